What follows belongs to an exercise in optimizing a design on an open flow for small area, a short achievable clock period and few clock cycles per item; a production flow would make more cautious choices.
Where RTL was checked, it was by simulation tests only, not by an equivalence proof against the original.
The runs stand in the order in which they began. Some may have run side by side, so a run need not build on the results above it, and the first need not be the original design.
Some runs may be left out. An edit can pass the tests and still lose a function that they never use.
For runs 2 to 13, 16, 17, 26 to 29, 35 and 37 to 42, only the layout was checked, not whether the RTL still works.

<file path="flow/config.mk">
export PLATFORM = sky130hd
export DESIGN_NAME = cordic_vec_top
export DESIGN_NICKNAME = cordic_vec_top
export VERILOG_FILES = /design/flow/design.v
export SDC_FILE = /design/flow/constraint.sdc
export NUM_CORES = 4
export LEC_CHECK = 0
export CAP_MARGIN = 20
export CORE_MARGIN = 2
export CORE_UTILIZATION = 40
export SLEW_MARGIN = 20
</file>
<file path="flow/constraint.sdc">
create_clock -name core_clock -period 9.0 [get_ports {clk}]
set_input_delay 1.8000 -clock core_clock [delete_from_list [all_inputs] [get_ports {clk}]]
set_output_delay 1.8000 -clock core_clock [all_outputs]
set_load 0.01 [all_outputs]
</file>
<file path="flow/design.v">
package cordic_pkg;
    localparam int XY_W = 16;
    localparam int ANGLE_W = 32;
    localparam int MAX_ITER = 32;  
    localparam logic signed [31:0] ANG_PI = 32'sh8000_0000;
    localparam logic signed [31:0] ANG_PI_2 = 32'sh4000_0000;
    localparam logic signed [15:0] KINV_Q15 = 16'sd19898;  
    localparam int KINV_SHIFT = 15;
    localparam real PI = 3.14159265358979323846;
    function automatic logic signed [MAX_ITER-1:0] atan_lut(input int unsigned idx);
        case (idx)
          0: atan_lut = 32'sh2000_0000;
          1: atan_lut = 32'sh12E4_051D;
          2: atan_lut = 32'sh09FB_385B;
          3: atan_lut = 32'sh0511_11D4;
          4: atan_lut = 32'sh028B_0D43;
          5: atan_lut = 32'sh0145_77E1;
          6: atan_lut = 32'sh00A2_EC1E;
          7: atan_lut = 32'sh0051_F155;
          8: atan_lut = 32'sh0028_F953;
          9: atan_lut = 32'sh0014_7E6E;
          10: atan_lut = 32'sh000A_7CC8;
          11: atan_lut = 32'sh0005_3E64;
          12: atan_lut = 32'sh0002_9F32;
          13: atan_lut = 32'sh0001_4F99;
          14: atan_lut = 32'sh0000_A7CC;
          15: atan_lut = 32'sh0000_53E6;
          default: atan_lut = 32'sd0;
        endcase
    endfunction
endpackage
module cordic_stage #(
    parameter int XYI = 19,
    parameter int ANGLE_W = 32,
    parameter int I = 0,
    parameter logic MODE = 1'b0  
)(
    input logic clk,
    input logic rst_n,
    input logic ce,
    input logic signed [XYI:0] x_in,
    input logic signed [XYI:0] y_in,
    input logic signed [ANGLE_W-1:0] z_in,
    output logic signed [XYI:0] x_out,
    output logic signed [XYI:0] y_out,
    output logic signed [ANGLE_W-1:0] z_out
);
    typedef enum logic {MODE_ROT = 1'b0, MODE_VEC = 1'b1} cordic_mode_e;
    logic signed [XYI:0] x_shr;
    logic signed [XYI:0] y_shr;
    logic signed [ANGLE_W-1:0] atan_i;
    logic dir;
    always_comb begin
        x_shr = x_in >>> I;
        y_shr = y_in >>> I;
        atan_i = $signed(cordic_pkg::atan_lut(I));
        dir = (MODE == MODE_ROT) ? z_in[ANGLE_W-1] : y_in[XYI];
    end
    always_ff @(posedge clk or negedge rst_n) begin
        if (!rst_n) begin
            x_out <= '0;
            y_out <= '0;
            z_out <= '0;
        end else if (ce) begin
            if (MODE == MODE_ROT) begin
                x_out <= dir ? (x_in + y_shr) : (x_in - y_shr);
                y_out <= dir ? (y_in - x_shr) : (y_in + x_shr);
                z_out <= dir ? (z_in + atan_i) : (z_in - atan_i);
            end else begin
                x_out <= dir ? (x_in - y_shr) : (x_in + y_shr);
                y_out <= dir ? (y_in + x_shr) : (y_in - x_shr);
                z_out <= dir ? (z_in - atan_i) : (z_in + atan_i);
            end
        end
      end
endmodule
module cordic_preproc_vec #(
  parameter int XY_W = 16,
  parameter int XYI = 19,
  parameter int ANGLE_W = 32
)(
  input logic clk, 
  input logic rst_n,
  input logic ce,
  input logic load,
  input logic signed [XY_W-1:0] x_in,
  input logic signed [XY_W-1:0] y_in,
  output logic signed [XYI:0] x0,
  output logic signed [XYI:0] y0,
  output logic signed [ANGLE_W-1:0] z0
);
  logic signed [XYI:0] x_ext, y_ext;
  always_comb begin
    x_ext = {{(XYI-XY_W+1){x_in[XY_W-1]}}, x_in};
    y_ext = {{(XYI-XY_W+1){y_in[XY_W-1]}}, y_in};
  end
  always_ff @(posedge clk or negedge rst_n) begin
    if (!rst_n) begin
      x0 <= '0;
      y0 <= '0;
      z0 <= '0;
    end else if (ce) begin
      if (load) begin
        if (x_ext == 0) begin
          x0 <= (y_ext < 0) ? -y_ext : y_ext;
          y0 <= '0;
          z0 <= (y_ext < 0) ? -$signed(cordic_pkg::ANG_PI_2) : $signed(cordic_pkg::ANG_PI_2);
        end else if (x_ext < 0) begin
          x0 <= -x_ext;
          y0 <= -y_ext;
          z0 <= (y_ext < 0) ? -$signed(cordic_pkg::ANG_PI) : $signed(cordic_pkg::ANG_PI);
        end else begin
          x0 <= x_ext;
          y0 <= y_ext;
          z0 <= '0;
        end
      end
    end
  end
endmodule
module cordic_vectoring #(
    parameter int XY_W = 16,
    parameter int ANGLE_W = 32,
    parameter int ITER = 16,
    parameter int GUARD = 3,
    parameter int GAIN_COMP = 0
)(
    input logic clk,
    input logic rst_n,
    input logic in_valid,
    output logic in_ready,
    input logic signed [XY_W-1:0] x_start,
    input logic signed [XY_W-1:0] y_start,
    output logic out_valid,
    input logic out_ready,
    output logic signed [XY_W-1:0] mag,
    output logic signed [ANGLE_W-1:0] theta
);
    logic stall;
    logic accept;
    assign stall = out_valid && !out_ready;
    assign in_ready = !stall;
    assign accept = in_valid && in_ready;
    logic [ITER:0] vld;
    always_ff @(posedge clk or negedge rst_n) begin
        if (!rst_n) begin
            vld <= '0;
        end else if (!stall) begin
            vld <= {vld[ITER-1:0], accept};
        end
    end
    assign out_valid = vld[ITER];
    localparam int XYI = XY_W + GUARD;
    logic signed [XYI:0] x0, y0;
    logic signed [ANGLE_W-1:0] z0;
    cordic_preproc_vec #(
        .XY_W(XY_W),
        .XYI(XYI),
        .ANGLE_W(ANGLE_W)
    ) u_preproc_vec (
        .clk(clk),
        .rst_n(rst_n),
        .ce(!stall),
        .load(accept),
        .x_in(x_start),
        .y_in(y_start),
        .x0(x0),
        .y0(y0),
        .z0(z0)
    );
    logic signed [XYI:0] x_pipe [0:ITER];
    logic signed [XYI:0] y_pipe [0:ITER];
    logic signed [ANGLE_W-1:0] z_pipe [0:ITER];
    assign x_pipe[0] = x0;
    assign y_pipe[0] = y0;
    assign z_pipe[0] = z0;
    genvar i;
    generate
        for (i = 0; i < ITER; i++) begin : STG
            cordic_stage #(
                .XYI(XYI),
                .ANGLE_W(ANGLE_W),
                .I(i),
                .MODE(1'b1)
            ) u_stage (
                .clk(clk),
                .rst_n(rst_n),
                .ce(!stall),
                .x_in(x_pipe[i]),
                .y_in(y_pipe[i]),
                .z_in(z_pipe[i]),
                .x_out(x_pipe[i+1]),
                .y_out(y_pipe[i+1]),
                .z_out(z_pipe[i+1])
            );
        end
    endgenerate
    logic signed [XYI:0] mag_raw;
    assign mag_raw = x_pipe[ITER];
    localparam int MULT_W = (XYI+1) + 16;
    logic signed [MULT_W-1:0] mag_prod;
    logic signed [XYI:0] mag_sc;
    logic signed [XYI:0] mag_sel;
    always_comb begin
        mag_prod = $signed(mag_raw) * $signed(cordic_pkg::KINV_Q15);
        mag_sc = $signed(mag_prod >>> cordic_pkg::KINV_SHIFT);
        mag_sel = (GAIN_COMP != 0) ? mag_sc : mag_raw;
    end
    assign mag = mag_sel[XY_W-1:0];
    assign theta = z_pipe[ITER];
endmodule
module cordic_vec_top (
    input logic clk,
    input logic rst_n,
    input logic in_valid,
    output logic in_ready,
    input logic signed [15:0] x_start,
    input logic signed [15:0] y_start,
    output logic out_valid,
    input logic out_ready,
    output logic signed [15:0] mag,
    output logic signed [31:0] theta
);
    cordic_vectoring #(
        .XY_W(16),
        .ANGLE_W(32),
        .ITER(16),
        .GUARD(3),
        .GAIN_COMP(1)
    ) u_vec (
        .clk(clk),
        .rst_n(rst_n),
        .in_valid(in_valid),
        .in_ready(in_ready),
        .x_start(x_start),
        .y_start(y_start),
        .out_valid(out_valid),
        .out_ready(out_ready),
        .mag(mag),
        .theta(theta)
    );
endmodule
</file>
<file path="flow/run.sh">
#!/bin/bash
# synth_recipe.tcl (not shown) runs the flow's synth.tcl, then flattens the netlist and writes it again
# the make line also repeats each setting of config.mk as NAME=value (left out here)
make -C /OpenROAD-flow-scripts/flow DESIGN_CONFIG=/design/flow/config.mk WORK_HOME=/design/flow/orfs CLKGATE_MAP_FILE= SYNTH_SCRIPT=/design/flow/synth_recipe.tcl finish
</file>
==> results of run 1 <==
==> worst paths after layout <==
check / from / end / slack, ns / depth (start not counted)
setup / recovery: u_vec.STG[15].u_stage.x_out[7] / mag[8] / 0.40 / 23
hold / removal: u_vec.vld[15] / u_vec.vld[15] / 0.46 / 2
setup reg to reg: u_vec.STG[11].u_stage.x_out[14] / u_vec.STG[12].u_stage.y_out[19] / 3.85 / 14
hold reg to reg: u_vec.vld[15] / u_vec.vld[15] / 0.46 / 2
max in group asynchronous: rst_n / u_vec.u_preproc_vec.x0[13] / 5.94 / 3
min in group asynchronous: rst_n / u_vec.STG[7].u_stage.y_out[1] / 1.00 / 1
==> routing by layer <==
metal / vias to the layer above / track usage / wire (um)
met2: 1360 / 0.358 / 127000
met4: 0 / 0.0517 / 5700
met3: 361 / 0.0204 / 8170
met1: 40900 / 0.271 / 121000
li1: 42400 / - / -
met5: - / 0 / 0
==> cells by family after synthesis <==
logic type | Yosys count
compound gates | 3545
xor+xnor | 1105
fa+ha+maj | 1325
buf+inv | 1042
flops | 1119
mux | 78
simple gates | 3739
==> critical path: stages, from the launching register on <==
cell,delay (ns)
dfrtp_2,0.46
ha_1,0.32
xor2_1,0.17
ha_1,0.29
inv_1,0.08
fa_1,0.45
fa_1,0.55
inv_1,0.05
fa_1,0.49
inv_1,0.05
fa_1,0.47
inv_1,0.04
ha_1,0.29
a21o_1,0.17
a21oi_1,0.19
o21ai_2,0.11
a2111oi_2,0.22
buf_4,0.18
o31ai_4,0.10
and2_1,0.21
o21a_1,0.21
o21a_1,0.20
nor2_1,0.12
clkdlybuf4s50_1,0.54
==> stage by stage <==
stage	cell area (um^2)	instances
after CTS	108000	15200
after floorplan	99000	12000
after detailed placement	103000	15000
final	108000	15200
after global placement	103000	15000
after global routing	108000	15200
==> cell type report <==
class / instances / area, um^2
sequential: 1119 / 28000
antenna: 1 / 2.50
fill: 24200 / 137000
clock inverter: 54 / 920
timing repair buffer: 180 / 1740
clock buffer: 206 / 4150
multi-input combinational: 9792 / 67100
tap: 3220 / 4030
inverter: 656 / 2470
==> flip-flops by register name (all words and copies together) (netlist names) <==
signal and flops:
u_vec.u_preproc_vec.x0 20, u_vec.STG.u_stage.z_out 456, u_vec.vld 17, u_vec.STG.u_stage.y_out 285, u_vec.u_preproc_vec.y0 20, u_vec.STG.u_stage.x_out 319
u_vec.u_preproc_vec.z0 2
==> cell usage in the layout (no fill, tap or decap), drive strengths merged, types with 135 or more instances in the layout <==
cell,instances
nor3,308
o21ai,806
nand3,180
xnor2,581
dfrtp,1119
xor2,524
a211oi,135
inv,659
o31ai,144
nor2b,135
a21oi,1306
nor2,1231
fa,151
a21o,302
nand2,1179
ha,1174
clkbuf,206
==> timing repair <==
| action | 4_1_cts | 5_1_grt |
|---|---|---|
| buffers inserted | 10 | 1 |
| resized for setup | 16 | 6 |
| endpoints found under the setup margin | 13 | 4 |
| hold buffers | 0 | 0 |
| pin swaps | 4 | 4 |
==> results.toml, run 1 <==
[clock_network]
numCtsBuffers = 143
path_clk_slew_ns = 0.06
htree_levels = 4
cts.sinks = 1119
clock_latency_ns = 0.82
cts_root_buffer = "clkbuf_16"
ctsLongestPathBuffers = 3
cts_tree = "built"

[global_route]
grt_max_degree = 204
grt_overflow_total = 0
grt_pass1_vias = 83800
track_usage = 0.205
grt_pass1_wl_um = 433000
antenna_found_initial = 1

[logic_synthesis]
synth.area.top_cells = "dfrtp_1, ha_1, a21oi_1, xnor2_1, nor2_1"
synth.ff_latch_count = 1119
synth_top_cell_by_area = "dfrtp_1"
synth_top_family_by_area = "compound AO/OA/AOI/OAI gates"
syn-num-nets = 13300
ys_seq_area_frac = 0.283
synthMostInstantiatedCell = "a21oi_1"
synth-edff-count = 0
synth_compound_area_frac = 0.220
synth_adder_area_share = 0.179
syn_inst = 12000
synth_area_per_cell_um2 = 8.28
netlist_area_mm2 = 0.0990
yosys_warnings = 24
synth_cell_types = 80
muxShareOfSynthArea = 0.00833
yosys.area.top_type_share = 0.283
synthXorXnorAreaFrac = 0.0978
synth_common_cells = "a21oi_1, nor2_1, nand2_1"
postSynth.asyncResetShare = 1.00
synth_flop_cell = "dfrtp_1"
synthSimpleGateAreaFrac = 0.173

[timing]
min_period_over_period = 0.956
layout_setup_ws_ns = 0.399
slew_headroom = 0.199
tightest_slew_ns = 1.19
maxSlewViolCount = 0
rsz0062_at_grt = "false"
clock_skew_ns = 0.0408
max_freq_mhz = 116
finalSetupViolCount = 0
min_period_ns = 8.60
hold_viol_final = 0
whs_ns = 0.461
timing.setup.tns_ns = 0

[run_status]
outcome = "finished clean"

[place]
place_ws_ns = 0.0262
dp_hpwl_um = 199000
gp_congestion = 0.887
io_buffer_count = 85

[die]
initial_core_util = 0.402
rows = 182
fp.dieW_um = 501
ios = 86
die_area_mm2 = 0.251
die_h_um = 501
fp.coreArea_mm2 = 0.246

[setup_path]
end_kind = "output port"
arrival_ns = 6.80
crit_type = "flip-flop to output port"
cp-start-kind = "flip-flop"
critical_path.max_fanout = 5
critical_path_required_ns = 7.20

[route]
vias = 85000
vias_per_cell = 5.58
wl_per_cell_um = 17.2
drc = 0
wl_um = 262000
drt_iter0_drc = 5162
drt_pre_antenna_iters = 6
ant_nets = 0

[layout]
nets = 13300
final_core_util = 0.441
syn2layout_area_growth_pct = 9.58
drive_above_1_share = 0.0392

[job]
drv_cap = 0

[min_path]
holdCritPathClass = "flip-flop to flip-flop"
Testbench counts, summed over its fixed seeds: cycles 16,136, items 16,000.
Power of run 1 is left out: the tool's default activity adds up to more than one toggle a clock period on the data nets, which glitch-free logic cannot reach.
--- run 2: outline of the changes from run 1 ---
flow/design.v: 242 -> 1123 lines; modules unchanged: 0
  cordic_vec_top: edited, 31 -> 1123 lines, shown in part
  removed: cordic_stage, cordic_preproc_vec, cordic_vectoring
  code outside the modules changed too, not shown
==> module cordic_vec_top, changes in run 2, first 41 of 1148 lines <==
@@ -1,31 +1,1123 @@
 module cordic_vec_top (
-    input logic clk,
-    input logic rst_n,
-    input logic in_valid,
+    input  logic clk,
+    input  logic rst_n,
+    input  logic in_valid,
     output logic in_ready,
-    input logic signed [15:0] x_start,
-    input logic signed [15:0] y_start,
+    input  logic signed [15:0] x_start,
+    input  logic signed [15:0] y_start,
     output logic out_valid,
-    input logic out_ready,
+    input  logic out_ready,
     output logic signed [15:0] mag,
     output logic signed [31:0] theta
 );
-    cordic_vectoring #(
-        .XY_W(16),
-        .ANGLE_W(32),
-        .ITER(16),
-        .GUARD(3),
-        .GAIN_COMP(1)
-    ) u_vec (
-        .clk(clk),
-        .rst_n(rst_n),
-        .in_valid(in_valid),
-        .in_ready(in_ready),
-        .x_start(x_start),
-        .y_start(y_start),
-        .out_valid(out_valid),
-        .out_ready(out_ready),
-        .mag(mag),
-        .theta(theta)
-    );
+    logic k_v, o_v, adv;
+    assign adv = ~k_v;
+    assign in_ready = adv;
+    logic o_en;
==> run 2 against run 1 <==
  * Design area shrank 63%
  * Register-to-register slack lost 2.6 ns
  * Sequential cell count shrank 653
  * Non-clock buffer count shrank 74
  * First-iteration DRC count shrank 76%
  * Sequential share of layout area grew 7.5 points
  * Global-route usage shrank 4.7 points
  * Routed wire length shrank 72%
  * Clock-buffer cell count shrank 142
  * Largest cell class unchanged
  * Fmax grew 11%
  * Via count shrank 72%
  * Worst hold slack lost 0.048 ns
==> results.toml, run 2 <==
[run_status]
outcome = "finished clean"

[setup_path]
slowest_stage = "nor4_1"
cp-start-kind = "flip-flop"
end_kind = "flip-flop"
r2r_start = "s6_y[6]"
arrival_ns = 8.14
critical_path.max_fanout = 8
cp_slowest_stage_delay_ns = 0.72
rrSetupSlack_ns = 1.25
r2r-end = "s7_x[16]"
crit_type = "flip-flop to flip-flop"
critical_path_required_ns = 9.39
r2r_cells = 28

[route]
ant_nets = 0
vias_per_cell = 5.01
vias = 23600
wl_um = 72800
drc = 0
drt_iter0_drc = 1250
drt_pre_antenna_iters = 5
wl_per_cell_um = 15.4

[layout]
drive_above_1_share = 0.0505
reg_top3 = "k_theta: 32 flops, o_theta: 32 flops, s8_zu: 31 flops"
finalInstanceArea_mm2 = 0.0403
n_fill_cell = 8439
syn2layout_area_growth_pct = 11.3
final_cells = 4722
nets = 4029
diodes = 0
layout_common_cells = "edfxtp_1, xnor2_1, inv_1"
final_common_cell = "edfxtp_1"

[logic_synthesis]
synthMostInstantiatedCell = "edfxtp_1"
synth_top_family_by_area = "adder cells"
syn-num-nets = 3931
synthXorXnorAreaFrac = 0.140
synth_common_cells = "edfxtp_1, xnor2_1, inv_1"
synth-edff-count = 407
synth_cell_types = 87
ys_seq_area_frac = 0.371
netlist_area_mm2 = 0.0362
synth_area_per_cell_um2 = 10.6
yosys.area.top_type_share = 0.337
synth_compound_area_frac = 0.112
synth.ff_latch_count = 466
syn_inst = 3403
synth.area.top_cells = "edfxtp_1, fa_1, ha_1, xnor2_1, xor2_1"
synth_adder_area_share = 0.213
synth_flop_cell = "edfxtp_1"
muxShareOfSynthArea = 0.0111
yosys_warnings = 1
synth_top_cell_by_area = "edfxtp_1"
synthSimpleGateAreaFrac = 0.111
postSynth.asyncResetShare = 0.0236

[min_path]
holdCritPathClass = "flip-flop to flip-flop"
worstHoldEndpoint = "s4_d[4]"
holdCritStartpoint = "s3_d[4]"
hold_depth = 0

[place]
io_buffer_count = 85
gp_congestion = 0.840
dp_hpwl_um = 57300
dpl-instance-area_mm2 = 0.0385
dp_cells = 4621

[clock_network]
cts.sinks = 466
htree_levels = 2
ctsLongestPathBuffers = 3
post_cts_buffers = 0
path_clk_slew_ns = 0.06
cts_tree = "built"
hold_buffers = 0
cts-resized-gates = 0
cts_root_buffer = "clkbuf_16"
numCtsBuffers = 54
clock_latency_ns = 0.65

[die]
die_area_mm2 = 0.0930
fp.coreArea_mm2 = 0.0899
ios = 86
initial_core_util = 0.403
rows = 110
die_h_um = 305
fp.dieW_um = 305

[timing]
min_period_over_period = 0.861
finalSetupViolCount = 0
timing.setup.tns_ns = 0
clock_skew_ns = 0.0734
min_period_ns = 7.75
tightest_slew_ns = 1.01
hold_viol_final = 0
slew_headroom = 0.317
rsz0062_at_grt = "false"
max_freq_mhz = 129
maxSlewViolCount = 0

[global_route]
grt_overflow_total = 0
grt_max_degree = 160
grt_pass1_vias = 23900
grt_pass1_wl_um = 122000
antenna_found_initial = 0
track_usage = 0.158

[job]
drv_cap = 0
run 2: cell count changes in the layout (fill, tap and decap cells not counted), moves of 200 or more:
cell      before  now
o21ai_0      804  144
a21oi_1     1304  157
xor2_1       524  193
dfrtp_1     1106   10
ha_1        1174  290
edfxtp_1       0  407
a21o_1       302   49
nand2_1     1177  196
xnor2_1      581  381
nor2_1      1231  189
nor3_1       307   72
inv_1        650  336
run 2: area by class of cell:
type | instances | area, um^2 | share of cell area
clock buffers | 64 | 1420 | 0.0352
clock inverters | 37 | 395 | 0.00981
inverters | 339 | 1280 | 0.0317
multi-input cells | 2534 | 21300 | 0.527
flip-flops and latches | 466 | 13500 | 0.334
well taps | 1176 | 1470 | 0.0365
repair buffers | 106 | 1030 | 0.0256
run 2: worst max path at each step:
stage | endpoint | startpoint | cells after the start | slack [ns]
global placement | s7_x[16] | s6_y[6] | 28 | 1.39
detailed placement | s7_x[16] | s6_y[6] | 28 | 1.21
CTS | s7_x[16] | s6_y[6] | 28 | 1.19
floorplan | s7_x[16] | s6_y[6] | 28 | 2.36
global route | s7_x[16] | s6_y[6] | 28 | 0.35
finish | s7_x[16] | s6_y[6] | 28 | 1.25
run 2: cell families after synthesis:
family,after synthesis
buf+inv,403
compound gates,620
flops,466
mux,38
simple gates,803
fa+ha+maj,496
xor+xnor,577
run 2: metal layers:
| metal | vias up | part of all wire | GRT usage |
|---|---|---|---|
| met3 | 102 | 0.028 | 0.0186 |
| li1 | 12100 | - | - |
| met5 | - | 0 | 0 |
| met1 | 11200 | 0.47 | 0.210 |
| met2 | 271 | 0.48 | 0.273 |
| met4 | 0 | 0.023 | 0.0424 |
run 2: stage by stage:
stage | worst slack (ns) | util | hold slack (ns)
2_1_floorplan | 2.36 | - | 0.400
3_5_place_dp | 1.21 | 0.428 | 0.405
4_1_cts | 1.19 | 0.449 | 0.402
3_3_place_gp | 1.39 | 0.428 | 0.401
6_report | 1.25 | 0.449 | 0.413
5_1_grt | 0.348 | 0.449 | 0.405
run 2: critical path, delay by kind of cell, from the launching register on:
family,cells,cell delay [ns]
xor gates and xnor gates,6,1.57
DFF,1,0.56
and+or+nand+nor,12,2.96
adders and majority gates,5,1.60
buffers and inverters,1,0.07
AOI/OAI and AO/OA,4,0.73
Power of run 2 is left out for the same reason.
--- run 3: outline of the changes from run 2 ---
flow/design.v: 1123 -> 863 lines; modules unchanged: 0
  cordic_vec_top: edited, 1123 -> 863 lines, not shown
--- a/flow/config.mk
+++ b/flow/config.mk
@@ -5,7 +5,9 @@
 export SDC_FILE = /design/flow/constraint.sdc
 export NUM_CORES = 4
 export LEC_CHECK = 0
+export ABC_CLOCK_PERIOD_IN_PS = 2500
 export CAP_MARGIN = 20
 export CORE_MARGIN = 2
 export CORE_UTILIZATION = 40
+export SETUP_SLACK_MARGIN = 5
 export SLEW_MARGIN = 20
==> run 3 against run 2 <==
  * Routed wire length grew 13%
  * Worst hold slack lost 0.0020 ns
  * Still clean
  * Non-clock buffer count grew 268
  * Critical endpoint is now s11_mu[13]
  * Synthesized area grew 5.9%
  * Clock skew shrank 0.040 ns
  * Largest cell class unchanged
==> results.toml, run 3 <==
[logic_synthesis]
synth_cell_types = 86
synth.ff_latch_count = 565
synth-edff-count = 503
netlist_area_mm2 = 0.0384
yosys.area.top_type_share = 0.394
synthMostInstantiatedCell = "edfxtp_1"
syn-num-nets = 3961
yosys_warnings = 1
ys_seq_area_frac = 0.428
synth_flop_cell = "edfxtp_1"
syn_inst = 3484
synth_common_cells = "edfxtp_1, xnor2_1, inv_1"
synth_top_cell_by_area = "edfxtp_1"
postSynth.asyncResetShare = 0.0248
synth.area.top_cells = "edfxtp_1, ha_1, xnor2_1, fa_1, xor2_1"
synth_area_per_cell_um2 = 11.0

[timing]
min_period_ns = 6.03
timing.setup.tns_ns = 0
layout_setup_ws_ns = 2.97
hold_viol_final = 0
max_freq_mhz = 166
finalSetupViolCount = 0
rsz0062_at_grt = "true"
min_period_over_period = 0.670
tightest_slew_ns = 1.18
clock_skew_ns = 0.0331
maxSlewViolCount = 0
slew_headroom = 0.210

[setup_path]
critical_path.max_fanout = 2
crit_type = "flip-flop to flip-flop"
cp_slowest_stage_delay_ns = 0.49
crit_family = "adder cells"
arrival_ns = 6.39
cpMostUsedCell = "fa_2"
end_kind = "flip-flop"
crit_chain = "inv_4 -> fa_1 -> inv_1 -> fa_1 -> inv_1 -> fa_1 -> inv_2 -> fa_2 -> inv_2 -> fa_2 -> fa_2 -> fa_2 -> fa_2 -> fa_2 -> fa_2 -> fa_2 -> fa_2 -> fa_2 -> fa_2"
worstSetupStartpoint = "s10_x[12]"
slowest_stage = "fa_1"
critical_path_required_ns = 9.36
critPathBufInv = 5
r2r_start = "s10_x[12]"
cp-start-kind = "flip-flop"

[route]
wl_met1_um = 35700
ant_nets = 0
wl_um = 82200
drt_iter0_drc = 1388
vias = 25800
drt_pre_antenna_iters = 5
wl_per_cell_um = 15.9
top_layer = "met4"
wl_met2_um = 41100
drc = 0
vias_per_cell = 5.01
route.met3.wl_um = 2780

[clock_network]
path_clk_slew_ns = 0.06
cts_root_buffer = "clkbuf_16"
htree_levels = 3
cts.sinks = 565
ctsLongestPathBuffers = 3
cts_tree = "built"
hold_buffers = 0
numCtsBuffers = 69
clock_latency_ns = 0.62

[layout]
layout_common_cells = "edfxtp_1, xnor2_1, inv_1"
diodes = 0
finalInstanceArea_mm2 = 0.0475
reg_top3 = "k_theta: 32 flops, o_theta: 32 flops, s11_z: 31 flops"
drive_above_1_share = 0.212
nets = 4313
final_common_cell = "edfxtp_1"
syn2layout_area_growth_pct = 23.8

[global_route]
grt_max_degree = 175
grt_pass1_wl_um = 132000
track_usage = 0.164
antenna_found_initial = 1
grt_overflow_total = 0
grt_pass1_vias = 25900

[place]
io_buffer_count = 85
dp_hpwl_um = 57600
place_ws_ns = 2.75
gp_congestion = 0.863
dpl-instance-area_mm2 = 0.0413

[job]
drv_cap = 0

[die]
ios = 86
fp.coreArea_mm2 = 0.0950
die_h_um = 314
die_area_mm2 = 0.0984
fp.dieW_um = 314
rows = 113
initial_core_util = 0.404

[min_path]
holdCritStartpoint = "s9_d[2]"
holdCritPathClass = "flip-flop to flip-flop"

[run_status]
outcome = "finished clean"
run 3: cell count changes in the layout (fill, tap and decap cells not counted), sizes merged, moves of 20 or more:
cell,change
mux2,+42
nor3,-20
a21oi,+21
edfxtp,+96
clkbuf,+22
buf,+268
fa,-69
inv,-27
run 3: cell families (layout without fill, tap and decap cells):
logic type	after synthesis	after routing	share of synthesized area
compound gates	636	636	0.105
xor+xnor	590	590	0.135
fa+ha+maj	450	450	0.172
buf+inv	408	815	0.0404
flops	565	565	0.428
mux	77	77	0.0220
simple gates	758	758	0.0973
run 3: final timing paths:
| path | to | slack [ns] | cells past startpoint |
|---|---|---|---|
| setup / recovery | s11_mu[13] | 2.97 | 19 |
| setup reg to reg | s11_mu[13] | 2.97 | 19 |
| hold / removal | s10_d[2] | 0.41 | 0 |
| hold reg to reg | s10_d[2] | 0.41 | 0 |
| min in group asynchronous | s0_v | 1.56 | 1 |
| max in group asynchronous | k_v | 7.01 | 1 |
run 3: repair_timing:
action / in CTS / in global routing
pin swaps: 131 / 123
endpoints found under the setup margin: 134 / 129
resized for setup: 206 / 189
gates cloned: 0 / 0
buffers inserted: 190 / 85
run 3: routing by layer:
metal | GRT usage | up-vias
met2 | 0.289 | 383
met1 | 0.206 | 12400
met4 | 0.0527 | 0
met3 | 0.0260 | 164
met5 | 0 | -
li1 | - | 12900
run 3: cell type report:
class / instances / area, um^2
clock buffers: 86 / 1880
fillers: 8372 / 47500
clock inverters: 40 / 357
well taps: 1265 / 1580
repair buffers: 374 / 3360
inverters: 315 / 1210
flip-flops and latches: 565 / 16400
multi-input cells: 2511 / 22700
run 3: per-stage QoR:
stage / hold WS [ns] / util / instances
floorplan: 0.400 / - / 3484
global placement: 0.401 / 0.434 / 4755
detailed placement: 0.405 / 0.434 / 4755
CTS: 0.411 / 0.483 / 5071
global route: 0.421 / 0.500 / 5156
finish: 0.411 / 0.500 / 5156
Power of run 3 is left out for the same reason.
==> inputs of run 4 (changes only) <==
--- a/flow/config.mk
+++ b/flow/config.mk
@@ -5,9 +5,7 @@
 export SDC_FILE = /design/flow/constraint.sdc
 export NUM_CORES = 4
 export LEC_CHECK = 0
-export ABC_CLOCK_PERIOD_IN_PS = 2500
 export CAP_MARGIN = 20
 export CORE_MARGIN = 2
 export CORE_UTILIZATION = 40
-export SETUP_SLACK_MARGIN = 5
 export SLEW_MARGIN = 20
==> run 4 against run 3 <==
  * Design area down 9.7%
  * Via count shrank 6.2%
  * Worst hold slack lost 0.0025 ns
  * Register-to-register slack worse by 0.58 ns
  * Clock-buffer cell count shrank 7
  * Fmax down 8.8%
  * First-iteration DRC count grew 0.36%
  * Synthesized area is the same
  * Routed wire length is 8.7% lower
  * Clock skew is 0.0050 ns lower
==> results.toml, run 4 <==
[min_path]
holdCritStartpoint = "s9_d[8]"
holdCritPathClass = "flip-flop to flip-flop"

[clock_network]
htree_levels = 3
path_clk_slew_ns = 0.06
cts-resized-gates = 0
cts_root_buffer = "clkbuf_16"
cts.sinks = 565
ctsLongestPathBuffers = 3
numCtsBuffers = 69
hold_buffers = 0
post_cts_buffers = 0
cts_tree = "built"
clock_latency_ns = 0.62

[layout]
reg_top3 = "k_theta: 32 flops, o_theta: 32 flops, s11_z: 31 flops"
layout_common_cells = "edfxtp_1, xnor2_1, inv_1"
syn2layout_area_growth_pct = 11.8
finalInstanceArea_mm2 = 0.0429
n_fill_cell = 8867
diodes = 0
final_core_util = 0.451
nets = 4039
final_cells = 4881
drive_above_1_share = 0.0628
final_common_cell = "edfxtp_1"

[setup_path]
slowest_stage = "fa_1"
cpMostUsedCell = "fa_1"
critPathBufInv = 5
cp-start-kind = "flip-flop"
critical_path.max_fanout = 4
cp_slowest_stage_delay_ns = 0.56
crit_family = "adder cells"
crit_type = "flip-flop to flip-flop"
r2r_start = "s10_x[9]"
end_kind = "flip-flop"
worstSetupStartpoint = "s10_x[9]"
critical_path_required_ns = 9.36
rrSetupSlack_ns = 2.39
arrival_ns = 6.97
crit_chain = "inv_1 -> fa_1 -> inv_1 -> fa_1 -> inv_1 -> fa_1 -> inv_1 -> fa_1 -> inv_1 -> fa_1 -> fa_1 -> fa_1 -> fa_1 -> fa_1 -> fa_1 -> fa_1 -> fa_1 -> fa_1 -> fa_1"

[global_route]
grt_pass1_wl_um = 125000
grt_max_degree = 155
track_usage = 0.155
use_met2 = 0.271
antenna_found_initial = 1
grt.busiest_layer = "met2"
grt_pass1_vias = 24200
grt_overflow_total = 0
use_met3 = 0.0199
grt_util_met1 = 0.200

[timing]
maxSlewViolCount = 0
slew_headroom = 0.336
min_period_over_period = 0.735
timing.setup.tns_ns = 0
min_period_ns = 6.61
finalSetupViolCount = 0
hold_viol_final = 0
rsz0062_at_grt = "false"
tightest_slew_ns = 0.989
max_freq_mhz = 151
clock_skew_ns = 0.0281

[logic_synthesis]
synth_flop_cell = "edfxtp_1"
synth.area.top_cells = "edfxtp_1, ha_1, xnor2_1, fa_1, xor2_1"
synth_common_cells = "edfxtp_1, xnor2_1, inv_1"
synth_area_per_cell_um2 = 11.0
synthMostInstantiatedCell = "edfxtp_1"
synth_top_cell_by_area = "edfxtp_1"
synth.ff_latch_count = 565
synth-edff-count = 503
yosys.area.top_type_share = 0.394
postSynth.asyncResetShare = 0.0248
yosys_warnings = 1
syn_inst = 3484
netlist_area_mm2 = 0.0384
syn-num-nets = 3961
synth_cell_types = 86
ys_seq_area_frac = 0.428

[route]
wl_per_cell_um = 15.4
vias = 24200
wl_um = 75100
drt_iter0_drc = 1393
drc = 0
ant_nets = 0
vias_per_cell = 4.96
drt_pre_antenna_iters = 5

[place]
gp_congestion = 0.854
dpl-instance-area_mm2 = 0.0406
io_buffer_count = 85
dp_hpwl_um = 57300
dp_cells = 4756

[die]
ios = 86
fp.coreArea_mm2 = 0.0950
initial_core_util = 0.404
rows = 113
die_area_mm2 = 0.0984
die_h_um = 314
fp.dieW_um = 314

[run_status]
outcome = "finished clean"

[job]
drv_cap = 0
run 4: area by class of cell:
class | count | area (um^2) | area share
Clock buffer | 79 | 1790 | 0.0418
Inverter | 315 | 1190 | 0.0277
Sequential cell | 565 | 16400 | 0.383
Timing Repair Buffer | 100 | 988 | 0.0230
Tap cell | 1265 | 1580 | 0.0369
Multi-Input combinational cell | 2511 | 20400 | 0.476
Clock inverter | 46 | 526 | 0.0123
run 4: path summary, 6_finish.rpt:
| check | depth (start not counted) | end |
|---|---|---|
| max in group asynchronous | 1 | k_v |
| min | 0 | s10_d[8] |
| max | 19 | s11_mu[13] |
| min in group asynchronous | 1 | o_v |
| min reg2reg | 0 | s10_d[8] |
| max reg2reg | 19 | s11_mu[13] |
run 4: per-stage QoR:
step	worst slack (ns)	hold WS [ns]
floorplan	0.499	0.400
finish	2.39	0.409
global placement	2.39	0.401
global route	2.07	0.411
detailed placement	2.33	0.405
CTS	2.35	0.407
run 4: kinds of logic (layout without fill, tap and decap cells):
| group | Yosys count | count (layout) | synth area share |
|---|---|---|---|
| AOI/OAI and AO/OA | 636 | 636 | 0.105 |
| DFF | 565 | 565 | 0.428 |
| buffers and inverters | 408 | 540 | 0.0404 |
| and+or+nand+nor | 758 | 758 | 0.0973 |
| adders and majority gates | 450 | 450 | 0.172 |
| xor gates and xnor gates | 590 | 590 | 0.135 |
| muxes | 77 | 77 | 0.0220 |
run 4: layer usage:
layer	share of wire	up-vias
met3	0.028	103
met1	0.46	11500
met2	0.49	297
met5	0	-
li1	-	12300
met4	0.024	0
Power of run 4 is left out for the same reason.
==> run 5: too many edits to list; what changed since run 4 <==
flow/design.v: 863 -> 867 lines; modules unchanged: 0
  cordic_vec_top: edited, 863 -> 867 lines, not shown
==> run 5 against run 4 <==
  * Via count grew 4.7%
  * Synthesized area grew 3.7%
  * Critical endpoint is now s9_x[11]
  * Fmax grew 7.6%
  * Sequential share of layout area shrank 0.33 points
  * Core utilization shrank 0.21 points
  * Largest cell class unchanged
  * Cell count grew 3.1%
==> results.toml, run 5 <==
[run_status]
outcome = "finished clean"

[global_route]
grt_overflow_total = 0
grt_pass1_vias = 24900
grt_max_degree = 86
track_usage = 0.152
grt_pass1_wl_um = 128000
antenna_found_initial = 1

[setup_path]
critical_path_required_ns = 9.32
critical_path.max_fanout = 10
arrival_ns = 6.46
slowest_stage = "edfxtp_1"
cp-start-kind = "flip-flop"
crit_chain = "ha_1 -> ha_1 -> nand4_1 -> nor4_1 -> xnor2_1 -> xnor2_1 -> inv_1 -> fa_1 -> nor2b_1 -> nor3_1 -> o21bai_1 -> a21oi_1 -> xnor3_1 -> xor2_1 -> inv_1 -> ha_1 -> and3_1 -> nand2_1 -> or4_1 -> or2_1 -> o32ai_1 -> xnor2_1"
rrSetupSlack_ns = 2.85
end_kind = "flip-flop"
crit_type = "flip-flop to flip-flop"
cp_slowest_stage_delay_ns = 0.64

[layout]
layout_common_cells = "edfxtp_1, xnor2_1, ha_1"
drive_above_1_share = 0.0619
nets = 4209
finalInstanceArea_mm2 = 0.0442
final_core_util = 0.449
diodes = 0
final_common_cell = "edfxtp_1"
syn2layout_area_growth_pct = 11.1
reg_top3 = "k_theta: 32 flops, o_theta: 32 flops, s11_z: 31 flops"

[die]
fp.coreArea_mm2 = 0.0984
fp.dieW_um = 319
rows = 115
initial_core_util = 0.404
ios = 86
die_area_mm2 = 0.102
die_h_um = 319

[logic_synthesis]
syn-num-nets = 4124
yosys_warnings = 1
synth_flop_cell = "edfxtp_1"
synth_cell_types = 107
synthMostInstantiatedCell = "edfxtp_1"
ys_seq_area_frac = 0.422
syn_inst = 3617
yosys.area.top_type_share = 0.389
synth_common_cells = "edfxtp_1, xnor2_1, ha_1"
postSynth.asyncResetShare = 0.0243
synth_top_cell_by_area = "edfxtp_1"
synth_area_per_cell_um2 = 11.0
synth.area.top_cells = "edfxtp_1, ha_1, xnor2_1, fa_1, xor2_1"
synth-edff-count = 515
netlist_area_mm2 = 0.0398
synth.ff_latch_count = 577

[route]
drt_pre_antenna_iters = 5
ant_nets = 0
wl_um = 76800
drt_iter0_drc = 1407
drc = 0
wl_per_cell_um = 15.3
vias = 25300
vias_per_cell = 5.03

[clock_network]
cts_root_buffer = "clkbuf_16"
path_clk_slew_ns = 0.06
cts_tree = "built"
cts-resized-gates = 0
clock_latency_ns = 0.61
htree_levels = 3
post_cts_buffers = 0
numCtsBuffers = 66
ctsLongestPathBuffers = 3
hold_buffers = 0
cts.sinks = 577

[timing]
timing.setup.tns_ns = 0
min_period_ns = 6.15
hold_viol_final = 0
min_period_over_period = 0.683
slew_headroom = 0.291
max_freq_mhz = 163
clock_skew_ns = 0.0208
rsz0062_at_grt = "false"
tightest_slew_ns = 1.04
maxSlewViolCount = 0
finalSetupViolCount = 0

[place]
dpl-instance-area_mm2 = 0.0420
dp_hpwl_um = 59100
io_buffer_count = 85
gp_congestion = 0.866

[job]
drv_cap = 0

[min_path]
holdCritPathClass = "flip-flop to flip-flop"
[run 5: cell count changes after synthesis, sizes merged, moves of 14 or more]
cell / previous run / this run
a21oi: 180 / 218
clkbuf: 68 / 53
fa: 133 / 117
ha: 308 / 354
inv: 312 / 351
nand2b: 58 / 44
nor2: 200 / 183
o211ai: 8 / 23
o21bai: 48 / 65
xnor2: 394 / 377
[run 5: cell families after synthesis]
| family | Yosys count | share of synthesized area |
|---|---|---|
| AOI/OAI and AO/OA | 721 | 0.119 |
| muxes | 79 | 0.0219 |
| DFF | 577 | 0.422 |
| and+or+nand+nor | 745 | 0.0944 |
| adders and majority gates | 472 | 0.170 |
| xor gates and xnor gates | 585 | 0.130 |
| buffers and inverters | 438 | 0.0426 |
[run 5: path summary, 6_finish.rpt]
kind,to,start,cells past startpoint
max in group asynchronous,k_v,rst_n,1
min reg2reg,s5_d[0],s4_d[0],0
max,s9_x[11],s8_y[8],22
max reg2reg,s9_x[11],s8_y[8],22
min,s5_d[0],s4_d[0],0
min in group asynchronous,k_v,rst_n,1
[run 5: layout make-up]
cell class              count  area (um^2)
clock buffers              85         1830
clock inverters            28          349
fillers                  9168        54200
inverters                 351         1320
multi-input cells        2602        21300
flip-flops and latches    577        16800
well taps                1287         1610
repair buffers            104         1010
[run 5: worst max-delay path: cells and delay by family (launching register included)]
kind                     cells  cell delay, ns
flip-flops                   1            0.64
buffers and inverters        2            0.32
AND/OR/NAND/NOR              8            1.76
AO/OA/AOI/OAI                3            0.54
adder cells (fa/ha/maj)      4            1.36
XOR/XNOR                     5            1.26
[run 5: layer usage]
metal  global-route usage  routed length (um)  vias to the layer above
met4               0.0422                1660                        0
li1                     -                   -                    12900
met3               0.0215                2070                      111
met1                0.203               36400                    12000
met5                    0                   0                        -
met2                0.259               36700                      279
[run 5: through the flow]
step	hold slack (ns)	worst slack, ns	std cells
after detailed placement	0.405	2.83	4920
after global routing	0.426	2.31	5034
final	0.410	2.85	5034
after floorplan	0.400	0.556	3617
after global placement	0.401	2.91	4920
after CTS	0.411	2.81	5033
Power of run 5 is left out for the same reason.
--- run 6: outline of the changes from run 5 ---
flow/design.v: 867 -> 3528 lines; modules unchanged: 0
  cordic_vec_top: edited, 867 -> 3528 lines, shown in part
==> module cordic_vec_top, changes in run 6, first 29 of 2951 lines <==
@@ -10,14 +10,14 @@
     output logic signed [15:0] mag,
     output logic signed [31:0] theta
 );
-    logic k_v, o_v, adv;
-    assign adv = ~k_v;
-    assign in_ready = adv;
-    logic o_en;
-    assign o_en = ~o_v | out_ready;
+    logic i_v, o_v, adv;
+    assign adv = ~o_v | out_ready;
+    assign in_ready = ~i_v;
+    logic [15:0] i_x, i_y;
+    always_ff @(posedge clk) if (~i_v) begin i_x <= x_start; i_y <= y_start; end
     logic [15:0] s0_x, s0_y;
     logic s0_v;
-    always_ff @(posedge clk) if (adv) begin s0_x <= x_start; s0_y <= y_start; end
+    always_ff @(posedge clk) if (adv) begin s0_x <= i_v ? i_x : x_start; s0_y <= i_v ? i_y : y_start; end
     logic xneg, yneg, xz, yz, sflip;
     logic [16:0] pa, pb;
     assign xneg = s0_x[15]; assign yneg = s0_y[15];
@@ -42,12 +42,297 @@
     logic d_1;
     assign d_1 = s1_y[15];
     logic [16:0] x_2;
-    logic signed [16:0] ysh_1;
-    assign ysh_1 = $signed({{1{s1_y[15]}}, s1_y}) >>> 1;
-    assign x_2 = s1_x + (ysh_1 ^ {17{d_1}}) + {16'd0, d_1};
-    logic [15:0] xsh_1, y_2;
==> run 6 against run 5 <==
  * Critical endpoint is now s9_y[4]
  * Global-route usage is 0.55 points higher
  * Fmax is 2.2% higher
  * Sequential share of layout area fell by 1.8 points
  * Register-to-register slack better by 0.13 ns
  * Die area is 2.7% higher
  * First-iteration DRC count is 2.9% lower
  * Synthesized area increased by 2.7%
  * Non-clock buffer count shrank 3
  * Critical path type unchanged
  * Still clean
  * Clock-buffer cell count is 7 higher
  * Critical path depth decreased by 1
  * Design area rose by 2.7%
==> results.toml, run 6 <==
[job]
drv_cap = 0

[setup_path]
worst-path-stages = 21
critical_path.max_fanout = 20
arrival_ns = 6.40
crit_family = "compound AO/OA/AOI/OAI gates"
cp-start-kind = "flip-flop"
r2r_cells = 21
end_kind = "flip-flop"
cpMostUsedCell = "a21o_1"
cp_slowest_stage_delay_ns = 0.84
crit_chain = "xnor2_1 -> ha_1 -> nand3_1 -> or3_1 -> a211o_1 -> o211a_2 -> xor2_1 -> ha_1 -> a21o_1 -> a21o_1 -> a211oi_1 -> nand4_1 -> mux2_4 -> nand2_2 -> xnor2_1 -> ha_1 -> a31o_2 -> a21o_1 -> a21o_1 -> a21oi_1 -> xnor2_1"
critPathBufInv = 0
critical_path_required_ns = 9.38
slowest_stage = "edfxtp_1"
crit_type = "flip-flop to flip-flop"

[die]
initial_core_util = 0.402
fp.dieW_um = 324
fp.coreArea_mm2 = 0.102
die_area_mm2 = 0.105
ios = 86
rows = 117
die_h_um = 324

[logic_synthesis]
ys_seq_area_frac = 0.402
syn-num-nets = 4392
synth_cell_types = 106
synth-edff-count = 514
synthMostInstantiatedCell = "edfxtp_1"
synth_flop_cell = "edfxtp_1"
netlist_area_mm2 = 0.0409
yosys.area.top_type_share = 0.378
synth_area_per_cell_um2 = 10.5
postSynth.asyncResetShare = 0.0250
synth.area.top_cells = "edfxtp_1, ha_1, xnor2_1, fa_1, xor2_1"
synth_top_cell_by_area = "edfxtp_1"
synth.ff_latch_count = 560
syn_inst = 3888
synth_common_cells = "edfxtp_1, xnor2_1, ha_1"
yosys_warnings = 1

[timing]
rsz0062_at_grt = "false"
max_freq_mhz = 166
timing.setup.tns_ns = 0
tightest_slew_ns = 1.03
layout_setup_ws_ns = 2.99
finalSetupViolCount = 0
min_period_over_period = 0.668
min_period_ns = 6.01
clock_skew_ns = 0.0375
maxSlewViolCount = 0
slew_headroom = 0.316
hold_viol_final = 0

[clock_network]
cts_root_buffer = "clkbuf_16"
cts-resized-gates = 0
cts.sinks = 560
numCtsBuffers = 68
htree_levels = 3
ctsLongestPathBuffers = 3
path_clk_slew_ns = 0.07
clock_latency_ns = 0.66
hold_buffers = 0
cts_tree = "built"
post_cts_buffers = 0

[route]
wl_per_cell_um = 15.2
vias_per_cell = 5.11
drt_pre_antenna_iters = 5
drc = 0
ant_nets = 0
wl_um = 81700
drt_iter0_drc = 1366
vias = 27500

[layout]
final_common_cell = "edfxtp_1"
n_fill_cell = 9679
syn2layout_area_growth_pct = 11.2
diodes = 0
final_core_util = 0.447
layout_common_cells = "edfxtp_1, xnor2_1, ha_1"
reg_top3 = "o_theta: 31 flops, s11_z: 31 flops"
drive_above_1_share = 0.0571
nets = 4460

[min_path]
hold_depth = 0
holdCritPathClass = "flip-flop to flip-flop"

[global_route]
track_usage = 0.158
grt_pass1_vias = 27100
grt_pass1_wl_um = 136000
grt_overflow_total = 0
grt_max_degree = 149
antenna_found_initial = 0

[place]
dp_hpwl_um = 62300
gp_congestion = 0.899
io_buffer_count = 84
place_ws_ns = 2.96

[run_status]
outcome = "finished clean"
[run 6: area by class of cell]
cell class | instances | area, um^2 | share of cell area
Multi-Input combinational cell | 2897 | 22800 | 0.502
Tap cell | 1368 | 1710 | 0.0377
Inverter | 328 | 1230 | 0.0271
Clock inverter | 29 | 354 | 0.00780
Sequential cell | 560 | 16400 | 0.362
Timing Repair Buffer | 101 | 1010 | 0.0222
Clock buffer | 92 | 1890 | 0.0417
[run 6: routing by layer]
metal | up-vias | track usage | share of wire
li1 | 13900 | - | -
met3 | 130 | 0.0239 | 0.034
met2 | 422 | 0.274 | 0.48
met5 | - | 0 | 0
met1 | 13000 | 0.201 | 0.46
met4 | 0 | 0.0513 | 0.029
[run 6: cells by family (layout without fill, tap and decap cells)]
group                    count (synthesis)  in the layout  synth area share
AND/OR/NAND/NOR                        974            974             0.121
AO/OA/AOI/OAI                          738            738             0.118
XOR/XNOR                               631            631             0.135
flip-flops                             560            560             0.402
adder cells (fa/ha/maj)                468            468             0.161
buffers and inverters                  431            550            0.0403
multiplexers                            85             85            0.0225
other                                    1              1         0.0000918
[run 6: path summary, 6_finish.rpt]
check	start	end	slack (ns)
max	s8_y[8]	s9_y[4]	2.99
min	s1_q[1]	s2_q[1]	0.39
max reg2reg	s8_y[8]	s9_y[4]	2.99
min reg2reg	s1_q[1]	s2_q[1]	0.39
max in group asynchronous	rst_n	s6_v	7.06
min in group asynchronous	rst_n	i_v	1.54
[run 6: metrics by stage]
stage / instance area, um^2 / cells / hold WS, ns
floorplan: 40900 / 3888 / 0.400
finish: 45400 / 5375 / 0.393
global route: 45400 / 5375 / 0.419
detailed placement: 43200 / 5254 / 0.405
global placement: 43200 / 5254 / 0.400
CTS: 45400 / 5375 / 0.403
Power of run 6 is left out for the same reason.
--- run 7: outline of the changes from run 6 ---
flow/design.v: 3528 -> 2514 lines; modules unchanged: 0
  cordic_vec_top: edited, 3528 -> 2514 lines, shown in part
==> module cordic_vec_top as of run 7, first 28 of 2514 lines <==
module cordic_vec_top (
    input  logic clk,
    input  logic rst_n,
    input  logic in_valid,
    output logic in_ready,
    input  logic signed [15:0] x_start,
    input  logic signed [15:0] y_start,
    output logic out_valid,
    input  logic out_ready,
    output logic signed [15:0] mag,
    output logic signed [31:0] theta
);
    logic i_v, o_v, adv;
    assign adv = ~o_v | out_ready;
    assign in_ready = ~i_v;
    logic [15:0] i_x, i_y;
    always_ff @(posedge clk) if (~i_v) begin i_x <= x_start; i_y <= y_start; end
    logic [15:0] s0_x, s0_y;
    logic s0_v;
    always_ff @(posedge clk) if (adv) begin s0_x <= i_v ? i_x : x_start; s0_y <= i_v ? i_y : y_start; end
    logic xneg, yneg, xz, yz, sflip;
    logic [16:0] pa, pb;
    assign xneg = s0_x[15]; assign yneg = s0_y[15];
    assign xz = (s0_x == 16'd0); assign yz = (s0_y == 16'd0);
    assign pa = xneg ? (17'd0 - {1'b1, s0_x}) : {1'b0, s0_x};
    assign pb = yneg ? (17'd0 - {1'b1, s0_y}) : {1'b0, s0_y};
    assign sflip = (~xneg & ~xz & ~yneg) | (xneg & (yneg | yz));
    logic [16:0] x_1;
==> run 7 against run 6 <==
  * Worst setup slack lost 1.3 ns
  * Worst hold slack gained 0.0076 ns
  * Design area fell by 4.5%
  * Sequential cell count is the same
  * Largest cell class unchanged
  * Register-to-register slack got worse by 1.3 ns
  * Synthesized area down 4.9%
  * Non-clock buffer count decreased by 2
  * Still clean on timing, DRC and antenna
  * Critical endpoint is now s9_x[16]
  * Synthesized cell count down 15%
  * Clock-buffer cell count down 14
  * Cell count decreased by 12%
  * Routed wire length fell by 12%
==> results.toml, run 7 <==
[logic_synthesis]
synth_flop_cell = "edfxtp_1"
synth_area_per_cell_um2 = 11.8
synth_top_cell_by_area = "edfxtp_1"
synth-edff-count = 514
synthMostInstantiatedCell = "edfxtp_1"
synth.ff_latch_count = 560
ys_seq_area_frac = 0.423
yosys_warnings = 1
synth.area.top_cells = "edfxtp_1, ha_1, fa_1, xnor2_1, xor2_1"
netlist_area_mm2 = 0.0388
synth_common_cells = "edfxtp_1, ha_1, inv_1"
syn_inst = 3292
yosys.area.top_type_share = 0.397
synth_cell_types = 94
syn-num-nets = 3947
postSynth.asyncResetShare = 0.0250

[clock_network]
ctsLongestPathBuffers = 3
htree_levels = 3
path_clk_slew_ns = 0.06
cts.sinks = 560
post_cts_buffers = 0
hold_buffers = 0
cts_root_buffer = "clkbuf_16"
cts-resized-gates = 0
clock_latency_ns = 0.64
cts_tree = "built"
numCtsBuffers = 66

[route]
wl_met2_um = 34500
drt_pre_antenna_iters = 5
drc = 0
top_layer = "met4"
drt_iter0_drc = 1266
route.met3.wl_um = 2440
wl_per_cell_um = 15.2
wl_met1_um = 32700
vias_per_cell = 4.95
wl_um = 71500
vias = 23300
ant_nets = 0

[min_path]
holdCritStartpoint = "s5_q[0]"
holdCritPathClass = "flip-flop to flip-flop"
hold_depth = 0

[timing]
timing.setup.tns_ns = 0
min_period_over_period = 0.818
hold_viol_final = 0
maxSlewViolCount = 0
finalSetupViolCount = 0
clock_skew_ns = 0.0342
max_freq_mhz = 136
slew_headroom = 0.258
min_period_ns = 7.36
tightest_slew_ns = 1.11
rsz0062_at_grt = "false"

[global_route]
track_usage = 0.148
grt_overflow_total = 0
grt_pass1_wl_um = 120000
antenna_found_initial = 1
grt_max_degree = 154
grt_pass1_vias = 23500

[die]
fp.dieW_um = 316
initial_core_util = 0.403
die_area_mm2 = 0.0996
rows = 114
fp.coreArea_mm2 = 0.0964
die_h_um = 316
ios = 86

[setup_path]
slowest_stage = "xor2_1"
worstSetupStartpoint = "s8_y[8]"
cp_slowest_stage_delay_ns = 0.68
arrival_ns = 7.75
cpMostUsedCell = "and3_1"
worst-path-stages = 27
critical_path_required_ns = 9.39
cp-start-kind = "flip-flop"
r2r_cells = 27
end_kind = "flip-flop"
crit_family = "XOR/XNOR gates"
r2r_start = "s8_y[8]"
critPathBufInv = 1
critical_path.max_fanout = 11
crit_type = "flip-flop to flip-flop"

[layout]
diodes = 0
layout_common_cells = "edfxtp_1, ha_1, inv_1"
nets = 4043
n_fill_cell = 8987
reg_top3 = "o_theta: 31 flops, s11_z: 31 flops"
final_core_util = 0.450
drive_above_1_share = 0.0645
final_common_cell = "edfxtp_1"
syn2layout_area_growth_pct = 11.7

[place]
dp_hpwl_um = 55500
gp_congestion = 0.854
io_buffer_count = 84

[job]
drv_cap = 0

[run_status]
outcome = "finished clean"
run 7: changes by cell type after synthesis, sizes merged, moves of 26 or more:
cell,change
xnor2,-173
nor2,-140
fa,+92
nand2,-82
a21oi,-77
nand3,-68
inv,+67
ha,+59
o21ai,-43
and3,+33
o21bai,-26
run 7: path summary, 6_finish.rpt:
check	end	slack, ns
max	s9_x[16]	1.64
min	s6_q[0]	0.40
max reg2reg	s9_x[16]	1.64
min reg2reg	s6_q[0]	0.40
max in group asynchronous	s7_v	7.04
min in group asynchronous	s1_v	1.55
run 7: logic make-up after synthesis:
family | Yosys count | synth area share
adder cells (fa/ha/maj) | 619 | 0.236
AND/OR/NAND/NOR | 577 | 0.0767
flip-flops | 560 | 0.423
AO/OA/AOI/OAI | 513 | 0.0879
XOR/XNOR | 485 | 0.111
buffers and inverters | 466 | 0.0453
multiplexers | 71 | 0.0206
other | 1 | 0.0000966
run 7: per-stage QoR:
stage	instances	hold slack [ns]	worst slack [ns]	instance area, um^2
2_1_floorplan	3292	0.400	2.39	38800
3_5_place_dp	4596	0.405	1.54	41200
5_1_grt	4717	0.407	1.07	43400
6_report	4717	0.401	1.64	43400
3_3_place_gp	4595	0.402	1.64	41100
4_1_cts	4717	0.395	1.56	43400
run 7: area by class of cell:
cell class                      count  area [um^2]  area share
Multi-Input combinational cell   2266        20700       0.477
Sequential cell                   560        16400       0.379
Clock buffer                       78         1780      0.0411
Tap cell                         1276         1600      0.0368
Inverter                          395         1480      0.0342
Timing Repair Buffer               99          982      0.0226
Clock inverter                     43          434      0.0100
run 7: routing by layer:
layer | vias up | track usage
met3 | 101 | 0.0228
li1 | 11700 | -
met4 | 0 | 0.0474
met1 | 11200 | 0.192
met2 | 356 | 0.253
met5 | - | 0
run 7: worst reg2reg max path: stages, from the launching register on:
cell	delay, ns
edfxtp_1	0.66
xor2_1	0.29
inv_1	0.07
ha_1	0.20
a21o_1	0.19
a21oi_1	0.21
nand3_1	0.21
a31oi_1	0.25
xor2_1	0.68
xnor2_1	0.24
ha_1	0.24
a21o_1	0.17
a31o_2	0.23
a31o_2	0.26
fa_1	0.38
xnor2_1	0.15
xnor2_1	0.68
xnor2_1	0.18
ha_1	0.27
and3_1	0.18
and3_1	0.18
and3_1	0.18
and3_1	0.18
and3_1	0.18
and3_1	0.18
and3_1	0.17
ha_1	0.18
xnor2_1	0.12
Power of run 7 is left out for the same reason.
==> run 8: too many edits to list; what changed since run 7 <==
flow/design.v: 2514 -> 4122 lines; modules unchanged: 0
  cordic_vec_top: edited, 2514 -> 4122 lines, shown in part
==> module cordic_vec_top as of run 8, first 23 of 4122 lines <==
module cordic_vec_top (
    input  logic clk,
    input  logic rst_n,
    input  logic in_valid,
    output logic in_ready,
    input  logic signed [15:0] x_start,
    input  logic signed [15:0] y_start,
    output logic out_valid,
    input  logic out_ready,
    output logic signed [15:0] mag,
    output logic signed [31:0] theta
);
    logic i_v, o_v, adv;
    assign adv = ~o_v | out_ready;
    assign in_ready = ~i_v;
    logic [15:0] i_x, i_y;
    always_ff @(posedge clk) if (~i_v) begin i_x <= x_start; i_y <= y_start; end
    logic [15:0] s0_x, s0_y;
    logic s0_v;
    always_ff @(posedge clk) if (adv) begin s0_x <= i_v ? i_x : x_start; s0_y <= i_v ? i_y : y_start; end
    logic xneg, yneg, xz, yz, sflip;
    logic [16:0] pa, pb;
    assign xneg = s0_x[15]; assign yneg = s0_y[15];
--- a/flow/config.mk
+++ b/flow/config.mk
@@ -5,6 +5,7 @@
 export SDC_FILE = /design/flow/constraint.sdc
 export NUM_CORES = 4
 export LEC_CHECK = 0
+export ABC_CLOCK_PERIOD_IN_PS = 2000
 export CAP_MARGIN = 20
 export CORE_MARGIN = 2
 export CORE_UTILIZATION = 40
==> run 8 against run 7 <==
  * First-iteration DRC count rose by 13%
  * Global-route usage is 0.84 points higher
  * Clock skew rose by 0.0087 ns
  * Fmax grew 19%
  * Core utilization is 0.058 points higher
  * Worst setup slack improved by 1.2 ns
  * Cell count up 12%
  * Synthesized cell count grew 15%
  * Sequential share of layout area decreased by 1.5 points
  * Non-clock buffer count grew 3
  * Clock-buffer cell count up 5
  * Critical endpoint is now s9_x[13]
  * Highest routed layer unchanged
==> results.toml, run 8 <==
[setup_path]
rrSetupSlack_ns = 2.84
slowest_stage = "edfxtp_1"
crit_family = "compound AO/OA/AOI/OAI gates"
end_kind = "flip-flop"
r2r_start = "s8_y[8]"
crit_type = "flip-flop to flip-flop"
cp_slowest_stage_delay_ns = 0.86
worst-path-stages = 21
r2r-end = "s9_x[13]"
cpMostUsedCell = "a21o_1"
critical_path_required_ns = 9.38
worstSetupStartpoint = "s8_y[8]"
r2r_cells = 21
critPathBufInv = 1
cp-start-kind = "flip-flop"
critical_path.max_fanout = 21
critPathCapture = "s9_x[13]"
arrival_ns = 6.55
crit_chain = "xnor2_1 -> ha_1 -> a21o_1 -> a21o_1 -> o21a_1 -> o211ai_2 -> xnor2_1 -> ha_1 -> a21o_1 -> a21o_1 -> a221o_1 -> a31oi_1 -> mux2i_1 -> xor2_1 -> buf_4 -> ha_1 -> nand2_1 -> nor3b_1 -> nand4_1 -> nand2b_1 -> xnor2_1"

[place]
place_ws_ns = 2.77
gp_congestion = 0.832
dpl-instance-area_mm2 = 0.0428
dp_hpwl_um = 60900
dp_cells = 5161
io_buffer_count = 84

[layout]
reg_top3 = "o_theta: 31 flops, s11_z: 31 flops"
n_fill_cell = 9419
register_area_mm2 = 0.0164
multi_input_area_mm2 = 0.0225
layout_common_cells = "edfxtp_1, xnor2_1, ha_1"
nets = 4380
drive_above_1_share = 0.0610
final_common_cell = "edfxtp_1"
finalInstanceArea_mm2 = 0.0452
diodes = 0
syn2layout_area_growth_pct = 11.5
final_cells = 5290

[global_route]
grt_max_degree = 168
grt_pass1_wl_um = 134000
antenna_found_initial = 0
grt_overflow_total = 0
track_usage = 0.157
grt_pass1_vias = 26700

[logic_synthesis]
synth-edff-count = 514
synth_top_cell_by_area = "edfxtp_1"
synth_area_per_cell_um2 = 10.7
synth_flop_cell = "edfxtp_1"
synthMostInstantiatedCell = "edfxtp_1"
netlist_area_mm2 = 0.0405
synth_common_cells = "edfxtp_1, xnor2_1, ha_1"
synth.ff_latch_count = 560
postSynth.asyncResetShare = 0.0250
synth_cell_types = 99
yosys.area.top_type_share = 0.381
synth.area.top_cells = "edfxtp_1, ha_1, xnor2_1, fa_1, xor2_1"
yosys_warnings = 1
syn-num-nets = 4304
syn_inst = 3800
ys_seq_area_frac = 0.405

[timing]
hold_viol_final = 0
max_freq_mhz = 162
maxSlewViolCount = 0
finalSetupViolCount = 0
slew_headroom = 0.370
clock_skew_ns = 0.0428
min_period_ns = 6.16
timing.setup.tns_ns = 0
tightest_slew_ns = 0.945
rsz0062_at_grt = "false"
min_period_over_period = 0.685
layout_setup_ws_ns = 2.84

[route]
drt_pre_antenna_iters = 5
wl_um = 79900
vias_per_cell = 5.07
vias = 26800
ant_nets = 0
wl_per_cell_um = 15.1
drc = 0
drt_iter0_drc = 1427

[clock_network]
cts.sinks = 560
ctsLongestPathBuffers = 3
clock_latency_ns = 0.65
numCtsBuffers = 70
hold_buffers = 0
cts-resized-gates = 0
path_clk_slew_ns = 0.06
post_cts_buffers = 0
cts_tree = "built"
htree_levels = 3
cts_root_buffer = "clkbuf_16"

[die]
initial_core_util = 0.404
die_area_mm2 = 0.104
fp.coreArea_mm2 = 0.100
fp.dieW_um = 322
rows = 116
ios = 86
die_h_um = 322

[run_status]
outcome = "finished clean"

[min_path]
holdCritPathClass = "flip-flop to flip-flop"

[job]
drv_cap = 0
-- run 8: changes by cell type after synthesis, moves of 45 or more --
| cell | previous run | this run |
|---|---|---|
| ha_1 | 432 | 374 |
| nand2_1 | 127 | 181 |
| a21oi_1 | 136 | 221 |
| nor2_1 | 121 | 213 |
| xnor2_1 | 271 | 427 |
| nand3_1 | 34 | 79 |
| inv_1 | 393 | 322 |
| fa_1 | 187 | 94 |
-- run 8: worst min path at each step --
| stage | start | end | slack, ns | cells after the start |
|---|---|---|---|---|
| floorplan | s11_z[10] | o_theta[10] | 0.40 | 0 |
| global placement | s11_z[26] | o_theta[26] | 0.40 | 0 |
| detailed placement | s9_d[6] | s10_d[6] | 0.40 | 0 |
| CTS | s11_z[2] | o_theta[2] | 0.41 | 0 |
| global route | s6_d[1] | s7_d[1] | 0.41 | 0 |
| finish | s11_z[24] | o_theta[24] | 0.41 | 0 |
-- run 8: cell type report --
class / instances / share of cell area
Clock buffer: 83 / 0.0403
Clock inverter: 46 / 0.0114
Inverter: 327 / 0.0272
Multi-Input combinational cell: 2815 / 0.498
Sequential cell: 560 / 0.364
Tap cell: 1357 / 0.0376
Timing Repair Buffer: 102 / 0.0222
-- run 8: kinds of logic (layout without fill, tap and decap cells) --
family,count (synthesis),count (layout),synth area share
buffers and inverters,425,558,0.0399
AO/OA/AOI/OAI,756,756,0.122
adder cells (fa/ha/maj),468,468,0.162
multiplexers,80,80,0.0215
XOR/XNOR,640,640,0.139
flip-flops,560,560,0.405
AND/OR/NAND/NOR,870,870,0.111
other,1,1,0.0000926
-- run 8: routing by layer --
metal	share of wire	up-vias	global-route usage
met2	0.48	380	0.271
met3	0.035	148	0.0261
met1	0.45	12600	0.197
met5	0	-	0
li1	-	13700	-
met4	0.033	0	0.0541
-- run 8: metrics by stage --
stage | utilization | hold WS [ns]
2_1_floorplan | - | 0.400
3_3_place_gp | 0.427 | 0.401
3_5_place_dp | 0.427 | 0.405
4_1_cts | 0.450 | 0.407
5_1_grt | 0.450 | 0.415
6_report | 0.450 | 0.412
Power of run 8 is left out for the same reason.
==> inputs of run 9 (changes only) <==
--- a/flow/config.mk
+++ b/flow/config.mk
@@ -9,4 +9,5 @@
 export CAP_MARGIN = 20
 export CORE_MARGIN = 2
 export CORE_UTILIZATION = 40
+export SETUP_SLACK_MARGIN = 5
 export SLEW_MARGIN = 20
==> run 9 against run 8 <==
  * Still clean on timing, DRC and antenna
  * Critical path depth rose by 1
  * Clock skew fell by 0.0037 ns
  * Clock-buffer cell count rose by 5
  * Synthesized cell count did not move
==> results.toml, run 9 <==
[logic_synthesis]
synthXorXnorAreaFrac = 0.139
syn-num-nets = 4304
muxShareOfSynthArea = 0.0215
postSynth.asyncResetShare = 0.0250
synth_top_cell_by_area = "edfxtp_1"
netlist_area_mm2 = 0.0405
synthMostInstantiatedCell = "edfxtp_1"
synthSimpleGateAreaFrac = 0.111
synth_adder_area_share = 0.162
synth_flop_cell = "edfxtp_1"
yosys.area.top_type_share = 0.381
synth_cell_types = 99
synth_compound_area_frac = 0.122
yosys_warnings = 1
synth.ff_latch_count = 560
synth_common_cells = "edfxtp_1, xnor2_1, ha_1"
synth_top_family_by_area = "adder cells"
syn_inst = 3800
synth-edff-count = 514
synth_area_per_cell_um2 = 10.7
ys_seq_area_frac = 0.405
synth.area.top_cells = "edfxtp_1, ha_1, xnor2_1, fa_1, xor2_1"

[route]
vias = 28300
drc = 0
wl_per_cell_um = 15.7
wl_um = 86300
ant_nets = 0
drt_pre_antenna_iters = 8
vias_per_cell = 5.13
drt_iter0_drc = 1399

[setup_path]
rrSetupSlack_ns = 4.04
cpMostUsedCell = "a21o_1"
cp-start-kind = "flip-flop"
r2r_start = "s8_y[8]"
arrival_ns = 5.34
critical_path.max_fanout = 6
cp_slowest_stage_delay_ns = 0.49
critical_path_required_ns = 9.37
r2r-end = "s9_y[5]"
r2r_cells = 22
end_kind = "flip-flop"
slowest_stage = "edfxtp_1"
crit_type = "flip-flop to flip-flop"
crit_chain = "xnor2_1 -> ha_1 -> a21o_1 -> a21o_1 -> o21a_1 -> o211ai_4 -> buf_12 -> xnor2_4 -> ha_4 -> a21o_1 -> a21o_1 -> a221o_1 -> a31oi_1 -> mux2i_2 -> xor2_4 -> buf_12 -> xnor2_2 -> ha_1 -> or2_2 -> a21oi_2 -> a31oi_2 -> xnor2_1"

[die]
initial_core_util = 0.404
die_h_um = 322
fp.dieW_um = 322
fp.coreArea_mm2 = 0.100
ios = 86
rows = 116
die_area_mm2 = 0.104

[global_route]
grt_max_degree = 132
grt_overflow_total = 0
track_usage = 0.164
antenna_found_initial = 0
grt_pass1_wl_um = 140000
grt_pass1_vias = 27700

[timing]
tightest_slew_ns = 0.898
finalSetupViolCount = 0
clock_skew_ns = 0.0392
max_freq_mhz = 202
min_period_ns = 4.96
hold_viol_final = 0
slew_headroom = 0.396
maxSlewViolCount = 0
min_period_over_period = 0.551
rsz0062_at_grt = "true"
timing.setup.tns_ns = 0

[clock_network]
htree_levels = 3
ctsLongestPathBuffers = 3
cts.sinks = 560
path_clk_slew_ns = 0.06
clock_latency_ns = 0.65
cts_root_buffer = "clkbuf_16"
cts_tree = "built"
numCtsBuffers = 68
hold_buffers = 0

[run_status]
outcome = "finished clean"

[min_path]
holdCritPathClass = "flip-flop to flip-flop"
hold_depth = 0
holdCritStartpoint = "s5_d[2]"
worstHoldEndpoint = "s6_d[2]"

[layout]
final_core_util = 0.492
reg_top3 = "o_theta: 31 flops, s11_z: 31 flops"
syn2layout_area_growth_pct = 21.8
layout_common_cells = "edfxtp_1, xnor2_1, ha_1"
drive_above_1_share = 0.184
diodes = 0
final_common_cell = "edfxtp_1"
nets = 4606

[place]
gp_congestion = 0.852
dp_hpwl_um = 61500
io_buffer_count = 84

[job]
drv_cap = 0
[run 9: cells by family after synthesis]
family | after synthesis
flip-flops | 560
AO/OA/AOI/OAI | 756
buffers and inverters | 425
multiplexers | 80
adder cells (fa/ha/maj) | 468
AND/OR/NAND/NOR | 870
other | 1
XOR/XNOR | 640
[run 9: layer usage]
layer / up-vias / wire, um / global-route usage
li1: 14100 / - / -
met1: 13600 / 38200 / 0.204
met2: 422 / 43000 / 0.291
met3: 132 / 2870 / 0.0251
met4: 0 / 2270 / 0.0483
met5: - / 0 / 0
[run 9: final cells by class]
type                            count  area [um^2]
Timing Repair Buffer              329         3020
Clock buffer                       88         1810
Sequential cell                   560        16400
Clock inverter                     37          443
Multi-Input combinational cell   2816        24700
Fill cell                        8986        50900
Tap cell                         1357         1700
Inverter                          327         1240
[run 9: per-stage QoR]
stage	hold WS, ns	setup WS [ns]	instance area (um^2)	instances
after floorplan	0.400	3.86	41100	3800
after global placement	0.401	2.66	43300	5162
after detailed placement	0.405	2.70	43300	5163
after CTS	0.398	4.06	47800	5440
after global routing	0.416	3.84	49300	5514
final	0.407	4.04	49300	5514
[run 9: critical path: cells and delay by family, from the launching register on]
| kind | cells | cell delay [ns] |
|---|---|---|
| simple gates | 1 | 0.33 |
| flops | 1 | 0.49 |
| fa+ha+maj | 3 | 0.86 |
| xor+xnor | 5 | 0.72 |
| buf+inv | 2 | 0.33 |
| mux | 1 | 0.13 |
| compound gates | 10 | 1.83 |
[run 9: what timing repair did]
action,4_1_cts,5_1_grt
gates cloned,3,1
endpoints found under the setup margin,112,255
buffers inserted,149,73
gates resized for setup,199,183
pin swaps,121,115
[run 9: worst max-delay path by stage]
| stage | startpoint | to | slack, ns | depth (start not counted) |
|---|---|---|---|---|
| floorplan | s8_y[8] | s9_y[5] | 3.86 | 24 |
| global placement | s8_y[8] | s9_y[5] | 2.66 | 20 |
| detailed placement | s8_y[8] | s9_y[5] | 2.70 | 20 |
| CTS | s8_y[8] | s9_y[5] | 4.06 | 22 |
| global route | s8_y[8] | s9_y[5] | 3.84 | 22 |
| finish | s8_y[8] | s9_y[5] | 4.04 | 22 |
Power of run 9 is left out for the same reason.
--- run 10: outline of the changes from run 9 ---
flow/design.v: 4122 -> 4515 lines; modules unchanged: 0
  cordic_vec_top: edited, 4122 -> 4515 lines, not shown
==> run 10 against run 9 <==
  * Design area increased by 1.0%
  * Global-route usage decreased by 0.99 points
  * Cell count fell by 1.5%
  * Routed wire length shrank 3.2%
  * First-iteration DRC count up 3.6%
  * Non-clock buffer count down 83
  * Synthesized cell count decreased by 1.3%
  * Die area rose by 4.9%
  * Worst hold slack better by 0.0037 ns
  * Highest routed layer unchanged
  * Sequential share of layout area is 5.4 points higher
  * Critical path type unchanged
  * Largest cell class unchanged
  * Sequential cell count is 95 higher
  * Clock-buffer cell count increased by 8
==> results.toml, run 10 <==
[layout]
layout_common_cells = "edfxtp_1, xnor2_1, ha_1"
diodes = 0
drive_above_1_share = 0.131
final_cells = 5433
syn2layout_area_growth_pct = 17.3
top_register = "o_theta"
nets = 4495
final_common_cell = "edfxtp_1"
largest_reg_flops = 31

[global_route]
track_usage = 0.154
grt_pass1_vias = 27100
grt_pass1_wl_um = 137000
grt_overflow_total = 0
antenna_found_initial = 0
grt_max_degree = 141

[die]
initial_core_util = 0.403
rows = 119
die_area_mm2 = 0.109
fp.coreArea_mm2 = 0.105
die_h_um = 330
ios = 86
fp.dieW_um = 330

[min_path]
holdCritStartpoint = "s11_d[11]"
holdCritPathClass = "flip-flop to flip-flop"
worstHoldEndpoint = "s12_d[11]"
hold_depth = 0

[setup_path]
slowest_stage = "fa_1"
cp-start-kind = "flip-flop"
critPathBufInv = 2
critical_path.max_fanout = 3
end_kind = "flip-flop"
rrSetupSlack_ns = 4.60
r2r_start = "s12_d[5]"
arrival_ns = 4.79
critical_path_required_ns = 9.39
cp_slowest_stage_delay_ns = 0.55
r2r-end = "s13_zl[14]"
crit_chain = "buf_6 -> ha_4 -> nand2_4 -> o211ai_1 -> o21ai_1 -> fa_1 -> fa_1 -> inv_2 -> ha_4 -> fa_2 -> a21o_1 -> a21oi_2 -> o21bai_1 -> a21oi_2 -> o21bai_1 -> a21oi_2 -> o211ai_1 -> a21o_1 -> a21oi_2 -> xnor2_1"
crit_type = "flip-flop to flip-flop"
crit_family = "adder cells"
cpMostUsedCell = "a21oi_2"
r2r_cells = 20

[clock_network]
hold_buffers = 0
path_clk_slew_ns = 0.06
numCtsBuffers = 78
ctsLongestPathBuffers = 3
clock_latency_ns = 0.65
cts_root_buffer = "clkbuf_16"
htree_levels = 3
cts_tree = "built"
cts.sinks = 655

[logic_synthesis]
synthSimpleGateAreaFrac = 0.0983
ys_seq_area_frac = 0.453
synth.ff_latch_count = 655
yosys_warnings = 1
syn-num-nets = 4267
synth_common_cells = "edfxtp_1, xnor2_1, ha_1"
postSynth.asyncResetShare = 0.0244
synth_top_cell_by_area = "edfxtp_1"
muxShareOfSynthArea = 0.0179
synth_top_family_by_area = "adder cells"
yosys.area.top_type_share = 0.429
synth.area.top_cells = "edfxtp_1, ha_1, xnor2_1, fa_1, xor2_1"
netlist_area_mm2 = 0.0425
synth_cell_types = 98
synth_area_per_cell_um2 = 11.3
synth_compound_area_frac = 0.0988
synth-edff-count = 607
syn_inst = 3751
synth_flop_cell = "edfxtp_1"
synthXorXnorAreaFrac = 0.139
synthMostInstantiatedCell = "edfxtp_1"
synth_adder_area_share = 0.158

[route]
ant_nets = 0
vias = 27300
wl_per_cell_um = 15.4
wl_um = 83600
drt_iter0_drc = 1450
vias_per_cell = 5.02
drc = 0
drt_pre_antenna_iters = 16

[timing]
finalSetupViolCount = 0
rsz0062_at_grt = "true"
slew_headroom = 0.336
min_period_ns = 4.40
whs_ns = 0.411
max_freq_mhz = 227
maxSlewViolCount = 0
min_period_over_period = 0.489
tightest_slew_ns = 0.996
timing.setup.tns_ns = 0
hold_viol_final = 0
clock_skew_ns = 0.0170

[place]
io_buffer_count = 84
gp_congestion = 0.852
dp_cells = 5149
dp_hpwl_um = 60300

[run_status]
outcome = "finished clean"

[job]
drv_cap = 0
-- run 10: cell types whose count changed after synthesis, moves of 13 or more --
cell / change
nand4_1: +17
o21bai_1: -14
and3_1: -17
nor2_1: +26
edfxtp_1: +93
ha_1: +13
inv_1: -39
o31ai_1: -13
a21boi_0: +13
a21o_1: -38
a21oi_1: -35
xnor2_1: +41
-- run 10: area by class of cell --
cell class	count	area [um^2]
clock buffer	96	2060
clock inverter	47	598
fill	9600	55600
inverter	284	1090
multi-input combinational	2714	22900
sequential	655	19300
tap	1391	1740
timing repair buffer	246	2250
-- run 10: through the flow --
| step | area, um^2 | util | setup WS, ns |
|---|---|---|---|
| floorplan | 42900 | - | 4.68 |
| global placement | 45200 | 0.428 | 3.92 |
| detailed placement | 45200 | 0.428 | 3.88 |
| CTS | 49000 | 0.465 | 4.63 |
| global route | 49900 | 0.473 | 4.43 |
| finish | 49900 | 0.473 | 4.60 |
-- run 10: metal layers --
metal  global-route usage  up-vias  routed length [um]
met3               0.0211      119                2310
met1                0.195    13000               37600
met2                0.274      333               41800
li1                     -    13800                   -
met5                    0        -                   0
met4               0.0423        0                1820
-- run 10: timing repair --
item                       4_1_cts  5_1_grt
setup buffers                  100       40
setup endpoints to repair       63       40
gates resized for setup         81       95
gates cloned                     1        0
pin swaps                       47       68
-- run 10: cells by family after synthesis --
kind of cell             count (synthesis)
multiplexers                            70
flip-flops                             655
AND/OR/NAND/NOR                        846
AO/OA/AOI/OAI                          644
buffers and inverters                  382
XOR/XNOR                               673
adder cells (fa/ha/maj)                480
other                                    1
-- run 10: how the worst max path moves through the flow --
stage	slack (ns)	start	endpoint	cells past startpoint
2_1_floorplan	4.68	s0_x[15]	s1_y[15]	21
3_3_place_gp	3.92	s0_y[15]	s1_y[15]	20
3_5_place_dp	3.88	s0_x[15]	s1_y[15]	20
4_1_cts	4.63	s11_y[5]	s12_x[15]	20
5_1_grt	4.43	s12_d[5]	s13_zc	20
6_report	4.60	s12_d[5]	s13_zl[14]	20
Power of run 10 is left out for the same reason.
--- run 11: outline of the changes from run 10 ---
flow/design.v: 4515 -> 3455 lines; modules unchanged: 0
  cordic_vec_top: edited, 4515 -> 3455 lines, shown in part
==> module cordic_vec_top as of run 11, first 29 of 3455 lines <==
module cordic_vec_top (
    input  logic clk,
    input  logic rst_n,
    input  logic in_valid,
    output logic in_ready,
    input  logic signed [15:0] x_start,
    input  logic signed [15:0] y_start,
    output logic out_valid,
    input  logic out_ready,
    output logic signed [15:0] mag,
    output logic signed [31:0] theta
);
    logic i_v, o_v, adv;
    assign adv = ~o_v | out_ready;
    assign in_ready = ~i_v;
    logic [15:0] i_x, i_y;
    always_ff @(posedge clk) if (~i_v) begin i_x <= x_start; i_y <= y_start; end
    logic [15:0] s0_x, s0_y;
    logic s0_v;
    always_ff @(posedge clk) if (adv) begin s0_x <= i_v ? i_x : x_start; s0_y <= i_v ? i_y : y_start; end
    logic xneg, yneg, xz, yz, sflip, cyn, cxn;
    assign xneg = s0_x[15]; assign yneg = s0_y[15];
    assign xz = (s0_x == 16'd0); assign yz = (s0_y == 16'd0);
    assign sflip = (~xneg & ~xz & ~yneg) | (xneg & (yneg | yz));
    assign cyn = ~sflip ^ yneg;
    assign cxn = sflip ^ xneg;
    wire pxc_1;
    wire pxc_2;
    assign pxc_1 = (s0_x[0] ^ xneg) ^ (s0_y[0] ^ yneg);
==> run 11 against run 10 <==
  * Core utilization increased by 0.35 points
  * Worst hold slack got worse by 0.018 ns
  * Clock skew increased by 0.0091 ns
  * Sequential share of layout area up 2.4 points
  * Sequential cell count is the same
  * Via count is 16% lower
  * Register-to-register slack got worse by 0.34 ns
  * Die area is 6.5% lower
  * Global-route usage shrank 0.86 points
  * Critical endpoint is now s12_x[16]
  * Fmax fell by 7.2%
==> results.toml, run 11 <==
[run_status]
outcome = "finished clean"

[route]
wl_um = 73100
vias_per_cell = 4.81
ant_nets = 0
drt_iter0_drc = 1196
drt_pre_antenna_iters = 5
wl_per_cell_um = 15.4
drc = 0
vias = 22900

[clock_network]
cts_tree = "built"
htree_levels = 3
clock_latency_ns = 0.64
cts.sinks = 655
ctsLongestPathBuffers = 3
cts_root_buffer = "clkbuf_16"
path_clk_slew_ns = 0.06
numCtsBuffers = 78

[layout]
largest_reg_flops = 31
top_register = "o_theta"
drive_above_1_share = 0.151
final_common_cell = "edfxtp_1"
nets = 3999
n_fill_cell = 8857
layout_common_cells = "edfxtp_1, ha_1, inv_1"
finalInstanceArea_mm2 = 0.0469
syn2layout_area_growth_pct = 18.0
final_core_util = 0.476

[logic_synthesis]
synth.ff_latch_count = 655
ys_seq_area_frac = 0.485
yosys_warnings = 1
yosys.area.top_type_share = 0.459
syn-num-nets = 3730
synth.area.top_cells = "edfxtp_1, ha_1, fa_1, xnor2_1, xor2_1"
postSynth.asyncResetShare = 0.0244
synth_cell_types = 73
syn_inst = 3135
synth-edff-count = 607
synthMostInstantiatedCell = "edfxtp_1"
synth_area_per_cell_um2 = 12.7
synth_top_cell_by_area = "edfxtp_1"
synth_flop_cell = "edfxtp_1"
netlist_area_mm2 = 0.0397
synth_common_cells = "edfxtp_1, ha_1, inv_1"

[timing]
min_period_ns = 4.74
finalSetupViolCount = 0
rsz0062_at_grt = "true"
min_period_over_period = 0.527
clock_skew_ns = 0.0260
slew_headroom = 0.269
timing.setup.tns_ns = 0
tightest_slew_ns = 1.10
maxSlewViolCount = 0
max_freq_mhz = 211
hold_viol_final = 0

[setup_path]
cp_slowest_stage_delay_ns = 0.43
critical_path.max_fanout = 3
end_kind = "flip-flop"
crit_family = "adder cells"
critical_path_required_ns = 9.37
cp-start-kind = "flip-flop"
arrival_ns = 5.11
cpMostUsedCell = "xor2_2"
critPathBufInv = 3
slowest_stage = "edfxtp_1"
crit_type = "flip-flop to flip-flop"

[place]
gp_congestion = 0.863
io_buffer_count = 84
dpl-instance-area_mm2 = 0.0425
dp_hpwl_um = 52500

[global_route]
grt_overflow_total = 0
grt_max_degree = 184
track_usage = 0.145
grt_pass1_vias = 23400
antenna_found_initial = 1
grt_pass1_wl_um = 120000

[die]
rows = 115
initial_core_util = 0.404
fp.coreArea_mm2 = 0.0984
ios = 86
die_area_mm2 = 0.102
fp.dieW_um = 319
die_h_um = 319

[min_path]
holdCritPathClass = "flip-flop to flip-flop"

[job]
drv_cap = 0
run 11: cell count changes after synthesis, moves of 69 or more:
cell and delta:
nor2_1 -97, nand2_1 -79, o21ai_0 -79, xnor2_1 -173, fa_1 +69, a21oi_1 -83
run 11: worst register-to-register path: stages (launching register included):
cell and delay, ns:
edfxtp_1 0.43, xor2_2 0.21, inv_1 0.06, ha_1 0.28
inv_1 0.04, o21bai_1 0.17, a21oi_2 0.08, fa_2 0.36
xnor2_2 0.20, xor2_2 0.23, inv_2 0.09, xnor2_2 0.13
ha_1 0.28, a21oi_2 0.13, o21a_1 0.14, ha_2 0.18
and3_4 0.20, nand3_4 0.07, a21oi_4 0.12, and3_4 0.19
and2_4 0.14, nand4_1 0.11, nor3b_2 0.21, ha_2 0.21
xor2_2 0.14, xnor2_1 0.07
run 11: cell families after synthesis:
family,count (synthesis),share of synthesized area
mux,69,0.0195
fa+ha+maj,563,0.208
compound gates,374,0.0615
xor+xnor,554,0.122
flops,655,0.485
simple gates,535,0.0675
buf+inv,384,0.0368
other cells,1,0.0000944
run 11: final timing paths:
path,from,end,slack (ns),cells past startpoint
max,s11_x[14],s12_x[16],4.26,25
min,s7_d[6],s8_d[6],0.39,0
max reg2reg,s11_x[14],s12_x[16],4.26,25
min reg2reg,s7_d[6],s8_d[6],0.39,0
max in group asynchronous,rst_n,s8_v,6.94,1
min in group asynchronous,rst_n,i_v,1.60,1
run 11: layout make-up:
class | count | area, um^2 | share of cell area
multi-input cells | 2096 | 20000 | 0.426
repair buffers | 254 | 2350 | 0.0501
clock buffers | 97 | 2080 | 0.0443
inverters | 319 | 1210 | 0.0258
diodes | 1 | 2.50 | 0.0000534
clock inverters | 47 | 392 | 0.00835
flip-flops and latches | 655 | 19300 | 0.411
well taps | 1287 | 1610 | 0.0343
run 11: per-layer routing:
layer,vias to the layer above,part of all wire,GRT usage
met1,10900,0.43,0.178
met3,118,0.037,0.0236
met2,333,0.50,0.256
met4,0,0.033,0.0539
met5,-,0,0
li1,11500,-,-
run 11: repair_timing:
item,in CTS,in global routing
gates resized for setup,82,82
gates cloned,2,0
hold buffers,0,0
pin swaps,80,74
setup endpoints to repair,74,68
setup buffers,103,47
run 11: through the flow:
| stage | setup slack (ns) | hold slack, ns | std cells |
|---|---|---|---|
| 2_1_floorplan | 4.30 | 0.400 | 3135 |
| 3_3_place_gp | 3.94 | 0.400 | 4459 |
| 3_5_place_dp | 3.89 | 0.405 | 4459 |
| 4_1_cts | 4.24 | 0.386 | 4708 |
| 5_1_grt | 3.97 | 0.406 | 4755 |
| 6_report | 4.26 | 0.393 | 4756 |
Power of run 11 is left out for the same reason.
==> run 12: too many edits to list; what changed since run 11 <==
flow/design.v: 3455 -> 3491 lines; modules unchanged: 0
  cordic_vec_top: edited, 3455 -> 3491 lines, not shown
==> run 12 against run 11 <==
  * Register-to-register slack better by 0.37 ns
  * Via count barely moved
  * Clock skew up 0.0082 ns
  * Critical path depth shrank 8
  * Worst hold slack improved by 0.0059 ns
  * Clock-buffer cell count is 6 higher
  * Design area grew 2.0%
  * Non-clock buffer count down 60
  * Largest cell class is now sequential cells
  * Highest routed layer unchanged
==> results.toml, run 12 <==
[run_status]
outcome = "finished clean"

[setup_path]
slowest_stage = "fa_1"
cp-start-kind = "flip-flop"
critical_path_required_ns = 9.36
crit_chain = "ha_2 -> and3_4 -> and3_4 -> and3_4 -> and3_4 -> nand4_1 -> buf_4 -> xnor2_4 -> inv_2 -> fa_1 -> inv_1 -> fa_1 -> fa_1 -> ha_1 -> or3_1 -> o21ai_1 -> a21oi_1"
r2r_cells = 17
worstSetupStartpoint = "s13_y[4]"
crit_type = "flip-flop to flip-flop"
r2r_start = "s13_y[4]"
arrival_ns = 4.73
rrSetupSlack_ns = 4.63
end_kind = "flip-flop"
critical_path.max_fanout = 4
cp_slowest_stage_delay_ns = 0.50
critPathCapture = "s14_mc"
cpMostUsedCell = "and3_4"
r2r-end = "s14_mc"

[place]
io_buffer_count = 84
gp_congestion = 0.823
dp_hpwl_um = 52200

[die]
fp.coreArea_mm2 = 0.102
die_h_um = 326
ios = 86
fp.dieW_um = 326
rows = 117
die_area_mm2 = 0.106
initial_core_util = 0.405

[logic_synthesis]
postSynth.asyncResetShare = 0.0240
synthMostInstantiatedCell = "edfxtp_1"
synth_cell_types = 76
synth-edff-count = 658
syn_inst = 3172
syn-num-nets = 3776
synth_top_cell_by_area = "edfxtp_1"
synth_common_cells = "edfxtp_1, ha_1, xnor2_1"
synth.ff_latch_count = 707
ys_seq_area_frac = 0.504
synth_area_per_cell_um2 = 13.0
synth_flop_cell = "edfxtp_1"
synth.area.top_cells = "edfxtp_1, ha_1, fa_1, xnor2_1, xor2_1"
yosys_warnings = 1
netlist_area_mm2 = 0.0414
yosys.area.top_type_share = 0.478

[route]
vias_per_cell = 4.76
vias = 22900
wl_um = 72300
wl_per_cell_um = 15.0
drc = 0
drt_pre_antenna_iters = 5
ant_nets = 0
drt_iter0_drc = 1180

[clock_network]
clock_latency_ns = 0.64
path_clk_slew_ns = 0.06
htree_levels = 3
ctsLongestPathBuffers = 3
cts_root_buffer = "clkbuf_16"
numCtsBuffers = 79
cts_tree = "built"
cts.sinks = 707

[timing]
clock_skew_ns = 0.0342
rsz0062_at_grt = "true"
maxSlewViolCount = 0
min_period_over_period = 0.485
tightest_slew_ns = 1.25
finalSetupViolCount = 0
timing.setup.tns_ns = 0
slew_headroom = 0.159
max_freq_mhz = 229
min_period_ns = 4.37
hold_viol_final = 0

[min_path]
holdCritPathClass = "flip-flop to flip-flop"

[layout]
reg_top3 = "o_theta: 31 flops, s14_zu: 31 flops, s14_zv: 29 flops"
layout_common_cells = "edfxtp_1, ha_1, xnor2_1"
syn2layout_area_growth_pct = 15.6
nets = 3988
n_fill_cell = 9161
diodes = 0
drive_above_1_share = 0.124
final_common_cell = "edfxtp_1"

[global_route]
grt_pass1_wl_um = 120000
grt_overflow_total = 0
antenna_found_initial = 0
grt_pass1_vias = 23500
track_usage = 0.139
grt_max_degree = 169

[job]
drv_cap = 0
## run 12: logic make-up (layout without fill, tap and decap cells)
| kind of cell | count (synthesis) | count (layout) | share of synthesized area |
|---|---|---|---|
| multiplexers | 70 | 70 | 0.0193 |
| other | 1 | 1 | 0.0000907 |
| buffers and inverters | 344 | 612 | 0.0318 |
| AO/OA/AOI/OAI | 378 | 378 | 0.0599 |
| AND/OR/NAND/NOR | 533 | 533 | 0.0636 |
| XOR/XNOR | 569 | 569 | 0.121 |
| adder cells (fa/ha/maj) | 570 | 570 | 0.201 |
| flip-flops | 707 | 707 | 0.504 |
## run 12: worst max-delay path: cells and delay by family, from the launching register on
kind,cells,cell delay (ns)
buffers and inverters,3,0.31
DFF,1,0.37
AOI/OAI and AO/OA,2,0.13
xor gates and xnor gates,1,0.17
and+or+nand+nor,6,1.22
adders and majority gates,5,1.91
## run 12: routing by layer
layer | part of all wire | vias up | GRT usage
li1 | - | 11500 | -
met1 | 0.44 | 11000 | 0.172
met2 | 0.50 | 268 | 0.243
met3 | 0.034 | 117 | 0.0250
met4 | 0.030 | 0 | 0.0492
met5 | 0 | - | 0
## run 12: layout make-up
type                    instances  area [um^2]  area share
flip-flops and latches        707        20800       0.436
multi-input cells            2121        20000       0.418
clock buffers                 103         2110      0.0441
repair buffers                194         1820      0.0380
well taps                    1368         1710      0.0358
inverters                     281         1080      0.0226
clock inverters                34          305     0.00638
## run 12: worst min-delay path by stage
stage | startpoint | to | slack, ns | cells after the start
CTS | s11_q[1] | s12_q[1] | 0.38 | 0
global route | s11_q[1] | s12_q[1] | 0.39 | 0
floorplan | s14_zu[1] | o_theta[1] | 0.40 | 0
global placement | s9_d[2] | s10_d[2] | 0.40 | 0
detailed placement | s9_d[1] | s10_d[1] | 0.40 | 0
finish | s8_d[4] | s9_d[4] | 0.40 | 0
## run 12: metrics by stage
step	setup slack [ns]	cells	util	hold WS, ns	cell area [um^2]
global placement	3.71	4578	0.430	0.401	43900
detailed placement	3.68	4578	0.430	0.405	43900
floorplan	4.66	3172	-	0.400	41500
CTS	4.67	4770	0.461	0.385	47100
finish	4.63	4808	0.468	0.399	47800
global route	4.46	4808	0.468	0.393	47800
## run 12: repair_timing
item | CTS | global route
endpoints found under the hold margin | 0 | 0
gates cloned | 1 | 0
buffers inserted | 54 | 38
resized for setup | 58 | 93
hold buffers | 0 | 0
endpoints found under the setup margin | 60 | 53
pin swaps | 32 | 61
Power of run 12 is left out for the same reason.
==> run 13: too many edits to list; what changed since run 12 <==
flow/design.v: 3491 -> 4574 lines; modules unchanged: 0
  cordic_vec_top: edited, 3491 -> 4574 lines, shown in part
==> module cordic_vec_top as of run 13, first 29 of 4574 lines <==
module cordic_vec_top (
    input  logic clk,
    input  logic rst_n,
    input  logic in_valid,
    output logic in_ready,
    input  logic signed [15:0] x_start,
    input  logic signed [15:0] y_start,
    output logic out_valid,
    input  logic out_ready,
    output logic signed [15:0] mag,
    output logic signed [31:0] theta
);
    logic i_v, o_v, adv;
    assign adv = ~o_v | out_ready;
    assign in_ready = ~i_v;
    logic [15:0] i_x, i_y;
    always_ff @(posedge clk) if (~i_v) begin i_x <= x_start; i_y <= y_start; end
    logic [15:0] s0_x, s0_y;
    logic s0_v;
    always_ff @(posedge clk) if (adv) begin s0_x <= i_v ? i_x : x_start; s0_y <= i_v ? i_y : y_start; end
    logic xneg, yneg, xz, yz, sflip, cyn, cxn;
    assign xneg = s0_x[15]; assign yneg = s0_y[15];
    assign xz = (s0_x == 16'd0); assign yz = (s0_y == 16'd0);
    assign sflip = (~xneg & ~xz & ~yneg) | (xneg & (yneg | yz));
    assign cyn = ~sflip ^ yneg;
    assign cxn = sflip ^ xneg;
    wire pxc_1;
    wire pxc_2;
    assign pxc_1 = (s0_x[0] ^ xneg) ^ (s0_y[0] ^ yneg);
==> run 13 against run 12 <==
  * Clock-buffer cell count decreased by 2
  * Sequential cell count unchanged
  * Worst hold slack improved by 0.013 ns
  * Core utilization decreased by 0.73 points
  * Cell count increased by 11%
  * Critical endpoint is now s1_y[15]
==> results.toml, run 13 <==
[layout]
final_core_util = 0.461
layout_common_cells = "edfxtp_1, xnor2_1, ha_1"
final_common_cell = "edfxtp_1"
finalInstanceArea_mm2 = 0.0495
diodes = 0
syn2layout_area_growth_pct = 14.0
drive_above_1_share = 0.0888
reg_top3 = "o_theta: 31 flops, s14_zu: 31 flops, s14_zv: 29 flops"
nets = 4376
n_fill_cell = 9684

[die]
die_h_um = 333
initial_core_util = 0.404
die_area_mm2 = 0.111
fp.dieW_um = 333
fp.coreArea_mm2 = 0.107
ios = 86
rows = 120

[logic_synthesis]
synth_flop_cell = "edfxtp_1"
postSynth.asyncResetShare = 0.0240
synth_cell_types = 82
syn_inst = 3683
netlist_area_mm2 = 0.0434
synth.area.top_cells = "edfxtp_1, ha_1, xnor2_1, xor2_1, fa_1"
ys_seq_area_frac = 0.480
yosys.area.top_type_share = 0.455
synthMostInstantiatedCell = "edfxtp_1"
yosys_warnings = 1
synth_area_per_cell_um2 = 11.8
synth.ff_latch_count = 707
syn-num-nets = 4206
synth_common_cells = "edfxtp_1, xnor2_1, ha_1"
synth_top_cell_by_area = "edfxtp_1"
synth-edff-count = 658

[clock_network]
cts.sinks = 707
cts_tree = "built"
ctsLongestPathBuffers = 3
cts_root_buffer = "clkbuf_16"
htree_levels = 3
numCtsBuffers = 84
clock_latency_ns = 0.64
path_clk_slew_ns = 0.06
hold_buffers = 0

[route]
drt_iter0_drc = 1410
wl_um = 81500
drc = 0
vias = 26400
drt_pre_antenna_iters = 5
vias_per_cell = 4.97
wl_per_cell_um = 15.3
ant_nets = 0

[timing]
tightest_slew_ns = 1.07
max_freq_mhz = 242
hold_viol_final = 0
maxSlewViolCount = 0
finalSetupViolCount = 0
min_period_ns = 4.12
clock_skew_ns = 0.0196
min_period_over_period = 0.458
timing.setup.tns_ns = 0
rsz0062_at_grt = "true"
slew_headroom = 0.289
layout_setup_ws_ns = 4.88

[place]
dp_hpwl_um = 59800
gp_congestion = 0.837
io_buffer_count = 84
place_ws_ns = 3.99
dpl-instance-area_mm2 = 0.0460

[global_route]
grt_max_degree = 172
grt_overflow_total = 0
grt_pass1_wl_um = 134000
grt_pass1_vias = 26600
antenna_found_initial = 1
track_usage = 0.148

[job]
drv_cap = 0

[setup_path]
critical_path_required_ns = 9.40
critPathCapture = "s1_y[15]"
r2r_start = "s0_y[15]"
arrival_ns = 4.52
r2r_cells = 19
critical_path.max_fanout = 4
rrSetupSlack_ns = 4.88
r2r-end = "s1_y[15]"
worstSetupStartpoint = "s0_y[15]"
crit_type = "flip-flop to flip-flop"
cp-start-kind = "flip-flop"
end_kind = "flip-flop"

[min_path]
holdCritPathClass = "flip-flop to flip-flop"

[run_status]
outcome = "finished clean"
==> run 13: cell count changes after synthesis, sizes merged, moves of 17 or more <==
| cell | previous run | this run |
|---|---|---|
| xnor2 | 301 | 450 |
| or3 | 7 | 24 |
| nor2b | 25 | 45 |
| a21boi | 5 | 27 |
| o21ai | 81 | 136 |
| nand4 | 7 | 32 |
| a21oi | 106 | 177 |
| nor2 | 146 | 217 |
| nand2 | 107 | 181 |
| nand3 | 41 | 82 |
| xor2 | 268 | 240 |
| fa | 158 | 92 |
| o21bai | 20 | 39 |
==> run 13: worst min-delay path by stage <==
stage,start,end,cells past startpoint
CTS,s12_q[0],s13_q[0],0
detailed placement,s9_d[6],s10_d[6],0
global route,s10_d[9],s11_d[9],0
global placement,s13_q[1],s14_zv[31],0
floorplan,s14_zu[1],o_theta[1],0
finish,s12_q[0],s13_q[0],0
==> run 13: layer usage <==
layer	up-vias	share of wire	global-route usage
li1	13400	-	-
met1	12500	0.44	0.182
met2	364	0.49	0.261
met3	137	0.036	0.0255
met4	0	0.028	0.0509
met5	-	0	0
==> run 13: final cells by class <==
cell class,count,area (um^2),share of cell area
inverters,266,1010,0.0204
multi-input cells,2633,21600,0.437
repair buffers,161,1540,0.0312
clock buffers,101,2210,0.0446
flip-flops and latches,707,20800,0.421
well taps,1403,1760,0.0355
clock inverters,51,478,0.00967
==> run 13: cells by family (layout without fill, tap and decap cells) <==
family	Yosys count	in the layout	synth area share
AND/OR/NAND/NOR	789	789	0.0889
flip-flops	707	707	0.480
XOR/XNOR	690	690	0.139
AO/OA/AOI/OAI	596	596	0.0877
adder cells (fa/ha/maj)	487	487	0.156
buffers and inverters	343	579	0.0301
multiplexers	70	70	0.0175
other	1	1	0.0000864
==> run 13: worst max-delay path: stages, from the launching register on <==
cell       delay, ns
edfxtp_1        0.42
buf_12          0.16
clkinv_8        0.04
ha_4            0.10
nor4b_4         0.16
nand4b_1        0.27
o21ai_2         0.26
o31ai_4         0.10
buf_6           0.14
xor2_2          0.14
ha_1            0.30
ha_2            0.19
or4_4           0.54
nor3_4          0.18
o31ai_4         0.11
o22ai_2         0.15
o2111ai_2       0.16
a21o_1          0.23
a21oi_2         0.15
xor2_1          0.07
==> run 13: per-stage QoR <==
| stage | cells | hold slack, ns |
|---|---|---|
| 2_1_floorplan | 3683 | 0.400 |
| 3_3_place_gp | 5113 | 0.400 |
| 3_5_place_dp | 5113 | 0.405 |
| 4_1_cts | 5303 | 0.411 |
| 5_1_grt | 5322 | 0.420 |
| 6_report | 5322 | 0.412 |
==> run 13: what timing repair did <==
action,CTS,global route
gates cloned,2,0
buffers inserted,36,19
resized for setup,44,28
pin swaps,22,25
setup endpoints to repair,58,21
Power of run 13 is left out for the same reason.
==> inputs of run 14 (changes only) <==
--- a/flow/design.v
+++ b/flow/design.v
@@ -17,13 +17,25 @@
     always_ff @(posedge clk) if (~i_v) begin i_x <= x_start; i_y <= y_start; end
     logic [15:0] s0_x, s0_y;
     logic s0_v;
-    always_ff @(posedge clk) if (adv) begin s0_x <= i_v ? i_x : x_start; s0_y <= i_v ? i_y : y_start; end
+    logic [15:0] e_x, e_y;
+    assign e_x = i_v ? i_x : x_start;
+    assign e_y = i_v ? i_y : y_start;
+    logic e_xn, e_yn, e_xz, e_yz, e_sf;
+    assign e_xn = e_x[15]; assign e_yn = e_y[15];
+    assign e_xz = (e_x == 16'd0); assign e_yz = (e_y == 16'd0);
+    assign e_sf = (~e_xn & ~e_xz & ~e_yn) | (e_xn & (e_yn | e_yz));
+    logic s0_cyn, s0_cxn, s0_d0;
+    logic [1:0] s0_q;
+    always_ff @(posedge clk) if (adv) begin
+        s0_x <= e_x; s0_y <= e_y;
+        s0_cyn <= ~e_sf ^ e_yn; s0_cxn <= e_sf ^ e_xn;
+        s0_d0 <= (~e_xn & ~e_xz & e_yn) | (e_xn & ~e_yn & ~e_yz);
+        s0_q <= e_xz ? {e_yn, 1'b1} : (e_xn ? 2'b10 : 2'b00);
+    end
     logic xneg, yneg, xz, yz, sflip, cyn, cxn;
     assign xneg = s0_x[15]; assign yneg = s0_y[15];
-    assign xz = (s0_x == 16'd0); assign yz = (s0_y == 16'd0);
-    assign sflip = (~xneg & ~xz & ~yneg) | (xneg & (yneg | yz));
-    assign cyn = ~sflip ^ yneg;
-    assign cxn = sflip ^ xneg;
+    assign cyn = s0_cyn;
+    assign cxn = s0_cxn;
     wire pxc_1;
     wire pxc_2;
     assign pxc_1 = (s0_x[0] ^ xneg) ^ (s0_y[0] ^ yneg);
@@ -458,8 +470,8 @@
     logic [1:0] q0;
     assign x_1 = pxs;
     assign y_1 = pys;
-    assign d_0 = (~xneg & ~xz & yneg) | (xneg & ~yneg & ~yz);
-    assign q0 = xz ? {yneg, 1'b1} : (xneg ? 2'b10 : 2'b00);
+    assign d_0 = s0_d0;
+    assign q0 = s0_q;
     logic s1_v;
     logic [16:0] s1_x;
     logic [0:0] s1_d;
@@ -3239,392 +3251,342 @@
     logic [1:0] s13_q;
     logic [4:0] s13_y;
     always_ff @(posedge clk) if (adv) begin s13_x <= x_15; s13_d <= {d_14, s12_d[13], s12_d[12], s12_d[11], s12_d[10], s12_d[9], s12_d[8], s12_d[7], s12_d[6], s12_d[5], s12_d[4], s12_d[3], s12_d[2], s12_d[1], s12_d[0]}; s13_q <= s12_q; s13_y <= y_15; end
-    wire x16aw_1 = s13_x[0] & s13_y[4];
-    wire x16aw_2 = s13_x[1] & s13_x[0];
-    wire x16aw_3 = s13_x[2] & s13_x[1];
-    wire x16aw_4 = s13_x[3] & s13_x[2];
-    wire x16aw_5 = s13_x[4] & s13_x[3];
-    wire x16aw_6 = s13_x[5] & s13_x[4];
-    wire x16aw_7 = s13_x[6] & s13_x[5];
-    wire x16aw_8 = s13_x[7] & s13_x[6];
-    wire x16aw_9 = s13_x[8] & s13_x[7];
-    wire x16aw_10 = s13_x[9] & s13_x[8];
-    wire x16aw_11 = s13_x[10] & s13_x[9];
-    wire x16aw_12 = s13_x[11] & s13_x[10];
-    wire x16aw_13 = s13_x[12] & s13_x[11];
-    wire x16aw_14 = s13_x[13] & s13_x[12];
-    wire x16aw_15 = s13_x[14] & s13_x[13];
-    wire x16aw_16 = s13_x[15] & s13_x[14];
-    wire x16aw_17 = s13_x[16] & s13_x[15];
-    wire x16aw_18 = x16aw_2 & s13_y[4];
-    wire x16aw_19 = x16aw_3 & x16aw_1;
-    wire x16aw_20 = x16aw_4 & x16aw_2;
-    wire x16aw_21 = x16aw_5 & x16aw_3;
-    wire x16aw_22 = x16aw_6 & x16aw_4;
-    wire x16aw_23 = x16aw_7 & x16aw_5;
-    wire x16aw_24 = x16aw_8 & x16aw_6;
-    wire x16aw_25 = x16aw_9 & x16aw_7;
-    wire x16aw_26 = x16aw_10 & x16aw_8;
-    wire x16aw_27 = x16aw_11 & x16aw_9;
-    wire x16aw_28 = x16aw_12 & x16aw_10;
-    wire x16aw_29 = x16aw_13 & x16aw_11;
-    wire x16aw_30 = x16aw_14 & x16aw_12;
-    wire x16aw_31 = x16aw_15 & x16aw_13;
-    wire x16aw_32 = x16aw_16 & x16aw_14;
-    wire x16aw_33 = x16aw_17 & x16aw_15;
-    wire x16aw_34 = x16aw_20 & s13_y[4];
-    wire x16aw_35 = x16aw_21 & x16aw_1;
-    wire x16aw_36 = x16aw_22 & x16aw_18;
-    wire x16aw_37 = x16aw_23 & x16aw_19;
-    wire x16aw_38 = x16aw_24 & x16aw_20;
-    wire x16aw_39 = x16aw_25 & x16aw_21;
-    wire x16aw_40 = x16aw_26 & x16aw_22;
-    wire x16aw_41 = x16aw_27 & x16aw_23;
-    wire x16aw_42 = x16aw_28 & x16aw_24;
-    wire x16aw_43 = x16aw_29 & x16aw_25;
-    wire x16aw_44 = x16aw_30 & x16aw_26;
-    wire x16aw_45 = x16aw_31 & x16aw_27;
-    wire x16aw_46 = x16aw_32 & x16aw_28;
-    wire x16aw_47 = x16aw_33 & x16aw_29;
-    wire x16aw_48 = x16aw_38 & s13_y[4];
-    wire x16aw_49 = x16aw_39 & x16aw_1;
-    wire x16aw_50 = x16aw_40 & x16aw_18;
-    wire x16aw_51 = x16aw_41 & x16aw_19;
-    wire x16aw_52 = x16aw_42 & x16aw_34;
-    wire x16aw_53 = x16aw_43 & x16aw_35;
-    wire x16aw_54 = x16aw_44 & x16aw_36;
-    wire x16aw_55 = x16aw_45 & x16aw_37;
-    wire x16aw_56 = x16aw_46 & x16aw_38;
-    wire x16aw_57 = x16aw_47 & x16aw_39;
-    wire x16aw_58 = x16aw_56 & s13_y[4];
-    wire x16aw_59 = x16aw_57 & x16aw_1;
-    wire x16aw_60 = s13_x[0] ^ s13_y[4];
-    wire x16aw_61 = s13_x[1] ^ x16aw_1;
-    wire x16aw_62 = s13_x[2] ^ x16aw_18;
-    wire x16aw_63 = s13_x[3] ^ x16aw_19;
-    wire x16aw_64 = s13_x[4] ^ x16aw_34;
-    wire x16aw_65 = s13_x[5] ^ x16aw_35;
-    wire x16aw_66 = s13_x[6] ^ x16aw_36;
-    wire x16aw_67 = s13_x[7] ^ x16aw_37;
-    wire x16aw_68 = s13_x[8] ^ x16aw_48;
-    wire x16aw_69 = s13_x[9] ^ x16aw_49;
-    wire x16aw_70 = s13_x[10] ^ x16aw_50;
-    wire x16aw_71 = s13_x[11] ^ x16aw_51;
-    wire x16aw_72 = s13_x[12] ^ x16aw_52;
-    wire x16aw_73 = s13_x[13] ^ x16aw_53;
-    wire x16aw_74 = s13_x[14] ^ x16aw_54;
-    wire x16aw_75 = s13_x[15] ^ x16aw_55;
-    wire x16aw_76 = s13_x[16] ^ x16aw_58;
-    logic [16:0] x16a;
-    assign x16a = {x16aw_76, x16aw_75, x16aw_74, x16aw_73, x16aw_72, x16aw_71, x16aw_70, x16aw_69, x16aw_68, x16aw_67, x16aw_66, x16aw_65, x16aw_64, x16aw_63, x16aw_62, x16aw_61, x16aw_60};
     wire mc_1;
     wire mc_2;
-    assign mc_1 = x16a[8] ^ ~x16a[0];
-    assign mc_2 = x16a[8] & ~x16a[0];
+    assign mc_1 = s13_x[0] ^ s13_x[2];
+    assign mc_2 = s13_x[0] & s13_x[2];
     wire mc_3;
     wire mc_4;
-    assign mc_3 = x16a[9] ^ ~x16a[1];
-    assign mc_4 = x16a[9] & ~x16a[1];
+    assign mc_3 = s13_x[1] ^ s13_x[3];
+    assign mc_4 = s13_x[1] & s13_x[3];
     wire mc_5;
     wire mc_6;
-    assign mc_5 = x16a[10] ^ ~x16a[2];
-    assign mc_6 = x16a[10] & ~x16a[2];
+    assign mc_5 = s13_x[2] ^ s13_x[4];
+    assign mc_6 = s13_x[2] & s13_x[4];
     wire mc_7;
     wire mc_8;
-    assign mc_7 = x16a[0] ^ x16a[11] ^ ~x16a[3];
-    assign mc_8 = (x16a[0] & x16a[11]) | (x16a[0] & ~x16a[3]) | (x16a[11] & ~x16a[3]);
+    assign mc_7 = s13_x[3] ^ s13_x[5];
+    assign mc_8 = s13_x[3] & s13_x[5];
     wire mc_9;
     wire mc_10;
-    assign mc_9 = x16a[1] ^ x16a[12] ^ ~x16a[4];
-    assign mc_10 = (x16a[1] & x16a[12]) | (x16a[1] & ~x16a[4]) | (x16a[12] & ~x16a[4]);
+    assign mc_9 = s13_x[8] ^ ~s13_x[0];
+    assign mc_10 = s13_x[8] & ~s13_x[0];
     wire mc_11;
     wire mc_12;
-    assign mc_11 = x16a[0] ^ x16a[2] ^ x16a[13];
-    assign mc_12 = (x16a[0] & x16a[2]) | (x16a[0] & x16a[13]) | (x16a[2] & x16a[13]);
+    assign mc_11 = s13_x[9] ^ ~s13_x[1] ^ ~s13_x[4];
+    assign mc_12 = (s13_x[9] & ~s13_x[1]) | (s13_x[9] & ~s13_x[4]) | (~s13_x[1] & ~s13_x[4]);
     wire mc_13;
     wire mc_14;
-    assign mc_13 = ~x16a[5] ^ ~x16a[8];
-    assign mc_14 = ~x16a[5] & ~x16a[8];
+    assign mc_13 = s13_x[10] ^ ~s13_x[2] ^ ~s13_x[5];
+    assign mc_14 = (s13_x[10] & ~s13_x[2]) | (s13_x[10] & ~s13_x[5]) | (~s13_x[2] & ~s13_x[5]);
     wire mc_15;
     wire mc_16;
-    assign mc_15 = x16a[1] ^ x16a[3] ^ x16a[14];
-    assign mc_16 = (x16a[1] & x16a[3]) | (x16a[1] & x16a[14]) | (x16a[3] & x16a[14]);
+    assign mc_15 = s13_x[0] ^ s13_x[11] ^ ~s13_x[3];
+    assign mc_16 = (s13_x[0] & s13_x[11]) | (s13_x[0] & ~s13_x[3]) | (s13_x[11] & ~s13_x[3]);
     wire mc_17;
     wire mc_18;
-    assign mc_17 = ~x16a[6] ^ ~x16a[9] ^ ~x16a[12];
-    assign mc_18 = (~x16a[6] & ~x16a[9]) | (~x16a[6] & ~x16a[12]) | (~x16a[9] & ~x16a[12]);
+    assign mc_17 = s13_x[1] ^ s13_x[12] ^ ~s13_x[4];
+    assign mc_18 = (s13_x[1] & s13_x[12]) | (s13_x[1] & ~s13_x[4]) | (s13_x[12] & ~s13_x[4]);
     wire mc_19;
     wire mc_20;
-    assign mc_19 = x16a[2] ^ x16a[4] ^ x16a[15];
-    assign mc_20 = (x16a[2] & x16a[4]) | (x16a[2] & x16a[15]) | (x16a[4] & x16a[15]);
+    assign mc_19 = s13_x[13] ^ ~s13_x[5] ^ ~s13_x[8];
+    assign mc_20 = (s13_x[13] & ~s13_x[5]) | (s13_x[13] & ~s13_x[8]) | (~s13_x[5] & ~s13_x[8]);
     wire mc_21;
     wire mc_22;
-    assign mc_21 = ~x16a[7] ^ ~x16a[10] ^ ~x16a[13];
-    assign mc_22 = (~x16a[7] & ~x16a[10]) | (~x16a[7] & ~x16a[13]) | (~x16a[10] & ~x16a[13]);
+    assign mc_21 = ~s13_x[11] ^ s13_y[4];
+    assign mc_22 = ~s13_x[11] & s13_y[4];
     wire mc_23;
     wire mc_24;
-    assign mc_23 = x16a[3] ^ x16a[5] ^ x16a[16];
-    assign mc_24 = (x16a[3] & x16a[5]) | (x16a[3] & x16a[16]) | (x16a[5] & x16a[16]);
+    assign mc_23 = s13_x[14] ^ ~s13_x[6] ^ ~s13_x[9];
+    assign mc_24 = (s13_x[14] & ~s13_x[6]) | (s13_x[14] & ~s13_x[9]) | (~s13_x[6] & ~s13_x[9]);
     wire mc_25;
     wire mc_26;
-    assign mc_25 = ~x16a[8] ^ ~x16a[11] ^ ~x16a[14];
-    assign mc_26 = (~x16a[8] & ~x16a[11]) | (~x16a[8] & ~x16a[14]) | (~x16a[11] & ~x16a[14]);
+    assign mc_25 = ~s13_x[12] ^ mc_3 ^ mc_2;
+    assign mc_26 = (~s13_x[12] & mc_3) | (~s13_x[12] & mc_2) | (mc_3 & mc_2);
     wire mc_27;
     wire mc_28;
-    assign mc_27 = x16a[4] ^ x16a[6] ^ ~x16a[9];
-    assign mc_28 = (x16a[4] & x16a[6]) | (x16a[4] & ~x16a[9]) | (x16a[6] & ~x16a[9]);
+    assign mc_27 = s13_x[15] ^ ~s13_x[7] ^ ~s13_x[10];
+    assign mc_28 = (s13_x[15] & ~s13_x[7]) | (s13_x[15] & ~s13_x[10]) | (~s13_x[7] & ~s13_x[10]);
     wire mc_29;
     wire mc_30;
-    assign mc_29 = ~x16a[12] ^ ~x16a[15];
-    assign mc_30 = ~x16a[12] & ~x16a[15];
+    assign mc_29 = ~s13_x[13] ^ mc_5 ^ mc_4;
+    assign mc_30 = (~s13_x[13] & mc_5) | (~s13_x[13] & mc_4) | (mc_5 & mc_4);
     wire mc_31;
     wire mc_32;
-    assign mc_31 = x16a[5] ^ x16a[7] ^ ~x16a[10];
-    assign mc_32 = (x16a[5] & x16a[7]) | (x16a[5] & ~x16a[10]) | (x16a[7] & ~x16a[10]);
+    assign mc_31 = s13_x[16] ^ ~s13_x[8] ^ ~s13_x[11];
+    assign mc_32 = (s13_x[16] & ~s13_x[8]) | (s13_x[16] & ~s13_x[11]) | (~s13_x[8] & ~s13_x[11]);
     wire mc_33;
     wire mc_34;
-    assign mc_33 = ~x16a[13] ^ ~x16a[16];
-    assign mc_34 = ~x16a[13] & ~x16a[16];
+    assign mc_33 = ~s13_x[14] ^ mc_7 ^ mc_6;
+    assign mc_34 = (~s13_x[14] & mc_7) | (~s13_x[14] & mc_6) | (mc_7 & mc_6);
     wire mc_35;
     wire mc_36;
-    assign mc_35 = x16a[6] ^ x16a[8] ^ ~x16a[11];
-    assign mc_36 = (x16a[6] & x16a[8]) | (x16a[6] & ~x16a[11]) | (x16a[8] & ~x16a[11]);
+    assign mc_35 = s13_x[4] ^ s13_x[6] ^ ~s13_x[9];
+    assign mc_36 = (s13_x[4] & s13_x[6]) | (s13_x[4] & ~s13_x[9]) | (s13_x[6] & ~s13_x[9]);
     wire mc_37;
     wire mc_38;
-    assign mc_37 = ~x16a[14] ^ 1'b1;
-    assign mc_38 = ~x16a[14] & 1'b1;
+    assign mc_37 = ~s13_x[12] ^ ~s13_x[15] ^ mc_8;
+    assign mc_38 = (~s13_x[12] & ~s13_x[15]) | (~s13_x[12] & mc_8) | (~s13_x[15] & mc_8);
     wire mc_39;
     wire mc_40;
-    assign mc_39 = x16a[7] ^ x16a[9] ^ ~x16a[12];
-    assign mc_40 = (x16a[7] & x16a[9]) | (x16a[7] & ~x16a[12]) | (x16a[9] & ~x16a[12]);
+    assign mc_39 = s13_x[5] ^ s13_x[7] ^ ~s13_x[10];
+    assign mc_40 = (s13_x[5] & s13_x[7]) | (s13_x[5] & ~s13_x[10]) | (s13_x[7] & ~s13_x[10]);
     wire mc_41;
     wire mc_42;
-    assign mc_41 = ~x16a[15] ^ 1'b1;
-    assign mc_42 = ~x16a[15] & 1'b1;
+    assign mc_41 = ~s13_x[13] ^ ~s13_x[16];
+    assign mc_42 = ~s13_x[13] & ~s13_x[16];
     wire mc_43;
     wire mc_44;
-    assign mc_43 = x16a[8] ^ x16a[10] ^ ~x16a[13];
-    assign mc_44 = (x16a[8] & x16a[10]) | (x16a[8] & ~x16a[13]) | (x16a[10] & ~x16a[13]);
+    assign mc_43 = s13_x[6] ^ s13_x[8] ^ ~s13_x[11];
+    assign mc_44 = (s13_x[6] & s13_x[8]) | (s13_x[6] & ~s13_x[11]) | (s13_x[8] & ~s13_x[11]);
     wire mc_45;
     wire mc_46;
-    assign mc_45 = ~x16a[16] ^ 1'b1;
-    assign mc_46 = ~x16a[16] & 1'b1;
+    assign mc_45 = ~s13_x[14] ^ 1'b1;
+    assign mc_46 = ~s13_x[14] & 1'b1;
     wire mc_47;
     wire mc_48;
-    assign mc_47 = x16a[9] ^ x16a[11];
-    assign mc_48 = x16a[9] & x16a[11];
+    assign mc_47 = s13_x[7] ^ s13_x[9] ^ ~s13_x[12];
+    assign mc_48 = (s13_x[7] & s13_x[9]) | (s13_x[7] & ~s13_x[12]) | (s13_x[9] & ~s13_x[12]);
     wire mc_49;
     wire mc_50;
-    assign mc_49 = x16a[10] ^ x16a[12];
-    assign mc_50 = x16a[10] & x16a[12];
+    assign mc_49 = ~s13_x[15] ^ 1'b1;
+    assign mc_50 = ~s13_x[15] & 1'b1;
     wire mc_51;
     wire mc_52;
-    assign mc_51 = x16a[11] ^ x16a[13];
-    assign mc_52 = x16a[11] & x16a[13];
+    assign mc_51 = s13_x[8] ^ s13_x[10] ^ ~s13_x[13];
+    assign mc_52 = (s13_x[8] & s13_x[10]) | (s13_x[8] & ~s13_x[13]) | (s13_x[10] & ~s13_x[13]);
     wire mc_53;
     wire mc_54;
-    assign mc_53 = x16a[5] ^ ~x16a[0];
-    assign mc_54 = x16a[5] & ~x16a[0];
+    assign mc_53 = ~s13_x[16] ^ 1'b1;
+    assign mc_54 = ~s13_x[16] & 1'b1;
     wire mc_55;
     wire mc_56;
-    assign mc_55 = x16a[6] ^ ~x16a[1];
-    assign mc_56 = x16a[6] & ~x16a[1];
+    assign mc_55 = s13_x[9] ^ s13_x[11];
+    assign mc_56 = s13_x[9] & s13_x[11];
     wire mc_57;
     wire mc_58;
-    assign mc_57 = x16a[7] ^ ~x16a[2];
-    assign mc_58 = x16a[7] & ~x16a[2];
+    assign mc_57 = s13_x[10] ^ s13_x[12];
+    assign mc_58 = s13_x[10] & s13_x[12];
     wire mc_59;
     wire mc_60;
-    assign mc_59 = ~x16a[3] ^ ~x16a[6] ^ 1'b1;
-    assign mc_60 = (~x16a[3] & ~x16a[6]) | (~x16a[3] & 1'b1) | (~x16a[6] & 1'b1);
+    assign mc_59 = s13_x[11] ^ s13_x[13];
+    assign mc_60 = s13_x[11] & s13_x[13];
     wire mc_61;
     wire mc_62;
-    assign mc_61 = ~x16a[4] ^ ~x16a[7] ^ mc_3;
-    assign mc_62 = (~x16a[4] & ~x16a[7]) | (~x16a[4] & mc_3) | (~x16a[7] & mc_3);
+    assign mc_61 = s13_x[2] ^ ~s13_x[0];
+    assign mc_62 = s13_x[2] & ~s13_x[0];
     wire mc_63;
     wire mc_64;
-    assign mc_63 = ~x16a[5] ^ ~x16a[8] ^ mc_5;
-    assign mc_64 = (~x16a[5] & ~x16a[8]) | (~x16a[5] & mc_5) | (~x16a[8] & mc_5);
+    assign mc_63 = s13_x[3] ^ ~s13_x[1];
+    assign mc_64 = s13_x[3] & ~s13_x[1];
     wire mc_65;
     wire mc_66;
-    assign mc_65 = ~x16a[6] ^ ~x16a[9] ^ mc_7;
-    assign mc_66 = (~x16a[6] & ~x16a[9]) | (~x16a[6] & mc_7) | (~x16a[9] & mc_7);
+    assign mc_65 = s13_x[4] ^ ~s13_x[2];
+    assign mc_66 = s13_x[4] & ~s13_x[2];
     wire mc_67;
     wire mc_68;
-    assign mc_67 = ~x16a[7] ^ ~x16a[10] ^ mc_9;
-    assign mc_68 = (~x16a[7] & ~x16a[10]) | (~x16a[7] & mc_9) | (~x16a[10] & mc_9);
+    assign mc_67 = s13_x[5] ^ ~s13_x[0] ^ ~s13_x[3];
+    assign mc_68 = (s13_x[5] & ~s13_x[0]) | (s13_x[5] & ~s13_x[3]) | (~s13_x[0] & ~s13_x[3]);
     wire mc_69;
     wire mc_70;
-    assign mc_69 = ~x16a[11] ^ mc_11 ^ mc_13;
-    assign mc_70 = (~x16a[11] & mc_11) | (~x16a[11] & mc_13) | (mc_11 & mc_13);
+    assign mc_69 = s13_x[6] ^ ~s13_x[1] ^ ~s13_x[4];
+    assign mc_70 = (s13_x[6] & ~s13_x[1]) | (s13_x[6] & ~s13_x[4]) | (~s13_x[1] & ~s13_x[4]);
     wire mc_71;
     wire mc_72;
-    assign mc_71 = mc_15 ^ mc_17 ^ mc_12;
-    assign mc_72 = (mc_15 & mc_17) | (mc_15 & mc_12) | (mc_17 & mc_12);
+    assign mc_71 = s13_x[7] ^ ~s13_x[2] ^ ~s13_x[5];
+    assign mc_72 = (s13_x[7] & ~s13_x[2]) | (s13_x[7] & ~s13_x[5]) | (~s13_x[2] & ~s13_x[5]);
     wire mc_73;
     wire mc_74;
-    assign mc_73 = mc_19 ^ mc_21 ^ mc_16;
-    assign mc_74 = (mc_19 & mc_21) | (mc_19 & mc_16) | (mc_21 & mc_16);
+    assign mc_73 = ~s13_x[3] ^ ~s13_x[6] ^ 1'b1;
+    assign mc_74 = (~s13_x[3] & ~s13_x[6]) | (~s13_x[3] & 1'b1) | (~s13_x[6] & 1'b1);
     wire mc_75;
     wire mc_76;
-    assign mc_75 = mc_23 ^ mc_25 ^ mc_20;
-    assign mc_76 = (mc_23 & mc_25) | (mc_23 & mc_20) | (mc_25 & mc_20);
+    assign mc_75 = ~s13_x[7] ^ s13_y[4] ^ mc_11;
+    assign mc_76 = (~s13_x[7] & s13_y[4]) | (~s13_x[7] & mc_11) | (s13_y[4] & mc_11);
     wire mc_77;
     wire mc_78;
-    assign mc_77 = mc_27 ^ mc_29 ^ mc_24;
-    assign mc_78 = (mc_27 & mc_29) | (mc_27 & mc_24) | (mc_29 & mc_24);
+    assign mc_77 = ~s13_x[8] ^ s13_y[4] ^ mc_13;
+    assign mc_78 = (~s13_x[8] & s13_y[4]) | (~s13_x[8] & mc_13) | (s13_y[4] & mc_13);
     wire mc_79;
     wire mc_80;
-    assign mc_79 = mc_31 ^ mc_33 ^ mc_28;
-    assign mc_80 = (mc_31 & mc_33) | (mc_31 & mc_28) | (mc_33 & mc_28);
+    assign mc_79 = ~s13_x[6] ^ ~s13_x[9] ^ mc_15;
+    assign mc_80 = (~s13_x[6] & ~s13_x[9]) | (~s13_x[6] & mc_15) | (~s13_x[9] & mc_15);
     wire mc_81;
     wire mc_82;
-    assign mc_81 = mc_35 ^ mc_37 ^ mc_32;
-    assign mc_82 = (mc_35 & mc_37) | (mc_35 & mc_32) | (mc_37 & mc_32);
+    assign mc_81 = ~s13_x[7] ^ ~s13_x[10] ^ mc_17;
+    assign mc_82 = (~s13_x[7] & ~s13_x[10]) | (~s13_x[7] & mc_17) | (~s13_x[10] & mc_17);
     wire mc_83;
     wire mc_84;
-    assign mc_83 = mc_39 ^ mc_41 ^ mc_36;
-    assign mc_84 = (mc_39 & mc_41) | (mc_39 & mc_36) | (mc_41 & mc_36);
+    assign mc_83 = mc_1 ^ mc_19 ^ mc_21;
+    assign mc_84 = (mc_1 & mc_19) | (mc_1 & mc_21) | (mc_19 & mc_21);
     wire mc_85;
     wire mc_86;
-    assign mc_85 = mc_43 ^ mc_45 ^ mc_40;
-    assign mc_86 = (mc_43 & mc_45) | (mc_43 & mc_40) | (mc_45 & mc_40);
+    assign mc_85 = mc_23 ^ mc_25 ^ mc_20;
+    assign mc_86 = (mc_23 & mc_25) | (mc_23 & mc_20) | (mc_25 & mc_20);
     wire mc_87;
     wire mc_88;
-    assign mc_87 = ~x16a[14] ^ mc_47 ^ mc_44;
-    assign mc_88 = (~x16a[14] & mc_47) | (~x16a[14] & mc_44) | (mc_47 & mc_44);
+    assign mc_87 = mc_27 ^ mc_29 ^ mc_24;
+    assign mc_88 = (mc_27 & mc_29) | (mc_27 & mc_24) | (mc_29 & mc_24);
     wire mc_89;
     wire mc_90;
-    assign mc_89 = ~x16a[15] ^ 1'b1 ^ mc_49;
-    assign mc_90 = (~x16a[15] & 1'b1) | (~x16a[15] & mc_49) | (1'b1 & mc_49);
+    assign mc_89 = mc_31 ^ mc_33 ^ mc_28;
+    assign mc_90 = (mc_31 & mc_33) | (mc_31 & mc_28) | (mc_33 & mc_28);
     wire mc_91;
     wire mc_92;
-    assign mc_91 = ~x16a[16] ^ 1'b1 ^ mc_51;
-    assign mc_92 = (~x16a[16] & 1'b1) | (~x16a[16] & mc_51) | (1'b1 & mc_51);
+    assign mc_91 = mc_35 ^ mc_37 ^ mc_32;
+    assign mc_92 = (mc_35 & mc_37) | (mc_35 & mc_32) | (mc_37 & mc_32);
     wire mc_93;
     wire mc_94;
-    assign mc_93 = x16a[12] ^ x16a[14];
-    assign mc_94 = x16a[12] & x16a[14];
+    assign mc_93 = mc_39 ^ mc_41 ^ mc_36;
+    assign mc_94 = (mc_39 & mc_41) | (mc_39 & mc_36) | (mc_41 & mc_36);
     wire mc_95;
     wire mc_96;
-    assign mc_95 = x16a[13] ^ x16a[15];
-    assign mc_96 = x16a[13] & x16a[15];
+    assign mc_95 = mc_43 ^ mc_45 ^ mc_40;
+    assign mc_96 = (mc_43 & mc_45) | (mc_43 & mc_40) | (mc_45 & mc_40);
     wire mc_97;
     wire mc_98;
-    assign mc_97 = x16a[14] ^ x16a[16];
-    assign mc_98 = x16a[14] & x16a[16];
+    assign mc_97 = mc_47 ^ mc_49 ^ mc_44;
+    assign mc_98 = (mc_47 & mc_49) | (mc_47 & mc_44) | (mc_49 & mc_44);
     wire mc_99;
     wire mc_100;
-    assign mc_99 = x16a[2] ^ ~x16a[0];
-    assign mc_100 = x16a[2] & ~x16a[0];
+    assign mc_99 = mc_51 ^ mc_53 ^ mc_48;
+    assign mc_100 = (mc_51 & mc_53) | (mc_51 & mc_48) | (mc_53 & mc_48);
     wire mc_101;
     wire mc_102;
-    assign mc_101 = x16a[3] ^ ~x16a[1];
-    assign mc_102 = x16a[3] & ~x16a[1];
+    assign mc_101 = ~s13_x[14] ^ mc_55 ^ mc_52;
+    assign mc_102 = (~s13_x[14] & mc_55) | (~s13_x[14] & mc_52) | (mc_55 & mc_52);
     wire mc_103;
     wire mc_104;
-    assign mc_103 = x16a[4] ^ ~x16a[2];
-    assign mc_104 = x16a[4] & ~x16a[2];
+    assign mc_103 = ~s13_x[15] ^ 1'b1 ^ mc_57;
+    assign mc_104 = (~s13_x[15] & 1'b1) | (~s13_x[15] & mc_57) | (1'b1 & mc_57);
     wire mc_105;
     wire mc_106;
-    assign mc_105 = ~x16a[3] ^ 1'b1 ^ mc_53;
-    assign mc_106 = (~x16a[3] & 1'b1) | (~x16a[3] & mc_53) | (1'b1 & mc_53);
+    assign mc_105 = ~s13_x[16] ^ 1'b1 ^ mc_59;
+    assign mc_106 = (~s13_x[16] & 1'b1) | (~s13_x[16] & mc_59) | (1'b1 & mc_59);
     wire mc_107;
     wire mc_108;
-    assign mc_107 = ~x16a[4] ^ mc_55 ^ mc_54;
-    assign mc_108 = (~x16a[4] & mc_55) | (~x16a[4] & mc_54) | (mc_55 & mc_54);
+    assign mc_107 = s13_x[12] ^ s13_x[14];
+    assign mc_108 = s13_x[12] & s13_x[14];
     wire mc_109;
     wire mc_110;
-    assign mc_109 = ~x16a[5] ^ mc_57 ^ mc_56;
-    assign mc_110 = (~x16a[5] & mc_57) | (~x16a[5] & mc_56) | (mc_57 & mc_56);
+    assign mc_109 = s13_x[13] ^ s13_x[15];
+    assign mc_110 = s13_x[13] & s13_x[15];
     wire mc_111;
     wire mc_112;
-    assign mc_111 = mc_1 ^ mc_59 ^ mc_58;
-    assign mc_112 = (mc_1 & mc_59) | (mc_1 & mc_58) | (mc_59 & mc_58);
+    assign mc_111 = s13_x[14] ^ s13_x[16];
+    assign mc_112 = s13_x[14] & s13_x[16];
     wire mc_113;
     wire mc_114;
-    assign mc_113 = mc_2 ^ mc_61 ^ mc_60;
-    assign mc_114 = (mc_2 & mc_61) | (mc_2 & mc_60) | (mc_61 & mc_60);
+    assign mc_113 = s13_y[4] ^ 1'b1;
+    assign mc_114 = s13_y[4] & 1'b1;
     wire mc_115;
     wire mc_116;
-    assign mc_115 = mc_4 ^ mc_63 ^ mc_62;
-    assign mc_116 = (mc_4 & mc_63) | (mc_4 & mc_62) | (mc_63 & mc_62);
+    assign mc_115 = s13_y[4] ^ mc_63 ^ mc_62;
+    assign mc_116 = (s13_y[4] & mc_63) | (s13_y[4] & mc_62) | (mc_63 & mc_62);
     wire mc_117;
     wire mc_118;
-    assign mc_117 = mc_6 ^ mc_65 ^ mc_64;
-    assign mc_118 = (mc_6 & mc_65) | (mc_6 & mc_64) | (mc_65 & mc_64);
+    assign mc_117 = s13_y[4] ^ mc_65 ^ mc_64;
+    assign mc_118 = (s13_y[4] & mc_65) | (s13_y[4] & mc_64) | (mc_65 & mc_64);
     wire mc_119;
     wire mc_120;
-    assign mc_119 = mc_8 ^ mc_67 ^ mc_66;
-    assign mc_120 = (mc_8 & mc_67) | (mc_8 & mc_66) | (mc_67 & mc_66);
+    assign mc_119 = 1'b1 ^ mc_67 ^ mc_66;
+    assign mc_120 = (1'b1 & mc_67) | (1'b1 & mc_66) | (mc_67 & mc_66);
     wire mc_121;
     wire mc_122;
-    assign mc_121 = mc_10 ^ mc_69 ^ mc_68;
-    assign mc_122 = (mc_10 & mc_69) | (mc_10 & mc_68) | (mc_69 & mc_68);
+    assign mc_121 = s13_y[4] ^ mc_69 ^ mc_68;
+    assign mc_122 = (s13_y[4] & mc_69) | (s13_y[4] & mc_68) | (mc_69 & mc_68);
     wire mc_123;
     wire mc_124;
-    assign mc_123 = mc_14 ^ mc_71 ^ mc_70;
-    assign mc_124 = (mc_14 & mc_71) | (mc_14 & mc_70) | (mc_71 & mc_70);
+    assign mc_123 = s13_y[4] ^ mc_71 ^ mc_70;
+    assign mc_124 = (s13_y[4] & mc_71) | (s13_y[4] & mc_70) | (mc_71 & mc_70);
     wire mc_125;
     wire mc_126;
-    assign mc_125 = mc_18 ^ mc_73 ^ mc_72;
-    assign mc_126 = (mc_18 & mc_73) | (mc_18 & mc_72) | (mc_73 & mc_72);
+    assign mc_125 = mc_9 ^ mc_73 ^ mc_72;
+    assign mc_126 = (mc_9 & mc_73) | (mc_9 & mc_72) | (mc_73 & mc_72);
     wire mc_127;
     wire mc_128;
-    assign mc_127 = mc_22 ^ mc_75 ^ mc_74;
-    assign mc_128 = (mc_22 & mc_75) | (mc_22 & mc_74) | (mc_75 & mc_74);
+    assign mc_127 = mc_10 ^ mc_75 ^ mc_74;
+    assign mc_128 = (mc_10 & mc_75) | (mc_10 & mc_74) | (mc_75 & mc_74);
     wire mc_129;
     wire mc_130;
-    assign mc_129 = mc_26 ^ mc_77 ^ mc_76;
-    assign mc_130 = (mc_26 & mc_77) | (mc_26 & mc_76) | (mc_77 & mc_76);
+    assign mc_129 = mc_12 ^ mc_77 ^ mc_76;
+    assign mc_130 = (mc_12 & mc_77) | (mc_12 & mc_76) | (mc_77 & mc_76);
     wire mc_131;
     wire mc_132;
-    assign mc_131 = mc_30 ^ mc_79 ^ mc_78;
-    assign mc_132 = (mc_30 & mc_79) | (mc_30 & mc_78) | (mc_79 & mc_78);
+    assign mc_131 = mc_14 ^ mc_79 ^ mc_78;
+    assign mc_132 = (mc_14 & mc_79) | (mc_14 & mc_78) | (mc_79 & mc_78);
     wire mc_133;
     wire mc_134;
-    assign mc_133 = mc_34 ^ mc_81 ^ mc_80;
-    assign mc_134 = (mc_34 & mc_81) | (mc_34 & mc_80) | (mc_81 & mc_80);
+    assign mc_133 = mc_16 ^ mc_81 ^ mc_80;
+    assign mc_134 = (mc_16 & mc_81) | (mc_16 & mc_80) | (mc_81 & mc_80);
     wire mc_135;
     wire mc_136;
-    assign mc_135 = mc_38 ^ mc_83 ^ mc_82;
-    assign mc_136 = (mc_38 & mc_83) | (mc_38 & mc_82) | (mc_83 & mc_82);
+    assign mc_135 = mc_18 ^ mc_83 ^ mc_82;
+    assign mc_136 = (mc_18 & mc_83) | (mc_18 & mc_82) | (mc_83 & mc_82);
     wire mc_137;
     wire mc_138;
-    assign mc_137 = mc_42 ^ mc_85 ^ mc_84;
-    assign mc_138 = (mc_42 & mc_85) | (mc_42 & mc_84) | (mc_85 & mc_84);
+    assign mc_137 = mc_22 ^ mc_85 ^ mc_84;
+    assign mc_138 = (mc_22 & mc_85) | (mc_22 & mc_84) | (mc_85 & mc_84);
     wire mc_139;
     wire mc_140;
-    assign mc_139 = mc_46 ^ mc_87 ^ mc_86;
-    assign mc_140 = (mc_46 & mc_87) | (mc_46 & mc_86) | (mc_87 & mc_86);
+    assign mc_139 = mc_26 ^ mc_87 ^ mc_86;
+    assign mc_140 = (mc_26 & mc_87) | (mc_26 & mc_86) | (mc_87 & mc_86);
     wire mc_141;
     wire mc_142;
-    assign mc_141 = mc_48 ^ mc_89 ^ mc_88;
-    assign mc_142 = (mc_48 & mc_89) | (mc_48 & mc_88) | (mc_89 & mc_88);
+    assign mc_141 = mc_30 ^ mc_89 ^ mc_88;
+    assign mc_142 = (mc_30 & mc_89) | (mc_30 & mc_88) | (mc_89 & mc_88);
     wire mc_143;
     wire mc_144;
-    assign mc_143 = mc_50 ^ mc_91 ^ mc_90;
-    assign mc_144 = (mc_50 & mc_91) | (mc_50 & mc_90) | (mc_91 & mc_90);
+    assign mc_143 = mc_34 ^ mc_91 ^ mc_90;
+    assign mc_144 = (mc_34 & mc_91) | (mc_34 & mc_90) | (mc_91 & mc_90);
     wire mc_145;
     wire mc_146;
-    assign mc_145 = mc_52 ^ mc_93 ^ mc_92;
-    assign mc_146 = (mc_52 & mc_93) | (mc_52 & mc_92) | (mc_93 & mc_92);
+    assign mc_145 = mc_38 ^ mc_93 ^ mc_92;
+    assign mc_146 = (mc_38 & mc_93) | (mc_38 & mc_92) | (mc_93 & mc_92);
     wire mc_147;
     wire mc_148;
-    assign mc_147 = 1'b1 ^ mc_95 ^ mc_94;
-    assign mc_148 = (1'b1 & mc_95) | (1'b1 & mc_94) | (mc_95 & mc_94);
+    assign mc_147 = mc_42 ^ mc_95 ^ mc_94;
+    assign mc_148 = (mc_42 & mc_95) | (mc_42 & mc_94) | (mc_95 & mc_94);
     wire mc_149;
     wire mc_150;
-    assign mc_149 = 1'b1 ^ mc_97 ^ mc_96;
-    assign mc_150 = (1'b1 & mc_97) | (1'b1 & mc_96) | (mc_97 & mc_96);
+    assign mc_149 = mc_46 ^ mc_97 ^ mc_96;
+    assign mc_150 = (mc_46 & mc_97) | (mc_46 & mc_96) | (mc_97 & mc_96);
     wire mc_151;
     wire mc_152;
-    assign mc_151 = x16a[15] ^ 1'b1 ^ mc_98;
-    assign mc_152 = (x16a[15] & 1'b1) | (x16a[15] & mc_98) | (1'b1 & mc_98);
+    assign mc_151 = mc_50 ^ mc_99 ^ mc_98;
+    assign mc_152 = (mc_50 & mc_99) | (mc_50 & mc_98) | (mc_99 & mc_98);
     wire mc_153;
     wire mc_154;
-    assign mc_153 = x16a[16] ^ 1'b1;
-    assign mc_154 = x16a[16] & 1'b1;
+    assign mc_153 = mc_54 ^ mc_101 ^ mc_100;
+    assign mc_154 = (mc_54 & mc_101) | (mc_54 & mc_100) | (mc_101 & mc_100);
+    wire mc_155;
+    wire mc_156;
+    assign mc_155 = mc_56 ^ mc_103 ^ mc_102;
+    assign mc_156 = (mc_56 & mc_103) | (mc_56 & mc_102) | (mc_103 & mc_102);
+    wire mc_157;
+    wire mc_158;
+    assign mc_157 = mc_58 ^ mc_105 ^ mc_104;
+    assign mc_158 = (mc_58 & mc_105) | (mc_58 & mc_104) | (mc_105 & mc_104);
+    wire mc_159;
+    wire mc_160;
+    assign mc_159 = mc_60 ^ mc_107 ^ mc_106;
+    assign mc_160 = (mc_60 & mc_107) | (mc_60 & mc_106) | (mc_107 & mc_106);
+    wire mc_161;
+    wire mc_162;
+    assign mc_161 = 1'b1 ^ mc_109 ^ mc_108;
+    assign mc_162 = (1'b1 & mc_109) | (1'b1 & mc_108) | (mc_109 & mc_108);
+    wire mc_163;
+    wire mc_164;
+    assign mc_163 = 1'b1 ^ mc_111 ^ mc_110;
+    assign mc_164 = (1'b1 & mc_111) | (1'b1 & mc_110) | (mc_111 & mc_110);
+    wire mc_165;
+    wire mc_166;
+    assign mc_165 = s13_x[15] ^ 1'b1 ^ mc_112;
+    assign mc_166 = (s13_x[15] & 1'b1) | (s13_x[15] & mc_112) | (1'b1 & mc_112);
+    wire mc_167;
+    wire mc_168;
+    assign mc_167 = s13_x[16] ^ 1'b1;
+    assign mc_168 = s13_x[16] & 1'b1;
     logic [31:0] zt0;
     wire [3:0] zi0 = {~s13_d[3], ~s13_d[2], ~s13_d[1], ~s13_d[0]};
     always_comb case (zi0)
@@ -3915,8 +3877,8 @@
     assign zc_104 = zt0[27] & zt1[27];
     logic [30:0] mu, mv;
     logic [31:0] zu, zv;
-    assign mu = {mc_153, mc_151, mc_149, mc_147, mc_145, mc_143, mc_141, mc_139, mc_137, mc_135, mc_133, mc_131, mc_129, mc_127, mc_125, mc_123, mc_121, mc_119, mc_117, mc_115, mc_113, mc_111, mc_109, mc_107, mc_105, mc_103, mc_101, 1'b1, x16a[1], x16a[0], 1'b0};
-    assign mv = {mc_152, mc_150, mc_148, mc_146, mc_144, mc_142, mc_140, mc_138, mc_136, mc_134, mc_132, mc_130, mc_128, mc_126, mc_124, mc_122, mc_120, mc_118, mc_116, mc_114, mc_112, mc_110, mc_108, mc_106, mc_104, mc_102, mc_100, mc_99, 1'b0, 1'b0, 1'b0};
+    assign mu = {mc_167, mc_165, mc_163, mc_161, mc_159, mc_157, mc_155, mc_153, mc_151, mc_149, mc_147, mc_145, mc_143, mc_141, mc_139, mc_137, mc_135, mc_133, mc_131, mc_129, mc_127, mc_125, mc_123, mc_121, mc_119, mc_117, mc_115, mc_61, s13_x[1], s13_x[0], 1'b0};
+    assign mv = {mc_166, mc_164, mc_162, mc_160, mc_158, mc_156, mc_154, mc_152, mc_150, mc_148, mc_146, mc_144, mc_142, mc_140, mc_138, mc_136, mc_134, mc_132, mc_130, mc_128, mc_126, mc_124, mc_122, mc_120, mc_118, mc_116, mc_114, mc_113, 1'b0, s13_y[4], 1'b0};
     assign zu = {zt0[31], zt0[30], zt0[29], zt0[28], zc_103, zc_101, zc_99, zc_97, zc_95, zc_93, zc_91, zc_89, zc_87, zc_85, zc_83, zc_81, zc_79, zc_77, zc_75, zc_73, zc_71, zc_69, zc_67, zc_65, zc_63, zc_61, zc_59, zc_57, zc_55, zc_53, zc_51, zc_1};
     assign zv = {s13_q[1], s13_q[0], 1'b0, zc_104, zc_102, zc_100, zc_98, zc_96, zc_94, zc_92, zc_90, zc_88, zc_86, zc_84, zc_82, zc_80, zc_78, zc_76, zc_74, zc_72, zc_70, zc_68, zc_66, zc_64, zc_62, zc_60, zc_58, zc_56, zc_54, zc_52, zc_50, zc_49};
     logic s14_v;
==> flow/flow/run.sh (new file) <==
#!/bin/bash
# Own flow: the standard synthesis and layout (standard.sh), but with the
# post-synthesis / post-CTS / post-route repair_timing aiming at a larger
# setup margin (the clock period and all constraints stay the design's).
set -euo pipefail
MARGIN=$(cat flow/margin.txt)
bash standard.sh synth > synth.log 2>&1
# same make command as standard.sh, with SETUP_SLACK_MARGIN raised
CMD=$(grep '^make ' standard.sh | sed -e 's/"\${@:-finish}"//' -e "s/SETUP_SLACK_MARGIN=[^ ]*//")
eval "$CMD SETUP_SLACK_MARGIN=$MARGIN finish" > layout.log 2>&1
RES=$(ls -d orfs/results/*/cordic_vec_top/base)
: # left out here: write the final layout as DEF
==> flow/flow/margin.txt (new file) <==
6
==> flow/standard.sh (new file) <==
#!/bin/bash
# synth_recipe.tcl (not shown) runs the flow's synth.tcl, then flattens the netlist and writes it again
# the make line also repeats each setting of config.mk as NAME=value (left out here)
make -C /OpenROAD-flow-scripts/flow DESIGN_CONFIG=/design/flow/config.mk WORK_HOME=/design/flow/orfs CLKGATE_MAP_FILE= SYNTH_SCRIPT=/design/flow/synth_recipe.tcl "${@:-finish}"
removed: flow/run.sh
==> run 14 against run 13 <==
  * Die area rose by 2.0%
  * Sequential share of layout area fell by 2.3 points
  * Core utilization rose by 1.8 points
  * Critical path depth rose by 2
  * Via count rose by 7.1%
  * Sequential cell count rose by 5
  * Worst hold slack improved by 0.0053 ns
  * Register-to-register slack improved by 0.52 ns
  * First-iteration DRC count rose by 4.1%
  * Synthesized area rose by 2.0%
  * Critical endpoint is now s11_y[6]
==> results.toml, run 14 <==
[run_status]
outcome = "finished clean"

[logic_synthesis]
synth_common_cells = "edfxtp_1, xnor2_1, ha_1"
syn_inst = 3814
yosys.area.top_type_share = 0.450
synth.area.top_cells = "edfxtp_1, ha_1, xnor2_1, xor2_1, fa_1"
synthMostInstantiatedCell = "edfxtp_1"
synth.ff_latch_count = 712
postSynth.asyncResetShare = 0.0239
synth_area_per_cell_um2 = 11.6
syn-num-nets = 4340
synth_top_cell_by_area = "edfxtp_1"
ys_seq_area_frac = 0.474
synth_flop_cell = "edfxtp_1"
synth_cell_types = 82
synth-edff-count = 663
netlist_area_mm2 = 0.0443
yosys_warnings = 1

[die]
fp.coreArea_mm2 = 0.110
die_h_um = 337
initial_core_util = 0.402
ios = 86
die_area_mm2 = 0.113
rows = 122
fp.dieW_um = 337

[timing]
rsz0062_at_grt = "true"
tightest_slew_ns = 0.913
clock_skew_ns = 0.0313
hold_viol_final = 0
max_freq_mhz = 277
min_period_ns = 3.61
timing.setup.tns_ns = 0
min_period_over_period = 0.401
finalSetupViolCount = 0
layout_setup_ws_ns = 5.39
slew_headroom = 0.391
maxSlewViolCount = 0
whs_ns = 0.417

[setup_path]
critical_path_required_ns = 9.38
end_kind = "flip-flop"
rrSetupSlack_ns = 5.39
cp_slowest_stage_delay_ns = 0.38
cpMostUsedCell = "o21a_1"
cp-start-kind = "flip-flop"
r2r_cells = 21
crit_family = "compound AO/OA/AOI/OAI gates"
slowest_stage = "edfxtp_1"
crit_chain = "buf_6 -> xnor2_4 -> ha_4 -> and3_4 -> a21oi_4 -> a31oi_2 -> o21a_1 -> nor2_2 -> xnor2_2 -> buf_6 -> xnor2_4 -> ha_4 -> a21oi_2 -> nor2b_1 -> o21a_1 -> o21a_1 -> o21ai_1 -> nand2b_1 -> nor2_1 -> mux2i_1 -> xnor2_1"
critPathBufInv = 2
arrival_ns = 3.99
r2r_start = "s10_y[8]"
r2r-end = "s11_y[6]"
critical_path.max_fanout = 7
crit_type = "flip-flop to flip-flop"

[layout]
nets = 4627
diodes = 0
final_common_cell = "edfxtp_1"
syn2layout_area_growth_pct = 19.1
drive_above_1_share = 0.164
reg_top3 = "o_theta: 31 flops, s14_zu: 31 flops, s14_zv: 29 flops"
final_core_util = 0.478
layout_common_cells = "edfxtp_1, xnor2_1, ha_1"
n_fill_cell = 9948

[min_path]
hold_depth = 0
holdCritPathClass = "flip-flop to flip-flop"
worstHoldEndpoint = "s11_d[4]"
holdCritStartpoint = "s10_d[4]"

[route]
vias_per_cell = 5.00
wl_um = 91000
wl_per_cell_um = 16.1
ant_nets = 0
top_layer = "met4"
wl_met1_um = 42000
drc = 0
route.met3.wl_um = 3630
vias = 28300
drt_pre_antenna_iters = 5
drt_iter0_drc = 1468
wl_met2_um = 43100

[clock_network]
clock_latency_ns = 0.65
htree_levels = 3
ctsLongestPathBuffers = 3
cts_tree = "built"
path_clk_slew_ns = 0.06
cts.sinks = 712
numCtsBuffers = 83
hold_buffers = 0
cts_root_buffer = "clkbuf_16"

[global_route]
grt_pass1_wl_um = 144000
grt_pass1_vias = 27500
antenna_found_initial = 2
track_usage = 0.157
grt_max_degree = 162
grt_overflow_total = 0

[place]
io_buffer_count = 84
dp_hpwl_um = 62700
place_ws_ns = 4.59
gp_congestion = 0.833

[job]
drv_cap = 0
-- run 14: cell types whose count changed in the layout (fill, tap and decap cells not counted), sizes merged, moves of 9 or more --
cell	change
fa	+9
o21a	-15
a21oi	+33
a21o	+24
nand4	+12
xnor2	-18
a2111oi	+10
clkdlybuf4s50	-54
or3	-15
inv	+15
buf	+174
o21ai	+25
o21bai	-11
a31oi	+10
-- run 14: through the flow --
| stage | instances | instance area (um^2) |
|---|---|---|
| after detailed placement | 5313 | 47000 |
| final | 5659 | 52700 |
| after floorplan | 3814 | 44600 |
| after global routing | 5659 | 52700 |
| after CTS | 5587 | 51300 |
| after global placement | 5313 | 47000 |
-- run 14: worst max path at each step --
stage                     startpoint        to  slack [ns]  depth (start not counted)
after floorplan            out_ready     s11_v        4.69                          4
after global placement      s10_y[8]  s11_y[6]        4.49                         20
after detailed placement    s10_y[8]  s11_y[6]        4.59                         20
after CTS                   s10_y[8]  s11_y[6]        5.34                         21
after global routing        s10_y[8]  s11_y[6]        5.16                         22
final                       s10_y[8]  s11_y[6]        5.39                         21
-- run 14: final cells by class --
type | count | area [um^2] | share of cell area
multi-input cells | 2728 | 23300 | 0.442
flip-flops and latches | 712 | 21000 | 0.398
repair buffers | 293 | 2690 | 0.0510
clock buffers | 100 | 2170 | 0.0412
well taps | 1488 | 1860 | 0.0353
inverters | 283 | 1080 | 0.0205
clock inverters | 55 | 638 | 0.0121
-- run 14: worst register-to-register path, stage by stage, from the launching register on --
cell	delay (ns)
edfxtp_1	0.38
buf_6	0.17
xnor2_4	0.14
ha_4	0.25
and3_4	0.18
a21oi_4	0.12
a31oi_2	0.11
o21a_1	0.20
nor2_2	0.12
xnor2_2	0.12
buf_6	0.16
xnor2_4	0.13
ha_4	0.24
a21oi_2	0.13
nor2b_1	0.06
o21a_1	0.16
o21a_1	0.16
o21ai_1	0.12
nand2b_1	0.08
nor2_1	0.09
mux2i_1	0.09
xnor2_1	0.13
-- run 14: routing by layer --
layer | vias up | GRT usage
met1 | 13500 | 0.211
li1 | 14200 | -
met5 | - | 0
met2 | 494 | 0.265
met4 | 0 | 0.0455
met3 | 142 | 0.0217
-- run 14: cells by family after synthesis --
group	Yosys count	share of synthesized area
muxes	75	0.0189
adders and majority gates	490	0.156
other	1	0.0000847
AOI/OAI and AO/OA	680	0.0965
DFF	712	0.474
xor gates and xnor gates	675	0.134
buffers and inverters	376	0.0323
and+or+nand+nor	805	0.0893
-- run 14: timing repair --
action,CTS,global route
buffers inserted,111,69
pin swaps,73,92
setup endpoints to repair,818,305
cloned,8,3
endpoints found under the hold margin,0,0
resized for setup,358,185
Testbench counts for the RTL of run 14, summed over its fixed seeds: cycles 16,128, items 16,000.
Power of run 14 is left out for the same reason.
==> inputs of run 15 (changes only) <==
==> flow/run.sh (new file) <==
#!/bin/bash
# synth_recipe.tcl (not shown) runs the flow's synth.tcl, then flattens the netlist and writes it again
# the make line also repeats each setting of config.mk as NAME=value (left out here)
make -C /OpenROAD-flow-scripts/flow DESIGN_CONFIG=/design/flow/config.mk WORK_HOME=/design/flow/orfs CLKGATE_MAP_FILE= SYNTH_SCRIPT=/design/flow/synth_recipe.tcl finish
removed: flow/flow/run.sh
removed: flow/flow/margin.txt
removed: flow/standard.sh
==> run 15 against run 14 <==
  * Largest cell class unchanged
  * Die area did not move
  * Clock skew rose by 0.013 ns
  * Routed wire length down 7.6%
  * Register-to-register slack worse by 0.27 ns
  * Sequential share of layout area up 2.2 points
  * Fmax down 6.8%
  * Worst hold slack worse by 0.021 ns
  * Synthesized cell count stayed put
  * Core utilization is 2.5 points lower
  * Still clean
  * Clock-buffer cell count down 1
==> results.toml, run 15 <==
[timing]
min_period_over_period = 0.430
whs_ns = 0.397
max_freq_mhz = 258
tightest_slew_ns = 1.01
rsz0062_at_grt = "true"
hold_viol_final = 0
slew_headroom = 0.325
clock_skew_ns = 0.0440
layout_setup_ws_ns = 5.13
finalSetupViolCount = 0
min_period_ns = 3.87
timing.setup.tns_ns = 0
maxSlewViolCount = 0

[logic_synthesis]
postSynth.asyncResetShare = 0.0239
synth_common_cells = "edfxtp_1, xnor2_1, ha_1"
yosys_warnings = 1
netlist_area_mm2 = 0.0443
synth_cell_types = 82
synthMostInstantiatedCell = "edfxtp_1"
synth.area.top_cells = "edfxtp_1, ha_1, xnor2_1, xor2_1, fa_1"
yosys.area.top_type_share = 0.450
syn-num-nets = 4340
synth.ff_latch_count = 712
ys_seq_area_frac = 0.474
synth_flop_cell = "edfxtp_1"
synth_area_per_cell_um2 = 11.6
syn_inst = 3814
synth_top_cell_by_area = "edfxtp_1"
synth-edff-count = 663

[layout]
multi_input_area_mm2 = 0.0219
syn2layout_area_growth_pct = 12.9
final_core_util = 0.453
register_area_mm2 = 0.0210
n_fill_cell = 10100
layout_common_cells = "edfxtp_1, xnor2_1, ha_1"
drive_above_1_share = 0.0704
nets = 4463
reg_top3 = "o_theta: 31 flops, s14_zu: 31 flops, s14_zv: 29 flops"
final_common_cell = "edfxtp_1"
diodes = 0

[place]
gp_congestion = 0.836
dp_hpwl_um = 62000
io_buffer_count = 84
place_ws_ns = 4.36

[global_route]
antenna_found_initial = 0
track_usage = 0.148
grt_overflow_total = 0
grt_pass1_vias = 26100
grt_pass1_wl_um = 136000
grt_max_degree = 169

[setup_path]
cp-start-kind = "flip-flop"
end_kind = "flip-flop"
slowest_stage = "edfxtp_1"
crit_chain = "xnor2_1 -> ha_1 -> and3_1 -> a21oi_2 -> a31oi_1 -> o21a_1 -> nor2_2 -> xnor2_2 -> buf_6 -> xnor2_1 -> ha_1 -> nor2b_1 -> o21a_1 -> o21a_1 -> o21ai_0 -> nand2b_1 -> nor2_1 -> mux2i_1 -> xnor2_1"
crit_type = "flip-flop to flip-flop"
critical_path.max_fanout = 6
r2r-end = "s11_y[6]"
r2r_start = "s10_y[8]"
r2r_cells = 19
arrival_ns = 4.25
cp_slowest_stage_delay_ns = 0.50
rrSetupSlack_ns = 5.13
critical_path_required_ns = 9.38

[clock_network]
cts_tree = "built"
path_clk_slew_ns = 0.06
clock_latency_ns = 0.64
htree_levels = 3
ctsLongestPathBuffers = 3
cts_root_buffer = "clkbuf_16"
cts.sinks = 712
numCtsBuffers = 81

[die]
rows = 122
ios = 86
fp.dieW_um = 337
die_h_um = 337
initial_core_util = 0.402
fp.coreArea_mm2 = 0.110
die_area_mm2 = 0.113

[min_path]
holdCritStartpoint = "s10_q[1]"
worstHoldEndpoint = "s11_q[1]"
holdCritPathClass = "flip-flop to flip-flop"
hold_depth = 0

[route]
ant_nets = 0
vias_per_cell = 4.93
drt_iter0_drc = 1432
wl_per_cell_um = 15.3
drc = 0
vias = 27100
wl_um = 84100
drt_pre_antenna_iters = 5

[run_status]
outcome = "finished clean"

[job]
drv_cap = 0
[run 15: cell types whose count changed in the layout (fill, tap and decap cells not counted), sizes merged]
| cell | before | now |
|---|---|---|
| buf | 249 | 47 |
| clkdlybuf4s50 | 30 | 84 |
| clkinv | 36 | 29 |
| bufbuf | 6 | 0 |
| dlymetal6s2s | 4 | 0 |
| clkbuf | 103 | 100 |
| clkinvlp | 6 | 8 |
| bufinv | 10 | 11 |
| dlygate4sd2 | 1 | 0 |
| inv | 286 | 287 |
| nand2b | 42 | 41 |
[run 15: what timing repair did]
item,4_1_cts,5_1_grt
cloned,0,2
buffers inserted,3,26
hold buffers,0,0
pin swaps,0,3
resized for setup,2,9
setup endpoints to repair,4,86
[run 15: per-stage QoR]
| stage | instances | cell area, um^2 |
|---|---|---|
| global placement | 5311 | 46800 |
| finish | 5493 | 50000 |
| global route | 5493 | 50000 |
| floorplan | 3814 | 44300 |
| detailed placement | 5311 | 46800 |
| CTS | 5465 | 49700 |
[run 15: worst max path at each step]
stage	startpoint	endpoint	cells past startpoint	slack, ns
6_report	s10_y[8]	s11_y[6]	19	5.13
5_1_grt	s10_y[8]	s11_y[6]	19	4.82
4_1_cts	s10_y[8]	s11_y[6]	20	4.99
3_5_place_dp	out_ready	s14_mv[7]	4	4.36
3_3_place_gp	out_ready	o_mag[12]	4	4.37
2_1_floorplan	out_ready	s11_v	4	4.69
[run 15: logic make-up after synthesis]
group / Yosys count / share of synthesized area
compound gates: 680 / 0.0965
xor+xnor: 675 / 0.134
fa+ha+maj: 490 / 0.156
buf+inv: 376 / 0.0323
flops: 712 / 0.474
mux: 75 / 0.0189
other cells: 1 / 0.0000847
simple gates: 805 / 0.0893
[run 15: cell type report]
cell class,instances,area share
Multi-Input combinational cell,2727,0.439
Inverter,283,0.0213
Clock inverter,52,0.0118
Tap cell,1488,0.0373
Sequential cell,712,0.420
Timing Repair Buffer,132,0.0249
Clock buffer,99,0.0459
[run 15: worst max-delay path, delay by kind of cell (launching register included)]
family | cells | cell delay (ns)
compound gates | 6 | 0.92
xor+xnor | 4 | 0.55
fa+ha+maj | 2 | 0.72
buf+inv | 1 | 0.18
flops | 1 | 0.50
mux | 1 | 0.09
simple gates | 5 | 0.67
[run 15: layer usage]
layer / track usage / share of wire
met2: 0.238 / 0.45
met4: 0.0414 / 0.022
met5: 0 / 0
met1: 0.205 / 0.48
met3: 0.0246 / 0.039
Power of run 15 is left out for the same reason.
--- run 16: outline of the changes from run 15 ---
flow/design.v: 4536 -> 4617 lines; modules unchanged: 0
  cordic_vec_top: edited, 4536 -> 4617 lines, not shown
removed: flow/run.sh
==> flow/flow/run.sh (new file) <==
#!/bin/bash
# Own flow: the standard synthesis and layout (standard.sh), but with the
# post-synthesis / post-CTS / post-route repair_timing aiming at a larger
# setup margin (the clock period and all constraints stay the design's).
set -euo pipefail
MARGIN=$(cat flow/margin.txt)
bash standard.sh synth > synth.log 2>&1
# same make command as standard.sh, with SETUP_SLACK_MARGIN raised
CMD=$(grep '^make ' standard.sh | sed -e 's/"\${@:-finish}"//' -e "s/SETUP_SLACK_MARGIN=[^ ]*//")
eval "$CMD SETUP_SLACK_MARGIN=$MARGIN finish" > layout.log 2>&1
RES=$(ls -d orfs/results/*/cordic_vec_top/base)
: # left out here: write the final layout as DEF
==> flow/flow/margin.txt (new file) <==
6
==> flow/standard.sh (new file) <==
#!/bin/bash
# synth_recipe.tcl (not shown) runs the flow's synth.tcl, then flattens the netlist and writes it again
# the make line also repeats each setting of config.mk as NAME=value (left out here)
make -C /OpenROAD-flow-scripts/flow DESIGN_CONFIG=/design/flow/config.mk WORK_HOME=/design/flow/orfs CLKGATE_MAP_FILE= SYNTH_SCRIPT=/design/flow/synth_recipe.tcl "${@:-finish}"
==> run 16 against run 15 <==
  * Via count is 5.5% higher
  * Cell count increased by 3.4%
  * Critical path depth fell by 7
  * Clock skew fell by 0.015 ns
  * First-iteration DRC count grew 10%
  * Largest cell class unchanged
  * Non-clock buffer count up 94
==> results.toml, run 16 <==
[die]
fp.coreArea_mm2 = 0.113
die_h_um = 342
rows = 123
ios = 86
die_area_mm2 = 0.117
initial_core_util = 0.405
fp.dieW_um = 342

[clock_network]
cts_root_buffer = "clkbuf_16"
cts_tree = "built"
cts.sinks = 735
htree_levels = 3
clock_latency_ns = 0.66
path_clk_slew_ns = 0.06
numCtsBuffers = 85
ctsLongestPathBuffers = 3

[logic_synthesis]
synth.ff_latch_count = 735
yosys.area.top_type_share = 0.451
synth.area.top_cells = "edfxtp_1, ha_1, xnor2_1, fa_1, xor2_1"
synth_cell_types = 86
ys_seq_area_frac = 0.475
postSynth.asyncResetShare = 0.0245
syn-num-nets = 4417
synth_area_per_cell_um2 = 11.8
synth_top_cell_by_area = "edfxtp_1"
yosys_warnings = 1
synth-edff-count = 685
synth_flop_cell = "edfxtp_1"
netlist_area_mm2 = 0.0456
synth_common_cells = "edfxtp_1, xnor2_1, ha_1"
synthMostInstantiatedCell = "edfxtp_1"
syn_inst = 3876

[timing]
finalSetupViolCount = 0
tightest_slew_ns = 0.802
min_period_ns = 3.16
rsz0062_at_grt = "true"
maxSlewViolCount = 0
clock_skew_ns = 0.0292
layout_setup_ws_ns = 5.84
hold_viol_final = 0
max_freq_mhz = 317
slew_headroom = 0.464
min_period_over_period = 0.351
timing.setup.tns_ns = 0

[setup_path]
crit_family = "compound AO/OA/AOI/OAI gates"
slowest_stage = "or4_4"
cp_slowest_stage_delay_ns = 0.43
critical_path_required_ns = 9.40
crit_type = "flip-flop to flip-flop"
r2r_start = "s0_cxn"
r2r_cells = 12
rrSetupSlack_ns = 5.84
crit_chain = "buf_6 -> xor2_1 -> ha_1 -> inv_2 -> fa_2 -> nor2b_4 -> o31a_1 -> or4_4 -> a32o_2 -> a311oi_2 -> o21ai_1 -> xnor2_1"
end_kind = "flip-flop"
cp-start-kind = "flip-flop"
critical_path.max_fanout = 5
critPathBufInv = 2
r2r-end = "s1_y[15]"
arrival_ns = 3.56

[layout]
reg_top3 = "o_theta: 31 flops, s15_zu: 30 flops, s15_zv: 28 flops"
final_common_cell = "edfxtp_1"
top_register = "o_theta"
layout_common_cells = "edfxtp_1, xnor2_1, ha_1"
drive_above_1_share = 0.130
finalInstanceArea_mm2 = 0.0531
n_fill_cell = 10100
syn2layout_area_growth_pct = 16.4
nets = 4648
largest_reg_flops = 31

[global_route]
antenna_found_initial = 2
grt_util_met1 = 0.209
grt_overflow_total = 0
use_met2 = 0.258
use_met3 = 0.0226
grt_pass1_vias = 28400
grt.busiest_layer = "met2"
track_usage = 0.156
grt_pass1_wl_um = 147000
grt_max_degree = 93

[place]
place_ws_ns = 4.42
gp_congestion = 0.845
dp_hpwl_um = 63900
io_buffer_count = 84
dpl-instance-area_mm2 = 0.0483

[route]
vias_per_cell = 5.03
drc = 0
drt_iter0_drc = 1579
ant_nets = 0
drt_pre_antenna_iters = 5
wl_um = 91800
wl_per_cell_um = 16.2
vias = 28600

[min_path]
holdCritPathClass = "flip-flop to flip-flop"
worstHoldEndpoint = "s9_d[4]"
holdCritStartpoint = "s8_d[4]"
hold_depth = 0

[run_status]
outcome = "finished clean"

[job]
drv_cap = 0
## run 16: cell type report
class                   instances  area (um^2)  share of cell area
clock inverters                55          539              0.0101
clock buffers                 102         2310              0.0434
inverters                     275         1040              0.0197
multi-input cells            2784        23400               0.441
diodes                          1         2.50           0.0000471
flip-flops and latches        735        21700               0.408
well taps                    1500         1880              0.0353
repair buffers                226         2270              0.0426
## run 16: per-stage QoR
step | util | hold slack [ns] | std cells
floorplan | - | 0.400 | 3876
global placement | 0.428 | 0.401 | 5392
CTS | 0.463 | 0.392 | 5648
finish | 0.471 | 0.403 | 5678
global route | 0.471 | 0.416 | 5677
detailed placement | 0.428 | 0.405 | 5392
## run 16: worst max path at each step
stage | depth (start not counted) | end | slack [ns] | start
after CTS | 3 | in_ready | 5.75 | i_v
after floorplan | 3 | s13_v | 4.79 | out_ready
final | 12 | s1_y[15] | 5.84 | s0_cxn
after global routing | 12 | s1_y[15] | 5.75 | s0_cxn
after detailed placement | 4 | o_mag[15] | 4.42 | out_ready
after global placement | 4 | o_mag[15] | 4.48 | out_ready
## run 16: routing by layer
layer	up-vias	share of wire
met3	157	0.038
met1	13500	0.47
met4	0	0.028
met2	467	0.46
li1	14400	-
met5	-	0
## run 16: cells by family after synthesis
family,Yosys count,share of synthesized area
AND/OR/NAND/NOR,859,0.0963
flip-flops,735,0.475
AO/OA/AOI/OAI,693,0.0982
XOR/XNOR,654,0.125
adder cells (fa/ha/maj),505,0.158
buffers and inverters,359,0.0301
multiplexers,70,0.0167
other,1,0.0000821
## run 16: what timing repair did
| item | 4_1_cts | 5_1_grt |
|---|---|---|
| gates cloned | 12 | 6 |
| buffers inserted | 87 | 23 |
| resized for setup | 299 | 125 |
| setup endpoints to repair | 807 | 623 |
| pin swaps | 27 | 50 |
| hold buffers | 0 | 0 |
Power of run 16 is left out for the same reason.
## Run 17: large edit since run 16, in outline
flow/design.v: 4617 -> 3558 lines; modules unchanged: 0
  cordic_vec_top: edited, 4617 -> 3558 lines, shown in part
==> module cordic_vec_top as of run 17, first 30 of 3558 lines <==
module cordic_vec_top (
    input  logic clk,
    input  logic rst_n,
    input  logic in_valid,
    output logic in_ready,
    input  logic signed [15:0] x_start,
    input  logic signed [15:0] y_start,
    output logic out_valid,
    input  logic out_ready,
    output logic signed [15:0] mag,
    output logic signed [31:0] theta
);
    logic i_v, o_v, adv;
    assign adv = ~o_v | out_ready;
    assign in_ready = ~i_v;
    logic [15:0] i_x, i_y;
    always_ff @(posedge clk) if (~i_v) begin i_x <= x_start; i_y <= y_start; end
    logic [15:0] s0_x, s0_y;
    logic s0_v;
    logic [15:0] e_x, e_y;
    assign e_x = i_v ? i_x : x_start;
    assign e_y = i_v ? i_y : y_start;
    logic e_xn, e_yn, e_xz, e_yz, e_sf;
    assign e_xn = e_x[15]; assign e_yn = e_y[15];
    assign e_xz = (e_x == 16'd0); assign e_yz = (e_y == 16'd0);
    assign e_sf = (~e_xn & ~e_xz & ~e_yn) | (e_xn & (e_yn | e_yz));
    logic s0_cyn, s0_cxn, s0_d0;
    logic [1:0] s0_q;
    always_ff @(posedge clk) if (adv) begin
        s0_x <= e_x; s0_y <= e_y;
==> run 17 against run 16 <==
  * Routed wire length is 15% lower
  * Highest routed layer unchanged
  * Register-to-register slack worse by 0.24 ns
  * Die area is 7.6% lower
  * Still clean
  * Global-route usage is 1.0 points lower
  * Core utilization is 0.97 points higher
  * Cell count is 14% lower
  * Largest cell class is now sequential cells
==> results.toml, run 17 <==
[run_status]
outcome = "finished clean"

[timing]
slew_headroom = 0.470
min_period_over_period = 0.378
timing.setup.tns_ns = 0
hold_viol_final = 0
maxSlewViolCount = 0
tightest_slew_ns = 0.793
min_period_ns = 3.40
finalSetupViolCount = 0
layout_setup_ws_ns = 5.60
max_freq_mhz = 294
clock_skew_ns = 0.0321
rsz0062_at_grt = "true"

[clock_network]
path_clk_slew_ns = 0.07
clock_latency_ns = 0.65
htree_levels = 3
cts.sinks = 735
hold_buffers = 0
cts_root_buffer = "clkbuf_16"
ctsLongestPathBuffers = 3
numCtsBuffers = 86
cts_tree = "built"

[global_route]
grt_pass1_wl_um = 125000
track_usage = 0.146
grt_pass1_vias = 24000
grt_overflow_total = 0
grt_max_degree = 124
antenna_found_initial = 2

[logic_synthesis]
synth.ff_latch_count = 735
synthMostInstantiatedCell = "edfxtp_1"
yosys.area.top_type_share = 0.488
synth-edff-count = 685
synth_common_cells = "edfxtp_1, ha_1, inv_1"
synth_flop_cell = "edfxtp_1"
yosys_warnings = 1
netlist_area_mm2 = 0.0421
synth_top_cell_by_area = "edfxtp_1"
syn_inst = 3122
synth_area_per_cell_um2 = 13.5
synth_cell_types = 72
ys_seq_area_frac = 0.514
synth.area.top_cells = "edfxtp_1, ha_1, fa_1, xor2_1, xnor2_1"
syn-num-nets = 3739
postSynth.asyncResetShare = 0.0245

[layout]
layout_common_cells = "edfxtp_1, ha_1, inv_1"
syn2layout_area_growth_pct = 19.8
reg_top3 = "o_theta: 31 flops, s15_zu: 30 flops, s15_zv: 28 flops"
top_register = "o_theta"
largest_reg_flops = 31
n_fill_cell = 9239
drive_above_1_share = 0.180
final_common_cell = "edfxtp_1"
nets = 4054
finalInstanceArea_mm2 = 0.0505

[setup_path]
end_kind = "flip-flop"
critPathBufInv = 3
crit_chain = "xor2_2 -> inv_1 -> ha_1 -> inv_1 -> o21bai_1 -> a21oi_1 -> fa_2 -> xnor2_4 -> inv_2 -> ha_4 -> and3_4 -> nand3_4 -> nor3b_4 -> and3_4 -> and4b_1 -> ha_4 -> xnor2_1"
crit_type = "flip-flop to flip-flop"
critical_path.max_fanout = 3
slowest_stage = "edfxtp_1"
cp_slowest_stage_delay_ns = 0.45
critical_path_required_ns = 9.38
cp-start-kind = "flip-flop"
crit_family = "adder cells"
arrival_ns = 3.77

[place]
place_ws_ns = 4.42
io_buffer_count = 84
dpl-instance-area_mm2 = 0.0449
gp_congestion = 0.801
dp_hpwl_um = 51800

[die]
die_area_mm2 = 0.108
ios = 86
fp.dieW_um = 329
die_h_um = 329
rows = 119
fp.coreArea_mm2 = 0.105
initial_core_util = 0.402

[job]
drv_cap = 0

[route]
vias_per_cell = 4.72
wl_per_cell_um = 15.9
drt_pre_antenna_iters = 5
drc = 0
drt_iter0_drc = 892
ant_nets = 0
wl_um = 77900
vias = 23100

[min_path]
holdCritPathClass = "flip-flop to flip-flop"
## run 17: repair_timing
item,CTS,global route
buffers inserted,98,64
pin swaps,50,96
setup endpoints to repair,841,487
cloned,13,3
gates resized for setup,308,166
## run 17: final timing paths
check | endpoint | from | cells after the start | slack (ns)
worst max-delay path | s14_x[16] | s13_y[5] | 17 | 5.60
worst min-delay path | s14_d[2] | s13_d[2] | 0 | 0.40
worst max register to register | s14_x[16] | s13_y[5] | 17 | 5.60
worst min register to register | s14_d[2] | s13_d[2] | 0 | 0.40
max in group asynchronous | i_v | rst_n | 1 | 6.82
min in group asynchronous | s14_v | rst_n | 1 | 1.64
## run 17: layer usage
metal | wire [um] | share of wire | vias to the layer above | track usage
met1 | 32000 | 0.41 | 11200 | 0.168
li1 | - | - | 11500 | -
met2 | 40600 | 0.52 | 291 | 0.268
met5 | 0 | 0 | - | 0
met4 | 2680 | 0.034 | 0 | 0.0572
met3 | 2500 | 0.032 | 137 | 0.0236
## run 17: cells by family after synthesis
group	after synthesis	share of synthesized area
flops	735	0.514
fa+ha+maj	583	0.207
xor+xnor	574	0.119
simple gates	450	0.0556
buf+inv	380	0.0341
compound gates	330	0.0523
mux	69	0.0181
other cells	1	0.0000890
## run 17: cell type report
class | instances | area, um^2 | area share
Sequential cell | 735 | 21700 | 0.429
Tap cell | 1391 | 1740 | 0.0345
Inverter | 327 | 1240 | 0.0247
Clock buffer | 104 | 2290 | 0.0454
Antenna cell | 1 | 2.50 | 0.0000496
Multi-Input combinational cell | 2009 | 20300 | 0.403
Clock inverter | 54 | 472 | 0.00935
Timing Repair Buffer | 278 | 2730 | 0.0542
## run 17: metrics by stage
| step | cells | util | hold slack [ns] |
|---|---|---|---|
| 2_1_floorplan | 3122 | - | 0.400 |
| 3_3_place_gp | 4562 | 0.428 | 0.401 |
| 3_5_place_dp | 4562 | 0.428 | 0.405 |
| 4_1_cts | 4831 | 0.467 | 0.394 |
| 5_1_grt | 4898 | 0.481 | 0.421 |
| 6_report | 4899 | 0.481 | 0.400 |
Power of run 17 is left out for the same reason.
## Run 18: large edit since run 17, in outline
flow/design.v: 3558 -> 3888 lines; modules unchanged: 0
  cordic_vec_top: edited, 3558 -> 3888 lines, not shown
==> run 18 against run 17 <==
  * Global-route usage up 0.89 points
  * Register-to-register slack improved by 0.20 ns
  * Synthesized cell count is 8.5% higher
  * Core utilization is 0.34 points lower
  * Worst setup slack gained 0.20 ns
  * Routed wire length grew 12%
==> results.toml, run 18 <==
[global_route]
antenna_found_initial = 1
grt_max_degree = 135
grt_overflow_total = 0
grt_pass1_wl_um = 138000
grt_pass1_vias = 26000
track_usage = 0.155

[logic_synthesis]
synth.area.top_cells = "edfxtp_1, ha_1, fa_1, xor2_1, xnor2_1"
syn-num-nets = 3989
postSynth.asyncResetShare = 0.0245
netlist_area_mm2 = 0.0436
yosys_warnings = 1
synth_area_per_cell_um2 = 12.9
ys_seq_area_frac = 0.497
synth_top_cell_by_area = "edfxtp_1"
yosys.area.top_type_share = 0.472
synth_flop_cell = "edfxtp_1"
synth_common_cells = "edfxtp_1, ha_1, inv_1"
synth_cell_types = 94
synth-edff-count = 685
synthMostInstantiatedCell = "edfxtp_1"
syn_inst = 3388
synth.ff_latch_count = 735

[die]
rows = 121
die_h_um = 334
fp.coreArea_mm2 = 0.109
initial_core_util = 0.402
ios = 86
fp.dieW_um = 334
die_area_mm2 = 0.112

[setup_path]
crit_type = "flip-flop to flip-flop"
end_kind = "flip-flop"
cp_slowest_stage_delay_ns = 0.48
cpMostUsedCell = "and2_4"
crit_chain = "buf_6 -> xnor2_2 -> ha_1 -> o21ai_2 -> a21oi_2 -> or4b_4 -> and2_4 -> inv_4 -> ha_4 -> o21ai_4 -> a21oi_4 -> buf_4 -> and2_4 -> nand4_1 -> xor2_1"
cp-start-kind = "flip-flop"
arrival_ns = 3.59
critical_path.max_fanout = 4
r2r_start = "s13_y[5]"
critical_path_required_ns = 9.39
slowest_stage = "or4b_4"
worstSetupStartpoint = "s13_y[5]"

[clock_network]
clock_latency_ns = 0.67
htree_levels = 3
ctsLongestPathBuffers = 3
cts_tree = "built"
numCtsBuffers = 85
cts_root_buffer = "clkbuf_16"
cts.sinks = 735
path_clk_slew_ns = 0.06
hold_buffers = 0

[timing]
timing.setup.tns_ns = 0
tightest_slew_ns = 0.790
min_period_ns = 3.19
clock_skew_ns = 0.0501
max_freq_mhz = 313
hold_viol_final = 0
layout_setup_ws_ns = 5.81
finalSetupViolCount = 0
slew_headroom = 0.473
min_period_over_period = 0.355
maxSlewViolCount = 0
rsz0062_at_grt = "true"

[route]
vias = 25400
drt_pre_antenna_iters = 4
drc = 0
wl_um = 87300
wl_met2_um = 45300
ant_nets = 0
route.met3.wl_um = 2670
wl_per_cell_um = 16.9
top_layer = "met4"
wl_met1_um = 36900
drt_iter0_drc = 1200
vias_per_cell = 4.92

[layout]
final_cells = 5168
syn2layout_area_growth_pct = 18.8
largest_reg_flops = 31
nets = 4288
diodes = 0
drive_above_1_share = 0.169
final_common_cell = "edfxtp_1"
top_register = "o_theta"
layout_common_cells = "edfxtp_1, ha_1, inv_1"
final_core_util = 0.477
reg_top3 = "o_theta: 31 flops, s15_zu: 30 flops, s15_zv: 28 flops"

[min_path]
holdCritStartpoint = "s11_q[0]"
holdCritPathClass = "flip-flop to flip-flop"

[place]
io_buffer_count = 84
place_ws_ns = 4.69
dp_hpwl_um = 60500
dp_cells = 4833
gp_congestion = 0.846

[run_status]
outcome = "finished clean"

[job]
drv_cap = 0
==> run 18: area by class of cell <==
cell class              instances  area, um^2
well taps                    1414        1770
clock buffers                 106        2280
clock inverters                48         502
multi-input cells            2283       21900
inverters                     305        1170
repair buffers                277        2590
fillers                      9468       56700
flip-flops and latches        735       21700
==> run 18: cells by family after synthesis <==
group,after synthesis,synth area share
AO/OA/AOI/OAI,502,0.0765
XOR/XNOR,580,0.116
adder cells (fa/ha/maj),566,0.192
buffers and inverters,372,0.0327
flip-flops,735,0.497
multiplexers,71,0.0180
other,1,0.0000860
AND/OR/NAND/NOR,561,0.0672
==> run 18: what timing repair did <==
action / CTS / global route
gates resized for setup: 313 / 173
setup endpoints to repair: 813 / 308
hold endpoints to repair: 0 / 0
buffers inserted: 110 / 58
pin swaps: 46 / 97
cloned: 8 / 5
==> run 18: worst paths after layout <==
path,to,slack [ns],cells past startpoint
max in group asynchronous,o_v,6.87,1
min in group asynchronous,s14_v,1.59,1
worst min register to register,s12_q[0],0.38,0
worst max register to register,s14_x[15],5.81,15
worst min-delay path,s12_q[0],0.38,0
worst max-delay path,s14_x[15],5.81,15
==> run 18: worst max-delay path, delay by kind of cell (launching register included) <==
family | cells | cell delay (ns)
xor+xnor | 2 | 0.28
fa+ha+maj | 2 | 0.46
compound gates | 4 | 0.47
buf+inv | 3 | 0.37
flops | 1 | 0.47
simple gates | 4 | 0.87
==> run 18: metal layers <==
metal	up-vias	GRT usage
li1	12700	-
met1	12300	0.187
met2	322	0.280
met3	142	0.0244
met4	0	0.0488
met5	-	0
==> run 18: stage by stage <==
stage | hold WS, ns | area (um^2)
after global placement | 0.400 | 46200
after floorplan | 0.400 | 43900
after global routing | 0.375 | 51800
after CTS | 0.360 | 50400
after detailed placement | 0.405 | 46200
final | 0.378 | 51800
Testbench counts for the RTL of run 18, summed over its fixed seeds: cycles 16,136, items 16,000.
Power of run 18 is left out for the same reason.
==> run 19: too many edits to list; what changed since run 18 <==
flow/design.v: 3888 -> 4529 lines; modules unchanged: 0
  cordic_vec_top: edited, 3888 -> 4529 lines, shown in part
==> module cordic_vec_top as of run 19, first 30 of 4529 lines <==
module cordic_vec_top (
    input  logic clk,
    input  logic rst_n,
    input  logic in_valid,
    output logic in_ready,
    input  logic signed [15:0] x_start,
    input  logic signed [15:0] y_start,
    output logic out_valid,
    input  logic out_ready,
    output logic signed [15:0] mag,
    output logic signed [31:0] theta
);
    logic i_v, o_v, adv;
    assign adv = ~o_v | out_ready;
    assign in_ready = ~i_v;
    logic [15:0] i_x, i_y;
    always_ff @(posedge clk) if (~i_v) begin i_x <= x_start; i_y <= y_start; end
    logic [15:0] s0_x, s0_y;
    logic s0_v;
    logic [15:0] e_x, e_y;
    assign e_x = i_v ? i_x : x_start;
    assign e_y = i_v ? i_y : y_start;
    logic e_xn, e_yn, e_xz, e_yz, e_sf;
    assign e_xn = e_x[15]; assign e_yn = e_y[15];
    assign e_xz = (e_x == 16'd0); assign e_yz = (e_y == 16'd0);
    assign e_sf = (~e_xn & ~e_xz & ~e_yn) | (e_xn & (e_yn | e_yz));
    logic s0_cyn, s0_cxn, s0_d0;
    logic [1:0] s0_q;
    always_ff @(posedge clk) if (adv) begin
        s0_x <= e_x; s0_y <= e_y;
==> run 19 against run 18 <==
  * Still clean on timing, DRC and antenna
  * Synthesized area increased by 4.8%
  * Worst hold slack improved by 0.024 ns
  * Core utilization decreased by 1.2 points
  * Via count increased by 14%
  * Clock-buffer cell count decreased by 4
  * Design area increased by 1.4%
  * Critical endpoint is now s15_mc
==> results.toml, run 19 <==
[run_status]
outcome = "finished clean"

[place]
gp_congestion = 0.850
dp_hpwl_um = 65400
place_ws_ns = 4.32
io_buffer_count = 84

[global_route]
antenna_found_initial = 1
grt.busiest_layer = "met2"
track_usage = 0.156
grt_overflow_total = 0
grt_pass1_vias = 28400
use_met2 = 0.269
grt_pass1_wl_um = 147000
grt_util_met1 = 0.202
use_met3 = 0.0218
grt_max_degree = 82

[logic_synthesis]
synth_top_cell_by_area = "edfxtp_1"
postSynth.asyncResetShare = 0.0245
yosys_warnings = 1
synth_flop_cell = "edfxtp_1"
ys_seq_area_frac = 0.475
synth.area.top_cells = "edfxtp_1, ha_1, xnor2_1, xor2_1, fa_1"
synth_area_per_cell_um2 = 11.6
synth_cell_types = 92
syn_inst = 3952
yosys.area.top_type_share = 0.451
synth_common_cells = "edfxtp_1, xnor2_1, ha_1"
synth-edff-count = 686
netlist_area_mm2 = 0.0457
syn-num-nets = 4466
synth.ff_latch_count = 736
synthMostInstantiatedCell = "edfxtp_1"

[setup_path]
r2r_start = "s14_x[4]"
rrSetupSlack_ns = 5.82
cp-start-kind = "flip-flop"
arrival_ns = 3.59
critical_path.max_fanout = 3
r2r-end = "s15_mc"
end_kind = "flip-flop"
critical_path_required_ns = 9.41
r2r_cells = 9
crit_type = "flip-flop to flip-flop"

[layout]
layout_common_cells = "edfxtp_1, xnor2_1, ha_1"
n_fill_cell = 10300
final_core_util = 0.465
register_area_mm2 = 0.0217
nets = 4653
multi_input_area_mm2 = 0.0233
reg_top3 = "o_theta: 31 flops, s15_zu: 31 flops, s15_zv: 28 flops"
syn2layout_area_growth_pct = 15.0
diodes = 0
drive_above_1_share = 0.116
final_common_cell = "edfxtp_1"

[timing]
maxSlewViolCount = 0
min_period_ns = 3.18
finalSetupViolCount = 0
min_period_over_period = 0.353
max_freq_mhz = 314
slew_headroom = 0.357
timing.setup.tns_ns = 0
hold_viol_final = 0
tightest_slew_ns = 0.962
rsz0062_at_grt = "true"
clock_skew_ns = 0.0382
layout_setup_ws_ns = 5.82

[die]
ios = 86
die_area_mm2 = 0.117
fp.coreArea_mm2 = 0.113
die_h_um = 342
rows = 123
initial_core_util = 0.405
fp.dieW_um = 342

[clock_network]
cts_root_buffer = "clkbuf_16"
cts.sinks = 736
clock_latency_ns = 0.68
cts_tree = "built"
htree_levels = 3
ctsLongestPathBuffers = 3
numCtsBuffers = 84
path_clk_slew_ns = 0.06

[min_path]
worstHoldEndpoint = "s9_q[1]"
holdCritPathClass = "flip-flop to flip-flop"
hold_depth = 0
holdCritStartpoint = "s8_q[1]"

[route]
drt_pre_antenna_iters = 5
drc = 0
vias_per_cell = 5.09
ant_nets = 0
wl_um = 92300
vias = 29100
wl_per_cell_um = 16.2
drt_iter0_drc = 1499

[job]
drv_cap = 0
-- run 19: worst max-delay path by stage --
stage,from,to,slack (ns),depth (start not counted)
after floorplan,out_ready,s13_v,4.79,3
after global placement,out_ready,s14_d[0],4.35,4
after detailed placement,out_ready,s14_d[0],4.32,4
after CTS,o_theta[1],theta[1],5.83,1
after global routing,s14_x[4],s15_mc,5.64,10
final,s14_x[4],s15_mc,5.82,9
-- run 19: cell families after synthesis --
logic type,Yosys count,synth area share
buf+inv,344,0.0292
fa+ha+maj,478,0.147
mux,76,0.0186
xor+xnor,668,0.128
simple gates,879,0.0942
flops,736,0.475
compound gates,770,0.108
other cells,1,0.0000821
-- run 19: metal layers --
metal | vias to the layer above | part of all wire
met4 | 0 | 0.028
li1 | 14600 | -
met3 | 152 | 0.034
met1 | 13800 | 0.45
met2 | 453 | 0.49
met5 | - | 0
-- run 19: stage by stage --
step,hold slack (ns),std cells,instance area (um^2)
after floorplan,0.400,3952,45800
after global placement,0.401,5456,48200
after detailed placement,0.405,5456,48200
after CTS,0.409,5670,51800
after global routing,0.410,5708,52500
final,0.402,5708,52500
-- run 19: final cells by class --
cell class | count | area share
clock inverter | 53 | 0.0117
multi-input combinational | 2874 | 0.443
clock buffer | 102 | 0.0421
timing repair buffer | 198 | 0.0370
sequential | 736 | 0.413
tap | 1500 | 0.0357
inverter | 245 | 0.0177
-- run 19: worst max-delay path, cell delays in order, from the launching register on --
cell       delay, ns
edfxtp_1        0.43
fa_1            0.59
fa_1            0.43
fa_1            0.49
inv_1           0.04
ha_2            0.21
a2111oi_4       0.35
a21oi_2         0.11
a2111oi_2       0.21
nor2_1          0.06
-- run 19: timing repair --
action / CTS / global route
cloned: 9 / 2
buffers inserted: 50 / 36
setup endpoints to repair: 765 / 446
gates resized for setup: 279 / 94
hold buffers: 0 / 0
pin swaps: 19 / 22
Testbench counts for the RTL of run 19, summed over its fixed seeds: cycles 16,136, items 16,000.
Power of run 19 is left out for the same reason.
==> inputs of run 20 (changes only) <==
==> flow/design.v: back to that of run 18 <==
--- a/flow/config.mk
+++ b/flow/config.mk
@@ -9,5 +9,7 @@
 export CAP_MARGIN = 20
 export CORE_MARGIN = 2
 export CORE_UTILIZATION = 40
+export CTS_CLUSTER_DIAMETER = 100
+export CTS_CLUSTER_SIZE = 30
 export SETUP_SLACK_MARGIN = 5
 export SLEW_MARGIN = 20
==> run 20 against run 19 <==
  * Synthesized area is 4.6% lower
  * Via count shrank 14%
  * Cell count is 11% lower
  * Design area decreased by 4.0%
  * Synthesized cell count is 14% lower
  * Non-clock buffer count grew 104
==> results.toml, run 20 <==
[setup_path]
crit_type = "flip-flop to flip-flop"
rrSetupSlack_ns = 5.85
critical_path_required_ns = 9.36
cp-start-kind = "flip-flop"
critical_path.max_fanout = 6
end_kind = "flip-flop"
arrival_ns = 3.52

[global_route]
grt_overflow_total = 0
grt_pass1_wl_um = 134000
track_usage = 0.150
antenna_found_initial = 1
grt_max_degree = 130
grt_pass1_vias = 25400

[timing]
slew_headroom = 0.478
hold_viol_final = 0
timing.setup.tns_ns = 0
maxSlewViolCount = 0
min_period_ns = 3.15
tightest_slew_ns = 0.781
rsz0062_at_grt = "true"
finalSetupViolCount = 0
max_freq_mhz = 317
min_period_over_period = 0.351
clock_skew_ns = 0.0466

[place]
gp_congestion = 0.846
dp_hpwl_um = 60500
io_buffer_count = 84
dpl-instance-area_mm2 = 0.0462

[layout]
finalInstanceArea_mm2 = 0.0504
largest_reg_flops = 31
nets = 4265
top_register = "o_theta"
layout_common_cells = "edfxtp_1, ha_1, xor2_1"
diodes = 0
drive_above_1_share = 0.160
n_fill_cell = 9609
syn2layout_area_growth_pct = 15.6
final_core_util = 0.464
reg_top3 = "o_theta: 31 flops, s15_zu: 30 flops, s15_zv: 28 flops"
final_common_cell = "edfxtp_1"

[route]
wl_per_cell_um = 16.9
ant_nets = 0
drt_iter0_drc = 1097
drc = 0
drt_pre_antenna_iters = 5
vias_per_cell = 4.93
vias = 25100
wl_um = 86300

[logic_synthesis]
synth.ff_latch_count = 735
synth_area_per_cell_um2 = 12.9
syn-num-nets = 3989
synthMostInstantiatedCell = "edfxtp_1"
synth_common_cells = "edfxtp_1, ha_1, inv_1"
synth.area.top_cells = "edfxtp_1, ha_1, fa_1, xor2_1, xnor2_1"
synth-edff-count = 685
postSynth.asyncResetShare = 0.0245
yosys.area.top_type_share = 0.472
synth_top_cell_by_area = "edfxtp_1"
yosys_warnings = 1
synth_flop_cell = "edfxtp_1"
ys_seq_area_frac = 0.497
syn_inst = 3388
netlist_area_mm2 = 0.0436
synth_cell_types = 94

[clock_network]
cts_tree = "built"
numCtsBuffers = 37
ctsLongestPathBuffers = 3
cts_root_buffer = "clkbuf_16"
htree_levels = 2
path_clk_slew_ns = 0.11
clock_latency_ns = 0.63
hold_buffers = 0
cts.sinks = 735

[die]
rows = 121
die_h_um = 334
die_area_mm2 = 0.112
ios = 86
fp.dieW_um = 334
fp.coreArea_mm2 = 0.109
initial_core_util = 0.402

[job]
drv_cap = 0

[min_path]
holdCritPathClass = "flip-flop to flip-flop"

[run_status]
outcome = "finished clean"
-- run 20: stage by stage --
stage                     std cells  setup slack, ns  hold WS (ns)
after floorplan                3388             4.79         0.400
after global placement         4833             4.71         0.400
after detailed placement       4833             4.69         0.405
after CTS                      5006             5.71         0.429
after global routing           5101             5.70         0.433
final                          5101             5.85         0.428
-- run 20: path summary, 6_finish.rpt --
path                       startpoint       end  depth (start not counted)
setup / recovery             s0_y[15]  s1_x[13]                         14
hold / removal                s7_d[3]   s8_d[3]                          0
setup reg to reg             s0_y[15]  s1_x[13]                         14
hold reg to reg               s7_d[3]   s8_d[3]                          0
max in group asynchronous       rst_n       o_v                          1
min in group asynchronous       rst_n       o_v                          1
-- run 20: logic make-up after synthesis --
| kind of cell | synth area share |
|---|---|
| multiplexers | 0.0180 |
| flip-flops | 0.497 |
| other | 0.0000860 |
| XOR/XNOR | 0.116 |
| AO/OA/AOI/OAI | 0.0765 |
| adder cells (fa/ha/maj) | 0.192 |
| AND/OR/NAND/NOR | 0.0672 |
| buffers and inverters | 0.0327 |
-- run 20: area by class of cell --
cell class	instances	area [um^2]	area share
multi-input cells	2283	21700	0.431
clock buffers	41	941	0.0187
flip-flops and latches	735	21700	0.430
inverters	305	1170	0.0233
well taps	1414	1770	0.0351
clock inverters	21	323	0.00640
repair buffers	302	2830	0.0562
-- run 20: critical path: stages (launching register included) --
cell and delay (ns):
edfxtp_1 0.47, buf_12 0.18, xor2_1 0.16, ha_1 0.34
ha_4 0.23, nor2b_4 0.12, o31a_1 0.30, o21ai_2 0.17
a21oi_2 0.08, buf_6 0.13, o41ai_4 0.20, buf_4 0.19
buf_4 0.11, o21ai_2 0.05, xor2_1 0.15
-- run 20: layer usage --
layer / vias to the layer above / track usage / part of all wire
met5: - / 0 / 0
met1: 12200 / 0.185 / 0.43
li1: 12500 / - / -
met3: 114 / 0.0173 / 0.027
met2: 284 / 0.277 / 0.52
met4: 0 / 0.0422 / 0.028
-- run 20: what timing repair did --
action,CTS,global route
setup endpoints to repair,812,229
resized for setup,307,182
pin swaps,40,106
cloned,8,7
buffers inserted,103,88
Testbench counts for the RTL of run 20, summed over its fixed seeds: cycles 16,136, items 16,000.
Power of run 20 is left out for the same reason.
==> inputs of run 21 (changes only) <==
--- a/flow/config.mk
+++ b/flow/config.mk
@@ -8,8 +8,7 @@
 export ABC_CLOCK_PERIOD_IN_PS = 2000
 export CAP_MARGIN = 20
 export CORE_MARGIN = 2
-export CORE_UTILIZATION = 40
-export CTS_CLUSTER_DIAMETER = 100
-export CTS_CLUSTER_SIZE = 30
+export CORE_UTILIZATION = 60
+export PLACE_DENSITY = 0.75
 export SETUP_SLACK_MARGIN = 5
 export SLEW_MARGIN = 20
==> run 21 against run 20 <==
  * Fmax down 0.15%
  * Sequential share of layout area down 0.75 points
  * Still clean
  * Synthesized area unchanged
  * Core utilization up 25 points
  * Sequential cell count unchanged
  * Synthesized cell count unchanged
  * Non-clock buffer count down 4
  * Design area up 1.8%
  * Worst hold slack worse by 0.017 ns
==> results.toml, run 21 <==
[run_status]
outcome = "finished clean"

[layout]
largest_reg_flops = 31
layout_common_cells = "edfxtp_1, ha_1, inv_1"
finalInstanceArea_mm2 = 0.0513
reg_top3 = "o_theta: 31 flops, s15_zu: 30 flops, s15_zv: 28 flops"
diodes = 0
n_fill_cell = 4707
final_core_util = 0.715
drive_above_1_share = 0.177
syn2layout_area_growth_pct = 17.6
nets = 4302
top_register = "o_theta"
final_common_cell = "edfxtp_1"

[timing]
clock_skew_ns = 0.0200
min_period_over_period = 0.351
finalSetupViolCount = 0
tightest_slew_ns = 0.783
slew_headroom = 0.477
hold_viol_final = 0
maxSlewViolCount = 0
max_freq_mhz = 317
timing.setup.tns_ns = 0
rsz0062_at_grt = "true"
min_period_ns = 3.16

[global_route]
use_met2 = 0.436
track_usage = 0.234
use_met3 = 0.0275
grt_util_met1 = 0.280
grt.busiest_layer = "met2"
grt_pass1_wl_um = 140000
grt_max_degree = 98
grt_overflow_total = 0
grt_pass1_vias = 27600
antenna_found_initial = 0

[min_path]
holdCritStartpoint = "s6_d[3]"
worstHoldEndpoint = "s7_d[3]"
holdCritPathClass = "flip-flop to flip-flop"
hold_depth = 0

[logic_synthesis]
synth.ff_latch_count = 735
ys_seq_area_frac = 0.497
postSynth.asyncResetShare = 0.0245
synth_top_cell_by_area = "edfxtp_1"
synth.area.top_cells = "edfxtp_1, ha_1, fa_1, xor2_1, xnor2_1"
synth_common_cells = "edfxtp_1, ha_1, inv_1"
synth_cell_types = 94
yosys.area.top_type_share = 0.472
synthMostInstantiatedCell = "edfxtp_1"
yosys_warnings = 1
synth_flop_cell = "edfxtp_1"
syn_inst = 3388
synth_area_per_cell_um2 = 12.9
synth-edff-count = 685
syn-num-nets = 3989
netlist_area_mm2 = 0.0436

[route]
wl_um = 88900
vias = 26400
drt_pre_antenna_iters = 6
drc = 0
wl_per_cell_um = 18.9
vias_per_cell = 5.59
ant_nets = 0
drt_iter0_drc = 1437

[setup_path]
cpMostUsedCell = "a21o_1"
end_kind = "flip-flop"
arrival_ns = 3.51
critical_path.max_fanout = 5
cp-start-kind = "flip-flop"
cp_slowest_stage_delay_ns = 0.45
crit_chain = "buf_12 -> buf_6 -> xor2_2 -> ha_1 -> a21o_1 -> a21o_1 -> a21o_1 -> a41o_1 -> o311a_1 -> o21ai_2 -> nor2_2 -> ha_4 -> xor2_1"
crit_family = "compound AO/OA/AOI/OAI gates"
r2r_cells = 13
crit_type = "flip-flop to flip-flop"
rrSetupSlack_ns = 5.84
r2r_start = "s2_y[15]"
slowest_stage = "edfxtp_1"
critical_path_required_ns = 9.35
r2r-end = "s3_x[16]"
critPathBufInv = 2

[die]
ios = 86
fp.coreArea_mm2 = 0.0717
fp.dieW_um = 274
rows = 98
die_h_um = 274
initial_core_util = 0.608
die_area_mm2 = 0.0749

[clock_network]
htree_levels = 3
clock_latency_ns = 0.62
hold_buffers = 0
cts_root_buffer = "clkbuf_16"
cts_tree = "built"
ctsLongestPathBuffers = 3
numCtsBuffers = 78
path_clk_slew_ns = 0.06
cts.sinks = 735

[place]
dp_hpwl_um = 60900
dpl-instance-area_mm2 = 0.0456
io_buffer_count = 84
gp_congestion = 0.881

[job]
drv_cap = 0
[run 21: cell families (layout without fill, tap and decap cells)]
kind of cell,Yosys count,count (layout),share of synthesized area
buf+inv,372,746,0.0327
mux,71,71,0.0180
xor+xnor,580,580,0.116
simple gates,561,563,0.0672
fa+ha+maj,566,566,0.192
other cells,1,1,0.0000860
flops,735,735,0.497
compound gates,502,502,0.0765
[run 21: layout make-up]
cell class | instances | area, um^2 | share of cell area
timing repair buffer | 298 | 2710 | 0.0528
tap | 950 | 1190 | 0.0232
clock buffer | 107 | 2260 | 0.0440
sequential | 735 | 21700 | 0.422
multi-input combinational | 2283 | 22000 | 0.428
clock inverter | 36 | 357 | 0.00695
inverter | 305 | 1160 | 0.0227
[run 21: what timing repair did]
| action | CTS | global route |
|---|---|---|
| setup endpoints to repair | 835 | 328 |
| pin swaps | 58 | 108 |
| gates cloned | 11 | 2 |
| resized for setup | 312 | 206 |
| buffers inserted | 116 | 74 |
[run 21: worst max-delay path by stage]
| stage | end | cells past startpoint | slack, ns | startpoint |
|---|---|---|---|---|
| 2_1_floorplan | s13_v | 3 | 4.79 | out_ready |
| 3_3_place_gp | s5_y[13] | 4 | 4.45 | out_ready |
| 3_5_place_dp | s5_y[10] | 4 | 4.41 | out_ready |
| 4_1_cts | in_ready | 3 | 5.85 | i_v |
| 5_1_grt | s14_x[13] | 15 | 5.73 | s13_y[5] |
| 6_report | s3_x[16] | 13 | 5.84 | s2_y[15] |
[run 21: metal layers]
layer	wire length (um)	up-vias
li1	-	12600
met1	35700	13100
met2	47600	483
met3	2680	176
met4	2860	0
met5	0	-
[run 21: stage by stage]
step	hold WS [ns]	setup slack [ns]	instances
after floorplan	0.400	4.79	3388
after CTS	0.410	5.85	4638
after global routing	0.424	5.73	4714
after global placement	0.401	4.45	4368
final	0.412	5.84	4714
after detailed placement	0.405	4.41	4368
Power of run 21 is left out for the same reason.
==> inputs of run 22 (changes only) <==
--- a/flow/config.mk
+++ b/flow/config.mk
@@ -8,7 +8,8 @@
 export ABC_CLOCK_PERIOD_IN_PS = 2000
 export CAP_MARGIN = 20
 export CORE_MARGIN = 2
-export CORE_UTILIZATION = 60
-export PLACE_DENSITY = 0.75
+export CORE_UTILIZATION = 40
+export CTS_CLUSTER_DIAMETER = 80
+export CTS_CLUSTER_SIZE = 20
 export SETUP_SLACK_MARGIN = 5
 export SLEW_MARGIN = 20
==> run 22 against run 21 <==
  * Critical path depth increased by 1
  * Clock-buffer cell count decreased by 48
  * Die area increased by 49%
  * Non-clock buffer count decreased by 10
  * Worst hold slack got worse by 0.0021 ns
  * Routed wire length decreased by 1.9%
  * Via count decreased by 4.3%
  * Synthesized area unchanged
  * Sequential cell count unchanged
  * Global-route usage decreased by 8.2 points
  * Sequential share of layout area increased by 0.37 points
==> results.toml, run 22 <==
[clock_network]
hold_buffers = 0
numCtsBuffers = 51
path_clk_slew_ns = 0.09
htree_levels = 2
ctsLongestPathBuffers = 3
cts.sinks = 735
cts_root_buffer = "clkbuf_16"
clock_latency_ns = 0.63
cts_tree = "built"

[route]
drt_pre_antenna_iters = 6
drt_iter0_drc = 1160
wl_per_cell_um = 17.1
vias_per_cell = 4.94
vias = 25200
ant_nets = 0
drc = 0
wl_um = 87200

[setup_path]
cp_slowest_stage_delay_ns = 0.48
crit_chain = "buf_6 -> xnor2_2 -> ha_1 -> o21ai_2 -> a21oi_2 -> or4b_4 -> and2_4 -> inv_4 -> ha_4 -> o21ai_4 -> a21oi_4 -> o211ai_1 -> or2_1 -> xnor2_1"
critical_path_required_ns = 9.38
end_kind = "flip-flop"
critPathBufInv = 2
crit_family = "simple AND/OR/NAND/NOR gates"
cp-start-kind = "flip-flop"
crit_type = "flip-flop to flip-flop"
critical_path.max_fanout = 4
arrival_ns = 3.51
slowest_stage = "or4b_4"

[layout]
drive_above_1_share = 0.160
layout_common_cells = "edfxtp_1, ha_1, inv_1"
largest_reg_flops = 31
reg_top3 = "o_theta: 31 flops, s15_zu: 30 flops, s15_zv: 28 flops"
final_common_cell = "edfxtp_1"
n_fill_cell = 9556
syn2layout_area_growth_pct = 16.6
nets = 4265
top_register = "o_theta"
finalInstanceArea_mm2 = 0.0509
diodes = 0

[logic_synthesis]
synth_flop_cell = "edfxtp_1"
synth.area.top_cells = "edfxtp_1, ha_1, fa_1, xor2_1, xnor2_1"
synthMostInstantiatedCell = "edfxtp_1"
yosys_warnings = 1
synth-edff-count = 685
synth.ff_latch_count = 735
postSynth.asyncResetShare = 0.0245
synth_top_cell_by_area = "edfxtp_1"
netlist_area_mm2 = 0.0436
synth_area_per_cell_um2 = 12.9
syn-num-nets = 3989
synth_common_cells = "edfxtp_1, ha_1, inv_1"
syn_inst = 3388
ys_seq_area_frac = 0.497
synth_cell_types = 94
yosys.area.top_type_share = 0.472

[min_path]
holdCritPathClass = "flip-flop to flip-flop"

[timing]
rsz0062_at_grt = "true"
hold_viol_final = 0
timing.setup.tns_ns = 0
finalSetupViolCount = 0
maxSlewViolCount = 0
max_freq_mhz = 319
min_period_ns = 3.13
min_period_over_period = 0.348
tightest_slew_ns = 0.773
slew_headroom = 0.483
clock_skew_ns = 0.0176

[global_route]
track_usage = 0.152
grt_pass1_wl_um = 136000
antenna_found_initial = 1
grt_overflow_total = 0
grt_max_degree = 106
grt_pass1_vias = 25500

[die]
fp.coreArea_mm2 = 0.109
initial_core_util = 0.402
ios = 86
rows = 121
fp.dieW_um = 334
die_area_mm2 = 0.112
die_h_um = 334

[place]
dp_hpwl_um = 60500
gp_congestion = 0.846
dpl-instance-area_mm2 = 0.0462
io_buffer_count = 84

[job]
drv_cap = 0

[run_status]
outcome = "finished clean"
## run 22: cell counts after synthesis
No cell type changed its count.
## run 22: through the flow
stage	hold slack [ns]	std cells	setup WS (ns)	utilization
CTS	0.414	5030	5.78	0.454
floorplan	0.400	3388	4.79	-
finish	0.410	5109	5.87	0.468
global placement	0.400	4833	4.71	0.426
global route	0.418	5109	5.72	0.468
detailed placement	0.405	4833	4.69	0.426
## run 22: final timing paths
path | startpoint | end | slack [ns] | depth (start not counted)
max in group asynchronous | rst_n | s13_v | 6.88 | 1
min in group asynchronous | rst_n | o_v | 1.62 | 1
max reg2reg | s13_y[5] | s14_x[9] | 5.87 | 14
max | s13_y[5] | s14_x[9] | 5.87 | 14
min reg2reg | s4_d[1] | s5_d[1] | 0.41 | 0
min | s4_d[1] | s5_d[1] | 0.41 | 0
## run 22: cells by family after synthesis
group                      after synthesis  synth area share
DFF                                    735             0.497
xor gates and xnor gates               580             0.116
adders and majority gates              566             0.192
and+or+nand+nor                        561            0.0672
AOI/OAI and AO/OA                      502            0.0765
buffers and inverters                  372            0.0327
muxes                                   71            0.0180
other                                    1         0.0000860
## run 22: worst register-to-register path: cells and delay by family, from the launching register on
kind | cells | cell delay (ns)
flip-flops | 1 | 0.47
AO/OA/AOI/OAI | 5 | 0.58
AND/OR/NAND/NOR | 3 | 0.89
adder cells (fa/ha/maj) | 2 | 0.47
XOR/XNOR | 2 | 0.24
buffers and inverters | 2 | 0.23
## run 22: cell type report
cell class / count / area [um^2] / share of cell area
timing repair buffer: 288 / 2760 / 0.0543
sequential: 735 / 21700 / 0.426
clock inverter: 25 / 317 / 0.00622
multi-input combinational: 2283 / 21800 / 0.429
clock buffer: 59 / 1350 / 0.0265
tap: 1414 / 1770 / 0.0348
inverter: 305 / 1170 / 0.0230
## run 22: layer usage
| metal | global-route usage | routed length, um | part of all wire | up-vias |
|---|---|---|---|---|
| met5 | 0 | 0 | 0 | - |
| met3 | 0.0191 | 2400 | 0.028 | 108 |
| met4 | 0.0419 | 2370 | 0.027 | 0 |
| met1 | 0.186 | 37000 | 0.42 | 12200 |
| li1 | - | - | - | 12600 |
| met2 | 0.280 | 45400 | 0.52 | 302 |
## run 22: repair_timing
| action | 4_1_cts | 5_1_grt |
|---|---|---|
| gates cloned | 9 | 9 |
| pin swaps | 44 | 89 |
| setup buffers | 104 | 70 |
| setup endpoints to repair | 814 | 268 |
| resized for setup | 310 | 173 |
Power of run 22 is left out for the same reason.
==> inputs of run 23 (changes only) <==
==> flow/flow/margin.txt (replaced) <==
6.4
==> run 23 against run 22 <==
  * Still clean on timing, DRC and antenna
  * Core utilization increased by 3.9 points
  * Cell count increased by 3.5%
  * Via count increased by 4.6%
  * Fmax decreased by 0.36%
  * Die area unchanged
  * Sequential share of layout area decreased by 3.3 points
  * Worst hold slack improved by 0.0034 ns
==> results.toml, run 23 <==
[run_status]
outcome = "finished clean"

[clock_network]
numCtsBuffers = 48
cts_root_buffer = "clkbuf_16"
path_clk_slew_ns = 0.08
hold_buffers = 0
ctsLongestPathBuffers = 3
cts_tree = "built"
clock_latency_ns = 0.66
htree_levels = 2
cts.sinks = 735

[logic_synthesis]
synth_cell_types = 94
synth.area.top_cells = "edfxtp_1, ha_1, fa_1, xor2_1, xnor2_1"
ys_seq_area_frac = 0.497
synth_top_cell_by_area = "edfxtp_1"
syn_inst = 3388
netlist_area_mm2 = 0.0436
yosys_warnings = 1
postSynth.asyncResetShare = 0.0245
syn-num-nets = 3989
synth_common_cells = "edfxtp_1, ha_1, inv_1"
yosys.area.top_type_share = 0.472
synth_flop_cell = "edfxtp_1"
synthMostInstantiatedCell = "edfxtp_1"
synth.ff_latch_count = 735
synth-edff-count = 685
synth_area_per_cell_um2 = 12.9

[setup_path]
cp-start-kind = "flip-flop"
critical_path_required_ns = 9.38
r2r-end = "s2_x[16]"
r2r_cells = 12
critical_path.max_fanout = 6
arrival_ns = 3.53
crit_type = "flip-flop to flip-flop"
end_kind = "flip-flop"
r2r_start = "s1_y[15]"
rrSetupSlack_ns = 5.86

[route]
vias_per_cell = 4.99
wl_per_cell_um = 17.5
drc = 0
ant_nets = 0
drt_pre_antenna_iters = 5
drt_iter0_drc = 1168
vias = 26400
wl_um = 92700

[place]
dpl-instance-area_mm2 = 0.0466
gp_congestion = 0.843
io_buffer_count = 84
place_ws_ns = 4.46
dp_hpwl_um = 60200

[die]
initial_core_util = 0.402
rows = 121
ios = 86
fp.dieW_um = 334
die_area_mm2 = 0.112
fp.coreArea_mm2 = 0.109
die_h_um = 334

[min_path]
holdCritStartpoint = "s3_q[1]"
holdCritPathClass = "flip-flop to flip-flop"
hold_depth = 0
worstHoldEndpoint = "s4_q[1]"

[layout]
syn2layout_area_growth_pct = 26.3
finalInstanceArea_mm2 = 0.0551
reg_top3 = "o_theta: 31 flops, s15_zu: 30 flops, s15_zv: 28 flops"
layout_common_cells = "edfxtp_1, ha_1, xor2_1"
top_register = "o_theta"
final_common_cell = "edfxtp_1"
drive_above_1_share = 0.289
largest_reg_flops = 31
nets = 4450

[timing]
max_freq_mhz = 318
rsz0062_at_grt = "true"
min_period_ns = 3.14
whs_ns = 0.413
maxSlewViolCount = 0
timing.setup.tns_ns = 0
layout_setup_ws_ns = 5.86
hold_viol_final = 0
min_period_over_period = 0.349
slew_headroom = 0.447
finalSetupViolCount = 0
tightest_slew_ns = 0.826
clock_skew_ns = 0.0321

[global_route]
grt_overflow_total = 0
antenna_found_initial = 1
grt_pass1_vias = 26700
grt_max_degree = 93
grt_pass1_wl_um = 143000
track_usage = 0.160

[job]
drv_cap = 0
[run 23: layout make-up]
type / instances / area, um^2
fill: 9200 / 53500
multi-input combinational: 2283 / 24200
sequential: 735 / 21700
timing repair buffer: 476 / 4700
tap: 1414 / 1770
clock buffer: 56 / 1270
inverter: 305 / 1190
clock inverter: 19 / 230
antenna: 1 / 2.50
[run 23: worst max path at each step]
stage                          from        to  cells past startpoint
after floorplan           out_ready     s13_v                      3
after global placement    out_ready   s7_d[3]                      4
after detailed placement  out_ready   s6_d[3]                      4
after CTS                       i_v  in_ready                      3
after global routing       s13_y[5]  s14_x[9]                     13
final                      s1_y[15]  s2_x[16]                     12
[run 23: per-stage QoR]
step | utilization | cells
global route | 0.507 | 5289
floorplan | - | 3388
CTS | 0.483 | 5163
detailed placement | 0.430 | 4832
finish | 0.507 | 5289
global placement | 0.430 | 4832
[run 23: worst max-delay path, cell delays in order, from the launching register on]
cell and delay [ns]:
edfxtp_1 0.47, buf_12 0.19, xor2_1 0.21, ha_1 0.30, a21o_1 0.17, a21o_1 0.18
a21oi_2 0.17, o31ai_4 0.10, o31a_1 0.28, a311o_1 0.36, and2_4 0.16, ha_4 0.14
xor2_1 0.13
[run 23: what timing repair did]
item,4_1_cts,5_1_grt
cloned,20,5
buffers inserted,236,120
endpoints found under the setup margin,976,669
pin swaps,210,180
gates resized for setup,674,335
[run 23: layer usage]
metal	global-route usage	vias to the layer above	share of wire
li1	-	12900	-
met4	0.0492	0	0.030
met2	0.288	321	0.52
met1	0.200	13000	0.42
met3	0.0206	147	0.025
met5	0	-	0
[run 23: cells by family after synthesis]
family	Yosys count	share of synthesized area
DFF	735	0.497
xor gates and xnor gates	580	0.116
adders and majority gates	566	0.192
and+or+nand+nor	561	0.0672
AOI/OAI and AO/OA	502	0.0765
buffers and inverters	372	0.0327
muxes	71	0.0180
other	1	0.0000860
Power of run 23 is left out for the same reason.
==> inputs of run 24 (changes only) <==
==> flow/flow/margin.txt (replaced) <==
5.7
==> run 24 against run 23 <==
  * Still clean on timing, DRC and antenna
  * Global-route usage fell by 1.4 points
  * Non-clock buffer count fell by 276
  * Sequential cell count did not move
  * Synthesized area did not move
  * Clock skew barely moved
  * Fmax fell by 3.4%
  * Largest cell class is now sequential cells
==> results.toml, run 24 <==
[run_status]
outcome = "finished clean"

[clock_network]
cts_tree = "built"
clock_latency_ns = 0.63
path_clk_slew_ns = 0.08
cts_root_buffer = "clkbuf_16"
ctsLongestPathBuffers = 3
htree_levels = 2
hold_buffers = 0
cts.sinks = 735
numCtsBuffers = 46

[setup_path]
critPathBufInv = 1
rrSetupSlack_ns = 5.77
crit_family = "simple AND/OR/NAND/NOR gates"
crit_type = "input pin to flip-flop"
slowest_stage = "or4_4"
cp_slowest_stage_delay_ns = 0.56
critical_path.max_fanout = 3
crit_chain = "clkdlybuf4s50_1 -> mux2_1 -> or4_4 -> nor3_4 -> nand2b_4 -> a21oi_1"
critical_path_required_ns = 9.37
end_kind = "flip-flop"
arrival_ns = 3.63
r2r-end = "s3_x[16]"
r2r_cells = 12
r2r_start = "s2_y[15]"
cp-start-kind = "input pin"

[global_route]
grt_max_degree = 95
grt_overflow_total = 0
track_usage = 0.146
antenna_found_initial = 1
grt_pass1_vias = 24600
grt_pass1_wl_um = 130000

[layout]
top_register = "o_theta"
layout_common_cells = "edfxtp_1, ha_1, inv_1"
largest_reg_flops = 31
syn2layout_area_growth_pct = 11.9
reg_top3 = "o_theta: 31 flops, s15_zu: 30 flops, s15_zv: 28 flops"
finalInstanceArea_mm2 = 0.0488
nets = 4172
drive_above_1_share = 0.0864
final_common_cell = "edfxtp_1"

[timing]
min_period_ns = 3.25
tightest_slew_ns = 0.920
maxSlewViolCount = 0
finalSetupViolCount = 0
timing.setup.tns_ns = 0
max_freq_mhz = 307
hold_viol_final = 0
layout_setup_ws_ns = 5.75
whs_ns = 0.419
clock_skew_ns = 0.0324
rsz0062_at_grt = "true"
slew_headroom = 0.387
min_period_over_period = 0.362

[route]
ant_nets = 0
drt_pre_antenna_iters = 7
wl_per_cell_um = 16.4
vias = 24700
drc = 0
wl_um = 82300
vias_per_cell = 4.93
drt_iter0_drc = 1145

[logic_synthesis]
synth.area.top_cells = "edfxtp_1, ha_1, fa_1, xor2_1, xnor2_1"
ys_seq_area_frac = 0.497
postSynth.asyncResetShare = 0.0245
yosys_warnings = 1
synth_cell_types = 94
synth_common_cells = "edfxtp_1, ha_1, inv_1"
synthMostInstantiatedCell = "edfxtp_1"
netlist_area_mm2 = 0.0436
synth_top_cell_by_area = "edfxtp_1"
syn_inst = 3388
synth.ff_latch_count = 735
synth_area_per_cell_um2 = 12.9
synth_flop_cell = "edfxtp_1"
synth-edff-count = 685
yosys.area.top_type_share = 0.472
syn-num-nets = 3989

[place]
dpl-instance-area_mm2 = 0.0461
io_buffer_count = 84
dp_hpwl_um = 59800
place_ws_ns = 4.32
gp_congestion = 0.844

[die]
ios = 86
fp.coreArea_mm2 = 0.109
rows = 121
die_h_um = 334
fp.dieW_um = 334
die_area_mm2 = 0.112
initial_core_util = 0.402

[job]
drv_cap = 0

[min_path]
holdCritStartpoint = "s8_d[4]"
hold_depth = 0
worstHoldEndpoint = "s9_d[4]"
holdCritPathClass = "flip-flop to flip-flop"
## run 24: cells by family after synthesis
logic type	share of synthesized area
and+or+nand+nor	0.0672
muxes	0.0180
AOI/OAI and AO/OA	0.0765
DFF	0.497
xor gates and xnor gates	0.116
buffers and inverters	0.0327
other	0.0000860
adders and majority gates	0.192
## run 24: worst register-to-register path: cells and delay by family (launching register included)
kind | cells | cell delay (ns)
buffers and inverters | 1 | 0.19
and+or+nand+nor | 2 | 0.46
xor gates and xnor gates | 2 | 0.35
AOI/OAI and AO/OA | 5 | 1.15
adders and majority gates | 2 | 0.38
DFF | 1 | 0.47
## run 24: layer usage
| layer | GRT usage | vias up | wire, um |
|---|---|---|---|
| met2 | 0.268 | 283 | 42400 |
| met4 | 0.0401 | 0 | 1990 |
| met5 | 0 | - | 0 |
| met1 | 0.180 | 12000 | 35600 |
| li1 | - | 12300 | - |
| met3 | 0.0174 | 100 | 2350 |
## run 24: repair_timing
action,4_1_cts,5_1_grt
pin swaps,3,30
gates cloned,7,3
endpoints found under the setup margin,701,95
setup buffers,26,66
resized for setup,81,55
## run 24: per-stage QoR
stage               instances   util
floorplan                3388      -
global placement         4835  0.425
detailed placement       4835  0.425
CTS                      4944  0.442
global route             5014  0.450
finish                   5014  0.450
## run 24: worst max-delay path by stage
stage | startpoint | to | depth (start not counted)
floorplan | out_ready | s13_v | 3
CTS | out_ready | s4_x[4] | 4
global placement | out_ready | s4_x[4] | 4
finish | x_start[13] | s0_cxn | 6
detailed placement | out_ready | s4_x[4] | 4
global route | s2_y[15] | s3_x[16] | 12
## run 24: final cells by class
cell class                 instances  area, um^2
antenna                            1        2.50
clock buffer                      60        1220
clock inverter                    16         215
fill                            9840       59700
inverter                         305        1150
multi-input combinational       2283       20800
sequential                       735       21700
tap                             1414        1770
timing repair buffer             200        1960
Power of run 24 is left out for the same reason.
==> inputs of run 25 (changes only) <==
==> flow/flow/margin.txt (replaced) <==
5.8
--- a/flow/config.mk
+++ b/flow/config.mk
@@ -5,7 +5,7 @@
 export SDC_FILE = /design/flow/constraint.sdc
 export NUM_CORES = 4
 export LEC_CHECK = 0
-export ABC_CLOCK_PERIOD_IN_PS = 2000
+export ABC_CLOCK_PERIOD_IN_PS = 3000
 export CAP_MARGIN = 20
 export CORE_MARGIN = 2
 export CORE_UTILIZATION = 40
==> run 25 against run 24 <==
  * Still clean on timing, DRC and antenna
  * Register-to-register slack better by 0.08 ns
  * Fmax hardly changed
  * Sequential cell count stayed put
  * Worst hold slack worse by 0.012 ns
  * Worst setup slack worse by 0.0016 ns
  * Routed wire length is 1.7% higher
  * Cell count hardly changed
  * First-iteration DRC count is 9.3% higher
==> results.toml, run 25 <==
[logic_synthesis]
syn_inst = 3388
syn-num-nets = 3989
synth.area.top_cells = "edfxtp_1, ha_1, fa_1, xor2_1, xnor2_1"
synthMostInstantiatedCell = "edfxtp_1"
synth.ff_latch_count = 735
netlist_area_mm2 = 0.0436
synth-edff-count = 685
yosys_warnings = 1
synth_area_per_cell_um2 = 12.9
ys_seq_area_frac = 0.497
synth_top_cell_by_area = "edfxtp_1"
synth_common_cells = "edfxtp_1, ha_1, inv_1"
synth_cell_types = 94
postSynth.asyncResetShare = 0.0245
yosys.area.top_type_share = 0.472
synth_flop_cell = "edfxtp_1"

[setup_path]
critical_path.max_fanout = 121
end_kind = "flip-flop"
arrival_ns = 3.52
slowest_stage = "clkdlybuf4s50_1"
worstSetupStartpoint = "out_ready"
critical_path_required_ns = 9.26
crit_type = "input pin to flip-flop"
r2r-end = "s14_x[9]"
crit_family = "buffers and inverters"
cp-start-kind = "input pin"
cp_slowest_stage_delay_ns = 0.58
crit_chain = "clkdlybuf4s50_1 -> nand2b_4 -> buf_16"
rrSetupSlack_ns = 5.85
r2r_start = "s13_y[5]"
r2r_cells = 13
worst-path-stages = 3
critPathBufInv = 2
critPathCapture = "o_theta[9]"

[timing]
timing.setup.tns_ns = 0
slew_headroom = 0.450
min_period_ns = 3.26
max_freq_mhz = 307
tightest_slew_ns = 0.825
min_period_over_period = 0.362
finalSetupViolCount = 0
rsz0062_at_grt = "true"
hold_viol_final = 0
maxSlewViolCount = 0
clock_skew_ns = 0.0398

[die]
rows = 121
initial_core_util = 0.402
die_h_um = 334
fp.coreArea_mm2 = 0.109
ios = 86
fp.dieW_um = 334
die_area_mm2 = 0.112

[layout]
final_cells = 5013
layout_common_cells = "edfxtp_1, ha_1, inv_1"
n_fill_cell = 9819
largest_reg_flops = 31
nets = 4169
top_register = "o_theta"
final_common_cell = "edfxtp_1"
syn2layout_area_growth_pct = 12.3
reg_top3 = "o_theta: 31 flops, s15_zu: 30 flops, s15_zv: 28 flops"
drive_above_1_share = 0.0928
diodes = 0

[global_route]
grt_pass1_wl_um = 134000
track_usage = 0.149
grt_max_degree = 122
grt_overflow_total = 0
antenna_found_initial = 0
grt_pass1_vias = 25200

[route]
vias = 24800
drt_pre_antenna_iters = 5
wl_um = 83700
drt_iter0_drc = 1252
ant_nets = 0
drc = 0
vias_per_cell = 4.95
wl_per_cell_um = 16.7

[place]
dp_hpwl_um = 60400
dp_cells = 4833
gp_congestion = 0.862
io_buffer_count = 84

[clock_network]
htree_levels = 2
clock_latency_ns = 0.65
path_clk_slew_ns = 0.08
cts_root_buffer = "clkbuf_16"
cts_tree = "built"
ctsLongestPathBuffers = 3
numCtsBuffers = 49
cts.sinks = 735

[job]
drv_cap = 0

[min_path]
hold_depth = 0
holdCritPathClass = "flip-flop to flip-flop"

[run_status]
outcome = "finished clean"
==> run 25: cell type report <==
cell class | count | area, um^2 | area share
clock buffer | 59 | 1330 | 0.0271
tap | 1414 | 1770 | 0.0361
inverter | 305 | 1150 | 0.0235
clock inverter | 23 | 215 | 0.00439
sequential | 735 | 21700 | 0.442
timing repair buffer | 194 | 1920 | 0.0392
multi-input combinational | 2283 | 20900 | 0.428
==> run 25: worst register-to-register path: cells and delay by family (launching register included) <==
| family | cells | cell delay (ns) |
|---|---|---|
| xor+xnor | 2 | 0.31 |
| compound gates | 5 | 0.62 |
| buf+inv | 1 | 0.06 |
| simple gates | 3 | 0.94 |
| flops | 1 | 0.52 |
| fa+ha+maj | 2 | 0.47 |
==> run 25: how the worst min path moves through the flow <==
stage,startpoint,end,slack [ns]
2_1_floorplan,s15_zu[1],o_theta[1],0.40
3_3_place_gp,s13_d[3],s14_d[3],0.40
3_5_place_dp,s10_d[7],s11_d[7],0.40
4_1_cts,s7_d[4],s8_d[4],0.40
5_1_grt,s7_d[4],s8_d[4],0.42
6_report,s7_d[4],s8_d[4],0.41
==> run 25: cells by family (layout without fill, tap and decap cells) <==
group | Yosys count | count (layout) | share of synthesized area
fa+ha+maj | 566 | 566 | 0.192
xor+xnor | 580 | 580 | 0.116
buf+inv | 372 | 581 | 0.0327
mux | 71 | 71 | 0.0180
compound gates | 502 | 502 | 0.0765
other cells | 1 | 1 | 0.0000860
simple gates | 561 | 563 | 0.0672
flops | 735 | 735 | 0.497
==> run 25: what timing repair did <==
action / 4_1_cts / 5_1_grt
hold buffers: 0 / 0
pin swaps: 10 / 35
resized for setup: 91 / 71
endpoints found under the setup margin: 766 / 212
gates cloned: 6 / 2
buffers inserted: 48 / 42
==> run 25: per-layer routing <==
| metal | global-route usage | vias up | wire, um |
|---|---|---|---|
| li1 | - | 12300 | - |
| met1 | 0.189 | 12100 | 37000 |
| met2 | 0.269 | 266 | 42800 |
| met3 | 0.0191 | 98 | 2110 |
| met4 | 0.0355 | 0 | 1700 |
| met5 | 0 | - | 0 |
==> run 25: metrics by stage <==
stage | hold WS (ns) | cell area [um^2] | setup WS, ns | util
after floorplan | 0.400 | 43700 | 4.79 | -
after global placement | 0.401 | 46200 | 4.71 | 0.425
after detailed placement | 0.405 | 46200 | 4.69 | 0.425
after CTS | 0.402 | 48300 | 5.45 | 0.445
after global routing | 0.421 | 49000 | 5.70 | 0.451
final | 0.407 | 49000 | 5.74 | 0.451
Power of run 25 is left out for the same reason.
==> run 26: too many edits to list; what changed since run 25 <==
flow/design.v: 3888 -> 4024 lines; modules unchanged: 0
  cordic_vec_top: edited, 3888 -> 4024 lines, not shown
==> flow/flow/margin.txt (replaced) <==
6
--- a/flow/config.mk
+++ b/flow/config.mk
@@ -5,7 +5,7 @@
 export SDC_FILE = /design/flow/constraint.sdc
 export NUM_CORES = 4
 export LEC_CHECK = 0
-export ABC_CLOCK_PERIOD_IN_PS = 3000
+export ABC_CLOCK_PERIOD_IN_PS = 2000
 export CAP_MARGIN = 20
 export CORE_MARGIN = 2
 export CORE_UTILIZATION = 40
==> run 26 against run 25 <==
  * Still clean on timing, DRC and antenna
  * Sequential share of layout area shrank 5.9 points
  * Sequential cell count down 76
  * First-iteration DRC count decreased by 13%
  * Critical endpoint is now s10_y[7]
  * Largest cell class is now multi-input gates
  * Highest routed layer unchanged
==> results.toml, run 26 <==
[run_status]
outcome = "finished clean"

[clock_network]
numCtsBuffers = 46
ctsLongestPathBuffers = 3
path_clk_slew_ns = 0.09
cts_tree = "built"
cts_root_buffer = "clkbuf_16"
hold_buffers = 0
clock_latency_ns = 0.64
cts.sinks = 659
htree_levels = 2

[global_route]
track_usage = 0.156
antenna_found_initial = 1
grt_pass1_wl_um = 134000
grt_max_degree = 97
grt_pass1_vias = 25500
grt_overflow_total = 0

[layout]
top_register = "o_theta"
final_common_cell = "edfxtp_1"
layout_common_cells = "edfxtp_1, ha_1, inv_1"
final_cells = 5164
nets = 4339
drive_above_1_share = 0.229
syn2layout_area_growth_pct = 22.1
reg_top3 = "o_theta: 31 flops, s13_zu: 30 flops, s13_zv: 28 flops"
diodes = 0
largest_reg_flops = 31
finalInstanceArea_mm2 = 0.0506

[timing]
max_freq_mhz = 277
finalSetupViolCount = 0
timing.setup.tns_ns = 0
tightest_slew_ns = 0.821
min_period_ns = 3.61
maxSlewViolCount = 0
slew_headroom = 0.449
rsz0062_at_grt = "true"
min_period_over_period = 0.401
clock_skew_ns = 0.0398
hold_viol_final = 0
whs_ns = 0.410

[die]
die_area_mm2 = 0.106
ios = 86
die_h_um = 326
fp.coreArea_mm2 = 0.103
rows = 118
fp.dieW_um = 326
initial_core_util = 0.402

[job]
drv_cap = 0

[logic_synthesis]
yosys.area.top_type_share = 0.442
yosys_warnings = 1
synth_common_cells = "edfxtp_1, ha_1, inv_1"
synthMostInstantiatedCell = "edfxtp_1"
syn-num-nets = 3967
synth.area.top_cells = "edfxtp_1, ha_1, fa_1, xnor2_1, xor2_1"
synth_area_per_cell_um2 = 12.3
synth.ff_latch_count = 659
synth_cell_types = 87
postSynth.asyncResetShare = 0.0243
synth_flop_cell = "edfxtp_1"
synth-edff-count = 611
synth_top_cell_by_area = "edfxtp_1"
ys_seq_area_frac = 0.468
netlist_area_mm2 = 0.0415
syn_inst = 3385

[setup_path]
arrival_ns = 4.00
critPathBufInv = 1
critical_path.max_fanout = 6
worst-path-stages = 16
r2r_cells = 16
crit_type = "flip-flop to flip-flop"
cp-start-kind = "flip-flop"
crit_chain = "buf_12 -> xnor2_2 -> ha_1 -> nor2b_1 -> o21a_1 -> o21ai_2 -> a21oi_2 -> mux2i_2 -> and2_4 -> xnor2_2 -> ha_1 -> and2_4 -> a22oi_2 -> a31oi_4 -> a21oi_2 -> o211ai_1"
r2r_start = "s9_y[9]"
cp_slowest_stage_delay_ns = 0.45
slowest_stage = "edfxtp_1"
critical_path_required_ns = 9.39
crit_family = "compound AO/OA/AOI/OAI gates"
end_kind = "flip-flop"
worstSetupStartpoint = "s9_y[9]"

[route]
vias_per_cell = 4.88
ant_nets = 0
vias = 25200
drt_pre_antenna_iters = 5
drt_iter0_drc = 1093
wl_per_cell_um = 16.5
wl_um = 85500
drc = 0

[min_path]
hold_depth = 0
holdCritStartpoint = "s1_q[0]"
holdCritPathClass = "flip-flop to flip-flop"

[place]
io_buffer_count = 84
dp_hpwl_um = 58500
dp_cells = 4795
dpl-instance-area_mm2 = 0.0444
gp_congestion = 0.851
-- run 26: cell count changes in the layout (fill, tap and decap cells not counted), moves of 17 or more --
| cell | previous run | this run |
|---|---|---|
| ha_1 | 383 | 335 |
| nand2_1 | 115 | 132 |
| buf_2 | 0 | 47 |
| buf_4 | 87 | 232 |
| xnor2_2 | 2 | 21 |
| xor2_1 | 288 | 268 |
| and3_1 | 41 | 24 |
| dlygate4sd2_1 | 43 | 0 |
| a21oi_2 | 7 | 35 |
| o21ai_0 | 73 | 53 |
| buf_6 | 7 | 43 |
| a21oi_1 | 136 | 99 |
| ha_4 | 2 | 33 |
| edfxtp_1 | 685 | 611 |
-- run 26: final timing paths --
kind,slack (ns),endpoint
max,5.39,s10_y[7]
min,0.41,s2_q[0]
max reg2reg,5.39,s10_y[7]
min reg2reg,0.41,s2_q[0]
max in group asynchronous,6.93,i_v
min in group asynchronous,1.59,s0_v
-- run 26: final cells by class --
| type | count | area [um^2] |
|---|---|---|
| fill | 9032 | 52600 |
| tap | 1380 | 1730 |
| timing repair buffer | 393 | 3650 |
| sequential | 659 | 19400 |
| inverter | 326 | 1260 |
| multi-input combinational | 2331 | 23100 |
| clock buffer | 54 | 1240 |
| clock inverter | 21 | 229 |
-- run 26: routing by layer --
metal,vias to the layer above,global-route usage,share of wire
met1,12200,0.194,0.42
met4,0,0.0421,0.027
met3,109,0.0223,0.031
li1,12600,-,-
met2,299,0.283,0.52
met5,-,0,0
-- run 26: logic make-up after synthesis --
family	after synthesis	synth area share
AOI/OAI and AO/OA	475	0.0771
xor gates and xnor gates	609	0.129
adders and majority gates	546	0.195
buffers and inverters	398	0.0372
DFF	659	0.468
muxes	66	0.0176
other	1	0.0000904
and+or+nand+nor	631	0.0769
-- run 26: repair_timing --
| item | 4_1_cts | 5_1_grt |
|---|---|---|
| endpoints found under the setup margin | 831 | 663 |
| gates resized for setup | 461 | 208 |
| pin swaps | 138 | 152 |
| setup buffers | 163 | 114 |
| gates cloned | 10 | 7 |
-- run 26: metrics by stage --
step	utilization	worst slack, ns
finish	0.491	5.39
global route	0.491	5.24
CTS	0.470	5.44
detailed placement	0.430	4.33
global placement	0.430	4.37
floorplan	-	4.94
Power of run 26 is left out for the same reason.
==> run 27: too many edits to list; what changed since run 26 <==
flow/design.v: 4024 -> 3892 lines; modules unchanged: 0
  cordic_vec_top: edited, 4024 -> 3892 lines, shown in part
==> module cordic_vec_top, changes in run 27, first 31 of 1774 lines <==
@@ -10,16 +10,16 @@
     output logic signed [15:0] mag,
     output logic signed [31:0] theta
 );
-    logic i_v, o_v, adv;
-    assign adv = ~o_v | out_ready;
-    assign in_ready = ~i_v;
-    logic [15:0] i_x, i_y;
-    always_ff @(posedge clk) if (~i_v) begin i_x <= x_start; i_y <= y_start; end
+    logic k_v, o_v, adv;
+    assign adv = ~k_v;
+    assign in_ready = adv;
+    logic o_en;
+    assign o_en = ~o_v | out_ready;
     logic [15:0] s0_x, s0_y;
     logic s0_v;
     logic [15:0] e_x, e_y;
-    assign e_x = i_v ? i_x : x_start;
-    assign e_y = i_v ? i_y : y_start;
+    assign e_x = x_start;
+    assign e_y = y_start;
     logic e_xn, e_yn, e_xz, e_yz, e_sf;
     assign e_xn = e_x[15]; assign e_yn = e_y[15];
     assign e_xz = (e_x == 16'd0); assign e_yz = (e_y == 16'd0);
@@ -1861,83 +1861,59 @@
     assign d_9 = s9_y[9];
     logic [16:0] x_10;
     wire xa_9w_1 = s9_x[0] & d_9;
-    wire xa_9w_2 = s9_x[1] & s9_x[0];
-    wire xa_9w_3 = s9_x[2] & s9_x[1];
-    wire xa_9w_4 = s9_x[3] & s9_x[2];
==> flow/flow/margin.txt (replaced) <==
5.8
==> run 27 against run 26 <==
  * Global-route usage shrank 0.75 points
  * Routed wire length shrank 1.7%
  * Register-to-register slack gained 0.14 ns
  * Worst setup slack gained 0.14 ns
  * Sequential share of layout area grew 6.0 points
  * Design area shrank 1.8%
  * Core utilization shrank 3.4 points
  * Still clean
  * Largest cell class is now sequential cells
  * Clock-buffer cell count grew 16
  * Clock skew grew 0.0035 ns
  * Non-clock buffer count shrank 174
  * Fmax grew 4.1%
  * Synthesized area grew 6.1%
==> results.toml, run 27 <==
[run_status]
outcome = "finished clean"

[logic_synthesis]
synth_area_per_cell_um2 = 12.8
synth_flop_cell = "edfxtp_1"
netlist_area_mm2 = 0.0440
synth_cell_types = 96
synth_top_cell_by_area = "edfxtp_1"
syn-num-nets = 4051
yosys.area.top_type_share = 0.468
yosys_warnings = 1
syn_inst = 3450
synth_common_cells = "edfxtp_1, ha_1, inv_1"
synth-edff-count = 686
ys_seq_area_frac = 0.500
postSynth.asyncResetShare = 0.0239
synthMostInstantiatedCell = "edfxtp_1"
synth.ff_latch_count = 752
synth.area.top_cells = "edfxtp_1, ha_1, fa_1, xnor2_1, xor2_1"

[timing]
maxSlewViolCount = 0
slew_headroom = 0.364
min_period_over_period = 0.385
min_period_ns = 3.47
hold_viol_final = 0
max_freq_mhz = 288
finalSetupViolCount = 0
clock_skew_ns = 0.0433
timing.setup.tns_ns = 0
rsz0062_at_grt = "true"
tightest_slew_ns = 0.953

[clock_network]
ctsLongestPathBuffers = 3
hold_buffers = 0
cts.sinks = 752
numCtsBuffers = 50
path_clk_slew_ns = 0.09
clock_latency_ns = 0.65
cts_tree = "built"
htree_levels = 2
cts_root_buffer = "clkbuf_16"

[setup_path]
cp-start-kind = "flip-flop"
rrSetupSlack_ns = 5.53
slowest_stage = "edfxtp_1"
r2r_start = "s13_y[5]"
r2r_cells = 17
end_kind = "flip-flop"
critical_path_required_ns = 9.41
arrival_ns = 3.88
cp_slowest_stage_delay_ns = 0.39
r2r-end = "s14_x[13]"
crit_family = "compound AO/OA/AOI/OAI gates"
crit_type = "flip-flop to flip-flop"
critical_path.max_fanout = 5
crit_chain = "buf_6 -> buf_12 -> xnor2_1 -> ha_1 -> o21ai_4 -> a21o_1 -> a211oi_4 -> inv_2 -> ha_4 -> nand3b_1 -> o21ai_2 -> o221ai_2 -> xor2_1 -> nor3_2 -> and4b_1 -> o21ai_2 -> xnor2_1"
critPathBufInv = 3

[layout]
diodes = 0
layout_common_cells = "edfxtp_1, ha_1, inv_1"
syn2layout_area_growth_pct = 13.0
final_common_cell = "edfxtp_1"
nets = 4251
drive_above_1_share = 0.103
n_fill_cell = 9884
reg_top3 = "k_theta: 32 flops, o_theta: 32 flops, s15_zu: 30 flops"

[place]
dp_hpwl_um = 59700
gp_congestion = 0.877
io_buffer_count = 85

[global_route]
grt_overflow_total = 0
grt_max_degree = 97
grt_pass1_wl_um = 134000
track_usage = 0.149
grt_pass1_vias = 25400
antenna_found_initial = 0

[die]
fp.coreArea_mm2 = 0.109
fp.dieW_um = 336
die_area_mm2 = 0.113
initial_core_util = 0.404
ios = 86
rows = 121
die_h_um = 336

[min_path]
holdCritStartpoint = "s6_d[1]"
hold_depth = 0
holdCritPathClass = "flip-flop to flip-flop"
worstHoldEndpoint = "s7_d[1]"

[route]
wl_um = 84000
wl_per_cell_um = 16.5
ant_nets = 0
drc = 0
vias = 25100
drt_iter0_drc = 1367
drt_pre_antenna_iters = 6
vias_per_cell = 4.92

[job]
drv_cap = 0
-- run 27: cell count changes after synthesis, moves of 13 or more --
| cell | delta |
|---|---|
| xnor2_1 | -28 |
| inv_1 | -20 |
| o21ai_0 | +19 |
| and3_1 | +13 |
| nand2_1 | +25 |
| a21oi_1 | -23 |
| mux2_2 | -27 |
| edfxtp_1 | +75 |
| dfxtp_1 | +16 |
-- run 27: per-layer routing --
layer / vias up / track usage / share of wire
met1: 12200 / 0.180 / 0.43
met4: 0 / 0.0394 / 0.024
met5: - / 0 / 0
met3: 100 / 0.0208 / 0.029
li1: 12500 / - / -
met2: 262 / 0.276 / 0.52
-- run 27: repair_timing --
| item | in CTS | in global routing |
|---|---|---|
| setup endpoints to repair | 266 | 123 |
| resized for setup | 91 | 83 |
| pin swaps | 17 | 38 |
| buffers inserted | 50 | 65 |
| hold endpoints to repair | 0 | 0 |
| gates cloned | 5 | 2 |
-- run 27: worst reg2reg max path: cells and delay by family, from the launching register on --
| kind | cells | cell delay, ns |
|---|---|---|
| and+or+nand+nor | 3 | 0.66 |
| xor gates and xnor gates | 3 | 0.35 |
| adders and majority gates | 2 | 0.51 |
| AOI/OAI and AO/OA | 6 | 0.95 |
| buffers and inverters | 3 | 0.36 |
| DFF | 1 | 0.39 |
-- run 27: final cells by class --
class / instances / area [um^2] / share of cell area
sequential: 752 / 22000 / 0.443
multi-input combinational: 2315 / 21000 / 0.422
timing repair buffer: 219 / 2050 / 0.0413
tap: 1414 / 1770 / 0.0356
clock buffer: 70 / 1390 / 0.0280
inverter: 309 / 1190 / 0.0240
clock inverter: 20 / 264 / 0.00531
timing repair inverter: 3 / 48.8 / 0.000981
-- run 27: cell families after synthesis --
family / Yosys count / share of synthesized area
XOR/XNOR: 578 / 0.115
flip-flops: 752 / 0.500
buffers and inverters: 383 / 0.0338
AND/OR/NAND/NOR: 638 / 0.0735
adder cells (fa/ha/maj): 565 / 0.190
AO/OA/AOI/OAI: 489 / 0.0755
multiplexers: 45 / 0.0113
-- run 27: how the worst max path moves through the flow --
stage | startpoint | to | slack, ns | depth (start not counted)
final | s13_y[5] | s14_x[13] | 5.53 | 17
after global routing | s13_y[5] | s14_x[15] | 5.28 | 17
after detailed placement | s13_y[5] | s14_x[15] | 4.77 | 16
after global placement | s13_y[5] | s14_x[13] | 4.86 | 16
after floorplan | k_v | in_ready | 5.03 | 3
after CTS | s13_y[5] | s14_x[15] | 5.58 | 17
-- run 27: metrics by stage --
step,instances,utilization,setup WS (ns),hold WS [ns],instance area [um^2]
4_1_cts,5035,0.448,5.58,0.383,48800
6_report,5102,0.456,5.53,0.382,49700
3_3_place_gp,4890,0.427,4.86,0.400,46500
5_1_grt,5102,0.456,5.28,0.386,49700
2_1_floorplan,3450,-,5.03,0.400,44200
3_5_place_dp,4890,0.427,4.77,0.405,46500
Power of run 27 is left out for the same reason.
--- run 28: outline of the changes from run 27 ---
flow/design.v: 3892 -> 3928 lines; modules unchanged: 0
  cordic_vec_top: edited, 3892 -> 3928 lines, not shown
==> run 28 against run 27 <==
  * Still clean
  * Global-route usage is 0.20 points lower
  * Sequential cell count did not move
  * Register-to-register slack better by 0.35 ns
  * Fmax rose by 7.4%
  * Synthesized cell count fell by 1.8%
  * Critical path type is now flip-flop to output port
  * Largest cell class unchanged
==> results.toml, run 28 <==
[layout]
syn2layout_area_growth_pct = 11.7
diodes = 0
drive_above_1_share = 0.0855
reg_top3 = "k_theta: 32 flops, o_theta: 32 flops, s15_zu: 30 flops"
final_common_cell = "edfxtp_1"
nets = 4156
n_fill_cell = 9907
layout_common_cells = "edfxtp_1, ha_1, xnor2_1"

[logic_synthesis]
synth-edff-count = 686
synth_area_per_cell_um2 = 12.9
synthMostInstantiatedCell = "edfxtp_1"
synth.ff_latch_count = 752
syn_inst = 3389
yosys.area.top_type_share = 0.473
synth_common_cells = "edfxtp_1, ha_1, inv_1"
ys_seq_area_frac = 0.505
syn-num-nets = 3974
synth_top_cell_by_area = "edfxtp_1"
synth_flop_cell = "edfxtp_1"
synth.area.top_cells = "edfxtp_1, ha_1, fa_1, xnor2_1, xor2_1"
postSynth.asyncResetShare = 0.0239
synth_cell_types = 86
yosys_warnings = 1
netlist_area_mm2 = 0.0436

[setup_path]
critical_path_required_ns = 7.20
r2r_start = "s3_y[14]"
r2r-end = "s4_x[16]"
r2r_cells = 12
crit_type = "flip-flop to output port"
critical_path.max_fanout = 8
end_kind = "output port"
cp-start-kind = "flip-flop"
rrSetupSlack_ns = 5.88
arrival_ns = 1.43

[die]
fp.dieW_um = 334
ios = 86
die_h_um = 334
rows = 121
die_area_mm2 = 0.112
fp.coreArea_mm2 = 0.108
initial_core_util = 0.402

[global_route]
grt_max_degree = 80
grt_pass1_vias = 24900
track_usage = 0.147
grt_pass1_wl_um = 132000
grt_overflow_total = 0
antenna_found_initial = 0

[clock_network]
cts.sinks = 752
htree_levels = 2
ctsLongestPathBuffers = 3
path_clk_slew_ns = 0.08
numCtsBuffers = 48
cts_root_buffer = "clkbuf_16"
clock_latency_ns = 0.63
cts_tree = "built"
hold_buffers = 0

[route]
vias = 24700
drc = 0
drt_iter0_drc = 1068
drt_pre_antenna_iters = 7
wl_per_cell_um = 16.4
vias_per_cell = 4.93
wl_um = 82400
ant_nets = 0

[min_path]
holdCritPathClass = "flip-flop to flip-flop"
hold_depth = 0
holdCritStartpoint = "s8_d[2]"
worstHoldEndpoint = "s9_d[2]"

[timing]
min_period_ns = 3.23
hold_viol_final = 0
tightest_slew_ns = 0.985
min_period_over_period = 0.359
rsz0062_at_grt = "true"
timing.setup.tns_ns = 0
slew_headroom = 0.343
finalSetupViolCount = 0
clock_skew_ns = 0.0351
maxSlewViolCount = 0
max_freq_mhz = 310

[place]
gp_congestion = 0.847
io_buffer_count = 85
dp_hpwl_um = 60200

[run_status]
outcome = "finished clean"

[job]
drv_cap = 0
run 28: changes by cell type in the layout (fill, tap and decap cells not counted), moves of 13 or more:
cell      delta
xnor2_1     +14
ha_1        -13
nor3_1      -35
nand2b_1    -15
nor2_1      -26
buf_4       -13
and2_1      -14
a21oi_1     +27
run 28: layout make-up:
type	instances	area, um^2	area share
Sequential cell	752	22000	0.452
Tap cell	1414	1770	0.0364
Timing Repair inverter	3	48.8	0.00100
Multi-Input combinational cell	2263	20400	0.420
Clock inverter	17	188	0.00386
Timing Repair Buffer	195	1730	0.0355
Inverter	308	1190	0.0245
Clock buffer	64	1270	0.0261
run 28: critical path, cell delays in order (launching register included):
cell and delay [ns]:
dfrtp_4 0.55, clkinv_16 0.10, clkbuf_2 0.14
run 28: worst max path at each step:
stage	start	to	cells past startpoint	slack, ns
after floorplan	k_v	in_ready	3	5.04
after global placement	k_v	s0_q[1]	4	5.09
after detailed placement	k_v	s0_cxn	4	5.05
after CTS	k_v	in_ready	2	5.53
after global routing	k_v	in_ready	2	5.70
final	k_v	in_ready	2	5.77
run 28: per-stage QoR:
step	area, um^2	std cells	hold slack, ns	setup WS, ns	util
floorplan	43600	3389	0.400	5.04	-
CTS	48100	4980	0.390	5.53	0.443
finish	48700	5016	0.394	5.77	0.449
global route	48700	5016	0.403	5.70	0.449
global placement	46000	4836	0.401	5.09	0.425
detailed placement	46000	4836	0.405	5.05	0.425
run 28: cell families after synthesis:
kind of cell               after synthesis  synth area share
DFF                                    752             0.505
adders and majority gates              550             0.188
AOI/OAI and AO/OA                      528            0.0801
muxes                                   41            0.0103
and+or+nand+nor                        555            0.0646
buffers and inverters                  374            0.0331
xor gates and xnor gates               589             0.118
run 28: repair_timing:
action / CTS / global route
setup buffers: 60 / 34
pin swaps: 7 / 29
endpoints found under the setup margin: 337 / 38
gates resized for setup: 78 / 58
cloned: 3 / 2
run 28: per-layer routing:
metal | GRT usage | vias to the layer above | part of all wire | wire [um]
met1 | 0.177 | 12000 | 0.43 | 35200
met2 | 0.277 | 262 | 0.53 | 43300
li1 | - | 12400 | - | -
met3 | 0.0161 | 104 | 0.024 | 1940
met4 | 0.0388 | 0 | 0.023 | 1920
met5 | 0 | - | 0 | 0
Power of run 28 is left out for the same reason.
==> inputs of run 29 (changes only) <==
--- a/flow/design.v
+++ b/flow/design.v
@@ -10,16 +10,16 @@
     output logic signed [15:0] mag,
     output logic signed [31:0] theta
 );
-    logic k_v, o_v, adv;
-    assign adv = ~k_v;
-    assign in_ready = adv;
-    logic o_en;
-    assign o_en = ~o_v | out_ready;
+    logic i_v, o_v, adv;
+    assign adv = ~o_v | out_ready;
+    assign in_ready = ~i_v;
+    logic [15:0] i_x, i_y;
+    always_ff @(posedge clk) if (~i_v) begin i_x <= x_start; i_y <= y_start; end
     logic [15:0] s0_x, s0_y;
     logic s0_v;
     logic [15:0] e_x, e_y;
-    assign e_x = x_start;
-    assign e_y = y_start;
+    assign e_x = i_v ? i_x : x_start;
+    assign e_y = i_v ? i_y : y_start;
     logic e_xn, e_yn, e_xz, e_yz, e_sf;
     assign e_xn = e_x[15]; assign e_yn = e_y[15];
     assign e_xz = (e_x == 16'd0); assign e_yz = (e_y == 16'd0);
@@ -3890,11 +3890,11 @@
             s13_v <= 1'b0;
             s14_v <= 1'b0;
             s15_v <= 1'b0;
-            k_v <= 1'b0;
+            i_v <= 1'b0;
             o_v <= 1'b0;
         end else begin
             if (adv) begin
-                s0_v <= in_valid;
+                s0_v <= i_v | in_valid;
                 s1_v <= s0_v;
                 s2_v <= s1_v;
                 s3_v <= s2_v;
@@ -3910,18 +3910,14 @@
                 s13_v <= s12_v;
                 s14_v <= s13_v;
                 s15_v <= s14_v;
+                o_v <= s15_v;
             end
-            k_v <= ~o_en & (k_v | s15_v);
-            if (o_en) o_v <= k_v | s15_v;
+            i_v <= ~adv & (i_v | in_valid);
         end
     end
-    logic [15:0] k_mag, o_mag;
-    logic [31:0] k_theta, o_theta;
-    always_ff @(posedge clk) if (adv) begin k_mag <= f_mag; k_theta <= f_theta; end
-    always_ff @(posedge clk) if (o_en) begin
-        o_mag <= k_v ? k_mag : f_mag;
-        o_theta <= k_v ? k_theta : f_theta;
-    end
+    logic [15:0] o_mag;
+    logic [31:0] o_theta;
+    always_ff @(posedge clk) if (adv) begin o_mag <= f_mag; o_theta <= f_theta; end
     assign out_valid = o_v;
     assign mag = o_mag;
     assign theta = o_theta;
==> run 29 against run 28 <==
  * Still clean on timing, DRC and antenna
  * Non-clock buffer count fell by 19
  * Synthesized cell count shrank 1.4%
  * Sequential share of layout area fell by 0.24 points
  * Cell count down 1.6%
  * Clock skew is 0.0069 ns higher
  * Fmax is 0.14% lower
  * Routed wire length fell by 3.5%
  * First-iteration DRC count decreased by 7.8%
  * Global-route usage fell by 0.35 points
  * Die area is 0.87% lower
  * Design area shrank 1.1%
  * Largest cell class unchanged
==> results.toml, run 29 <==
[run_status]
outcome = "finished clean"

[logic_synthesis]
synth.ff_latch_count = 735
synth-edff-count = 685
yosys_warnings = 1
synth_flop_cell = "edfxtp_1"
synth_cell_types = 91
postSynth.asyncResetShare = 0.0245
muxShareOfSynthArea = 0.0167
netlist_area_mm2 = 0.0432
synth_compound_area_frac = 0.0754
syn-num-nets = 3925
yosys.area.top_type_share = 0.476
syn_inst = 3340
ys_seq_area_frac = 0.502
synth_top_cell_by_area = "edfxtp_1"
synth_common_cells = "edfxtp_1, ha_1, inv_1"
synth_area_per_cell_um2 = 12.9
synth.area.top_cells = "edfxtp_1, ha_1, fa_1, xnor2_1, xor2_1"
synth_top_family_by_area = "adder cells"
synthMostInstantiatedCell = "edfxtp_1"
synthXorXnorAreaFrac = 0.121
synth_adder_area_share = 0.190
synthSimpleGateAreaFrac = 0.0613

[setup_path]
cp-start-kind = "flip-flop"
rrSetupSlack_ns = 5.79
critical_path_required_ns = 7.20
critical_path.max_fanout = 18
r2r_cells = 12
r2r-end = "s1_y[15]"
r2r_start = "s0_cxn"
end_kind = "output port"
crit_type = "flip-flop to output port"
arrival_ns = 1.43

[route]
ant_nets = 0
wl_per_cell_um = 16.1
wl_um = 79500
drt_pre_antenna_iters = 5
drc = 0
drt_iter0_drc = 985
vias = 24000
vias_per_cell = 4.86

[layout]
largest_reg_flops = 31
syn2layout_area_growth_pct = 11.5
layout_common_cells = "edfxtp_1, ha_1, xnor2_1"
diodes = 0
finalInstanceArea_mm2 = 0.0481
nets = 4091
final_common_cell = "edfxtp_1"
multi_input_area_mm2 = 0.0203
top_register = "o_theta"
register_area_mm2 = 0.0217
final_cells = 4938
drive_above_1_share = 0.0812
n_fill_cell = 9651
reg_top3 = "o_theta: 31 flops, s15_zu: 30 flops, s15_zv: 28 flops"

[place]
place_ws_ns = 4.62
dp_hpwl_um = 57700
dpl-instance-area_mm2 = 0.0457
gp_congestion = 0.827
dp_cells = 4779
io_buffer_count = 84

[timing]
rsz0062_at_grt = "true"
tightest_slew_ns = 0.851
slew_headroom = 0.433
min_period_over_period = 0.359
timing.setup.tns_ns = 0
min_period_ns = 3.23
finalSetupViolCount = 0
maxSlewViolCount = 0
max_freq_mhz = 309
clock_skew_ns = 0.0419
hold_viol_final = 0
layout_setup_ws_ns = 5.77

[clock_network]
clock_latency_ns = 0.66
ctsLongestPathBuffers = 3
path_clk_slew_ns = 0.08
cts_root_buffer = "clkbuf_16"
cts_tree = "built"
htree_levels = 2
numCtsBuffers = 48
hold_buffers = 0
cts.sinks = 735

[global_route]
grt_pass1_wl_um = 128000
antenna_found_initial = 0
grt_overflow_total = 0
grt_max_degree = 109
track_usage = 0.143
grt_pass1_vias = 24200

[die]
fp.dieW_um = 333
die_h_um = 333
rows = 120
fp.coreArea_mm2 = 0.107
ios = 86
die_area_mm2 = 0.111
initial_core_util = 0.403

[job]
drv_cap = 0

[min_path]
worstHoldEndpoint = "s7_q[0]"
holdCritStartpoint = "s6_q[0]"
holdCritPathClass = "flip-flop to flip-flop"
hold_depth = 0
run 29: changes by cell type after synthesis, sizes merged, moves of 11 or more:
cell	before	now
dfxtp	48	32
nor3	30	42
and3	43	29
inv	307	318
o21ai	105	86
xnor2	304	315
nand2	153	129
mux2	32	56
run 29: cell type report:
type	instances	area share
sequential	735	0.450
inverter	319	0.0249
multi-input combinational	2226	0.421
timing repair buffer	176	0.0368
tap	1403	0.0365
clock inverter	18	0.00351
clock buffer	61	0.0271
run 29: cells by family (layout without fill, tap and decap cells):
group	after synthesis	in the layout
adders and majority gates	549	549
and+or+nand+nor	522	524
buffers and inverters	381	574
other	1	1
xor gates and xnor gates	597	597
DFF	735	735
muxes	65	65
AOI/OAI and AO/OA	490	490
run 29: metrics by stage:
step	hold WS, ns	util
floorplan	0.400	-
global placement	0.401	0.427
detailed placement	0.405	0.427
CTS	0.413	0.444
global route	0.420	0.450
finish	0.406	0.450
run 29: repair_timing:
item	4_1_cts	5_1_grt
cloned	5	2
setup buffers	33	40
endpoints found under the setup margin	743	49
pin swaps	3	18
resized for setup	69	52
run 29: how the worst max path moves through the flow:
| stage | start | end | slack [ns] | cells past startpoint |
|---|---|---|---|---|
| 2_1_floorplan | out_ready | s13_v | 4.79 | 3 |
| 3_3_place_gp | out_ready | s15_zu[20] | 4.64 | 3 |
| 3_5_place_dp | out_ready | s15_zv[31] | 4.62 | 3 |
| 4_1_cts | i_v | in_ready | 5.53 | 3 |
| 5_1_grt | i_v | in_ready | 5.69 | 3 |
| 6_report | i_v | in_ready | 5.77 | 3 |
run 29: worst max-delay path, stage by stage (launching register included):
cell,delay [ns]
dfrtp_2,0.43
buf_12,0.16
inv_1,0.08
clkbuf_2,0.13
run 29: per-layer routing:
layer,routed length [um],share of wire,global-route usage
met4,2060,0.026,0.0401
met3,2200,0.028,0.0205
met2,39600,0.50,0.254
met5,0,0,0
met1,35600,0.45,0.183
Power of run 29 is left out for the same reason.
==> inputs of run 30 (changes only) <==
--- a/flow/design.v
+++ b/flow/design.v
@@ -10,16 +10,17 @@
     output logic signed [15:0] mag,
     output logic signed [31:0] theta
 );
-    logic i_v, o_v, adv;
-    assign adv = ~o_v | out_ready;
-    assign in_ready = ~i_v;
-    logic [15:0] i_x, i_y;
-    always_ff @(posedge clk) if (~i_v) begin i_x <= x_start; i_y <= y_start; end
+    logic k_v, o_v, adv;
+    assign adv = ~k_v;
+    logic rdy_q;
+    assign in_ready = rdy_q;
+    logic o_en;
+    assign o_en = ~o_v | out_ready;
     logic [15:0] s0_x, s0_y;
     logic s0_v;
     logic [15:0] e_x, e_y;
-    assign e_x = i_v ? i_x : x_start;
-    assign e_y = i_v ? i_y : y_start;
+    assign e_x = x_start;
+    assign e_y = y_start;
     logic e_xn, e_yn, e_xz, e_yz, e_sf;
     assign e_xn = e_x[15]; assign e_yn = e_y[15];
     assign e_xz = (e_x == 16'd0); assign e_yz = (e_y == 16'd0);
@@ -3890,11 +3891,12 @@
             s13_v <= 1'b0;
             s14_v <= 1'b0;
             s15_v <= 1'b0;
-            i_v <= 1'b0;
+            k_v <= 1'b0;
+            rdy_q <= 1'b1;
             o_v <= 1'b0;
         end else begin
             if (adv) begin
-                s0_v <= i_v | in_valid;
+                s0_v <= in_valid;
                 s1_v <= s0_v;
                 s2_v <= s1_v;
                 s3_v <= s2_v;
@@ -3910,14 +3912,19 @@
                 s13_v <= s12_v;
                 s14_v <= s13_v;
                 s15_v <= s14_v;
-                o_v <= s15_v;
             end
-            i_v <= ~adv & (i_v | in_valid);
+            k_v <= ~o_en & (k_v | s15_v);
+            rdy_q <= o_en | ~(k_v | s15_v);
+            if (o_en) o_v <= k_v | s15_v;
         end
     end
-    logic [15:0] o_mag;
-    logic [31:0] o_theta;
-    always_ff @(posedge clk) if (adv) begin o_mag <= f_mag; o_theta <= f_theta; end
+    logic [15:0] k_mag, o_mag;
+    logic [31:0] k_theta, o_theta;
+    always_ff @(posedge clk) if (adv) begin k_mag <= f_mag; k_theta <= f_theta; end
+    always_ff @(posedge clk) if (o_en) begin
+        o_mag <= k_v ? k_mag : f_mag;
+        o_theta <= k_v ? k_theta : f_theta;
+    end
     assign out_valid = o_v;
     assign mag = o_mag;
     assign theta = o_theta;
==> flow/flow/margin.txt (replaced) <==
6.0
==> run 30 against run 29 <==
  * Global-route usage rose by 0.39 points
  * Register-to-register slack improved by 0.09 ns
  * Clock-buffer cell count increased by 6
  * Cell count rose by 3.6%
  * Still clean on timing, DRC and antenna
  * Sequential cell count up 18
  * Via count is 4.2% higher
  * Worst hold slack gained 0.0081 ns
  * Critical path depth is 9 higher
  * Fmax grew 3.6%
  * Non-clock buffer count is 93 higher
  * Design area is 3.5% higher
==> results.toml, run 30 <==
[run_status]
outcome = "finished clean"

[layout]
syn2layout_area_growth_pct = 14.3
final_cells = 5115
final_core_util = 0.459
final_common_cell = "edfxtp_1"
reg_top3 = "k_theta: 32 flops, o_theta: 32 flops, s15_zu: 30 flops"
finalInstanceArea_mm2 = 0.0498
nets = 4254
n_fill_cell = 9744
diodes = 0
layout_common_cells = "edfxtp_1, ha_1, xnor2_1"
drive_above_1_share = 0.139

[logic_synthesis]
synth_top_cell_by_area = "edfxtp_1"
syn-num-nets = 4003
synth.area.top_cells = "edfxtp_1, ha_1, fa_1, xnor2_1, xor2_1"
synth_cell_types = 77
netlist_area_mm2 = 0.0436
ys_seq_area_frac = 0.506
synth_common_cells = "edfxtp_1, ha_1, inv_1"
synth_flop_cell = "edfxtp_1"
syn_inst = 3418
synth.ff_latch_count = 753
synth-edff-count = 686
yosys_warnings = 1
postSynth.asyncResetShare = 0.0252
synthMostInstantiatedCell = "edfxtp_1"
yosys.area.top_type_share = 0.473
synth_area_per_cell_um2 = 12.7

[route]
drt_iter0_drc = 1154
ant_nets = 0
drt_pre_antenna_iters = 5
wl_per_cell_um = 16.4
wl_um = 83900
vias_per_cell = 4.89
vias = 25000
drc = 0

[timing]
clock_skew_ns = 0.0316
min_period_ns = 3.12
finalSetupViolCount = 0
max_freq_mhz = 320
rsz0062_at_grt = "true"
tightest_slew_ns = 1.01
hold_viol_final = 0
maxSlewViolCount = 0
slew_headroom = 0.326
timing.setup.tns_ns = 0
min_period_over_period = 0.347

[clock_network]
clock_latency_ns = 0.64
cts.sinks = 753
cts_root_buffer = "clkbuf_16"
cts_tree = "built"
numCtsBuffers = 47
hold_buffers = 0
path_clk_slew_ns = 0.09
htree_levels = 2
ctsLongestPathBuffers = 3

[place]
gp_congestion = 0.869
dpl-instance-area_mm2 = 0.0461
io_buffer_count = 85
dp_cells = 4868
dp_hpwl_um = 60000

[die]
initial_core_util = 0.402
ios = 86
die_area_mm2 = 0.112
rows = 121
fp.dieW_um = 334
fp.coreArea_mm2 = 0.108
die_h_um = 334

[setup_path]
cp_slowest_stage_delay_ns = 0.51
critical_path_required_ns = 9.36
arrival_ns = 3.49
crit_chain = "xor2_1 -> ha_1 -> inv_2 -> fa_2 -> nor2b_2 -> o31a_1 -> o211ai_1 -> buf_4 -> a211o_1 -> a21oi_2 -> nor4_1 -> a311o_1"
cp-start-kind = "flip-flop"
slowest_stage = "edfxtp_1"
crit_type = "flip-flop to flip-flop"
critical_path.max_fanout = 4
end_kind = "flip-flop"

[global_route]
track_usage = 0.147
grt_pass1_wl_um = 132000
grt_pass1_vias = 25100
antenna_found_initial = 0
grt_max_degree = 115
grt_overflow_total = 0

[min_path]
holdCritPathClass = "flip-flop to flip-flop"

[job]
drv_cap = 0
run 30: cell count changes after synthesis, moves of 14 or more:
cell	delta
nor2_1	+23
o21ai_1	-14
dfxtp_1	+16
nand2_1	+46
o21ai_0	+39
mux2_2	-21
run 30: what timing repair did:
action	CTS	global route
pin swaps	35	82
setup endpoints to repair	351	218
gates cloned	3	4
resized for setup	273	142
setup buffers	73	86
run 30: path summary, 6_finish.rpt:
path / depth (start not counted) / end / slack, ns / from
worst min-delay path: 0 / s14_d[7] / 0.41 / s13_d[7]
max in group asynchronous: 1 / k_v / 6.77 / rst_n
min in group asynchronous: 1 / s15_v / 1.64 / rst_n
worst max register to register: 12 / s1_y[15] / 5.88 / s0_x[0]
worst max-delay path: 12 / s1_y[15] / 5.88 / s0_x[0]
worst min register to register: 0 / s14_d[7] / 0.41 / s13_d[7]
run 30: per-stage QoR:
step           hold WS [ns]  setup slack [ns]
4_1_cts               0.414              5.75
2_1_floorplan         0.400              5.93
6_report              0.414              5.88
3_5_place_dp          0.405              5.34
5_1_grt               0.420              5.78
3_3_place_gp          0.401              5.40
run 30: cell type report:
class                   count  area, um^2  area share
flip-flops and latches    753       22000       0.443
multi-input cells        2286       21100       0.423
repair buffers            269        2260      0.0454
well taps                1414        1770      0.0355
clock buffers              67        1290      0.0260
inverters                 312        1200      0.0241
clock inverters            14         180     0.00362
run 30: metal layers:
metal / global-route usage / routed length, um / up-vias
met5: 0 / 0 / -
li1: - / - / 12500
met4: 0.0429 / 2410 / 0
met1: 0.181 / 36200 / 12000
met2: 0.271 / 43100 / 312
met3: 0.0164 / 2200 / 125
run 30: cells by family after synthesis:
| group | share of synthesized area |
|---|---|
| muxes | 0.0106 |
| buffers and inverters | 0.0331 |
| and+or+nand+nor | 0.0649 |
| xor gates and xnor gates | 0.119 |
| DFF | 0.506 |
| AOI/OAI and AO/OA | 0.0788 |
| adders and majority gates | 0.188 |
run 30: worst max-delay path: cells and delay by family (launching register included):
family / cells / cell delay (ns)
compound gates: 5 / 1.04
fa+ha+maj: 2 / 0.68
flops: 1 / 0.51
simple gates: 2 / 0.22
buf+inv: 2 / 0.21
xor+xnor: 1 / 0.21
Testbench counts for the RTL of run 30, summed over its fixed seeds: cycles 16,136, items 16,000.
Power of run 30 is left out for the same reason.
==> inputs of run 31 (changes only) <==
==> flow/flow/margin.txt (replaced) <==
5.8
==> run 31 against run 30 <==
  * Cell count is 1.6% lower
  * Worst hold slack improved by 0.0011 ns
  * Register-to-register slack barely moved
  * Routed wire length down 4.4%
  * Critical path depth decreased by 11
  * Highest routed layer unchanged
  * Clock-buffer cell count decreased by 1
  * Die area unchanged
  * Sequential share of layout area rose by 1.2 points
  * Design area decreased by 2.6%
  * Clock skew shrank 0.0042 ns
==> results.toml, run 31 <==
[run_status]
outcome = "finished clean"

[setup_path]
arrival_ns = 1.33
slowest_stage = "edfxtp_1"
worst-path-stages = 1
crit_chain = "dlygate4sd2_1"
cp-start-kind = "flip-flop"
end_kind = "output port"
cp_slowest_stage_delay_ns = 0.40
r2r_cells = 11
critical_path_required_ns = 7.20
critical_path.max_fanout = 1
critPathBufInv = 1
crit_family = "flip-flops"
crit_type = "flip-flop to output port"

[timing]
min_period_over_period = 0.347
timing.setup.tns_ns = 0
finalSetupViolCount = 0
maxSlewViolCount = 0
hold_viol_final = 0
slew_headroom = 0.351
max_freq_mhz = 320
clock_skew_ns = 0.0273
rsz0062_at_grt = "true"
tightest_slew_ns = 0.974
min_period_ns = 3.13

[min_path]
hold_depth = 0
holdCritPathClass = "flip-flop to flip-flop"

[die]
ios = 86
die_h_um = 334
fp.dieW_um = 334
die_area_mm2 = 0.112
initial_core_util = 0.402
fp.coreArea_mm2 = 0.108
rows = 121

[place]
dp_cells = 4864
dp_hpwl_um = 59700
gp_congestion = 0.834
io_buffer_count = 85

[logic_synthesis]
synth_flop_cell = "edfxtp_1"
postSynth.asyncResetShare = 0.0252
synth.ff_latch_count = 753
yosys.area.top_type_share = 0.473
syn_inst = 3418
synth_cell_types = 77
synth_area_per_cell_um2 = 12.7
ys_seq_area_frac = 0.506
netlist_area_mm2 = 0.0436
synth-edff-count = 686
synthMostInstantiatedCell = "edfxtp_1"
synth.area.top_cells = "edfxtp_1, ha_1, fa_1, xnor2_1, xor2_1"
syn-num-nets = 4003
yosys_warnings = 1
synth_top_cell_by_area = "edfxtp_1"
synth_common_cells = "edfxtp_1, ha_1, inv_1"

[global_route]
grt_pass1_wl_um = 129000
track_usage = 0.143
grt_max_degree = 182
antenna_found_initial = 0
grt_overflow_total = 0
grt_pass1_vias = 24700

[layout]
diodes = 0
nets = 4169
n_fill_cell = 9947
final_cells = 5032
final_core_util = 0.448
drive_above_1_share = 0.0793
layout_common_cells = "edfxtp_1, ha_1, xnor2_1"
final_common_cell = "edfxtp_1"
syn2layout_area_growth_pct = 11.4
reg_top3 = "k_theta: 32 flops, o_theta: 32 flops, s15_zu: 30 flops"

[clock_network]
numCtsBuffers = 48
hold_buffers = 0
cts_tree = "built"
ctsLongestPathBuffers = 3
path_clk_slew_ns = 0.08
cts_root_buffer = "clkbuf_16"
htree_levels = 2
clock_latency_ns = 0.65
cts.sinks = 753

[route]
drc = 0
wl_um = 80200
drt_iter0_drc = 1209
wl_per_cell_um = 15.9
vias = 24400
vias_per_cell = 4.86
drt_pre_antenna_iters = 4
ant_nets = 0

[job]
drv_cap = 0
==> run 31: cell count changes in the layout (fill, tap and decap cells not counted), moves of 12 or more <==
cell	delta
dlygate4sd2_1	+45
a21oi_2	-14
a21oi_1	+15
o21ai_0	+12
buf_4	-76
buf_2	-46
ha_1	+17
==> run 31: through the flow <==
step,hold WS (ns),instance area [um^2],setup WS [ns]
after floorplan,0.400,43600,5.81
final,0.416,48500,5.87
after global routing,0.424,48500,5.70
after CTS,0.417,47800,5.75
after global placement,0.401,46100,5.38
after detailed placement,0.405,46100,5.36
==> run 31: path summary, 6_finish.rpt <==
| path | slack [ns] | to | start |
|---|---|---|---|
| max in group asynchronous | 6.74 | k_v | rst_n |
| min | 0.42 | s6_q[0] | s5_q[0] |
| min in group asynchronous | 1.65 | s6_v | rst_n |
| max | 5.87 | theta[31] | o_theta[31] |
| max reg2reg | 5.88 | s1_y[15] | s0_x[0] |
| min reg2reg | 0.42 | s6_q[0] | s5_q[0] |
==> run 31: what timing repair did <==
action,4_1_cts,5_1_grt
setup endpoints to repair,113,74
gates cloned,0,2
resized for setup,73,59
pin swaps,5,24
setup buffers,33,49
==> run 31: per-layer routing <==
metal | part of all wire | GRT usage | vias to the layer above
li1 | - | - | 12400
met1 | 0.44 | 0.178 | 11700
met2 | 0.51 | 0.263 | 254
met3 | 0.025 | 0.0178 | 82
met4 | 0.021 | 0.0365 | 0
met5 | 0 | 0 | -
==> run 31: cells by family after synthesis <==
group | count (synthesis) | share of synthesized area
AO/OA/AOI/OAI | 525 | 0.0788
XOR/XNOR | 592 | 0.119
adder cells (fa/ha/maj) | 549 | 0.188
buffers and inverters | 379 | 0.0331
flip-flops | 753 | 0.506
multiplexers | 42 | 0.0106
AND/OR/NAND/NOR | 578 | 0.0649
==> run 31: cell type report <==
class | instances | area, um^2 | area share
inverters | 312 | 1180 | 0.0243
clock inverters | 18 | 195 | 0.00402
well taps | 1414 | 1770 | 0.0365
multi-input cells | 2286 | 20400 | 0.420
repair buffers | 183 | 1630 | 0.0337
flip-flops and latches | 753 | 22000 | 0.454
clock buffers | 66 | 1300 | 0.0269
Power of run 31 is left out for the same reason.
==> inputs of run 32 (changes only) <==
--- a/flow/config.mk
+++ b/flow/config.mk
@@ -9,7 +9,7 @@
 export CAP_MARGIN = 20
 export CORE_MARGIN = 2
 export CORE_UTILIZATION = 40
-export CTS_CLUSTER_DIAMETER = 80
-export CTS_CLUSTER_SIZE = 20
+export CTS_CLUSTER_DIAMETER = 90
+export CTS_CLUSTER_SIZE = 25
 export SETUP_SLACK_MARGIN = 5
 export SLEW_MARGIN = 20
==> run 32 against run 31 <==
  * Still clean on timing, DRC and antenna
  * Clock skew rose by 0.021 ns
  * Fmax is 0.39% higher
  * Global-route usage hardly changed
  * Synthesized cell count unchanged
  * Sequential share of layout area up 0.12 points
  * Via count about the same
  * Routed wire length hardly changed
  * Cell count fell by 0.20%
  * Clock-buffer cell count decreased by 10
  * Sequential cell count unchanged
  * Critical endpoint is now s15_mc
==> results.toml, run 32 <==
[die]
ios = 86
fp.coreArea_mm2 = 0.108
fp.dieW_um = 334
rows = 121
initial_core_util = 0.402
die_h_um = 334
die_area_mm2 = 0.112

[place]
dp_cells = 4864
io_buffer_count = 85
dp_hpwl_um = 59700
gp_congestion = 0.834
place_ws_ns = 5.36

[global_route]
antenna_found_initial = 0
track_usage = 0.143
grt_pass1_wl_um = 129000
grt_overflow_total = 0
grt_max_degree = 182
grt_pass1_vias = 24600

[timing]
maxSlewViolCount = 0
layout_setup_ws_ns = 5.89
rsz0062_at_grt = "true"
min_period_over_period = 0.346
slew_headroom = 0.332
whs_ns = 0.409
max_freq_mhz = 321
finalSetupViolCount = 0
hold_viol_final = 0
timing.setup.tns_ns = 0
min_period_ns = 3.11
tightest_slew_ns = 1.00
clock_skew_ns = 0.0480

[clock_network]
cts_root_buffer = "clkbuf_16"
path_clk_slew_ns = 0.09
htree_levels = 2
cts_tree = "built"
clock_latency_ns = 0.63
numCtsBuffers = 41
ctsLongestPathBuffers = 3
cts.sinks = 753
hold_buffers = 0

[setup_path]
worstSetupStartpoint = "s14_x[10]"
critical_path_required_ns = 9.37
critPathCapture = "s15_mc"
r2r_start = "s14_x[10]"
crit_type = "flip-flop to flip-flop"
end_kind = "flip-flop"
arrival_ns = 3.49
r2r-end = "s15_mc"
cp-start-kind = "flip-flop"
r2r_cells = 9
critical_path.max_fanout = 4
rrSetupSlack_ns = 5.89

[logic_synthesis]
yosys.area.top_type_share = 0.473
synth.ff_latch_count = 753
postSynth.asyncResetShare = 0.0252
synth-edff-count = 686
synth_common_cells = "edfxtp_1, ha_1, inv_1"
syn_inst = 3418
yosys_warnings = 1
synth.area.top_cells = "edfxtp_1, ha_1, fa_1, xnor2_1, xor2_1"
ys_seq_area_frac = 0.506
syn-num-nets = 4003
netlist_area_mm2 = 0.0436
synth_area_per_cell_um2 = 12.7
synthMostInstantiatedCell = "edfxtp_1"
synth_flop_cell = "edfxtp_1"
synth_cell_types = 77
synth_top_cell_by_area = "edfxtp_1"

[route]
drt_pre_antenna_iters = 5
drt_iter0_drc = 1191
ant_nets = 0
wl_per_cell_um = 16.0
vias_per_cell = 4.87
drc = 0
vias = 24400
wl_um = 80200

[layout]
final_common_cell = "edfxtp_1"
diodes = 0
drive_above_1_share = 0.0787
reg_top3 = "k_theta: 32 flops, o_theta: 32 flops, s15_zu: 30 flops"
syn2layout_area_growth_pct = 11.1
final_cells = 5022
layout_common_cells = "edfxtp_1, ha_1, xnor2_1"
nets = 4164

[job]
drv_cap = 0

[min_path]
holdCritPathClass = "flip-flop to flip-flop"

[run_status]
outcome = "finished clean"
-- run 32: area by class of cell --
cell class | count | area [um^2]
timing repair buffer | 185 | 1660
clock buffer | 56 | 1130
tap | 1414 | 1770
inverter | 312 | 1180
sequential | 753 | 22000
fill | 9954 | 60000
clock inverter | 16 | 186
multi-input combinational | 2286 | 20400
-- run 32: metal layers --
metal / global-route usage / vias up / wire [um]
met4: 0.0363 / 0 / 1840
li1: - / 12300 / -
met1: 0.178 / 11700 / 35400
met2: 0.261 / 276 / 40900
met3: 0.0180 / 84 / 2130
met5: 0 / - / 0
-- run 32: timing repair --
action | 4_1_cts | 5_1_grt
endpoints found under the setup margin | 115 | 73
gates resized for setup | 74 | 68
gates cloned | 0 | 2
pin swaps | 5 | 27
setup buffers | 34 | 50
-- run 32: worst min-delay path by stage --
stage | startpoint | end | depth (start not counted) | slack [ns]
detailed placement | s12_d[10] | s13_d[10] | 0 | 0.40
finish | s10_q[1] | s11_q[1] | 0 | 0.41
CTS | s10_q[1] | s11_q[1] | 0 | 0.41
floorplan | s9_d[0] | s10_d[0] | 0 | 0.40
global route | s11_d[4] | s12_d[4] | 0 | 0.43
global placement | s11_q[1] | s12_q[1] | 0 | 0.40
-- run 32: per-stage QoR --
| stage | util | area [um^2] |
|---|---|---|
| after global placement | 0.425 | 46100 |
| final | 0.446 | 48400 |
| after floorplan | - | 43600 |
| after global routing | 0.446 | 48400 |
| after CTS | 0.440 | 47600 |
| after detailed placement | 0.425 | 46100 |
-- run 32: cell families (layout without fill, tap and decap cells) --
kind of cell / count (synthesis) / count (layout) / share of synthesized area
AO/OA/AOI/OAI: 525 / 525 / 0.0788
XOR/XNOR: 592 / 592 / 0.119
adder cells (fa/ha/maj): 549 / 549 / 0.188
buffers and inverters: 379 / 569 / 0.0331
flip-flops: 753 / 753 / 0.506
multiplexers: 42 / 42 / 0.0106
AND/OR/NAND/NOR: 578 / 578 / 0.0649
-- run 32: critical path, cell delays in order (launching register included) --
cell      delay (ns)
edfxtp_1        0.46
inv_4           0.14
fa_1            0.43
fa_1            0.49
inv_1           0.05
fa_1            0.44
ha_4            0.26
a21o_1          0.17
a211o_1         0.28
o22a_1          0.16
Power of run 32 is left out for the same reason.
==> inputs of run 33 (changes only) <==
==> flow/flow/margin.txt (replaced) <==
5.9
==> run 33 against run 32 <==
  * Still clean
  * Worst hold slack lost 0.0066 ns
  * Core utilization grew 0.50 points
  * Design area grew 1.1%
  * Non-clock buffer count grew 26
  * Cell count grew 0.52%
  * Critical path type is now flip-flop to output port
==> results.toml, run 33 <==
[logic_synthesis]
synth.area.top_cells = "edfxtp_1, ha_1, fa_1, xnor2_1, xor2_1"
muxShareOfSynthArea = 0.0106
syn_inst = 3418
yosys.area.top_type_share = 0.473
synth_top_family_by_area = "adder cells"
synth-edff-count = 686
syn-num-nets = 4003
synth_common_cells = "edfxtp_1, ha_1, inv_1"
synth.ff_latch_count = 753
synth_compound_area_frac = 0.0788
synth_adder_area_share = 0.188
netlist_area_mm2 = 0.0436
synthSimpleGateAreaFrac = 0.0649
postSynth.asyncResetShare = 0.0252
synth_area_per_cell_um2 = 12.7
ys_seq_area_frac = 0.506
synth_flop_cell = "edfxtp_1"
synthMostInstantiatedCell = "edfxtp_1"
synthXorXnorAreaFrac = 0.119
synth_cell_types = 77
yosys_warnings = 1
synth_top_cell_by_area = "edfxtp_1"

[die]
initial_core_util = 0.402
fp.dieW_um = 334
die_area_mm2 = 0.112
rows = 121
ios = 86
fp.coreArea_mm2 = 0.108
die_h_um = 334

[route]
vias_per_cell = 4.90
drc = 0
ant_nets = 0
drt_pre_antenna_iters = 5
wl_um = 81500
drt_iter0_drc = 1112
vias = 24700
wl_per_cell_um = 16.2

[timing]
min_period_ns = 3.07
clock_skew_ns = 0.0330
hold_viol_final = 0
slew_headroom = 0.302
min_period_over_period = 0.341
max_freq_mhz = 326
maxSlewViolCount = 0
rsz0062_at_grt = "true"
layout_setup_ws_ns = 5.93
tightest_slew_ns = 1.05
finalSetupViolCount = 0
timing.setup.tns_ns = 0

[global_route]
antenna_found_initial = 0
grt_pass1_vias = 24900
grt_overflow_total = 0
grt_pass1_wl_um = 131000
track_usage = 0.145
grt_max_degree = 169

[setup_path]
critical_path.max_fanout = 1
arrival_ns = 1.27
slowest_stage = "edfxtp_1"
crit_type = "flip-flop to output port"
cp-start-kind = "flip-flop"
critPathBufInv = 1
end_kind = "output port"
worst-path-stages = 1
crit_family = "flip-flops"
crit_chain = "buf_2"
critical_path_required_ns = 7.20
cp_slowest_stage_delay_ns = 0.46
r2r_cells = 9

[min_path]
holdCritPathClass = "flip-flop to flip-flop"
hold_depth = 0

[layout]
final_common_cell = "edfxtp_1"
reg_top3 = "k_theta: 32 flops, o_theta: 32 flops, s15_zu: 30 flops"
diodes = 0
nets = 4189
drive_above_1_share = 0.105
finalInstanceArea_mm2 = 0.0489
n_fill_cell = 9853
layout_common_cells = "edfxtp_1, ha_1, xnor2_1"
syn2layout_area_growth_pct = 12.3

[place]
gp_congestion = 0.868
place_ws_ns = 5.28
dpl-instance-area_mm2 = 0.0461
dp_hpwl_um = 59700
io_buffer_count = 85

[clock_network]
numCtsBuffers = 40
htree_levels = 2
cts_root_buffer = "clkbuf_16"
ctsLongestPathBuffers = 3
cts.sinks = 753
path_clk_slew_ns = 0.10
cts_tree = "built"
clock_latency_ns = 0.65
hold_buffers = 0

[job]
drv_cap = 0

[run_status]
outcome = "finished clean"
## run 33: cell counts after synthesis
No cell type changed its count.
## run 33: per-stage QoR
step           std cells  hold WS, ns   util
5_1_grt             5048        0.411  0.451
3_5_place_dp        4862        0.405  0.425
6_report            5048        0.402  0.451
2_1_floorplan       3418        0.400      -
3_3_place_gp        4862        0.402  0.425
4_1_cts             4998        0.403  0.443
## run 33: cell families (layout without fill, tap and decap cells)
kind of cell	Yosys count	in the layout
flops	753	753
compound gates	525	525
simple gates	578	578
mux	42	42
fa+ha+maj	549	549
buf+inv	379	595
xor+xnor	592	592
## run 33: layout make-up
cell class | count | area (um^2) | area share
clock buffers | 53 | 1060 | 0.0217
flip-flops and latches | 753 | 22000 | 0.450
well taps | 1414 | 1770 | 0.0362
multi-input cells | 2286 | 20800 | 0.425
repair buffers | 211 | 1870 | 0.0383
clock inverters | 19 | 210 | 0.00430
inverters | 312 | 1190 | 0.0243
## run 33: worst paths after layout
kind | start | endpoint | slack, ns
max in group asynchronous | rst_n | k_v | 6.76
hold reg to reg | s2_q[1] | s3_q[1] | 0.40
hold / removal | s2_q[1] | s3_q[1] | 0.40
setup / recovery | o_theta[4] | theta[4] | 5.93
setup reg to reg | s14_x[11] | s15_mc | 5.95
min in group asynchronous | rst_n | s1_v | 1.65
## run 33: layer usage
layer,vias up,global-route usage,share of wire
met5,-,0,0
met4,0,0.0386,0.025
met3,105,0.0155,0.023
met2,285,0.271,0.52
met1,11900,0.177,0.43
li1,12400,-,-
## run 33: timing repair
action / in CTS / in global routing
setup buffers: 63 / 48
pin swaps: 17 / 53
cloned: 1 / 2
gates resized for setup: 192 / 110
endpoints found under the setup margin: 233 / 74
Power of run 33 is left out for the same reason.
==> inputs of run 34 (changes only) <==
--- a/flow/design.v
+++ b/flow/design.v
@@ -2903,64 +2903,76 @@
     assign mc_167 = s14_x[16] ^ 1'b1;
     assign mc_168 = s14_x[16] & 1'b1;
     logic [31:0] zt0;
-    wire [2:0] zi0 = {~s14_d[2], ~s14_d[1], ~s14_d[0]};
+    wire [3:0] zi0 = {~s14_d[3], ~s14_d[2], ~s14_d[1], ~s14_d[0]};
     always_comb case (zi0)
-        3'd0: zt0 = 32'hb8f830b3;
-        3'd1: zt0 = 32'hdec03aed;
-        3'd2: zt0 = 32'hcceea169;
-        3'd3: zt0 = 32'hf2b6aba3;
-        3'd4: zt0 = 32'hc31a545b;
-        3'd5: zt0 = 32'he8e25e95;
-        3'd6: zt0 = 32'hd710c511;
-        3'd7: zt0 = 32'hfcd8cf4b;
+        4'd0: zt0 = 32'hb8f830b3;
+        4'd1: zt0 = 32'hdec03aed;
+        4'd2: zt0 = 32'hcceea169;
+        4'd3: zt0 = 32'hf2b6aba3;
+        4'd4: zt0 = 32'hc31a545b;
+        4'd5: zt0 = 32'he8e25e95;
+        4'd6: zt0 = 32'hd710c511;
+        4'd7: zt0 = 32'hfcd8cf4b;
+        4'd8: zt0 = 32'hbe0e4b39;
+        4'd9: zt0 = 32'he3d65573;
+        4'd10: zt0 = 32'hd204bbef;
+        4'd11: zt0 = 32'hf7ccc629;
+        4'd12: zt0 = 32'hc8306ee1;
+        4'd13: zt0 = 32'hedf8791b;
+        4'd14: zt0 = 32'hdc26df97;
+        4'd15: zt0 = 32'h1eee9d1;
     endcase
-    logic [27:0] zt1;
-    wire [2:0] zi1 = {~s14_d[5], ~s14_d[4], ~s14_d[3]};
+    logic [26:0] zt1;
+    wire [3:0] zi1 = {~s14_d[7], ~s14_d[6], ~s14_d[5], ~s14_d[4]};
     always_comb case (zi1)
-        3'd0: zt1 = 28'h0;
-        3'd1: zt1 = 28'h5161a86;
-        3'd2: zt1 = 28'h28aefc2;
-        3'd3: zt1 = 28'h7a10a48;
-        3'd4: zt1 = 28'h145d83c;
-        3'd5: zt1 = 28'h65bf2c2;
-        3'd6: zt1 = 28'h3d0c7fe;
-        3'd7: zt1 = 28'h8e6e284;
+        4'd0: zt1 = 27'h0;
+        4'd1: zt1 = 27'h28aefc2;
+        4'd2: zt1 = 27'h145d83c;
+        4'd3: zt1 = 27'h3d0c7fe;
+        4'd4: zt1 = 27'ha3e2aa;
+        4'd5: zt1 = 27'h32ed26c;
+        4'd6: zt1 = 27'h1e9bae6;
+        4'd7: zt1 = 27'h474aaa8;
+        4'd8: zt1 = 27'h51f2a6;
+        4'd9: zt1 = 27'h2dce268;
+        4'd10: zt1 = 27'h197cae2;
+        4'd11: zt1 = 27'h422baa4;
+        4'd12: zt1 = 27'hf5d550;
+        4'd13: zt1 = 27'h380c512;
+        4'd14: zt1 = 27'h23bad8c;
+        4'd15: zt1 = 27'h4c69d4e;
     endcase
-    logic [24:0] zt2;
-    wire [2:0] zi2 = {~s14_d[8], ~s14_d[7], ~s14_d[6]};
+    logic [22:0] zt2;
+    wire [3:0] zi2 = {~s14_d[11], ~s14_d[10], ~s14_d[9], ~s14_d[8]};
     always_comb case (zi2)
-        3'd0: zt2 = 25'h0;
-        3'd1: zt2 = 25'ha3e2aa;
-        3'd2: zt2 = 25'h51f2a6;
-        3'd3: zt2 = 25'hf5d550;
-        3'd4: zt2 = 25'h28fcdc;
-        3'd5: zt2 = 25'hccdf86;
-        3'd6: zt2 = 25'h7aef82;
-        3'd7: zt2 = 25'h11ed22c;
+        4'd0: zt2 = 23'h0;
+        4'd1: zt2 = 23'h28fcdc;
+        4'd2: zt2 = 23'h14f990;
+        4'd3: zt2 = 23'h3df66c;
+        4'd4: zt2 = 23'ha7cc8;
+        4'd5: zt2 = 23'h3379a4;
+        4'd6: zt2 = 23'h1f7658;
+        4'd7: zt2 = 23'h487334;
+        4'd8: zt2 = 23'h53e64;
+        4'd9: zt2 = 23'h2e3b40;
+        4'd10: zt2 = 23'h1a37f4;
+        4'd11: zt2 = 23'h4334d0;
+        4'd12: zt2 = 23'hfbb2c;
+        4'd13: zt2 = 23'h38b808;
+        4'd14: zt2 = 23'h24b4bc;
+        4'd15: zt2 = 23'h4db198;
     endcase
-    logic [21:0] zt3;
-    wire [2:0] zi3 = {~s14_d[11], ~s14_d[10], ~s14_d[9]};
+    logic [18:0] zt3;
+    wire [2:0] zi3 = {~s14_y[4], ~s14_d[13], ~s14_d[12]};
     always_comb case (zi3)
-        3'd0: zt3 = 22'h0;
-        3'd1: zt3 = 22'h14f990;
-        3'd2: zt3 = 22'ha7cc8;
-        3'd3: zt3 = 22'h1f7658;
-        3'd4: zt3 = 22'h53e64;
-        3'd5: zt3 = 22'h1a37f4;
-        3'd6: zt3 = 22'hfbb2c;
-        3'd7: zt3 = 22'h24b4bc;
-    endcase
-    logic [18:0] zt4;
-    wire [2:0] zi4 = {~s14_y[4], ~s14_d[13], ~s14_d[12]};
-    always_comb case (zi4)
-        3'd0: zt4 = 19'h0;
-        3'd1: zt4 = 19'h29f32;
-        3'd2: zt4 = 19'h14f98;
-        3'd3: zt4 = 19'h3eeca;
-        3'd4: zt4 = 19'ha7cc;
-        3'd5: zt4 = 19'h346fe;
-        3'd6: zt4 = 19'h1f764;
-        3'd7: zt4 = 19'h49696;
+        3'd0: zt3 = 19'h0;
+        3'd1: zt3 = 19'h29f32;
+        3'd2: zt3 = 19'h14f98;
+        3'd3: zt3 = 19'h3eeca;
+        3'd4: zt3 = 19'ha7cc;
+        3'd5: zt3 = 19'h346fe;
+        3'd6: zt3 = 19'h1f764;
+        3'd7: zt3 = 19'h49696;
     endcase
     wire zc_1;
     wire zc_2;
@@ -3052,222 +3064,122 @@
     assign zc_44 = zt0[21] & zt1[21];
     wire zc_45;
     wire zc_46;
-    assign zc_45 = zt2[0] ^ zt3[0];
-    assign zc_46 = zt2[0] & zt3[0];
+    assign zc_45 = zt0[22] ^ zt1[22];
+    assign zc_46 = zt0[22] & zt1[22];
     wire zc_47;
     wire zc_48;
-    assign zc_47 = zt3[1] ^ zt4[1] ^ zc_3;
-    assign zc_48 = (zt3[1] & zt4[1]) | (zt3[1] & zc_3) | (zt4[1] & zc_3);
+    assign zc_47 = zt2[0] ^ zt3[0];
+    assign zc_48 = zt2[0] & zt3[0];
     wire zc_49;
     wire zc_50;
-    assign zc_49 = zt3[2] ^ zt4[2] ^ zc_5;
-    assign zc_50 = (zt3[2] & zt4[2]) | (zt3[2] & zc_5) | (zt4[2] & zc_5);
+    assign zc_49 = zt3[1] ^ zc_3 ^ zc_2;
+    assign zc_50 = (zt3[1] & zc_3) | (zt3[1] & zc_2) | (zc_3 & zc_2);
     wire zc_51;
     wire zc_52;
-    assign zc_51 = zt3[3] ^ zt4[3] ^ zc_7;
-    assign zc_52 = (zt3[3] & zt4[3]) | (zt3[3] & zc_7) | (zt4[3] & zc_7);
+    assign zc_51 = zt3[2] ^ zc_5 ^ zc_4;
+    assign zc_52 = (zt3[2] & zc_5) | (zt3[2] & zc_4) | (zc_5 & zc_4);
     wire zc_53;
     wire zc_54;
-    assign zc_53 = zt3[4] ^ zt4[4] ^ zc_9;
-    assign zc_54 = (zt3[4] & zt4[4]) | (zt3[4] & zc_9) | (zt4[4] & zc_9);
+    assign zc_53 = zt3[3] ^ zc_7 ^ zc_6;
+    assign zc_54 = (zt3[3] & zc_7) | (zt3[3] & zc_6) | (zc_7 & zc_6);
     wire zc_55;
     wire zc_56;
-    assign zc_55 = zt3[5] ^ zt4[5] ^ zc_11;
-    assign zc_56 = (zt3[5] & zt4[5]) | (zt3[5] & zc_11) | (zt4[5] & zc_11);
+    assign zc_55 = zt3[4] ^ zc_9 ^ zc_8;
+    assign zc_56 = (zt3[4] & zc_9) | (zt3[4] & zc_8) | (zc_9 & zc_8);
     wire zc_57;
     wire zc_58;
-    assign zc_57 = zt3[6] ^ zt4[6] ^ zc_13;
-    assign zc_58 = (zt3[6] & zt4[6]) | (zt3[6] & zc_13) | (zt4[6] & zc_13);
+    assign zc_57 = zt3[5] ^ zc_11 ^ zc_10;
+    assign zc_58 = (zt3[5] & zc_11) | (zt3[5] & zc_10) | (zc_11 & zc_10);
     wire zc_59;
     wire zc_60;
-    assign zc_59 = zt3[7] ^ zt4[7] ^ zc_15;
-    assign zc_60 = (zt3[7] & zt4[7]) | (zt3[7] & zc_15) | (zt4[7] & zc_15);
+    assign zc_59 = zt3[6] ^ zc_13 ^ zc_12;
+    assign zc_60 = (zt3[6] & zc_13) | (zt3[6] & zc_12) | (zc_13 & zc_12);
     wire zc_61;
     wire zc_62;
-    assign zc_61 = zt3[8] ^ zt4[8] ^ zc_17;
-    assign zc_62 = (zt3[8] & zt4[8]) | (zt3[8] & zc_17) | (zt4[8] & zc_17);
+    assign zc_61 = zt3[7] ^ zc_15 ^ zc_14;
+    assign zc_62 = (zt3[7] & zc_15) | (zt3[7] & zc_14) | (zc_15 & zc_14);
     wire zc_63;
     wire zc_64;
-    assign zc_63 = zt3[9] ^ zt4[9] ^ zc_19;
-    assign zc_64 = (zt3[9] & zt4[9]) | (zt3[9] & zc_19) | (zt4[9] & zc_19);
+    assign zc_63 = zt3[8] ^ zc_17 ^ zc_16;
+    assign zc_64 = (zt3[8] & zc_17) | (zt3[8] & zc_16) | (zc_17 & zc_16);
     wire zc_65;
     wire zc_66;
-    assign zc_65 = zt3[10] ^ zt4[10] ^ zc_21;
-    assign zc_66 = (zt3[10] & zt4[10]) | (zt3[10] & zc_21) | (zt4[10] & zc_21);
+    assign zc_65 = zt3[9] ^ zc_19 ^ zc_18;
+    assign zc_66 = (zt3[9] & zc_19) | (zt3[9] & zc_18) | (zc_19 & zc_18);
     wire zc_67;
     wire zc_68;
-    assign zc_67 = zt3[11] ^ zt4[11] ^ zc_23;
-    assign zc_68 = (zt3[11] & zt4[11]) | (zt3[11] & zc_23) | (zt4[11] & zc_23);
+    assign zc_67 = zt3[10] ^ zc_21 ^ zc_20;
+    assign zc_68 = (zt3[10] & zc_21) | (zt3[10] & zc_20) | (zc_21 & zc_20);
     wire zc_69;
     wire zc_70;
-    assign zc_69 = zt3[12] ^ zt4[12] ^ zc_25;
-    assign zc_70 = (zt3[12] & zt4[12]) | (zt3[12] & zc_25) | (zt4[12] & zc_25);
+    assign zc_69 = zt3[11] ^ zc_23 ^ zc_22;
+    assign zc_70 = (zt3[11] & zc_23) | (zt3[11] & zc_22) | (zc_23 & zc_22);
     wire zc_71;
     wire zc_72;
-    assign zc_71 = zt3[13] ^ zt4[13] ^ zc_27;
-    assign zc_72 = (zt3[13] & zt4[13]) | (zt3[13] & zc_27) | (zt4[13] & zc_27);
+    assign zc_71 = zt3[12] ^ zc_25 ^ zc_24;
+    assign zc_72 = (zt3[12] & zc_25) | (zt3[12] & zc_24) | (zc_25 & zc_24);
     wire zc_73;
     wire zc_74;
-    assign zc_73 = zt3[14] ^ zt4[14] ^ zc_29;
-    assign zc_74 = (zt3[14] & zt4[14]) | (zt3[14] & zc_29) | (zt4[14] & zc_29);
+    assign zc_73 = zt3[13] ^ zc_27 ^ zc_26;
+    assign zc_74 = (zt3[13] & zc_27) | (zt3[13] & zc_26) | (zc_27 & zc_26);
     wire zc_75;
     wire zc_76;
-    assign zc_75 = zt3[15] ^ zt4[15] ^ zc_31;
-    assign zc_76 = (zt3[15] & zt4[15]) | (zt3[15] & zc_31) | (zt4[15] & zc_31);
+    assign zc_75 = zt3[14] ^ zc_29 ^ zc_28;
+    assign zc_76 = (zt3[14] & zc_29) | (zt3[14] & zc_28) | (zc_29 & zc_28);
     wire zc_77;
     wire zc_78;
-    assign zc_77 = zt3[16] ^ zt4[16] ^ zc_33;
-    assign zc_78 = (zt3[16] & zt4[16]) | (zt3[16] & zc_33) | (zt4[16] & zc_33);
+    assign zc_77 = zt3[15] ^ zc_31 ^ zc_30;
+    assign zc_78 = (zt3[15] & zc_31) | (zt3[15] & zc_30) | (zc_31 & zc_30);
     wire zc_79;
     wire zc_80;
-    assign zc_79 = zt3[17] ^ zt4[17] ^ zc_35;
-    assign zc_80 = (zt3[17] & zt4[17]) | (zt3[17] & zc_35) | (zt4[17] & zc_35);
+    assign zc_79 = zt3[16] ^ zc_33 ^ zc_32;
+    assign zc_80 = (zt3[16] & zc_33) | (zt3[16] & zc_32) | (zc_33 & zc_32);
     wire zc_81;
     wire zc_82;
-    assign zc_81 = zt3[18] ^ zt4[18] ^ zc_37;
-    assign zc_82 = (zt3[18] & zt4[18]) | (zt3[18] & zc_37) | (zt4[18] & zc_37);
+    assign zc_81 = zt3[17] ^ zc_35 ^ zc_34;
+    assign zc_82 = (zt3[17] & zc_35) | (zt3[17] & zc_34) | (zc_35 & zc_34);
     wire zc_83;
     wire zc_84;
-    assign zc_83 = zt2[19] ^ zt3[19] ^ zc_39;
-    assign zc_84 = (zt2[19] & zt3[19]) | (zt2[19] & zc_39) | (zt3[19] & zc_39);
+    assign zc_83 = zt3[18] ^ zc_37 ^ zc_36;
+    assign zc_84 = (zt3[18] & zc_37) | (zt3[18] & zc_36) | (zc_37 & zc_36);
     wire zc_85;
     wire zc_86;
-    assign zc_85 = zt2[20] ^ zt3[20] ^ zc_41;
-    assign zc_86 = (zt2[20] & zt3[20]) | (zt2[20] & zc_41) | (zt3[20] & zc_41);
+    assign zc_85 = zt2[19] ^ zc_39 ^ zc_38;
+    assign zc_86 = (zt2[19] & zc_39) | (zt2[19] & zc_38) | (zc_39 & zc_38);
     wire zc_87;
     wire zc_88;
-    assign zc_87 = zt2[21] ^ zt3[21] ^ zc_43;
-    assign zc_88 = (zt2[21] & zt3[21]) | (zt2[21] & zc_43) | (zt3[21] & zc_43);
+    assign zc_87 = zt2[20] ^ zc_41 ^ zc_40;
+    assign zc_88 = (zt2[20] & zc_41) | (zt2[20] & zc_40) | (zc_41 & zc_40);
     wire zc_89;
     wire zc_90;
-    assign zc_89 = zt0[22] ^ zt1[22] ^ zt2[22];
-    assign zc_90 = (zt0[22] & zt1[22]) | (zt0[22] & zt2[22]) | (zt1[22] & zt2[22]);
+    assign zc_89 = zt2[21] ^ zc_43 ^ zc_42;
+    assign zc_90 = (zt2[21] & zc_43) | (zt2[21] & zc_42) | (zc_43 & zc_42);
     wire zc_91;
     wire zc_92;
-    assign zc_91 = zt0[23] ^ zt1[23];
-    assign zc_92 = zt0[23] & zt1[23];
+    assign zc_91 = zt2[22] ^ zc_45 ^ zc_44;
+    assign zc_92 = (zt2[22] & zc_45) | (zt2[22] & zc_44) | (zc_45 & zc_44);
     wire zc_93;
     wire zc_94;
-    assign zc_93 = zt0[24] ^ zt1[24];
-    assign zc_94 = zt0[24] & zt1[24];
+    assign zc_93 = zt0[23] ^ zt1[23] ^ zc_46;
+    assign zc_94 = (zt0[23] & zt1[23]) | (zt0[23] & zc_46) | (zt1[23] & zc_46);
     wire zc_95;
     wire zc_96;
-    assign zc_95 = zt4[0] ^ zc_1;
-    assign zc_96 = zt4[0] & zc_1;
+    assign zc_95 = zt0[24] ^ zt1[24];
+    assign zc_96 = zt0[24] & zt1[24];
     wire zc_97;
     wire zc_98;
-    assign zc_97 = zc_2 ^ zc_47 ^ zc_46;
-    assign zc_98 = (zc_2 & zc_47) | (zc_2 & zc_46) | (zc_47 & zc_46);
+    assign zc_97 = zt0[25] ^ zt1[25];
+    assign zc_98 = zt0[25] & zt1[25];
     wire zc_99;
     wire zc_100;
-    assign zc_99 = zc_4 ^ zc_49 ^ zc_48;
-    assign zc_100 = (zc_4 & zc_49) | (zc_4 & zc_48) | (zc_49 & zc_48);
-    wire zc_101;
-    wire zc_102;
-    assign zc_101 = zc_6 ^ zc_51 ^ zc_50;
-    assign zc_102 = (zc_6 & zc_51) | (zc_6 & zc_50) | (zc_51 & zc_50);
-    wire zc_103;
-    wire zc_104;
-    assign zc_103 = zc_8 ^ zc_53 ^ zc_52;
-    assign zc_104 = (zc_8 & zc_53) | (zc_8 & zc_52) | (zc_53 & zc_52);
-    wire zc_105;
-    wire zc_106;
-    assign zc_105 = zc_10 ^ zc_55 ^ zc_54;
-    assign zc_106 = (zc_10 & zc_55) | (zc_10 & zc_54) | (zc_55 & zc_54);
-    wire zc_107;
-    wire zc_108;
-    assign zc_107 = zc_12 ^ zc_57 ^ zc_56;
-    assign zc_108 = (zc_12 & zc_57) | (zc_12 & zc_56) | (zc_57 & zc_56);
-    wire zc_109;
-    wire zc_110;
-    assign zc_109 = zc_14 ^ zc_59 ^ zc_58;
-    assign zc_110 = (zc_14 & zc_59) | (zc_14 & zc_58) | (zc_59 & zc_58);
-    wire zc_111;
-    wire zc_112;
-    assign zc_111 = zc_16 ^ zc_61 ^ zc_60;
-    assign zc_112 = (zc_16 & zc_61) | (zc_16 & zc_60) | (zc_61 & zc_60);
-    wire zc_113;
-    wire zc_114;
-    assign zc_113 = zc_18 ^ zc_63 ^ zc_62;
-    assign zc_114 = (zc_18 & zc_63) | (zc_18 & zc_62) | (zc_63 & zc_62);
-    wire zc_115;
-    wire zc_116;
-    assign zc_115 = zc_20 ^ zc_65 ^ zc_64;
-    assign zc_116 = (zc_20 & zc_65) | (zc_20 & zc_64) | (zc_65 & zc_64);
-    wire zc_117;
-    wire zc_118;
-    assign zc_117 = zc_22 ^ zc_67 ^ zc_66;
-    assign zc_118 = (zc_22 & zc_67) | (zc_22 & zc_66) | (zc_67 & zc_66);
-    wire zc_119;
-    wire zc_120;
-    assign zc_119 = zc_24 ^ zc_69 ^ zc_68;
-    assign zc_120 = (zc_24 & zc_69) | (zc_24 & zc_68) | (zc_69 & zc_68);
-    wire zc_121;
-    wire zc_122;
-    assign zc_121 = zc_26 ^ zc_71 ^ zc_70;
-    assign zc_122 = (zc_26 & zc_71) | (zc_26 & zc_70) | (zc_71 & zc_70);
-    wire zc_123;
-    wire zc_124;
-    assign zc_123 = zc_28 ^ zc_73 ^ zc_72;
-    assign zc_124 = (zc_28 & zc_73) | (zc_28 & zc_72) | (zc_73 & zc_72);
-    wire zc_125;
-    wire zc_126;
-    assign zc_125 = zc_30 ^ zc_75 ^ zc_74;
-    assign zc_126 = (zc_30 & zc_75) | (zc_30 & zc_74) | (zc_75 & zc_74);
-    wire zc_127;
-    wire zc_128;
-    assign zc_127 = zc_32 ^ zc_77 ^ zc_76;
-    assign zc_128 = (zc_32 & zc_77) | (zc_32 & zc_76) | (zc_77 & zc_76);
-    wire zc_129;
-    wire zc_130;
-    assign zc_129 = zc_34 ^ zc_79 ^ zc_78;
-    assign zc_130 = (zc_34 & zc_79) | (zc_34 & zc_78) | (zc_79 & zc_78);
-    wire zc_131;
-    wire zc_132;
-    assign zc_131 = zc_36 ^ zc_81 ^ zc_80;
-    assign zc_132 = (zc_36 & zc_81) | (zc_36 & zc_80) | (zc_81 & zc_80);
-    wire zc_133;
-    wire zc_134;
-    assign zc_133 = zc_38 ^ zc_83 ^ zc_82;
-    assign zc_134 = (zc_38 & zc_83) | (zc_38 & zc_82) | (zc_83 & zc_82);
-    wire zc_135;
-    wire zc_136;
-    assign zc_135 = zc_40 ^ zc_85 ^ zc_84;
-    assign zc_136 = (zc_40 & zc_85) | (zc_40 & zc_84) | (zc_85 & zc_84);
-    wire zc_137;
-    wire zc_138;
-    assign zc_137 = zc_42 ^ zc_87 ^ zc_86;
-    assign zc_138 = (zc_42 & zc_87) | (zc_42 & zc_86) | (zc_87 & zc_86);
-    wire zc_139;
-    wire zc_140;
-    assign zc_139 = zc_44 ^ zc_89 ^ zc_88;
-    assign zc_140 = (zc_44 & zc_89) | (zc_44 & zc_88) | (zc_89 & zc_88);
-    wire zc_141;
-    wire zc_142;
-    assign zc_141 = zt2[23] ^ zc_91 ^ zc_90;
-    assign zc_142 = (zt2[23] & zc_91) | (zt2[23] & zc_90) | (zc_91 & zc_90);
-    wire zc_143;
-    wire zc_144;
-    assign zc_143 = zt2[24] ^ zc_93 ^ zc_92;
-    assign zc_144 = (zt2[24] & zc_93) | (zt2[24] & zc_92) | (zc_93 & zc_92);
-    wire zc_145;
-    wire zc_146;
-    assign zc_145 = zt0[25] ^ zt1[25] ^ zc_94;
-    assign zc_146 = (zt0[25] & zt1[25]) | (zt0[25] & zc_94) | (zt1[25] & zc_94);
-    wire zc_147;
-    wire zc_148;
-    assign zc_147 = zt0[26] ^ zt1[26];
-    assign zc_148 = zt0[26] & zt1[26];
-    wire zc_149;
-    wire zc_150;
-    assign zc_149 = zt0[27] ^ zt1[27];
-    assign zc_150 = zt0[27] & zt1[27];
+    assign zc_99 = zt0[26] ^ zt1[26];
+    assign zc_100 = zt0[26] & zt1[26];
     logic [30:0] mu, mv;
     logic [31:0] zu, zv;
     assign mu = {mc_167, mc_165, mc_163, mc_161, mc_159, mc_157, mc_155, mc_153, mc_151, mc_149, mc_147, mc_145, mc_143, mc_141, mc_139, mc_137, mc_135, mc_133, mc_131, mc_129, mc_127, mc_125, mc_123, mc_121, mc_119, mc_117, mc_115, mc_61, s14_x[1], s14_x[0], 1'b0};
     assign mv = {mc_166, mc_164, mc_162, mc_160, mc_158, mc_156, mc_154, mc_152, mc_150, mc_148, mc_146, mc_144, mc_142, mc_140, mc_138, mc_136, mc_134, mc_132, mc_130, mc_128, mc_126, mc_124, mc_122, mc_120, mc_118, mc_116, mc_114, mc_113, 1'b0, s14_y[4], 1'b0};
-    assign zu = {zt0[31], zt0[30], zt0[29], zt0[28], zc_149, zc_147, zc_145, zc_143, zc_141, zc_139, zc_137, zc_135, zc_133, zc_131, zc_129, zc_127, zc_125, zc_123, zc_121, zc_119, zc_117, zc_115, zc_113, zc_111, zc_109, zc_107, zc_105, zc_103, zc_101, zc_99, zc_97, zc_45};
-    assign zv = {s14_q[1], s14_q[0], 1'b0, zc_150, zc_148, zc_146, zc_144, zc_142, zc_140, zc_138, zc_136, zc_134, zc_132, zc_130, zc_128, zc_126, zc_124, zc_122, zc_120, zc_118, zc_116, zc_114, zc_112, zc_110, zc_108, zc_106, zc_104, zc_102, zc_100, zc_98, zc_96, zc_95};
+    assign zu = {zt0[31], zt0[30], zt0[29], zt0[28], zt0[27], zc_99, zc_97, zc_95, zc_93, zc_91, zc_89, zc_87, zc_85, zc_83, zc_81, zc_79, zc_77, zc_75, zc_73, zc_71, zc_69, zc_67, zc_65, zc_63, zc_61, zc_59, zc_57, zc_55, zc_53, zc_51, zc_49, zc_1};
+    assign zv = {s14_q[1], s14_q[0], 1'b0, 1'b0, zc_100, zc_98, zc_96, zc_94, zc_92, zc_90, zc_88, zc_86, zc_84, zc_82, zc_80, zc_78, zc_76, zc_74, zc_72, zc_70, zc_68, zc_66, zc_64, zc_62, zc_60, zc_58, zc_56, zc_54, zc_52, zc_50, zc_48, zc_47};
     logic s15_v;
     logic [15:0] s15_mu, s15_mv;
     logic s15_mc;
==> flow/flow/margin.txt (replaced) <==
5.8
==> run 34 against run 33 <==
  * Design area is 1.5% lower
  * First-iteration DRC count is 18% higher
  * Sequential cell count is 1 higher
  * Worst setup slack worse by 0.062 ns
  * Worst hold slack better by 0.012 ns
  * Fmax is 2.0% lower
  * Non-clock buffer count is 54 lower
  * Cell count hardly changed
==> results.toml, run 34 <==
[timing]
timing.setup.tns_ns = 0
min_period_over_period = 0.348
rsz0062_at_grt = "true"
finalSetupViolCount = 0
tightest_slew_ns = 1.06
slew_headroom = 0.297
min_period_ns = 3.13
max_freq_mhz = 319
clock_skew_ns = 0.0340
hold_viol_final = 0
maxSlewViolCount = 0

[clock_network]
path_clk_slew_ns = 0.09
cts_root_buffer = "clkbuf_16"
numCtsBuffers = 41
ctsLongestPathBuffers = 3
cts_tree = "built"
hold_buffers = 0
clock_latency_ns = 0.62
cts.sinks = 754
htree_levels = 2

[route]
vias = 25000
wl_per_cell_um = 16.2
ant_nets = 0
drt_pre_antenna_iters = 5
wl_um = 81900
vias_per_cell = 4.95
drc = 0
drt_iter0_drc = 1313

[layout]
n_fill_cell = 9947
reg_top3 = "k_theta: 32 flops, o_theta: 32 flops, s15_zu: 31 flops"
syn2layout_area_growth_pct = 10.1
final_common_cell = "edfxtp_1"
drive_above_1_share = 0.0652
diodes = 0
layout_common_cells = "edfxtp_1, ha_1, xnor2_1"
nets = 4162

[die]
initial_core_util = 0.403
rows = 121
fp.dieW_um = 335
die_area_mm2 = 0.112
ios = 86
die_h_um = 335
fp.coreArea_mm2 = 0.109

[setup_path]
cp-start-kind = "flip-flop"
crit_type = "flip-flop to output port"
r2r-end = "s3_x[16]"
critPathBufInv = 1
r2r_cells = 12
end_kind = "output port"
arrival_ns = 1.33
crit_family = "flip-flops"
cp_slowest_stage_delay_ns = 0.41
rrSetupSlack_ns = 5.91
slowest_stage = "dfrtp_1"
critical_path.max_fanout = 2
crit_chain = "dlygate4sd2_1"
critical_path_required_ns = 7.20
r2r_start = "s2_y[15]"

[global_route]
grt_max_degree = 189
grt_pass1_vias = 24900
grt_overflow_total = 0
track_usage = 0.146
grt_pass1_wl_um = 132000
antenna_found_initial = 0

[place]
gp_congestion = 0.849
io_buffer_count = 85
dp_hpwl_um = 61200

[logic_synthesis]
ys_seq_area_frac = 0.504
synth_flop_cell = "edfxtp_1"
syn_inst = 3486
netlist_area_mm2 = 0.0438
synth_common_cells = "edfxtp_1, ha_1, xnor2_1"
synthMostInstantiatedCell = "edfxtp_1"
synth.area.top_cells = "edfxtp_1, ha_1, fa_1, xnor2_1, xor2_1"
synth_cell_types = 77
synth.ff_latch_count = 754
synth_area_per_cell_um2 = 12.6
yosys_warnings = 1
syn-num-nets = 4044
postSynth.asyncResetShare = 0.0252
yosys.area.top_type_share = 0.471
synth_top_cell_by_area = "edfxtp_1"
synth-edff-count = 687

[min_path]
holdCritStartpoint = "s9_d[1]"
worstHoldEndpoint = "s10_d[1]"
holdCritPathClass = "flip-flop to flip-flop"
hold_depth = 0

[job]
drv_cap = 0

[run_status]
outcome = "finished clean"
run 34: cell count changes in the layout (fill, tap and decap cells not counted), sizes merged, moves of 9 or more:
| cell | change |
|---|---|
| a21o | +18 |
| a31oi | +13 |
| nor3 | +9 |
| dlygate4sd2 | +48 |
| clkdlybuf4s15 | -29 |
| nor2 | +10 |
| buf | -69 |
| o21ai | +35 |
| fa | -24 |
| o211ai | +10 |
| inv | -45 |
run 34: cell families after synthesis:
kind of cell,count (synthesis),share of synthesized area
simple gates,607,0.0687
compound gates,608,0.0892
buf+inv,349,0.0307
fa+ha+maj,522,0.175
mux,49,0.0127
xor+xnor,597,0.119
flops,754,0.504
run 34: cell type report:
class	count	area, um^2	area share
timing repair buffer	157	1430	0.0297
clock buffer	60	1170	0.0243
inverter	267	1030	0.0213
sequential	754	22100	0.458
tap	1414	1770	0.0367
multi-input combinational	2383	20500	0.426
clock inverter	15	200	0.00415
run 34: repair_timing:
action | CTS | global route
gates resized for setup | 63 | 48
buffers inserted | 27 | 28
endpoints found under the setup margin | 303 | 171
gates cloned | 0 | 0
pin swaps | 1 | 9
run 34: worst max-delay path by stage:
stage | start | end | slack (ns) | depth (start not counted)
final | o_v | out_valid | 5.87 | 1
after global routing | s2_y[15] | s3_x[16] | 5.72 | 12
after CTS | rdy_q | in_ready | 5.71 | 1
after detailed placement | y_start[13] | s0_cyn | 5.30 | 6
after global placement | y_start[10] | s0_cyn | 5.21 | 6
after floorplan | s14_y[4] | s15_mc | 5.81 | 11
run 34: per-stage QoR:
stage          instances  worst slack [ns]  instance area [um^2]  utilization  hold slack (ns)
5_1_grt             5050              5.72                 48200        0.443            0.433
2_1_floorplan       3486              5.81                 43800            -            0.400
3_3_place_gp        4920              5.21                 46200        0.425            0.400
3_5_place_dp        4920              5.30                 46200        0.425            0.405
6_report            5050              5.87                 48200        0.443            0.414
4_1_cts             5022              5.71                 47800        0.440            0.422
run 34: routing by layer:
layer  up-vias  wire length [um]  track usage
met5         -                 0            0
li1      12700                 -            -
met2       266             42800        0.269
met3        90              1880       0.0158
met4         0              1730       0.0356
met1     12000             35600        0.181
Testbench counts for the RTL of run 34, summed over its fixed seeds: cycles 16,136, items 16,000.
Power of run 34 is left out for the same reason.
==> inputs of run 35 (changes only) <==
--- a/flow/design.v
+++ b/flow/design.v
@@ -10,17 +10,17 @@
     output logic signed [15:0] mag,
     output logic signed [31:0] theta
 );
-    logic k_v, o_v, adv;
-    assign adv = ~k_v;
+    logic i_v, o_v, adv;
+    assign adv = ~o_v | out_ready;
     logic rdy_q;
     assign in_ready = rdy_q;
-    logic o_en;
-    assign o_en = ~o_v | out_ready;
+    logic [15:0] i_x, i_y;
+    always_ff @(posedge clk) if (~i_v) begin i_x <= x_start; i_y <= y_start; end
     logic [15:0] s0_x, s0_y;
     logic s0_v;
     logic [15:0] e_x, e_y;
-    assign e_x = x_start;
-    assign e_y = y_start;
+    assign e_x = i_v ? i_x : x_start;
+    assign e_y = i_v ? i_y : y_start;
     logic e_xn, e_yn, e_xz, e_yz, e_sf;
     assign e_xn = e_x[15]; assign e_yn = e_y[15];
     assign e_xz = (e_x == 16'd0); assign e_yz = (e_y == 16'd0);
@@ -3803,12 +3803,12 @@
             s13_v <= 1'b0;
             s14_v <= 1'b0;
             s15_v <= 1'b0;
-            k_v <= 1'b0;
+            i_v <= 1'b0;
             rdy_q <= 1'b1;
             o_v <= 1'b0;
         end else begin
             if (adv) begin
-                s0_v <= in_valid;
+                s0_v <= i_v | in_valid;
                 s1_v <= s0_v;
                 s2_v <= s1_v;
                 s3_v <= s2_v;
@@ -3824,19 +3824,15 @@
                 s13_v <= s12_v;
                 s14_v <= s13_v;
                 s15_v <= s14_v;
+                o_v <= s15_v;
             end
-            k_v <= ~o_en & (k_v | s15_v);
-            rdy_q <= o_en | ~(k_v | s15_v);
-            if (o_en) o_v <= k_v | s15_v;
+            i_v <= ~adv & (i_v | in_valid);
+            rdy_q <= adv | ~(i_v | in_valid);
         end
     end
-    logic [15:0] k_mag, o_mag;
-    logic [31:0] k_theta, o_theta;
-    always_ff @(posedge clk) if (adv) begin k_mag <= f_mag; k_theta <= f_theta; end
-    always_ff @(posedge clk) if (o_en) begin
-        o_mag <= k_v ? k_mag : f_mag;
-        o_theta <= k_v ? k_theta : f_theta;
-    end
+    logic [15:0] o_mag;
+    logic [31:0] o_theta;
+    always_ff @(posedge clk) if (adv) begin o_mag <= f_mag; o_theta <= f_theta; end
     assign out_valid = o_v;
     assign mag = o_mag;
     assign theta = o_theta;
==> flow/flow/margin.txt (replaced) <==
5.9
==> run 35 against run 34 <==
  * Global-route usage grew 0.32 points
  * Design area grew 0.67%
  * Core utilization grew 1.1 points
  * Worst setup slack lost 0.049 ns
  * Largest cell class unchanged
==> results.toml, run 35 <==
[run_status]
outcome = "finished clean"

[timing]
finalSetupViolCount = 0
max_freq_mhz = 315
hold_viol_final = 0
tightest_slew_ns = 1.03
rsz0062_at_grt = "true"
slew_headroom = 0.312
timing.setup.tns_ns = 0
maxSlewViolCount = 0
min_period_over_period = 0.353
min_period_ns = 3.18
clock_skew_ns = 0.0273
layout_setup_ws_ns = 5.82

[global_route]
antenna_found_initial = 0
grt_pass1_wl_um = 131000
grt_overflow_total = 0
grt_pass1_vias = 24800
grt_max_degree = 181
track_usage = 0.149

[setup_path]
crit_type = "flip-flop to flip-flop"
cp_slowest_stage_delay_ns = 0.44
critical_path.max_fanout = 10
slowest_stage = "edfxtp_1"
end_kind = "flip-flop"
critical_path_required_ns = 9.39
crit_chain = "buf_12 -> xor2_1 -> ha_1 -> a21o_1 -> a21oi_2 -> a31oi_4 -> o2111ai_4 -> a31oi_4 -> o21a_1 -> o21a_1 -> and2_1 -> ha_2 -> xor2_1"
cp-start-kind = "flip-flop"
arrival_ns = 3.57
crit_family = "compound AO/OA/AOI/OAI gates"
critPathBufInv = 1

[route]
vias_per_cell = 4.96
wl_per_cell_um = 16.7
drt_iter0_drc = 1187
drc = 0
vias = 24500
wl_um = 82600
ant_nets = 0
drt_pre_antenna_iters = 5

[logic_synthesis]
syn-num-nets = 3885
synth.ff_latch_count = 737
syn_inst = 3327
synth_flop_cell = "edfxtp_1"
synth_cell_types = 88
synth.area.top_cells = "edfxtp_1, ha_1, fa_1, xnor2_1, xor2_1"
synth_area_per_cell_um2 = 12.9
synthMostInstantiatedCell = "edfxtp_1"
yosys.area.top_type_share = 0.480
postSynth.asyncResetShare = 0.0258
synth_top_cell_by_area = "edfxtp_1"
ys_seq_area_frac = 0.506
yosys_warnings = 1
synth_common_cells = "edfxtp_1, ha_1, xnor2_1"
netlist_area_mm2 = 0.0429
synth-edff-count = 686

[clock_network]
hold_buffers = 0
cts.sinks = 737
cts_root_buffer = "clkbuf_16"
htree_levels = 2
path_clk_slew_ns = 0.09
numCtsBuffers = 42
clock_latency_ns = 0.64
ctsLongestPathBuffers = 3
cts_tree = "built"

[layout]
syn2layout_area_growth_pct = 13.2
final_core_util = 0.455
layout_common_cells = "edfxtp_1, ha_1, xnor2_1"
final_cells = 4945
reg_top3 = "o_theta: 31 flops, s15_zu: 31 flops, s15_zv: 28 flops"
final_common_cell = "edfxtp_1"
drive_above_1_share = 0.123
diodes = 0
nets = 4077

[place]
place_ws_ns = 4.48
dp_hpwl_um = 59800
io_buffer_count = 84
gp_congestion = 0.845
dp_cells = 4770

[die]
ios = 86
initial_core_util = 0.402
die_area_mm2 = 0.110
fp.coreArea_mm2 = 0.107
fp.dieW_um = 331
die_h_um = 331
rows = 120

[min_path]
holdCritPathClass = "flip-flop to flip-flop"

[job]
drv_cap = 0
==> run 35: cell count changes in the layout (fill, tap and decap cells not counted), moves of 13 or more <==
cell           change
o21a_1            +13
nand2_1           -36
dfxtp_1           -16
buf_2             +30
dlygate4sd2_1     -48
a21oi_1           -26
buf_4             +37
o21ai_0           -58
ha_1              -19
a211oi_1          -16
ha_4              +15
mux2_2            +21
==> run 35: per-stage QoR <==
| step | hold slack [ns] | instance area (um^2) |
|---|---|---|
| after global routing | 0.419 | 48500 |
| after global placement | 0.401 | 45400 |
| after detailed placement | 0.405 | 45400 |
| final | 0.407 | 48500 |
| after floorplan | 0.400 | 43000 |
| after CTS | 0.404 | 47700 |
==> run 35: final cells by class <==
cell class	count	area [um^2]
flip-flops and latches	737	21700
inverters	257	971
fillers	9571	58200
clock buffers	48	1130
well taps	1403	1760
repair buffers	211	1990
multi-input cells	2270	20700
clock inverters	19	289
==> run 35: path summary, 6_finish.rpt <==
kind	from	end	slack, ns	depth (start not counted)
max	s2_y[15]	s3_x[16]	5.82	13
min	s5_q[1]	s6_q[1]	0.41	0
max reg2reg	s2_y[15]	s3_x[16]	5.82	13
min reg2reg	s5_q[1]	s6_q[1]	0.41	0
max in group asynchronous	rst_n	o_v	6.77	1
min in group asynchronous	rst_n	i_v	1.64	1
==> run 35: routing by layer <==
metal / up-vias / share of wire / GRT usage
li1: 12200 / - / -
met1: 11900 / 0.42 / 0.180
met2: 319 / 0.52 / 0.273
met3: 119 / 0.030 / 0.0222
met4: 0 / 0.027 / 0.0428
met5: - / 0 / 0
==> run 35: timing repair <==
item,4_1_cts,5_1_grt
endpoints found under the setup margin,663,356
hold endpoints to repair,0,0
resized for setup,227,126
pin swaps,30,68
setup buffers,58,43
gates cloned,6,1
==> run 35: cells by family (layout without fill, tap and decap cells) <==
family,count (synthesis),count (layout),synth area share
flops,737,737,0.506
xor+xnor,596,596,0.122
simple gates,556,557,0.0635
compound gates,523,523,0.0816
fa+ha+maj,522,522,0.179
buf+inv,321,535,0.0290
mux,71,71,0.0189
other cells,1,1,0.0000875
Power of run 35 is left out for the same reason.
==> inputs of run 36 (changes only) <==
--- a/flow/design.v
+++ b/flow/design.v
@@ -10,17 +10,17 @@
     output logic signed [15:0] mag,
     output logic signed [31:0] theta
 );
-    logic i_v, o_v, adv;
-    assign adv = ~o_v | out_ready;
+    logic k_v, o_v, adv;
+    assign adv = ~k_v;
     logic rdy_q;
     assign in_ready = rdy_q;
-    logic [15:0] i_x, i_y;
-    always_ff @(posedge clk) if (~i_v) begin i_x <= x_start; i_y <= y_start; end
+    logic o_en;
+    assign o_en = ~o_v | out_ready;
     logic [15:0] s0_x, s0_y;
     logic s0_v;
     logic [15:0] e_x, e_y;
-    assign e_x = i_v ? i_x : x_start;
-    assign e_y = i_v ? i_y : y_start;
+    assign e_x = x_start;
+    assign e_y = y_start;
     logic e_xn, e_yn, e_xz, e_yz, e_sf;
     assign e_xn = e_x[15]; assign e_yn = e_y[15];
     assign e_xz = (e_x == 16'd0); assign e_yz = (e_y == 16'd0);
@@ -3803,12 +3803,12 @@
             s13_v <= 1'b0;
             s14_v <= 1'b0;
             s15_v <= 1'b0;
-            i_v <= 1'b0;
+            k_v <= 1'b0;
             rdy_q <= 1'b1;
             o_v <= 1'b0;
         end else begin
             if (adv) begin
-                s0_v <= i_v | in_valid;
+                s0_v <= in_valid;
                 s1_v <= s0_v;
                 s2_v <= s1_v;
                 s3_v <= s2_v;
@@ -3824,15 +3824,19 @@
                 s13_v <= s12_v;
                 s14_v <= s13_v;
                 s15_v <= s14_v;
-                o_v <= s15_v;
             end
-            i_v <= ~adv & (i_v | in_valid);
-            rdy_q <= adv | ~(i_v | in_valid);
+            k_v <= ~o_en & (k_v | s15_v);
+            rdy_q <= o_en | ~(k_v | s15_v);
+            if (o_en) o_v <= k_v | s15_v;
         end
     end
-    logic [15:0] o_mag;
-    logic [31:0] o_theta;
-    always_ff @(posedge clk) if (adv) begin o_mag <= f_mag; o_theta <= f_theta; end
+    logic [15:0] k_mag, o_mag;
+    logic [31:0] k_theta, o_theta;
+    always_ff @(posedge clk) if (adv) begin k_mag <= f_mag; k_theta <= f_theta; end
+    always_ff @(posedge clk) if (o_en) begin
+        o_mag <= k_v ? k_mag : f_mag;
+        o_theta <= k_v ? k_theta : f_theta;
+    end
     assign out_valid = o_v;
     assign mag = o_mag;
     assign theta = o_theta;
==> run 36 against run 35 <==
  * Worst setup slack better by 0.12 ns
  * Critical path depth shrank 12
  * Global-route usage is 0.38 points lower
  * Clock-buffer cell count increased by 7
  * Via count up 3.0%
  * Non-clock buffer count decreased by 21
  * Fmax is 4.1% higher
  * Synthesized area is 2.1% higher
  * Critical path type is now flip-flop to output port
  * Critical endpoint is now in_ready
  * Largest cell class unchanged
==> results.toml, run 36 <==
[setup_path]
crit_family = "flip-flops"
crit_chain = "buf_6"
arrival_ns = 1.26
critical_path_required_ns = 7.20
end_kind = "output port"
critPathBufInv = 1
rrSetupSlack_ns = 6.01
crit_type = "flip-flop to output port"
cp-start-kind = "flip-flop"
r2r_cells = 11
r2r-end = "s15_mc"
slowest_stage = "dfstp_2"
cp_slowest_stage_delay_ns = 0.54
r2r_start = "s14_x[10]"
critical_path.max_fanout = 1

[clock_network]
cts.sinks = 754
cts_root_buffer = "clkbuf_16"
hold_buffers = 0
ctsLongestPathBuffers = 3
cts_tree = "built"
htree_levels = 2
path_clk_slew_ns = 0.09
numCtsBuffers = 41
clock_latency_ns = 0.63

[place]
dp_hpwl_um = 60300
gp_congestion = 0.851
io_buffer_count = 85

[min_path]
holdCritStartpoint = "s6_d[0]"
holdCritPathClass = "flip-flop to flip-flop"
hold_depth = 0
worstHoldEndpoint = "s7_d[0]"

[global_route]
track_usage = 0.145
grt_pass1_vias = 25000
grt_util_met1 = 0.169
grt_overflow_total = 0
antenna_found_initial = 1
grt.busiest_layer = "met2"
grt_max_degree = 183
use_met3 = 0.0190
use_met2 = 0.273
grt_pass1_wl_um = 131000

[route]
vias = 25200
wl_um = 81700
wl_per_cell_um = 16.1
drt_iter0_drc = 1298
drc = 0
vias_per_cell = 4.97
drt_pre_antenna_iters = 5
ant_nets = 0

[logic_synthesis]
synth_area_per_cell_um2 = 12.6
synth-edff-count = 687
synth.area.top_cells = "edfxtp_1, ha_1, fa_1, xnor2_1, xor2_1"
yosys_warnings = 1
synth_common_cells = "edfxtp_1, ha_1, xnor2_1"
synth.ff_latch_count = 754
ys_seq_area_frac = 0.504
synth_top_cell_by_area = "edfxtp_1"
synth_flop_cell = "edfxtp_1"
syn_inst = 3486
synthMostInstantiatedCell = "edfxtp_1"
postSynth.asyncResetShare = 0.0252
yosys.area.top_type_share = 0.471
netlist_area_mm2 = 0.0438
synth_cell_types = 77
syn-num-nets = 4044

[die]
die_h_um = 335
ios = 86
initial_core_util = 0.403
die_area_mm2 = 0.112
fp.coreArea_mm2 = 0.109
fp.dieW_um = 335
rows = 121

[timing]
min_period_ns = 3.06
max_freq_mhz = 327
hold_viol_final = 0
slew_headroom = 0.254
finalSetupViolCount = 0
clock_skew_ns = 0.0359
rsz0062_at_grt = "true"
min_period_over_period = 0.340
whs_ns = 0.409
maxSlewViolCount = 0
tightest_slew_ns = 1.12
timing.setup.tns_ns = 0

[layout]
reg_top3 = "k_theta: 32 flops, o_theta: 32 flops, s15_zu: 31 flops"
final_common_cell = "edfxtp_1"
register_area_mm2 = 0.0221
multi_input_area_mm2 = 0.0207
drive_above_1_share = 0.0887
n_fill_cell = 9896
nets = 4195
layout_common_cells = "edfxtp_1, ha_1, xnor2_1"
syn2layout_area_growth_pct = 10.8

[run_status]
outcome = "finished clean"

[job]
drv_cap = 0
==> run 36: cells by family (layout without fill, tap and decap cells) <==
group / count (synthesis) / count (layout) / synth area share
other: 0 / 1 / 0
buffers and inverters: 349 / 529 / 0.0307
adder cells (fa/ha/maj): 522 / 522 / 0.175
XOR/XNOR: 597 / 597 / 0.119
flip-flops: 754 / 754 / 0.504
AND/OR/NAND/NOR: 607 / 607 / 0.0687
AO/OA/AOI/OAI: 608 / 608 / 0.0892
multiplexers: 49 / 49 / 0.0127
==> run 36: worst max path at each step <==
stage                           start          end  cells past startpoint
after global routing         s2_y[15]     s3_x[16]                     12
final                           rdy_q     in_ready                      1
after CTS                   s15_zu[2]  o_theta[22]                     10
after floorplan              s14_x[3]       s15_mc                     10
after global placement    y_start[10]       s0_cyn                      6
after detailed placement  y_start[10]       s0_cyn                      6
==> run 36: cell type report <==
class                      count  share of cell area
antenna                        1           0.0000516
clock buffer                  55              0.0229
clock inverter                17             0.00431
inverter                     267              0.0211
multi-input combinational   2383               0.426
sequential                   754               0.455
tap                         1414              0.0365
timing repair buffer         190              0.0344
==> run 36: per-layer routing <==
metal | routed length, um | vias up
li1 | - | 12700
met1 | 33600 | 12100
met2 | 43500 | 308
met3 | 2330 | 95
met4 | 2300 | 0
met5 | 0 | -
==> run 36: stage by stage <==
| stage | area, um^2 | setup slack (ns) | util | instances |
|---|---|---|---|---|
| CTS | 48000 | 5.85 | 0.442 | 5038 |
| finish | 48500 | 5.94 | 0.446 | 5081 |
| detailed placement | 46200 | 5.34 | 0.425 | 4920 |
| global placement | 46200 | 5.29 | 0.425 | 4920 |
| global route | 48500 | 5.81 | 0.446 | 5080 |
| floorplan | 43800 | 5.91 | - | 3486 |
==> run 36: repair_timing <==
action / in CTS / in global routing
resized for setup: 181 / 72
cloned: 1 / 1
endpoints found under the setup margin: 337 / 86
pin swaps: 3 / 20
buffers inserted: 45 / 40
Testbench counts for the RTL of run 36, summed over its fixed seeds: cycles 16,136, items 16,000.
Power of run 36 is left out for the same reason.
==> inputs of run 37 (changes only) <==
--- a/flow/design.v
+++ b/flow/design.v
@@ -1988,34 +1988,43 @@
     logic [1:0] s10_q;
     logic [8:0] s10_y;
     always_ff @(posedge clk) if (adv) begin s10_x <= x_10; s10_q <= s9_q; s10_d <= {d_9, s9_d[7], s9_d[6], s9_d[5], s9_d[4], s9_d[3], s9_d[2], s9_d[1], s9_d[0]}; s10_y <= y_10; end
+    logic [16:0] k_x, m_x;
+    assign m_x = k_v ? k_x : s10_x;
+    logic [1:0] k_q, m_q;
+    assign m_q = k_v ? k_q : s10_q;
+    logic [8:0] k_d, m_d;
+    assign m_d = k_v ? k_d : s10_d;
+    logic [8:0] k_y, m_y;
+    assign m_y = k_v ? k_y : s10_y;
+    always_ff @(posedge clk) if (adv) begin k_x <= s10_x; k_q <= s10_q; k_d <= s10_d; k_y <= s10_y; end
     logic d_10;
-    assign d_10 = s10_y[8];
+    assign d_10 = m_y[8];
     logic [16:0] x_11;
-    wire xa_10w_1 = s10_x[1] & s10_x[0];
-    wire xa_10w_2 = s10_x[3] & s10_x[2];
-    wire xa_10w_3 = s10_x[5] & s10_x[4];
-    wire xa_10w_4 = s10_x[7] & s10_x[6];
-    wire xa_10w_5 = s10_x[9] & s10_x[8];
-    wire xa_10w_6 = s10_x[11] & s10_x[10];
-    wire xa_10w_7 = s10_x[13] & s10_x[12];
-    wire xa_10w_8 = s10_x[15] & s10_x[14];
-    wire xa_10w_9 = s10_x[2] & xa_10w_1;
+    wire xa_10w_1 = m_x[1] & m_x[0];
+    wire xa_10w_2 = m_x[3] & m_x[2];
+    wire xa_10w_3 = m_x[5] & m_x[4];
+    wire xa_10w_4 = m_x[7] & m_x[6];
+    wire xa_10w_5 = m_x[9] & m_x[8];
+    wire xa_10w_6 = m_x[11] & m_x[10];
+    wire xa_10w_7 = m_x[13] & m_x[12];
+    wire xa_10w_8 = m_x[15] & m_x[14];
+    wire xa_10w_9 = m_x[2] & xa_10w_1;
     wire xa_10w_10 = xa_10w_2 & xa_10w_1;
-    wire xa_10w_11 = s10_x[6] & xa_10w_3;
+    wire xa_10w_11 = m_x[6] & xa_10w_3;
     wire xa_10w_12 = xa_10w_4 & xa_10w_3;
-    wire xa_10w_13 = s10_x[10] & xa_10w_5;
+    wire xa_10w_13 = m_x[10] & xa_10w_5;
     wire xa_10w_14 = xa_10w_6 & xa_10w_5;
-    wire xa_10w_15 = s10_x[14] & xa_10w_7;
+    wire xa_10w_15 = m_x[14] & xa_10w_7;
     wire xa_10w_16 = xa_10w_8 & xa_10w_7;
-    wire xa_10w_17 = s10_x[4] & xa_10w_10;
+    wire xa_10w_17 = m_x[4] & xa_10w_10;
     wire xa_10w_18 = xa_10w_3 & xa_10w_10;
     wire xa_10w_19 = xa_10w_11 & xa_10w_10;
     wire xa_10w_20 = xa_10w_12 & xa_10w_10;
-    wire xa_10w_21 = s10_x[12] & xa_10w_14;
+    wire xa_10w_21 = m_x[12] & xa_10w_14;
     wire xa_10w_22 = xa_10w_7 & xa_10w_14;
     wire xa_10w_23 = xa_10w_15 & xa_10w_14;
     wire xa_10w_24 = xa_10w_16 & xa_10w_14;
-    wire xa_10w_25 = s10_x[8] & xa_10w_20;
+    wire xa_10w_25 = m_x[8] & xa_10w_20;
     wire xa_10w_26 = xa_10w_5 & xa_10w_20;
     wire xa_10w_27 = xa_10w_13 & xa_10w_20;
     wire xa_10w_28 = xa_10w_14 & xa_10w_20;
@@ -2023,59 +2032,59 @@
     wire xa_10w_30 = xa_10w_22 & xa_10w_20;
     wire xa_10w_31 = xa_10w_23 & xa_10w_20;
     wire xa_10w_32 = xa_10w_24 & xa_10w_20;
-    wire xa_10w_33 = s10_x[16] & xa_10w_32;
-    wire xa_10w_34 = s10_x[0] ^ d_10;
-    wire xa_10w_35 = d_10 & s10_x[0];
-    wire xa_10w_36 = s10_x[1] ^ xa_10w_35;
+    wire xa_10w_33 = m_x[16] & xa_10w_32;
+    wire xa_10w_34 = m_x[0] ^ d_10;
+    wire xa_10w_35 = d_10 & m_x[0];
+    wire xa_10w_36 = m_x[1] ^ xa_10w_35;
     wire xa_10w_37 = d_10 & xa_10w_1;
-    wire xa_10w_38 = s10_x[2] ^ xa_10w_37;
+    wire xa_10w_38 = m_x[2] ^ xa_10w_37;
     wire xa_10w_39 = d_10 & xa_10w_9;
-    wire xa_10w_40 = s10_x[3] ^ xa_10w_39;
+    wire xa_10w_40 = m_x[3] ^ xa_10w_39;
     wire xa_10w_41 = d_10 & xa_10w_10;
-    wire xa_10w_42 = s10_x[4] ^ xa_10w_41;
+    wire xa_10w_42 = m_x[4] ^ xa_10w_41;
     wire xa_10w_43 = d_10 & xa_10w_17;
-    wire xa_10w_44 = s10_x[5] ^ xa_10w_43;
+    wire xa_10w_44 = m_x[5] ^ xa_10w_43;
     wire xa_10w_45 = d_10 & xa_10w_18;
-    wire xa_10w_46 = s10_x[6] ^ xa_10w_45;
+    wire xa_10w_46 = m_x[6] ^ xa_10w_45;
     wire xa_10w_47 = d_10 & xa_10w_19;
-    wire xa_10w_48 = s10_x[7] ^ xa_10w_47;
+    wire xa_10w_48 = m_x[7] ^ xa_10w_47;
     wire xa_10w_49 = d_10 & xa_10w_20;
-    wire xa_10w_50 = s10_x[8] ^ xa_10w_49;
+    wire xa_10w_50 = m_x[8] ^ xa_10w_49;
     wire xa_10w_51 = d_10 & xa_10w_25;
-    wire xa_10w_52 = s10_x[9] ^ xa_10w_51;
+    wire xa_10w_52 = m_x[9] ^ xa_10w_51;
     wire xa_10w_53 = d_10 & xa_10w_26;
-    wire xa_10w_54 = s10_x[10] ^ xa_10w_53;
+    wire xa_10w_54 = m_x[10] ^ xa_10w_53;
     wire xa_10w_55 = d_10 & xa_10w_27;
-    wire xa_10w_56 = s10_x[11] ^ xa_10w_55;
+    wire xa_10w_56 = m_x[11] ^ xa_10w_55;
     wire xa_10w_57 = d_10 & xa_10w_28;
-    wire xa_10w_58 = s10_x[12] ^ xa_10w_57;
+    wire xa_10w_58 = m_x[12] ^ xa_10w_57;
     wire xa_10w_59 = d_10 & xa_10w_29;
-    wire xa_10w_60 = s10_x[13] ^ xa_10w_59;
+    wire xa_10w_60 = m_x[13] ^ xa_10w_59;
     wire xa_10w_61 = d_10 & xa_10w_30;
-    wire xa_10w_62 = s10_x[14] ^ xa_10w_61;
+    wire xa_10w_62 = m_x[14] ^ xa_10w_61;
     wire xa_10w_63 = d_10 & xa_10w_31;
-    wire xa_10w_64 = s10_x[15] ^ xa_10w_63;
+    wire xa_10w_64 = m_x[15] ^ xa_10w_63;
     wire xa_10w_65 = d_10 & xa_10w_32;
-    wire xa_10w_66 = s10_x[16] ^ xa_10w_65;
+    wire xa_10w_66 = m_x[16] ^ xa_10w_65;
     logic [16:0] xa_10;
     assign xa_10 = {xa_10w_66, xa_10w_64, xa_10w_62, xa_10w_60, xa_10w_58, xa_10w_56, xa_10w_54, xa_10w_52, xa_10w_50, xa_10w_48, xa_10w_46, xa_10w_44, xa_10w_42, xa_10w_40, xa_10w_38, xa_10w_36, xa_10w_34};
     assign x_11 = xa_10;
-    wire ya_10w_1 = s10_y[0] ^ ~(s10_x[10] ^ d_10);
-    wire ya_10w_2 = s10_y[0] & ~(s10_x[10] ^ d_10);
-    wire ya_10w_3 = s10_y[1] ^ ~(s10_x[11] ^ d_10);
-    wire ya_10w_4 = s10_y[1] & ~(s10_x[11] ^ d_10);
-    wire ya_10w_5 = s10_y[2] ^ ~(s10_x[12] ^ d_10);
-    wire ya_10w_6 = s10_y[2] & ~(s10_x[12] ^ d_10);
-    wire ya_10w_7 = s10_y[3] ^ ~(s10_x[13] ^ d_10);
-    wire ya_10w_8 = s10_y[3] & ~(s10_x[13] ^ d_10);
-    wire ya_10w_9 = s10_y[4] ^ ~(s10_x[14] ^ d_10);
-    wire ya_10w_10 = s10_y[4] & ~(s10_x[14] ^ d_10);
-    wire ya_10w_11 = s10_y[5] ^ ~(s10_x[15] ^ d_10);
-    wire ya_10w_12 = s10_y[5] & ~(s10_x[15] ^ d_10);
-    wire ya_10w_13 = s10_y[6] ^ ~(s10_x[16] ^ d_10);
-    wire ya_10w_14 = s10_y[6] & ~(s10_x[16] ^ d_10);
-    wire ya_10w_15 = s10_y[7] ^ ~d_10;
-    wire ya_10w_16 = s10_y[7] & ~d_10;
+    wire ya_10w_1 = m_y[0] ^ ~(m_x[10] ^ d_10);
+    wire ya_10w_2 = m_y[0] & ~(m_x[10] ^ d_10);
+    wire ya_10w_3 = m_y[1] ^ ~(m_x[11] ^ d_10);
+    wire ya_10w_4 = m_y[1] & ~(m_x[11] ^ d_10);
+    wire ya_10w_5 = m_y[2] ^ ~(m_x[12] ^ d_10);
+    wire ya_10w_6 = m_y[2] & ~(m_x[12] ^ d_10);
+    wire ya_10w_7 = m_y[3] ^ ~(m_x[13] ^ d_10);
+    wire ya_10w_8 = m_y[3] & ~(m_x[13] ^ d_10);
+    wire ya_10w_9 = m_y[4] ^ ~(m_x[14] ^ d_10);
+    wire ya_10w_10 = m_y[4] & ~(m_x[14] ^ d_10);
+    wire ya_10w_11 = m_y[5] ^ ~(m_x[15] ^ d_10);
+    wire ya_10w_12 = m_y[5] & ~(m_x[15] ^ d_10);
+    wire ya_10w_13 = m_y[6] ^ ~(m_x[16] ^ d_10);
+    wire ya_10w_14 = m_y[6] & ~(m_x[16] ^ d_10);
+    wire ya_10w_15 = m_y[7] ^ ~d_10;
+    wire ya_10w_16 = m_y[7] & ~d_10;
     wire ya_10w_17 = ya_10w_2 | (ya_10w_1 & ~d_10);
     wire ya_10w_18 = ya_10w_6 | (ya_10w_5 & ya_10w_4);
     wire ya_10w_19 = ya_10w_5 & ya_10w_3;
@@ -2111,7 +2120,7 @@
     logic [9:0] s11_d;
     logic [1:0] s11_q;
     logic [7:0] s11_y;
-    always_ff @(posedge clk) if (adv) begin s11_x <= x_11; s11_q <= s10_q; s11_d <= {d_10, s10_d[8], s10_d[7], s10_d[6], s10_d[5], s10_d[4], s10_d[3], s10_d[2], s10_d[1], s10_d[0]}; s11_y <= y_11; end
+    always_ff @(posedge clk) if (o_en) begin s11_x <= x_11; s11_q <= m_q; s11_d <= {d_10, m_d[8], m_d[7], m_d[6], m_d[5], m_d[4], m_d[3], m_d[2], m_d[1], m_d[0]}; s11_y <= y_11; end
     logic d_11;
     assign d_11 = s11_y[7];
     logic [16:0] x_12;
@@ -2231,7 +2240,7 @@
     logic [10:0] s12_d;
     logic [1:0] s12_q;
     logic [6:0] s12_y;
-    always_ff @(posedge clk) if (adv) begin s12_x <= x_12; s12_q <= s11_q; s12_d <= {d_11, s11_d[9], s11_d[8], s11_d[7], s11_d[6], s11_d[5], s11_d[4], s11_d[3], s11_d[2], s11_d[1], s11_d[0]}; s12_y <= y_12; end
+    always_ff @(posedge clk) if (o_en) begin s12_x <= x_12; s12_q <= s11_q; s12_d <= {d_11, s11_d[9], s11_d[8], s11_d[7], s11_d[6], s11_d[5], s11_d[4], s11_d[3], s11_d[2], s11_d[1], s11_d[0]}; s12_y <= y_12; end
     logic d_12;
     assign d_12 = s12_y[6];
     logic [16:0] x_13;
@@ -2343,7 +2352,7 @@
     logic [11:0] s13_d;
     logic [1:0] s13_q;
     logic [5:0] s13_y;
-    always_ff @(posedge clk) if (adv) begin s13_x <= x_13; s13_q <= s12_q; s13_d <= {d_12, s12_d[10], s12_d[9], s12_d[8], s12_d[7], s12_d[6], s12_d[5], s12_d[4], s12_d[3], s12_d[2], s12_d[1], s12_d[0]}; s13_y <= y_13; end
+    always_ff @(posedge clk) if (o_en) begin s13_x <= x_13; s13_q <= s12_q; s13_d <= {d_12, s12_d[10], s12_d[9], s12_d[8], s12_d[7], s12_d[6], s12_d[5], s12_d[4], s12_d[3], s12_d[2], s12_d[1], s12_d[0]}; s13_y <= y_13; end
     logic d_13;
     assign d_13 = s13_y[5];
     logic [16:0] x_14;
@@ -2565,7 +2574,7 @@
     logic [13:0] s14_d;
     logic [1:0] s14_q;
     logic [4:0] s14_y;
-    always_ff @(posedge clk) if (adv) begin s14_x <= x_15; s14_q <= s13_q; s14_d <= {d_14, d_13, s13_d[11], s13_d[10], s13_d[9], s13_d[8], s13_d[7], s13_d[6], s13_d[5], s13_d[4], s13_d[3], s13_d[2], s13_d[1], s13_d[0]}; s14_y <= y_15; end
+    always_ff @(posedge clk) if (o_en) begin s14_x <= x_15; s14_q <= s13_q; s14_d <= {d_14, d_13, s13_d[11], s13_d[10], s13_d[9], s13_d[8], s13_d[7], s13_d[6], s13_d[5], s13_d[4], s13_d[3], s13_d[2], s13_d[1], s13_d[0]}; s14_y <= y_15; end
     wire mc_1;
     wire mc_2;
     assign mc_1 = s14_x[0] ^ s14_x[2];
@@ -3309,7 +3318,7 @@
     wire mlow_123 = mlow_29 ^ mlow_108;
     logic [15:0] mlo;
     assign mlo = {mlow_109, mlow_123, mlow_122, mlow_121, mlow_120, mlow_119, mlow_118, mlow_117, mlow_116, mlow_115, mlow_114, mlow_113, mlow_112, mlow_111, mlow_110, mlow_1};
-    always_ff @(posedge clk) if (adv) begin s15_mu <= mu[30:15]; s15_mv <= mv[30:15]; s15_mc <= mlo[15]; s15_zu <= zu; s15_zv <= zv; end
+    always_ff @(posedge clk) if (o_en) begin s15_mu <= mu[30:15]; s15_mv <= mv[30:15]; s15_mc <= mlo[15]; s15_zu <= zu; s15_zv <= zv; end
     logic [15:0] f_mag;
     logic [31:0] f_theta;
     wire msumw_1 = s15_mu[0] ^ s15_mv[0];
@@ -3819,24 +3828,22 @@
                 s8_v <= s7_v;
                 s9_v <= s8_v;
                 s10_v <= s9_v;
-                s11_v <= s10_v;
+            end
+            k_v <= ~o_en & (k_v | s10_v);
+            rdy_q <= o_en | ~(k_v | s10_v);
+            if (o_en) begin
+                s11_v <= k_v | s10_v;
                 s12_v <= s11_v;
                 s13_v <= s12_v;
                 s14_v <= s13_v;
                 s15_v <= s14_v;
+                o_v <= s15_v;
             end
-            k_v <= ~o_en & (k_v | s15_v);
-            rdy_q <= o_en | ~(k_v | s15_v);
-            if (o_en) o_v <= k_v | s15_v;
         end
     end
-    logic [15:0] k_mag, o_mag;
-    logic [31:0] k_theta, o_theta;
-    always_ff @(posedge clk) if (adv) begin k_mag <= f_mag; k_theta <= f_theta; end
-    always_ff @(posedge clk) if (o_en) begin
-        o_mag <= k_v ? k_mag : f_mag;
-        o_theta <= k_v ? k_theta : f_theta;
-    end
+    logic [15:0] o_mag;
+    logic [31:0] o_theta;
+    always_ff @(posedge clk) if (o_en) begin o_mag <= f_mag; o_theta <= f_theta; end
     assign out_valid = o_v;
     assign mag = o_mag;
     assign theta = o_theta;
==> run 37 against run 36 <==
  * Cell count down 0.75%
  * Core utilization up 0.21 points
  * Critical endpoint is now s1_y[15]
  * Highest routed layer unchanged
  * First-iteration DRC count shrank 1.2%
  * Largest cell class unchanged
==> results.toml, run 37 <==
[timing]
slew_headroom = 0.248
timing.setup.tns_ns = 0
hold_viol_final = 0
max_freq_mhz = 315
maxSlewViolCount = 0
clock_skew_ns = 0.0329
min_period_over_period = 0.352
layout_setup_ws_ns = 5.83
rsz0062_at_grt = "true"
finalSetupViolCount = 0
tightest_slew_ns = 1.13
min_period_ns = 3.17
whs_ns = 0.415

[setup_path]
critical_path.max_fanout = 9
r2r-end = "s1_y[15]"
slowest_stage = "edfxtp_1"
r2r_cells = 11
cp-start-kind = "flip-flop"
cpMostUsedCell = "o31a_1"
end_kind = "flip-flop"
critical_path_required_ns = 9.38
worst-path-stages = 11
crit_chain = "buf_12 -> xor2_1 -> ha_1 -> ha_4 -> nor2b_1 -> o31a_1 -> o211ai_1 -> a21oi_2 -> o31a_1 -> o2111a_1 -> a211o_1"
r2r_start = "s0_cxn"
arrival_ns = 3.55
critPathBufInv = 1
crit_type = "flip-flop to flip-flop"
crit_family = "compound AO/OA/AOI/OAI gates"
cp_slowest_stage_delay_ns = 0.43
rrSetupSlack_ns = 5.83

[die]
rows = 121
fp.coreArea_mm2 = 0.109
die_area_mm2 = 0.112
die_h_um = 334
fp.dieW_um = 334
ios = 86
initial_core_util = 0.402

[layout]
reg_top3 = "o_theta: 31 flops, s15_zu: 31 flops, s15_zv: 28 flops"
finalInstanceArea_mm2 = 0.0487
layout_common_cells = "edfxtp_1, ha_1, xnor2_1"
final_common_cell = "edfxtp_1"
nets = 4152
drive_above_1_share = 0.0959
n_fill_cell = 9827
diodes = 0
syn2layout_area_growth_pct = 11.6

[clock_network]
ctsLongestPathBuffers = 3
hold_buffers = 0
htree_levels = 2
cts_root_buffer = "clkbuf_16"
cts_tree = "built"
clock_latency_ns = 0.63
path_clk_slew_ns = 0.09
numCtsBuffers = 42
cts.sinks = 742

[place]
dpl-instance-area_mm2 = 0.0461
dp_hpwl_um = 59200
place_ws_ns = 4.56
io_buffer_count = 84
gp_congestion = 0.848

[logic_synthesis]
synth.area.top_cells = "edfxtp_1, ha_1, fa_1, xnor2_1, xor2_1"
postSynth.asyncResetShare = 0.0256
synth_area_per_cell_um2 = 12.7
synthMostInstantiatedCell = "edfxtp_1"
yosys_warnings = 1
synth-edff-count = 686
syn-num-nets = 3982
synth.ff_latch_count = 742
synth_cell_types = 97
synth_flop_cell = "edfxtp_1"
synth_common_cells = "edfxtp_1, ha_1, xnor2_1"
ys_seq_area_frac = 0.500
yosys.area.top_type_share = 0.472
netlist_area_mm2 = 0.0436
synth_top_cell_by_area = "edfxtp_1"
syn_inst = 3427

[job]
drv_cap = 0

[route]
ant_nets = 0
drt_pre_antenna_iters = 7
drt_iter0_drc = 1282
drc = 0
wl_per_cell_um = 16.0
wl_um = 80800
vias_per_cell = 4.95
vias = 24900

[min_path]
holdCritPathClass = "flip-flop to flip-flop"
worstHoldEndpoint = "s12_d[0]"
holdCritStartpoint = "s11_d[0]"
hold_depth = 0

[global_route]
antenna_found_initial = 1
track_usage = 0.143
grt_pass1_vias = 24700
grt_overflow_total = 0
grt_pass1_wl_um = 129000
grt_max_degree = 193

[run_status]
outcome = "finished clean"
==> run 37: cell types whose count changed in the layout (fill, tap and decap cells not counted), sizes merged, moves of 10 or more <==
cell / change
o21ai: -29
nand2: -20
mux2i: +17
xor2: -17
nor3: -15
a21o: -13
mux2: +12
a211oi: -11
dfxtp: -11
clkdlybuf4s15: +10
==> run 37: worst max path at each step <==
stage | start | to
2_1_floorplan | k_v | s0_cxn
3_3_place_gp | out_ready | s15_zv[10]
3_5_place_dp | out_ready | s15_zv[10]
4_1_cts | s0_y[15] | s1_x[13]
5_1_grt | s0_cxn | s1_y[15]
6_report | s0_cxn | s1_y[15]
==> run 37: cell families (layout without fill, tap and decap cells) <==
logic type,count (synthesis),after routing,synth area share
DFF,742,742,0.500
and+or+nand+nor,591,593,0.0693
xor gates and xnor gates,588,588,0.119
AOI/OAI and AO/OA,567,567,0.0860
adders and majority gates,519,519,0.175
buffers and inverters,341,541,0.0309
muxes,78,78,0.0204
other,1,1,0.0000859
==> run 37: layout make-up <==
class,instances,area [um^2],area share
clock buffer,56,1140,0.0234
timing repair buffer,196,1860,0.0381
inverter,269,1020,0.0210
sequential,742,21800,0.448
clock inverter,20,272,0.00558
multi-input combinational,2346,20800,0.427
tap,1414,1770,0.0363
==> run 37: routing by layer <==
metal | wire, um | GRT usage | vias up
li1 | - | - | 12500
met1 | 35900 | 0.183 | 12000
met2 | 40600 | 0.253 | 317
met3 | 2140 | 0.0155 | 103
met4 | 2150 | 0.0439 | 0
met5 | 0 | 0 | -
==> run 37: per-stage QoR <==
step	util	cells
floorplan	-	3427
CTS	0.442	4990
global placement	0.425	4872
global route	0.448	5043
finish	0.448	5043
detailed placement	0.425	4872
==> run 37: repair_timing <==
action                                  in CTS  in global routing
pin swaps                                   13                 39
gates resized for setup                    163                 76
setup buffers                               41                 48
gates cloned                                 1                  5
endpoints found under the setup margin     419                285
Power of run 37 is left out for the same reason.
==> run 38: too many edits to list; what changed since run 37 <==
flow/design.v: 3850 -> 3821 lines; modules unchanged: 0
  cordic_vec_top: edited, 3850 -> 3821 lines, not shown
==> run 38 against run 37 <==
  * Clock skew about the same
  * Worst hold slack got worse by 0.0081 ns
  * Synthesized area decreased by 1.7%
  * Die area decreased by 1.7%
  * Sequential share of layout area decreased by 0.11 points
==> results.toml, run 38 <==
[logic_synthesis]
postSynth.asyncResetShare = 0.0252
yosys.area.top_type_share = 0.480
ys_seq_area_frac = 0.514
synth-edff-count = 686
synth_top_cell_by_area = "edfxtp_1"
netlist_area_mm2 = 0.0429
syn-num-nets = 3902
synthMostInstantiatedCell = "edfxtp_1"
synth.area.top_cells = "edfxtp_1, ha_1, fa_1, xnor2_1, xor2_1"
synth_area_per_cell_um2 = 12.7
synth_flop_cell = "edfxtp_1"
synth_compound_area_frac = 0.0760
synthSimpleGateAreaFrac = 0.0750
synth_adder_area_share = 0.171
syn_inst = 3370
synth_common_cells = "edfxtp_1, ha_1, xnor2_1"
synth.ff_latch_count = 753
yosys_warnings = 1
synthXorXnorAreaFrac = 0.116
synth_cell_types = 80
muxShareOfSynthArea = 0.0202
synth_top_family_by_area = "adder cells"

[setup_path]
arrival_ns = 3.72
critical_path_required_ns = 9.37
critical_path.max_fanout = 11
rrSetupSlack_ns = 5.65
r2r_start = "s1_y[15]"
cp-start-kind = "flip-flop"
r2r-end = "s2_x[16]"
worstSetupStartpoint = "s1_y[15]"
crit_type = "flip-flop to flip-flop"
critPathCapture = "s2_x[16]"
end_kind = "flip-flop"
r2r_cells = 13

[min_path]
hold_depth = 0
holdCritPathClass = "flip-flop to flip-flop"

[timing]
slew_headroom = 0.305
min_period_ns = 3.35
timing.setup.tns_ns = 0
max_freq_mhz = 299
finalSetupViolCount = 0
clock_skew_ns = 0.0326
tightest_slew_ns = 1.04
layout_setup_ws_ns = 5.65
maxSlewViolCount = 0
rsz0062_at_grt = "true"
min_period_over_period = 0.372
hold_viol_final = 0

[clock_network]
numCtsBuffers = 40
htree_levels = 2
ctsLongestPathBuffers = 3
path_clk_slew_ns = 0.10
cts.sinks = 753
cts_tree = "built"
clock_latency_ns = 0.62
cts_root_buffer = "clkbuf_16"

[layout]
syn2layout_area_growth_pct = 15.0
reg_top3 = "k_theta: 32 flops, o_theta: 32 flops, s15_zu: 31 flops"
n_fill_cell = 9549
multi_input_area_mm2 = 0.0208
final_common_cell = "edfxtp_1"
register_area_mm2 = 0.0220
diodes = 0
drive_above_1_share = 0.139
layout_common_cells = "edfxtp_1, ha_1, xnor2_1"
finalInstanceArea_mm2 = 0.0493
nets = 4138

[place]
dp_hpwl_um = 54500
place_ws_ns = 4.41
dpl-instance-area_mm2 = 0.0455
gp_congestion = 0.823
io_buffer_count = 85

[global_route]
grt_pass1_vias = 24300
grt_max_degree = 166
track_usage = 0.137
grt_pass1_wl_um = 124000
antenna_found_initial = 0
grt_overflow_total = 0

[route]
drc = 0
wl_um = 77100
ant_nets = 0
vias = 24600
vias_per_cell = 4.88
drt_iter0_drc = 1261
drt_pre_antenna_iters = 5
wl_per_cell_um = 15.3

[die]
fp.coreArea_mm2 = 0.107
die_h_um = 331
die_area_mm2 = 0.110
fp.dieW_um = 331
rows = 120
ios = 86
initial_core_util = 0.402

[job]
drv_cap = 0

[run_status]
outcome = "finished clean"
[run 38: cell count changes after synthesis, sizes merged, moves of 9 or more]
cell and delta:
a21oi -40, nand2b +9, nor3 +35, nor4 -13, dfxtp +11, nand2 +25, inv -33, nor2b -13
a21o -15, xor2 -16, ha -22, or3 +12, nor2 +30, o21ai +23
[run 38: metrics by stage]
stage | cells | hold WS, ns | utilization
after floorplan | 3370 | 0.400 | -
after global placement | 4803 | 0.401 | 0.426
after detailed placement | 4803 | 0.405 | 0.426
after CTS | 4946 | 0.389 | 0.449
after global routing | 5035 | 0.425 | 0.462
final | 5035 | 0.407 | 0.462
[run 38: worst max-delay path: stages (launching register included)]
cell,delay [ns]
edfxtp_1,0.44
buf_12,0.18
xor2_2,0.18
ha_1,0.31
and2_1,0.18
a2111oi_4,0.38
o21ai_2,0.13
a31oi_4,0.23
o21ai_2,0.09
o21a_1,0.20
o21a_1,0.21
o21a_1,0.19
ha_1,0.19
xor2_1,0.16
[run 38: cell families (layout without fill, tap and decap cells)]
group | count (synthesis) | in the layout
fa+ha+maj | 497 | 497
mux | 78 | 78
compound gates | 499 | 499
buf+inv | 308 | 570
flops | 753 | 753
simple gates | 667 | 667
xor+xnor | 568 | 568
[run 38: metal layers]
metal | global-route usage | share of wire | up-vias | wire length, um
met5 | 0 | 0 | - | 0
met4 | 0.0338 | 0.019 | 0 | 1490
met3 | 0.0157 | 0.025 | 74 | 1930
met2 | 0.244 | 0.50 | 263 | 38400
met1 | 0.179 | 0.46 | 11900 | 35300
li1 | - | - | 12400 | -
[run 38: timing repair]
| action | CTS | global route |
|---|---|---|
| gates cloned | 5 | 2 |
| hold buffers | 0 | 0 |
| buffers inserted | 70 | 87 |
| pin swaps | 48 | 99 |
| setup endpoints to repair | 174 | 179 |
| gates resized for setup | 222 | 172 |
[run 38: cell type report]
cell class,instances,share of cell area
multi-input combinational,2309,0.423
clock buffer,54,0.0227
tap,1403,0.0356
sequential,753,0.447
clock inverter,14,0.00317
timing repair buffer,266,0.0496
inverter,236,0.0190
[run 38: worst min-delay path by stage]
stage | endpoint | from
4_1_cts | s9_d[6] | s8_d[6]
3_3_place_gp | s11_q[0] | s10_q[0]
5_1_grt | s9_d[6] | s8_d[6]
3_5_place_dp | s11_d[6] | s10_d[6]
6_report | s9_d[6] | s8_d[6]
2_1_floorplan | s10_d[0] | s9_d[0]
Power of run 38 is left out for the same reason.
--- run 39: outline of the changes from run 38 ---
flow/design.v: 3821 -> 3990 lines; modules unchanged: 0
  cordic_vec_top: edited, 3821 -> 3990 lines, not shown
==> run 39 against run 38 <==
  * Synthesized area increased by 1.6%
  * Register-to-register slack improved by 0.03 ns
  * Sequential share of layout area increased by 0.10 points
  * Still clean on timing, DRC and antenna
  * First-iteration DRC count increased by 9.6%
  * Cell count increased by 2.2%
  * Synthesized cell count increased by 4.3%
  * Highest routed layer unchanged
==> results.toml, run 39 <==
[run_status]
outcome = "finished clean"

[timing]
finalSetupViolCount = 0
slew_headroom = 0.211
maxSlewViolCount = 0
hold_viol_final = 0
clock_skew_ns = 0.0395
rsz0062_at_grt = "true"
tightest_slew_ns = 1.18
max_freq_mhz = 302
timing.setup.tns_ns = 0
min_period_over_period = 0.368
min_period_ns = 3.31

[die]
initial_core_util = 0.402
fp.dieW_um = 334
rows = 121
die_area_mm2 = 0.112
ios = 86
die_h_um = 334
fp.coreArea_mm2 = 0.108

[min_path]
holdCritPathClass = "flip-flop to flip-flop"

[route]
wl_um = 79200
top_layer = "met4"
wl_met1_um = 34800
vias = 25400
route.met3.wl_um = 2440
drt_iter0_drc = 1382
wl_met2_um = 39800
vias_per_cell = 4.94
wl_per_cell_um = 15.4
drc = 0
ant_nets = 0
drt_pre_antenna_iters = 5

[logic_synthesis]
muxShareOfSynthArea = 0.0196
synth-edff-count = 686
synth.area.top_cells = "edfxtp_1, ha_1, xnor2_1, fa_1, xor2_1"
yosys_warnings = 1
ys_seq_area_frac = 0.506
synth_area_per_cell_um2 = 12.4
synthSimpleGateAreaFrac = 0.0816
synth_common_cells = "edfxtp_1, xnor2_1, ha_1"
synth_top_family_by_area = "adder cells"
synth_cell_types = 81
synth.ff_latch_count = 753
netlist_area_mm2 = 0.0436
postSynth.asyncResetShare = 0.0252
synth_top_cell_by_area = "edfxtp_1"
syn-num-nets = 4036
synth_flop_cell = "edfxtp_1"
syn_inst = 3514
yosys.area.top_type_share = 0.473
synthMostInstantiatedCell = "edfxtp_1"
synth_adder_area_share = 0.163
synth_compound_area_frac = 0.0859
synthXorXnorAreaFrac = 0.118

[place]
dp_hpwl_um = 57000
io_buffer_count = 85
dp_cells = 4957
gp_congestion = 0.838
dpl-instance-area_mm2 = 0.0461

[clock_network]
path_clk_slew_ns = 0.10
cts_tree = "built"
cts_root_buffer = "clkbuf_16"
htree_levels = 2
numCtsBuffers = 42
cts.sinks = 753
ctsLongestPathBuffers = 3
clock_latency_ns = 0.65
hold_buffers = 0

[global_route]
grt_overflow_total = 0
track_usage = 0.139
grt_pass1_wl_um = 127000
grt_pass1_vias = 24900
antenna_found_initial = 0
grt_max_degree = 188

[layout]
final_common_cell = "edfxtp_1"
finalInstanceArea_mm2 = 0.0492
layout_common_cells = "edfxtp_1, xnor2_1, ha_1"
nets = 4224
drive_above_1_share = 0.122
reg_top3 = "k_theta: 32 flops, o_theta: 32 flops, s15_zu: 31 flops"
diodes = 0
final_cells = 5148
syn2layout_area_growth_pct = 12.9

[setup_path]
arrival_ns = 3.71
crit_type = "flip-flop to flip-flop"
cp-start-kind = "flip-flop"
critical_path_required_ns = 9.40
end_kind = "flip-flop"
critical_path.max_fanout = 8

[job]
drv_cap = 0
[run 39: changes by cell type after synthesis, sizes merged, moves of 9 or more]
cell,before,now
a211oi,14,26
a21o,65,56
a21oi,128,149
fa,150,138
inv,234,224
nand2,186,197
nand3,57,73
nand4,11,22
nor2,161,181
nor2b,22,33
o21ai,140,151
xnor2,309,365
xor2,259,221
[run 39: worst paths after layout]
path / startpoint / end / slack [ns] / cells past startpoint
min reg2reg: s11_q[1] / s12_q[1] / 0.41 / 0
max in group asynchronous: rst_n / k_v / 6.78 / 1
max reg2reg: s3_y[14] / s4_x[16] / 5.69 / 13
min in group asynchronous: rst_n / s14_v / 1.64 / 1
min: s11_q[1] / s12_q[1] / 0.41 / 0
max: s3_y[14] / s4_x[16] / 5.69 / 13
[run 39: logic make-up after synthesis]
group / Yosys count
AO/OA/AOI/OAI: 579
XOR/XNOR: 586
adder cells (fa/ha/maj): 486
buffers and inverters: 297
flip-flops: 753
multiplexers: 77
AND/OR/NAND/NOR: 736
[run 39: per-layer routing]
metal,vias up,global-route usage
li1,12900,-
met1,12000,0.173
met2,361,0.251
met3,110,0.0194
met4,0,0.0416
met5,-,0
[run 39: what timing repair did]
item / CTS / global route
pin swaps: 26 / 51
buffers inserted: 59 / 52
cloned: 3 / 1
endpoints found under the hold margin: 0 / 0
endpoints found under the setup margin: 251 / 138
resized for setup: 280 / 119
[run 39: critical path: stages (launching register included)]
cell       delay [ns]
edfxtp_1         0.44
buf_12           0.18
xor2_2           0.17
ha_1             0.35
and3_4           0.18
a2111oi_4        0.31
or4_4            0.20
nand3_4          0.09
or4_4            0.43
nand4_1          0.17
nor2_2           0.08
and2_4           0.16
ha_4             0.15
xor2_1           0.16
[run 39: final cells by class]
class | instances | area, um^2
inverters | 226 | 880
clock buffers | 52 | 1110
well taps | 1414 | 1770
multi-input cells | 2464 | 21200
repair buffers | 215 | 1860
fillers | 9781 | 59200
flip-flops and latches | 753 | 22000
clock inverters | 24 | 318
[run 39: metrics by stage]
stage                     worst slack (ns)  utilization  hold slack [ns]
final                                 5.69        0.454            0.407
after global routing                  5.60        0.454            0.409
after CTS                             5.71        0.446            0.389
after detailed placement              4.56        0.426            0.405
after global placement                4.59        0.426            0.400
after floorplan                       5.32            -            0.400
Power of run 39 is left out for the same reason.
## Run 40: large edit since run 39, in outline
flow/design.v: 3990 -> 3698 lines; modules unchanged: 0
  cordic_vec_top: edited, 3990 -> 3698 lines, not shown
==> run 40 against run 39 <==
  * Routed wire length fell by 2.2%
  * Fmax is 4.3% higher
  * Critical path depth decreased by 2
  * Highest routed layer unchanged
==> results.toml, run 40 <==
[die]
ios = 86
die_area_mm2 = 0.110
fp.dieW_um = 332
rows = 120
die_h_um = 332
initial_core_util = 0.402
fp.coreArea_mm2 = 0.107

[setup_path]
r2r-end = "s2_y[15]"
worstSetupStartpoint = "s1_y[15]"
end_kind = "flip-flop"
r2r_start = "s1_y[15]"
crit_type = "flip-flop to flip-flop"
rrSetupSlack_ns = 5.82
r2r_cells = 11
critPathCapture = "s2_y[15]"
arrival_ns = 3.57
critical_path_required_ns = 9.39
slowest_stage = "edfxtp_1"
crit_chain = "clkbuf_16 -> xnor2_2 -> ha_1 -> and2_4 -> o21ai_4 -> a31oi_4 -> o211a_1 -> o31a_1 -> o41a_1 -> a21oi_2 -> xor2_1"
cp-start-kind = "flip-flop"
critical_path.max_fanout = 5
cp_slowest_stage_delay_ns = 0.50

[clock_network]
ctsLongestPathBuffers = 3
hold_buffers = 0
htree_levels = 2
cts.sinks = 754
numCtsBuffers = 41
clock_latency_ns = 0.67
path_clk_slew_ns = 0.09
cts_tree = "built"
cts_root_buffer = "clkbuf_16"

[logic_synthesis]
synth.area.top_cells = "edfxtp_1, ha_1, fa_1, xor2_1, xnor2_1"
synthMostInstantiatedCell = "edfxtp_1"
postSynth.asyncResetShare = 0.0252
synth_flop_cell = "edfxtp_1"
synth_cell_types = 80
synth-edff-count = 687
synth_common_cells = "edfxtp_1, ha_1, xor2_1"
synth_area_per_cell_um2 = 12.9
netlist_area_mm2 = 0.0430
yosys_warnings = 1
ys_seq_area_frac = 0.514
synth_top_cell_by_area = "edfxtp_1"
syn_inst = 3325
yosys.area.top_type_share = 0.480
syn-num-nets = 3887
synth.ff_latch_count = 754

[global_route]
grt_max_degree = 199
grt_pass1_wl_um = 125000
antenna_found_initial = 0
grt_pass1_vias = 24100
grt_overflow_total = 0
track_usage = 0.139

[layout]
multi_input_area_mm2 = 0.0207
layout_common_cells = "edfxtp_1, ha_1, xor2_1"
n_fill_cell = 9517
nets = 4109
diodes = 0
reg_top3 = "k_theta: 32 flops, o_theta: 32 flops, s15_zu: 31 flops"
finalInstanceArea_mm2 = 0.0490
final_common_cell = "edfxtp_1"
register_area_mm2 = 0.0221
syn2layout_area_growth_pct = 14.0
drive_above_1_share = 0.131

[timing]
hold_viol_final = 0
slew_headroom = 0.298
timing.setup.tns_ns = 0
min_period_ns = 3.18
maxSlewViolCount = 0
tightest_slew_ns = 1.05
finalSetupViolCount = 0
rsz0062_at_grt = "true"
whs_ns = 0.375
layout_setup_ws_ns = 5.82
clock_skew_ns = 0.0585
max_freq_mhz = 315
min_period_over_period = 0.353

[min_path]
holdCritPathClass = "flip-flop to flip-flop"

[route]
vias = 24400
drc = 0
vias_per_cell = 4.89
wl_um = 77500
wl_per_cell_um = 15.6
drt_iter0_drc = 1229
drt_pre_antenna_iters = 5
ant_nets = 0

[job]
drv_cap = 0

[place]
dp_hpwl_um = 55400
gp_congestion = 0.875
place_ws_ns = 5.20
io_buffer_count = 85
dpl-instance-area_mm2 = 0.0455

[run_status]
outcome = "finished clean"
==> run 40: changes by cell type after synthesis, sizes merged, moves of 18 or more <==
cell | previous run | this run
xnor2 | 365 | 287
ha | 348 | 370
nand2 | 197 | 140
nor2 | 181 | 125
a21oi | 149 | 124
xor2 | 221 | 303
o21ai | 151 | 112
inv | 224 | 249
fa | 138 | 156
==> run 40: per-stage QoR <==
step,std cells,util
global route,4980,0.459
global placement,4755,0.426
detailed placement,4755,0.426
floorplan,3325,-
finish,4980,0.459
CTS,4907,0.446
==> run 40: how the worst min path moves through the flow <==
stage	from	to	slack [ns]	cells past startpoint
global placement	s11_d[6]	s12_d[6]	0.40	0
CTS	s9_d[3]	s10_d[3]	0.37	0
finish	s9_d[3]	s10_d[3]	0.38	0
floorplan	s9_d[0]	s10_d[0]	0.40	0
detailed placement	s9_d[3]	s10_d[3]	0.40	0
global route	s8_d[0]	s9_d[0]	0.39	0
==> run 40: final cells by class <==
type | count | share of cell area
clock buffer | 53 | 0.0219
clock inverter | 20 | 0.00582
inverter | 251 | 0.0196
multi-input combinational | 2248 | 0.422
sequential | 754 | 0.451
tap | 1403 | 0.0358
timing repair buffer | 251 | 0.0445
==> run 40: worst max-delay path: cells and delay by family, from the launching register on <==
family	cells	cell delay [ns]
AO/OA/AOI/OAI	6	1.49
AND/OR/NAND/NOR	1	0.17
adder cells (fa/ha/maj)	1	0.35
XOR/XNOR	2	0.22
buffers and inverters	1	0.22
flip-flops	1	0.50
==> run 40: timing repair <==
item,4_1_cts,5_1_grt
pin swaps,33,86
buffers inserted,77,70
gates cloned,2,3
endpoints found under the setup margin,250,183
resized for setup,240,144
==> run 40: logic make-up (layout without fill, tap and decap cells) <==
family          after synthesis  count (layout)  synth area share
buf+inv                     323             575            0.0287
mux                          52              52            0.0137
fa+ha+maj                   526             526             0.180
simple gates                625             625            0.0737
xor+xnor                    590             590             0.120
compound gates              455             455            0.0694
flops                       754             754             0.514
==> run 40: routing by layer <==
layer  share of wire  vias to the layer above  track usage
li1                -                    12200            -
met1            0.43                    11700        0.173
met2            0.51                      303        0.250
met3           0.028                      115       0.0190
met4           0.032                        0       0.0453
met5               0                        -            0
Power of run 40 is left out for the same reason.
==> inputs of run 41 (changes only) <==
==> flow/flow/margin.txt (replaced) <==
6.0
==> run 41 against run 40 <==
  * Core utilization grew 0.79 points
  * Synthesized area is the same
  * Clock-buffer cell count is the same
  * Synthesized cell count is the same
  * Worst hold slack gained 0.022 ns
  * Sequential share of layout area shrank 0.76 points
  * First-iteration DRC count grew 6.6%
  * Non-clock buffer count grew 52
  * Via count grew 1.0%
  * Fmax grew 3.0%
==> results.toml, run 41 <==
[die]
die_area_mm2 = 0.110
fp.dieW_um = 332
initial_core_util = 0.402
rows = 120
fp.coreArea_mm2 = 0.107
ios = 86
die_h_um = 332

[min_path]
holdCritPathClass = "flip-flop to flip-flop"
hold_depth = 0

[setup_path]
arrival_ns = 1.28
crit_chain = "buf_6"
end_kind = "output port"
r2r_cells = 14
slowest_stage = "dfstp_2"
crit_family = "flip-flops"
cp_slowest_stage_delay_ns = 0.54
r2r-end = "s14_y[4]"
r2r_start = "s13_y[5]"
worst-path-stages = 1
cp-start-kind = "flip-flop"
critical_path_required_ns = 7.20
critPathCapture = "in_ready"
critical_path.max_fanout = 1
crit_type = "flip-flop to output port"
worstSetupStartpoint = "rdy_q"
critPathBufInv = 1
rrSetupSlack_ns = 5.92

[timing]
max_freq_mhz = 324
min_period_over_period = 0.343
maxSlewViolCount = 0
layout_setup_ws_ns = 5.92
hold_viol_final = 0
slew_headroom = 0.322
rsz0062_at_grt = "true"
min_period_ns = 3.08
clock_skew_ns = 0.0456
finalSetupViolCount = 0
timing.setup.tns_ns = 0
tightest_slew_ns = 1.02

[route]
wl_um = 81900
drc = 0
ant_nets = 0
drt_iter0_drc = 1310
vias_per_cell = 4.89
wl_per_cell_um = 16.3
vias = 24600
drt_pre_antenna_iters = 5

[logic_synthesis]
syn-num-nets = 3887
synth.ff_latch_count = 754
yosys.area.top_type_share = 0.480
synth-edff-count = 687
synth_top_cell_by_area = "edfxtp_1"
synth.area.top_cells = "edfxtp_1, ha_1, fa_1, xor2_1, xnor2_1"
syn_inst = 3325
synth_common_cells = "edfxtp_1, ha_1, xor2_1"
netlist_area_mm2 = 0.0430
synth_cell_types = 80
synth_flop_cell = "edfxtp_1"
ys_seq_area_frac = 0.514
synth_area_per_cell_um2 = 12.9
synthMostInstantiatedCell = "edfxtp_1"
postSynth.asyncResetShare = 0.0252
yosys_warnings = 1

[global_route]
track_usage = 0.147
grt_max_degree = 183
grt_pass1_wl_um = 130000
grt_overflow_total = 0
antenna_found_initial = 0
grt_pass1_vias = 24800

[layout]
n_fill_cell = 9395
nets = 4161
reg_top3 = "k_theta: 32 flops, o_theta: 32 flops, s15_zu: 31 flops"
final_common_cell = "edfxtp_1"
drive_above_1_share = 0.161
layout_common_cells = "edfxtp_1, ha_1, xor2_1"
diodes = 0
syn2layout_area_growth_pct = 16.0

[place]
gp_congestion = 0.863
dp_hpwl_um = 57300
place_ws_ns = 5.22
io_buffer_count = 85

[clock_network]
cts.sinks = 754
clock_latency_ns = 0.66
htree_levels = 2
ctsLongestPathBuffers = 3
path_clk_slew_ns = 0.10
cts_tree = "built"
cts_root_buffer = "clkbuf_16"
numCtsBuffers = 41

[run_status]
outcome = "finished clean"

[job]
drv_cap = 0
## run 41: how the worst min path moves through the flow
stage	endpoint	slack [ns]	startpoint
after floorplan	s10_d[0]	0.40	s9_d[0]
after global placement	s11_d[6]	0.40	s10_d[6]
after detailed placement	s10_d[1]	0.40	s9_d[1]
after CTS	s8_d[0]	0.39	s7_d[0]
after global routing	s8_d[0]	0.40	s7_d[0]
final	s8_d[0]	0.40	s7_d[0]
## run 41: timing repair
item / in CTS / in global routing
hold endpoints to repair: 0 / 0
setup endpoints to repair: 475 / 304
gates cloned: 3 / 4
pin swaps: 63 / 121
resized for setup: 328 / 142
setup buffers: 106 / 88
hold buffers: 0 / 0
## run 41: cells by family (layout without fill, tap and decap cells)
logic type	count (synthesis)	in the layout	share of synthesized area
DFF	754	754	0.514
xor gates and xnor gates	590	590	0.120
muxes	52	52	0.0137
adders and majority gates	526	526	0.180
and+or+nand+nor	625	625	0.0737
buffers and inverters	323	627	0.0287
AOI/OAI and AO/OA	455	455	0.0694
## run 41: cell type report
cell class	count	area [um^2]	share of cell area
Sequential cell	754	22100	0.443
Multi-Input combinational cell	2248	21000	0.422
Timing Repair Buffer	303	2670	0.0535
Tap cell	1403	1760	0.0352
Clock buffer	53	1070	0.0215
Inverter	251	965	0.0194
Clock inverter	20	250	0.00502
## run 41: stage by stage
stage                     hold slack (ns)  std cells  area (um^2)   util
final                               0.398       5032        49800  0.467
after global routing                0.401       5032        49800  0.467
after CTS                           0.392       4939        48300  0.452
after detailed placement            0.405       4757        45600  0.427
after global placement              0.400       4757        45600  0.427
after floorplan                     0.400       3325        43200      -
## run 41: routing by layer
layer  vias up  share of wire  GRT usage
met2       271           0.51      0.268
li1      12300              -          -
met5         -              0          0
met1     11900           0.43      0.179
met3       106          0.026     0.0165
met4         0          0.028     0.0477
Power of run 41 is left out for the same reason.
## Run 42: large edit since run 41, in outline
flow/design.v: 3698 -> 3946 lines; modules unchanged: 0
  cordic_vec_top: edited, 3698 -> 3946 lines, not shown
==> flow/flow/margin.txt (replaced) <==
5.9
==> run 42 against run 41 <==
  * Clock skew is 0.028 ns lower
  * Synthesized area is 2.1% higher
  * Register-to-register slack worse by 0.10 ns
  * Design area is 1.8% lower
  * Core utilization is 1.7 points lower
  * Fmax is 3.2% lower
  * Sequential share of layout area is 0.81 points higher
  * Via count is 3.4% higher
  * Critical path depth is 11 higher
  * Routed wire length is 1.3% higher
  * Critical path type is now flip-flop to flip-flop
  * Sequential cell count stayed put
  * Synthesized cell count is 6.0% higher
==> results.toml, run 42 <==
[run_status]
outcome = "finished clean"

[global_route]
track_usage = 0.146
grt_pass1_vias = 24800
grt_overflow_total = 0
grt_pass1_wl_um = 132000
grt_max_degree = 183
antenna_found_initial = 2

[route]
vias_per_cell = 4.97
vias = 25400
ant_nets = 0
wl_um = 83000
drc = 0
wl_per_cell_um = 16.2
drt_pre_antenna_iters = 5
drt_iter0_drc = 1359

[timing]
hold_viol_final = 0
clock_skew_ns = 0.0179
min_period_ns = 3.18
timing.setup.tns_ns = 0
finalSetupViolCount = 0
rsz0062_at_grt = "true"
slew_headroom = 0.231
layout_setup_ws_ns = 5.82
tightest_slew_ns = 1.15
max_freq_mhz = 314
min_period_over_period = 0.354
maxSlewViolCount = 0

[logic_synthesis]
postSynth.asyncResetShare = 0.0252
yosys_warnings = 1
ys_seq_area_frac = 0.503
yosys.area.top_type_share = 0.470
syn_inst = 3523
syn-num-nets = 4070
synth_common_cells = "edfxtp_1, ha_1, xnor2_1"
synth_flop_cell = "edfxtp_1"
synthMostInstantiatedCell = "edfxtp_1"
synth_top_cell_by_area = "edfxtp_1"
synth_cell_types = 83
synth.ff_latch_count = 754
netlist_area_mm2 = 0.0439
synth.area.top_cells = "edfxtp_1, ha_1, xnor2_1, fa_1, xor2_1"
synth-edff-count = 687
synth_area_per_cell_um2 = 12.4

[layout]
finalInstanceArea_mm2 = 0.0489
reg_top3 = "k_theta: 32 flops, o_theta: 32 flops, s15_zu: 31 flops"
nets = 4224
layout_common_cells = "edfxtp_1, ha_1, xnor2_1"
syn2layout_area_growth_pct = 11.6
drive_above_1_share = 0.0919
final_common_cell = "edfxtp_1"

[setup_path]
r2r_cells = 12
crit_chain = "buf_4 -> xor2_1 -> ha_1 -> ha_4 -> and2_1 -> a311o_1 -> o31ai_2 -> o21ai_2 -> o41ai_4 -> o2111ai_2 -> a21oi_2 -> xnor2_1"
end_kind = "flip-flop"
crit_type = "flip-flop to flip-flop"
r2r-end = "s1_y[14]"
cp_slowest_stage_delay_ns = 0.48
cp-start-kind = "flip-flop"
arrival_ns = 3.54
critical_path_required_ns = 9.35
r2r_start = "s0_cyn"
critical_path.max_fanout = 5
critPathCapture = "s1_y[14]"
rrSetupSlack_ns = 5.82
slowest_stage = "edfxtp_1"
worstSetupStartpoint = "s0_cyn"

[clock_network]
hold_buffers = 0
path_clk_slew_ns = 0.09
cts_root_buffer = "clkbuf_16"
htree_levels = 2
cts_tree = "built"
cts.sinks = 754
numCtsBuffers = 41
clock_latency_ns = 0.61
ctsLongestPathBuffers = 3

[die]
die_area_mm2 = 0.112
fp.coreArea_mm2 = 0.109
rows = 121
initial_core_util = 0.403
fp.dieW_um = 335
ios = 86
die_h_um = 335

[place]
dp_hpwl_um = 61200
place_ws_ns = 5.15
io_buffer_count = 85
dpl-instance-area_mm2 = 0.0463
gp_congestion = 0.858

[job]
drv_cap = 0

[min_path]
holdCritPathClass = "flip-flop to flip-flop"
[run 42: cell count changes after synthesis, moves of 11 or more]
| cell | delta |
|---|---|
| a21oi_1 | +20 |
| xnor2_1 | +56 |
| nand3_1 | +24 |
| o21a_1 | +13 |
| nor2b_1 | +11 |
| o21bai_1 | +15 |
| inv_1 | -12 |
| nor2_1 | +39 |
| fa_1 | -18 |
| nand2_1 | +43 |
| xor2_1 | -35 |
| o21ai_0 | +18 |
[run 42: per-stage QoR]
step | util | cells | hold WS [ns]
floorplan | - | 3523 | 0.400
global placement | 0.425 | 4956 | 0.401
detailed placement | 0.425 | 4956 | 0.405
CTS | 0.440 | 5055 | 0.412
global route | 0.449 | 5117 | 0.417
finish | 0.449 | 5117 | 0.417
[run 42: cells by family after synthesis]
family                   synth area share
flip-flops                          0.503
AND/OR/NAND/NOR                    0.0829
XOR/XNOR                            0.122
AO/OA/AOI/OAI                      0.0801
adder cells (fa/ha/maj)             0.170
buffers and inverters              0.0282
multiplexers                       0.0139
[run 42: how the worst min path moves through the flow]
stage | from | endpoint | cells past startpoint
4_1_cts | s6_d[2] | s7_d[2] | 0
6_report | s6_d[2] | s7_d[2] | 0
5_1_grt | s7_q[1] | s8_q[1] | 0
3_3_place_gp | s11_d[9] | s12_d[9] | 0
2_1_floorplan | s9_d[0] | s10_d[0] | 0
3_5_place_dp | s10_d[5] | s11_d[5] | 0
[run 42: timing repair]
action / CTS / global route
resized for setup: 149 / 111
hold endpoints to repair: 0 / 0
setup endpoints to repair: 267 / 231
setup buffers: 32 / 59
gates cloned: 0 / 1
pin swaps: 7 / 49
[run 42: layout make-up]
type	instances	area (um^2)
fill	9798	59900
sequential	754	22100
multi-input combinational	2449	21200
tap	1414	1770
timing repair buffer	193	1750
clock buffer	51	1070
inverter	238	930
clock inverter	16	176
antenna	2	5.00
[run 42: worst max-delay path: cells and delay by family, from the launching register on]
kind                       cells  cell delay (ns)
xor gates and xnor gates       2             0.20
AOI/OAI and AO/OA              6             1.36
and+or+nand+nor                1             0.15
adders and majority gates      2             0.56
DFF                            1             0.48
buffers and inverters          1             0.18
[run 42: layer usage]
layer / track usage / share of wire / vias to the layer above
li1: - / - / 12800
met1: 0.180 / 0.43 / 12200
met2: 0.273 / 0.52 / 275
met3: 0.0151 / 0.023 / 93
met4: 0.0336 / 0.021 / 0
met5: 0 / 0 / -
Power of run 42 is left out for the same reason.

-- separate check: timing with driven ports --
The results above use ideal ports. As a check the final layouts listed here were re-extracted and re-timed, cells and wires unchanged.
Step 1 (the two cells are an assumption about what drives the block):
set clk [get_ports {clk}]
set_driving_cell -lib_cell sky130_fd_sc_hd__clkbuf_16 $clk
set_driving_cell -lib_cell sky130_fd_sc_hd__buf_2 [delete_from_list [all_inputs] $clk]
Step 2 adds t to the input delays and takes it off the output delays; t is the mean of the earliest and latest rising clock arrival at the registers after step 1. Input paths then give back, and output paths get back, about the clock's delay inside the block.
Three values: no drivers, after step 1, after step 2; two values: the first two.
run | t, ns | setup slack, ns | worst setup path after step 2 | worst register clock-pin slew, ns | cell pins on the clock port's net
run 1 | 0.895 | 0.399 / 0.308 / 1.204 | register to output | 0.07 / 0.07 | 1
run 2 | 0.672 | 1.251 / 1.251 / 1.251 | register to register | 0.06 / 0.06 | 1
run 3 | 0.666 | 2.968 / 2.968 / 2.968 | register to register | 0.06 / 0.06 | 1
run 4 | 0.674 | 2.385 / 2.385 / 2.385 | register to register | 0.06 / 0.06 | 1
run 5 | 0.669 | 2.854 / 2.854 / 2.854 | register to register | 0.06 / 0.06 | 1
run 6 | 0.701 | 2.986 / 2.986 / 2.986 | register to register | 0.07 / 0.07 | 1
run 7 | 0.686 | 1.636 / 1.636 / 1.636 | register to register | 0.06 / 0.06 | 1
run 8 | 0.693 | 2.836 / 2.836 / 2.836 | register to register | 0.06 / 0.06 | 1
run 9 | 0.692 | 4.038 / 4.038 / 4.038 | register to register | 0.06 / 0.06 | 1
run 10 | 0.702 | 4.600 / 4.600 / 4.600 | register to register | 0.06 / 0.06 | 1
run 11 | 0.688 | 4.258 / 4.258 / 4.258 | register to register | 0.06 / 0.06 | 1
run 12 | 0.687 | 4.632 / 4.632 / 4.632 | register to register | 0.06 / 0.06 | 1
run 13 | 0.698 | 4.876 / 4.876 / 4.664 | input to register | 0.06 / 0.06 | 1
run 14 | 0.702 | 5.394 / 5.394 / 5.294 | input to register | 0.06 / 0.06 | 1
run 15 | 0.683 | 5.128 / 5.112 / 4.522 | input to register | 0.06 / 0.06 | 1
run 16 | 0.720 | 5.843 / 5.796 / 5.338 | input to register | 0.07 / 0.07 | 1
run 17 | 0.697 | 5.601 / 5.601 / 5.358 | input to register | 0.07 / 0.07 | 1
run 18 | 0.711 | 5.806 / 5.806 / 5.338 | input to register | 0.07 / 0.07 | 1
run 19 | 0.728 | 5.819 / 5.819 / 5.354 | input to register | 0.06 / 0.06 | 1
run 20 | 0.673 | 5.845 / 5.840 / 5.353 | input to register | 0.12 / 0.12 | 1
run 21 | 0.678 | 5.841 / 5.828 / 5.360 | input to register | 0.07 / 0.07 | 1
run 22 | 0.689 | 5.867 / 5.825 / 5.296 | input to register | 0.09 / 0.09 | 1
run 23 | 0.711 | 5.855 / 5.794 / 5.600 | input to register | 0.09 / 0.09 | 1
run 24 | 0.679 | 5.745 / 5.741 / 5.113 | input to register | 0.09 / 0.09 | 1
run 25 | 0.700 | 5.743 / 5.698 / 5.088 | input to register | 0.09 / 0.09 | 1
run 26 | 0.690 | 5.391 / 5.391 / 5.391 | register to register | 0.09 / 0.09 | 1
run 27 | 0.711 | 5.532 / 5.532 / 5.404 | input to register | 0.09 / 0.09 | 1
run 28 | 0.679 | 5.772 / 5.707 / 5.349 | input to register | 0.09 / 0.09 | 1
run 29 | 0.705 | 5.767 / 5.702 / 5.219 | input to register | 0.09 / 0.09 | 1
run 30 | 0.693 | 5.879 / 5.850 / 5.564 | input to register | 0.09 / 0.09 | 1
run 31 | 0.705 | 5.874 / 5.805 / 5.387 | input to register | 0.09 / 0.09 | 1
run 32 | 0.675 | 5.887 / 5.822 / 5.444 | input to register | 0.10 / 0.10 | 1
run 33 | 0.693 | 5.932 / 5.866 / 5.595 | input to register | 0.10 / 0.10 | 1
run 34 | 0.677 | 5.870 / 5.801 / 5.332 | input to register | 0.10 / 0.10 | 1
run 35 | 0.693 | 5.820 / 5.820 / 5.242 | input to register | 0.10 / 0.10 | 1
run 36 | 0.681 | 5.944 / 5.874 / 5.375 | input to register | 0.10 / 0.10 | 1
run 37 | 0.684 | 5.829 / 5.829 / 5.409 | input to register | 0.10 / 0.10 | 1
run 38 | 0.669 | 5.652 / 5.652 / 5.308 | input to register | 0.10 / 0.10 | 1
run 39 | 0.705 | 5.685 / 5.685 / 5.129 | input to register | 0.10 / 0.10 | 1
run 40 | 0.702 | 5.822 / 5.822 / 5.590 | input to register | 0.10 / 0.10 | 1
run 41 | 0.699 | 5.916 / 5.851 / 5.612 | input to register | 0.10 / 0.10 | 1
run 42 | 0.668 | 5.815 / 5.815 / 5.447 | input to register | 0.10 / 0.10 | 1
After both steps every run listed still meets setup and hold. The setup slack of run 25, which loses most, moves by -0.045 ns with the drivers and by -0.655 ns with both steps.
